Source: an optimization exercise on an open RTL-to-GDS flow (aim: small area, a short achievable clock period and few clock cycles per item). Production flows keep margins and buffers that such runs may drop. Where RTL was checked, it was by simulation tests only, not by an equivalence proof against the original. Order is by start time. A run may have started before the one above it ended, and the first run may already hold edits. The series may have gaps, and a smaller design here may also do less where the tests do not look. The RTL of runs 1 to 8, 10, 15, 16, 18, 20 and 30 was laid out without a check of its function. Power is estimated from default activity; no workload was simulated. The clock port is modelled as an ideal driver; clocking choices that lean on that would not hold on a real chip.

## design/flow/design.v

```verilog
module output_fifo #(
  parameter DEPTH = 128,
  parameter AW    = 7
)(
  input         s_aclk,
  input         s_aresetn,
  input         s_axis_tvalid,
  output        s_axis_tready,
  input  [31:0] s_axis_tdata,
  output        m_axis_tvalid,
  input         m_axis_tready,
  output [31:0] m_axis_tdata
);
reg [31:0]  mem [0:DEPTH-1];
reg [AW-1:0] wr_ptr;
reg [AW-1:0] rd_ptr;
reg [AW:0]   count;
wire wr = s_axis_tvalid & s_axis_tready;
wire rd = m_axis_tready & m_axis_tvalid;
assign s_axis_tready = (count != DEPTH);
assign m_axis_tvalid = (count != 0);
assign m_axis_tdata  = mem[rd_ptr];
always @(posedge s_aclk)
begin
    if(!s_aresetn)
    begin
        wr_ptr <= 0;
        rd_ptr <= 0;
        count  <= 0;
    end
    else
    begin
        if(wr)
            wr_ptr <= wr_ptr + 1'b1;
        if(rd)
            rd_ptr <= rd_ptr + 1'b1;
        count <= count + wr - rd;
    end
end
always @(posedge s_aclk)
begin
    if(wr)
        mem[wr_ptr] <= s_axis_tdata;
end
endmodule
module mulitiplier(
input             i_clk,
input             i_rst_n,
input [31:0]      i_data,
input             i_data_valid,
output            o_data_ready,
output reg[31:0]  o_data,
output reg        o_data_valid,
input             i_data_ready
);
assign o_data_ready   =   ~o_data_valid | i_data_ready;
always @(posedge i_clk)
begin
    if(!i_rst_n)
        o_data_valid   <=  1'b0;
    else if(o_data_ready)
    begin
        o_data        <=    i_data[15:0]*i_data[31:0];
        o_data_valid  <=    i_data_valid;
	end  
end
endmodule
module output_ctrl #(
parameter NPOINTS = 64,
parameter CW      = 6
)(
input        i_clk,
input        i_rst_n,
input [31:0] i_data,
input        i_data_valid,
output       o_data_ready,
output [31:0]o_data,
output  reg  o_data_valid,
input        i_data_ready
);
reg [CW-1:0] sample_cnt;
reg [CW-1:0] read_cnt;
wire        valid_input_data;
wire        valid_output_data;
wire        fifo_rd_en;
wire        fifo_ready;
reg  [31:0] fifo_wr_data;
wire [31:0] fifo_rd_data;
reg         window_cnt;
reg         fifo_wr_en;
assign o_data_ready      = fifo_ready & ~(window_cnt & o_data_valid);
assign valid_input_data  = i_data_valid & o_data_ready;
assign valid_output_data = o_data_valid & i_data_ready;
assign fifo_rd_en        = valid_output_data | (window_cnt & valid_input_data);
assign o_data            = fifo_rd_data;
always @(posedge i_clk)
begin
    if(!i_rst_n)
	 begin
	     sample_cnt  <=   0;
	 end
	 else
	 begin
       if(valid_input_data)
	         sample_cnt   <=   sample_cnt + 1'b1;
	 end			
end
always @(posedge i_clk)
begin
    if(!i_rst_n)
	 begin
	     read_cnt  <=   0;
	 end
	 else
	 begin
       if(valid_output_data)
	         read_cnt   <=   read_cnt + 1'b1;
	 end			
end
always @(posedge i_clk)
begin
    if(!i_rst_n)
	     window_cnt   <=   0;
	 else
	 begin
        if((sample_cnt == NPOINTS-1) & valid_input_data)
	         window_cnt   <=   window_cnt + 1;
	 end			
end
always @(posedge i_clk)
begin
    if(!i_rst_n)
	     o_data_valid   <=   0;
	 else
	 begin
        if((read_cnt == NPOINTS-1) & valid_output_data)
	         o_data_valid    <=    1'b0;
        else if((window_cnt==1) & (sample_cnt == NPOINTS-1) & valid_input_data)
	         o_data_valid    <=    1'b1;
	 end			
end
always @(posedge i_clk)
begin
    if(valid_input_data)
	 begin
	     fifo_wr_en    <=    1'b1;
	     if(window_cnt == 0)
		      fifo_wr_data <= i_data;
		  else
            fifo_wr_data <= i_data + fifo_rd_data;		  
	 end
	 else
	     fifo_wr_en    <=    1'b0;
end
output_fifo #(
  .DEPTH(2*NPOINTS),
  .AW(CW+1)
) fifo (
  .s_aclk(i_clk),  
  .s_aresetn(i_rst_n),  
  .s_axis_tvalid(fifo_wr_en),  
  .s_axis_tready(fifo_ready),  
  .s_axis_tdata(fifo_wr_data),  
  .m_axis_tvalid(),            
  .m_axis_tready(fifo_rd_en),  
  .m_axis_tdata(fifo_rd_data)  
);
endmodule
module fft_computer(
input        i_clk,
input        i_rst_n,
input        i_data_valid,
input [31:0] i_data,
output       o_data_ready,
output       o_data_valid,
output [31:0]o_data,
input        i_data_ready
); 
wire [31:0] mult_data;
wire        mult_data_valid;
wire        mult_data_ready;
mulitiplier mult (
    .i_clk(i_clk), 
    .i_rst_n(i_rst_n), 
    .i_data(i_data), 
    .i_data_valid(i_data_valid), 
    .o_data_ready(o_data_ready), 
    .o_data(mult_data), 
    .o_data_valid(mult_data_valid), 
    .i_data_ready(mult_data_ready)
);
output_ctrl ctrl (
    .i_clk(i_clk), 
    .i_rst_n(i_rst_n), 
    .i_data(mult_data), 
    .i_data_valid(mult_data_valid), 
    .o_data_ready(mult_data_ready), 
    .o_data(o_data), 
    .o_data_valid(o_data_valid), 
    .i_data_ready(i_data_ready)
);
endmodule
```

## design/flow/constraint.sdc

```tcl
create_clock -name core_clock -period 10.0 [get_ports {i_clk}]
set_input_delay 2.0000 -clock core_clock [delete_from_list [all_inputs] [get_ports {i_clk}]]
set_output_delay 2.0000 -clock core_clock [all_outputs]
set_load 0.01 [all_outputs]
```

## design/flow/config.mk

```make
export PLATFORM = sky130hd
export DESIGN_NAME = fft_computer
export DESIGN_NICKNAME = fft_computer
export VERILOG_FILES = /design/flow/design.v
export SDC_FILE = /design/flow/constraint.sdc
export NUM_CORES = 4
export LEC_CHECK = 0
export CAP_MARGIN = 20
export CORE_MARGIN = 2
export CORE_UTILIZATION = 45
export SLEW_MARGIN = 20
export SYNTH_MEMORY_MAX_BITS = 65536
```

## design/flow/run.sh

```bash
#!/bin/bash
# synth_recipe.tcl (not shown) runs the flow's synth.tcl, then flattens the netlist and writes it again
# the make line also repeats each setting of config.mk as NAME=value (left out here)
make -C /OpenROAD-flow-scripts/flow DESIGN_CONFIG=/design/flow/config.mk WORK_HOME=/design/flow/orfs CLKGATE_MAP_FILE= SYNTH_SCRIPT=/design/flow/synth_recipe.tcl finish
```

==> results.sh, run 1 <==
export IMPL_drive_gt1_share_pct=28.44
export IMPL_whs_path_depth=2
export IMPL_io_buffers=69
export IMPL_final_min_clock_period_ns=8.240
export IMPL_skew_ns=0.07172
export IMPL_place_inst=12696
export IMPL_slew_violations=0
export IMPL_grt_ovfl_total=0
export IMPL_ir_worst_vdd_mv=0.3447
export IMPL_drtPass1Iterations=6
export IMPL_setup_tns_ns=0
export IMPL_async_flop_share_pct=0
export IMPL_required_ns=10.65
export IMPL_h_tree_depth=5
export IMPL_finalHoldViolations=0
export IMPL_core_region_area_um2=379200
export IMPL_endpoint_kind="flop"
export IMPL_worstPathArrival_ns=8.89
export IMPL_avgSynthCellArea_um2=22.31
export IMPL_syn2layout_area_growth_pct=12.99
export IMPL_p_seq_share_pct=47.5
export IMPL_relSlewSlack_pct=22.25
export IMPL_reg2regPathDepth=19
export IMPL_clkTransAtPathRegs_ns=0.06
export IMPL_worst_slew_pin_slew_ns=1.166
export IMPL_viasPerCell=6.084
export IMPL_power_density_nw_per_um2=224.0
export IMPL_drc_errors=0
export IMPL_cts_root_buf="clkbuf_16"
export IMPL_synth_enable_flop_cells=4159
export IMPL_switching_power_uw=11350
export IMPL_final_setup_viol_count=0
export IMPL_dieWidth_um=621.4
export IMPL_cts_sinks=4204
export IMPL_fin_cells=13468
export IMPL_ios=70
export IMPL_routabilityCongestion=0.8817
export IMPL_syn_area_um2=171500
export IMPL_clock_path_buffers=4
export IMPL_critical_path_class="in -> reg"
export IMPL_seq_area_frac_synth_pct=73.34
export IMPL_clkLatencyLatePin_ns=0.97
export IMPL_synth_nets=8108
export IMPL_cts_resized=0
export IMPL_ys_ff_latch=4204
export IMPL_nNetsFinal=8522
export IMPL_grt_first_pass_wirelength_um=642200
export IMPL_antenna_found_initial=55
export IMPL_cts_tree="done"
export IMPL_gr_usage_all_layers_pct=23.53
export IMPL_yosys_warnings=3
export IMPL_initial_core_util_pct=45.23
export IMPL_dr_first_iter_drc_count=10652
export IMPL_status="no timing/DRC/antenna violations"
export IMPL_drt_total_wl_um=456400
export IMPL_leakagePower_uw=0.05985
export IMPL_yosysUniqueCellTypes=63
export IMPL_rsz0062_at_grt="false"
export IMPL_maxCapViolations=0
export IMPL_placementRows=226
export IMPL_die_h_um=621.4
export IMPL_hold_path_class="reg -> reg"
export IMPL_grt_max_degree=100
export IMPL_dr_total_vias=81940
export IMPL_finalCritPeriodShare_pct=82.40
export IMPL_crit_fanout=13
export IMPL_ant_nets=0
export IMPL_wl_per_cell_um=33.89
export IMPL_synth_flop_cell="edfxtp_1"
export IMPL_dieArea_um2=386100
export IMPL_place_hpwl_um=258400
export IMPL_p_int_uw=32060
export IMPL_synth_cells=7687
export IMPL_cts_setup_buffers=0
export IMPL_switching_share_pct=26.15
export IMPL_p_comb_share_pct=17.3
export IMPL_start_kind="primary input"
export IMPL_cts_hold_fix_buffers=0
export IMPL_power_clock_fraction_pct=35.2
export IMPL_fmax_mhz=121.4
export IMPL_cts_buffers=418
export IMPL_grt_pass1_vias=84177
==> routing by layer <==
layer	track usage, %	wire, um	vias to the layer above
li1	-	-	32487
met1	33.71	183300	44980
met2	38.00	220700	3887
met3	3.940	40690	580
met4	5.811	11690	6
met5	0	42	-
==> synthesized netlist by cell type, types with 4 or more instances <==
| library cell | instances | share of area (%) |
|---|---|---|
| a21boi_0 | 8 | 0.035 |
| a21o_1 | 33 | 0.14 |
| a21oi_1 | 64 | 0.19 |
| a31oi_1 | 5 | 0.018 |
| and2_1 | 116 | 0.42 |
| and3_1 | 10 | 0.036 |
| buf_1 | 30 | 0.066 |
| buf_2 | 48 | 0.14 |
| buf_6 | 8 | 0.053 |
| clkbuf_1 | 292 | 0.64 |
| dfxtp_1 | 45 | 0.53 |
| edfxtp_1 | 4159 | 73 |
| fa_1 | 272 | 3.2 |
| ha_1 | 113 | 0.82 |
| inv_1 | 362 | 0.79 |
| mux2_2 | 59 | 0.39 |
| mux2i_1 | 23 | 0.13 |
| mux4_2 | 1324 | 17 |
| nand2_1 | 228 | 0.50 |
| nand2b_1 | 11 | 0.040 |
| nand3_1 | 22 | 0.064 |
| nand4_1 | 15 | 0.055 |
| nor2_1 | 173 | 0.38 |
| nor2b_1 | 24 | 0.088 |
| nor3_1 | 12 | 0.035 |
| o21a_1 | 8 | 0.035 |
| o21ai_0 | 27 | 0.079 |
| o21bai_1 | 11 | 0.048 |
| o22ai_1 | 10 | 0.036 |
| or2_2 | 4 | 0.015 |
| or3_1 | 11 | 0.040 |
| xnor2_1 | 74 | 0.38 |
| xor2_1 | 32 | 0.16 |
==> kinds of logic (layout without fill, tap and decap cells) <==
group	Yosys count	after routing	share of synthesized area (%)
mux	1406	1406	17.91
fa+ha+maj	385	385	3.999
compound gates	203	203	0.7725
xor+xnor	106	106	0.5413
flops	4204	4204	73.34
buf+inv	741	1493	1.694
other cells	0	13	0
simple gates	642	642	1.749
==> cell type report <==
class | count | area (um2)
inverter | 362 | 1359
clock inverter | 233 | 2181
tap | 5016 | 6276
sequential | 4204 | 125800
clock buffer | 525 | 11000
antenna | 13 | 32.53
multi-input combinational | 2742 | 43810
timing repair buffer | 373 | 3332
fill | 29391 | 185400
==> placed cells by master, fill, tap and decap left out, types with 12 or more instances in the layout <==
master / netlist / final
nor2b_1: 24 / 24
clkinv_2: 0 / 69
clkbuf_16: 0 / 423
bufinv_16: 0 / 38
nand4_1: 15 / 15
mux2_2: 59 / 59
nand2_1: 228 / 225
clkbuf_1: 292 / 99
mux4_2: 1324 / 1324
xor2_1: 32 / 32
buf_4: 1 / 274
a21o_1: 33 / 33
ha_1: 113 / 113
clkdlybuf4s50_1: 0 / 69
dfxtp_1: 45 / 38
inv_1: 362 / 362
and2_1: 116 / 116
diode_2: 0 / 13
nor2_1: 173 / 45
mux2i_1: 23 / 23
fa_1: 272 / 272
edfxtp_1: 4159 / 4159
nand3_1: 22 / 18
nor3_1: 12 / 12
a21oi_1: 64 / 64
clkinv_1: 0 / 101
buf_12: 0 / 24
o21ai_0: 27 / 27
xnor2_1: 74 / 74
nor2_4: 0 / 128
==> power groups by stage <==
stage               clock [uW]  sequential (uW)  combinational (uW)
floorplan                    0            21400                4700
global placement             0            21000                7440
detailed placement           0            21000                7560
CTS                      15500            20600                7660
global route             16100            20600                8410
finish                   15300            20600                7530
==> through the flow <==
step | instance area (um2) | worst slack (ns) | hold slack [ns] | util (%) | power (uW)
CTS | 193700 | 1.798 | 0.5181 | 51.09 | 43770
finish | 193800 | 1.760 | 0.5074 | 51.11 | 43420
floorplan | 171500 | 1.932 | 0.4599 | - | 26120
global route | 193800 | 1.463 | 0.5547 | 51.10 | 45170
global placement | 180500 | 0.8986 | 0.4735 | 47.60 | 28420
detailed placement | 180600 | 0.8617 | 0.5093 | 47.62 | 28540
==> registers in the layout, summed over array words and instances, names as in the netlist, named ones only <==
signal,cells
ctrl.fifo.wr_ptr,7
ctrl.fifo.rd_ptr,7
ctrl.window_cnt,1
ctrl.fifo.count,8
ctrl.o_data_valid,1
ctrl.sample_cnt,6
ctrl.fifo_wr_en,1
ctrl.read_cnt,6
ctrl.fifo_wr_data,32
mult.o_data_valid,1
mult.o_data,31
ctrl.fifo.mem,4096
==> worst paths after layout <==
| path | startpoint | to | slack [ns] |
|---|---|---|---|
| setup / recovery | i_data[3] | mult.o_data[31] | 1.76 |
| hold / removal | ctrl.read_cnt[5] | ctrl.read_cnt[5] | 0.51 |
| setup reg to reg | flop | ctrl.fifo_wr_data[30] | 2.21 |
| hold reg to reg | ctrl.read_cnt[5] | ctrl.read_cnt[5] | 0.51 |
==> worst max-delay path: stages <==
cell,delay (ns)
clkdlybuf4s50_1,0.83
inv_1,0.32
nor2_1,0.26
ha_1,0.30
xor2_1,0.19
fa_1,0.54
fa_1,0.52
inv_1,0.06
fa_1,0.44
fa_1,0.51
inv_1,0.05
fa_1,0.48
inv_1,0.04
ha_1,0.35
a21o_1,0.21
a21o_1,0.17
a21o_1,0.18
a21o_1,0.17
a21o_1,0.18
a32oi_1,0.23
a21oi_1,0.16
a211oi_1,0.34
o21bai_1,0.10
a21oi_1,0.19
xnor2_1,0.09
==> run 2: changes to the inputs <==
==> design/flow/design.v (replaced) <==
module output_fifo #(
  parameter NPOINTS = 64
)(
  input         i_clk,
  input         i_wr,         
  input  [31:0] i_wr_data,
  output [31:0] o_tap_pre,    
  output [31:0] o_head        
);
reg [32*NPOINTS-1:0] sr;
assign o_tap_pre = sr[32*(NPOINTS-1)-1 -: 32];
assign o_head    = sr[31:0];
always @(posedge i_clk)
    sr <= {sr[32*(NPOINTS-1)-1:0], i_wr ? i_wr_data : sr[32*NPOINTS-1 -: 32]};
endmodule
module power_tree(
  input  [31:0] x,
  input  [31:0] p0,
  output [31:0] s,
  output [31:0] c
);
  wire pp1 = (x[0] & x[1]);
  wire pp2 = (x[0] & x[2]);
  wire pp3 = (x[0] & x[3]);
  wire pp4 = (x[1] & x[2]);
  wire pp5 = (x[0] & x[4]);
  wire pp6 = (x[1] & x[3]);
  wire pp7 = (x[0] & x[5]);
  wire pp8 = (x[1] & x[4]);
  wire pp9 = (x[2] & x[3]);
  wire pp10 = (x[0] & x[6]);
  wire pp11 = (x[1] & x[5]);
  wire pp12 = (x[2] & x[4]);
  wire pp13 = (x[0] & x[7]);
  wire pp14 = (x[1] & x[6]);
  wire pp15 = (x[2] & x[5]);
  wire pp16 = (x[3] & x[4]);
  wire pp17 = (x[0] & x[8]);
  wire pp18 = (x[1] & x[7]);
  wire pp19 = (x[2] & x[6]);
  wire pp20 = (x[3] & x[5]);
  wire pp21 = (x[0] & x[9]);
  wire pp22 = (x[1] & x[8]);
  wire pp23 = (x[2] & x[7]);
  wire pp24 = (x[3] & x[6]);
  wire pp25 = (x[4] & x[5]);
  wire pp26 = (x[0] & x[10]);
  wire pp27 = (x[1] & x[9]);
  wire pp28 = (x[2] & x[8]);
  wire pp29 = (x[3] & x[7]);
  wire pp30 = (x[4] & x[6]);
  wire pp31 = (x[0] & x[11]);
  wire pp32 = (x[1] & x[10]);
  wire pp33 = (x[2] & x[9]);
  wire pp34 = (x[3] & x[8]);
  wire pp35 = (x[4] & x[7]);
  wire pp36 = (x[5] & x[6]);
  wire pp37 = (x[0] & x[12]);
  wire pp38 = (x[1] & x[11]);
  wire pp39 = (x[2] & x[10]);
  wire pp40 = (x[3] & x[9]);
  wire pp41 = (x[4] & x[8]);
  wire pp42 = (x[5] & x[7]);
  wire pp43 = (x[0] & x[13]);
  wire pp44 = (x[1] & x[12]);
  wire pp45 = (x[2] & x[11]);
  wire pp46 = (x[3] & x[10]);
  wire pp47 = (x[4] & x[9]);
  wire pp48 = (x[5] & x[8]);
  wire pp49 = (x[6] & x[7]);
  wire pp50 = (x[0] & x[14]);
  wire pp51 = (x[1] & x[13]);
  wire pp52 = (x[2] & x[12]);
  wire pp53 = (x[3] & x[11]);
  wire pp54 = (x[4] & x[10]);
  wire pp55 = (x[5] & x[9]);
  wire pp56 = (x[6] & x[8]);
  wire pp57 = (x[0] & x[15]);
  wire pp58 = (x[1] & x[14]);
  wire pp59 = (x[2] & x[13]);
  wire pp60 = (x[3] & x[12]);
  wire pp61 = (x[4] & x[11]);
  wire pp62 = (x[5] & x[10]);
  wire pp63 = (x[6] & x[9]);
  wire pp64 = (x[7] & x[8]);
  wire pp65 = (x[0] & x[16]);
  wire pp66 = (x[1] & x[15]);
  wire pp67 = (x[2] & x[14]);
  wire pp68 = (x[3] & x[13]);
  wire pp69 = (x[4] & x[12]);
  wire pp70 = (x[5] & x[11]);
  wire pp71 = (x[6] & x[10]);
  wire pp72 = (x[7] & x[9]);
  wire pp73 = (x[0] & x[17]);
  wire pp74 = (x[1] & x[16]);
  wire pp75 = (x[2] & x[15]);
  wire pp76 = (x[3] & x[14]);
  wire pp77 = (x[4] & x[13]);
  wire pp78 = (x[5] & x[12]);
  wire pp79 = (x[6] & x[11]);
  wire pp80 = (x[7] & x[10]);
  wire pp81 = (x[8] & x[9]);
  wire pp82 = (x[0] & x[18]);
  wire pp83 = (x[1] & x[17]);
  wire pp84 = (x[2] & x[16]);
  wire pp85 = (x[3] & x[15]);
  wire pp86 = (x[4] & x[14]);
  wire pp87 = (x[5] & x[13]);
  wire pp88 = (x[6] & x[12]);
  wire pp89 = (x[7] & x[11]);
  wire pp90 = (x[8] & x[10]);
  wire pp91 = (x[0] & x[19]);
  wire pp92 = (x[1] & x[18]);
  wire pp93 = (x[2] & x[17]);
  wire pp94 = (x[3] & x[16]);
  wire pp95 = (x[4] & x[15]);
  wire pp96 = (x[5] & x[14]);
  wire pp97 = (x[6] & x[13]);
  wire pp98 = (x[7] & x[12]);
  wire pp99 = (x[8] & x[11]);
  wire pp100 = (x[9] & x[10]);
  wire pp101 = (x[0] & x[20]);
  wire pp102 = (x[1] & x[19]);
  wire pp103 = (x[2] & x[18]);
  wire pp104 = (x[3] & x[17]);
  wire pp105 = (x[4] & x[16]);
  wire pp106 = (x[5] & x[15]);
  wire pp107 = (x[6] & x[14]);
  wire pp108 = (x[7] & x[13]);
  wire pp109 = (x[8] & x[12]);
  wire pp110 = (x[9] & x[11]);
  wire pp111 = (x[0] & x[21]);
  wire pp112 = (x[1] & x[20]);
  wire pp113 = (x[2] & x[19]);
  wire pp114 = (x[3] & x[18]);
  wire pp115 = (x[4] & x[17]);
  wire pp116 = (x[5] & x[16]);
  wire pp117 = (x[6] & x[15]);
  wire pp118 = (x[7] & x[14]);
  wire pp119 = (x[8] & x[13]);
  wire pp120 = (x[9] & x[12]);
  wire pp121 = (x[10] & x[11]);
  wire pp122 = (x[0] & x[22]);
  wire pp123 = (x[1] & x[21]);
  wire pp124 = (x[2] & x[20]);
  wire pp125 = (x[3] & x[19]);
  wire pp126 = (x[4] & x[18]);
  wire pp127 = (x[5] & x[17]);
  wire pp128 = (x[6] & x[16]);
  wire pp129 = (x[7] & x[15]);
  wire pp130 = (x[8] & x[14]);
  wire pp131 = (x[9] & x[13]);
  wire pp132 = (x[10] & x[12]);
  wire pp133 = (x[0] & x[23]);
  wire pp134 = (x[1] & x[22]);
  wire pp135 = (x[2] & x[21]);
  wire pp136 = (x[3] & x[20]);
  wire pp137 = (x[4] & x[19]);
  wire pp138 = (x[5] & x[18]);
  wire pp139 = (x[6] & x[17]);
  wire pp140 = (x[7] & x[16]);
  wire pp141 = (x[8] & x[15]);
  wire pp142 = (x[9] & x[14]);
  wire pp143 = (x[10] & x[13]);
  wire pp144 = (x[11] & x[12]);
  wire pp145 = (x[0] & x[24]);
  wire pp146 = (x[1] & x[23]);
  wire pp147 = (x[2] & x[22]);
  wire pp148 = (x[3] & x[21]);
  wire pp149 = (x[4] & x[20]);
  wire pp150 = (x[5] & x[19]);
  wire pp151 = (x[6] & x[18]);
  wire pp152 = (x[7] & x[17]);
  wire pp153 = (x[8] & x[16]);
  wire pp154 = (x[9] & x[15]);
  wire pp155 = (x[10] & x[14]);
  wire pp156 = (x[11] & x[13]);
  wire pp157 = (x[0] & x[25]);
  wire pp158 = (x[1] & x[24]);
  wire pp159 = (x[2] & x[23]);
  wire pp160 = (x[3] & x[22]);
  wire pp161 = (x[4] & x[21]);
  wire pp162 = (x[5] & x[20]);
  wire pp163 = (x[6] & x[19]);
  wire pp164 = (x[7] & x[18]);
  wire pp165 = (x[8] & x[17]);
  wire pp166 = (x[9] & x[16]);
  wire pp167 = (x[10] & x[15]);
  wire pp168 = (x[11] & x[14]);
  wire pp169 = (x[12] & x[13]);
  wire pp170 = (x[0] & x[26]);
  wire pp171 = (x[1] & x[25]);
  wire pp172 = (x[2] & x[24]);
  wire pp173 = (x[3] & x[23]);
  wire pp174 = (x[4] & x[22]);
  wire pp175 = (x[5] & x[21]);
  wire pp176 = (x[6] & x[20]);
  wire pp177 = (x[7] & x[19]);
  wire pp178 = (x[8] & x[18]);
  wire pp179 = (x[9] & x[17]);
  wire pp180 = (x[10] & x[16]);
  wire pp181 = (x[11] & x[15]);
  wire pp182 = (x[12] & x[14]);
  wire pp183 = (x[0] & x[27]);
  wire pp184 = (x[1] & x[26]);
  wire pp185 = (x[2] & x[25]);
  wire pp186 = (x[3] & x[24]);
  wire pp187 = (x[4] & x[23]);
  wire pp188 = (x[5] & x[22]);
  wire pp189 = (x[6] & x[21]);
  wire pp190 = (x[7] & x[20]);
  wire pp191 = (x[8] & x[19]);
  wire pp192 = (x[9] & x[18]);
  wire pp193 = (x[10] & x[17]);
  wire pp194 = (x[11] & x[16]);
  wire pp195 = (x[12] & x[15]);
  wire pp196 = (x[13] & x[14]);
  wire pp197 = (x[0] & x[28]);
  wire pp198 = (x[1] & x[27]);
  wire pp199 = (x[2] & x[26]);
  wire pp200 = (x[3] & x[25]);
  wire pp201 = (x[4] & x[24]);
  wire pp202 = (x[5] & x[23]);
  wire pp203 = (x[6] & x[22]);
  wire pp204 = (x[7] & x[21]);
  wire pp205 = (x[8] & x[20]);
  wire pp206 = (x[9] & x[19]);
  wire pp207 = (x[10] & x[18]);
  wire pp208 = (x[11] & x[17]);
  wire pp209 = (x[12] & x[16]);
  wire pp210 = (x[13] & x[15]);
  wire pp211 = (x[0] & x[29]);
  wire pp212 = (x[1] & x[28]);
  wire pp213 = (x[2] & x[27]);
  wire pp214 = (x[3] & x[26]);
  wire pp215 = (x[4] & x[25]);
  wire pp216 = (x[5] & x[24]);
  wire pp217 = (x[6] & x[23]);
  wire pp218 = (x[7] & x[22]);
  wire pp219 = (x[8] & x[21]);
  wire pp220 = (x[9] & x[20]);
  wire pp221 = (x[10] & x[19]);
  wire pp222 = (x[11] & x[18]);
  wire pp223 = (x[12] & x[17]);
  wire pp224 = (x[13] & x[16]);
  wire pp225 = (x[14] & x[15]);
  wire pp226 = (x[0] & x[30]);
  wire pp227 = (x[1] & x[29]);
  wire pp228 = (x[2] & x[28]);
  wire pp229 = (x[3] & x[27]);
  wire pp230 = (x[4] & x[26]);
  wire pp231 = (x[5] & x[25]);
  wire pp232 = (x[6] & x[24]);
  wire pp233 = (x[7] & x[23]);
  wire pp234 = (x[8] & x[22]);
  wire pp235 = (x[9] & x[21]);
  wire pp236 = (x[10] & x[20]);
  wire pp237 = (x[11] & x[19]);
  wire pp238 = (x[12] & x[18]);
  wire pp239 = (x[13] & x[17]);
  wire pp240 = (x[14] & x[16]);
  wire pp241 = (x[0] & x[31]);
  wire pp242 = (x[1] & x[30]);
  wire pp243 = (x[2] & x[29]);
  wire pp244 = (x[3] & x[28]);
  wire pp245 = (x[4] & x[27]);
  wire pp246 = (x[5] & x[26]);
  wire pp247 = (x[6] & x[25]);
  wire pp248 = (x[7] & x[24]);
  wire pp249 = (x[8] & x[23]);
  wire pp250 = (x[9] & x[22]);
  wire pp251 = (x[10] & x[21]);
  wire pp252 = (x[11] & x[20]);
  wire pp253 = (x[12] & x[19]);
  wire pp254 = (x[13] & x[18]);
  wire pp255 = (x[14] & x[17]);
  wire pp256 = (x[15] & x[16]);
  wire s257 = x[11] ^ pp117;
  wire c258 = x[11] & pp117;
  wire s259 = pp129 ^ pp130;
  wire c260 = pp129 & pp130;
  wire s261 = x[12] ^ pp141 ^ pp142;
  wire c262 = (x[12] & pp141) | (x[12] & pp142) | (pp141 & pp142);
  wire s263 = pp143 ^ pp144;
  wire c264 = pp143 & pp144;
  wire s265 = pp154 ^ pp155 ^ pp156;
  wire c266 = (pp154 & pp155) | (pp154 & pp156) | (pp155 & pp156);
  wire s267 = pp157 ^ pp158;
  wire c268 = pp157 & pp158;
  wire s269 = x[13] ^ pp167 ^ pp168;
  wire c270 = (x[13] & pp167) | (x[13] & pp168) | (pp167 & pp168);
  wire s271 = pp169 ^ pp170 ^ pp171;
  wire c272 = (pp169 & pp170) | (pp169 & pp171) | (pp170 & pp171);
  wire s273 = pp172 ^ pp173;
  wire c274 = pp172 & pp173;
  wire s275 = pp181 ^ pp182 ^ pp183;
  wire c276 = (pp181 & pp182) | (pp181 & pp183) | (pp182 & pp183);
  wire s277 = pp184 ^ pp185 ^ pp186;
  wire c278 = (pp184 & pp185) | (pp184 & pp186) | (pp185 & pp186);
  wire s279 = pp187 ^ pp188;
  wire c280 = pp187 & pp188;
  wire s281 = x[14] ^ pp195 ^ pp196;
  wire c282 = (x[14] & pp195) | (x[14] & pp196) | (pp195 & pp196);
  wire s283 = pp197 ^ pp198 ^ pp199;
  wire c284 = (pp197 & pp198) | (pp197 & pp199) | (pp198 & pp199);
  wire s285 = pp200 ^ pp201 ^ pp202;
  wire c286 = (pp200 & pp201) | (pp200 & pp202) | (pp201 & pp202);
  wire s287 = pp203 ^ pp204;
  wire c288 = pp203 & pp204;
  wire s289 = pp210 ^ pp211 ^ pp212;
  wire c290 = (pp210 & pp211) | (pp210 & pp212) | (pp211 & pp212);
  wire s291 = pp213 ^ pp214 ^ pp215;
  wire c292 = (pp213 & pp214) | (pp213 & pp215) | (pp214 & pp215);
  wire s293 = pp216 ^ pp217 ^ pp218;
  wire c294 = (pp216 & pp217) | (pp216 & pp218) | (pp217 & pp218);
  wire s295 = pp219 ^ pp220;
  wire c296 = pp219 & pp220;
  wire s297 = x[15] ^ pp225 ^ pp226;
  wire c298 = (x[15] & pp225) | (x[15] & pp226) | (pp225 & pp226);
  wire s299 = pp227 ^ pp228 ^ pp229;
  wire c300 = (pp227 & pp228) | (pp227 & pp229) | (pp228 & pp229);
  wire s301 = pp230 ^ pp231 ^ pp232;
  wire c302 = (pp230 & pp231) | (pp230 & pp232) | (pp231 & pp232);
  wire s303 = pp233 ^ pp234 ^ pp235;
  wire c304 = (pp233 & pp234) | (pp233 & pp235) | (pp234 & pp235);
  wire s305 = pp236 ^ pp237;
  wire c306 = pp236 & pp237;
  wire s307 = pp241 ^ pp242 ^ pp243;
  wire c308 = (pp241 & pp242) | (pp241 & pp243) | (pp242 & pp243);
  wire s309 = pp244 ^ pp245 ^ pp246;
  wire c310 = (pp244 & pp245) | (pp244 & pp246) | (pp245 & pp246);
  wire s311 = pp247 ^ pp248 ^ pp249;
  wire c312 = (pp247 & pp248) | (pp247 & pp249) | (pp248 & pp249);
  wire s313 = pp250 ^ pp251 ^ pp252;
  wire c314 = (pp250 & pp251) | (pp250 & pp252) | (pp251 & pp252);
  wire s315 = pp253 ^ pp254;
  wire c316 = pp253 & pp254;
  wire s317 = x[8] ^ pp57 ^ pp58;
  wire c318 = (x[8] & pp57) | (x[8] & pp58) | (pp57 & pp58);
  wire s319 = pp66 ^ pp67 ^ pp68;
  wire c320 = (pp66 & pp67) | (pp66 & pp68) | (pp67 & pp68);
  wire s321 = x[9] ^ pp75 ^ pp76;
  wire c322 = (x[9] & pp75) | (x[9] & pp76) | (pp75 & pp76);
  wire s323 = pp77 ^ pp78 ^ pp79;
  wire c324 = (pp77 & pp78) | (pp77 & pp79) | (pp78 & pp79);
  wire s325 = pp85 ^ pp86 ^ pp87;
  wire c326 = (pp85 & pp86) | (pp85 & pp87) | (pp86 & pp87);
  wire s327 = pp88 ^ pp89 ^ pp90;
  wire c328 = (pp88 & pp89) | (pp88 & pp90) | (pp89 & pp90);
  wire s329 = x[10] ^ pp95 ^ pp96;
  wire c330 = (x[10] & pp95) | (x[10] & pp96) | (pp95 & pp96);
  wire s331 = pp97 ^ pp98 ^ pp99;
  wire c332 = (pp97 & pp98) | (pp97 & pp99) | (pp98 & pp99);
  wire s333 = pp100 ^ pp101 ^ pp102;
  wire c334 = (pp100 & pp101) | (pp100 & pp102) | (pp101 & pp102);
  wire s335 = pp106 ^ pp107 ^ pp108;
  wire c336 = (pp106 & pp107) | (pp106 & pp108) | (pp107 & pp108);
  wire s337 = pp109 ^ pp110 ^ pp111;
  wire c338 = (pp109 & pp110) | (pp109 & pp111) | (pp110 & pp111);
  wire s339 = pp112 ^ pp113 ^ pp114;
  wire c340 = (pp112 & pp113) | (pp112 & pp114) | (pp113 & pp114);
  wire s341 = s257 ^ pp118 ^ pp119;
  wire c342 = (s257 & pp118) | (s257 & pp119) | (pp118 & pp119);
  wire s343 = pp120 ^ pp121 ^ pp122;
  wire c344 = (pp120 & pp121) | (pp120 & pp122) | (pp121 & pp122);
  wire s345 = pp123 ^ pp124 ^ pp125;
  wire c346 = (pp123 & pp124) | (pp123 & pp125) | (pp124 & pp125);
  wire s347 = pp126 ^ pp127;
  wire c348 = pp126 & pp127;
  wire s349 = c258 ^ s259 ^ pp131;
  wire c350 = (c258 & s259) | (c258 & pp131) | (s259 & pp131);
  wire s351 = pp132 ^ pp133 ^ pp134;
  wire c352 = (pp132 & pp133) | (pp132 & pp134) | (pp133 & pp134);
  wire s353 = pp135 ^ pp136 ^ pp137;
  wire c354 = (pp135 & pp136) | (pp135 & pp137) | (pp136 & pp137);
  wire s355 = pp138 ^ pp139 ^ pp140;
  wire c356 = (pp138 & pp139) | (pp138 & pp140) | (pp139 & pp140);
  wire s357 = c260 ^ s261 ^ s263;
  wire c358 = (c260 & s261) | (c260 & s263) | (s261 & s263);
  wire s359 = pp145 ^ pp146 ^ pp147;
  wire c360 = (pp145 & pp146) | (pp145 & pp147) | (pp146 & pp147);
  wire s361 = pp148 ^ pp149 ^ pp150;
  wire c362 = (pp148 & pp149) | (pp148 & pp150) | (pp149 & pp150);
  wire s363 = pp151 ^ pp152 ^ pp153;
  wire c364 = (pp151 & pp152) | (pp151 & pp153) | (pp152 & pp153);
  wire s365 = c262 ^ c264 ^ s265;
  wire c366 = (c262 & c264) | (c262 & s265) | (c264 & s265);
  wire s367 = s267 ^ pp159 ^ pp160;
  wire c368 = (s267 & pp159) | (s267 & pp160) | (pp159 & pp160);
  wire s369 = pp161 ^ pp162 ^ pp163;
  wire c370 = (pp161 & pp162) | (pp161 & pp163) | (pp162 & pp163);
  wire s371 = pp164 ^ pp165 ^ pp166;
  wire c372 = (pp164 & pp165) | (pp164 & pp166) | (pp165 & pp166);
  wire s373 = c266 ^ c268 ^ s269;
  wire c374 = (c266 & c268) | (c266 & s269) | (c268 & s269);
  wire s375 = s271 ^ s273 ^ pp174;
  wire c376 = (s271 & s273) | (s271 & pp174) | (s273 & pp174);
  wire s377 = pp175 ^ pp176 ^ pp177;
  wire c378 = (pp175 & pp176) | (pp175 & pp177) | (pp176 & pp177);
  wire s379 = pp178 ^ pp179 ^ pp180;
  wire c380 = (pp178 & pp179) | (pp178 & pp180) | (pp179 & pp180);
  wire s381 = c270 ^ c272 ^ c274;
  wire c382 = (c270 & c272) | (c270 & c274) | (c272 & c274);
  wire s383 = s275 ^ s277 ^ s279;
  wire c384 = (s275 & s277) | (s275 & s279) | (s277 & s279);
  wire s385 = pp189 ^ pp190 ^ pp191;
  wire c386 = (pp189 & pp190) | (pp189 & pp191) | (pp190 & pp191);
  wire s387 = pp192 ^ pp193 ^ pp194;
  wire c388 = (pp192 & pp193) | (pp192 & pp194) | (pp193 & pp194);
  wire s389 = c276 ^ c278 ^ c280;
  wire c390 = (c276 & c278) | (c276 & c280) | (c278 & c280);
  wire s391 = s281 ^ s283 ^ s285;
  wire c392 = (s281 & s283) | (s281 & s285) | (s283 & s285);
  wire s393 = s287 ^ pp205 ^ pp206;
  wire c394 = (s287 & pp205) | (s287 & pp206) | (pp205 & pp206);
  wire s395 = pp207 ^ pp208 ^ pp209;
  wire c396 = (pp207 & pp208) | (pp207 & pp209) | (pp208 & pp209);
  wire s397 = c282 ^ c284 ^ c286;
  wire c398 = (c282 & c284) | (c282 & c286) | (c284 & c286);
  wire s399 = c288 ^ s289 ^ s291;
  wire c400 = (c288 & s289) | (c288 & s291) | (s289 & s291);
  wire s401 = s293 ^ s295 ^ pp221;
  wire c402 = (s293 & s295) | (s293 & pp221) | (s295 & pp221);
  wire s403 = pp222 ^ pp223 ^ pp224;
  wire c404 = (pp222 & pp223) | (pp222 & pp224) | (pp223 & pp224);
  wire s405 = c290 ^ c292 ^ c294;
  wire c406 = (c290 & c292) | (c290 & c294) | (c292 & c294);
  wire s407 = c296 ^ s297 ^ s299;
  wire c408 = (c296 & s297) | (c296 & s299) | (s297 & s299);
  wire s409 = s301 ^ s303 ^ s305;
  wire c410 = (s301 & s303) | (s301 & s305) | (s303 & s305);
  wire s411 = pp238 ^ pp239 ^ pp240;
  wire c412 = (pp238 & pp239) | (pp238 & pp240) | (pp239 & pp240);
  wire s413 = c298 ^ c300 ^ c302;
  wire c414 = (c298 & c300) | (c298 & c302) | (c300 & c302);
  wire s415 = c304 ^ c306 ^ s307;
  wire c416 = (c304 & c306) | (c304 & s307) | (c306 & s307);
  wire s417 = s309 ^ s311 ^ s313;
  wire c418 = (s309 & s311) | (s309 & s313) | (s311 & s313);
  wire s419 = s315 ^ pp255 ^ pp256;
  wire c420 = (s315 & pp255) | (s315 & pp256) | (pp255 & pp256);
  wire s421 = x[5] ^ pp21;
  wire c422 = x[5] & pp21;
  wire s423 = pp26 ^ pp27;
  wire c424 = pp26 & pp27;
  wire s425 = x[6] ^ pp31 ^ pp32;
  wire c426 = (x[6] & pp31) | (x[6] & pp32) | (pp31 & pp32);
  wire s427 = pp33 ^ pp34;
  wire c428 = pp33 & pp34;
  wire s429 = pp37 ^ pp38 ^ pp39;
  wire c430 = (pp37 & pp38) | (pp37 & pp39) | (pp38 & pp39);
  wire s431 = pp40 ^ pp41;
  wire c432 = pp40 & pp41;
  wire s433 = x[7] ^ pp43 ^ pp44;
  wire c434 = (x[7] & pp43) | (x[7] & pp44) | (pp43 & pp44);
  wire s435 = pp45 ^ pp46 ^ pp47;
  wire c436 = (pp45 & pp46) | (pp45 & pp47) | (pp46 & pp47);
  wire s437 = pp48 ^ pp49;
  wire c438 = pp48 & pp49;
  wire s439 = pp50 ^ pp51 ^ pp52;
  wire c440 = (pp50 & pp51) | (pp50 & pp52) | (pp51 & pp52);
  wire s441 = pp53 ^ pp54 ^ pp55;
  wire c442 = (pp53 & pp54) | (pp53 & pp55) | (pp54 & pp55);
  wire s443 = pp56 ^ p0[15];
  wire c444 = pp56 & p0[15];
  wire s445 = s317 ^ pp59 ^ pp60;
  wire c446 = (s317 & pp59) | (s317 & pp60) | (pp59 & pp60);
  wire s447 = pp61 ^ pp62 ^ pp63;
  wire c448 = (pp61 & pp62) | (pp61 & pp63) | (pp62 & pp63);
  wire s449 = pp64 ^ pp65 ^ p0[16];
  wire c450 = (pp64 & pp65) | (pp64 & p0[16]) | (pp65 & p0[16]);
  wire s451 = c318 ^ s319 ^ pp69;
  wire c452 = (c318 & s319) | (c318 & pp69) | (s319 & pp69);
  wire s453 = pp70 ^ pp71 ^ pp72;
  wire c454 = (pp70 & pp71) | (pp70 & pp72) | (pp71 & pp72);
  wire s455 = pp73 ^ pp74 ^ p0[17];
  wire c456 = (pp73 & pp74) | (pp73 & p0[17]) | (pp74 & p0[17]);
  wire s457 = c320 ^ s321 ^ s323;
  wire c458 = (c320 & s321) | (c320 & s323) | (s321 & s323);
  wire s459 = pp80 ^ pp81 ^ pp82;
  wire c460 = (pp80 & pp81) | (pp80 & pp82) | (pp81 & pp82);
  wire s461 = pp83 ^ pp84 ^ p0[18];
  wire c462 = (pp83 & pp84) | (pp83 & p0[18]) | (pp84 & p0[18]);
  wire s463 = c322 ^ c324 ^ s325;
  wire c464 = (c322 & c324) | (c322 & s325) | (c324 & s325);
  wire s465 = s327 ^ pp91 ^ pp92;
  wire c466 = (s327 & pp91) | (s327 & pp92) | (pp91 & pp92);
  wire s467 = pp93 ^ pp94 ^ p0[19];
  wire c468 = (pp93 & pp94) | (pp93 & p0[19]) | (pp94 & p0[19]);
  wire s469 = c326 ^ c328 ^ s329;
  wire c470 = (c326 & c328) | (c326 & s329) | (c328 & s329);
  wire s471 = s331 ^ s333 ^ pp103;
  wire c472 = (s331 & s333) | (s331 & pp103) | (s333 & pp103);
  wire s473 = pp104 ^ pp105 ^ p0[20];
  wire c474 = (pp104 & pp105) | (pp104 & p0[20]) | (pp105 & p0[20]);
  wire s475 = c330 ^ c332 ^ c334;
  wire c476 = (c330 & c332) | (c330 & c334) | (c332 & c334);
  wire s477 = s335 ^ s337 ^ s339;
  wire c478 = (s335 & s337) | (s335 & s339) | (s337 & s339);
  wire s479 = pp115 ^ pp116 ^ p0[21];
  wire c480 = (pp115 & pp116) | (pp115 & p0[21]) | (pp116 & p0[21]);
  wire s481 = c336 ^ c338 ^ c340;
  wire c482 = (c336 & c338) | (c336 & c340) | (c338 & c340);
  wire s483 = s341 ^ s343 ^ s345;
  wire c484 = (s341 & s343) | (s341 & s345) | (s343 & s345);
  wire s485 = s347 ^ pp128 ^ p0[22];
  wire c486 = (s347 & pp128) | (s347 & p0[22]) | (pp128 & p0[22]);
  wire s487 = c342 ^ c344 ^ c346;
  wire c488 = (c342 & c344) | (c342 & c346) | (c344 & c346);
  wire s489 = c348 ^ s349 ^ s351;
  wire c490 = (c348 & s349) | (c348 & s351) | (s349 & s351);
  wire s491 = s353 ^ s355 ^ p0[23];
  wire c492 = (s353 & s355) | (s353 & p0[23]) | (s355 & p0[23]);
  wire s493 = c350 ^ c352 ^ c354;
  wire c494 = (c350 & c352) | (c350 & c354) | (c352 & c354);
  wire s495 = c356 ^ s357 ^ s359;
  wire c496 = (c356 & s357) | (c356 & s359) | (s357 & s359);
  wire s497 = s361 ^ s363 ^ p0[24];
  wire c498 = (s361 & s363) | (s361 & p0[24]) | (s363 & p0[24]);
  wire s499 = c358 ^ c360 ^ c362;
  wire c500 = (c358 & c360) | (c358 & c362) | (c360 & c362);
  wire s501 = c364 ^ s365 ^ s367;
  wire c502 = (c364 & s365) | (c364 & s367) | (s365 & s367);
  wire s503 = s369 ^ s371 ^ p0[25];
  wire c504 = (s369 & s371) | (s369 & p0[25]) | (s371 & p0[25]);
  wire s505 = c366 ^ c368 ^ c370;
  wire c506 = (c366 & c368) | (c366 & c370) | (c368 & c370);
  wire s507 = c372 ^ s373 ^ s375;
  wire c508 = (c372 & s373) | (c372 & s375) | (s373 & s375);
  wire s509 = s377 ^ s379 ^ p0[26];
  wire c510 = (s377 & s379) | (s377 & p0[26]) | (s379 & p0[26]);
  wire s511 = c374 ^ c376 ^ c378;
  wire c512 = (c374 & c376) | (c374 & c378) | (c376 & c378);
  wire s513 = c380 ^ s381 ^ s383;
  wire c514 = (c380 & s381) | (c380 & s383) | (s381 & s383);
  wire s515 = s385 ^ s387 ^ p0[27];
  wire c516 = (s385 & s387) | (s385 & p0[27]) | (s387 & p0[27]);
  wire s517 = c382 ^ c384 ^ c386;
  wire c518 = (c382 & c384) | (c382 & c386) | (c384 & c386);
  wire s519 = c388 ^ s389 ^ s391;
  wire c520 = (c388 & s389) | (c388 & s391) | (s389 & s391);
  wire s521 = s393 ^ s395 ^ p0[28];
  wire c522 = (s393 & s395) | (s393 & p0[28]) | (s395 & p0[28]);
  wire s523 = c390 ^ c392 ^ c394;
  wire c524 = (c390 & c392) | (c390 & c394) | (c392 & c394);
  wire s525 = c396 ^ s397 ^ s399;
  wire c526 = (c396 & s397) | (c396 & s399) | (s397 & s399);
  wire s527 = s401 ^ s403 ^ p0[29];
  wire c528 = (s401 & s403) | (s401 & p0[29]) | (s403 & p0[29]);
  wire s529 = c398 ^ c400 ^ c402;
  wire c530 = (c398 & c400) | (c398 & c402) | (c400 & c402);
  wire s531 = c404 ^ s405 ^ s407;
  wire c532 = (c404 & s405) | (c404 & s407) | (s405 & s407);
  wire s533 = s409 ^ s411 ^ p0[30];
  wire c534 = (s409 & s411) | (s409 & p0[30]) | (s411 & p0[30]);
  wire s535 = c406 ^ c408 ^ c410;
  wire c536 = (c406 & c408) | (c406 & c410) | (c408 & c410);
  wire s537 = c412 ^ s413 ^ s415;
  wire c538 = (c412 & s413) | (c412 & s415) | (s413 & s415);
  wire s539 = s417 ^ s419 ^ p0[31];
  wire c540 = (s417 & s419) | (s417 & p0[31]) | (s419 & p0[31]);
  wire s541 = x[3] ^ pp7;
  wire c542 = x[3] & pp7;
  wire s543 = pp10 ^ pp11;
  wire c544 = pp10 & pp11;
  wire s545 = x[4] ^ pp13 ^ pp14;
  wire c546 = (x[4] & pp13) | (x[4] & pp14) | (pp13 & pp14);
  wire s547 = pp15 ^ pp16;
  wire c548 = pp15 & pp16;
  wire s549 = pp17 ^ pp18 ^ pp19;
  wire c550 = (pp17 & pp18) | (pp17 & pp19) | (pp18 & pp19);
  wire s551 = pp20 ^ p0[9];
  wire c552 = pp20 & p0[9];
  wire s553 = s421 ^ pp22 ^ pp23;
  wire c554 = (s421 & pp22) | (s421 & pp23) | (pp22 & pp23);
  wire s555 = pp24 ^ pp25 ^ p0[10];
  wire c556 = (pp24 & pp25) | (pp24 & p0[10]) | (pp25 & p0[10]);
  wire s557 = c422 ^ s423 ^ pp28;
  wire c558 = (c422 & s423) | (c422 & pp28) | (s423 & pp28);
  wire s559 = pp29 ^ pp30 ^ p0[11];
  wire c560 = (pp29 & pp30) | (pp29 & p0[11]) | (pp30 & p0[11]);
  wire s561 = c424 ^ s425 ^ s427;
  wire c562 = (c424 & s425) | (c424 & s427) | (s425 & s427);
  wire s563 = pp35 ^ pp36 ^ p0[12];
  wire c564 = (pp35 & pp36) | (pp35 & p0[12]) | (pp36 & p0[12]);
  wire s565 = c426 ^ c428 ^ s429;
  wire c566 = (c426 & c428) | (c426 & s429) | (c428 & s429);
  wire s567 = s431 ^ pp42 ^ p0[13];
  wire c568 = (s431 & pp42) | (s431 & p0[13]) | (pp42 & p0[13]);
  wire s569 = c430 ^ c432 ^ s433;
  wire c570 = (c430 & c432) | (c430 & s433) | (c432 & s433);
  wire s571 = s435 ^ s437 ^ p0[14];
  wire c572 = (s435 & s437) | (s435 & p0[14]) | (s437 & p0[14]);
  wire s573 = c434 ^ c436 ^ c438;
  wire c574 = (c434 & c436) | (c434 & c438) | (c436 & c438);
  wire s575 = s439 ^ s441 ^ s443;
  wire c576 = (s439 & s441) | (s439 & s443) | (s441 & s443);
  wire s577 = c440 ^ c442 ^ c444;
  wire c578 = (c440 & c442) | (c440 & c444) | (c442 & c444);
  wire s579 = s445 ^ s447 ^ s449;
  wire c580 = (s445 & s447) | (s445 & s449) | (s447 & s449);
  wire s581 = c446 ^ c448 ^ c450;
  wire c582 = (c446 & c448) | (c446 & c450) | (c448 & c450);
  wire s583 = s451 ^ s453 ^ s455;
  wire c584 = (s451 & s453) | (s451 & s455) | (s453 & s455);
  wire s585 = c452 ^ c454 ^ c456;
  wire c586 = (c452 & c454) | (c452 & c456) | (c454 & c456);
  wire s587 = s457 ^ s459 ^ s461;
  wire c588 = (s457 & s459) | (s457 & s461) | (s459 & s461);
  wire s589 = c458 ^ c460 ^ c462;
  wire c590 = (c458 & c460) | (c458 & c462) | (c460 & c462);
  wire s591 = s463 ^ s465 ^ s467;
  wire c592 = (s463 & s465) | (s463 & s467) | (s465 & s467);
  wire s593 = c464 ^ c466 ^ c468;
  wire c594 = (c464 & c466) | (c464 & c468) | (c466 & c468);
  wire s595 = s469 ^ s471 ^ s473;
  wire c596 = (s469 & s471) | (s469 & s473) | (s471 & s473);
  wire s597 = c470 ^ c472 ^ c474;
  wire c598 = (c470 & c472) | (c470 & c474) | (c472 & c474);
  wire s599 = s475 ^ s477 ^ s479;
  wire c600 = (s475 & s477) | (s475 & s479) | (s477 & s479);
  wire s601 = c476 ^ c478 ^ c480;
  wire c602 = (c476 & c478) | (c476 & c480) | (c478 & c480);
  wire s603 = s481 ^ s483 ^ s485;
  wire c604 = (s481 & s483) | (s481 & s485) | (s483 & s485);
  wire s605 = c482 ^ c484 ^ c486;
  wire c606 = (c482 & c484) | (c482 & c486) | (c484 & c486);
  wire s607 = s487 ^ s489 ^ s491;
  wire c608 = (s487 & s489) | (s487 & s491) | (s489 & s491);
  wire s609 = c488 ^ c490 ^ c492;
  wire c610 = (c488 & c490) | (c488 & c492) | (c490 & c492);
  wire s611 = s493 ^ s495 ^ s497;
  wire c612 = (s493 & s495) | (s493 & s497) | (s495 & s497);
  wire s613 = c494 ^ c496 ^ c498;
  wire c614 = (c494 & c496) | (c494 & c498) | (c496 & c498);
  wire s615 = s499 ^ s501 ^ s503;
  wire c616 = (s499 & s501) | (s499 & s503) | (s501 & s503);
  wire s617 = c500 ^ c502 ^ c504;
  wire c618 = (c500 & c502) | (c500 & c504) | (c502 & c504);
  wire s619 = s505 ^ s507 ^ s509;
  wire c620 = (s505 & s507) | (s505 & s509) | (s507 & s509);
  wire s621 = c506 ^ c508 ^ c510;
  wire c622 = (c506 & c508) | (c506 & c510) | (c508 & c510);
  wire s623 = s511 ^ s513 ^ s515;
  wire c624 = (s511 & s513) | (s511 & s515) | (s513 & s515);
  wire s625 = c512 ^ c514 ^ c516;
  wire c626 = (c512 & c514) | (c512 & c516) | (c514 & c516);
  wire s627 = s517 ^ s519 ^ s521;
  wire c628 = (s517 & s519) | (s517 & s521) | (s519 & s521);
  wire s629 = c518 ^ c520 ^ c522;
  wire c630 = (c518 & c520) | (c518 & c522) | (c520 & c522);
  wire s631 = s523 ^ s525 ^ s527;
  wire c632 = (s523 & s525) | (s523 & s527) | (s525 & s527);
  wire s633 = c524 ^ c526 ^ c528;
  wire c634 = (c524 & c526) | (c524 & c528) | (c526 & c528);
  wire s635 = s529 ^ s531 ^ s533;
  wire c636 = (s529 & s531) | (s529 & s533) | (s531 & s533);
  wire s637 = c530 ^ c532 ^ c534;
  wire c638 = (c530 & c532) | (c530 & c534) | (c532 & c534);
  wire s639 = s535 ^ s537 ^ s539;
  wire c640 = (s535 & s537) | (s535 & s539) | (s537 & s539);
  wire s641 = x[2] ^ pp3;
  wire c642 = x[2] & pp3;
  wire s643 = pp5 ^ pp6;
  wire c644 = pp5 & pp6;
  wire s645 = s541 ^ pp8 ^ pp9;
  wire c646 = (s541 & pp8) | (s541 & pp9) | (pp8 & pp9);
  wire s647 = c542 ^ s543 ^ pp12;
  wire c648 = (c542 & s543) | (c542 & pp12) | (s543 & pp12);
  wire s649 = c544 ^ s545 ^ s547;
  wire c650 = (c544 & s545) | (c544 & s547) | (s545 & s547);
  wire s651 = c546 ^ c548 ^ s549;
  wire c652 = (c546 & c548) | (c546 & s549) | (c548 & s549);
  wire s653 = c550 ^ c552 ^ s553;
  wire c654 = (c550 & c552) | (c550 & s553) | (c552 & s553);
  wire s655 = c554 ^ c556 ^ s557;
  wire c656 = (c554 & c556) | (c554 & s557) | (c556 & s557);
  wire s657 = c558 ^ c560 ^ s561;
  wire c658 = (c558 & c560) | (c558 & s561) | (c560 & s561);
  wire s659 = c562 ^ c564 ^ s565;
  wire c660 = (c562 & c564) | (c562 & s565) | (c564 & s565);
  wire s661 = c566 ^ c568 ^ s569;
  wire c662 = (c566 & c568) | (c566 & s569) | (c568 & s569);
  wire s663 = c570 ^ c572 ^ s573;
  wire c664 = (c570 & c572) | (c570 & s573) | (c572 & s573);
  wire s665 = c574 ^ c576 ^ s577;
  wire c666 = (c574 & c576) | (c574 & s577) | (c576 & s577);
  wire s667 = c578 ^ c580 ^ s581;
  wire c668 = (c578 & c580) | (c578 & s581) | (c580 & s581);
  wire s669 = c582 ^ c584 ^ s585;
  wire c670 = (c582 & c584) | (c582 & s585) | (c584 & s585);
  wire s671 = c586 ^ c588 ^ s589;
  wire c672 = (c586 & c588) | (c586 & s589) | (c588 & s589);
  wire s673 = c590 ^ c592 ^ s593;
  wire c674 = (c590 & c592) | (c590 & s593) | (c592 & s593);
  wire s675 = c594 ^ c596 ^ s597;
  wire c676 = (c594 & c596) | (c594 & s597) | (c596 & s597);
  wire s677 = c598 ^ c600 ^ s601;
  wire c678 = (c598 & c600) | (c598 & s601) | (c600 & s601);
  wire s679 = c602 ^ c604 ^ s605;
  wire c680 = (c602 & c604) | (c602 & s605) | (c604 & s605);
  wire s681 = c606 ^ c608 ^ s609;
  wire c682 = (c606 & c608) | (c606 & s609) | (c608 & s609);
  wire s683 = c610 ^ c612 ^ s613;
  wire c684 = (c610 & c612) | (c610 & s613) | (c612 & s613);
  wire s685 = c614 ^ c616 ^ s617;
  wire c686 = (c614 & c616) | (c614 & s617) | (c616 & s617);
  wire s687 = c618 ^ c620 ^ s621;
  wire c688 = (c618 & c620) | (c618 & s621) | (c620 & s621);
  wire s689 = c622 ^ c624 ^ s625;
  wire c690 = (c622 & c624) | (c622 & s625) | (c624 & s625);
  wire s691 = c626 ^ c628 ^ s629;
  wire c692 = (c626 & c628) | (c626 & s629) | (c628 & s629);
  wire s693 = c630 ^ c632 ^ s633;
  wire c694 = (c630 & c632) | (c630 & s633) | (c632 & s633);
  wire s695 = c634 ^ c636 ^ s637;
  wire c696 = (c634 & c636) | (c634 & s637) | (c636 & s637);
  wire s697 = x[1] ^ pp1;
  wire c698 = x[1] & pp1;
  wire s699 = pp2 ^ p0[3];
  wire c700 = pp2 & p0[3];
  wire s701 = s641 ^ pp4 ^ p0[4];
  wire c702 = (s641 & pp4) | (s641 & p0[4]) | (pp4 & p0[4]);
  wire s703 = c642 ^ s643 ^ p0[5];
  wire c704 = (c642 & s643) | (c642 & p0[5]) | (s643 & p0[5]);
  wire s705 = c644 ^ s645 ^ p0[6];
  wire c706 = (c644 & s645) | (c644 & p0[6]) | (s645 & p0[6]);
  wire s707 = c646 ^ s647 ^ p0[7];
  wire c708 = (c646 & s647) | (c646 & p0[7]) | (s647 & p0[7]);
  wire s709 = c648 ^ s649 ^ p0[8];
  wire c710 = (c648 & s649) | (c648 & p0[8]) | (s649 & p0[8]);
  wire s711 = c650 ^ s651 ^ s551;
  wire c712 = (c650 & s651) | (c650 & s551) | (s651 & s551);
  wire s713 = c652 ^ s653 ^ s555;
  wire c714 = (c652 & s653) | (c652 & s555) | (s653 & s555);
  wire s715 = c654 ^ s655 ^ s559;
  wire c716 = (c654 & s655) | (c654 & s559) | (s655 & s559);
  wire s717 = c656 ^ s657 ^ s563;
  wire c718 = (c656 & s657) | (c656 & s563) | (s657 & s563);
  wire s719 = c658 ^ s659 ^ s567;
  wire c720 = (c658 & s659) | (c658 & s567) | (s659 & s567);
  wire s721 = c660 ^ s661 ^ s571;
  wire c722 = (c660 & s661) | (c660 & s571) | (s661 & s571);
  wire s723 = c662 ^ s663 ^ s575;
  wire c724 = (c662 & s663) | (c662 & s575) | (s663 & s575);
  wire s725 = c664 ^ s665 ^ s579;
  wire c726 = (c664 & s665) | (c664 & s579) | (s665 & s579);
  wire s727 = c666 ^ s667 ^ s583;
  wire c728 = (c666 & s667) | (c666 & s583) | (s667 & s583);
  wire s729 = c668 ^ s669 ^ s587;
  wire c730 = (c668 & s669) | (c668 & s587) | (s669 & s587);
  wire s731 = c670 ^ s671 ^ s591;
  wire c732 = (c670 & s671) | (c670 & s591) | (s671 & s591);
  wire s733 = c672 ^ s673 ^ s595;
  wire c734 = (c672 & s673) | (c672 & s595) | (s673 & s595);
  wire s735 = c674 ^ s675 ^ s599;
  wire c736 = (c674 & s675) | (c674 & s599) | (s675 & s599);
  wire s737 = c676 ^ s677 ^ s603;
  wire c738 = (c676 & s677) | (c676 & s603) | (s677 & s603);
  wire s739 = c678 ^ s679 ^ s607;
  wire c740 = (c678 & s679) | (c678 & s607) | (s679 & s607);
  wire s741 = c680 ^ s681 ^ s611;
  wire c742 = (c680 & s681) | (c680 & s611) | (s681 & s611);
  wire s743 = c682 ^ s683 ^ s615;
  wire c744 = (c682 & s683) | (c682 & s615) | (s683 & s615);
  wire s745 = c684 ^ s685 ^ s619;
  wire c746 = (c684 & s685) | (c684 & s619) | (s685 & s619);
  wire s747 = c686 ^ s687 ^ s623;
  wire c748 = (c686 & s687) | (c686 & s623) | (s687 & s623);
  wire s749 = c688 ^ s689 ^ s627;
  wire c750 = (c688 & s689) | (c688 & s627) | (s689 & s627);
  wire s751 = c690 ^ s691 ^ s631;
  wire c752 = (c690 & s691) | (c690 & s631) | (s691 & s631);
  wire s753 = c692 ^ s693 ^ s635;
  wire c754 = (c692 & s693) | (c692 & s635) | (s693 & s635);
  wire s755 = c694 ^ s695 ^ s639;
  wire c756 = (c694 & s695) | (c694 & s639) | (s695 & s639);
  assign s = {c754, c752, c750, c748, c746, c744, c742, c740, c738, c736, c734, c732, c730, c728, c726, c724, c722, c720, c718, c716, c714, c712, c710, c708, c706, c704, c702, c700, c698, s697, p0[1], x[0]};
  assign c = {s755, s753, s751, s749, s747, s745, s743, s741, s739, s737, s735, s733, s731, s729, s727, s725, s723, s721, s719, s717, s715, s713, s711, s709, s707, s705, s703, s701, s699, p0[2], 1'b0, p0[0]};
endmodule
module output_ctrl #(
  parameter LAT = 3             
)(
  input        i_clk,
  input        i_rst_n,
  input        i_data_valid,
  output       o_data_ready,
  output       o_acc,           
  output       o_win,           
  output       o_ld,            
  output       o_data_valid,
  input        i_data_ready,
  input        i_wr_sum         
);
reg [5:0] k;         
reg       win;       
reg [5:0] din;       
reg [5:0] dout;      
reg [5:0] rcnt;      
reg [6:0] avail;     
reg       pend;      
reg       rdy;
reg       can_ld;
reg       ovalid;
wire acc = i_data_valid & rdy;
wire ld  = can_ld & (~ovalid | i_data_ready);
assign o_data_ready = rdy;
assign o_acc        = acc;
assign o_win        = win;
assign o_ld         = ld;
assign o_data_valid = ovalid;
wire       last   = (k == 6'd63);
wire       rebase = acc & ~win & (k == 6'd0) & ~pend;
wire [5:0] k_n    = acc ? k + 6'd1 : k;
wire       win_n  = (acc & last) ? ~win : win;
wire [5:0] din_n  = acc ? 6'd0 : din + 6'd1;
wire [5:0] rcnt_n = ld ? rcnt + 6'd1 : rcnt;
wire [5:0] dout_n = rebase ? 6'd1 - LAT : (ld ? dout : dout + 6'd1);
wire [6:0] avail_n = avail + {6'd0, i_wr_sum} - {6'd0, ld};
wire       pend_n = (pend & ~(ld & (rcnt == 6'd63))) | (acc & win);
wire slot_free_n = win_n | ~pend_n | (k_n < rcnt_n);
wire first_n     = (k_n == 6'd0) & ~win_n;
wire rdy_n       = slot_free_n & ((din_n == 6'd0) | (first_n & ~pend_n));
wire can_ld_n    = (avail_n != 7'd0) & (dout_n == 6'd0);
always @(posedge i_clk)
begin
    if(!i_rst_n)
    begin
        k      <= 6'd0;
        win    <= 1'b0;
        din    <= 6'd0;
        dout   <= 6'd0;
        rcnt   <= 6'd0;
        avail  <= 7'd0;
        pend   <= 1'b0;
        rdy    <= 1'b1;
        can_ld <= 1'b0;
        ovalid <= 1'b0;
    end
    else
    begin
        k      <= k_n;
        win    <= win_n;
        din    <= din_n;
        dout   <= dout_n;
        rcnt   <= rcnt_n;
        avail  <= avail_n;
        pend   <= pend_n;
        rdy    <= rdy_n;
        can_ld <= can_ld_n;
        ovalid <= ld | (ovalid & ~i_data_ready);
    end
end
endmodule
module fft_computer(
input        i_clk,
input        i_rst_n,
input        i_data_valid,
input [31:0] i_data,
output       o_data_ready,
output       o_data_valid,
output [31:0]o_data,
input        i_data_ready
);
wire        acc, win, ld;
wire [31:0] tap_pre, head;
reg  [31:0] x;           
reg         v1, w1;
reg  [31:0] cs_s, cs_c;  
reg         v2, w2;
reg  [31:0] out_r;
output_ctrl ctrl (
    .i_clk(i_clk),
    .i_rst_n(i_rst_n),
    .i_data_valid(i_data_valid),
    .o_data_ready(o_data_ready),
    .o_acc(acc),
    .o_win(win),
    .o_ld(ld),
    .o_data_valid(o_data_valid),
    .i_data_ready(i_data_ready),
    .i_wr_sum(v2 & w2)
);
wire [31:0] ring_p0;
wire [31:0] p0 = w1 ? ring_p0 : 32'd0;
wire [31:0] t_s, t_c;
power_tree tree (
    .x(x),
    .p0(p0),
    .s(t_s),
    .c(t_c)
);
output_fifo store (
    .i_clk(i_clk),
    .i_wr(v2),
    .i_wr_data(cs_s + cs_c),
    .o_tap_pre(tap_pre),
    .o_head(head)
);
assign ring_p0 = tap_pre;
always @(posedge i_clk)
begin
    x    <= i_data;
    w1   <= win;
    cs_s <= t_s;
    cs_c <= t_c;
    w2   <= w1;
    if(ld)
        out_r <= head;
end
always @(posedge i_clk)
begin
    if(!i_rst_n)
    begin
        v1 <= 1'b0;
        v2 <= 1'b0;
    end
    else
    begin
        v1 <= acc;
        v2 <= v1;
    end
end
assign o_data = out_r;
endmodule
==> run 2 against run 1 <==
Net effect:
- fmax up 68%
- clock power down 52%
- first-iteration DRC count down 91%
- cell count down 59%
- critical path depth down 11
- synthesized area down 68%
- sequential cell count down 1989
- critical path type unchanged
- critical endpoint is now ctrl.can_ld
- largest cell class unchanged
- highest routed layer is now met4
==> results.sh, run 2 <==
export IMPL_status="no timing/DRC/antenna violations"
export IMPL_yosys_warnings=3
export IMPL_synth_enable_flop_cells=32
export IMPL_synth_flop_cell="dfxtp_1"
export IMPL_maxCapViolations=0
export IMPL_slew_violations=0
export IMPL_regMostFlops="store.sr"
export IMPL_dr_first_iter_drc_count=952
export IMPL_final_setup_viol_count=0
export IMPL_grt_ovfl_total=0
export IMPL_ios=70
export IMPL_required_ns=10.69
export IMPL_clkTransAtPathRegs_ns=0.06
export IMPL_worst_slew_pin_slew_ns=0.9900
export IMPL_place_area_um2=57600
export IMPL_syn2layout_area_growth_pct=16.68
export IMPL_leakagePower_uw=0.02650
export IMPL_power_density_nw_per_um2=300.1
export IMPL_routabilityCongestion=0.7865
export IMPL_drc_errors=0
export IMPL_clkLatencyLatePin_ns=0.80
export IMPL_placementRows=128
export IMPL_postLayoutCoreUtil_pct=52.78
export IMPL_hold_path_class="reg -> reg"
export IMPL_ys_ff_latch=2215
export IMPL_rsz0062_at_grt="false"
export IMPL_cts_sinks=2215
export IMPL_syn_area_um2=54980
export IMPL_async_flop_share_pct=0
export IMPL_synth_nets=3772
export IMPL_initial_core_util_pct=45.23
export IMPL_fmax_mhz=204.4
export IMPL_critical_path_class="in -> reg"
export IMPL_setup_tns_ns=0
export IMPL_relSlewSlack_pct=33.16
export IMPL_avgSynthCellArea_um2=15.91
export IMPL_gr_usage_all_layers_pct=12.95
export IMPL_dr_total_vias=22627
export IMPL_yosysTopAreaCell="dfxtp_1"
export IMPL_antenna_found_initial=1
export IMPL_cts_resized=0
export IMPL_grt_max_degree=41
export IMPL_layout_common_cells="dfxtp_1, inv_1, fa_1, clkbuf_16, and2_1"
export IMPL_ir_worst_vdd_mv=0.1791
export IMPL_viasPerCell=4.143
export IMPL_fin_cells=5461
export IMPL_dieWidth_um=353.6
export IMPL_final_min_clock_period_ns=4.891
export IMPL_wl_per_cell_um=14.27
export IMPL_drtPass1Iterations=5
export IMPL_nNetsFinal=3992
export IMPL_io_buffers=69
export IMPL_core_region_area_um2=121600
export IMPL_synthTopCellsByArea="dfxtp_1, fa_1, and2_1"
export IMPL_finish_instance_area_um2=64160
export IMPL_cts_root_buf="clkbuf_16"
export IMPL_place_hpwl_um=45910
export IMPL_synth_most_common_cell="dfxtp_1"
export IMPL_h_tree_depth=4
export IMPL_cts_hold_fix_buffers=0
export IMPL_drt_total_wl_um=77930
export IMPL_die_h_um=353.6
export IMPL_final_common_cell="dfxtp_1"
export IMPL_yosysUniqueCellTypes=60
export IMPL_skew_ns=0.04842
export IMPL_endpoint_kind="flop"
export IMPL_grt_pass1_vias=23491
export IMPL_seq_area_frac_synth_pct=81.23
export IMPL_finalHoldViolations=0
export IMPL_place_inst=5105
export IMPL_cts_buffers=193
export IMPL_clock_path_buffers=3
export IMPL_yosysTopAreaCellShare_pct=79.48
export IMPL_cts_setup_buffers=0
export IMPL_crit_fanout=40
export IMPL_ant_nets=0
export IMPL_start_kind="primary input"
export IMPL_grt_first_pass_wirelength_um=126800
export IMPL_synth_common_cells="dfxtp_1, inv_1, fa_1"
export IMPL_dieArea_um2=125000
export IMPL_cts_tree="done"
export IMPL_largest_register_ffs=2048
export IMPL_drive_gt1_share_pct=9.416
export IMPL_finalCritPeriodShare_pct=48.91
export IMPL_totalPowerFinal_uw=19260
export IMPL_synth_cells=3455
export IMPL_worstPathArrival_ns=5.58
[run 2: path summary, 6_finish.rpt]
check	start	endpoint	slack (ns)	cells after the start
setup / recovery	i_data_ready	ctrl.can_ld	5.11	14
hold / removal	store.sr[158]	store.sr[190]	0.30	0
setup reg to reg	x[11]	cs_c[31]	5.59	11
hold reg to reg	store.sr[158]	store.sr[190]	0.30	0
[run 2: critical path, stage by stage]
cell and delay [ns]:
clkdlybuf4s50_1 0.45, nand2b_1 0.12, nand2_1 0.18, inv_2 0.08, buf_4 0.60, ha_1 0.34
inv_1 0.06, ha_1 0.29, a21o_1 0.18, a21oi_1 0.23, xnor2_1 0.12, or4b_2 0.64
nor4_1 0.20, nor4_1 0.07
[run 2: cell families (layout without fill, tap and decap cells)]
| group | count (synthesis) | after routing | synth area share (%) |
|---|---|---|---|
| AOI/OAI and AO/OA | 117 | 117 | 1.516 |
| xor gates and xnor gates | 87 | 87 | 1.386 |
| adders and majority gates | 281 | 281 | 9.248 |
| buffers and inverters | 287 | 666 | 1.962 |
| DFF | 2215 | 2215 | 81.23 |
| muxes | 30 | 30 | 0.6053 |
| other | 0 | 2 | 0 |
| and+or+nand+nor | 438 | 438 | 4.055 |
[run 2: final cells by class]
class | instances | area [um2]
sequential | 2215 | 44660
multi-input combinational | 953 | 9243
antenna | 2 | 5.005
clock inverter | 79 | 1028
tap | 1625 | 2033
inverter | 229 | 859.6
clock buffer | 275 | 5529
timing repair buffer | 83 | 795.8
fill | 9866 | 57400
[run 2: metrics by stage]
step	hold slack [ns]	setup WS [ns]
6_report	0.2974	5.109
3_3_place_gp	0.3095	4.266
2_1_floorplan	0.3096	5.183
3_5_place_dp	0.3121	4.236
5_1_grt	0.3056	4.893
4_1_cts	0.2999	5.122
[run 2: layer usage]
| metal | GRT usage (%) | vias to the layer above | share of wire [%] |
|---|---|---|---|
| met5 | 0 | - | 0 |
| met4 | 5.549 | 0 | 2.7 |
| met3 | 3.381 | 157 | 4.5 |
| met2 | 19.87 | 367 | 44 |
| met1 | 17.41 | 10980 | 48 |
| li1 | - | 11123 | - |
[run 2: power breakdown]
part	switching, uW	internal [uW]
logic	966	701
clock network	3130	4230
registers	287	9940
==> run 3: changes to the inputs <==
--- a/design/flow/config.mk
+++ b/design/flow/config.mk
@@ -8,5 +8,7 @@
 export CAP_MARGIN = 20
 export CORE_MARGIN = 2
 export CORE_UTILIZATION = 45
+export CTS_BUF_LIST = sky130_fd_sc_hd__clkbuf_8
+export CTS_CLUSTER_SIZE = 30
 export SLEW_MARGIN = 20
 export SYNTH_MEMORY_MAX_BITS = 65536
==> run 3 against run 2 <==
Net effect:
- wire length grew 0.67%
- highest routed layer unchanged
- clock power is 6.5% lower
- largest power group unchanged
- total power fell by 2.5%
- still clean
- critical endpoint unchanged
==> results.sh, run 3 <==
export IMPL_clkTransAtPathRegs_ns=0.06
export IMPL_dieArea_um2=125000
export IMPL_ys_ff_latch=2215
export IMPL_power_clock_fraction_pct=36.7
export IMPL_p_int_uw=14490
export IMPL_yosysTopAreaCell="dfxtp_1"
export IMPL_status="no timing/DRC/antenna violations"
export IMPL_gr_usage_all_layers_pct=13.07
export IMPL_synth_nets=3772
export IMPL_crit_fanout=40
export IMPL_final_min_clock_period_ns=4.723
export IMPL_required_ns=10.85
export IMPL_worstPathArrival_ns=5.57
export IMPL_cts_hold_fix_buffers=0
export IMPL_dr_total_vias=23255
export IMPL_setup_tns_ns=0
export IMPL_clock_path_buffers=4
export IMPL_regMostFlops="store.sr"
export IMPL_dieWidth_um=353.6
export IMPL_h_tree_depth=5
export IMPL_largest_register_ffs=2048
export IMPL_io_buffers=69
export IMPL_synth_common_cells="dfxtp_1, inv_1, fa_1"
export IMPL_syn2layout_area_growth_pct=16.43
export IMPL_setup_ws_ns=5.277
export IMPL_p_comb_share_pct=8.8
export IMPL_place_ws_ns=4.236
export IMPL_die_h_um=353.6
export IMPL_seq_area_frac_synth_pct=81.23
export IMPL_final_common_cell="dfxtp_1"
export IMPL_synthTopCellsByArea="dfxtp_1, fa_1, and2_1"
export IMPL_syn_area_um2=54980
export IMPL_cts_setup_buffers=0
export IMPL_critical_path_class="in -> reg"
export IMPL_yosysTopAreaCellShare_pct=79.48
export IMPL_crit_chain="clkdlybuf4s50_1 > nand2b_1 > nand2_1 > inv_2 > buf_4 > ha_1 > inv_1 > ha_1 > a21o_1 > a21oi_1 > xnor2_1 > or4b_2 > nor4_1 > nor4_1"
export IMPL_yosysUniqueCellTypes=60
export IMPL_cts_resized=0
export IMPL_placementRows=128
export IMPL_finalCritPeriodShare_pct=47.23
export IMPL_place_hpwl_um=45910
export IMPL_critPathTopFamily="simple AND/OR/NAND/NOR gates"
export IMPL_layout_common_cells="dfxtp_1, clkbuf_8, inv_1, fa_1, and2_1"
export IMPL_cts_tree="done"
export IMPL_worst_slew_pin_slew_ns=0.9914
export IMPL_antenna_found_initial=2
export IMPL_relSlewSlack_pct=33.82
export IMPL_hold_slack_ns=0.2668
export IMPL_cp_slowest_cell="or4b_2"
export IMPL_clkLatencyLatePin_ns=0.97
export IMPL_initial_core_util_pct=45.23
export IMPL_grt_ovfl_total=0
export IMPL_grt_pass1_vias=24522
export IMPL_dr_first_iter_drc_count=909
export IMPL_core_region_area_um2=121600
export IMPL_viasPerCell=4.109
export IMPL_final_setup_viol_count=0
export IMPL_p_seq_share_pct=54.5
export IMPL_synth_enable_flop_cells=32
export IMPL_skew_ns=0.08728
export IMPL_maxCapViolations=0
export IMPL_postLayoutCoreUtil_pct=52.66
export IMPL_totalPowerFinal_uw=18770
export IMPL_start_kind="primary input"
export IMPL_drive_gt1_share_pct=12.32
export IMPL_grt_first_pass_wirelength_um=128600
export IMPL_worst_path_buf_inv=4
export IMPL_avgSynthCellArea_um2=15.91
export IMPL_nNetsFinal=4130
export IMPL_synth_flop_cell="dfxtp_1"
export IMPL_cts_root_buf="clkbuf_8"
export IMPL_wl_per_cell_um=13.86
export IMPL_ir_worst_vdd_mv=0.1898
export IMPL_synth_most_common_cell="dfxtp_1"
export IMPL_switching_power_uw=4279
export IMPL_cts_buffers=331
export IMPL_drc_errors=0
export IMPL_switching_share_pct=22.80
export IMPL_drtPass1Iterations=5
export IMPL_finalHoldViolations=0
export IMPL_slew_violations=0
export IMPL_yosys_warnings=3
export IMPL_grt_max_degree=41
export IMPL_ios=70
export IMPL_async_flop_share_pct=0
export IMPL_fmax_mhz=211.7
export IMPL_cp_slowest_stage_delay_ns=0.65
export IMPL_drt_total_wl_um=78450
export IMPL_cts_sinks=2215
export IMPL_ant_nets=0
export IMPL_routabilityCongestion=0.7865
export IMPL_leakagePower_uw=0.02700
export IMPL_hold_path_class="reg -> reg"
export IMPL_synth_cells=3455
export IMPL_power_density_nw_per_um2=293.1
export IMPL_rsz0062_at_grt="false"
export IMPL_endpoint_kind="flop"
==> run 3: final timing paths <==
kind,from,endpoint,slack (ns),cells after the start
setup / recovery,i_data_ready,ctrl.can_ld,5.28,14
hold / removal,store.sr[79],store.sr[111],0.27,0
setup reg to reg,x[11],cs_c[31],5.59,11
hold reg to reg,store.sr[79],store.sr[111],0.27,0
==> run 3: layout make-up <==
cell class / instances / area, um2
flip-flops and latches: 2215 / 44660
inverters: 229 / 859.6
clock buffers: 402 / 5533
repair buffers: 83 / 795.8
fillers: 9952 / 57540
well taps: 1625 / 2033
clock inverters: 152 / 885.9
multi-input cells: 953 / 9243
diodes: 1 / 2.502
==> run 3: cells by family after synthesis <==
group                      share of synthesized area [%]
buffers and inverters                              1.962
muxes                                             0.6053
and+or+nand+nor                                    4.055
adders and majority gates                          9.248
xor gates and xnor gates                           1.386
DFF                                                81.23
AOI/OAI and AO/OA                                  1.516
==> run 3: layer usage <==
metal	part of all wire [%]	GRT usage, %	up-vias
li1	-	-	11435
met3	4.7	3.711	166
met1	48	17.32	11223
met5	0	0	-
met4	3.0	6.698	0
met2	44	19.60	431
==> run 3: per-stage QoR <==
stage	std cells	area (um2)
after floorplan	3455	54980
after global placement	5105	57600
after detailed placement	5105	57600
after CTS	5659	64010
after global routing	5660	64020
final	5660	64020
==> run 3: power groups by stage <==
stage          clock [uW]  combinational (uW)  sequential [uW]
2_1_floorplan           0                1230            10300
5_1_grt              7560                1910            10300
6_report             6880                1660            10200
3_3_place_gp            0                1670            10400
4_1_cts              7160                1690            10200
3_5_place_dp            0                1680            10400
==> run 4: changes to the inputs <==
==> design/flow/design.v (replaced) <==
module output_fifo #(
  parameter NPOINTS = 64
)(
  input         i_clk,
  input         i_wr,         
  input  [31:0] i_wr_data,
  output [31:0] o_tap_pre,    
  output [31:0] o_head        
);
reg [32*NPOINTS-1:0] sr;
assign o_tap_pre = sr[32*(NPOINTS-1)-1 -: 32];
assign o_head    = sr[31:0];
always @(posedge i_clk)
    sr <= {sr[32*(NPOINTS-1)-1:0], i_wr ? i_wr_data : sr[32*NPOINTS-1 -: 32]};
endmodule
module power_tree_a(
  input  [31:0] x,
  input  [31:0] p0,
  output [91:0] m
);
  wire pp1 = x[0] & x[1];
  wire pp2 = x[0] & x[2];
  wire pp3 = x[0] & x[3];
  wire pp4 = x[0] & x[4];
  wire pp5 = x[0] & x[5];
  wire pp6 = x[0] & x[6];
  wire pp7 = x[0] & x[7];
  wire pp8 = x[0] & x[8];
  wire pp9 = x[0] & x[9];
  wire pp10 = x[0] & x[10];
  wire pp11 = x[0] & x[11];
  wire pp12 = x[0] & x[12];
  wire pp13 = x[0] & x[13];
  wire pp14 = x[0] & x[14];
  wire pp15 = x[0] & x[15];
  wire pp16 = x[1] & x[2];
  wire pp17 = x[1] & x[3];
  wire pp18 = x[1] & x[4];
  wire pp19 = x[1] & x[5];
  wire pp20 = x[1] & x[6];
  wire pp21 = x[1] & x[7];
  wire pp22 = x[1] & x[8];
  wire pp23 = x[1] & x[9];
  wire pp24 = x[1] & x[10];
  wire pp25 = x[1] & x[11];
  wire pp26 = x[1] & x[12];
  wire pp27 = x[1] & x[13];
  wire pp28 = x[1] & x[14];
  wire pp29 = x[1] & x[15];
  wire pp30 = x[2] & x[3];
  wire pp31 = x[2] & x[4];
  wire pp32 = x[2] & x[5];
  wire pp33 = x[2] & x[6];
  wire pp34 = x[2] & x[7];
  wire pp35 = x[2] & x[8];
  wire pp36 = x[2] & x[9];
  wire pp37 = x[2] & x[10];
  wire pp38 = x[2] & x[11];
  wire pp39 = x[2] & x[12];
  wire pp40 = x[2] & x[13];
  wire pp41 = x[2] & x[14];
  wire pp42 = x[2] & x[15];
  wire pp43 = x[3] & x[4];
  wire pp44 = x[3] & x[5];
  wire pp45 = x[3] & x[6];
  wire pp46 = x[3] & x[7];
  wire pp47 = x[3] & x[8];
  wire pp48 = x[3] & x[9];
  wire pp49 = x[3] & x[10];
  wire pp50 = x[3] & x[11];
  wire pp51 = x[3] & x[12];
  wire pp52 = x[3] & x[13];
  wire pp53 = x[3] & x[14];
  wire pp54 = x[3] & x[15];
  wire pp55 = x[4] & x[5];
  wire pp56 = x[4] & x[6];
  wire pp57 = x[4] & x[7];
  wire pp58 = x[4] & x[8];
  wire pp59 = x[4] & x[9];
  wire pp60 = x[4] & x[10];
  wire pp61 = x[4] & x[11];
  wire pp62 = x[4] & x[12];
  wire pp63 = x[4] & x[13];
  wire pp64 = x[4] & x[14];
  wire pp65 = x[4] & x[15];
  wire pp66 = x[5] & x[6];
  wire pp67 = x[5] & x[7];
  wire pp68 = x[5] & x[8];
  wire pp69 = x[5] & x[9];
  wire pp70 = x[5] & x[10];
  wire pp71 = x[5] & x[11];
  wire pp72 = x[5] & x[12];
  wire pp73 = x[5] & x[13];
  wire pp74 = x[5] & x[14];
  wire pp75 = x[5] & x[15];
  wire pp76 = x[6] & x[7];
  wire pp77 = x[6] & x[8];
  wire pp78 = x[6] & x[9];
  wire pp79 = x[6] & x[10];
  wire pp80 = x[6] & x[11];
  wire pp81 = x[6] & x[12];
  wire pp82 = x[6] & x[13];
  wire pp83 = x[6] & x[14];
  wire pp84 = x[6] & x[15];
  wire pp85 = x[7] & x[8];
  wire pp86 = x[7] & x[9];
  wire pp87 = x[7] & x[10];
  wire pp88 = x[7] & x[11];
  wire pp89 = x[7] & x[12];
  wire pp90 = x[7] & x[13];
  wire pp91 = x[7] & x[14];
  wire pp92 = x[7] & x[15];
  wire pp93 = x[8] & x[9];
  wire pp94 = x[8] & x[10];
  wire pp95 = x[8] & x[11];
  wire pp96 = x[8] & x[12];
  wire pp97 = x[8] & x[13];
  wire pp98 = x[8] & x[14];
  wire pp99 = x[8] & x[15];
  wire pp100 = x[9] & x[10];
  wire pp101 = x[9] & x[11];
  wire pp102 = x[9] & x[12];
  wire pp103 = x[9] & x[13];
  wire pp104 = x[9] & x[14];
  wire pp105 = x[9] & x[15];
  wire pp106 = x[10] & x[11];
  wire pp107 = x[10] & x[12];
  wire pp108 = x[10] & x[13];
  wire pp109 = x[10] & x[14];
  wire pp110 = x[10] & x[15];
  wire pp111 = x[11] & x[12];
  wire pp112 = x[11] & x[13];
  wire pp113 = x[11] & x[14];
  wire pp114 = x[11] & x[15];
  wire pp115 = x[12] & x[13];
  wire pp116 = x[12] & x[14];
  wire pp117 = x[12] & x[15];
  wire pp118 = x[13] & x[14];
  wire pp119 = x[13] & x[15];
  wire pp120 = x[14] & x[15];
  wire pp121 = x[0] & x[16];
  wire pp122 = x[0] & x[17];
  wire pp123 = x[0] & x[18];
  wire pp124 = x[0] & x[19];
  wire pp125 = x[0] & x[20];
  wire pp126 = x[0] & x[21];
  wire pp127 = x[0] & x[22];
  wire pp128 = x[0] & x[23];
  wire pp129 = x[0] & x[24];
  wire pp130 = x[0] & x[25];
  wire pp131 = x[0] & x[26];
  wire pp132 = x[0] & x[27];
  wire pp133 = x[0] & x[28];
  wire pp134 = x[0] & x[29];
  wire pp135 = x[0] & x[30];
  wire pp136 = x[0] & x[31];
  wire pp137 = x[1] & x[16];
  wire pp138 = x[1] & x[17];
  wire pp139 = x[1] & x[18];
  wire pp140 = x[1] & x[19];
  wire pp141 = x[1] & x[20];
  wire pp142 = x[1] & x[21];
  wire pp143 = x[1] & x[22];
  wire pp144 = x[1] & x[23];
  wire pp145 = x[1] & x[24];
  wire pp146 = x[1] & x[25];
  wire pp147 = x[1] & x[26];
  wire pp148 = x[1] & x[27];
  wire pp149 = x[1] & x[28];
  wire pp150 = x[1] & x[29];
  wire pp151 = x[1] & x[30];
  wire pp152 = x[2] & x[16];
  wire pp153 = x[2] & x[17];
  wire pp154 = x[2] & x[18];
  wire pp155 = x[2] & x[19];
  wire pp156 = x[2] & x[20];
  wire pp157 = x[2] & x[21];
  wire pp158 = x[2] & x[22];
  wire pp159 = x[2] & x[23];
  wire pp160 = x[2] & x[24];
  wire pp161 = x[2] & x[25];
  wire pp162 = x[2] & x[26];
  wire pp163 = x[2] & x[27];
  wire pp164 = x[2] & x[28];
  wire pp165 = x[2] & x[29];
  wire pp166 = x[3] & x[16];
  wire pp167 = x[3] & x[17];
  wire pp168 = x[3] & x[18];
  wire pp169 = x[3] & x[19];
  wire pp170 = x[3] & x[20];
  wire pp171 = x[3] & x[21];
  wire pp172 = x[3] & x[22];
  wire pp173 = x[3] & x[23];
  wire pp174 = x[3] & x[24];
  wire pp175 = x[3] & x[25];
  wire pp176 = x[3] & x[26];
  wire pp177 = x[3] & x[27];
  wire pp178 = x[3] & x[28];
  wire pp179 = x[4] & x[16];
  wire pp180 = x[4] & x[17];
  wire pp181 = x[4] & x[18];
  wire pp182 = x[4] & x[19];
  wire pp183 = x[4] & x[20];
  wire pp184 = x[4] & x[21];
  wire pp185 = x[4] & x[22];
  wire pp186 = x[4] & x[23];
  wire pp187 = x[4] & x[24];
  wire pp188 = x[4] & x[25];
  wire pp189 = x[4] & x[26];
  wire pp190 = x[4] & x[27];
  wire pp191 = x[5] & x[16];
  wire pp192 = x[5] & x[17];
  wire pp193 = x[5] & x[18];
  wire pp194 = x[5] & x[19];
  wire pp195 = x[5] & x[20];
  wire pp196 = x[5] & x[21];
  wire pp197 = x[5] & x[22];
  wire pp198 = x[5] & x[23];
  wire pp199 = x[5] & x[24];
  wire pp200 = x[5] & x[25];
  wire pp201 = x[5] & x[26];
  wire pp202 = x[6] & x[16];
  wire pp203 = x[6] & x[17];
  wire pp204 = x[6] & x[18];
  wire pp205 = x[6] & x[19];
  wire pp206 = x[6] & x[20];
  wire pp207 = x[6] & x[21];
  wire pp208 = x[6] & x[22];
  wire pp209 = x[6] & x[23];
  wire pp210 = x[6] & x[24];
  wire pp211 = x[6] & x[25];
  wire pp212 = x[7] & x[16];
  wire pp213 = x[7] & x[17];
  wire pp214 = x[7] & x[18];
  wire pp215 = x[7] & x[19];
  wire pp216 = x[7] & x[20];
  wire pp217 = x[7] & x[21];
  wire pp218 = x[7] & x[22];
  wire pp219 = x[7] & x[23];
  wire pp220 = x[7] & x[24];
  wire pp221 = x[8] & x[16];
  wire pp222 = x[8] & x[17];
  wire pp223 = x[8] & x[18];
  wire pp224 = x[8] & x[19];
  wire pp225 = x[8] & x[20];
  wire pp226 = x[8] & x[21];
  wire pp227 = x[8] & x[22];
  wire pp228 = x[8] & x[23];
  wire pp229 = x[9] & x[16];
  wire pp230 = x[9] & x[17];
  wire pp231 = x[9] & x[18];
  wire pp232 = x[9] & x[19];
  wire pp233 = x[9] & x[20];
  wire pp234 = x[9] & x[21];
  wire pp235 = x[9] & x[22];
  wire pp236 = x[10] & x[16];
  wire pp237 = x[10] & x[17];
  wire pp238 = x[10] & x[18];
  wire pp239 = x[10] & x[19];
  wire pp240 = x[10] & x[20];
  wire pp241 = x[10] & x[21];
  wire pp242 = x[11] & x[16];
  wire pp243 = x[11] & x[17];
  wire pp244 = x[11] & x[18];
  wire pp245 = x[11] & x[19];
  wire pp246 = x[11] & x[20];
  wire pp247 = x[12] & x[16];
  wire pp248 = x[12] & x[17];
  wire pp249 = x[12] & x[18];
  wire pp250 = x[12] & x[19];
  wire pp251 = x[13] & x[16];
  wire pp252 = x[13] & x[17];
  wire pp253 = x[13] & x[18];
  wire pp254 = x[14] & x[16];
  wire pp255 = x[14] & x[17];
  wire pp256 = x[15] & x[16];
  wire s257 = x[11] ^ pp84;
  wire c258 = x[11] & pp84;
  wire s259 = pp92 ^ pp98;
  wire c260 = pp92 & pp98;
  wire s261 = x[12] ^ pp99 ^ pp104;
  wire c262 = (x[12] & pp99) | (x[12] & pp104) | (pp99 & pp104);
  wire s263 = pp108 ^ pp111;
  wire c264 = pp108 & pp111;
  wire s265 = pp105 ^ pp109 ^ pp112;
  wire c266 = (pp105 & pp109) | (pp105 & pp112) | (pp109 & pp112);
  wire s267 = pp130 ^ pp145;
  wire c268 = pp130 & pp145;
  wire s269 = x[13] ^ pp110 ^ pp113;
  wire c270 = (x[13] & pp110) | (x[13] & pp113) | (pp110 & pp113);
  wire s271 = pp115 ^ pp131 ^ pp146;
  wire c272 = (pp115 & pp131) | (pp115 & pp146) | (pp131 & pp146);
  wire s273 = pp160 ^ pp173;
  wire c274 = pp160 & pp173;
  wire s275 = pp114 ^ pp116 ^ pp132;
  wire c276 = (pp114 & pp116) | (pp114 & pp132) | (pp116 & pp132);
  wire s277 = pp147 ^ pp161 ^ pp174;
  wire c278 = (pp147 & pp161) | (pp147 & pp174) | (pp161 & pp174);
  wire s279 = pp186 ^ pp197;
  wire c280 = pp186 & pp197;
  wire s281 = x[14] ^ pp117 ^ pp118;
  wire c282 = (x[14] & pp117) | (x[14] & pp118) | (pp117 & pp118);
  wire s283 = pp133 ^ pp148 ^ pp162;
  wire c284 = (pp133 & pp148) | (pp133 & pp162) | (pp148 & pp162);
  wire s285 = pp175 ^ pp187 ^ pp198;
  wire c286 = (pp175 & pp187) | (pp175 & pp198) | (pp187 & pp198);
  wire s287 = pp208 ^ pp217;
  wire c288 = pp208 & pp217;
  wire s289 = pp119 ^ pp134 ^ pp149;
  wire c290 = (pp119 & pp134) | (pp119 & pp149) | (pp134 & pp149);
  wire s291 = pp163 ^ pp176 ^ pp188;
  wire c292 = (pp163 & pp176) | (pp163 & pp188) | (pp176 & pp188);
  wire s293 = pp199 ^ pp209 ^ pp218;
  wire c294 = (pp199 & pp209) | (pp199 & pp218) | (pp209 & pp218);
  wire s295 = pp226 ^ pp233;
  wire c296 = pp226 & pp233;
  wire s297 = x[15] ^ pp120 ^ pp135;
  wire c298 = (x[15] & pp120) | (x[15] & pp135) | (pp120 & pp135);
  wire s299 = pp150 ^ pp164 ^ pp177;
  wire c300 = (pp150 & pp164) | (pp150 & pp177) | (pp164 & pp177);
  wire s301 = pp189 ^ pp200 ^ pp210;
  wire c302 = (pp189 & pp200) | (pp189 & pp210) | (pp200 & pp210);
  wire s303 = pp219 ^ pp227 ^ pp234;
  wire c304 = (pp219 & pp227) | (pp219 & pp234) | (pp227 & pp234);
  wire s305 = pp240 ^ pp245;
  wire c306 = pp240 & pp245;
  wire s307 = pp136 ^ pp151 ^ pp165;
  wire s308 = pp178 ^ pp190 ^ pp201;
  wire s309 = pp211 ^ pp220 ^ pp228;
  wire s310 = pp235 ^ pp241 ^ pp246;
  wire s311 = pp250 ^ pp253;
  wire s312 = x[8] ^ pp15 ^ pp28;
  wire c313 = (x[8] & pp15) | (x[8] & pp28) | (pp15 & pp28);
  wire s314 = pp29 ^ pp41 ^ pp52;
  wire c315 = (pp29 & pp41) | (pp29 & pp52) | (pp41 & pp52);
  wire s316 = x[9] ^ pp42 ^ pp53;
  wire c317 = (x[9] & pp42) | (x[9] & pp53) | (pp42 & pp53);
  wire s318 = pp63 ^ pp72 ^ pp80;
  wire c319 = (pp63 & pp72) | (pp63 & pp80) | (pp72 & pp80);
  wire s320 = pp54 ^ pp64 ^ pp73;
  wire c321 = (pp54 & pp64) | (pp54 & pp73) | (pp64 & pp73);
  wire s322 = pp81 ^ pp88 ^ pp94;
  wire c323 = (pp81 & pp88) | (pp81 & pp94) | (pp88 & pp94);
  wire s324 = x[10] ^ pp65 ^ pp74;
  wire c325 = (x[10] & pp65) | (x[10] & pp74) | (pp65 & pp74);
  wire s326 = pp82 ^ pp89 ^ pp95;
  wire c327 = (pp82 & pp89) | (pp82 & pp95) | (pp89 & pp95);
  wire s328 = pp100 ^ pp125 ^ pp140;
  wire c329 = (pp100 & pp125) | (pp100 & pp140) | (pp125 & pp140);
  wire s330 = pp75 ^ pp83 ^ pp90;
  wire c331 = (pp75 & pp83) | (pp75 & pp90) | (pp83 & pp90);
  wire s332 = pp96 ^ pp101 ^ pp126;
  wire c333 = (pp96 & pp101) | (pp96 & pp126) | (pp101 & pp126);
  wire s334 = pp141 ^ pp155 ^ pp168;
  wire c335 = (pp141 & pp155) | (pp141 & pp168) | (pp155 & pp168);
  wire s336 = s257 ^ pp91 ^ pp97;
  wire c337 = (s257 & pp91) | (s257 & pp97) | (pp91 & pp97);
  wire s338 = pp102 ^ pp106 ^ pp127;
  wire c339 = (pp102 & pp106) | (pp102 & pp127) | (pp106 & pp127);
  wire s340 = pp142 ^ pp156 ^ pp169;
  wire c341 = (pp142 & pp156) | (pp142 & pp169) | (pp156 & pp169);
  wire s342 = pp181 ^ pp192;
  wire c343 = pp181 & pp192;
  wire s344 = c258 ^ s259 ^ pp103;
  wire c345 = (c258 & s259) | (c258 & pp103) | (s259 & pp103);
  wire s346 = pp107 ^ pp128 ^ pp143;
  wire c347 = (pp107 & pp128) | (pp107 & pp143) | (pp128 & pp143);
  wire s348 = pp157 ^ pp170 ^ pp182;
  wire c349 = (pp157 & pp170) | (pp157 & pp182) | (pp170 & pp182);
  wire s350 = pp193 ^ pp203 ^ pp212;
  wire c351 = (pp193 & pp203) | (pp193 & pp212) | (pp203 & pp212);
  wire s352 = c260 ^ s261 ^ s263;
  wire c353 = (c260 & s261) | (c260 & s263) | (s261 & s263);
  wire s354 = pp129 ^ pp144 ^ pp158;
  wire c355 = (pp129 & pp144) | (pp129 & pp158) | (pp144 & pp158);
  wire s356 = pp171 ^ pp183 ^ pp194;
  wire c357 = (pp171 & pp183) | (pp171 & pp194) | (pp183 & pp194);
  wire s358 = pp204 ^ pp213 ^ pp221;
  wire c359 = (pp204 & pp213) | (pp204 & pp221) | (pp213 & pp221);
  wire s360 = c262 ^ c264 ^ s265;
  wire c361 = (c262 & c264) | (c262 & s265) | (c264 & s265);
  wire s362 = s267 ^ pp159 ^ pp172;
  wire c363 = (s267 & pp159) | (s267 & pp172) | (pp159 & pp172);
  wire s364 = pp184 ^ pp195 ^ pp205;
  wire c365 = (pp184 & pp195) | (pp184 & pp205) | (pp195 & pp205);
  wire s366 = pp214 ^ pp222 ^ pp229;
  wire c367 = (pp214 & pp222) | (pp214 & pp229) | (pp222 & pp229);
  wire s368 = c266 ^ c268 ^ s269;
  wire c369 = (c266 & c268) | (c266 & s269) | (c268 & s269);
  wire s370 = s271 ^ s273 ^ pp185;
  wire c371 = (s271 & s273) | (s271 & pp185) | (s273 & pp185);
  wire s372 = pp196 ^ pp206 ^ pp215;
  wire c373 = (pp196 & pp206) | (pp196 & pp215) | (pp206 & pp215);
  wire s374 = pp223 ^ pp230 ^ pp236;
  wire c375 = (pp223 & pp230) | (pp223 & pp236) | (pp230 & pp236);
  wire s376 = c270 ^ c272 ^ c274;
  wire c377 = (c270 & c272) | (c270 & c274) | (c272 & c274);
  wire s378 = s275 ^ s277 ^ s279;
  wire c379 = (s275 & s277) | (s275 & s279) | (s277 & s279);
  wire s380 = pp207 ^ pp216 ^ pp224;
  wire c381 = (pp207 & pp216) | (pp207 & pp224) | (pp216 & pp224);
  wire s382 = pp231 ^ pp237 ^ pp242;
  wire c383 = (pp231 & pp237) | (pp231 & pp242) | (pp237 & pp242);
  wire s384 = c276 ^ c278 ^ c280;
  wire c385 = (c276 & c278) | (c276 & c280) | (c278 & c280);
  wire s386 = s281 ^ s283 ^ s285;
  wire c387 = (s281 & s283) | (s281 & s285) | (s283 & s285);
  wire s388 = s287 ^ pp225 ^ pp232;
  wire c389 = (s287 & pp225) | (s287 & pp232) | (pp225 & pp232);
  wire s390 = pp238 ^ pp243 ^ pp247;
  wire c391 = (pp238 & pp243) | (pp238 & pp247) | (pp243 & pp247);
  wire s392 = c282 ^ c284 ^ c286;
  wire c393 = (c282 & c284) | (c282 & c286) | (c284 & c286);
  wire s394 = c288 ^ s289 ^ s291;
  wire c395 = (c288 & s289) | (c288 & s291) | (s289 & s291);
  wire s396 = s293 ^ s295 ^ pp239;
  wire c397 = (s293 & s295) | (s293 & pp239) | (s295 & pp239);
  wire s398 = pp244 ^ pp248 ^ pp251;
  wire c399 = (pp244 & pp248) | (pp244 & pp251) | (pp248 & pp251);
  wire s400 = c290 ^ c292 ^ c294;
  wire c401 = (c290 & c292) | (c290 & c294) | (c292 & c294);
  wire s402 = c296 ^ s297 ^ s299;
  wire c403 = (c296 & s297) | (c296 & s299) | (s297 & s299);
  wire s404 = s301 ^ s303 ^ s305;
  wire c405 = (s301 & s303) | (s301 & s305) | (s303 & s305);
  wire s406 = pp249 ^ pp252 ^ pp254;
  wire c407 = (pp249 & pp252) | (pp249 & pp254) | (pp252 & pp254);
  wire s408 = c298 ^ c300 ^ c302;
  wire s409 = c304 ^ c306 ^ s307;
  wire s410 = s308 ^ s309 ^ s310;
  wire s411 = s311 ^ pp255 ^ pp256;
  wire s412 = x[5] ^ pp9;
  wire c413 = x[5] & pp9;
  wire s414 = pp10 ^ pp23;
  wire c415 = pp10 & pp23;
  wire s416 = x[6] ^ pp11 ^ pp24;
  wire c417 = (x[6] & pp11) | (x[6] & pp24) | (pp11 & pp24);
  wire s418 = pp36 ^ pp47;
  wire c419 = pp36 & pp47;
  wire s420 = pp12 ^ pp25 ^ pp37;
  wire c421 = (pp12 & pp25) | (pp12 & pp37) | (pp25 & pp37);
  wire s422 = pp48 ^ pp58;
  wire c423 = pp48 & pp58;
  wire s424 = x[7] ^ pp13 ^ pp26;
  wire c425 = (x[7] & pp13) | (x[7] & pp26) | (pp13 & pp26);
  wire s426 = pp38 ^ pp49 ^ pp59;
  wire c427 = (pp38 & pp49) | (pp38 & pp59) | (pp49 & pp59);
  wire s428 = pp68 ^ pp76;
  wire c429 = pp68 & pp76;
  wire s430 = pp14 ^ pp27 ^ pp39;
  wire c431 = (pp14 & pp27) | (pp14 & pp39) | (pp27 & pp39);
  wire s432 = pp50 ^ pp60 ^ pp69;
  wire c433 = (pp50 & pp60) | (pp50 & pp69) | (pp60 & pp69);
  wire s434 = pp77 ^ p0[15];
  wire c435 = pp77 & p0[15];
  wire s436 = s312 ^ pp40 ^ pp51;
  wire c437 = (s312 & pp40) | (s312 & pp51) | (pp40 & pp51);
  wire s438 = pp61 ^ pp70 ^ pp78;
  wire c439 = (pp61 & pp70) | (pp61 & pp78) | (pp70 & pp78);
  wire s440 = pp85 ^ pp121 ^ p0[16];
  wire c441 = (pp85 & pp121) | (pp85 & p0[16]) | (pp121 & p0[16]);
  wire s442 = c313 ^ s314 ^ pp62;
  wire c443 = (c313 & s314) | (c313 & pp62) | (s314 & pp62);
  wire s444 = pp71 ^ pp79 ^ pp86;
  wire c445 = (pp71 & pp79) | (pp71 & pp86) | (pp79 & pp86);
  wire s446 = pp122 ^ pp137 ^ p0[17];
  wire c447 = (pp122 & pp137) | (pp122 & p0[17]) | (pp137 & p0[17]);
  wire s448 = c315 ^ s316 ^ s318;
  wire c449 = (c315 & s316) | (c315 & s318) | (s316 & s318);
  wire s450 = pp87 ^ pp93 ^ pp123;
  wire c451 = (pp87 & pp93) | (pp87 & pp123) | (pp93 & pp123);
  wire s452 = pp138 ^ pp152 ^ p0[18];
  wire c453 = (pp138 & pp152) | (pp138 & p0[18]) | (pp152 & p0[18]);
  wire s454 = c317 ^ c319 ^ s320;
  wire c455 = (c317 & c319) | (c317 & s320) | (c319 & s320);
  wire s456 = s322 ^ pp124 ^ pp139;
  wire c457 = (s322 & pp124) | (s322 & pp139) | (pp124 & pp139);
  wire s458 = pp153 ^ pp166 ^ p0[19];
  wire c459 = (pp153 & pp166) | (pp153 & p0[19]) | (pp166 & p0[19]);
  wire s460 = c321 ^ c323 ^ s324;
  wire c461 = (c321 & c323) | (c321 & s324) | (c323 & s324);
  wire s462 = s326 ^ s328 ^ pp154;
  wire c463 = (s326 & s328) | (s326 & pp154) | (s328 & pp154);
  wire s464 = pp167 ^ pp179 ^ p0[20];
  wire c465 = (pp167 & pp179) | (pp167 & p0[20]) | (pp179 & p0[20]);
  wire s466 = c325 ^ c327 ^ c329;
  wire c467 = (c325 & c327) | (c325 & c329) | (c327 & c329);
  wire s468 = s330 ^ s332 ^ s334;
  wire c469 = (s330 & s332) | (s330 & s334) | (s332 & s334);
  wire s470 = pp180 ^ pp191 ^ p0[21];
  wire c471 = (pp180 & pp191) | (pp180 & p0[21]) | (pp191 & p0[21]);
  wire s472 = c331 ^ c333 ^ c335;
  wire c473 = (c331 & c333) | (c331 & c335) | (c333 & c335);
  wire s474 = s336 ^ s338 ^ s340;
  wire c475 = (s336 & s338) | (s336 & s340) | (s338 & s340);
  wire s476 = s342 ^ pp202 ^ p0[22];
  wire c477 = (s342 & pp202) | (s342 & p0[22]) | (pp202 & p0[22]);
  wire s478 = c337 ^ c339 ^ c341;
  wire c479 = (c337 & c339) | (c337 & c341) | (c339 & c341);
  wire s480 = c343 ^ s344 ^ s346;
  wire c481 = (c343 & s344) | (c343 & s346) | (s344 & s346);
  wire s482 = s348 ^ s350 ^ p0[23];
  wire c483 = (s348 & s350) | (s348 & p0[23]) | (s350 & p0[23]);
  wire s484 = c345 ^ c347 ^ c349;
  wire c485 = (c345 & c347) | (c345 & c349) | (c347 & c349);
  wire s486 = c351 ^ s352 ^ s354;
  wire c487 = (c351 & s352) | (c351 & s354) | (s352 & s354);
  wire s488 = s356 ^ s358 ^ p0[24];
  wire c489 = (s356 & s358) | (s356 & p0[24]) | (s358 & p0[24]);
  wire s490 = c353 ^ c355 ^ c357;
  wire c491 = (c353 & c355) | (c353 & c357) | (c355 & c357);
  wire s492 = c359 ^ s360 ^ s362;
  wire c493 = (c359 & s360) | (c359 & s362) | (s360 & s362);
  wire s494 = s364 ^ s366 ^ p0[25];
  wire c495 = (s364 & s366) | (s364 & p0[25]) | (s366 & p0[25]);
  wire s496 = c361 ^ c363 ^ c365;
  wire c497 = (c361 & c363) | (c361 & c365) | (c363 & c365);
  wire s498 = c367 ^ s368 ^ s370;
  wire c499 = (c367 & s368) | (c367 & s370) | (s368 & s370);
  wire s500 = s372 ^ s374 ^ p0[26];
  wire c501 = (s372 & s374) | (s372 & p0[26]) | (s374 & p0[26]);
  wire s502 = c369 ^ c371 ^ c373;
  wire c503 = (c369 & c371) | (c369 & c373) | (c371 & c373);
  wire s504 = c375 ^ s376 ^ s378;
  wire c505 = (c375 & s376) | (c375 & s378) | (s376 & s378);
  wire s506 = s380 ^ s382 ^ p0[27];
  wire c507 = (s380 & s382) | (s380 & p0[27]) | (s382 & p0[27]);
  wire s508 = c377 ^ c379 ^ c381;
  wire c509 = (c377 & c379) | (c377 & c381) | (c379 & c381);
  wire s510 = c383 ^ s384 ^ s386;
  wire c511 = (c383 & s384) | (c383 & s386) | (s384 & s386);
  wire s512 = s388 ^ s390 ^ p0[28];
  wire c513 = (s388 & s390) | (s388 & p0[28]) | (s390 & p0[28]);
  wire s514 = c385 ^ c387 ^ c389;
  wire c515 = (c385 & c387) | (c385 & c389) | (c387 & c389);
  wire s516 = c391 ^ s392 ^ s394;
  wire c517 = (c391 & s392) | (c391 & s394) | (s392 & s394);
  wire s518 = s396 ^ s398 ^ p0[29];
  wire c519 = (s396 & s398) | (s396 & p0[29]) | (s398 & p0[29]);
  wire s520 = c393 ^ c395 ^ c397;
  wire c521 = (c393 & c395) | (c393 & c397) | (c395 & c397);
  wire s522 = c399 ^ s400 ^ s402;
  wire c523 = (c399 & s400) | (c399 & s402) | (s400 & s402);
  wire s524 = s404 ^ s406 ^ p0[30];
  wire c525 = (s404 & s406) | (s404 & p0[30]) | (s406 & p0[30]);
  wire s526 = c401 ^ c403 ^ c405;
  wire s527 = c407 ^ s408 ^ s409;
  wire s528 = s410 ^ s411 ^ p0[31];
  wire s529 = x[3] ^ pp5;
  wire c530 = x[3] & pp5;
  wire s531 = pp6 ^ pp19;
  wire c532 = pp6 & pp19;
  wire s533 = x[4] ^ pp7 ^ pp20;
  wire c534 = (x[4] & pp7) | (x[4] & pp20) | (pp7 & pp20);
  wire s535 = pp32 ^ pp43;
  wire c536 = pp32 & pp43;
  wire s537 = pp8 ^ pp21 ^ pp33;
  wire c538 = (pp8 & pp21) | (pp8 & pp33) | (pp21 & pp33);
  wire s539 = pp44 ^ p0[9];
  wire c540 = pp44 & p0[9];
  wire s541 = s412 ^ pp22 ^ pp34;
  wire c542 = (s412 & pp22) | (s412 & pp34) | (pp22 & pp34);
  wire s543 = pp45 ^ pp55 ^ p0[10];
  wire c544 = (pp45 & pp55) | (pp45 & p0[10]) | (pp55 & p0[10]);
  wire s545 = c413 ^ s414 ^ pp35;
  wire c546 = (c413 & s414) | (c413 & pp35) | (s414 & pp35);
  wire s547 = pp46 ^ pp56 ^ p0[11];
  wire c548 = (pp46 & pp56) | (pp46 & p0[11]) | (pp56 & p0[11]);
  wire s549 = c415 ^ s416 ^ s418;
  wire c550 = (c415 & s416) | (c415 & s418) | (s416 & s418);
  wire s551 = pp57 ^ pp66 ^ p0[12];
  wire c552 = (pp57 & pp66) | (pp57 & p0[12]) | (pp66 & p0[12]);
  wire s553 = c417 ^ c419 ^ s420;
  wire c554 = (c417 & c419) | (c417 & s420) | (c419 & s420);
  wire s555 = s422 ^ pp67 ^ p0[13];
  wire c556 = (s422 & pp67) | (s422 & p0[13]) | (pp67 & p0[13]);
  wire s557 = c421 ^ c423 ^ s424;
  wire c558 = (c421 & c423) | (c421 & s424) | (c423 & s424);
  wire s559 = s426 ^ s428 ^ p0[14];
  wire c560 = (s426 & s428) | (s426 & p0[14]) | (s428 & p0[14]);
  wire s561 = c425 ^ c427 ^ c429;
  wire c562 = (c425 & c427) | (c425 & c429) | (c427 & c429);
  wire s563 = s430 ^ s432 ^ s434;
  wire c564 = (s430 & s432) | (s430 & s434) | (s432 & s434);
  wire s565 = c431 ^ c433 ^ c435;
  wire c566 = (c431 & c433) | (c431 & c435) | (c433 & c435);
  wire s567 = s436 ^ s438 ^ s440;
  wire c568 = (s436 & s438) | (s436 & s440) | (s438 & s440);
  wire s569 = c437 ^ c439 ^ c441;
  wire c570 = (c437 & c439) | (c437 & c441) | (c439 & c441);
  wire s571 = s442 ^ s444 ^ s446;
  wire c572 = (s442 & s444) | (s442 & s446) | (s444 & s446);
  wire s573 = c443 ^ c445 ^ c447;
  wire c574 = (c443 & c445) | (c443 & c447) | (c445 & c447);
  wire s575 = s448 ^ s450 ^ s452;
  wire c576 = (s448 & s450) | (s448 & s452) | (s450 & s452);
  wire s577 = c449 ^ c451 ^ c453;
  wire c578 = (c449 & c451) | (c449 & c453) | (c451 & c453);
  wire s579 = s454 ^ s456 ^ s458;
  wire c580 = (s454 & s456) | (s454 & s458) | (s456 & s458);
  wire s581 = c455 ^ c457 ^ c459;
  wire c582 = (c455 & c457) | (c455 & c459) | (c457 & c459);
  wire s583 = s460 ^ s462 ^ s464;
  wire c584 = (s460 & s462) | (s460 & s464) | (s462 & s464);
  wire s585 = c461 ^ c463 ^ c465;
  wire c586 = (c461 & c463) | (c461 & c465) | (c463 & c465);
  wire s587 = s466 ^ s468 ^ s470;
  wire c588 = (s466 & s468) | (s466 & s470) | (s468 & s470);
  wire s589 = c467 ^ c469 ^ c471;
  wire c590 = (c467 & c469) | (c467 & c471) | (c469 & c471);
  wire s591 = s472 ^ s474 ^ s476;
  wire c592 = (s472 & s474) | (s472 & s476) | (s474 & s476);
  wire s593 = c473 ^ c475 ^ c477;
  wire c594 = (c473 & c475) | (c473 & c477) | (c475 & c477);
  wire s595 = s478 ^ s480 ^ s482;
  wire c596 = (s478 & s480) | (s478 & s482) | (s480 & s482);
  wire s597 = c479 ^ c481 ^ c483;
  wire c598 = (c479 & c481) | (c479 & c483) | (c481 & c483);
  wire s599 = s484 ^ s486 ^ s488;
  wire c600 = (s484 & s486) | (s484 & s488) | (s486 & s488);
  wire s601 = c485 ^ c487 ^ c489;
  wire c602 = (c485 & c487) | (c485 & c489) | (c487 & c489);
  wire s603 = s490 ^ s492 ^ s494;
  wire c604 = (s490 & s492) | (s490 & s494) | (s492 & s494);
  wire s605 = c491 ^ c493 ^ c495;
  wire c606 = (c491 & c493) | (c491 & c495) | (c493 & c495);
  wire s607 = s496 ^ s498 ^ s500;
  wire c608 = (s496 & s498) | (s496 & s500) | (s498 & s500);
  wire s609 = c497 ^ c499 ^ c501;
  wire c610 = (c497 & c499) | (c497 & c501) | (c499 & c501);
  wire s611 = s502 ^ s504 ^ s506;
  wire c612 = (s502 & s504) | (s502 & s506) | (s504 & s506);
  wire s613 = c503 ^ c505 ^ c507;
  wire c614 = (c503 & c505) | (c503 & c507) | (c505 & c507);
  wire s615 = s508 ^ s510 ^ s512;
  wire c616 = (s508 & s510) | (s508 & s512) | (s510 & s512);
  wire s617 = c509 ^ c511 ^ c513;
  wire c618 = (c509 & c511) | (c509 & c513) | (c511 & c513);
  wire s619 = s514 ^ s516 ^ s518;
  wire c620 = (s514 & s516) | (s514 & s518) | (s516 & s518);
  wire s621 = c515 ^ c517 ^ c519;
  wire c622 = (c515 & c517) | (c515 & c519) | (c517 & c519);
  wire s623 = s520 ^ s522 ^ s524;
  wire c624 = (s520 & s522) | (s520 & s524) | (s522 & s524);
  wire s625 = c521 ^ c523 ^ c525;
  wire s626 = s526 ^ s527 ^ s528;
  wire s627 = x[2] ^ pp3;
  wire c628 = x[2] & pp3;
  wire s629 = pp4 ^ pp17;
  wire c630 = pp4 & pp17;
  wire s631 = s529 ^ pp18 ^ pp30;
  wire c632 = (s529 & pp18) | (s529 & pp30) | (pp18 & pp30);
  wire s633 = c530 ^ s531 ^ pp31;
  wire c634 = (c530 & s531) | (c530 & pp31) | (s531 & pp31);
  wire s635 = c532 ^ s533 ^ s535;
  wire c636 = (c532 & s533) | (c532 & s535) | (s533 & s535);
  wire s637 = c534 ^ c536 ^ s537;
  wire c638 = (c534 & c536) | (c534 & s537) | (c536 & s537);
  wire s639 = c538 ^ c540 ^ s541;
  wire c640 = (c538 & c540) | (c538 & s541) | (c540 & s541);
  wire s641 = c542 ^ c544 ^ s545;
  wire c642 = (c542 & c544) | (c542 & s545) | (c544 & s545);
  wire s643 = c546 ^ c548 ^ s549;
  wire c644 = (c546 & c548) | (c546 & s549) | (c548 & s549);
  wire s645 = c550 ^ c552 ^ s553;
  wire c646 = (c550 & c552) | (c550 & s553) | (c552 & s553);
  wire s647 = c554 ^ c556 ^ s557;
  wire c648 = (c554 & c556) | (c554 & s557) | (c556 & s557);
  wire s649 = c558 ^ c560 ^ s561;
  wire c650 = (c558 & c560) | (c558 & s561) | (c560 & s561);
  wire s651 = c562 ^ c564 ^ s565;
  wire c652 = (c562 & c564) | (c562 & s565) | (c564 & s565);
  wire s653 = c566 ^ c568 ^ s569;
  wire c654 = (c566 & c568) | (c566 & s569) | (c568 & s569);
  wire s655 = c570 ^ c572 ^ s573;
  wire c656 = (c570 & c572) | (c570 & s573) | (c572 & s573);
  wire s657 = c574 ^ c576 ^ s577;
  wire c658 = (c574 & c576) | (c574 & s577) | (c576 & s577);
  wire s659 = c578 ^ c580 ^ s581;
  wire c660 = (c578 & c580) | (c578 & s581) | (c580 & s581);
  wire s661 = c582 ^ c584 ^ s585;
  wire c662 = (c582 & c584) | (c582 & s585) | (c584 & s585);
  wire s663 = c586 ^ c588 ^ s589;
  wire c664 = (c586 & c588) | (c586 & s589) | (c588 & s589);
  wire s665 = c590 ^ c592 ^ s593;
  wire c666 = (c590 & c592) | (c590 & s593) | (c592 & s593);
  wire s667 = c594 ^ c596 ^ s597;
  wire c668 = (c594 & c596) | (c594 & s597) | (c596 & s597);
  wire s669 = c598 ^ c600 ^ s601;
  wire c670 = (c598 & c600) | (c598 & s601) | (c600 & s601);
  wire s671 = c602 ^ c604 ^ s605;
  wire c672 = (c602 & c604) | (c602 & s605) | (c604 & s605);
  wire s673 = c606 ^ c608 ^ s609;
  wire c674 = (c606 & c608) | (c606 & s609) | (c608 & s609);
  wire s675 = c610 ^ c612 ^ s613;
  wire c676 = (c610 & c612) | (c610 & s613) | (c612 & s613);
  wire s677 = c614 ^ c616 ^ s617;
  wire c678 = (c614 & c616) | (c614 & s617) | (c616 & s617);
  wire s679 = c618 ^ c620 ^ s621;
  wire c680 = (c618 & c620) | (c618 & s621) | (c620 & s621);
  wire s681 = c622 ^ c624 ^ s625;
  assign m = {s626, s681, c680, s623, s679, c678, s619, s677, c676, s615, s675, c674, s611, s673, c672, s607, s671, c670, s603, s669, c668, s599, s667, c666, s595, s665, c664, s591, s663, c662, s587, s661, c660, s583, s659, c658, s579, s657, c656, s575, s655, c654, s571, s653, c652, s567, s651, c650, s563, s649, c648, s559, s647, c646, s555, s645, c644, s551, s643, c642, s547, s641, c640, s543, s639, c638, s539, s637, c636, p0[8], s635, c634, p0[7], s633, c632, p0[6], s631, c630, p0[5], s629, c628, p0[4], pp16, s627, p0[3], pp2, p0[2], pp1, x[1], p0[1], p0[0], x[0]};
endmodule
module power_tree_b(
  input  [91:0] m,
  output [31:0] p
);
  wire s682 = m[3] ^ m[4];
  wire c683 = m[3] & m[4];
  wire s684 = m[6] ^ m[7];
  wire c685 = m[6] & m[7];
  wire s686 = m[8] ^ m[9] ^ m[10];
  wire c687 = (m[8] & m[9]) | (m[8] & m[10]) | (m[9] & m[10]);
  wire s688 = m[11] ^ m[12] ^ m[13];
  wire c689 = (m[11] & m[12]) | (m[11] & m[13]) | (m[12] & m[13]);
  wire s690 = m[14] ^ m[15] ^ m[16];
  wire c691 = (m[14] & m[15]) | (m[14] & m[16]) | (m[15] & m[16]);
  wire s692 = m[17] ^ m[18] ^ m[19];
  wire c693 = (m[17] & m[18]) | (m[17] & m[19]) | (m[18] & m[19]);
  wire s694 = m[20] ^ m[21] ^ m[22];
  wire c695 = (m[20] & m[21]) | (m[20] & m[22]) | (m[21] & m[22]);
  wire s696 = m[23] ^ m[24] ^ m[25];
  wire c697 = (m[23] & m[24]) | (m[23] & m[25]) | (m[24] & m[25]);
  wire s698 = m[26] ^ m[27] ^ m[28];
  wire c699 = (m[26] & m[27]) | (m[26] & m[28]) | (m[27] & m[28]);
  wire s700 = m[29] ^ m[30] ^ m[31];
  wire c701 = (m[29] & m[30]) | (m[29] & m[31]) | (m[30] & m[31]);
  wire s702 = m[32] ^ m[33] ^ m[34];
  wire c703 = (m[32] & m[33]) | (m[32] & m[34]) | (m[33] & m[34]);
  wire s704 = m[35] ^ m[36] ^ m[37];
  wire c705 = (m[35] & m[36]) | (m[35] & m[37]) | (m[36] & m[37]);
  wire s706 = m[38] ^ m[39] ^ m[40];
  wire c707 = (m[38] & m[39]) | (m[38] & m[40]) | (m[39] & m[40]);
  wire s708 = m[41] ^ m[42] ^ m[43];
  wire c709 = (m[41] & m[42]) | (m[41] & m[43]) | (m[42] & m[43]);
  wire s710 = m[44] ^ m[45] ^ m[46];
  wire c711 = (m[44] & m[45]) | (m[44] & m[46]) | (m[45] & m[46]);
  wire s712 = m[47] ^ m[48] ^ m[49];
  wire c713 = (m[47] & m[48]) | (m[47] & m[49]) | (m[48] & m[49]);
  wire s714 = m[50] ^ m[51] ^ m[52];
  wire c715 = (m[50] & m[51]) | (m[50] & m[52]) | (m[51] & m[52]);
  wire s716 = m[53] ^ m[54] ^ m[55];
  wire c717 = (m[53] & m[54]) | (m[53] & m[55]) | (m[54] & m[55]);
  wire s718 = m[56] ^ m[57] ^ m[58];
  wire c719 = (m[56] & m[57]) | (m[56] & m[58]) | (m[57] & m[58]);
  wire s720 = m[59] ^ m[60] ^ m[61];
  wire c721 = (m[59] & m[60]) | (m[59] & m[61]) | (m[60] & m[61]);
  wire s722 = m[62] ^ m[63] ^ m[64];
  wire c723 = (m[62] & m[63]) | (m[62] & m[64]) | (m[63] & m[64]);
  wire s724 = m[65] ^ m[66] ^ m[67];
  wire c725 = (m[65] & m[66]) | (m[65] & m[67]) | (m[66] & m[67]);
  wire s726 = m[68] ^ m[69] ^ m[70];
  wire c727 = (m[68] & m[69]) | (m[68] & m[70]) | (m[69] & m[70]);
  wire s728 = m[71] ^ m[72] ^ m[73];
  wire c729 = (m[71] & m[72]) | (m[71] & m[73]) | (m[72] & m[73]);
  wire s730 = m[74] ^ m[75] ^ m[76];
  wire c731 = (m[74] & m[75]) | (m[74] & m[76]) | (m[75] & m[76]);
  wire s732 = m[77] ^ m[78] ^ m[79];
  wire c733 = (m[77] & m[78]) | (m[77] & m[79]) | (m[78] & m[79]);
  wire s734 = m[80] ^ m[81] ^ m[82];
  wire c735 = (m[80] & m[81]) | (m[80] & m[82]) | (m[81] & m[82]);
  wire s736 = m[83] ^ m[84] ^ m[85];
  wire c737 = (m[83] & m[84]) | (m[83] & m[85]) | (m[84] & m[85]);
  wire s738 = m[86] ^ m[87] ^ m[88];
  wire c739 = (m[86] & m[87]) | (m[86] & m[88]) | (m[87] & m[88]);
  wire s740 = m[89] ^ m[90] ^ m[91];
  wire [31:0] s = {c739, c737, c735, c733, c731, c729, c727, c725, c723, c721, c719, c717, c715, c713, c711, c709, c707, c705, c703, c701, c699, c697, c695, c693, c691, c689, c687, c685, c683, s682, m[2], m[0]};
  wire [31:0] c = {s740, s738, s736, s734, s732, s730, s728, s726, s724, s722, s720, s718, s716, s714, s712, s710, s708, s706, s704, s702, s700, s698, s696, s694, s692, s690, s688, s686, s684, m[5], 1'b0, m[1]};
  assign p = s + c;
endmodule
module output_ctrl #(
  parameter LAT = 3             
)(
  input        i_clk,
  input        i_rst_n,
  input        i_data_valid,
  output       o_data_ready,
  output       o_acc,           
  output       o_win,           
  output       o_ld,            
  output       o_data_valid,
  input        i_data_ready,
  input        i_wr_sum         
);
reg [5:0] k;         
reg       win;       
reg [5:0] din;       
reg [5:0] dout;      
reg [5:0] rcnt;      
reg [6:0] avail;     
reg       pend;      
reg       rdy;
reg       can_ld;
reg       ovalid;
wire acc = i_data_valid & rdy;
wire ld  = can_ld & (~ovalid | i_data_ready);
assign o_data_ready = rdy;
assign o_acc        = acc;
assign o_win        = win;
assign o_ld         = ld;
assign o_data_valid = ovalid;
function rdy_next;
    input       a, l;
    input [5:0] k, din, rcnt;
    input       win, pend;
    reg   [5:0] k_n, rcnt_n;
    reg         win_n, pend_n, aligned_n, free_n, first_n;
    begin
        k_n       = a ? k + 6'd1 : k;
        win_n     = (a & (k == 6'd63)) ? ~win : win;
        rcnt_n    = l ? rcnt + 6'd1 : rcnt;
        pend_n    = (pend & ~(l & (rcnt == 6'd63))) | (a & win);
        aligned_n = a | (din == 6'd63);
        first_n   = (k_n == 6'd0) & ~win_n;
        free_n    = win_n | ~pend_n | (k_n < rcnt_n);
        rdy_next  = free_n & (aligned_n | (first_n & ~pend_n));
    end
endfunction
wire r00 = rdy_next(1'b0, 1'b0, k, din, rcnt, win, pend);
wire r01 = rdy_next(1'b0, 1'b1, k, din, rcnt, win, pend);
wire r10 = rdy_next(1'b1, 1'b0, k, din, rcnt, win, pend);
wire r11 = rdy_next(1'b1, 1'b1, k, din, rcnt, win, pend);
wire [6:0] avw  = avail + {6'd0, i_wr_sum};
wire       c0   = (avw != 7'd0) & (dout == 6'd63);
wire       c1   = (avw != 7'd1) & (dout == 6'd0);
wire       rebase = acc & ~win & (k == 6'd0) & ~pend;
always @(posedge i_clk)
begin
    if(!i_rst_n)
    begin
        k      <= 6'd0;
        win    <= 1'b0;
        din    <= 6'd0;
        dout   <= 6'd0;
        rcnt   <= 6'd0;
        avail  <= 7'd0;
        pend   <= 1'b0;
        rdy    <= 1'b1;
        can_ld <= 1'b0;
        ovalid <= 1'b0;
    end
    else
    begin
        if(acc)
        begin
            k <= k + 6'd1;
            if(k == 6'd63)
                win <= ~win;
        end
        din    <= acc ? 6'd0 : din + 6'd1;
        dout   <= rebase ? 6'd1 - LAT : (ld ? dout : dout + 6'd1);
        if(ld)
            rcnt <= rcnt + 6'd1;
        avail  <= ld ? avw - 7'd1 : avw;
        pend   <= (pend & ~(ld & (rcnt == 6'd63))) | (acc & win);
        rdy    <= acc ? (ld ? r11 : r10) : (ld ? r01 : r00);
        can_ld <= ld ? c1 : c0;
        ovalid <= ld | (ovalid & ~i_data_ready);
    end
end
endmodule
module fft_computer(
input        i_clk,
input        i_rst_n,
input        i_data_valid,
input [31:0] i_data,
output       o_data_ready,
output       o_data_valid,
output [31:0]o_data,
input        i_data_ready
);
localparam MW = 92;      
wire        acc, win, ld;
wire [31:0] tap, head, sum;
wire [MW-1:0] m_d;
reg  [31:0]   x;         
reg           v1, w1;
reg  [MW-1:0] m;         
reg           v2, w2;
reg  [31:0]   out_r;
output_ctrl ctrl (
    .i_clk(i_clk),
    .i_rst_n(i_rst_n),
    .i_data_valid(i_data_valid),
    .o_data_ready(o_data_ready),
    .o_acc(acc),
    .o_win(win),
    .o_ld(ld),
    .o_data_valid(o_data_valid),
    .i_data_ready(i_data_ready),
    .i_wr_sum(v2 & w2)
);
power_tree_a tree_a (
    .x(x),
    .p0(w1 ? tap : 32'd0),
    .m(m_d)
);
power_tree_b tree_b (
    .m(m),
    .p(sum)
);
output_fifo store (
    .i_clk(i_clk),
    .i_wr(v2),
    .i_wr_data(sum),
    .o_tap_pre(tap),
    .o_head(head)
);
always @(posedge i_clk)
begin
    x  <= i_data;
    w1 <= win;
    m  <= m_d;
    w2 <= w1;
    if(ld)
        out_r <= head;
end
always @(posedge i_clk)
begin
    if(!i_rst_n)
    begin
        v1 <= 1'b0;
        v2 <= 1'b0;
    end
    else
    begin
        v1 <= acc;
        v2 <= v1;
    end
end
assign o_data = out_r;
endmodule
--- a/design/flow/config.mk
+++ b/design/flow/config.mk
@@ -8,7 +8,5 @@
 export CAP_MARGIN = 20
 export CORE_MARGIN = 2
 export CORE_UTILIZATION = 45
-export CTS_BUF_LIST = sky130_fd_sc_hd__clkbuf_8
-export CTS_CLUSTER_SIZE = 30
 export SLEW_MARGIN = 20
 export SYNTH_MEMORY_MAX_BITS = 65536
==> run 4 against run 3 <==
Net effect:
- still clean on timing, DRC and antenna
- sequential share of layout area down 0.31 points
- critical path depth is 13 lower
- synthesized area rose by 1.6%
- via count rose by 0.29%
- sequential cell count grew 29
- clock-buffer cell count fell by 125
- combinational power grew 22%
- critical endpoint is now o_data[4]
- highest routed layer unchanged
==> results.sh, run 4 <==
export IMPL_wl_per_cell_um=14.55
export IMPL_final_min_clock_period_ns=3.870
export IMPL_cts_setup_buffers=0
export IMPL_worst_path_buf_inv=1
export IMPL_dr_first_iter_drc_count=1284
export IMPL_routabilityCongestion=0.7795
export IMPL_relSlewSlack_pct=37.65
export IMPL_finalCritPeriodShare_pct=38.70
export IMPL_cts_root_buf="clkbuf_16"
export IMPL_finalHoldViolations=0
export IMPL_hp_start="store.sr[1928]"
export IMPL_yosysTopAreaCell="dfxtp_1"
export IMPL_slew_violations=0
export IMPL_regArea_um2=45250
export IMPL_yosysUniqueCellTypes=61
export IMPL_endpoint_kind="output port"
export IMPL_drtPass1Iterations=5
export IMPL_place_hpwl_um=48460
export IMPL_drc_errors=0
export IMPL_r2r_start="x[11]"
export IMPL_synth_common_cells="dfxtp_1, fa_1, inv_1"
export IMPL_critical_path_class="reg -> out"
export IMPL_crit_chain="clkdlybuf4s50_1"
export IMPL_gr_usage_all_layers_pct=13.36
export IMPL_die_h_um=356.3
export IMPL_multi_input_area_um2=9639
export IMPL_rsz0062_at_grt="false"
export IMPL_fmax_mhz=258.4
export IMPL_crit_fanout=1
export IMPL_placementRows=129
export IMPL_syn2layout_area_growth_pct=16.60
export IMPL_synth_nets=3869
export IMPL_initial_core_util_pct=45.24
export IMPL_dieArea_um2=127000
export IMPL_cts_tree="done"
export IMPL_grt_max_degree=45
export IMPL_postLayoutCoreUtil_pct=52.75
export IMPL_cp_slowest_stage_delay_ns=0.60
export IMPL_clkLatencyLatePin_ns=0.82
export IMPL_dieWidth_um=356.3
export IMPL_place_inst=5195
export IMPL_cts_resized=0
export IMPL_leakagePower_uw=0.02687
export IMPL_io_buffers=69
export IMPL_layout_common_cells="dfxtp_1, fa_1, clkbuf_16, inv_1, nand2_1"
export IMPL_ios=70
export IMPL_ys_ff_latch=2244
export IMPL_setup_tns_ns=0
export IMPL_ir_worst_vdd_mv=0.2018
export IMPL_cts_buffers=195
export IMPL_ant_nets=0
export IMPL_largest_register_ffs=2048
export IMPL_whs_path_depth=0
export IMPL_cp_slowest_cell="clkdlybuf4s50_1"
export IMPL_synthTopCellsByArea="dfxtp_1, fa_1, ha_1"
export IMPL_totalPowerFinal_uw=20320
export IMPL_grt_ovfl_total=0
export IMPL_critPathLaunch="out_r[4]"
export IMPL_grt_first_pass_wirelength_um=131500
export IMPL_cts_hold_fix_buffers=0
export IMPL_drt_total_wl_um=80730
export IMPL_drive_gt1_share_pct=9.409
export IMPL_final_common_cell="dfxtp_1"
export IMPL_synth_most_common_cell="dfxtp_1"
export IMPL_worstPathArrival_ns=1.87
export IMPL_yosys_warnings=3
export IMPL_hold_path_class="reg -> reg"
export IMPL_viasPerCell=4.203
export IMPL_cts_sinks=2244
export IMPL_seq_area_frac_synth_pct=80.99
export IMPL_clock_path_buffers=3
export IMPL_maxCapViolations=0
export IMPL_yosysTopAreaCellShare_pct=79.27
export IMPL_synth_cells=3539
export IMPL_reg2regPathDepth=8
export IMPL_worst_slew_pin_slew_ns=0.9340
export IMPL_core_region_area_um2=123500
export IMPL_h_tree_depth=4
export IMPL_synth_flop_cell="dfxtp_1"
export IMPL_start_kind="flop"
export IMPL_async_flop_share_pct=0
export IMPL_hold_slack_ns=0.2779
export IMPL_critPathTopFamily="buffers and inverters"
export IMPL_antenna_found_initial=3
export IMPL_grt_pass1_vias=24159
export IMPL_top_regs="store.sr x2048, m x92"
export IMPL_power_density_nw_per_um2=312.0
export IMPL_synth_enable_flop_cells=32
export IMPL_fill_cells=10120
export IMPL_clkTransAtPathRegs_ns=0.06
export IMPL_path_depth=1
export IMPL_required_ns=8.00
export IMPL_syn_area_um2=55860
export IMPL_dr_total_vias=23323
export IMPL_nNetsFinal=4085
export IMPL_regMostFlops="store.sr"
export IMPL_avgSynthCellArea_um2=15.79
export IMPL_status="no timing/DRC/antenna violations"
export IMPL_fin_cells=5549
export IMPL_final_setup_viol_count=0
export IMPL_skew_ns=0.05906
run 4: through the flow:
stage / cell area [um2] / worst slack [ns]
detailed placement: 58460 / 5.721
global route: 65130 / 6.053
finish: 65140 / 6.130
CTS: 65130 / 6.040
global placement: 58460 / 5.679
floorplan: 55860 / 5.976
run 4: cells by family after synthesis:
family	synth area share, %
AO/OA/AOI/OAI	1.794
XOR/XNOR	1.380
adder cells (fa/ha/maj)	9.380
buffers and inverters	1.756
flip-flops	80.99
multiplexers	0.4502
AND/OR/NAND/NOR	4.251
run 4: worst paths after layout:
check                                       to  slack (ns)
worst max-delay path                 o_data[4]        6.13
worst min-delay path            store.sr[1960]        0.28
worst max register to register           m[75]        6.27
worst min register to register  store.sr[1960]        0.28
run 4: layout make-up:
class,instances,share of cell area [%]
flip-flops and latches,2244,69.46
multi-input cells,1035,14.80
clock buffers,277,8.775
well taps,1637,3.145
clock inverters,76,1.464
repair buffers,83,1.222
inverters,196,1.129
diodes,1,0.003842
run 4: report_power, final:
part           switching [uW]  internal, uW  leakage [uW]
registers                 397         10400        0.0183
logic                    1210           824       0.00533
clock network            3170          4280       0.00327
total                    4780         15500        0.0269
run 4: metal layers:
metal	GRT usage, %	vias to the layer above	share of wire [%]
met3	3.284	153	4.9
met5	0	-	0
met4	5.300	0	2.5
met2	19.48	400	43
li1	-	11469	-
met1	19.15	11301	50
==> run 5: changes to the inputs <==
==> design/flow/design.v: back to that of run 2 <==
--- a/design/flow/config.mk
+++ b/design/flow/config.mk
@@ -8,5 +8,8 @@
 export CAP_MARGIN = 20
 export CORE_MARGIN = 2
 export CORE_UTILIZATION = 45
+export CTS_BUF_LIST = sky130_fd_sc_hd__clkbuf_16
+export CTS_CLUSTER_DIAMETER = 70
+export CTS_CLUSTER_SIZE = 32
 export SLEW_MARGIN = 20
 export SYNTH_MEMORY_MAX_BITS = 65536
==> run 5 against run 4 <==
Net effect:
- combinational power fell by 18%
- utilization is 2.7 points lower
- cell count is 5.2% lower
- hold slack better by 0.032 ns
- via count down 6.7%
- non-clock buffer count is the same
- clock-buffer cell count down 184
- clock skew fell by 0.0028 ns
- synthesized area down 1.6%
- clock power is 37% lower
- critical path depth increased by 13
- setup slack lost 1.1 ns
- critical path type is now in -> reg
- largest power group unchanged
==> results.sh, run 5 <==
export IMPL_hold_slack_ns=0.3097
export IMPL_p_int_uw=12590
export IMPL_dieArea_um2=125000
export IMPL_use_met3_pct=2.680
export IMPL_syn2layout_area_growth_pct=10.60
export IMPL_place_hpwl_um=45910
export IMPL_viasPerCell=4.140
export IMPL_cts_hold_fix_buffers=0
export IMPL_cts_tree="done"
export IMPL_drive_gt1_share_pct=5.260
export IMPL_grt_busiest_layer="met2"
export IMPL_ios=70
export IMPL_drtPass1Iterations=5
export IMPL_grt_max_degree=41
export IMPL_clock_path_buffers=3
export IMPL_antenna_found_initial=2
export IMPL_leakagePower_uw=0.02488
export IMPL_grt_use_met2_pct=18.84
export IMPL_core_region_area_um2=121600
export IMPL_final_setup_viol_count=0
export IMPL_drc_errors=0
export IMPL_yosysUniqueCellTypes=60
export IMPL_yosysTopAreaCell="dfxtp_1"
export IMPL_synth_compound_area_share_pct=1.516
export IMPL_dr_total_vias=21766
export IMPL_syn_area_um2=54980
export IMPL_finalCritPeriodShare_pct=49.63
export IMPL_grt_ovfl_total=0
export IMPL_relSlewSlack_pct=32.29
export IMPL_seq_area_frac_synth_pct=81.23
export IMPL_layout_common_cells="dfxtp_1, inv_1, fa_1, and2_1, nand2_1"
export IMPL_io_buffers=69
export IMPL_switching_share_pct=24.00
export IMPL_placementRows=128
export IMPL_clkTransAtPathRegs_ns=0.11
export IMPL_setup_tns_ns=0
export IMPL_largest_register_ffs=2048
export IMPL_cts_root_buf="clkbuf_16"
export IMPL_synth_flop_cell="dfxtp_1"
export IMPL_cts_buffers=93
export IMPL_grtUsageMet1_pct=17.20
export IMPL_h_tree_depth=3
export IMPL_avgSynthCellArea_um2=15.91
export IMPL_drt_total_wl_um=74840
export IMPL_hp_start="store.sr[446]"
export IMPL_synth_xor_xnor_area_share_pct=1.386
export IMPL_r2r_setup_slack_ns=5.56
export IMPL_async_flop_share_pct=0
export IMPL_status="no timing/DRC/antenna violations"
export IMPL_ys_ff_latch=2215
export IMPL_hold_path_class="reg -> reg"
export IMPL_maxCapViolations=0
export IMPL_ant_nets=0
export IMPL_grt_pass1_vias=21998
export IMPL_gr_usage_all_layers_pct=12.25
export IMPL_worstPathArrival_ns=5.58
export IMPL_die_h_um=353.6
export IMPL_clkLatencyLatePin_ns=0.73
export IMPL_yosys_warnings=3
export IMPL_power_density_nw_per_um2=272.5
export IMPL_fmax_mhz=201.5
export IMPL_final_min_clock_period_ns=4.963
export IMPL_initial_core_util_pct=45.23
export IMPL_synth_cells=3455
export IMPL_synth_area_mux_share_pct=0.6053
export IMPL_crit_chain="clkdlybuf4s50_1 > nand2b_1 > nand2_1 > inv_2 > buf_4 > ha_1 > inv_1 > ha_1 > a21o_1 > a21oi_1 > xnor2_1 > or4b_2 > nor4_1 > nor4_1"
export IMPL_synthTopCellsByArea="dfxtp_1, fa_1, and2_1"
export IMPL_critical_path_class="in -> reg"
export IMPL_synth_common_cells="dfxtp_1, inv_1, fa_1"
export IMPL_r2r_start="x[11]"
export IMPL_regMostFlops="store.sr"
export IMPL_power_clock_fraction_pct=28.4
export IMPL_wl_per_cell_um=14.23
export IMPL_nNetsFinal=3892
export IMPL_skew_ns=0.05625
export IMPL_dieWidth_um=353.6
export IMPL_postLayoutCoreUtil_pct=50.03
export IMPL_cp_slowest_cell="or4b_2"
export IMPL_slew_violations=0
export IMPL_crit_fanout=40
export IMPL_routabilityCongestion=0.7865
export IMPL_synth_top_family_by_area="adder cells"
export IMPL_dr_first_iter_drc_count=1119
export IMPL_grt_first_pass_wirelength_um=120800
export IMPL_worst_slew_pin_slew_ns=1.014
export IMPL_finalHoldViolations=0
export IMPL_place_area_um2=57600
export IMPL_required_ns=10.61
export IMPL_ir_worst_vdd_mv=0.1816
export IMPL_cts_sinks=2215
export IMPL_synth_nets=3772
export IMPL_yosysTopAreaCellShare_pct=79.48
export IMPL_critPathLaunch="i_data_ready"
export IMPL_rsz0062_at_grt="false"
export IMPL_finish_instance_area_um2=60810
export IMPL_cts_setup_buffers=0
export IMPL_synth_enable_flop_cells=32
export IMPL_final_common_cell="dfxtp_1"
export IMPL_switching_power_uw=3976
export IMPL_cp_slowest_stage_delay_ns=0.64
export IMPL_synthAdderAreaFrac_pct=9.248
export IMPL_synth_most_common_cell="dfxtp_1"
export IMPL_p_comb_share_pct=10.0
export IMPL_p_seq_share_pct=61.6
export IMPL_yosys_area_share_simple_pct=4.055
export IMPL_cts_resized=0
export IMPL_endpoint_kind="flop"
export IMPL_start_kind="primary input"
==> run 5: cells by family after synthesis <==
family          after synthesis
simple gates                438
xor+xnor                     87
buf+inv                     287
flops                      2215
compound gates              117
fa+ha+maj                   281
mux                          30
==> run 5: worst max-delay path: cells and delay by family <==
kind | cells | cell delay (ns)
and+or+nand+nor | 5 | 1.21
buffers and inverters | 4 | 1.19
adders and majority gates | 2 | 0.63
AOI/OAI and AO/OA | 2 | 0.41
xor gates and xnor gates | 1 | 0.12
==> run 5: final cells by class <==
| type | count | area, um2 |
|---|---|---|
| clock inverters | 58 | 884.6 |
| well taps | 1625 | 2033 |
| fillers | 10184 | 60740 |
| diodes | 2 | 5.005 |
| flip-flops and latches | 2215 | 44660 |
| multi-input cells | 953 | 9243 |
| clock buffers | 93 | 2327 |
| repair buffers | 83 | 795.8 |
| inverters | 229 | 859.6 |
==> run 5: power by group through the flow <==
| stage | sequential (uW) | clock (uW) | combinational (uW) |
|---|---|---|---|
| final | 10200 | 4700 | 1660 |
| after global routing | 10300 | 5190 | 1910 |
| after CTS | 10200 | 4880 | 1690 |
| after detailed placement | 10400 | 0 | 1680 |
| after global placement | 10400 | 0 | 1670 |
| after floorplan | 10300 | 0 | 1230 |
==> run 5: worst paths after layout <==
check / to / cells after the start
setup reg to reg: cs_c[31] / 11
setup / recovery: ctrl.can_ld / 14
hold reg to reg: store.sr[478] / 0
hold / removal: store.sr[478] / 0
==> run 5: metal layers <==
layer  share of wire (%)  vias up  wire length [um]
li1                    -    10816                 -
met1                  50    10539             37270
met2                  43      264             32400
met3                 3.9      145              2899
met4                 3.0        2              2257
met5               0.017        -                13
==> run 5: stage by stage <==
step	instances	total power (uW)	worst slack [ns]
floorplan	3455	11510	5.183
global placement	5105	12070	4.266
detailed placement	5105	12110	4.236
CTS	5256	16800	5.022
global route	5256	17430	4.818
finish	5258	16570	5.037
==> run 6: changes to the inputs <==
--- a/design/flow/config.mk
+++ b/design/flow/config.mk
@@ -8,8 +8,8 @@
 export CAP_MARGIN = 20
 export CORE_MARGIN = 2
 export CORE_UTILIZATION = 45
-export CTS_BUF_LIST = sky130_fd_sc_hd__clkbuf_16
-export CTS_CLUSTER_DIAMETER = 70
-export CTS_CLUSTER_SIZE = 32
+export CTS_BUF_LIST = sky130_fd_sc_hd__clkbuf_8
+export CTS_CLUSTER_DIAMETER = 60
+export CTS_CLUSTER_SIZE = 18
 export SLEW_MARGIN = 20
 export SYNTH_MEMORY_MAX_BITS = 65536
==> run 6 against run 5 <==
Net effect:
- synthesized cell count stayed put
- highest routed layer is now met4
- critical path depth stayed put
- largest cell class unchanged
- combinational power hardly changed
==> results.sh, run 6 <==
export IMPL_worstPathArrival_ns=5.57
export IMPL_synth_flop_cell="dfxtp_1"
export IMPL_hold_slack_ns=0.3008
export IMPL_synth_common_cells="dfxtp_1, inv_1, fa_1"
export IMPL_p_comb_share_pct=10.4
export IMPL_grt_pass1_vias=22702
export IMPL_clkLatencyLatePin_ns=0.88
export IMPL_cts_buffers=151
export IMPL_p_int_uw=12110
export IMPL_grt_first_pass_wirelength_um=122800
export IMPL_final_min_clock_period_ns=4.786
export IMPL_synthTopCellsByArea="dfxtp_1, fa_1, and2_1"
export IMPL_drc_errors=0
export IMPL_power_clock_fraction_pct=25.6
export IMPL_p_seq_share_pct=64.0
export IMPL_maxCapViolations=0
export IMPL_yosysUniqueCellTypes=60
export IMPL_initial_core_util_pct=45.23
export IMPL_ios=70
export IMPL_yosys_warnings=3
export IMPL_grt_max_degree=41
export IMPL_slew_violations=0
export IMPL_avgSynthCellArea_um2=15.91
export IMPL_finalHoldViolations=0
export IMPL_final_setup_viol_count=0
export IMPL_cts_tree="done"
export IMPL_power_density_nw_per_um2=265.1
export IMPL_async_flop_share_pct=0
export IMPL_use_met3_pct=3.180
export IMPL_start_kind="primary input"
export IMPL_critPathLaunch="i_data_ready"
export IMPL_die_h_um=353.6
export IMPL_seq_area_frac_synth_pct=81.23
export IMPL_r2r_start="x[11]"
export IMPL_critical_path_class="in -> reg"
export IMPL_switching_power_uw=3843
export IMPL_endpoint_kind="flop"
export IMPL_cts_sinks=2215
export IMPL_dr_total_vias=22095
export IMPL_cts_root_buf="clkbuf_8"
export IMPL_wl_per_cell_um=14.18
export IMPL_clock_path_buffers=3
export IMPL_yosysTopAreaCellShare_pct=79.48
export IMPL_viasPerCell=4.156
export IMPL_grt_ovfl_total=0
export IMPL_cts_resized=0
export IMPL_syn_area_um2=54980
export IMPL_routabilityCongestion=0.7865
export IMPL_io_buffers=69
export IMPL_fmax_mhz=208.9
export IMPL_syn2layout_area_growth_pct=9.480
export IMPL_yosysTopAreaCell="dfxtp_1"
export IMPL_drt_total_wl_um=75380
export IMPL_ant_nets=0
export IMPL_skew_ns=0.05405
export IMPL_fill_cells=10248
export IMPL_grtUsageMet1_pct=17.16
export IMPL_worst_slew_pin_slew_ns=0.9940
export IMPL_synth_cells=3455
export IMPL_totalPowerFinal_uw=15960
export IMPL_placementRows=128
export IMPL_antenna_found_initial=2
export IMPL_largest_register_ffs=2048
export IMPL_synth_most_common_cell="dfxtp_1"
export IMPL_switching_share_pct=24.08
export IMPL_drtPass1Iterations=5
export IMPL_layout_common_cells="dfxtp_1, inv_1, fa_1, and2_1, nand2_1"
export IMPL_cts_setup_buffers=0
export IMPL_place_hpwl_um=45910
export IMPL_dr_first_iter_drc_count=1013
export IMPL_core_region_area_um2=121600
export IMPL_synth_enable_flop_cells=32
export IMPL_status="no timing/DRC/antenna violations"
export IMPL_grt_use_met2_pct=19.11
export IMPL_required_ns=10.78
export IMPL_clkTransAtPathRegs_ns=0.10
export IMPL_dieArea_um2=125000
export IMPL_setup_tns_ns=0
export IMPL_ys_ff_latch=2215
export IMPL_h_tree_depth=4
export IMPL_synth_nets=3772
export IMPL_rsz0062_at_grt="false"
export IMPL_drive_gt1_share_pct=6.538
export IMPL_cts_hold_fix_buffers=0
export IMPL_nNetsFinal=3950
export IMPL_leakagePower_uw=0.02468
export IMPL_regMostFlops="store.sr"
export IMPL_hp_start="store.sr[769]"
export IMPL_relSlewSlack_pct=33.65
export IMPL_finalCritPeriodShare_pct=47.86
export IMPL_dieWidth_um=353.6
export IMPL_hold_path_class="reg -> reg"
export IMPL_grt_busiest_layer="met2"
export IMPL_final_common_cell="dfxtp_1"
export IMPL_ir_worst_vdd_mv=0.1658
export IMPL_multi_input_area_um2=9243
export IMPL_crit_fanout=40
export IMPL_regArea_um2=44660
export IMPL_gr_usage_all_layers_pct=12.54
==> run 6: cell counts after synthesis <==
Identical to the previous run, type by type.
==> run 6: final cells by class <==
class                           count  area share, %
Antenna cell                        6        0.02494
Inverter                          229          1.428
Multi-Input combinational cell    953          15.35
Clock inverter                     52         0.7753
Tap cell                         1625          3.378
Timing Repair Buffer               83          1.322
Clock buffer                      154          3.521
Sequential cell                  2215          74.20
==> run 6: worst paths after layout <==
| kind | end | slack (ns) | cells after the start |
|---|---|---|---|
| worst max-delay path | ctrl.can_ld | 5.21 | 14 |
| worst min-delay path | store.sr[801] | 0.30 | 0 |
| worst max register to register | cs_c[31] | 5.57 | 11 |
| worst min register to register | store.sr[801] | 0.30 | 0 |
==> run 6: layer usage <==
metal	part of all wire, %	up-vias	routed length [um]
li1	-	10929	-
met3	4.8	156	3619
met2	44	319	33030
met5	0	-	0
met1	49	10691	36710
met4	2.7	0	2017
==> run 6: power groups by stage <==
stage	combinational, uW	clock [uW]	sequential (uW)
2_1_floorplan	1230	0	10300
3_3_place_gp	1670	0	10400
3_5_place_dp	1680	0	10400
4_1_cts	1690	4310	10200
5_1_grt	1910	4650	10300
6_report	1660	4090	10200
==> run 6: kinds of logic after synthesis <==
family                     count (synthesis)  synth area share [%]
muxes                                     30                0.6053
xor gates and xnor gates                  87                 1.386
adders and majority gates                281                 9.248
and+or+nand+nor                          438                 4.055
buffers and inverters                    287                 1.962
AOI/OAI and AO/OA                        117                 1.516
DFF                                     2215                 81.23
==> run 6: worst max-delay path, cell delays in order <==
cell and delay, ns:
clkdlybuf4s50_1 0.45, nand2b_1 0.12, nand2_1 0.18, inv_2 0.08, buf_4 0.60, ha_1 0.36, inv_1 0.06, ha_1 0.16
inv_1 0.06, fa_1 0.44, xnor2_1 0.16, or4b_2 0.61, nor4_1 0.20, nor4_1 0.07
==> run 6: through the flow <==
stage               std cells  utilization, %  cell area (um2)  worst slack [ns]
floorplan                3455               -            54980             5.183
CTS                      5311           49.51            60180             5.261
global route             5316           49.52            60190             5.053
finish                   5317           49.52            60200             5.214
detailed placement       5105           47.38            57600             4.236
global placement         5105           47.38            57600             4.266
==> run 7: changes to the inputs <==
==> design/flow/design.v: back to that of run 4 <==
==> design/flow/flow/run.sh (new file) <==
#!/bin/bash
# The standard layout (standard.sh), with timing repair aimed at a
# setup slack of SETUP_SLACK_MARGIN ns instead of 0 at the same clock period.
set -euo pipefail
bash standard.sh SETUP_SLACK_MARGIN=6.5 finish > make.log 2>&1
==> design/flow/standard.sh (new file) <==
#!/bin/bash
# synth_recipe.tcl (not shown) runs the flow's synth.tcl, then flattens the netlist and writes it again
# the make line also repeats each setting of config.mk as NAME=value (left out here)
make -C /OpenROAD-flow-scripts/flow DESIGN_CONFIG=/design/flow/config.mk WORK_HOME=/design/flow/orfs CLKGATE_MAP_FILE= SYNTH_SCRIPT=/design/flow/synth_recipe.tcl "${@:-finish}"
--- a/design/flow/config.mk
+++ b/design/flow/config.mk
@@ -8,8 +8,8 @@
 export CAP_MARGIN = 20
 export CORE_MARGIN = 2
 export CORE_UTILIZATION = 45
-export CTS_BUF_LIST = sky130_fd_sc_hd__clkbuf_8
-export CTS_CLUSTER_DIAMETER = 60
-export CTS_CLUSTER_SIZE = 18
+export CTS_BUF_LIST = sky130_fd_sc_hd__clkbuf_16
+export CTS_CLUSTER_DIAMETER = 70
+export CTS_CLUSTER_SIZE = 32
 export SLEW_MARGIN = 20
 export SYNTH_MEMORY_MAX_BITS = 65536
removed: design/flow/run.sh
==> run 7 against run 6 <==
Net effect:
- still clean
- total power is 9.6% higher
- non-clock buffer count is 4 higher
- sequential cell count is 29 higher
- critical path depth is 13 lower
- wire length is 3.6% higher
- via count is 2.4% higher
- register-to-register slack better by 1.1 ns
- cell count is 0.62% higher
- hold slack worse by 0.0038 ns
- first-iteration DRC count is 26% higher
- largest cell class unchanged
- highest routed layer unchanged
==> results.sh, run 7 <==
export IMPL_status="no timing/DRC/antenna violations"
export IMPL_p_comb_share_pct=11.8
export IMPL_initial_core_util_pct=45.24
export IMPL_die_h_um=356.3
export IMPL_postLayoutCoreUtil_pct=50.01
export IMPL_nNetsFinal=3987
export IMPL_final_common_cell="dfxtp_1"
export IMPL_place_area_um2=58460
export IMPL_relSlewSlack_pct=41.15
export IMPL_skew_ns=0.05050
export IMPL_clock_path_buffers=3
export IMPL_yosys_warnings=3
export IMPL_synth_nets=3869
export IMPL_finalCritPeriodShare_pct=34.30
export IMPL_yosysTopAreaCellShare_pct=79.27
export IMPL_routabilityCongestion=0.7821
export IMPL_top_regs="store.sr x2048, m x92"
export IMPL_cts_buffers=93
export IMPL_critPathTopFamily="flip-flops"
export IMPL_ant_nets=0
export IMPL_synth_cells=3539
export IMPL_synth_flop_cell="dfxtp_1"
export IMPL_crit_fanout=1
export IMPL_wl_per_cell_um=14.59
export IMPL_regMostFlops="store.sr"
export IMPL_required_ns=8.00
export IMPL_switching_power_uw=4309
export IMPL_h_tree_depth=3
export IMPL_hold_slack_ns=0.2971
export IMPL_cp_slowest_cell="edfxtp_1"
export IMPL_io_buffers=69
export IMPL_avgSynthCellArea_um2=15.79
export IMPL_drt_total_wl_um=78080
export IMPL_rsz0062_at_grt="true"
export IMPL_yosysTopAreaCell="dfxtp_1"
export IMPL_grt_pass1_vias=22698
export IMPL_placementRows=129
export IMPL_worst_slew_pin_slew_ns=0.8817
export IMPL_seq_area_frac_synth_pct=80.99
export IMPL_clkTransAtPathRegs_ns=0.11
export IMPL_power_clock_fraction_pct=26.4
export IMPL_worst_path_buf_inv=1
export IMPL_ys_ff_latch=2244
export IMPL_cts_tree="done"
export IMPL_multi_input_area_um2=9674
export IMPL_cts_sinks=2244
export IMPL_dr_total_vias=22620
export IMPL_cp_slowest_stage_delay_ns=0.56
export IMPL_maxCapViolations=0
export IMPL_p_int_uw=13170
export IMPL_yosysUniqueCellTypes=61
export IMPL_synth_most_common_cell="dfxtp_1"
export IMPL_place_hpwl_um=48950
export IMPL_regArea_um2=45280
export IMPL_gr_usage_all_layers_pct=12.63
export IMPL_finish_instance_area_um2=61750
export IMPL_hold_path_class="reg -> reg"
export IMPL_cts_root_buf="clkbuf_16"
export IMPL_ir_worst_vdd_mv=0.1905
export IMPL_critical_path_class="reg -> out"
export IMPL_largest_register_ffs=2048
export IMPL_grt_first_pass_wirelength_um=125100
export IMPL_ios=70
export IMPL_worstPathArrival_ns=1.43
export IMPL_p_seq_share_pct=61.8
export IMPL_crit_chain="buf_6"
export IMPL_switching_share_pct=24.65
export IMPL_core_region_area_um2=123500
export IMPL_finalHoldViolations=0
export IMPL_dieArea_um2=127000
export IMPL_setup_tns_ns=0
export IMPL_power_density_nw_per_um2=283.1
export IMPL_dieWidth_um=356.3
export IMPL_drc_errors=0
export IMPL_leakagePower_uw=0.02522
export IMPL_grt_max_degree=40
export IMPL_fill_cells=10413
export IMPL_start_kind="flop"
export IMPL_final_setup_viol_count=0
export IMPL_synth_common_cells="dfxtp_1, fa_1, inv_1"
export IMPL_drive_gt1_share_pct=5.798
export IMPL_drtPass1Iterations=5
export IMPL_syn_area_um2=55860
export IMPL_synthTopCellsByArea="dfxtp_1, fa_1, ha_1"
export IMPL_clkLatencyLatePin_ns=0.70
export IMPL_antenna_found_initial=5
export IMPL_slew_violations=0
export IMPL_fmax_mhz=291.5
export IMPL_dr_first_iter_drc_count=1279
export IMPL_layout_common_cells="dfxtp_1, fa_1, inv_1, nand2_1, and2_1"
export IMPL_async_flop_share_pct=0
export IMPL_syn2layout_area_growth_pct=10.53
export IMPL_grt_ovfl_total=0
export IMPL_final_min_clock_period_ns=3.430
export IMPL_endpoint_kind="output port"
export IMPL_viasPerCell=4.228
export IMPL_synth_enable_flop_cells=32
run 7: changes by cell type after synthesis, sizes merged, moves of 14 or more:
cell | previous run | this run
inv | 229 | 195
dfxtp | 2183 | 2212
nor2 | 33 | 61
a21oi | 32 | 53
ha | 72 | 86
o21ai | 14 | 28
run 7: stage by stage:
stage | setup slack (ns) | total power (uW) | cells
4_1_cts | 6.328 | 17690 | 5341
6_report | 6.570 | 17480 | 5350
2_1_floorplan | 6.512 | 12300 | 3539
3_3_place_gp | 5.667 | 13010 | 5195
5_1_grt | 6.480 | 18410 | 5347
3_5_place_dp | 5.705 | 13040 | 5195
run 7: logic make-up after synthesis:
kind of cell,share of synthesized area [%]
flip-flops,80.99
XOR/XNOR,1.380
buffers and inverters,1.756
AO/OA/AOI/OAI,1.794
AND/OR/NAND/NOR,4.251
adder cells (fa/ha/maj),9.380
multiplexers,0.4502
run 7: timing repair:
action,4_1_cts,5_1_grt
gates cloned,0,2
gates resized for setup,62,43
buffers inserted,0,2
hold buffers,0,0
endpoints found under the setup margin,49,31
run 7: power groups by stage:
stage	logic, uW	registers, uW	clock network [uW]
final	2060	10800	4620
after floorplan	1440	10900	0
after CTS	2040	10800	4810
after global placement	2010	11000	0
after global routing	2300	11000	5150
after detailed placement	2010	11000	0
run 7: per-layer routing:
layer	share of wire [%]	vias up	GRT usage, %	wire length [um]
li1	-	11153	-	-
met1	51	11021	18.50	39940
met2	42	322	18.51	32580
met3	4.3	124	2.777	3362
met4	2.8	0	4.363	2193
met5	0	-	0	0
run 7: final timing paths:
check	startpoint	end	slack [ns]	depth (start not counted)
max	out_r[4]	o_data[4]	6.57	1
min	store.sr[868]	store.sr[900]	0.30	0
max reg2reg	m[8]	store.sr[28]	6.63	10
min reg2reg	store.sr[868]	store.sr[900]	0.30	0
run 7: final cells by class:
| cell class | instances | area share [%] |
|---|---|---|
| Antenna cell | 5 | 0.02026 |
| Clock buffer | 96 | 3.890 |
| Clock inverter | 50 | 1.151 |
| Inverter | 196 | 1.191 |
| Multi-Input combinational cell | 1035 | 15.67 |
| Sequential cell | 2244 | 73.33 |
| Tap cell | 1637 | 3.317 |
| Timing Repair Buffer | 87 | 1.433 |
==> run 8: changes to the inputs <==
==> design/flow/flow/run.sh (replaced) <==
#!/bin/bash
# The standard layout (standard.sh), with timing repair aimed at a
# setup slack of SETUP_SLACK_MARGIN ns instead of 0 at the same clock period.
set -euo pipefail
bash standard.sh SETUP_SLACK_MARGIN=6.0 finish > make.log 2>&1
--- a/design/flow/config.mk
+++ b/design/flow/config.mk
@@ -8,8 +8,8 @@
 export CAP_MARGIN = 20
 export CORE_MARGIN = 2
 export CORE_UTILIZATION = 45
-export CTS_BUF_LIST = sky130_fd_sc_hd__clkbuf_16
-export CTS_CLUSTER_DIAMETER = 70
-export CTS_CLUSTER_SIZE = 32
+export CTS_BUF_LIST = sky130_fd_sc_hd__clkbuf_8
+export CTS_CLUSTER_DIAMETER = 60
+export CTS_CLUSTER_SIZE = 18
 export SLEW_MARGIN = 20
 export SYNTH_MEMORY_MAX_BITS = 65536
==> run 8 against run 7 <==
Net effect:
- still clean on timing, DRC and antenna
- via count rose by 1.0%
- synthesized cell count did not move
- sequential share of layout area rose by 0.72 points
- clock skew fell by 0.011 ns
- utilization fell by 0.52 points
- synthesized area did not move
- clock-buffer cell count rose by 58
- total power fell by 2.5%
- clock power fell by 9.1%
- die area did not move
- setup slack got worse by 0.40 ns
- critical endpoint is now o_data[7]
- largest cell class unchanged
==> results.sh, run 8 <==
export IMPL_final_min_clock_period_ns=3.832
export IMPL_wl_met1_um=38700
export IMPL_drtPass1Iterations=5
export IMPL_crit_chain="clkdlybuf4s50_1"
export IMPL_leakagePower_uw=0.02504
export IMPL_layout_common_cells="dfxtp_1, inv_1, fa_1, nand2_1, and2_1"
export IMPL_rsz0062_at_grt="false"
export IMPL_critPathTopFamily="buffers and inverters"
export IMPL_cp_slowest_stage_delay_ns=0.55
export IMPL_largest_register_ffs=2048
export IMPL_ant_nets=0
export IMPL_nNetsFinal=4039
export IMPL_drt_total_wl_um=78430
export IMPL_fmax_mhz=261.0
export IMPL_start_kind="flop"
export IMPL_drive_gt1_share_pct=6.300
export IMPL_place_area_um2=58440
export IMPL_ys_ff_latch=2244
export IMPL_avgSynthCellArea_um2=15.79
export IMPL_dr_total_vias=22849
export IMPL_cts_tree="done"
export IMPL_power_density_nw_per_um2=278.9
export IMPL_clock_path_buffers=3
export IMPL_required_ns=8.00
export IMPL_finalCritPeriodShare_pct=38.32
export IMPL_setup_ws_ns=6.168
export IMPL_grt_max_degree=45
export IMPL_synth_flop_cell="dfxtp_1"
export IMPL_finish_instance_area_um2=61100
export IMPL_yosys_warnings=3
export IMPL_hold_path_class="reg -> reg"
export IMPL_totalPowerFinal_uw=17040
export IMPL_clkTransAtPathRegs_ns=0.11
export IMPL_grt_pass1_vias=23525
export IMPL_syn2layout_area_growth_pct=9.376
export IMPL_top_layer_used="met4"
export IMPL_grt_ovfl_total=0
export IMPL_io_buffers=69
export IMPL_regMostFlops="store.sr"
export IMPL_yosysUniqueCellTypes=61
export IMPL_wl_per_cell_um=14.50
export IMPL_cts_buffers=152
export IMPL_cts_hold_fix_buffers=0
export IMPL_yosysTopAreaCellShare_pct=79.27
export IMPL_gr_usage_all_layers_pct=13.00
export IMPL_setup_tns_ns=0
export IMPL_final_common_cell="dfxtp_1"
export IMPL_maxCapViolations=0
export IMPL_core_region_area_um2=123500
export IMPL_route_met2_wl_um=32620
export IMPL_worst_path_buf_inv=1
export IMPL_finalHoldViolations=0
export IMPL_syn_area_um2=55860
export IMPL_dieArea_um2=127000
export IMPL_final_setup_viol_count=0
export IMPL_slew_violations=0
export IMPL_cts_sinks=2244
export IMPL_relSlewSlack_pct=29.32
export IMPL_dieWidth_um=356.3
export IMPL_crit_fanout=1
export IMPL_cts_setup_buffers=0
export IMPL_synth_nets=3869
export IMPL_worstPathArrival_ns=1.83
export IMPL_fill_cells=10477
export IMPL_placementRows=129
export IMPL_antenna_found_initial=6
export IMPL_cts_resized=14
export IMPL_met3WireLength_um=4458
export IMPL_cp_slowest_cell="clkdlybuf4s50_1"
export IMPL_place_hpwl_um=48980
export IMPL_cts_root_buf="clkbuf_8"
export IMPL_drc_errors=0
export IMPL_ir_worst_vdd_mv=0.1606
export IMPL_initial_core_util_pct=45.24
export IMPL_seq_area_frac_synth_pct=80.99
export IMPL_top_regs="store.sr x2048, m x92"
export IMPL_grt_first_pass_wirelength_um=127400
export IMPL_clkLatencyLatePin_ns=0.89
export IMPL_skew_ns=0.03977
export IMPL_status="no timing/DRC/antenna violations"
export IMPL_h_tree_depth=4
export IMPL_endpoint_kind="output port"
export IMPL_async_flop_share_pct=0
export IMPL_synth_cells=3539
export IMPL_die_h_um=356.3
export IMPL_synth_common_cells="dfxtp_1, fa_1, inv_1"
export IMPL_ios=70
export IMPL_fin_cells=5407
export IMPL_synth_most_common_cell="dfxtp_1"
export IMPL_yosysTopAreaCell="dfxtp_1"
export IMPL_dr_first_iter_drc_count=1077
export IMPL_place_inst=5192
export IMPL_viasPerCell=4.226
export IMPL_place_ws_ns=5.676
export IMPL_synth_enable_flop_cells=32
export IMPL_routabilityCongestion=0.7766
export IMPL_synthTopCellsByArea="dfxtp_1, fa_1, ha_1"
export IMPL_critical_path_class="reg -> out"
export IMPL_worst_slew_pin_slew_ns=1.059
## run 8: cell counts after synthesis
No cell type changed its count.
## run 8: final timing paths
path	cells after the start	slack [ns]	start	to
worst max-delay path	1	6.17	out_r[7]	o_data[7]
worst min-delay path	0	0.31	store.sr[566]	store.sr[598]
worst max register to register	8	6.24	x[1]	m[78]
worst min register to register	0	0.31	store.sr[566]	store.sr[598]
## run 8: power breakdown
part           internal [uW]  switching, uW  total, uW
Clock                   1550           2650       4200
Sequential             10400            380      10800
Combinational            820           1220       2040
Total                  12800           4250      17000
## run 8: logic make-up after synthesis
logic type	after synthesis	share of synthesized area, %
AO/OA/AOI/OAI	152	1.794
XOR/XNOR	88	1.380
adder cells (fa/ha/maj)	294	9.380
buffers and inverters	260	1.756
flip-flops	2244	80.99
multiplexers	22	0.4502
AND/OR/NAND/NOR	479	4.251
## run 8: final cells by class
cell class	count	area [um2]	area share, %
Clock buffer	154	2120	3.469
Inverter	196	735.7	1.204
Clock inverter	53	534.3	0.8744
Antenna cell	8	20.02	0.03276
Sequential cell	2244	45250	74.05
Tap cell	1637	2048	3.352
Timing Repair Buffer	80	757.0	1.239
Multi-Input combinational cell	1035	9639	15.78
## run 8: routing by layer
metal	track usage, %	vias to the layer above
li1	-	11248
met1	18.21	11059
met2	18.57	385
met3	3.785	157
met4	6.059	0
met5	0	-
## run 8: per-stage QoR
step           utilization [%]  hold WS (ns)
2_1_floorplan                -        0.3096
3_3_place_gp             47.33        0.3096
3_5_place_dp             47.33        0.3121
4_1_cts                  49.47        0.3019
5_1_grt                  49.48        0.3049
6_report                 49.48        0.3065
==> run 9: changes to the inputs <==
--- a/design/flow/design.v
+++ b/design/flow/design.v
@@ -2,8 +2,7 @@
   parameter NPOINTS = 64
 )(
   input         i_clk,
-  input         i_wr,         
-  input  [31:0] i_wr_data,
+  input  [31:0] i_wr_data,    
   output [31:0] o_tap_pre,    
   output [31:0] o_head        
 );
@@ -11,7 +10,7 @@
 assign o_tap_pre = sr[32*(NPOINTS-1)-1 -: 32];
 assign o_head    = sr[31:0];
 always @(posedge i_clk)
-    sr <= {sr[32*(NPOINTS-1)-1:0], i_wr ? i_wr_data : sr[32*NPOINTS-1 -: 32]};
+    sr <= {sr[32*(NPOINTS-1)-1:0], i_wr_data};
 endmodule
 module power_tree_a(
   input  [31:0] x,
@@ -892,7 +891,7 @@
 );
 power_tree_a tree_a (
     .x(x),
-    .p0(w1 ? tap : 32'd0),
+    .p0((v1 & ~w1) ? 32'd0 : tap),
     .m(m_d)
 );
 power_tree_b tree_b (
@@ -901,14 +900,13 @@
 );
 output_fifo store (
     .i_clk(i_clk),
-    .i_wr(v2),
     .i_wr_data(sum),
     .o_tap_pre(tap),
     .o_head(head)
 );
 always @(posedge i_clk)
 begin
-    x  <= i_data;
+    x  <= acc ? i_data : 32'd0;
     w1 <= win;
     m  <= m_d;
     w2 <= w1;
==> design/flow/flow/run.sh (replaced) <==
#!/bin/bash
# The standard layout (standard.sh) at the same clock period, with
# timing repair aimed at a setup slack of SETUP_SLACK_MARGIN ns instead of 0
# and the port buffers started as buf_2 (repair may resize them).
set -euo pipefail
bash standard.sh SETUP_SLACK_MARGIN=7.0 "BUFFER_PORTS_ARGS=-buffer_cell sky130_fd_sc_hd__buf_2" finish > make.log 2>&1
==> run 9 against run 8 <==
Net effect:
- sequential share of layout area down 1.1 points
- critical endpoint is now o_data_ready
- wire length up 2.2%
- global-route usage is 0.30 points higher
- highest routed layer unchanged
- clock power about the same
- synthesized area shrank 1.4%
==> results.sh, run 9 <==
export IMPL_yosysTopAreaCellShare_pct=79.23
export IMPL_largest_register_ffs=2016
export IMPL_yosysTopAreaCell="dfxtp_1"
export IMPL_p_comb_share_pct=4.9
export IMPL_start_kind="flop"
export IMPL_worst_slew_pin_slew_ns=0.8666
export IMPL_endpoint_kind="output port"
export IMPL_clkTransAtPathRegs_ns=0.10
export IMPL_initial_core_util_pct=45.31
export IMPL_cts_sinks=2212
export IMPL_synth_most_common_cell="dfxtp_1"
export IMPL_synth_common_cells="dfxtp_1, fa_1, inv_1"
export IMPL_place_ws_ns=5.940
export IMPL_p_int_uw=13020
export IMPL_status="no timing/DRC/antenna violations"
export IMPL_crit_chain="buf_12 > buf_8"
export IMPL_grt_ovfl_total=0
export IMPL_required_ns=8.00
export IMPL_grt_max_degree=35
export IMPL_synth_enable_flop_cells=32
export IMPL_dr_total_vias=22850
export IMPL_antenna_found_initial=7
export IMPL_finalHoldViolations=0
export IMPL_ant_nets=0
export IMPL_power_density_nw_per_um2=271.1
export IMPL_cts_hold_fix_buffers=0
export IMPL_h_tree_depth=4
export IMPL_top_regs="store.sr x2016, m x92"
export IMPL_yosys_warnings=3
export IMPL_synth_nets=3820
export IMPL_io_buffers=69
export IMPL_final_common_cell="dfxtp_1"
export IMPL_avgSynthCellArea_um2=15.78
export IMPL_leakagePower_uw=0.02569
export IMPL_die_h_um=353.9
export IMPL_clock_path_buffers=3
export IMPL_final_min_clock_period_ns=3.489
export IMPL_drt_total_wl_um=80120
export IMPL_switching_power_uw=3601
export IMPL_synth_cells=3490
export IMPL_worst_path_buf_inv=2
export IMPL_cp_slowest_cell="dfxtp_4"
export IMPL_dieArea_um2=125200
export IMPL_relSlewSlack_pct=42.16
export IMPL_drive_gt1_share_pct=13.44
export IMPL_placementRows=128
export IMPL_seq_area_frac_synth_pct=80.97
export IMPL_clkLatencyLatePin_ns=0.88
export IMPL_power_clock_fraction_pct=25.3
export IMPL_place_hpwl_um=46230
export IMPL_dr_first_iter_drc_count=1380
export IMPL_dieWidth_um=353.9
export IMPL_gr_usage_all_layers_pct=13.30
export IMPL_p_seq_share_pct=69.8
export IMPL_yosysUniqueCellTypes=59
export IMPL_ios=70
export IMPL_skew_ns=0.04060
export IMPL_slew_violations=0
export IMPL_regMostFlops="store.sr"
export IMPL_drtPass1Iterations=5
export IMPL_ir_worst_vdd_mv=0.1628
export IMPL_layout_common_cells="dfxtp_1, inv_1, fa_1, clkbuf_8, nand2_1"
export IMPL_viasPerCell=4.223
export IMPL_wl_per_cell_um=14.81
export IMPL_setup_ws_ns=6.511
export IMPL_synthTopCellsByArea="dfxtp_1, fa_1, ha_1"
export IMPL_fmax_mhz=286.6
export IMPL_cts_buffers=151
export IMPL_cts_root_buf="clkbuf_8"
export IMPL_ys_ff_latch=2212
export IMPL_core_region_area_um2=121600
export IMPL_synth_flop_cell="dfxtp_1"
export IMPL_hold_path_class="reg -> reg"
export IMPL_syn2layout_area_growth_pct=11.26
export IMPL_cts_tree="done"
export IMPL_switching_share_pct=21.67
export IMPL_critPathTopFamily="flip-flops"
export IMPL_crit_fanout=8
export IMPL_critical_path_class="reg -> out"
export IMPL_cp_slowest_stage_delay_ns=0.36
export IMPL_maxCapViolations=0
export IMPL_nNetsFinal=4055
export IMPL_finalCritPeriodShare_pct=34.89
export IMPL_rsz0062_at_grt="true"
export IMPL_async_flop_share_pct=0
export IMPL_postLayoutCoreUtil_pct=50.42
export IMPL_setup_tns_ns=0
export IMPL_worstPathArrival_ns=1.49
export IMPL_drc_errors=0
export IMPL_grt_first_pass_wirelength_um=128900
export IMPL_routabilityCongestion=0.7905
export IMPL_grt_pass1_vias=23277
export IMPL_final_setup_viol_count=0
export IMPL_syn_area_um2=55080
[run 9: repair_timing]
item | CTS | global route
pin swaps | 27 | 40
buffers inserted | 59 | 9
setup endpoints to repair | 84 | 69
resized for setup | 101 | 80
cloned | 2 | 0
hold endpoints to repair | 0 | 0
[run 9: worst paths after layout]
kind / startpoint / end / slack [ns] / cells after the start
setup / recovery: ctrl.rdy / o_data_ready / 6.51 / 2
hold / removal: store.sr[1317] / store.sr[1349] / 0.31 / 0
setup reg to reg: x[1] / m[81] / 6.77 / 9
hold reg to reg: store.sr[1317] / store.sr[1349] / 0.31 / 0
[run 9: cell type report]
| class | count | area [um2] |
|---|---|---|
| tap | 1625 | 2033 |
| antenna | 5 | 12.51 |
| sequential | 2212 | 44690 |
| clock buffer | 155 | 2133 |
| multi-input combinational | 1016 | 9899 |
| fill | 10215 | 60270 |
| clock inverter | 54 | 561.8 |
| inverter | 199 | 747.0 |
| timing repair buffer | 145 | 1211 |
[run 9: routing by layer]
metal / global-route usage, % / vias up / wire (um)
li1: - / 11234 / -
met2: 18.79 / 390 / 33110
met1: 19.43 / 11070 / 40760
met4: 5.804 / 0 / 2441
met3: 3.155 / 156 / 3808
met5: 0 / - / 0
[run 9: kinds of logic (layout without fill, tap and decap cells)]
group                    count (synthesis)  count (layout)  share of synthesized area, %
buffers and inverters                  262             553                         1.788
adder cells (fa/ha/maj)                294             294                         9.513
AND/OR/NAND/NOR                        483             483                         4.516
AO/OA/AOI/OAI                          145             145                         1.713
multiplexers                             1               1                       0.01817
XOR/XNOR                                93              93                         1.479
flip-flops                            2212            2212                         80.97
other                                    0               5                             0
[run 9: power by group through the flow]
| stage | Clock [uW] | Sequential (uW) | Combinational, uW |
|---|---|---|---|
| 4_1_cts | 4400 | 11700 | 783 |
| 3_5_place_dp | 0 | 11800 | 691 |
| 5_1_grt | 4740 | 11800 | 889 |
| 2_1_floorplan | 0 | 11600 | 490 |
| 6_report | 4200 | 11600 | 807 |
| 3_3_place_gp | 0 | 11800 | 698 |
[run 9: worst register-to-register path, cell delays in order, from the launching register on]
cell and delay (ns):
dfxtp_4 0.36, buf_12 0.14, and2_4 0.15, fa_2 0.54, inv_2 0.04, fa_1 0.47, fa_2 0.55, inv_2 0.04
fa_2 0.36, fa_2 0.52
[run 9: stage by stage]
step / total power [uW] / std cells / cell area [um2] / hold slack (ns)
floorplan: 12050 / 3490 / 55460 / 0.3096
global placement: 12520 / 5127 / 57410 / 0.3096
detailed placement: 12530 / 5127 / 57410 / 0.3121
CTS: 16850 / 5397 / 60970 / 0.3108
global route: 17480 / 5408 / 61280 / 0.3154
finish: 16620 / 5411 / 61280 / 0.3066
Testbench counts for the RTL of run 9, summed over its fixed seeds: cycles 8,224, items 4,096.
==> run 10: changes to the inputs <==
--- a/design/flow/design.v
+++ b/design/flow/design.v
@@ -15,7 +15,7 @@
 module power_tree_a(
   input  [31:0] x,
   input  [31:0] p0,
-  output [91:0] m
+  output [62:0] m
 );
   wire pp1 = x[0] & x[1];
   wire pp2 = x[0] & x[2];
@@ -698,73 +698,73 @@
   wire s679 = c618 ^ c620 ^ s621;
   wire c680 = (c618 & c620) | (c618 & s621) | (c620 & s621);
   wire s681 = c622 ^ c624 ^ s625;
-  assign m = {s626, s681, c680, s623, s679, c678, s619, s677, c676, s615, s675, c674, s611, s673, c672, s607, s671, c670, s603, s669, c668, s599, s667, c666, s595, s665, c664, s591, s663, c662, s587, s661, c660, s583, s659, c658, s579, s657, c656, s575, s655, c654, s571, s653, c652, s567, s651, c650, s563, s649, c648, s559, s647, c646, s555, s645, c644, s551, s643, c642, s547, s641, c640, s543, s639, c638, s539, s637, c636, p0[8], s635, c634, p0[7], s633, c632, p0[6], s631, c630, p0[5], s629, c628, p0[4], pp16, s627, p0[3], pp2, p0[2], pp1, x[1], p0[1], p0[0], x[0]};
+  wire s682 = x[1] ^ pp1;
+  wire c683 = x[1] & pp1;
+  wire s684 = pp2 ^ p0[3];
+  wire c685 = pp2 & p0[3];
+  wire s686 = s627 ^ pp16 ^ p0[4];
+  wire c687 = (s627 & pp16) | (s627 & p0[4]) | (pp16 & p0[4]);
+  wire s688 = c628 ^ s629 ^ p0[5];
+  wire c689 = (c628 & s629) | (c628 & p0[5]) | (s629 & p0[5]);
+  wire s690 = c630 ^ s631 ^ p0[6];
+  wire c691 = (c630 & s631) | (c630 & p0[6]) | (s631 & p0[6]);
+  wire s692 = c632 ^ s633 ^ p0[7];
+  wire c693 = (c632 & s633) | (c632 & p0[7]) | (s633 & p0[7]);
+  wire s694 = c634 ^ s635 ^ p0[8];
+  wire c695 = (c634 & s635) | (c634 & p0[8]) | (s635 & p0[8]);
+  wire s696 = c636 ^ s637 ^ s539;
+  wire c697 = (c636 & s637) | (c636 & s539) | (s637 & s539);
+  wire s698 = c638 ^ s639 ^ s543;
+  wire c699 = (c638 & s639) | (c638 & s543) | (s639 & s543);
+  wire s700 = c640 ^ s641 ^ s547;
+  wire c701 = (c640 & s641) | (c640 & s547) | (s641 & s547);
+  wire s702 = c642 ^ s643 ^ s551;
+  wire c703 = (c642 & s643) | (c642 & s551) | (s643 & s551);
+  wire s704 = c644 ^ s645 ^ s555;
+  wire c705 = (c644 & s645) | (c644 & s555) | (s645 & s555);
+  wire s706 = c646 ^ s647 ^ s559;
+  wire c707 = (c646 & s647) | (c646 & s559) | (s647 & s559);
+  wire s708 = c648 ^ s649 ^ s563;
+  wire c709 = (c648 & s649) | (c648 & s563) | (s649 & s563);
+  wire s710 = c650 ^ s651 ^ s567;
+  wire c711 = (c650 & s651) | (c650 & s567) | (s651 & s567);
+  wire s712 = c652 ^ s653 ^ s571;
+  wire c713 = (c652 & s653) | (c652 & s571) | (s653 & s571);
+  wire s714 = c654 ^ s655 ^ s575;
+  wire c715 = (c654 & s655) | (c654 & s575) | (s655 & s575);
+  wire s716 = c656 ^ s657 ^ s579;
+  wire c717 = (c656 & s657) | (c656 & s579) | (s657 & s579);
+  wire s718 = c658 ^ s659 ^ s583;
+  wire c719 = (c658 & s659) | (c658 & s583) | (s659 & s583);
+  wire s720 = c660 ^ s661 ^ s587;
+  wire c721 = (c660 & s661) | (c660 & s587) | (s661 & s587);
+  wire s722 = c662 ^ s663 ^ s591;
+  wire c723 = (c662 & s663) | (c662 & s591) | (s663 & s591);
+  wire s724 = c664 ^ s665 ^ s595;
+  wire c725 = (c664 & s665) | (c664 & s595) | (s665 & s595);
+  wire s726 = c666 ^ s667 ^ s599;
+  wire c727 = (c666 & s667) | (c666 & s599) | (s667 & s599);
+  wire s728 = c668 ^ s669 ^ s603;
+  wire c729 = (c668 & s669) | (c668 & s603) | (s669 & s603);
+  wire s730 = c670 ^ s671 ^ s607;
+  wire c731 = (c670 & s671) | (c670 & s607) | (s671 & s607);
+  wire s732 = c672 ^ s673 ^ s611;
+  wire c733 = (c672 & s673) | (c672 & s611) | (s673 & s611);
+  wire s734 = c674 ^ s675 ^ s615;
+  wire c735 = (c674 & s675) | (c674 & s615) | (s675 & s615);
+  wire s736 = c676 ^ s677 ^ s619;
+  wire c737 = (c676 & s677) | (c676 & s619) | (s677 & s619);
+  wire s738 = c678 ^ s679 ^ s623;
+  wire c739 = (c678 & s679) | (c678 & s623) | (s679 & s623);
+  wire s740 = c680 ^ s681 ^ s626;
+  assign m = {s740, c739, s738, c737, s736, c735, s734, c733, s732, c731, s730, c729, s728, c727, s726, c725, s724, c723, s722, c721, s720, c719, s718, c717, s716, c715, s714, c713, s712, c711, s710, c709, s708, c707, s706, c705, s704, c703, s702, c701, s700, c699, s698, c697, s696, c695, s694, c693, s692, c691, s690, c689, s688, c687, s686, c685, s684, c683, p0[2], s682, p0[1], p0[0], x[0]};
 endmodule
 module power_tree_b(
-  input  [91:0] m,
+  input  [62:0] m,
   output [31:0] p
 );
-  wire s682 = m[3] ^ m[4];
-  wire c683 = m[3] & m[4];
-  wire s684 = m[6] ^ m[7];
-  wire c685 = m[6] & m[7];
-  wire s686 = m[8] ^ m[9] ^ m[10];
-  wire c687 = (m[8] & m[9]) | (m[8] & m[10]) | (m[9] & m[10]);
-  wire s688 = m[11] ^ m[12] ^ m[13];
-  wire c689 = (m[11] & m[12]) | (m[11] & m[13]) | (m[12] & m[13]);
-  wire s690 = m[14] ^ m[15] ^ m[16];
-  wire c691 = (m[14] & m[15]) | (m[14] & m[16]) | (m[15] & m[16]);
-  wire s692 = m[17] ^ m[18] ^ m[19];
-  wire c693 = (m[17] & m[18]) | (m[17] & m[19]) | (m[18] & m[19]);
-  wire s694 = m[20] ^ m[21] ^ m[22];
-  wire c695 = (m[20] & m[21]) | (m[20] & m[22]) | (m[21] & m[22]);
-  wire s696 = m[23] ^ m[24] ^ m[25];
-  wire c697 = (m[23] & m[24]) | (m[23] & m[25]) | (m[24] & m[25]);
-  wire s698 = m[26] ^ m[27] ^ m[28];
-  wire c699 = (m[26] & m[27]) | (m[26] & m[28]) | (m[27] & m[28]);
-  wire s700 = m[29] ^ m[30] ^ m[31];
-  wire c701 = (m[29] & m[30]) | (m[29] & m[31]) | (m[30] & m[31]);
-  wire s702 = m[32] ^ m[33] ^ m[34];
-  wire c703 = (m[32] & m[33]) | (m[32] & m[34]) | (m[33] & m[34]);
-  wire s704 = m[35] ^ m[36] ^ m[37];
-  wire c705 = (m[35] & m[36]) | (m[35] & m[37]) | (m[36] & m[37]);
-  wire s706 = m[38] ^ m[39] ^ m[40];
-  wire c707 = (m[38] & m[39]) | (m[38] & m[40]) | (m[39] & m[40]);
-  wire s708 = m[41] ^ m[42] ^ m[43];
-  wire c709 = (m[41] & m[42]) | (m[41] & m[43]) | (m[42] & m[43]);
-  wire s710 = m[44] ^ m[45] ^ m[46];
-  wire c711 = (m[44] & m[45]) | (m[44] & m[46]) | (m[45] & m[46]);
-  wire s712 = m[47] ^ m[48] ^ m[49];
-  wire c713 = (m[47] & m[48]) | (m[47] & m[49]) | (m[48] & m[49]);
-  wire s714 = m[50] ^ m[51] ^ m[52];
-  wire c715 = (m[50] & m[51]) | (m[50] & m[52]) | (m[51] & m[52]);
-  wire s716 = m[53] ^ m[54] ^ m[55];
-  wire c717 = (m[53] & m[54]) | (m[53] & m[55]) | (m[54] & m[55]);
-  wire s718 = m[56] ^ m[57] ^ m[58];
-  wire c719 = (m[56] & m[57]) | (m[56] & m[58]) | (m[57] & m[58]);
-  wire s720 = m[59] ^ m[60] ^ m[61];
-  wire c721 = (m[59] & m[60]) | (m[59] & m[61]) | (m[60] & m[61]);
-  wire s722 = m[62] ^ m[63] ^ m[64];
-  wire c723 = (m[62] & m[63]) | (m[62] & m[64]) | (m[63] & m[64]);
-  wire s724 = m[65] ^ m[66] ^ m[67];
-  wire c725 = (m[65] & m[66]) | (m[65] & m[67]) | (m[66] & m[67]);
-  wire s726 = m[68] ^ m[69] ^ m[70];
-  wire c727 = (m[68] & m[69]) | (m[68] & m[70]) | (m[69] & m[70]);
-  wire s728 = m[71] ^ m[72] ^ m[73];
-  wire c729 = (m[71] & m[72]) | (m[71] & m[73]) | (m[72] & m[73]);
-  wire s730 = m[74] ^ m[75] ^ m[76];
-  wire c731 = (m[74] & m[75]) | (m[74] & m[76]) | (m[75] & m[76]);
-  wire s732 = m[77] ^ m[78] ^ m[79];
-  wire c733 = (m[77] & m[78]) | (m[77] & m[79]) | (m[78] & m[79]);
-  wire s734 = m[80] ^ m[81] ^ m[82];
-  wire c735 = (m[80] & m[81]) | (m[80] & m[82]) | (m[81] & m[82]);
-  wire s736 = m[83] ^ m[84] ^ m[85];
-  wire c737 = (m[83] & m[84]) | (m[83] & m[85]) | (m[84] & m[85]);
-  wire s738 = m[86] ^ m[87] ^ m[88];
-  wire c739 = (m[86] & m[87]) | (m[86] & m[88]) | (m[87] & m[88]);
-  wire s740 = m[89] ^ m[90] ^ m[91];
-  wire [31:0] s = {c739, c737, c735, c733, c731, c729, c727, c725, c723, c721, c719, c717, c715, c713, c711, c709, c707, c705, c703, c701, c699, c697, c695, c693, c691, c689, c687, c685, c683, s682, m[2], m[0]};
-  wire [31:0] c = {s740, s738, s736, s734, s732, s730, s728, s726, s724, s722, s720, s718, s716, s714, s712, s710, s708, s706, s704, s702, s700, s698, s696, s694, s692, s690, s688, s686, s684, m[5], 1'b0, m[1]};
+  wire [31:0] s = {m[61], m[59], m[57], m[55], m[53], m[51], m[49], m[47], m[45], m[43], m[41], m[39], m[37], m[35], m[33], m[31], m[29], m[27], m[25], m[23], m[21], m[19], m[17], m[15], m[13], m[11], m[9], m[7], m[5], m[3], m[2], m[0]};
+  wire [31:0] c = {m[62], m[60], m[58], m[56], m[54], m[52], m[50], m[48], m[46], m[44], m[42], m[40], m[38], m[36], m[34], m[32], m[30], m[28], m[26], m[24], m[22], m[20], m[18], m[16], m[14], m[12], m[10], m[8], m[6], m[4], 1'b0, m[1]};
   assign p = s + c;
 endmodule
 module output_ctrl #(
@@ -868,7 +868,7 @@
 output [31:0]o_data,
 input        i_data_ready
 );
-localparam MW = 92;      
+localparam MW = 63;      
 wire        acc, win, ld;
 wire [31:0] tap, head, sum;
 wire [MW-1:0] m_d;
==> run 10 against run 9 <==
Net effect:
- critical path depth rose by 10
- clock power fell by 5.0%
- wire length fell by 3.3%
- still clean on timing, DRC and antenna
- synthesized area fell by 0.70%
- sequential cell count fell by 29
- fmax fell by 10%
- utilization fell by 0.11 points
- largest cell class unchanged
- cell count fell by 0.31%
- total power fell by 3.0%
==> results.sh, run 10 <==
export IMPL_dr_first_iter_drc_count=1117
export IMPL_drt_total_wl_um=77440
export IMPL_power_density_nw_per_um2=266.4
export IMPL_wl_per_cell_um=14.36
export IMPL_yosysTopAreaCell="dfxtp_1"
export IMPL_antenna_found_initial=2
export IMPL_crit_fanout=4
export IMPL_synth_compound_area_share_pct=1.896
export IMPL_finalCritPeriodShare_pct=38.76
export IMPL_ios=70
export IMPL_finalHoldViolations=0
export IMPL_clock_path_buffers=3
export IMPL_ir_worst_vdd_mv=0.2052
export IMPL_skew_ns=0.05662
export IMPL_routabilityCongestion=0.8270
export IMPL_worstPathArrival_ns=4.65
export IMPL_avgSynthCellArea_um2=15.60
export IMPL_hold_slack_ns=0.2955
export IMPL_ys_ff_latch=2183
export IMPL_setup_ws_ns=6.124
export IMPL_async_flop_share_pct=0
export IMPL_cts_sinks=2183
export IMPL_top_regs="store.sr x2016, m x63"
export IMPL_synth_most_common_cell="dfxtp_1"
export IMPL_dr_total_vias=22755
export IMPL_setup_tns_ns=0
export IMPL_core_region_area_um2=120300
export IMPL_synth_enable_flop_cells=32
export IMPL_fmax_mhz=258.0
export IMPL_cts_tree="done"
export IMPL_layout_common_cells="dfxtp_1, inv_1, nand2_1, clkbuf_8, fa_1"
export IMPL_yosysUniqueCellTypes=63
export IMPL_synth_nets=3835
export IMPL_drc_errors=0
export IMPL_placementRows=127
export IMPL_drive_gt1_share_pct=13.23
export IMPL_die_h_um=352.7
export IMPL_synthTopCellsByArea="dfxtp_1, fa_1, ha_1"
export IMPL_status="no timing/DRC/antenna violations"
export IMPL_syn_area_um2=54700
export IMPL_synth_xor_xnor_area_share_pct=1.361
export IMPL_viasPerCell=4.219
export IMPL_leakagePower_uw=0.02501
export IMPL_synthAdderAreaFrac_pct=9.557
export IMPL_largest_register_ffs=2016
export IMPL_dieWidth_um=352.7
export IMPL_cts_buffers=147
export IMPL_critical_path_class="reg -> reg"
export IMPL_h_tree_depth=4
export IMPL_ant_nets=0
export IMPL_grt_pass1_vias=22968
export IMPL_final_min_clock_period_ns=3.876
export IMPL_initial_core_util_pct=45.47
export IMPL_place_hpwl_um=46520
export IMPL_hold_path_class="reg -> reg"
export IMPL_grt_ovfl_total=0
export IMPL_maxCapViolations=0
export IMPL_worst_slew_pin_slew_ns=0.8661
export IMPL_seq_area_frac_synth_pct=80.48
export IMPL_regMostFlops="store.sr"
export IMPL_final_common_cell="dfxtp_1"
export IMPL_synth_top_family_by_area="adder cells"
export IMPL_synth_cells=3506
export IMPL_clkLatencyLatePin_ns=0.84
export IMPL_slew_violations=0
export IMPL_yosysTopAreaCellShare_pct=78.72
export IMPL_nNetsFinal=4053
export IMPL_dieArea_um2=124400
export IMPL_grt_first_pass_wirelength_um=125600
export IMPL_endpoint_kind="flop"
export IMPL_clkTransAtPathRegs_ns=0.11
export IMPL_start_kind="flop"
export IMPL_io_buffers=69
export IMPL_synth_area_mux_share_pct=0.03660
export IMPL_synth_flop_cell="dfxtp_1"
export IMPL_yosys_area_share_simple_pct=4.675
export IMPL_relSlewSlack_pct=42.19
export IMPL_grt_max_degree=36
export IMPL_required_ns=10.77
export IMPL_place_ws_ns=5.578
export IMPL_synth_common_cells="dfxtp_1, inv_1, fa_1"
export IMPL_rsz0062_at_grt="true"
export IMPL_cts_root_buf="clkbuf_8"
export IMPL_fill_cells=10240
export IMPL_yosys_warnings=3
export IMPL_drtPass1Iterations=5
export IMPL_totalPowerFinal_uw=16120
export IMPL_gr_usage_all_layers_pct=12.85
export IMPL_final_setup_viol_count=0
export IMPL_syn2layout_area_growth_pct=10.63
-- run 10: changes by cell type after synthesis, moves of 6 or more --
cell / previous run / this run
dfxtp_1: 2180 / 2151
o21ai_1: 0 / 6
o21ai_0: 29 / 23
a21o_1: 12 / 20
inv_1: 199 / 224
xor2_1: 32 / 24
-- run 10: critical path, cell delays in order, from the launching register on --
cell and delay (ns):
dfxtp_4 0.39, buf_12 0.14, and2_4 0.15, fa_2 0.53, inv_2 0.04, fa_2 0.55
inv_2 0.04, fa_2 0.52, inv_2 0.04, fa_2 0.33, fa_2 0.53, inv_2 0.04
fa_2 0.51
-- run 10: final timing paths --
check | from | end | slack [ns] | cells after the start
max | x[13] | m[54] | 6.12 | 12
max reg2reg | x[13] | m[54] | 6.12 | 12
min | store.sr[388] | store.sr[420] | 0.30 | 0
min reg2reg | store.sr[388] | store.sr[420] | 0.30 | 0
-- run 10: cells by family (layout without fill, tap and decap cells) --
kind of cell / count (synthesis) / after routing
AOI/OAI and AO/OA: 154 / 154
adders and majority gates: 293 / 293
xor gates and xnor gates: 85 / 85
other: 0 / 4
buffers and inverters: 290 / 562
DFF: 2183 / 2183
muxes: 2 / 2
and+or+nand+nor: 499 / 499
-- run 10: stage by stage --
step,instances,instance area [um2],util [%]
2_1_floorplan,3506,55110,-
3_3_place_gp,5124,57010,47.39
3_5_place_dp,5125,57020,47.40
4_1_cts,5384,60350,50.17
5_1_grt,5391,60510,50.30
6_report,5394,60510,50.31
-- run 10: layout make-up --
class | count | area [um2] | share of cell area [%]
Tap cell | 1612 | 2017 | 3.333
Clock buffer | 151 | 2078 | 3.434
Inverter | 224 | 859.6 | 1.420
Antenna cell | 4 | 10.01 | 0.01654
Sequential cell | 2183 | 44120 | 72.91
Multi-Input combinational cell | 1033 | 9943 | 16.43
Clock inverter | 52 | 424.2 | 0.7009
Timing Repair Buffer | 135 | 1064 | 1.757
-- run 10: timing repair --
action | in CTS | in global routing
hold endpoints to repair | 0 | 0
hold buffers | 0 | 0
setup endpoints to repair | 83 | 75
resized for setup | 123 | 51
gates cloned | 1 | 0
pin swaps | 39 | 42
buffers inserted | 55 | 6
-- run 10: report_power, final --
part,internal (uW),switching [uW],total [uW]
sequential,10800,493,11200
combinational,352,526,878
clock,1470,2530,3990
-- run 10: layer usage --
layer	track usage [%]	part of all wire, %	vias to the layer above
met5	0	0	-
met4	4.692	2.8	0
met3	3.043	4.6	157
met2	18.61	42	381
met1	18.74	51	10986
li1	-	-	11231
==> run 11: changes to the inputs <==
==> design/flow/design.v: back to that of run 9 <==
--- a/design/flow/config.mk
+++ b/design/flow/config.mk
@@ -8,8 +8,8 @@
 export CAP_MARGIN = 20
 export CORE_MARGIN = 2
 export CORE_UTILIZATION = 45
-export CTS_BUF_LIST = sky130_fd_sc_hd__clkbuf_8
-export CTS_CLUSTER_DIAMETER = 60
-export CTS_CLUSTER_SIZE = 18
+export CTS_BUF_LIST = sky130_fd_sc_hd__clkbuf_16
+export CTS_CLUSTER_DIAMETER = 70
+export CTS_CLUSTER_SIZE = 32
 export SLEW_MARGIN = 20
 export SYNTH_MEMORY_MAX_BITS = 65536
==> run 11 against run 10 <==
Net effect:
- setup slack improved by 0.56 ns
- register-to-register slack improved by 0.69 ns
- cell count is 0.61% lower
- utilization increased by 0.46 points
- total power rose by 5.1%
==> results.sh, run 11 <==
export IMPL_avgSynthCellArea_um2=15.78
export IMPL_final_setup_viol_count=0
export IMPL_synth_compound_area_share_pct=1.713
export IMPL_gr_usage_all_layers_pct=12.92
export IMPL_start_kind="flop"
export IMPL_grt_first_pass_wirelength_um=126500
export IMPL_synth_enable_flop_cells=32
export IMPL_grt_ovfl_total=0
export IMPL_synth_xor_xnor_area_share_pct=1.479
export IMPL_async_flop_share_pct=0
export IMPL_top_regs="store.sr x2016, m x92"
export IMPL_largest_register_ffs=2016
export IMPL_seq_area_frac_synth_pct=80.97
export IMPL_multi_input_area_um2=9915
export IMPL_dieArea_um2=125200
export IMPL_final_min_clock_period_ns=3.320
export IMPL_ant_nets=0
export IMPL_routabilityCongestion=0.7905
export IMPL_cp_slowest_stage_delay_ns=0.45
export IMPL_slew_violations=0
export IMPL_ios=70
export IMPL_core_region_area_um2=121600
export IMPL_critical_path_class="reg -> out"
export IMPL_h_tree_depth=3
export IMPL_synth_most_common_cell="dfxtp_1"
export IMPL_drtPass1Iterations=5
export IMPL_clock_path_buffers=3
export IMPL_synth_area_mux_share_pct=0.01817
export IMPL_synth_cells=3490
export IMPL_antenna_found_initial=4
export IMPL_required_ns=8.00
export IMPL_synth_common_cells="dfxtp_1, fa_1, inv_1"
export IMPL_crit_fanout=1
export IMPL_dr_total_vias=22610
export IMPL_skew_ns=0.02677
export IMPL_setup_tns_ns=0
export IMPL_yosysUniqueCellTypes=59
export IMPL_synthTopCellsByArea="dfxtp_1, fa_1, ha_1"
export IMPL_placementRows=128
export IMPL_drc_errors=0
export IMPL_synth_flop_cell="dfxtp_1"
export IMPL_yosysTopAreaCellShare_pct=79.23
export IMPL_worstPathArrival_ns=1.32
export IMPL_grt_pass1_vias=22509
export IMPL_cts_sinks=2212
export IMPL_critPathTopFamily="flip-flops"
export IMPL_cts_tree="done"
export IMPL_nNetsFinal=4011
export IMPL_relSlewSlack_pct=42.32
export IMPL_place_hpwl_um=46230
export IMPL_drt_total_wl_um=79410
export IMPL_rsz0062_at_grt="true"
export IMPL_clkLatencyLatePin_ns=0.70
export IMPL_leakagePower_uw=0.02585
export IMPL_worst_slew_pin_slew_ns=0.8642
export IMPL_finalHoldViolations=0
export IMPL_drive_gt1_share_pct=12.40
export IMPL_worst_path_buf_inv=1
export IMPL_regMostFlops="store.sr"
export IMPL_initial_core_util_pct=45.31
export IMPL_syn2layout_area_growth_pct=12.04
export IMPL_fill_cells=10138
export IMPL_yosys_warnings=3
export IMPL_synth_top_family_by_area="adder cells"
export IMPL_crit_chain="buf_2"
export IMPL_viasPerCell=4.217
export IMPL_fmax_mhz=301.2
export IMPL_die_h_um=353.9
export IMPL_regArea_um2=44690
export IMPL_clkTransAtPathRegs_ns=0.11
export IMPL_synth_nets=3820
export IMPL_dr_first_iter_drc_count=1432
export IMPL_maxCapViolations=0
export IMPL_io_buffers=69
export IMPL_cts_buffers=91
export IMPL_cts_hold_fix_buffers=0
export IMPL_postLayoutCoreUtil_pct=50.77
export IMPL_layout_common_cells="dfxtp_1, inv_1, fa_1, nand2_1, and2_1"
export IMPL_wl_per_cell_um=14.81
export IMPL_hold_path_class="reg -> reg"
export IMPL_grt_max_degree=35
export IMPL_yosys_area_share_simple_pct=4.516
export IMPL_yosysTopAreaCell="dfxtp_1"
export IMPL_finalCritPeriodShare_pct=33.20
export IMPL_endpoint_kind="output port"
export IMPL_ir_worst_vdd_mv=0.1927
export IMPL_ys_ff_latch=2212
export IMPL_syn_area_um2=55080
export IMPL_cts_root_buf="clkbuf_16"
export IMPL_power_density_nw_per_um2=274.5
export IMPL_final_common_cell="dfxtp_1"
export IMPL_cp_slowest_cell="edfxtp_1"
export IMPL_status="no timing/DRC/antenna violations"
export IMPL_dieWidth_um=353.9
export IMPL_synthAdderAreaFrac_pct=9.513
## run 11: changes by cell type after synthesis, moves of 4 or more
cell and change:
o2111ai_1 +4, inv_1 -25, nor2_1 -5, o21ai_1 -6, a31oi_1 -5, dfxtp_1 +29
o21ai_0 +6, a21o_1 -8, xor2_1 +8, nor2b_1 -5
## run 11: power breakdown
part	total, uW	internal, uW	switching [uW]
logic	819	337	481
clock network	4520	1860	2660
registers	11600	11100	548
total	16900	13200	3690
## run 11: layout make-up
type	count	area share, %
repair buffers	161	2.206
multi-input cells	1016	16.06
flip-flops and latches	2212	72.42
clock buffers	91	3.690
clock inverters	55	1.103
diodes	2	0.008109
well taps	1625	3.294
inverters	199	1.214
## run 11: kinds of logic after synthesis
family                     count (synthesis)
adders and majority gates                294
buffers and inverters                    262
muxes                                      1
AOI/OAI and AO/OA                        145
xor gates and xnor gates                  93
and+or+nand+nor                          483
DFF                                     2212
## run 11: worst paths after layout
kind / startpoint / to / slack, ns / depth (start not counted)
max reg2reg: x[7] / m[87] / 6.81 / 10
min: store.sr[294] / store.sr[326] / 0.31 / 0
max: out_r[30] / o_data[30] / 6.68 / 1
min reg2reg: store.sr[294] / store.sr[326] / 0.31 / 0
## run 11: through the flow
| stage | area (um2) | cells | setup WS (ns) | total power, uW | hold WS [ns] |
|---|---|---|---|---|---|
| 2_1_floorplan | 55460 | 3490 | 6.688 | 12050 | 0.3096 |
| 3_3_place_gp | 57410 | 5127 | 5.982 | 12520 | 0.3096 |
| 3_5_place_dp | 57410 | 5127 | 5.940 | 12530 | 0.3121 |
| 4_1_cts | 61240 | 5334 | 6.569 | 17130 | 0.3192 |
| 5_1_grt | 61710 | 5359 | 6.585 | 17760 | 0.3155 |
| 6_report | 61720 | 5361 | 6.680 | 16940 | 0.3052 |
## run 11: layer usage
metal  GRT usage [%]  part of all wire [%]  vias to the layer above
met1           19.35                    52                    11009
met4           4.315                   2.9                        0
met5               0                     0                        -
met3           2.485                   4.5                      136
met2           18.76                    41                      308
li1                -                     -                    11157
## run 11: repair_timing
action / CTS / global route
setup buffers: 59 / 25
hold endpoints to repair: 0 / 0
gates resized for setup: 105 / 87
cloned: 2 / 0
pin swaps: 24 / 53
setup endpoints to repair: 89 / 79
Testbench counts for the RTL of run 11, summed over its fixed seeds: cycles 8,224, items 4,096.
==> run 12: changes to the inputs <==
--- a/design/flow/config.mk
+++ b/design/flow/config.mk
@@ -9,7 +9,7 @@
 export CORE_MARGIN = 2
 export CORE_UTILIZATION = 45
 export CTS_BUF_LIST = sky130_fd_sc_hd__clkbuf_16
-export CTS_CLUSTER_DIAMETER = 70
-export CTS_CLUSTER_SIZE = 32
+export CTS_CLUSTER_DIAMETER = 80
+export CTS_CLUSTER_SIZE = 36
 export SLEW_MARGIN = 20
 export SYNTH_MEMORY_MAX_BITS = 65536
==> run 12 against run 11 <==
Net effect:
- total power fell by 1.9%
- critical path depth unchanged
- clock-buffer cell count fell by 8
- register-to-register slack got worse by 0.04 ns
- via count is 0.83% lower
- setup slack improved by 0.0031 ns
- clock skew up 0.012 ns
- hold slack improved by 0.0023 ns
- fmax barely moved
- combinational power is essentially flat
- final area is 0.87% lower
- cell count decreased by 0.82%
- largest power group unchanged
==> results.sh, run 12 <==
export IMPL_status="no timing/DRC/antenna violations"
export IMPL_avgSynthCellArea_um2=15.78
export IMPL_cts_root_buf="clkbuf_16"
export IMPL_maxCapViolations=0
export IMPL_grt_max_degree=38
export IMPL_crit_chain="buf_2"
export IMPL_cp_slowest_cell="edfxtp_1"
export IMPL_viasPerCell=4.217
export IMPL_place_area_um2=57410
export IMPL_finalCritPeriodShare_pct=33.17
export IMPL_power_clock_fraction_pct=25.2
export IMPL_drtPass1Iterations=4
export IMPL_p_comb_share_pct=4.9
export IMPL_yosysTopAreaCell="dfxtp_1"
export IMPL_ir_worst_vdd_mv=0.1959
export IMPL_top_regs="store.sr x2016, m x92"
export IMPL_drc_errors=0
export IMPL_async_flop_share_pct=0
export IMPL_worst_slew_pin_slew_ns=0.8720
export IMPL_synth_enable_flop_cells=32
export IMPL_die_h_um=353.9
export IMPL_syn2layout_area_growth_pct=11.07
export IMPL_synth_flop_cell="dfxtp_1"
export IMPL_wl_per_cell_um=14.92
export IMPL_endpoint_kind="output port"
export IMPL_cts_sinks=2212
export IMPL_switching_power_uw=3596
export IMPL_final_min_clock_period_ns=3.317
export IMPL_placementRows=128
export IMPL_dieArea_um2=125200
export IMPL_core_region_area_um2=121600
export IMPL_cts_tree="done"
export IMPL_regMostFlops="store.sr"
export IMPL_fmax_mhz=301.5
export IMPL_synth_nets=3820
export IMPL_cts_buffers=79
export IMPL_synth_common_cells="dfxtp_1, fa_1, inv_1"
export IMPL_final_setup_viol_count=0
export IMPL_dr_total_vias=22423
export IMPL_worstPathArrival_ns=1.32
export IMPL_slew_violations=0
export IMPL_synthTopCellsByArea="dfxtp_1, fa_1, ha_1"
export IMPL_final_common_cell="dfxtp_1"
export IMPL_totalPowerFinal_uw=16620
export IMPL_syn_area_um2=55080
export IMPL_worst_path_buf_inv=1
export IMPL_postLayoutCoreUtil_pct=50.33
export IMPL_setup_tns_ns=0
export IMPL_power_density_nw_per_um2=271.6
export IMPL_synth_cells=3490
export IMPL_required_ns=8.00
export IMPL_routabilityCongestion=0.7905
export IMPL_relSlewSlack_pct=41.80
export IMPL_ant_nets=0
export IMPL_yosysTopAreaCellShare_pct=79.23
export IMPL_gr_usage_all_layers_pct=12.88
export IMPL_start_kind="flop"
export IMPL_clkTransAtPathRegs_ns=0.12
export IMPL_largest_register_ffs=2016
export IMPL_drive_gt1_share_pct=11.54
export IMPL_fill_cells=10174
export IMPL_p_seq_share_pct=69.8
export IMPL_clock_path_buffers=3
export IMPL_p_int_uw=13020
export IMPL_hold_path_class="reg -> reg"
export IMPL_skew_ns=0.03920
export IMPL_finish_instance_area_um2=61180
export IMPL_layout_common_cells="dfxtp_1, inv_1, fa_1, nand2_1, and2_1"
export IMPL_initial_core_util_pct=45.31
export IMPL_cp_slowest_stage_delay_ns=0.46
export IMPL_critPathTopFamily="flip-flops"
export IMPL_synth_most_common_cell="dfxtp_1"
export IMPL_yosysUniqueCellTypes=59
export IMPL_critical_path_class="reg -> out"
export IMPL_seq_area_frac_synth_pct=80.97
export IMPL_cts_hold_fix_buffers=0
export IMPL_drt_total_wl_um=79330
export IMPL_clkLatencyLatePin_ns=0.69
export IMPL_dieWidth_um=353.9
export IMPL_grt_ovfl_total=0
export IMPL_leakagePower_uw=0.02555
export IMPL_hold_slack_ns=0.3074
export IMPL_ys_ff_latch=2212
export IMPL_nNetsFinal=3982
export IMPL_place_hpwl_um=46230
export IMPL_yosys_warnings=3
export IMPL_h_tree_depth=3
export IMPL_finalHoldViolations=0
export IMPL_grt_first_pass_wirelength_um=126400
export IMPL_ios=70
export IMPL_grt_pass1_vias=22361
export IMPL_switching_share_pct=21.64
export IMPL_crit_fanout=1
export IMPL_dr_first_iter_drc_count=1314
export IMPL_rsz0062_at_grt="true"
export IMPL_antenna_found_initial=4
export IMPL_io_buffers=69
-- run 12: cell counts after synthesis --
Identical to the previous run, type by type.
-- run 12: per-stage QoR --
stage / cells / setup WS (ns)
detailed placement: 5127 / 5.940
floorplan: 3490 / 6.688
global placement: 5127 / 5.982
finish: 5317 / 6.683
CTS: 5295 / 6.583
global route: 5315 / 6.592
-- run 12: kinds of logic after synthesis --
group | after synthesis | synth area share [%]
compound gates | 145 | 1.713
xor+xnor | 93 | 1.479
fa+ha+maj | 294 | 9.513
buf+inv | 262 | 1.788
flops | 2212 | 80.97
mux | 1 | 0.01817
simple gates | 483 | 4.516
-- run 12: layout make-up --
class	count	area [um2]	area share, %
flip-flops and latches	2212	44690	73.05
multi-input cells	1016	9958	16.28
clock buffers	83	2077	3.395
well taps	1625	2033	3.323
repair buffers	144	1197	1.957
inverters	199	749.5	1.225
clock inverters	36	470.5	0.7689
diodes	2	5.005	0.008180
-- run 12: power groups by stage --
stage          Combinational [uW]  Sequential (uW)  Clock [uW]
4_1_cts                       774            11700        4350
2_1_floorplan                 490            11600           0
6_report                      819            11600        4190
3_3_place_gp                  698            11800           0
3_5_place_dp                  691            11800           0
5_1_grt                       902            11800        4660
-- run 12: timing repair --
action,4_1_cts,5_1_grt
endpoints found under the hold margin,0,0
cloned,2,0
buffers inserted,47,20
setup endpoints to repair,88,80
gates resized for setup,103,94
pin swaps,26,46
-- run 12: final timing paths --
kind	startpoint	to	slack, ns	cells past startpoint
worst max-delay path	out_r[30]	o_data[30]	6.68	1
worst min register to register	store.sr[544]	store.sr[576]	0.31	0
worst min-delay path	store.sr[544]	store.sr[576]	0.31	0
worst max register to register	x[3]	m[81]	6.77	8
-- run 12: metal layers --
metal / share of wire, % / wire, um / global-route usage, %
met5: 0 / 0 / 0
met3: 4.2 / 3347 / 2.423
met2: 41 / 32670 / 18.69
met4: 2.6 / 2025 / 3.804
met1: 52 / 41290 / 19.53
==> run 13: changes to the inputs <==
==> design/flow/flow/run.sh (replaced) <==
#!/bin/bash
# The standard layout (standard.sh) at the same clock period, with
# timing repair aimed at a setup slack of SETUP_SLACK_MARGIN ns instead of 0
# and the port buffers started as buf_2 (repair may resize them).
set -euo pipefail
bash standard.sh SETUP_SLACK_MARGIN=7.3 "BUFFER_PORTS_ARGS=-buffer_cell sky130_fd_sc_hd__buf_2" finish > make.log 2>&1
--- a/design/flow/config.mk
+++ b/design/flow/config.mk
@@ -7,7 +7,7 @@
 export LEC_CHECK = 0
 export CAP_MARGIN = 20
 export CORE_MARGIN = 2
-export CORE_UTILIZATION = 45
+export CORE_UTILIZATION = 60
 export CTS_BUF_LIST = sky130_fd_sc_hd__clkbuf_16
 export CTS_CLUSTER_DIAMETER = 80
 export CTS_CLUSTER_SIZE = 36
==> run 13 against run 12 <==
Net effect:
- clock power is 7.2% lower
- first-iteration DRC count down 4.3%
- wire length is 2.0% higher
- setup slack gained 0.023 ns
- register-to-register slack better by 0.05 ns
- largest cell class unchanged
- via count is 1.0% higher
- sequential power hardly changed
- global-route usage up 4.7 points
- total power down 1.1%
==> results.sh, run 13 <==
export IMPL_r2r_end="m[69]"
export IMPL_synth_most_common_cell="dfxtp_1"
export IMPL_seq_area_frac_synth_pct=80.97
export IMPL_finish_instance_area_um2=61280
export IMPL_hold_end="store.sr[1939]"
export IMPL_crit_fanout=1
export IMPL_cts_hold_fix_buffers=0
export IMPL_grt_ovfl_total=0
export IMPL_cts_root_buf="clkbuf_16"
export IMPL_ir_worst_vdd_mv=0.2024
export IMPL_nNetsFinal=4017
export IMPL_start_kind="flop"
export IMPL_reg2regPathDepth=13
export IMPL_die_h_um=307.0
export IMPL_cts_tree="done"
export IMPL_clkLatencyLatePin_ns=0.69
export IMPL_r2r_setup_slack_ns=6.82
export IMPL_top_regs="store.sr x2016, m x92"
export IMPL_r2r_start="x[7]"
export IMPL_final_min_clock_period_ns=3.294
export IMPL_grt_max_degree=45
export IMPL_leakagePower_uw=0.02566
export IMPL_crit_chain="buf_2"
export IMPL_dieArea_um2=94240
export IMPL_drive_gt1_share_pct=15.15
export IMPL_critical_path_class="reg -> out"
export IMPL_place_area_um2=56980
export IMPL_syn2layout_area_growth_pct=11.25
export IMPL_status="no timing/DRC/antenna violations"
export IMPL_relSlewSlack_pct=55.05
export IMPL_io_buffers=69
export IMPL_largest_register_ffs=2016
export IMPL_grt_pass1_vias=24008
export IMPL_worst_slew_pin_slew_ns=0.6694
export IMPL_clock_path_buffers=3
export IMPL_drtPass1Iterations=5
export IMPL_skew_ns=0.03758
export IMPL_p_seq_share_pct=70.8
export IMPL_synth_cells=3490
export IMPL_syn_area_um2=55080
export IMPL_final_common_cell="dfxtp_1"
export IMPL_finalHoldViolations=0
export IMPL_synth_flop_cell="dfxtp_1"
export IMPL_cts_sinks=2212
export IMPL_ys_ff_latch=2212
export IMPL_dieWidth_um=307.0
export IMPL_dr_first_iter_drc_count=1258
export IMPL_final_setup_viol_count=0
export IMPL_grt_first_pass_wirelength_um=130100
export IMPL_clkTransAtPathRegs_ns=0.12
export IMPL_power_clock_fraction_pct=23.7
export IMPL_initial_core_util_pct=60.28
export IMPL_wl_per_cell_um=16.51
export IMPL_synth_common_cells="dfxtp_1, fa_1, inv_1"
export IMPL_switching_share_pct=21.38
export IMPL_rsz0062_at_grt="true"
export IMPL_p_int_uw=12910
export IMPL_cts_buffers=75
export IMPL_core_region_area_um2=91390
export IMPL_drc_errors=0
export IMPL_p_comb_share_pct=5.5
export IMPL_fmax_mhz=303.5
export IMPL_avgSynthCellArea_um2=15.78
export IMPL_yosys_warnings=3
export IMPL_power_density_nw_per_um2=268.1
export IMPL_slew_violations=0
export IMPL_hold_path_class="reg -> reg"
export IMPL_drt_total_wl_um=80930
export IMPL_worst_path_buf_inv=1
export IMPL_antenna_found_initial=2
export IMPL_async_flop_share_pct=0
export IMPL_finalCritPeriodShare_pct=32.94
export IMPL_setup_tns_ns=0
export IMPL_hp_start="store.sr[1907]"
export IMPL_totalPowerFinal_uw=16430
export IMPL_yosysUniqueCellTypes=59
export IMPL_regMostFlops="store.sr"
export IMPL_required_ns=8.00
export IMPL_synthTopCellsByArea="dfxtp_1, fa_1, ha_1"
export IMPL_yosysTopAreaCell="dfxtp_1"
export IMPL_routabilityCongestion=0.8069
export IMPL_whs_path_depth=0
export IMPL_synth_enable_flop_cells=32
export IMPL_yosysTopAreaCellShare_pct=79.23
export IMPL_worstPathArrival_ns=1.29
export IMPL_synth_nets=3820
export IMPL_layout_common_cells="dfxtp_1, inv_1, fa_1, nand2_1, and2_1"
export IMPL_switching_power_uw=3512
export IMPL_hold_slack_ns=0.3190
export IMPL_place_hpwl_um=47810
export IMPL_h_tree_depth=3
export IMPL_cp_slowest_stage_delay_ns=0.45
export IMPL_viasPerCell=4.620
export IMPL_endpoint_kind="output port"
export IMPL_gr_usage_all_layers_pct=17.60
export IMPL_ant_nets=0
export IMPL_ios=70
export IMPL_critPathTopFamily="flip-flops"
export IMPL_dr_total_vias=22653
export IMPL_cp_slowest_cell="edfxtp_1"
export IMPL_maxCapViolations=0
export IMPL_placementRows=111
## run 13: routing by layer
| layer | routed length, um | GRT usage (%) | share of wire [%] |
|---|---|---|---|
| met4 | 1822 | 4.515 | 2.3 |
| met1 | 39130 | 24.74 | 48 |
| met2 | 37840 | 28.79 | 47 |
| met5 | 0 | 0 | 0 |
| met3 | 2131 | 2.805 | 2.6 |
## run 13: what timing repair did
item                                    CTS  global route
setup buffers                            82            25
endpoints found under the setup margin  111           104
cloned                                    2             1
hold endpoints to repair                  0             0
resized for setup                       219            97
pin swaps                                96            77
## run 13: worst max path at each step
stage	slack, ns	cells past startpoint	to	from
global placement	6.39	8	m[75]	x[9]
global route	6.62	1	o_data[29]	out_r[29]
detailed placement	6.27	8	ctrl.avail[5]	i_data_ready
floorplan	6.68	7	ctrl.avail[5]	i_data_ready
CTS	6.61	1	o_data[29]	out_r[29]
finish	6.71	1	o_data[29]	out_r[29]
## run 13: power groups by stage
stage                     sequential, uW  clock, uW  combinational (uW)
after floorplan                    11600          0                 497
after global placement             11800          0                 685
after detailed placement           11900          0                 695
after CTS                          11700       4020                 852
after global routing               11900       4310                 992
final                              11600       3890                 909
## run 13: stage by stage
step           setup slack (ns)  util (%)  std cells
3_3_place_gp              6.392     62.35       4686
3_5_place_dp              6.266     62.35       4686
5_1_grt                   6.624     67.05       4902
2_1_floorplan             6.678         -       3490
4_1_cts                   6.611     66.43       4876
6_report                  6.706     67.06       4903
## run 13: kinds of logic after synthesis
group,share of synthesized area (%)
fa+ha+maj,9.513
buf+inv,1.788
flops,80.97
xor+xnor,1.479
simple gates,4.516
mux,0.01817
compound gates,1.713
## run 13: final cells by class
class | count | area (um2)
clock buffer | 77 | 1927
clock inverter | 29 | 310.3
timing repair buffer | 183 | 1595
multi-input combinational | 1016 | 10490
inverter | 199 | 758.2
antenna | 1 | 2.502
tap | 1186 | 1484
sequential | 2212 | 44710
fill | 6297 | 30110
==> run 14: changes to the inputs <==
==> design/flow/flow/run.sh (replaced) <==
#!/bin/bash
# The standard layout (standard.sh) at the same clock period, with
# timing repair aimed at a setup slack of SETUP_SLACK_MARGIN ns instead of 0
# and the port buffers started as buf_2 (repair may resize them).
set -euo pipefail
bash standard.sh SETUP_SLACK_MARGIN=7.0 "BUFFER_PORTS_ARGS=-buffer_cell sky130_fd_sc_hd__buf_2" finish > make.log 2>&1
--- a/design/flow/config.mk
+++ b/design/flow/config.mk
@@ -7,9 +7,9 @@
 export LEC_CHECK = 0
 export CAP_MARGIN = 20
 export CORE_MARGIN = 2
-export CORE_UTILIZATION = 60
+export CORE_UTILIZATION = 65
 export CTS_BUF_LIST = sky130_fd_sc_hd__clkbuf_16
-export CTS_CLUSTER_DIAMETER = 80
-export CTS_CLUSTER_SIZE = 36
+export CTS_CLUSTER_DIAMETER = 70
+export CTS_CLUSTER_SIZE = 32
 export SLEW_MARGIN = 20
 export SYNTH_MEMORY_MAX_BITS = 65536
==> run 14 against run 13 <==
Net effect:
- still clean on timing, DRC and antenna
- wire length increased by 8.5%
- synthesized cell count is the same
- hold slack lost 0.0073 ns
- final area fell by 1.4%
- combinational power fell by 12%
- setup slack lost 0.090 ns
- fmax shrank 2.7%
- total power rose by 1.9%
- via count increased by 0.64%
- die area fell by 7.6%
- clock skew grew 0.020 ns
- largest cell class unchanged
- highest routed layer is now met5
==> results.sh, run 14 <==
export IMPL_drt_total_wl_um=87810
export IMPL_seq_area_frac_synth_pct=80.97
export IMPL_die_h_um=295.1
export IMPL_h_tree_depth=3
export IMPL_route_met2_wl_um=43390
export IMPL_p_int_uw=13020
export IMPL_syn2layout_area_growth_pct=9.683
export IMPL_grt_first_pass_wirelength_um=140000
export IMPL_worst_slew_pin_slew_ns=0.8004
export IMPL_ys_ff_latch=2212
export IMPL_met3WireLength_um=2806
export IMPL_cts_buffers=84
export IMPL_switching_share_pct=22.23
export IMPL_ios=70
export IMPL_wl_per_cell_um=18.21
export IMPL_yosysTopAreaCellShare_pct=79.23
export IMPL_initial_core_util_pct=65.72
export IMPL_critPathTopFamily="flip-flops"
export IMPL_leakagePower_uw=0.02550
export IMPL_largest_register_ffs=2016
export IMPL_synth_compound_area_share_pct=1.713
export IMPL_synth_flop_cell="dfxtp_1"
export IMPL_regArea_um2=44700
export IMPL_ir_worst_vdd_mv=0.2167
export IMPL_grt_ovfl_total=0
export IMPL_critical_path_class="reg -> out"
export IMPL_cts_hold_fix_buffers=0
export IMPL_yosysUniqueCellTypes=59
export IMPL_clkLatencyLatePin_ns=0.69
export IMPL_yosys_warnings=3
export IMPL_grt_max_degree=35
export IMPL_synth_most_common_cell="dfxtp_1"
export IMPL_start_kind="flop"
export IMPL_r2r_end="m[75]"
export IMPL_dr_first_iter_drc_count=1025
export IMPL_clkTransAtPathRegs_ns=0.12
export IMPL_drive_gt1_share_pct=10.85
export IMPL_status="no timing/DRC/antenna violations"
export IMPL_endpoint_kind="output port"
export IMPL_r2r_start="x[9]"
export IMPL_async_flop_share_pct=0
export IMPL_crit_end="o_data[23]"
export IMPL_syn_area_um2=55080
export IMPL_clock_path_buffers=3
export IMPL_finalHoldViolations=0
export IMPL_worstPathArrival_ns=1.38
export IMPL_yosysTopAreaCell="dfxtp_1"
export IMPL_routabilityCongestion=0.8331
export IMPL_place_hpwl_um=49240
export IMPL_final_setup_viol_count=0
export IMPL_synth_cells=3490
export IMPL_dr_total_vias=22799
export IMPL_p_seq_share_pct=70.1
export IMPL_crit_fanout=1
export IMPL_wl_met1_um=39000
export IMPL_nNetsFinal=3987
export IMPL_hold_slack_ns=0.3117
export IMPL_fmax_mhz=295.4
export IMPL_top_regs="store.sr x2016, m x92"
export IMPL_fill_cells=5181
export IMPL_top_layer_used="met5"
export IMPL_r2r_setup_slack_ns=6.82
export IMPL_relSlewSlack_pct=46.64
export IMPL_switching_power_uw=3723
export IMPL_finalCritPeriodShare_pct=33.85
export IMPL_drc_errors=0
export IMPL_io_buffers=69
export IMPL_gr_usage_all_layers_pct=20.94
export IMPL_rsz0062_at_grt="true"
export IMPL_final_common_cell="dfxtp_1"
export IMPL_avgSynthCellArea_um2=15.78
export IMPL_synth_enable_flop_cells=32
export IMPL_synth_top_family_by_area="adder cells"
export IMPL_maxCapViolations=0
export IMPL_cp_slowest_cell="edfxtp_1"
export IMPL_synth_xor_xnor_area_share_pct=1.479
export IMPL_multi_input_area_um2=9799
export IMPL_hold_path_class="reg -> reg"
export IMPL_synthTopCellsByArea="dfxtp_1, fa_1, ha_1"
export IMPL_p_comb_share_pct=4.8
export IMPL_synth_common_cells="dfxtp_1, fa_1, inv_1"
export IMPL_synth_area_mux_share_pct=0.01817
export IMPL_slew_violations=0
export IMPL_drtPass1Iterations=5
export IMPL_cp_slowest_stage_delay_ns=0.50
export IMPL_critPathLaunch="out_r[23]"
export IMPL_final_min_clock_period_ns=3.385
export IMPL_synthAdderAreaFrac_pct=9.513
export IMPL_synth_nets=3820
export IMPL_regMostFlops="store.sr"
export IMPL_yosys_area_share_simple_pct=4.516
export IMPL_crit_chain="buf_2"
export IMPL_power_density_nw_per_um2=277.1
export IMPL_viasPerCell=4.729
export IMPL_grt_pass1_vias=24956
export IMPL_worst_path_buf_inv=1
export IMPL_cts_sinks=2212
export IMPL_path_depth=1
export IMPL_antenna_found_initial=7
export IMPL_setup_tns_ns=0
export IMPL_ant_nets=0
export IMPL_dieWidth_um=295.1
export IMPL_placementRows=106
export IMPL_cts_tree="done"
export IMPL_required_ns=8.00
export IMPL_cts_root_buf="clkbuf_16"
export IMPL_power_clock_fraction_pct=25.1
export IMPL_dieArea_um2=87090
export IMPL_reg2regPathDepth=9
export IMPL_core_region_area_um2=83820
export IMPL_layout_common_cells="dfxtp_1, inv_1, fa_1, nand2_1, and2_1"
export IMPL_skew_ns=0.05711
[run 14: power by group through the flow]
| stage | Clock (uW) | Combinational [uW] | Sequential (uW) |
|---|---|---|---|
| 2_1_floorplan | 0 | 490 | 11600 |
| 3_3_place_gp | 0 | 665 | 11800 |
| 3_5_place_dp | 0 | 683 | 11900 |
| 4_1_cts | 4320 | 768 | 11800 |
| 5_1_grt | 4610 | 876 | 11900 |
| 6_report | 4200 | 797 | 11700 |
[run 14: worst min-delay path by stage]
stage,from,end,slack (ns),depth (start not counted)
5_1_grt,store.sr[256],store.sr[288],0.32,0
4_1_cts,store.sr[578],store.sr[610],0.31,0
2_1_floorplan,store.sr[968],store.sr[1000],0.31,0
3_5_place_dp,store.sr[1606],store.sr[1638],0.31,0
6_report,store.sr[1251],store.sr[1283],0.31,0
3_3_place_gp,store.sr[578],store.sr[610],0.31,0
[run 14: final cells by class]
class / count / area share [%]
clock buffers: 85 / 3.521
clock inverters: 30 / 0.7145
diodes: 1 / 0.004142
multi-input cells: 1016 / 16.22
flip-flops and latches: 2212 / 73.99
inverters: 199 / 1.240
well taps: 1134 / 2.348
repair buffers: 144 / 1.959
[run 14: logic make-up after synthesis]
kind of cell / Yosys count
multiplexers: 1
adder cells (fa/ha/maj): 294
XOR/XNOR: 93
flip-flops: 2212
buffers and inverters: 262
AO/OA/AOI/OAI: 145
AND/OR/NAND/NOR: 483
[run 14: through the flow]
step	cell area [um2]	setup WS, ns	std cells	total power, uW	util [%]
after detailed placement	56790	6.165	4635	12580	67.76
after global routing	60410	6.559	4820	17430	72.08
after global placement	56790	6.147	4635	12500	67.76
after floorplan	55460	6.688	3490	12050	-
after CTS	60110	6.554	4808	16910	71.71
final	60420	6.615	4821	16740	72.08
[run 14: layer usage]
layer | track usage (%) | up-vias
met3 | 2.819 | 160
li1 | - | 11052
met2 | 35.93 | 372
met1 | 27.88 | 11213
met5 | 0 | -
met4 | 6.549 | 2
[run 14: what timing repair did]
item                                    4_1_cts  5_1_grt
gates cloned                                  2        0
resized for setup                            94       71
endpoints found under the setup margin       81       72
pin swaps                                    26       33
setup buffers                                56       12
## Run 15: large edit since run 14, in outline
design/flow/design.v: 930 -> 1099 lines; modules unchanged: 2
  power_tree_a: edited, 688 -> 732 lines, shown in part
  power_tree_b: edited, 67 -> 192 lines, not shown
  fft_computer: edited, 70 -> 70 lines
==> module power_tree_a as of run 15, first 67 of 732 lines <==
module power_tree_a(
  input  [31:0] x,
  input  [31:0] p0,
  output [69:0] m
);
  wire pp1 = x[0] & x[1];
  wire pp2 = x[0] & x[2];
  wire pp3 = x[0] & x[3];
  wire pp4 = x[0] & x[4];
  wire pp5 = x[0] & x[5];
  wire pp6 = x[0] & x[6];
  wire pp7 = x[0] & x[7];
  wire pp8 = x[0] & x[8];
  wire pp9 = x[0] & x[9];
  wire pp10 = x[0] & x[10];
  wire pp11 = x[0] & x[11];
  wire pp12 = x[0] & x[12];
  wire pp13 = x[0] & x[13];
  wire pp14 = x[0] & x[14];
  wire pp15 = x[0] & x[15];
  wire pp16 = x[1] & x[2];
  wire pp17 = x[1] & x[3];
  wire pp18 = x[1] & x[4];
  wire pp19 = x[1] & x[5];
  wire pp20 = x[1] & x[6];
  wire pp21 = x[1] & x[7];
  wire pp22 = x[1] & x[8];
  wire pp23 = x[1] & x[9];
  wire pp24 = x[1] & x[10];
  wire pp25 = x[1] & x[11];
  wire pp26 = x[1] & x[12];
  wire pp27 = x[1] & x[13];
  wire pp28 = x[1] & x[14];
  wire pp29 = x[1] & x[15];
  wire pp30 = x[2] & x[3];
  wire pp31 = x[2] & x[4];
  wire pp32 = x[2] & x[5];
  wire pp33 = x[2] & x[6];
  wire pp34 = x[2] & x[7];
  wire pp35 = x[2] & x[8];
  wire pp36 = x[2] & x[9];
  wire pp37 = x[2] & x[10];
  wire pp38 = x[2] & x[11];
  wire pp39 = x[2] & x[12];
  wire pp40 = x[2] & x[13];
  wire pp41 = x[2] & x[14];
  wire pp42 = x[2] & x[15];
  wire pp43 = x[3] & x[4];
  wire pp44 = x[3] & x[5];
  wire pp45 = x[3] & x[6];
  wire pp46 = x[3] & x[7];
  wire pp47 = x[3] & x[8];
  wire pp48 = x[3] & x[9];
  wire pp49 = x[3] & x[10];
  wire pp50 = x[3] & x[11];
  wire pp51 = x[3] & x[12];
  wire pp52 = x[3] & x[13];
  wire pp53 = x[3] & x[14];
  wire pp54 = x[3] & x[15];
  wire pp55 = x[4] & x[5];
  wire pp56 = x[4] & x[6];
  wire pp57 = x[4] & x[7];
  wire pp58 = x[4] & x[8];
  wire pp59 = x[4] & x[9];
  wire pp60 = x[4] & x[10];
  wire pp61 = x[4] & x[11];
  wire pp62 = x[4] & x[12];
==> module fft_computer, changes in run 15 <==
@@ -8,7 +8,7 @@
 output [31:0]o_data,
 input        i_data_ready
 );
-localparam MW = 92;      
+localparam MW = 70;      
 wire        acc, win, ld;
 wire [31:0] tap, head, sum;
 wire [MW-1:0] m_d;
@@ -46,7 +46,7 @@
 );
 always @(posedge i_clk)
 begin
-    x  <= acc ? i_data : 32'd0;
+    x  <= {i_data[31:16], acc ? i_data[15:0] : 16'd0};
     w1 <= win;
     m  <= m_d;
     w2 <= w1;
==> design/flow/flow/run.sh (replaced) <==
#!/bin/bash
# The standard layout (standard.sh) at the same clock period, with
# timing repair aimed at a setup slack of SETUP_SLACK_MARGIN ns instead of 0
# and the port buffers started as buf_2 (repair may resize them).
set -euo pipefail
bash standard.sh SETUP_SLACK_MARGIN=6.75 "BUFFER_PORTS_ARGS=-buffer_cell sky130_fd_sc_hd__buf_2" finish > make.log 2>&1
--- a/design/flow/config.mk
+++ b/design/flow/config.mk
@@ -7,9 +7,9 @@
 export LEC_CHECK = 0
 export CAP_MARGIN = 20
 export CORE_MARGIN = 2
-export CORE_UTILIZATION = 65
+export CORE_UTILIZATION = 60
 export CTS_BUF_LIST = sky130_fd_sc_hd__clkbuf_16
-export CTS_CLUSTER_DIAMETER = 70
-export CTS_CLUSTER_SIZE = 32
+export CTS_CLUSTER_DIAMETER = 80
+export CTS_CLUSTER_SIZE = 36
 export SLEW_MARGIN = 20
 export SYNTH_MEMORY_MAX_BITS = 65536
==> run 15 against run 14 <==
Net effect:
- utilization decreased by 5.6 points
- sequential cell count is 22 lower
- setup slack lost 0.027 ns
- cell count shrank 0.50%
- sequential share of layout area about the same
- first-iteration DRC count is 21% higher
- synthesized cell count fell by 2.4%
- sequential power about the same
- final area shrank 1.0%
- critical path depth is 12 higher
- die area grew 6.6%
==> results.sh, run 15 <==
export IMPL_status="no timing/DRC/antenna violations"
export IMPL_async_flop_share_pct=0
export IMPL_cts_hold_fix_buffers=0
export IMPL_setup_ws_ns=6.588
export IMPL_clock_path_buffers=3
export IMPL_yosysTopAreaCell="dfxtp_1"
export IMPL_synth_flop_cell="dfxtp_1"
export IMPL_worstPathArrival_ns=4.00
export IMPL_hold_path_class="reg -> reg"
export IMPL_p_comb_share_pct=6.1
export IMPL_synth_nets=3746
export IMPL_final_setup_viol_count=0
export IMPL_p_int_uw=12880
export IMPL_grt_first_pass_wirelength_um=128700
export IMPL_wl_per_cell_um=16.80
export IMPL_grt_pass1_vias=22961
export IMPL_ir_worst_vdd_mv=0.2340
export IMPL_cp_slowest_stage_delay_ns=0.55
export IMPL_slew_violations=0
export IMPL_io_buffers=69
export IMPL_crit_fanout=5
export IMPL_switching_share_pct=21.63
export IMPL_p_seq_share_pct=70.6
export IMPL_die_h_um=304.7
export IMPL_dr_first_iter_drc_count=1238
export IMPL_maxCapViolations=0
export IMPL_dieArea_um2=92870
export IMPL_final_min_clock_period_ns=3.412
export IMPL_nNetsFinal=3930
export IMPL_place_area_um2=56010
export IMPL_required_ns=10.58
export IMPL_place_hpwl_um=46550
export IMPL_relSlewSlack_pct=65.65
export IMPL_power_density_nw_per_um2=274.8
export IMPL_synth_enable_flop_cells=32
export IMPL_antenna_found_initial=2
export IMPL_largest_register_ffs=2016
export IMPL_core_region_area_um2=89870
export IMPL_cts_buffers=74
export IMPL_leakagePower_uw=0.02516
export IMPL_syn2layout_area_growth_pct=10.16
export IMPL_clkLatencyLatePin_ns=0.67
export IMPL_viasPerCell=4.544
export IMPL_cts_sinks=2190
export IMPL_synth_cells=3405
export IMPL_place_inst=4611
export IMPL_endpoint_kind="flop"
export IMPL_syn_area_um2=54270
export IMPL_regMostFlops="store.sr"
export IMPL_finalHoldViolations=0
export IMPL_synth_common_cells="dfxtp_1, inv_1, fa_1"
export IMPL_seq_area_frac_synth_pct=81.38
export IMPL_drtPass1Iterations=5
export IMPL_ios=70
export IMPL_skew_ns=0.04206
export IMPL_h_tree_depth=3
export IMPL_yosys_warnings=3
export IMPL_drc_errors=0
export IMPL_postLayoutCoreUtil_pct=66.52
export IMPL_setup_tns_ns=0
export IMPL_crit_chain="buf_12 > and2_4 > fa_1 > inv_1 > fa_1 > inv_1 > fa_1 > inv_1 > fa_2 > xnor2_2 > xnor2_1 > xnor2_1 > xnor2_1"
export IMPL_placementRows=110
export IMPL_avgSynthCellArea_um2=15.94
export IMPL_num_antenna_cells=0
export IMPL_dr_total_vias=21796
export IMPL_worst_slew_pin_slew_ns=0.5153
export IMPL_cp_slowest_cell="fa_1"
export IMPL_cts_tree="done"
export IMPL_synthTopCellsByArea="dfxtp_1, fa_1, ha_1"
export IMPL_power_clock_fraction_pct=23.3
export IMPL_initial_core_util_pct=60.38
export IMPL_final_common_cell="dfxtp_1"
export IMPL_routabilityCongestion=0.7874
export IMPL_fill_cells=6273
export IMPL_synth_most_common_cell="dfxtp_1"
export IMPL_yosysTopAreaCellShare_pct=79.61
export IMPL_place_ws_ns=5.753
export IMPL_gr_usage_all_layers_pct=17.94
export IMPL_top_regs="store.sr x2016, m x70"
export IMPL_ant_nets=0
export IMPL_rsz0062_at_grt="true"
export IMPL_drive_gt1_share_pct=10.33
export IMPL_cts_root_buf="clkbuf_16"
export IMPL_fin_cells=4797
export IMPL_drt_total_wl_um=80580
export IMPL_yosysUniqueCellTypes=48
export IMPL_grt_max_degree=46
export IMPL_switching_power_uw=3554
export IMPL_finish_instance_area_um2=59780
export IMPL_ys_ff_latch=2190
export IMPL_layout_common_cells="dfxtp_1, inv_1, fa_1, nand2_1, and2_1"
export IMPL_grt_ovfl_total=0
export IMPL_finalCritPeriodShare_pct=34.12
export IMPL_critical_path_class="reg -> reg"
export IMPL_clkTransAtPathRegs_ns=0.12
export IMPL_fmax_mhz=293.1
export IMPL_start_kind="flop"
export IMPL_dieWidth_um=304.7
==> run 15: changes by cell type after synthesis, moves of 12 or more <==
cell     change
inv_1       +58
a21oi_1     -34
dfxtp_1     -22
nor2_1      -21
and3_1      -19
nand2_1     +18
fa_1        +15
o21ai_0     -15
and2_1      -12
==> run 15: final timing paths <==
path / start / endpoint / slack (ns) / depth (start not counted)
max: x[4] / m[68] / 6.59 / 13
max reg2reg: x[4] / m[68] / 6.59 / 13
min: store.sr[1966] / store.sr[1998] / 0.32 / 0
min reg2reg: store.sr[1966] / store.sr[1998] / 0.32 / 0
==> run 15: critical path, delay by kind of cell (launching register included) <==
family / cells / cell delay, ns
fa+ha+maj: 4 / 1.90
xor+xnor: 4 / 0.60
flops: 1 / 0.38
buf+inv: 4 / 0.30
simple gates: 1 / 0.15
==> run 15: cell type report <==
type / instances / area [um2] / area share, %
flip-flops and latches: 2190 / 44240 / 74.00
multi-input cells: 904 / 9218 / 15.42
clock buffers: 75 / 1877 / 3.139
repair buffers: 162 / 1692 / 2.830
well taps: 1176 / 1471 / 2.461
inverters: 257 / 968.4 / 1.620
clock inverters: 33 / 316.6 / 0.5295
==> run 15: power groups by stage <==
| stage | clock, uW | sequential, uW | combinational [uW] |
|---|---|---|---|
| floorplan | 0 | 11500 | 537 |
| global placement | 0 | 11800 | 809 |
| detailed placement | 0 | 11800 | 814 |
| CTS | 3950 | 11700 | 950 |
| global route | 4250 | 11900 | 1110 |
| finish | 3830 | 11600 | 995 |
==> run 15: layer usage <==
metal,up-vias,global-route usage (%),wire (um)
met5,-,0,0
met4,0,5.273,2246
met3,129,3.665,3468
met2,349,27.04,34990
met1,10683,26.47,39880
li1,10635,-,-
==> run 15: metrics by stage <==
step           total power, uW  hold slack [ns]
4_1_cts                  16580           0.3244
5_1_grt                  17220           0.3285
6_report                 16430           0.3228
3_5_place_dp             12640           0.3121
3_3_place_gp             12580           0.3098
2_1_floorplan            12060           0.3096
==> run 15: logic make-up (layout without fill, tap and decap cells) <==
kind of cell | count (synthesis) | in the layout | synth area share, %
buffers and inverters | 311 | 527 | 2.151
muxes | 1 | 1 | 0.01845
xor gates and xnor gates | 85 | 85 | 1.372
adders and majority gates | 305 | 305 | 10.12
AOI/OAI and AO/OA | 79 | 79 | 0.9730
DFF | 2190 | 2190 | 81.38
and+or+nand+nor | 434 | 434 | 3.991
==> run 15: repair_timing <==
item	4_1_cts	5_1_grt
gates resized for setup	143	60
setup buffers	51	15
endpoints found under the setup margin	87	63
pin swaps	32	36
cloned	11	1
==> run 16: changes to the inputs <==
==> design/flow/flow/run.sh (replaced) <==
#!/bin/bash
# The standard layout (standard.sh) at the same clock period, with
# timing repair aimed at a setup slack of SETUP_SLACK_MARGIN ns instead of 0
# and the port buffers started as buf_2 (repair may resize them).
set -euo pipefail
bash standard.sh SETUP_SLACK_MARGIN=7.00 "BUFFER_PORTS_ARGS=-buffer_cell sky130_fd_sc_hd__buf_2" finish > make.log 2>&1
==> run 16 against run 15 <==
Net effect:
- combinational power is 9% higher
- first-iteration DRC count is 1.3% lower
- hold slack worse by 0.00086 ns
- synthesized cell count stayed put
- sequential power hardly changed
- critical path depth is 2 lower
- clock power is 2% higher
- non-clock buffer count is 24 higher
- sequential cell count stayed put
- wire length is 0.24% higher
- total power is 0.90% higher
==> results.sh, run 16 <==
export IMPL_rsz0062_at_grt="true"
export IMPL_drtPass1Iterations=5
export IMPL_cts_sinks=2190
export IMPL_required_ns=10.54
export IMPL_synth_compound_area_share_pct=0.9730
export IMPL_clkLatencyLatePin_ns=0.69
export IMPL_synth_area_mux_share_pct=0.01844
export IMPL_synthTopCellsByArea="dfxtp_1, fa_1, ha_1"
export IMPL_cp_slowest_stage_delay_ns=0.56
export IMPL_power_clock_fraction_pct=23.4
export IMPL_syn2layout_area_growth_pct=11.08
export IMPL_fmax_mhz=299.1
export IMPL_regMostFlops="store.sr"
export IMPL_finalCritPeriodShare_pct=33.44
export IMPL_power_density_nw_per_um2=275.0
export IMPL_cts_hold_fix_buffers=0
export IMPL_placementRows=110
export IMPL_worstPathArrival_ns=3.88
export IMPL_start_kind="flop"
export IMPL_final_min_clock_period_ns=3.344
export IMPL_slew_violations=0
export IMPL_yosys_area_share_simple_pct=3.991
export IMPL_cp_slowest_cell="fa_1"
export IMPL_p_seq_share_pct=70.1
export IMPL_gr_usage_all_layers_pct=17.99
export IMPL_nNetsFinal=3955
export IMPL_core_region_area_um2=89870
export IMPL_drt_total_wl_um=80770
export IMPL_layout_common_cells="dfxtp_1, inv_1, fa_1, nand2_1, and2_1"
export IMPL_synth_cells=3405
export IMPL_syn_area_um2=54270
export IMPL_synth_enable_flop_cells=32
export IMPL_synthAdderAreaFrac_pct=10.12
export IMPL_crit_fanout=6
export IMPL_synth_flop_cell="dfxtp_1"
export IMPL_switching_share_pct=22.05
export IMPL_h_tree_depth=3
export IMPL_seq_area_frac_synth_pct=81.38
export IMPL_drc_errors=0
export IMPL_hold_path_class="reg -> reg"
export IMPL_switching_power_uw=3656
export IMPL_finalHoldViolations=0
export IMPL_ant_nets=0
export IMPL_yosysTopAreaCellShare_pct=79.61
export IMPL_maxCapViolations=0
export IMPL_final_common_cell="dfxtp_1"
export IMPL_synth_most_common_cell="dfxtp_1"
export IMPL_routabilityCongestion=0.8384
export IMPL_dr_first_iter_drc_count=1222
export IMPL_status="no timing/DRC/antenna violations"
export IMPL_crit_chain="buf_12 > and2_4 > fa_1 > inv_2 > fa_1 > inv_1 > fa_1 > inv_2 > fa_2 > inv_2 > fa_2"
export IMPL_top_regs="store.sr x2016, m x70"
export IMPL_leakagePower_uw=0.02528
export IMPL_yosysUniqueCellTypes=48
export IMPL_whs_path_depth=0
export IMPL_initial_core_util_pct=60.38
export IMPL_antenna_found_initial=4
export IMPL_async_flop_share_pct=0
export IMPL_place_inst=4602
export IMPL_synth_common_cells="dfxtp_1, inv_1, fa_1"
export IMPL_cts_buffers=75
export IMPL_critical_path_class="reg -> reg"
export IMPL_grt_max_degree=38
export IMPL_relSlewSlack_pct=62.19
export IMPL_synth_xor_xnor_area_share_pct=1.372
export IMPL_reg2regPathDepth=11
export IMPL_die_h_um=304.7
export IMPL_setup_tns_ns=0
export IMPL_grt_pass1_vias=23257
export IMPL_clock_path_buffers=3
export IMPL_synth_top_family_by_area="adder cells"
export IMPL_cts_root_buf="clkbuf_16"
export IMPL_avgSynthCellArea_um2=15.94
export IMPL_final_setup_viol_count=0
export IMPL_drive_gt1_share_pct=14.11
export IMPL_viasPerCell=4.557
export IMPL_grt_first_pass_wirelength_um=129900
export IMPL_ys_ff_latch=2190
export IMPL_synth_nets=3746
export IMPL_grt_ovfl_total=0
export IMPL_clkTransAtPathRegs_ns=0.12
export IMPL_yosys_warnings=3
export IMPL_fin_cells=4823
export IMPL_worst_slew_pin_slew_ns=0.5631
export IMPL_totalPowerFinal_uw=16580
export IMPL_yosysTopAreaCell="dfxtp_1"
export IMPL_wl_per_cell_um=16.75
export IMPL_dr_total_vias=21978
export IMPL_dieArea_um2=92870
export IMPL_p_int_uw=12920
export IMPL_r2r_setup_slack_ns=6.66
export IMPL_place_hpwl_um=46520
export IMPL_p_comb_share_pct=6.5
export IMPL_io_buffers=69
export IMPL_finish_instance_area_um2=60280
export IMPL_dieWidth_um=304.7
export IMPL_place_area_um2=56080
export IMPL_endpoint_kind="flop"
export IMPL_largest_register_ffs=2016
export IMPL_cts_tree="done"
export IMPL_skew_ns=0.04103
export IMPL_ir_worst_vdd_mv=0.1932
export IMPL_ios=70
run 16: cells by family (layout without fill, tap and decap cells):
group                      after synthesis  in the layout
DFF                                   2190           2190
and+or+nand+nor                        434            434
buffers and inverters                  311            550
adders and majority gates              305            305
xor gates and xnor gates                85             85
AOI/OAI and AO/OA                       79             79
muxes                                    1              1
other                                    0              3
run 16: cell type report:
cell class	instances	area [um2]
diodes	3	7.507
clock buffers	75	1877
clock inverters	32	381.6
fillers	6263	29590
inverters	257	973.4
multi-input cells	904	9568
flip-flops and latches	2190	44260
well taps	1176	1471
repair buffers	186	1740
run 16: worst max-delay path: cells and delay by family, from the launching register on:
kind,cells,cell delay (ns)
fa+ha+maj,5,2.31
buf+inv,5,0.36
simple gates,1,0.14
flops,1,0.40
run 16: timing repair:
| action | in CTS | in global routing |
|---|---|---|
| gates resized for setup | 174 | 103 |
| pin swaps | 40 | 43 |
| setup buffers | 81 | 25 |
| cloned | 5 | 0 |
| setup endpoints to repair | 119 | 85 |
run 16: power by group through the flow:
| stage | Combinational [uW] | Sequential (uW) | Clock [uW] |
|---|---|---|---|
| after floorplan | 556 | 11500 | 0 |
| after global placement | 836 | 11800 | 0 |
| after detailed placement | 836 | 11800 | 0 |
| after CTS | 1020 | 11700 | 4010 |
| after global routing | 1180 | 11900 | 4300 |
| final | 1080 | 11600 | 3890 |
run 16: worst paths after layout:
path	startpoint	end
hold / removal	store.sr[1938]	store.sr[1970]
setup / recovery	x[13]	m[65]
hold reg to reg	store.sr[1938]	store.sr[1970]
setup reg to reg	x[13]	m[65]
run 16: routing by layer:
metal | track usage [%] | part of all wire, % | vias to the layer above
met1 | 25.92 | 49 | 10813
li1 | - | - | 10685
met5 | 0 | 0 | -
met4 | 6.067 | 3.2 | 0
met2 | 28.01 | 44 | 330
met3 | 2.969 | 3.9 | 150
run 16: through the flow:
stage                     util, %  setup WS [ns]  hold slack, ns
after global routing        67.07          6.568          0.3134
after global placement      62.39          5.930          0.3095
after CTS                   66.54          6.608          0.3194
final                       67.07          6.656          0.3220
after detailed placement    62.39          5.909          0.3121
after floorplan                 -          6.786          0.3096
==> run 17: changes to the inputs <==
==> design/flow/design.v: back to that of run 9 <==
==> design/flow/flow/run.sh (replaced) <==
#!/bin/bash
# The standard layout (standard.sh) at the same clock period, with
# timing repair aimed at a setup slack of SETUP_SLACK_MARGIN ns instead of 0
# and the port buffers started as buf_2 (repair may resize them).
set -euo pipefail
bash standard.sh SETUP_SLACK_MARGIN=7.0 "BUFFER_PORTS_ARGS=-buffer_cell sky130_fd_sc_hd__buf_2" finish > make.log 2>&1
==> run 17 against run 16 <==
Net effect:
- highest routed layer unchanged
- still clean on timing, DRC and antenna
- wire length shrank 4.1%
- hold slack better by 0.0032 ns
- sequential power is essentially flat
- largest power group unchanged
- setup slack improved by 0.055 ns
- largest cell class unchanged
- combinational power decreased by 26%
==> results.sh, run 17 <==
export IMPL_dr_total_vias=22377
export IMPL_synthTopCellsByArea="dfxtp_1, fa_1, ha_1"
export IMPL_placementRows=111
export IMPL_skew_ns=0.04070
export IMPL_drt_total_wl_um=77490
export IMPL_cp_slowest_stage_delay_ns=0.45
export IMPL_core_region_area_um2=91390
export IMPL_ios=70
export IMPL_synth_common_cells="dfxtp_1, fa_1, inv_1"
export IMPL_routabilityCongestion=0.7971
export IMPL_finalCritPeriodShare_pct=32.89
export IMPL_r2r_setup_slack_ns=6.83
export IMPL_synth_enable_flop_cells=32
export IMPL_synth_flop_cell="dfxtp_1"
export IMPL_cts_tree="done"
export IMPL_cp_slowest_cell="edfxtp_1"
export IMPL_drive_gt1_share_pct=10.57
export IMPL_whs_path_depth=0
export IMPL_r2r_start="x[0]"
export IMPL_cts_hold_fix_buffers=0
export IMPL_syn2layout_area_growth_pct=9.195
export IMPL_drtPass1Iterations=5
export IMPL_antenna_found_initial=1
export IMPL_status="no timing/DRC/antenna violations"
export IMPL_relSlewSlack_pct=46.09
export IMPL_met3WireLength_um=2441
export IMPL_route_met2_wl_um=35250
export IMPL_maxCapViolations=0
export IMPL_dr_first_iter_drc_count=1245
export IMPL_critical_path_class="reg -> out"
export IMPL_yosysUniqueCellTypes=59
export IMPL_yosysTopAreaCell="dfxtp_1"
export IMPL_async_flop_share_pct=0
export IMPL_gr_usage_all_layers_pct=16.94
export IMPL_hold_path_class="reg -> reg"
export IMPL_critPathTopFamily="flip-flops"
export IMPL_synth_cells=3490
export IMPL_syn_area_um2=55080
export IMPL_worst_slew_pin_slew_ns=0.8078
export IMPL_nNetsFinal=3972
export IMPL_wl_met1_um=37680
export IMPL_power_density_nw_per_um2=270.9
export IMPL_initial_core_util_pct=60.28
export IMPL_finalHoldViolations=0
export IMPL_reg2regPathDepth=9
export IMPL_die_h_um=307.0
export IMPL_drc_errors=0
export IMPL_ys_ff_latch=2212
export IMPL_io_buffers=69
export IMPL_largest_register_ffs=2016
export IMPL_hp_start="store.sr[291]"
export IMPL_worst_path_buf_inv=1
export IMPL_ir_worst_vdd_mv=0.1951
export IMPL_grt_first_pass_wirelength_um=125300
export IMPL_final_min_clock_period_ns=3.289
export IMPL_regMostFlops="store.sr"
export IMPL_seq_area_frac_synth_pct=80.97
export IMPL_avgSynthCellArea_um2=15.78
export IMPL_clkTransAtPathRegs_ns=0.12
export IMPL_synth_most_common_cell="dfxtp_1"
export IMPL_rsz0062_at_grt="true"
export IMPL_h_tree_depth=3
export IMPL_final_common_cell="dfxtp_1"
export IMPL_ant_nets=0
export IMPL_top_layer_used="met4"
export IMPL_dieArea_um2=94240
export IMPL_cts_sinks=2212
export IMPL_crit_fanout=1
export IMPL_r2r_end="m[78]"
export IMPL_crit_chain="buf_2"
export IMPL_dieWidth_um=307.0
export IMPL_slew_violations=0
export IMPL_hold_slack_ns=0.3252
export IMPL_top_regs="store.sr x2016, m x92"
export IMPL_grt_ovfl_total=0
export IMPL_hold_end="store.sr[323]"
export IMPL_required_ns=8.00
export IMPL_yosysTopAreaCellShare_pct=79.23
export IMPL_fmax_mhz=304.1
export IMPL_cts_root_buf="clkbuf_16"
export IMPL_cts_buffers=75
export IMPL_worstPathArrival_ns=1.29
export IMPL_endpoint_kind="output port"
export IMPL_wl_per_cell_um=15.95
export IMPL_place_hpwl_um=46800
export IMPL_fin_cells=4858
export IMPL_final_setup_viol_count=0
export IMPL_setup_tns_ns=0
export IMPL_layout_common_cells="dfxtp_1, inv_1, fa_1, nand2_1, and2_1"
export IMPL_clock_path_buffers=3
export IMPL_viasPerCell=4.606
export IMPL_grt_max_degree=38
export IMPL_synth_nets=3820
export IMPL_yosys_warnings=3
export IMPL_place_ws_ns=6.123
export IMPL_start_kind="flop"
export IMPL_leakagePower_uw=0.02533
export IMPL_setup_ws_ns=6.711
export IMPL_place_inst=4686
export IMPL_grt_pass1_vias=23276
export IMPL_clkLatencyLatePin_ns=0.67
==> run 17: cell count changes after synthesis, sizes merged, moves of 10 or more <==
cell,change
fa,-15
clkbuf,+10
and2,+11
nand2,-18
a21oi,+33
and3,+19
dfxtp,+22
nor2,+21
inv,-58
==> run 17: worst max path at each step <==
| stage | from | endpoint | cells after the start |
|---|---|---|---|
| after CTS | out_r[19] | o_data[19] | 1 |
| after global placement | i_data_ready | ctrl.avail[4] | 9 |
| after global routing | out_r[19] | o_data[19] | 1 |
| after detailed placement | i_data_ready | ctrl.avail[4] | 9 |
| after floorplan | i_data_ready | ctrl.avail[5] | 7 |
| final | out_r[26] | o_data[26] | 1 |
==> run 17: layout make-up <==
cell class | instances | area (um2)
multi-input cells | 1016 | 9886
diodes | 1 | 2.502
fillers | 6407 | 31240
clock buffers | 77 | 1927
inverters | 199 | 748.2
well taps | 1186 | 1484
flip-flops and latches | 2212 | 44700
repair buffers | 138 | 1102
clock inverters | 29 | 300.3
==> run 17: repair_timing <==
item / in CTS / in global routing
setup endpoints to repair: 88 / 71
pin swaps: 29 / 40
buffers inserted: 55 / 8
gates resized for setup: 99 / 67
cloned: 2 / 0
==> run 17: metal layers <==
layer  GRT usage (%)  vias to the layer above
met5               0                        -
met4           5.343                        0
met3           2.812                      127
met2           26.97                      319
met1           23.99                    10896
li1                -                    11035
==> run 17: cell families (layout without fill, tap and decap cells) <==
kind of cell               count (synthesis)  count (layout)  share of synthesized area [%]
muxes                                      1               1                        0.01817
AOI/OAI and AO/OA                        145             145                          1.713
adders and majority gates                294             294                          9.513
DFF                                     2212            2212                          80.97
and+or+nand+nor                          483             483                          4.516
xor gates and xnor gates                  93              93                          1.479
other                                      0               1                              0
buffers and inverters                    262             443                          1.788
==> run 17: power by group <==
| group | internal [uW] | switching, uW | leakage, uW |
|---|---|---|---|
| sequential | 11100 | 549 | 0.0184 |
| combinational | 329 | 470 | 0.00581 |
| clock | 1480 | 2400 | 0.00114 |
| total | 12900 | 3420 | 0.0253 |
==> run 17: per-stage QoR <==
step,total power [uW],utilization (%),cell area (um2)
final,16290,65.82,60150
after global routing,17040,65.82,60150
after CTS,16470,65.49,59850
after detailed placement,12540,62.21,56850
after global placement,12510,62.21,56850
after floorplan,12050,-,55460
Testbench counts for the RTL of run 17, summed over its fixed seeds: cycles 8,224, items 4,096.
==> run 18: too many edits to list; what changed since run 17 <==
design/flow/design.v: 930 -> 1104 lines; modules unchanged: 2
  power_tree_a: edited, 688 -> 688 lines, shown in part
  power_tree_b: edited, 67 -> 241 lines, not shown
  fft_computer: edited, 70 -> 70 lines
==> module power_tree_a as of run 18, first 67 of 688 lines <==
module power_tree_a(
  input  [31:0] x,
  input  [31:0] p0,
  output [91:0] m
);
  wire pp1 = x[0] & x[1];
  wire pp2 = x[0] & x[2];
  wire pp3 = x[0] & x[3];
  wire pp4 = x[0] & x[4];
  wire pp5 = x[0] & x[5];
  wire pp6 = x[0] & x[6];
  wire pp7 = x[0] & x[7];
  wire pp8 = x[0] & x[8];
  wire pp9 = x[0] & x[9];
  wire pp10 = x[0] & x[10];
  wire pp11 = x[0] & x[11];
  wire pp12 = x[0] & x[12];
  wire pp13 = x[0] & x[13];
  wire pp14 = x[0] & x[14];
  wire pp15 = x[0] & x[15];
  wire pp16 = x[1] & x[2];
  wire pp17 = x[1] & x[3];
  wire pp18 = x[1] & x[4];
  wire pp19 = x[1] & x[5];
  wire pp20 = x[1] & x[6];
  wire pp21 = x[1] & x[7];
  wire pp22 = x[1] & x[8];
  wire pp23 = x[1] & x[9];
  wire pp24 = x[1] & x[10];
  wire pp25 = x[1] & x[11];
  wire pp26 = x[1] & x[12];
  wire pp27 = x[1] & x[13];
  wire pp28 = x[1] & x[14];
  wire pp29 = x[1] & x[15];
  wire pp30 = x[2] & x[3];
  wire pp31 = x[2] & x[4];
  wire pp32 = x[2] & x[5];
  wire pp33 = x[2] & x[6];
  wire pp34 = x[2] & x[7];
  wire pp35 = x[2] & x[8];
  wire pp36 = x[2] & x[9];
  wire pp37 = x[2] & x[10];
  wire pp38 = x[2] & x[11];
  wire pp39 = x[2] & x[12];
  wire pp40 = x[2] & x[13];
  wire pp41 = x[2] & x[14];
  wire pp42 = x[2] & x[15];
  wire pp43 = x[3] & x[4];
  wire pp44 = x[3] & x[5];
  wire pp45 = x[3] & x[6];
  wire pp46 = x[3] & x[7];
  wire pp47 = x[3] & x[8];
  wire pp48 = x[3] & x[9];
  wire pp49 = x[3] & x[10];
  wire pp50 = x[3] & x[11];
  wire pp51 = x[3] & x[12];
  wire pp52 = x[3] & x[13];
  wire pp53 = x[3] & x[14];
  wire pp54 = x[3] & x[15];
  wire pp55 = x[4] & x[5];
  wire pp56 = x[4] & x[6];
  wire pp57 = x[4] & x[7];
  wire pp58 = x[4] & x[8];
  wire pp59 = x[4] & x[9];
  wire pp60 = x[4] & x[10];
  wire pp61 = x[4] & x[11];
  wire pp62 = x[4] & x[12];
==> module fft_computer, changes in run 18 <==
@@ -46,7 +46,7 @@
 );
 always @(posedge i_clk)
 begin
-    x  <= acc ? i_data : 32'd0;
+    x  <= {i_data[31:16], acc ? i_data[15:0] : 16'd0};
     w1 <= win;
     m  <= m_d;
     w2 <= w1;
==> run 18 against run 17 <==
Net effect:
- via count is 2.9% lower
- still clean
- largest cell class unchanged
- wire length about the same
- final area barely moved
- clock power is essentially flat
- first-iteration DRC count is 12% lower
==> results.sh, run 18 <==
export IMPL_worstPathArrival_ns=3.85
export IMPL_cts_sinks=2212
export IMPL_leakagePower_uw=0.02559
export IMPL_use_met3_pct=3.104
export IMPL_grt_ovfl_total=0
export IMPL_setup_ws_ns=6.714
export IMPL_clock_path_buffers=3
export IMPL_final_common_cell="dfxtp_1"
export IMPL_synthTopCellsByArea="dfxtp_1, fa_1, and2_1"
export IMPL_required_ns=10.56
export IMPL_dieArea_um2=93890
export IMPL_synth_enable_flop_cells=32
export IMPL_crit_fanout=3
export IMPL_final_min_clock_period_ns=3.286
export IMPL_place_ws_ns=6.122
export IMPL_top_regs="store.sr x2016, m x92"
export IMPL_worst_path_buf_inv=3
export IMPL_cts_root_buf="clkbuf_16"
export IMPL_syn2layout_area_growth_pct=9.702
export IMPL_core_region_area_um2=90290
export IMPL_skew_ns=0.03924
export IMPL_cts_tree="done"
export IMPL_path_depth=12
export IMPL_drtPass1Iterations=5
export IMPL_cts_hold_fix_buffers=0
export IMPL_synth_cells=3430
export IMPL_place_hpwl_um=47150
export IMPL_r2r_setup_slack_ns=6.71
export IMPL_critPathLaunch="x[6]"
export IMPL_nNetsFinal=3944
export IMPL_yosysUniqueCellTypes=49
export IMPL_crit_chain="buf_12 > and2_4 > fa_1 > inv_1 > fa_1 > inv_1 > fa_1 > fa_2 > xnor2_2 > xnor2_1 > xnor2_1 > xnor2_1"
export IMPL_fin_cells=4806
export IMPL_gr_usage_all_layers_pct=17.11
export IMPL_grt_pass1_vias=22715
export IMPL_synth_nets=3774
export IMPL_ys_ff_latch=2212
export IMPL_critPathTopFamily="adder cells"
export IMPL_placementRows=110
export IMPL_grt_first_pass_wirelength_um=125100
export IMPL_grtUsageMet1_pct=25.85
export IMPL_layout_common_cells="dfxtp_1, inv_1, and2_1, fa_1, nand2_1"
export IMPL_seq_area_frac_synth_pct=81.28
export IMPL_initial_core_util_pct=60.78
export IMPL_drc_errors=0
export IMPL_drt_total_wl_um=77510
export IMPL_viasPerCell=4.521
export IMPL_wl_per_cell_um=16.13
export IMPL_status="no timing/DRC/antenna violations"
export IMPL_finalHoldViolations=0
export IMPL_critical_path_class="reg -> reg"
export IMPL_antenna_found_initial=9
export IMPL_clkTransAtPathRegs_ns=0.11
export IMPL_ios=70
export IMPL_start_kind="flop"
export IMPL_endpoint_kind="flop"
export IMPL_drive_gt1_share_pct=11.11
export IMPL_hold_slack_ns=0.3180
export IMPL_h_tree_depth=3
export IMPL_cp_slowest_cell="fa_1"
export IMPL_synth_flop_cell="dfxtp_1"
export IMPL_cp_slowest_stage_delay_ns=0.50
export IMPL_worst_slew_pin_slew_ns=0.7782
export IMPL_ant_nets=0
export IMPL_cts_buffers=76
export IMPL_crit_end="m[90]"
export IMPL_r2r_end="m[90]"
export IMPL_reg2regPathDepth=12
export IMPL_grt_max_degree=38
export IMPL_yosysTopAreaCellShare_pct=79.53
export IMPL_power_density_nw_per_um2=276.6
export IMPL_rsz0062_at_grt="true"
export IMPL_synth_most_common_cell="dfxtp_1"
export IMPL_routabilityCongestion=0.8046
export IMPL_dr_first_iter_drc_count=1098
export IMPL_hold_path_class="reg -> reg"
export IMPL_finalCritPeriodShare_pct=32.86
export IMPL_dieWidth_um=306.4
export IMPL_dr_total_vias=21729
export IMPL_grt_busiest_layer="met1"
export IMPL_maxCapViolations=0
export IMPL_setup_tns_ns=0
export IMPL_yosys_warnings=3
export IMPL_clkLatencyLatePin_ns=0.66
export IMPL_ir_worst_vdd_mv=0.2658
export IMPL_fmax_mhz=304.3
export IMPL_final_setup_viol_count=0
export IMPL_regMostFlops="store.sr"
export IMPL_synth_common_cells="dfxtp_1, inv_1, fa_1"
export IMPL_place_inst=4628
export IMPL_r2r_start="x[6]"
export IMPL_relSlewSlack_pct=48.06
export IMPL_slew_violations=0
export IMPL_yosysTopAreaCell="dfxtp_1"
export IMPL_largest_register_ffs=2016
export IMPL_syn_area_um2=54870
export IMPL_io_buffers=69
export IMPL_async_flop_share_pct=0
export IMPL_grt_use_met2_pct=25.61
export IMPL_avgSynthCellArea_um2=16.00
export IMPL_die_h_um=306.4
==> run 18: layer usage <==
metal	share of wire [%]	wire length [um]	vias to the layer above
li1	-	-	10703
met1	50	39050	10611
met2	43	33510	311
met3	4.2	3272	104
met4	2.2	1684	0
met5	0	0	-
==> run 18: timing repair <==
action,in CTS,in global routing
pin swaps,32,26
gates cloned,1,0
endpoints found under the setup margin,87,76
buffers inserted,55,14
resized for setup,132,83
hold endpoints to repair,0,0
==> run 18: area by class of cell <==
cell class | instances | area (um2)
repair buffers | 144 | 1186
clock buffers | 77 | 1927
fillers | 6315 | 30090
diodes | 2 | 5.005
flip-flops and latches | 2212 | 44700
clock inverters | 29 | 321.6
well taps | 1176 | 1471
inverters | 259 | 987.2
multi-input cells | 907 | 9603
==> run 18: worst min path at each step <==
stage | from | to | cells after the start
final | store.sr[1942] | store.sr[1974] | 0
after global placement | store.sr[1083] | store.sr[1115] | 0
after CTS | store.sr[1942] | store.sr[1974] | 0
after global routing | store.sr[1942] | store.sr[1974] | 0
after floorplan | store.sr[968] | store.sr[1000] | 0
after detailed placement | store.sr[69] | store.sr[101] | 0
==> run 18: cell families after synthesis <==
family                     count (synthesis)  share of synthesized area [%]
xor gates and xnor gates                  80                          1.277
adders and majority gates                308                          10.07
buffers and inverters                    311                          2.132
AOI/OAI and AO/OA                         86                          1.033
and+or+nand+nor                          431                          4.161
DFF                                     2212                          81.28
muxes                                      2                        0.03876
==> run 18: metrics by stage <==
step | utilization [%] | power, uW | area [um2]
floorplan | - | 12210 | 55230
global placement | 62.76 | 12700 | 56670
detailed placement | 62.76 | 12770 | 56670
CTS | 66.21 | 16770 | 59780
global route | 66.67 | 17440 | 60190
finish | 66.67 | 16650 | 60200
==> run 18: worst register-to-register path, cell delays in order, from the launching register on <==
cell and delay [ns]:
dfxtp_4 0.37, buf_12 0.12, and2_4 0.13, fa_1 0.47, inv_1 0.05, fa_1 0.50, inv_1 0.05, fa_1 0.50
fa_2 0.38, xnor2_2 0.18, xnor2_1 0.15, xnor2_1 0.15, xnor2_1 0.14
==> run 18: power breakdown <==
part	leakage, uW	internal, uW	switching (uW)
sequential	0.0184	11100	599
combinational	0.00607	453	591
clock	0.00114	1470	2430
total	0.0256	13000	3620
==> run 19: changes to the inputs <==
==> design/flow/design.v: back to that of run 9 <==
==> design/flow/flow/run.sh (replaced) <==
#!/bin/bash
# The standard layout (standard.sh) at the same clock period, with:
# - timing repair aimed at a setup slack of SETUP_SLACK_MARGIN ns instead of 0,
# - port buffers started as buf_2 (repair may resize them),
# - clock tree synthesis without dummy load cells.
set -euo pipefail
CTS="-sink_clustering_enable -repair_clock_nets -sink_clustering_size 36 -sink_clustering_max_diameter 80 -buf_list sky130_fd_sc_hd__clkbuf_16 -dont_use_dummy_load"
bash standard.sh SETUP_SLACK_MARGIN=7.0 "BUFFER_PORTS_ARGS=-buffer_cell sky130_fd_sc_hd__buf_2" "CTS_ARGS=$CTS" finish > make.log 2>&1
==> run 19 against run 18 <==
Net effect:
- still clean on timing, DRC and antenna
- clock-buffer cell count decreased by 2
- register-to-register slack gained 0.096 ns
- non-clock buffer count is 5 lower
- clock skew increased by 0.033 ns
- critical path depth is 11 lower
- clock power is 6.4% lower
- setup slack improved by 0.0060 ns
- global-route usage decreased by 0.19 points
- hold slack worse by 0.051 ns
- synthesized area is 0.38% higher
- cell count up 0.44%
- critical path type is now reg -> out
- largest cell class unchanged
==> results.sh, run 19 <==
export IMPL_crit_chain="buf_6"
export IMPL_fmax_mhz=304.9
export IMPL_synth_most_common_cell="dfxtp_1"
export IMPL_synthTopCellsByArea="dfxtp_1, fa_1, ha_1"
export IMPL_place_ws_ns=6.123
export IMPL_h_tree_depth=3
export IMPL_endpoint_kind="output port"
export IMPL_power_clock_fraction_pct=22.8
export IMPL_synth_top_family_by_area="adder cells"
export IMPL_critPathTopFamily="flip-flops"
export IMPL_gr_usage_all_layers_pct=16.93
export IMPL_clock_path_buffers=3
export IMPL_finalCritPeriodShare_pct=32.80
export IMPL_slew_violations=0
export IMPL_grt_max_degree=37
export IMPL_leakagePower_uw=0.02513
export IMPL_syn2layout_area_growth_pct=8.609
export IMPL_crit_fanout=1
export IMPL_synth_cells=3490
export IMPL_die_h_um=307.0
export IMPL_skew_ns=0.07240
export IMPL_grt_first_pass_wirelength_um=125200
export IMPL_switching_power_uw=3307
export IMPL_p_seq_share_pct=72.3
export IMPL_synth_enable_flop_cells=32
export IMPL_synth_area_mux_share_pct=0.01817
export IMPL_final_setup_viol_count=0
export IMPL_fin_cells=4827
export IMPL_antenna_found_initial=2
export IMPL_yosysTopAreaCellShare_pct=79.23
export IMPL_synth_nets=3820
export IMPL_syn_area_um2=55080
export IMPL_use_met3_pct=2.908
export IMPL_grt_ovfl_total=0
export IMPL_power_density_nw_per_um2=268.4
export IMPL_grt_busiest_layer="met2"
export IMPL_cts_tree="done"
export IMPL_synth_compound_area_share_pct=1.713
export IMPL_yosysUniqueCellTypes=59
export IMPL_p_int_uw=12750
export IMPL_io_buffers=69
export IMPL_largest_register_ffs=2016
export IMPL_dieWidth_um=307.0
export IMPL_r2r_setup_slack_ns=6.81
export IMPL_clkLatencyLatePin_ns=0.67
export IMPL_drtPass1Iterations=5
export IMPL_required_ns=8.00
export IMPL_nNetsFinal=3973
export IMPL_drt_total_wl_um=77500
export IMPL_initial_core_util_pct=60.28
export IMPL_finalHoldViolations=0
export IMPL_top_regs="store.sr x2016, m x92"
export IMPL_yosys_area_share_simple_pct=4.516
export IMPL_ir_worst_vdd_mv=0.1951
export IMPL_cp_slowest_stage_delay_ns=0.46
export IMPL_final_min_clock_period_ns=3.280
export IMPL_dieArea_um2=94240
export IMPL_synth_flop_cell="dfxtp_1"
export IMPL_rsz0062_at_grt="true"
export IMPL_drive_gt1_share_pct=10.55
export IMPL_synth_common_cells="dfxtp_1, fa_1, inv_1"
export IMPL_worst_slew_pin_slew_ns=0.8165
export IMPL_dr_first_iter_drc_count=1283
export IMPL_final_common_cell="dfxtp_1"
export IMPL_yosysTopAreaCell="dfxtp_1"
export IMPL_drc_errors=0
export IMPL_grtUsageMet1_pct=23.81
export IMPL_p_comb_share_pct=5.0
export IMPL_place_hpwl_um=46800
export IMPL_placementRows=111
export IMPL_yosys_warnings=3
export IMPL_core_region_area_um2=91390
export IMPL_cp_slowest_cell="edfxtp_1"
export IMPL_critical_path_class="reg -> out"
export IMPL_synth_xor_xnor_area_share_pct=1.479
export IMPL_fill_cells=6430
export IMPL_relSlewSlack_pct=45.51
export IMPL_setup_tns_ns=0
export IMPL_place_inst=4686
export IMPL_ios=70
export IMPL_worst_path_buf_inv=1
export IMPL_wl_per_cell_um=16.06
export IMPL_hold_path_class="reg -> reg"
export IMPL_ant_nets=0
export IMPL_cts_buffers=75
export IMPL_grt_use_met2_pct=26.85
export IMPL_grt_pass1_vias=23268
export IMPL_postLayoutCoreUtil_pct=65.46
export IMPL_ys_ff_latch=2212
export IMPL_setup_ws_ns=6.720
export IMPL_switching_share_pct=20.59
export IMPL_synthAdderAreaFrac_pct=9.513
export IMPL_worstPathArrival_ns=1.28
export IMPL_clkTransAtPathRegs_ns=0.12
export IMPL_regMostFlops="store.sr"
export IMPL_cts_sinks=2212
export IMPL_async_flop_share_pct=0
export IMPL_viasPerCell=4.641
export IMPL_cts_root_buf="clkbuf_16"
export IMPL_dr_total_vias=22403
export IMPL_seq_area_frac_synth_pct=80.97
export IMPL_status="no timing/DRC/antenna violations"
export IMPL_routabilityCongestion=0.7971
export IMPL_totalPowerFinal_uw=16060
export IMPL_num_antenna_cells=0
export IMPL_start_kind="flop"
export IMPL_maxCapViolations=0
export IMPL_layout_common_cells="dfxtp_1, inv_1, fa_1, nand2_1, and2_1"
export IMPL_avgSynthCellArea_um2=15.78
==> run 19: cell types whose count changed after synthesis, moves of 9 or more <==
cell | before | now
and2_1 | 200 | 159
clkbuf_1 | 50 | 62
nor2_1 | 37 | 51
xor2_1 | 23 | 32
a21oi_1 | 25 | 47
inv_1 | 259 | 199
and3_1 | 21 | 41
nand2_1 | 125 | 163
o21ai_0 | 14 | 29
fa_1 | 223 | 208
==> run 19: kinds of logic (layout without fill, tap and decap cells) <==
family	after synthesis	after routing
mux	1	1
simple gates	483	483
buf+inv	262	413
flops	2212	2212
compound gates	145	145
xor+xnor	93	93
fa+ha+maj	294	294
==> run 19: cell type report <==
class / instances / area [um2] / share of cell area [%]
sequential: 2212 / 44690 / 74.70
multi-input combinational: 1016 / 9906 / 16.56
clock buffer: 75 / 1877 / 3.137
tap: 1186 / 1484 / 2.480
timing repair buffer: 139 / 1120 / 1.872
inverter: 199 / 748.2 / 1.251
==> run 19: what timing repair did <==
item	CTS	global route
setup endpoints to repair	87	74
pin swaps	27	35
buffers inserted	51	13
hold buffers	0	0
resized for setup	104	68
gates cloned	2	0
==> run 19: routing by layer <==
layer  up-vias  part of all wire, %
met4         4                  3.4
met3       150                  3.2
met5         -                0.040
met2       307                   45
li1      11013                    -
met1     10929                   48
==> run 19: final timing paths <==
path | endpoint | depth (start not counted) | startpoint
max | o_data[19] | 1 | out_r[19]
min | store.sr[1986] | 0 | store.sr[1954]
max reg2reg | m[78] | 9 | x[0]
min reg2reg | store.sr[1986] | 0 | store.sr[1954]
==> run 19: per-stage QoR <==
step,cell area [um2],hold WS [ns]
floorplan,55460,0.3096
global placement,56850,0.3105
detailed placement,56850,0.3121
CTS,59490,0.2634
global route,59820,0.2578
finish,59820,0.2672
==> run 19: power by group through the flow <==
| stage | logic (uW) | registers (uW) | clock network [uW] |
|---|---|---|---|
| 4_1_cts | 775 | 11700 | 3790 |
| 3_3_place_gp | 678 | 11800 | 0 |
| 2_1_floorplan | 490 | 11600 | 0 |
| 6_report | 799 | 11600 | 3650 |
| 3_5_place_dp | 688 | 11900 | 0 |
| 5_1_grt | 882 | 11800 | 4070 |
Testbench counts for the RTL of run 19, summed over its fixed seeds: cycles 8,224, items 4,096.
--- run 20: outline of the changes from run 19 ---
design/flow/design.v: 930 -> 1167 lines; modules unchanged: 0
  output_fifo: edited, 14 -> 15 lines
  side_fifo: new, 36 lines
  power_tree_a: edited, 688 -> 688 lines, shown in part
  power_tree_b: edited, 67 -> 241 lines, not shown
  output_ctrl: edited, 91 -> 97 lines, not shown
  fft_computer: edited, 70 -> 90 lines
==> module output_fifo as of run 20 <==
module output_fifo #(
  parameter STAGES = 63,
  parameter RW     = 30
)(
  input           i_clk,
  input  [RW-1:0] i_wr_data,    
  output [RW-1:0] o_tap_pre,    
  output [RW-1:0] o_head        
);
reg [RW*STAGES-1:0] sr;
assign o_tap_pre = sr[RW*STAGES-1 -: RW];
assign o_head    = sr[RW-1:0];
always @(posedge i_clk)
    sr <= {sr[RW*(STAGES-1)-1:0], i_wr_data};
endmodule
==> module side_fifo as of run 20 <==
module side_fifo #(
  parameter DEPTH = 4,
  parameter AW    = 2,
  parameter DW    = 2
)(
  input           i_clk,
  input           i_rst_n,
  input           i_push,
  input  [DW-1:0] i_data,
  input           i_pop,
  output [DW-1:0] o_data        
);
reg [DW-1:0] mem [0:DEPTH-1];
reg [AW-1:0] wp, rp;
assign o_data = mem[rp];
always @(posedge i_clk)
begin
    if(!i_rst_n)
    begin
        wp <= {AW{1'b0}};
        rp <= {AW{1'b0}};
    end
    else
    begin
        if(i_push)
            wp <= wp + 1'b1;
        if(i_pop)
            rp <= rp + 1'b1;
    end
end
always @(posedge i_clk)
begin
    if(i_push)
        mem[wp] <= i_data;
end
endmodule
==> module power_tree_a as of run 20, first 67 of 688 lines <==
module power_tree_a(
  input  [31:0] x,
  input  [31:0] p0,
  output [90:0] m
);
  wire pp1 = x[0] & x[1];
  wire pp2 = x[0] & x[2];
  wire pp3 = x[0] & x[3];
  wire pp4 = x[0] & x[4];
  wire pp5 = x[0] & x[5];
  wire pp6 = x[0] & x[6];
  wire pp7 = x[0] & x[7];
  wire pp8 = x[0] & x[8];
  wire pp9 = x[0] & x[9];
  wire pp10 = x[0] & x[10];
  wire pp11 = x[0] & x[11];
  wire pp12 = x[0] & x[12];
  wire pp13 = x[0] & x[13];
  wire pp14 = x[0] & x[14];
  wire pp15 = x[0] & x[15];
  wire pp16 = x[1] & x[2];
  wire pp17 = x[1] & x[3];
  wire pp18 = x[1] & x[4];
  wire pp19 = x[1] & x[5];
  wire pp20 = x[1] & x[6];
  wire pp21 = x[1] & x[7];
  wire pp22 = x[1] & x[8];
  wire pp23 = x[1] & x[9];
  wire pp24 = x[1] & x[10];
  wire pp25 = x[1] & x[11];
  wire pp26 = x[1] & x[12];
  wire pp27 = x[1] & x[13];
  wire pp28 = x[1] & x[14];
  wire pp29 = x[1] & x[15];
  wire pp30 = x[2] & x[3];
  wire pp31 = x[2] & x[4];
  wire pp32 = x[2] & x[5];
  wire pp33 = x[2] & x[6];
  wire pp34 = x[2] & x[7];
  wire pp35 = x[2] & x[8];
  wire pp36 = x[2] & x[9];
  wire pp37 = x[2] & x[10];
  wire pp38 = x[2] & x[11];
  wire pp39 = x[2] & x[12];
  wire pp40 = x[2] & x[13];
  wire pp41 = x[2] & x[14];
  wire pp42 = x[2] & x[15];
  wire pp43 = x[3] & x[4];
  wire pp44 = x[3] & x[5];
  wire pp45 = x[3] & x[6];
  wire pp46 = x[3] & x[7];
  wire pp47 = x[3] & x[8];
  wire pp48 = x[3] & x[9];
  wire pp49 = x[3] & x[10];
  wire pp50 = x[3] & x[11];
  wire pp51 = x[3] & x[12];
  wire pp52 = x[3] & x[13];
  wire pp53 = x[3] & x[14];
  wire pp54 = x[3] & x[15];
  wire pp55 = x[4] & x[5];
  wire pp56 = x[4] & x[6];
  wire pp57 = x[4] & x[7];
  wire pp58 = x[4] & x[8];
  wire pp59 = x[4] & x[9];
  wire pp60 = x[4] & x[10];
  wire pp61 = x[4] & x[11];
  wire pp62 = x[4] & x[12];
==> module fft_computer as of run 20 <==
module fft_computer(
input        i_clk,
input        i_rst_n,
input        i_data_valid,
input [31:0] i_data,
output       o_data_ready,
output       o_data_valid,
output [31:0]o_data,
input        i_data_ready
);
localparam MW = 91;      
wire        acc, win, ld;
wire [29:0] tap, head;
wire [31:0] sum, p0;
wire [1:0]  side;
wire [MW-1:0] m_d;
reg  [31:0]   x;         
reg           v1, w1;
reg  [MW-1:0] m;         
reg           v2, w2;
reg  [31:0]   out_r;
output_ctrl ctrl (
    .i_clk(i_clk),
    .i_rst_n(i_rst_n),
    .i_data_valid(i_data_valid),
    .o_data_ready(o_data_ready),
    .o_acc(acc),
    .o_win(win),
    .o_ld(ld),
    .o_data_valid(o_data_valid),
    .i_data_ready(i_data_ready),
    .i_wr_sum(v2 & w2),
    .i_fl_sum(v1 & w1)
);
wire unpack = v1 & w1;
assign p0 = (v1 & ~w1) ? 32'd0 :
            {tap[29:2],
             unpack ? (tap[1] & tap[0]) : tap[1],
             unpack & tap[1] & ~tap[0],
             1'b0,
             tap[0]};
wire pack = v2 & ~w2;
wire [29:0] wr_word = {sum[31:4], pack ? (sum[0] ? sum[3] : sum[2]) : sum[3], sum[0]};
power_tree_a tree_a (
    .x(x),
    .p0(p0),
    .m(m_d)
);
power_tree_b tree_b (
    .m(m),
    .p(sum)
);
output_fifo store (
    .i_clk(i_clk),
    .i_wr_data(wr_word),
    .o_tap_pre(tap),
    .o_head(head)
);
side_fifo side_bits (
    .i_clk(i_clk),
    .i_rst_n(i_rst_n),
    .i_push(v2 & w2),
    .i_data(sum[2:1]),
    .i_pop(ld),
    .o_data(side)
);
always @(posedge i_clk)
begin
    x  <= {i_data[31:16], acc ? i_data[15:0] : 16'd0};
    w1 <= win;
    m  <= m_d;
    w2 <= w1;
    if(ld)
        out_r <= {head[29:2], head[1], side, head[0]};
end
always @(posedge i_clk)
begin
    if(!i_rst_n)
    begin
        v1 <= 1'b0;
        v2 <= 1'b0;
    end
    else
    begin
        v1 <= acc;
        v2 <= v1;
    end
end
assign o_data = out_r;
endmodule
==> design/flow/flow/run.sh (replaced) <==
#!/bin/bash
# The standard layout (standard.sh) at the same clock period, with
# timing repair aimed at a setup slack of SETUP_SLACK_MARGIN ns instead of 0
# and the port buffers started as buf_2 (repair may resize them).
set -euo pipefail
bash standard.sh SETUP_SLACK_MARGIN=7.0 "BUFFER_PORTS_ARGS=-buffer_cell sky130_fd_sc_hd__buf_2" finish > make.log 2>&1
==> run 20 against run 19 <==
Net effect:
- still clean on timing, DRC and antenna
- clock-buffer cell count decreased by 2
- clock skew is 0.034 ns lower
- wire length shrank 0.63%
- sequential cell count shrank 119
- cell count decreased by 2.6%
- critical path type unchanged
==> results.sh, run 20 <==
export IMPL_critPathTopFamily="flip-flops"
export IMPL_wl_per_cell_um=16.39
export IMPL_routabilityCongestion=0.8224
export IMPL_synthTopCellsByArea="dfxtp_1, fa_1, and2_1"
export IMPL_leakagePower_uw=0.02473
export IMPL_cts_sinks=2093
export IMPL_worst_path_buf_inv=1
export IMPL_synth_common_cells="dfxtp_1, inv_1, fa_1"
export IMPL_drive_gt1_share_pct=12.31
export IMPL_initial_core_util_pct=60.68
export IMPL_regArea_um2=42390
export IMPL_status="no timing/DRC/antenna violations"
export IMPL_r2r_setup_slack_ns=6.69
export IMPL_skew_ns=0.03847
export IMPL_dr_total_vias=21421
export IMPL_synth_cells=3336
export IMPL_maxCapViolations=0
export IMPL_r2r_start="x[28]"
export IMPL_grt_pass1_vias=22635
export IMPL_core_region_area_um2=87020
export IMPL_syn2layout_area_growth_pct=10.53
export IMPL_cts_tree="done"
export IMPL_drc_errors=0
export IMPL_power_density_nw_per_um2=277.4
export IMPL_p_int_uw=12580
export IMPL_worstPathArrival_ns=1.36
export IMPL_drtPass1Iterations=5
export IMPL_relSlewSlack_pct=56.65
export IMPL_switching_power_uw=3608
export IMPL_yosysUniqueCellTypes=54
export IMPL_async_flop_share_pct=0
export IMPL_final_setup_viol_count=0
export IMPL_cts_root_buf="clkbuf_16"
export IMPL_grt_max_degree=38
export IMPL_clock_path_buffers=3
export IMPL_r2r_end="m[89]"
export IMPL_crit_fanout=1
export IMPL_yosysTopAreaCell="dfxtp_1"
export IMPL_critPathLaunch="out_r[18]"
export IMPL_io_buffers=69
export IMPL_yosysTopAreaCellShare_pct=77.84
export IMPL_dr_first_iter_drc_count=1036
export IMPL_dieArea_um2=90390
export IMPL_fill_cells=6002
export IMPL_synth_flop_cell="dfxtp_1"
export IMPL_die_h_um=300.7
export IMPL_rsz0062_at_grt="true"
export IMPL_seq_area_frac_synth_pct=80.11
export IMPL_cp_slowest_stage_delay_ns=0.50
export IMPL_regMostFlops="store.sr"
export IMPL_placementRows=108
export IMPL_synth_most_common_cell="dfxtp_1"
export IMPL_p_comb_share_pct=6.7
export IMPL_antenna_found_initial=2
export IMPL_grt_ovfl_total=0
export IMPL_yosys_warnings=4
export IMPL_place_hpwl_um=45400
export IMPL_multi_input_area_um2=9913
export IMPL_ant_nets=0
export IMPL_ios=70
export IMPL_h_tree_depth=3
export IMPL_fmax_mhz=297.8
export IMPL_power_clock_fraction_pct=23.5
export IMPL_top_regs="store.sr x1890, m x91"
export IMPL_clkLatencyLatePin_ns=0.68
export IMPL_path_depth=1
export IMPL_required_ns=8.00
export IMPL_cts_buffers=73
export IMPL_avgSynthCellArea_um2=15.83
export IMPL_viasPerCell=4.558
export IMPL_hold_path_class="reg -> reg"
export IMPL_p_seq_share_pct=69.8
export IMPL_gr_usage_all_layers_pct=17.44
export IMPL_cp_slowest_cell="edfxtp_1"
export IMPL_layout_common_cells="dfxtp_1, inv_1, and2_1, fa_1, nand2_1"
export IMPL_clkTransAtPathRegs_ns=0.12
export IMPL_crit_chain="buf_2"
export IMPL_worst_slew_pin_slew_ns=0.6481
export IMPL_drt_total_wl_um=77010
export IMPL_dieWidth_um=300.7
export IMPL_ir_worst_vdd_mv=0.2597
export IMPL_largest_register_ffs=1890
export IMPL_endpoint_kind="output port"
export IMPL_finalHoldViolations=0
export IMPL_setup_tns_ns=0
export IMPL_final_min_clock_period_ns=3.358
export IMPL_start_kind="flop"
export IMPL_nNetsFinal=3862
export IMPL_reg2regPathDepth=11
export IMPL_syn_area_um2=52800
export IMPL_synth_nets=3687
export IMPL_switching_share_pct=22.29
export IMPL_grt_first_pass_wirelength_um=122800
export IMPL_postLayoutCoreUtil_pct=67.06
export IMPL_slew_violations=0
export IMPL_finalCritPeriodShare_pct=33.58
export IMPL_ys_ff_latch=2093
export IMPL_critical_path_class="reg -> out"
export IMPL_final_common_cell="dfxtp_1"
export IMPL_crit_end="o_data[18]"
export IMPL_synth_enable_flop_cells=40
run 20: cell types whose count changed in the layout (fill, tap and decap cells not counted), moves of 13 or more:
| cell | change |
|---|---|
| o21ai_0 | -13 |
| nor2_1 | -27 |
| dfxtp_1 | -131 |
| and2_1 | +43 |
| a21oi_1 | -14 |
| and3_1 | -14 |
| nand2_1 | -37 |
| fa_1 | +15 |
| inv_1 | +70 |
run 20: worst min-delay path by stage:
stage                          end  cells after the start  slack, ns      startpoint
global route         store.sr[148]                      0       0.29   store.sr[118]
detailed placement  store.sr[1201]                      0       0.31  store.sr[1171]
finish               store.sr[148]                      0       0.30   store.sr[118]
CTS                  store.sr[148]                      0       0.30   store.sr[118]
global placement      store.sr[62]                      0       0.31    store.sr[32]
floorplan           store.sr[1000]                      0       0.31   store.sr[970]
run 20: cell type report:
type,instances,share of cell area (%)
diodes,3,0.01286
multi-input cells,927,16.99
clock inverters,33,0.7118
well taps,1155,2.476
flip-flops and latches,2093,72.63
clock buffers,73,3.130
repair buffers,152,2.333
inverters,264,1.717
run 20: per-layer routing:
| metal | wire [um] | global-route usage, % | vias to the layer above |
|---|---|---|---|
| li1 | - | - | 10470 |
| met4 | 1894 | 5.094 | 0 |
| met1 | 38660 | 26.32 | 10504 |
| met3 | 3068 | 2.619 | 107 |
| met2 | 33390 | 26.39 | 340 |
| met5 | 0 | 0 | - |
run 20: what timing repair did:
item,in CTS,in global routing
hold buffers,0,0
pin swaps,67,60
cloned,4,1
endpoints found under the setup margin,94,84
gates resized for setup,182,71
setup buffers,57,12
run 20: per-stage QoR:
step	total power (uW)	std cells	hold WS [ns]	worst slack [ns]	cell area, um2
2_1_floorplan	11810	3336	0.3096	6.744	53060
3_3_place_gp	12330	4517	0.3095	5.927	54530
3_5_place_dp	12380	4517	0.3121	5.902	54530
4_1_cts	16320	4684	0.3036	6.570	58000
5_1_grt	16960	4697	0.2942	6.551	58350
6_report	16190	4700	0.3040	6.642	58360
run 20: power groups by stage:
stage               Combinational, uW  Sequential (uW)  Clock (uW)
floorplan                         632            11200           0
finish                           1090            11300        3800
CTS                              1050            11400        3910
global route                     1230            11500        4190
detailed placement                868            11500           0
global placement                  862            11500           0
run 20: logic make-up after synthesis:
logic type | share of synthesized area [%]
xor+xnor | 1.339
buf+inv | 2.270
compound gates | 1.190
mux | 0.1422
flops | 80.11
fa+ha+maj | 10.63
simple gates | 4.315
==> run 21: changes to the inputs <==
--- a/design/flow/design.v
+++ b/design/flow/design.v
@@ -52,7 +52,7 @@
 module power_tree_a(
   input  [31:0] x,
   input  [31:0] p0,
-  output [90:0] m
+  output [70:0] m
 );
   wire pp1 = x[0] & x[1];
   wire pp2 = x[0] & x[2];
@@ -734,138 +734,134 @@
   wire c678 = (c614 & c616) | (c614 & s617) | (c616 & s617);
   wire s679 = c618 ^ c620 ^ s621;
   wire c680 = (c618 & c620) | (c618 & s621) | (c620 & s621);
-  wire s681 = c622 ^ c624 ^ s625;
-  assign m = {s626, s681, c680, s623, s679, c678, s619, s677, c676, s615, s675, c674, s611, s673, c672, s607, s671, c670, s603, s669, c668, s599, s667, c666, s595, s665, c664, s591, s663, c662, s587, s661, c660, s583, s659, c658, s579, s657, c656, s575, s655, c654, s571, s653, c652, s567, s651, c650, s563, s649, c648, s559, s647, c646, s555, s645, c644, s551, s643, c642, s547, s641, c640, s543, s639, c638, s539, s637, c636, s535, s635, c634, s531, s633, c632, s529, s631, c630, p0[5], s629, c628, p0[4], pp16, s627, p0[3], pp2, p0[2], pp1, x[1], p0[0], x[0]};
+  wire s681 = x[1] ^ pp1 ^ p0[2];
+  wire c682 = (x[1] & pp1) | (x[1] & p0[2]) | (pp1 & p0[2]);
+  wire s683 = pp2 ^ p0[3] ^ c682;
+  wire c684 = (pp2 & p0[3]) | (pp2 & c682) | (p0[3] & c682);
+  wire s685 = pp16 ^ p0[4] ^ s627;
+  wire c686 = (pp16 & p0[4]) | (pp16 & s627) | (p0[4] & s627);
+  wire s687 = p0[5] ^ c628 ^ s629;
+  wire c688 = (p0[5] & c628) | (p0[5] & s629) | (c628 & s629);
+  wire s689 = c630 ^ s631 ^ s529;
+  wire c690 = (c630 & s631) | (c630 & s529) | (s631 & s529);
+  wire s691 = c632 ^ s531 ^ s633;
+  wire c692 = (c632 & s531) | (c632 & s633) | (s531 & s633);
+  wire s693 = s535 ^ c634 ^ s635;
+  wire c694 = (s535 & c634) | (s535 & s635) | (c634 & s635);
+  wire s695 = s539 ^ c636 ^ s637;
+  wire c696 = (s539 & c636) | (s539 & s637) | (c636 & s637);
+  wire s697 = c638 ^ s639 ^ s543;
+  wire c698 = (c638 & s639) | (c638 & s543) | (s639 & s543);
+  wire s699 = c640 ^ s547 ^ s641;
+  wire c700 = (c640 & s547) | (c640 & s641) | (s547 & s641);
+  wire s701 = s551 ^ c642 ^ s643;
+  wire c702 = (s551 & c642) | (s551 & s643) | (c642 & s643);
+  wire s703 = s555 ^ c644 ^ s645;
+  wire c704 = (s555 & c644) | (s555 & s645) | (c644 & s645);
+  wire s705 = s559 ^ c646 ^ s647;
+  wire c706 = (s559 & c646) | (s559 & s647) | (c646 & s647);
+  wire s707 = s563 ^ c648 ^ s649;
+  wire c708 = (s563 & c648) | (s563 & s649) | (c648 & s649);
+  wire s709 = c650 ^ s651 ^ s567;
+  wire c710 = (c650 & s651) | (c650 & s567) | (s651 & s567);
+  wire s711 = c652 ^ s571 ^ s653;
+  wire c712 = (c652 & s571) | (c652 & s653) | (s571 & s653);
+  wire s713 = s575 ^ c654 ^ s655;
+  wire c714 = (s575 & c654) | (s575 & s655) | (c654 & s655);
+  wire s715 = s579 ^ c656 ^ s657;
+  wire c716 = (s579 & c656) | (s579 & s657) | (c656 & s657);
+  wire s717 = s583 ^ c658 ^ s659;
+  wire c718 = (s583 & c658) | (s583 & s659) | (c658 & s659);
+  wire s719 = s587 ^ c660 ^ s661;
+  wire c720 = (s587 & c660) | (s587 & s661) | (c660 & s661);
+  wire s721 = s591 ^ c662 ^ s663;
+  wire c722 = (s591 & c662) | (s591 & s663) | (c662 & s663);
+  wire s723 = c664 ^ s665 ^ s595;
+  wire c724 = (c664 & s665) | (c664 & s595) | (s665 & s595);
+  assign m = {s626, s625, c624, c622, c680, s623, s679, c678, s619, s677, c676, s615, s675, c674, s611, s673, c672, s607, s671, c670, s603, s669, c668, c724, s599, s667, c666, s723, c722, s721, c720, s719, c718, s717, c716, s715, c714, s713, c712, s711, c710, s709, c708, s707, c706, s705, c704, s703, c702, s701, c700, s699, c698, s697, c696, s695, c694, s693, c692, s691, c690, s689, c688, s687, c686, s685, c684, s683, s681, p0[0], x[0]};
 endmodule
 module power_tree_b(
-  input  [90:0] m,
+  input  [70:0] m,
   output [31:0] p
 );
-  wire s682 = m[2] ^ m[3];
-  wire c683 = m[2] & m[3];
-  wire s684 = m[5] ^ m[6];
-  wire c685 = m[5] & m[6];
-  wire s686 = m[7] ^ m[8] ^ m[9];
-  wire c687 = (m[7] & m[8]) | (m[7] & m[9]) | (m[8] & m[9]);
-  wire s688 = m[10] ^ m[11] ^ m[12];
-  wire c689 = (m[10] & m[11]) | (m[10] & m[12]) | (m[11] & m[12]);
-  wire s690 = m[13] ^ m[14] ^ m[15];
-  wire c691 = (m[13] & m[14]) | (m[13] & m[15]) | (m[14] & m[15]);
-  wire s692 = m[16] ^ m[17] ^ m[18];
-  wire c693 = (m[16] & m[17]) | (m[16] & m[18]) | (m[17] & m[18]);
-  wire s694 = m[19] ^ m[20] ^ m[21];
-  wire c695 = (m[19] & m[20]) | (m[19] & m[21]) | (m[20] & m[21]);
-  wire s696 = m[22] ^ m[23] ^ m[24];
-  wire c697 = (m[22] & m[23]) | (m[22] & m[24]) | (m[23] & m[24]);
-  wire s698 = m[25] ^ m[26] ^ m[27];
-  wire c699 = (m[25] & m[26]) | (m[25] & m[27]) | (m[26] & m[27]);
-  wire s700 = m[28] ^ m[29] ^ m[30];
-  wire c701 = (m[28] & m[29]) | (m[28] & m[30]) | (m[29] & m[30]);
-  wire s702 = m[31] ^ m[32] ^ m[33];
-  wire c703 = (m[31] & m[32]) | (m[31] & m[33]) | (m[32] & m[33]);
-  wire s704 = m[34] ^ m[35] ^ m[36];
-  wire c705 = (m[34] & m[35]) | (m[34] & m[36]) | (m[35] & m[36]);
-  wire s706 = m[37] ^ m[38] ^ m[39];
-  wire c707 = (m[37] & m[38]) | (m[37] & m[39]) | (m[38] & m[39]);
-  wire s708 = m[40] ^ m[41] ^ m[42];
-  wire c709 = (m[40] & m[41]) | (m[40] & m[42]) | (m[41] & m[42]);
-  wire s710 = m[43] ^ m[44] ^ m[45];
-  wire c711 = (m[43] & m[44]) | (m[43] & m[45]) | (m[44] & m[45]);
-  wire s712 = m[46] ^ m[47] ^ m[48];
-  wire c713 = (m[46] & m[47]) | (m[46] & m[48]) | (m[47] & m[48]);
-  wire s714 = m[49] ^ m[50] ^ m[51];
-  wire c715 = (m[49] & m[50]) | (m[49] & m[51]) | (m[50] & m[51]);
-  wire s716 = m[52] ^ m[53] ^ m[54];
-  wire c717 = (m[52] & m[53]) | (m[52] & m[54]) | (m[53] & m[54]);
-  wire s718 = m[55] ^ m[56] ^ m[57];
-  wire c719 = (m[55] & m[56]) | (m[55] & m[57]) | (m[56] & m[57]);
-  wire s720 = m[58] ^ m[59] ^ m[60];
-  wire c721 = (m[58] & m[59]) | (m[58] & m[60]) | (m[59] & m[60]);
-  wire s722 = m[61] ^ m[62] ^ m[63];
-  wire c723 = (m[61] & m[62]) | (m[61] & m[63]) | (m[62] & m[63]);
-  wire s724 = m[64] ^ m[65] ^ m[66];
-  wire c725 = (m[64] & m[65]) | (m[64] & m[66]) | (m[65] & m[66]);
-  wire s726 = m[67] ^ m[68] ^ m[69];
-  wire c727 = (m[67] & m[68]) | (m[67] & m[69]) | (m[68] & m[69]);
-  wire s728 = m[70] ^ m[71] ^ m[72];
-  wire c729 = (m[70] & m[71]) | (m[70] & m[72]) | (m[71] & m[72]);
-  wire s730 = m[73] ^ m[74] ^ m[75];
-  wire c731 = (m[73] & m[74]) | (m[73] & m[75]) | (m[74] & m[75]);
-  wire s732 = m[76] ^ m[77] ^ m[78];
-  wire c733 = (m[76] & m[77]) | (m[76] & m[78]) | (m[77] & m[78]);
-  wire s734 = m[79] ^ m[80] ^ m[81];
-  wire c735 = (m[79] & m[80]) | (m[79] & m[81]) | (m[80] & m[81]);
-  wire s736 = m[82] ^ m[83] ^ m[84];
-  wire c737 = (m[82] & m[83]) | (m[82] & m[84]) | (m[83] & m[84]);
-  wire s738 = m[85] ^ m[86] ^ m[87];
-  wire c739 = (m[85] & m[86]) | (m[85] & m[87]) | (m[86] & m[87]);
-  wire s740 = m[88] ^ m[89] ^ m[90];
+  wire s725 = m[44] ^ m[45] ^ m[46];
+  wire c726 = (m[44] & m[45]) | (m[44] & m[46]) | (m[45] & m[46]);
+  wire s727 = m[48] ^ m[49] ^ m[50];
+  wire c728 = (m[48] & m[49]) | (m[48] & m[50]) | (m[49] & m[50]);
+  wire s729 = m[51] ^ m[52] ^ m[53];
+  wire c730 = (m[51] & m[52]) | (m[51] & m[53]) | (m[52] & m[53]);
+  wire s731 = m[54] ^ m[55] ^ m[56];
+  wire c732 = (m[54] & m[55]) | (m[54] & m[56]) | (m[55] & m[56]);
+  wire s733 = m[57] ^ m[58] ^ m[59];
+  wire c734 = (m[57] & m[58]) | (m[57] & m[59]) | (m[58] & m[59]);
+  wire s735 = m[60] ^ m[61] ^ m[62];
+  wire c736 = (m[60] & m[61]) | (m[60] & m[62]) | (m[61] & m[62]);
+  wire s737 = m[63] ^ m[64] ^ m[65];
+  wire c738 = (m[63] & m[64]) | (m[63] & m[65]) | (m[64] & m[65]);
+  wire s739 = m[66] ^ m[67] ^ m[68];
+  wire s740 = m[69] ^ m[70];
+  wire s741 = c738 ^ s739;
   wire g0_0 = m[0] & m[1];
   wire p0_0 = m[0] ^ m[1];
-  wire g0_2 = s682 & m[4];
-  wire p0_2 = s682 ^ m[4];
-  wire g0_3 = c683 & s684;
-  wire p0_3 = c683 ^ s684;
-  wire g0_4 = c685 & s686;
-  wire p0_4 = c685 ^ s686;
-  wire g0_5 = c687 & s688;
-  wire p0_5 = c687 ^ s688;
-  wire g0_6 = c689 & s690;
-  wire p0_6 = c689 ^ s690;
-  wire g0_7 = c691 & s692;
-  wire p0_7 = c691 ^ s692;
-  wire g0_8 = c693 & s694;
-  wire p0_8 = c693 ^ s694;
-  wire g0_9 = c695 & s696;
-  wire p0_9 = c695 ^ s696;
-  wire g0_10 = c697 & s698;
-  wire p0_10 = c697 ^ s698;
-  wire g0_11 = c699 & s700;
-  wire p0_11 = c699 ^ s700;
-  wire g0_12 = c701 & s702;
-  wire p0_12 = c701 ^ s702;
-  wire g0_13 = c703 & s704;
-  wire p0_13 = c703 ^ s704;
-  wire g0_14 = c705 & s706;
-  wire p0_14 = c705 ^ s706;
-  wire g0_15 = c707 & s708;
-  wire p0_15 = c707 ^ s708;
-  wire g0_16 = c709 & s710;
-  wire p0_16 = c709 ^ s710;
-  wire g0_17 = c711 & s712;
-  wire p0_17 = c711 ^ s712;
-  wire g0_18 = c713 & s714;
-  wire p0_18 = c713 ^ s714;
-  wire g0_19 = c715 & s716;
-  wire p0_19 = c715 ^ s716;
-  wire g0_20 = c717 & s718;
-  wire p0_20 = c717 ^ s718;
-  wire g0_21 = c719 & s720;
-  wire p0_21 = c719 ^ s720;
-  wire g0_22 = c721 & s722;
-  wire p0_22 = c721 ^ s722;
-  wire g0_23 = c723 & s724;
-  wire p0_23 = c723 ^ s724;
-  wire g0_24 = c725 & s726;
-  wire p0_24 = c725 ^ s726;
-  wire g0_25 = c727 & s728;
-  wire p0_25 = c727 ^ s728;
-  wire g0_26 = c729 & s730;
-  wire p0_26 = c729 ^ s730;
-  wire g0_27 = c731 & s732;
-  wire p0_27 = c731 ^ s732;
-  wire g0_28 = c733 & s734;
-  wire p0_28 = c733 ^ s734;
-  wire g0_29 = c735 & s736;
-  wire p0_29 = c735 ^ s736;
-  wire g0_30 = c737 & s738;
-  wire p0_30 = c737 ^ s738;
-  wire g0_31 = c739 & s740;
-  wire p0_31 = c739 ^ s740;
+  wire g0_4 = m[4] & m[5];
+  wire p0_4 = m[4] ^ m[5];
+  wire g0_5 = m[6] & m[7];
+  wire p0_5 = m[6] ^ m[7];
+  wire g0_6 = m[8] & m[9];
+  wire p0_6 = m[8] ^ m[9];
+  wire g0_7 = m[10] & m[11];
+  wire p0_7 = m[10] ^ m[11];
+  wire g0_8 = m[12] & m[13];
+  wire p0_8 = m[12] ^ m[13];
+  wire g0_9 = m[14] & m[15];
+  wire p0_9 = m[14] ^ m[15];
+  wire g0_10 = m[16] & m[17];
+  wire p0_10 = m[16] ^ m[17];
+  wire g0_11 = m[18] & m[19];
+  wire p0_11 = m[18] ^ m[19];
+  wire g0_12 = m[20] & m[21];
+  wire p0_12 = m[20] ^ m[21];
+  wire g0_13 = m[22] & m[23];
+  wire p0_13 = m[22] ^ m[23];
+  wire g0_14 = m[24] & m[25];
+  wire p0_14 = m[24] ^ m[25];
+  wire g0_15 = m[26] & m[27];
+  wire p0_15 = m[26] ^ m[27];
+  wire g0_16 = m[28] & m[29];
+  wire p0_16 = m[28] ^ m[29];
+  wire g0_17 = m[30] & m[31];
+  wire p0_17 = m[30] ^ m[31];
+  wire g0_18 = m[32] & m[33];
+  wire p0_18 = m[32] ^ m[33];
+  wire g0_19 = m[34] & m[35];
+  wire p0_19 = m[34] ^ m[35];
+  wire g0_20 = m[36] & m[37];
+  wire p0_20 = m[36] ^ m[37];
+  wire g0_21 = m[38] & m[39];
+  wire p0_21 = m[38] ^ m[39];
+  wire g0_22 = m[40] & m[41];
+  wire p0_22 = m[40] ^ m[41];
+  wire g0_23 = m[42] & m[43];
+  wire p0_23 = m[42] ^ m[43];
+  wire g0_24 = m[47] & s725;
+  wire p0_24 = m[47] ^ s725;
+  wire g0_25 = c726 & s727;
+  wire p0_25 = c726 ^ s727;
+  wire g0_26 = c728 & s729;
+  wire p0_26 = c728 ^ s729;
+  wire g0_27 = c730 & s731;
+  wire p0_27 = c730 ^ s731;
+  wire g0_28 = c732 & s733;
+  wire p0_28 = c732 ^ s733;
+  wire g0_29 = c734 & s735;
+  wire p0_29 = c734 ^ s735;
+  wire g0_30 = c736 & s737;
+  wire p0_30 = c736 ^ s737;
+  wire g0_31 = s741 & s740;
+  wire p0_31 = s741 ^ s740;
   wire Gu0_1 = 1'b0 & g0_0;
   wire Pu0_1 = 1'b0 & p0_0;
-  wire Gu0_3 = g0_3 | (p0_3 & g0_2);
-  wire Pu0_3 = p0_3 & p0_2;
+  wire Pu0_3 = m[3] & m[2];
   wire Gu0_5 = g0_5 | (p0_5 & g0_4);
   wire Pu0_5 = p0_5 & p0_4;
   wire Gu0_7 = g0_7 | (p0_7 & g0_6);
@@ -894,7 +890,7 @@
   wire Pu0_29 = p0_29 & p0_28;
   wire Gu0_31 = g0_31 | (p0_31 & g0_30);
   wire Pu0_31 = p0_31 & p0_30;
-  wire Gu1_3 = Gu0_3 | (Pu0_3 & Gu0_1);
+  wire Gu1_3 = Pu0_3 & Gu0_1;
   wire Pu1_3 = Pu0_3 & Pu0_1;
   wire Gu1_7 = Gu0_7 | (Pu0_7 & Gu0_5);
   wire Pu1_7 = Pu0_7 & Pu0_5;
@@ -946,8 +942,8 @@
   wire Pd7_25 = Pu0_25 & Pd5_23;
   wire Gd7_29 = Gu0_29 | (Pu0_29 & Gd6_27);
   wire Pd7_29 = Pu0_29 & Pd6_27;
-  wire Gd8_2 = g0_2 | (p0_2 & Gu0_1);
-  wire Pd8_2 = p0_2 & Pu0_1;
+  wire Gd8_2 = m[2] & Gu0_1;
+  wire Pd8_2 = m[2] & Pu0_1;
   wire Gd8_4 = g0_4 | (p0_4 & Gu1_3);
   wire Pd8_4 = p0_4 & Pu1_3;
   wire Gd8_6 = g0_6 | (p0_6 & Gd7_5);
@@ -976,7 +972,7 @@
   wire Pd8_28 = p0_28 & Pd6_27;
   wire Gd8_30 = g0_30 | (p0_30 & Gd7_29);
   wire Pd8_30 = p0_30 & Pd7_29;
-  assign p = {(p0_31 ^ Gd8_30), (p0_30 ^ Gd7_29), (p0_29 ^ Gd8_28), (p0_28 ^ Gd6_27), (p0_27 ^ Gd8_26), (p0_26 ^ Gd7_25), (p0_25 ^ Gd8_24), (p0_24 ^ Gd5_23), (p0_23 ^ Gd8_22), (p0_22 ^ Gd7_21), (p0_21 ^ Gd8_20), (p0_20 ^ Gd6_19), (p0_19 ^ Gd8_18), (p0_18 ^ Gd7_17), (p0_17 ^ Gd8_16), (p0_16 ^ Gu3_15), (p0_15 ^ Gd8_14), (p0_14 ^ Gd7_13), (p0_13 ^ Gd8_12), (p0_12 ^ Gd6_11), (p0_11 ^ Gd8_10), (p0_10 ^ Gd7_9), (p0_9 ^ Gd8_8), (p0_8 ^ Gu2_7), (p0_7 ^ Gd8_6), (p0_6 ^ Gd7_5), (p0_5 ^ Gd8_4), (p0_4 ^ Gu1_3), (p0_3 ^ Gd8_2), (p0_2 ^ Gu0_1), (1'b0 ^ g0_0), p0_0};
+  assign p = {(p0_31 ^ Gd8_30), (p0_30 ^ Gd7_29), (p0_29 ^ Gd8_28), (p0_28 ^ Gd6_27), (p0_27 ^ Gd8_26), (p0_26 ^ Gd7_25), (p0_25 ^ Gd8_24), (p0_24 ^ Gd5_23), (p0_23 ^ Gd8_22), (p0_22 ^ Gd7_21), (p0_21 ^ Gd8_20), (p0_20 ^ Gd6_19), (p0_19 ^ Gd8_18), (p0_18 ^ Gd7_17), (p0_17 ^ Gd8_16), (p0_16 ^ Gu3_15), (p0_15 ^ Gd8_14), (p0_14 ^ Gd7_13), (p0_13 ^ Gd8_12), (p0_12 ^ Gd6_11), (p0_11 ^ Gd8_10), (p0_10 ^ Gd7_9), (p0_9 ^ Gd8_8), (p0_8 ^ Gu2_7), (p0_7 ^ Gd8_6), (p0_6 ^ Gd7_5), (p0_5 ^ Gd8_4), (p0_4 ^ Gu1_3), (m[3] ^ Gd8_2), (m[2] ^ Gu0_1), (1'b0 ^ g0_0), p0_0};
 endmodule
 module output_ctrl #(
   parameter LAT   = 3,          
@@ -1085,7 +1081,7 @@
 output [31:0]o_data,
 input        i_data_ready
 );
-localparam MW = 91;      
+localparam MW = 71;      
 wire        acc, win, ld;
 wire [29:0] tap, head;
 wire [31:0] sum, p0;
==> design/flow/flow/run.sh (replaced) <==
#!/bin/bash
# The standard layout (standard.sh) at the same clock period, with:
# - timing repair aimed at a setup slack of SETUP_SLACK_MARGIN ns instead of 0,
# - port buffers started as buf_2 (repair may resize them),
# - clock tree synthesis without dummy load cells.
set -euo pipefail
CTS="-sink_clustering_enable -repair_clock_nets -sink_clustering_size 32 -sink_clustering_max_diameter 70 -buf_list sky130_fd_sc_hd__clkbuf_16 -dont_use_dummy_load"
bash standard.sh SETUP_SLACK_MARGIN=7.0 "BUFFER_PORTS_ARGS=-buffer_cell sky130_fd_sc_hd__buf_2" "CTS_ARGS=$CTS" finish > make.log 2>&1
--- a/design/flow/config.mk
+++ b/design/flow/config.mk
@@ -9,7 +9,7 @@
 export CORE_MARGIN = 2
 export CORE_UTILIZATION = 60
 export CTS_BUF_LIST = sky130_fd_sc_hd__clkbuf_16
-export CTS_CLUSTER_DIAMETER = 80
-export CTS_CLUSTER_SIZE = 36
+export CTS_CLUSTER_DIAMETER = 70
+export CTS_CLUSTER_SIZE = 32
 export SLEW_MARGIN = 20
 export SYNTH_MEMORY_MAX_BITS = 65536
==> run 21 against run 20 <==
Net effect:
- fmax is 1.6% higher
- synthesized cell count down 0.69%
- cell count shrank 0.70%
- clock power decreased by 5%
- highest routed layer unchanged
- global-route usage increased by 0.49 points
- clock skew rose by 0.034 ns
- critical path depth unchanged
- setup slack improved by 0.052 ns
- non-clock buffer count increased by 20
- sequential share of layout area grew 0.38 points
- critical path type unchanged
- die area down 1.1%
- register-to-register slack hardly changed
==> results.sh, run 21 <==
export IMPL_antenna_found_initial=2
export IMPL_cts_root_buf="clkbuf_16"
export IMPL_ir_worst_vdd_mv=0.2143
export IMPL_grt_max_degree=38
export IMPL_power_density_nw_per_um2=275.1
export IMPL_regMostFlops="store.sr"
export IMPL_drt_total_wl_um=78120
export IMPL_layout_common_cells="dfxtp_1, inv_1, fa_1, nand2_1, and2_1"
export IMPL_synth_flop_cell="dfxtp_1"
export IMPL_slew_violations=0
export IMPL_viasPerCell=4.570
export IMPL_grt_busiest_layer="met2"
export IMPL_worst_slew_pin_slew_ns=0.8235
export IMPL_yosysTopAreaCellShare_pct=77.92
export IMPL_skew_ns=0.07206
export IMPL_cts_buffers=79
export IMPL_status="no timing/DRC/antenna violations"
export IMPL_ys_ff_latch=2073
export IMPL_crit_chain="buf_6"
export IMPL_synth_common_cells="dfxtp_1, inv_1, fa_1"
export IMPL_yosys_warnings=4
export IMPL_die_h_um=299.1
export IMPL_switching_power_uw=3383
export IMPL_syn2layout_area_growth_pct=10.10
export IMPL_final_min_clock_period_ns=3.306
export IMPL_worst_path_buf_inv=1
export IMPL_path_depth=1
export IMPL_required_ns=8.00
export IMPL_yosysUniqueCellTypes=54
export IMPL_dr_total_vias=21328
export IMPL_use_met3_pct=3.646
export IMPL_final_common_cell="dfxtp_1"
export IMPL_place_hpwl_um=45620
export IMPL_wl_per_cell_um=16.74
export IMPL_h_tree_depth=3
export IMPL_p_seq_share_pct=70.7
export IMPL_clkLatencyLatePin_ns=0.67
export IMPL_synth_cells=3313
export IMPL_critPathTopFamily="flip-flops"
export IMPL_whs_path_depth=0
export IMPL_dieArea_um2=89430
export IMPL_initial_core_util_pct=60.40
export IMPL_cts_sinks=2073
export IMPL_nNetsFinal=3859
export IMPL_drc_errors=0
export IMPL_setup_tns_ns=0
export IMPL_clock_path_buffers=3
export IMPL_fmax_mhz=302.4
export IMPL_hold_path_class="reg -> reg"
export IMPL_power_clock_fraction_pct=22.8
export IMPL_cts_tree="done"
export IMPL_r2r_setup_slack_ns=6.70
export IMPL_finish_instance_area_um2=57510
export IMPL_async_flop_share_pct=0
export IMPL_final_setup_viol_count=0
export IMPL_cp_slowest_cell="edfxtp_1"
export IMPL_start_kind="flop"
export IMPL_cts_hold_fix_buffers=0
export IMPL_grtUsageMet1_pct=26.22
export IMPL_ant_nets=0
export IMPL_crit_end="o_data[31]"
export IMPL_r2r_end="m[58]"
export IMPL_endpoint_kind="output port"
export IMPL_p_int_uw=12440
export IMPL_switching_share_pct=21.39
export IMPL_ios=70
export IMPL_critical_path_class="reg -> out"
export IMPL_yosysTopAreaCell="dfxtp_1"
export IMPL_seq_area_frac_synth_pct=80.22
export IMPL_finalHoldViolations=0
export IMPL_leakagePower_uw=0.02417
export IMPL_drive_gt1_share_pct=12.42
export IMPL_r2r_start="x[11]"
export IMPL_grt_ovfl_total=0
export IMPL_synth_most_common_cell="dfxtp_1"
export IMPL_io_buffers=69
export IMPL_relSlewSlack_pct=45.04
export IMPL_regArea_um2=41990
export IMPL_gr_usage_all_layers_pct=17.93
export IMPL_placementRows=108
export IMPL_worstPathArrival_ns=1.31
export IMPL_synth_enable_flop_cells=40
export IMPL_critPathLaunch="out_r[31]"
export IMPL_p_comb_share_pct=6.5
export IMPL_routabilityCongestion=0.8129
export IMPL_top_regs="store.sr x1890, m x71"
export IMPL_totalPowerFinal_uw=15820
export IMPL_core_region_area_um2=86480
export IMPL_grt_use_met2_pct=27.29
export IMPL_grt_pass1_vias=22776
export IMPL_avgSynthCellArea_um2=15.77
export IMPL_hp_start="store.sr[180]"
export IMPL_drtPass1Iterations=5
export IMPL_synthTopCellsByArea="dfxtp_1, fa_1, edfxtp_1"
export IMPL_clkTransAtPathRegs_ns=0.11
export IMPL_dr_first_iter_drc_count=1006
export IMPL_reg2regPathDepth=10
export IMPL_syn_area_um2=52230
export IMPL_grt_first_pass_wirelength_um=124800
export IMPL_finalCritPeriodShare_pct=33.06
export IMPL_synth_nets=3660
export IMPL_fill_cells=6050
export IMPL_rsz0062_at_grt="true"
export IMPL_multi_input_area_um2=9540
export IMPL_maxCapViolations=0
export IMPL_dieWidth_um=299.1
export IMPL_largest_register_ffs=1890
export IMPL_cp_slowest_stage_delay_ns=0.50
export IMPL_place_area_um2=53970
export IMPL_crit_fanout=1
-- run 21: how the worst min path moves through the flow --
stage	to	slack, ns
final	store.sr[210]	0.29
after global routing	store.sr[1759]	0.28
after detailed placement	store.sr[1158]	0.31
after floorplan	store.sr[1000]	0.31
after global placement	store.sr[907]	0.31
after CTS	store.sr[1759]	0.29
-- run 21: what timing repair did --
item                       CTS  global route
setup buffers               72            22
pin swaps                   31            56
gates resized for setup    127            91
cloned                       3             1
setup endpoints to repair  116            77
-- run 21: power groups by stage --
| stage | Sequential [uW] | Clock, uW | Combinational [uW] |
|---|---|---|---|
| global route | 11400 | 4010 | 1150 |
| detailed placement | 11400 | 0 | 849 |
| finish | 11200 | 3610 | 1030 |
| floorplan | 11100 | 0 | 585 |
| global placement | 11400 | 0 | 845 |
| CTS | 11200 | 3730 | 993 |
-- run 21: cell families after synthesis --
group / synth area share (%)
XOR/XNOR: 1.356
AO/OA/AOI/OAI: 1.066
AND/OR/NAND/NOR: 4.250
buffers and inverters: 2.309
flip-flops: 80.22
adder cells (fa/ha/maj): 10.65
multiplexers: 0.1461
-- run 21: per-layer routing --
layer | part of all wire, % | routed length [um]
met5 | 0 | 0
met4 | 2.8 | 2217
met3 | 5.2 | 4052
met2 | 43 | 33780
met1 | 49 | 38070
-- run 21: metrics by stage --
step | instances | utilization (%) | hold slack [ns] | setup WS, ns
2_1_floorplan | 3313 | - | 0.3096 | 6.823
3_3_place_gp | 4488 | 62.41 | 0.3096 | 5.977
3_5_place_dp | 4488 | 62.41 | 0.3121 | 5.937
4_1_cts | 4642 | 65.96 | 0.2890 | 6.645
5_1_grt | 4665 | 66.49 | 0.2799 | 6.620
6_report | 4667 | 66.49 | 0.2910 | 6.694
-- run 21: layout make-up --
| cell class | count | area share, % |
|---|---|---|
| well taps | 1155 | 2.513 |
| diodes | 2 | 0.008703 |
| clock buffers | 79 | 3.438 |
| inverters | 265 | 1.741 |
| flip-flops and latches | 2073 | 73.01 |
| multi-input cells | 921 | 16.59 |
| repair buffers | 172 | 2.696 |
Testbench counts for the RTL of run 21, summed over its fixed seeds: cycles 8,224, items 4,096.
==> run 22: changes to the inputs <==
==> design/flow/flow/run.sh (replaced) <==
#!/bin/bash
# The standard layout (standard.sh) at the same clock period, with:
# - timing repair aimed at a setup slack of SETUP_SLACK_MARGIN ns instead of 0,
# - port buffers started as buf_2 (repair may resize them),
# - clock tree synthesis without dummy load cells.
set -euo pipefail
CTS="-sink_clustering_enable -repair_clock_nets -sink_clustering_size 34 -sink_clustering_max_diameter 70 -buf_list sky130_fd_sc_hd__clkbuf_16 -dont_use_dummy_load"
bash standard.sh SETUP_SLACK_MARGIN=7.0 "BUFFER_PORTS_ARGS=-buffer_cell sky130_fd_sc_hd__buf_2" "CTS_ARGS=$CTS" finish > make.log 2>&1
--- a/design/flow/config.mk
+++ b/design/flow/config.mk
@@ -10,6 +10,6 @@
 export CORE_UTILIZATION = 60
 export CTS_BUF_LIST = sky130_fd_sc_hd__clkbuf_16
 export CTS_CLUSTER_DIAMETER = 70
-export CTS_CLUSTER_SIZE = 32
+export CTS_CLUSTER_SIZE = 34
 export SLEW_MARGIN = 20
 export SYNTH_MEMORY_MAX_BITS = 65536
==> run 22 against run 21 <==
Net effect:
- total power down 0.31%
- clock-buffer cell count decreased by 2
- combinational power barely moved
- wire length increased by 0.21%
- critical path type unchanged
- first-iteration DRC count rose by 8.6%
- global-route usage about the same
- synthesized cell count unchanged
- final area is 0.23% higher
- critical path depth is the same
- setup slack worse by 0.0050 ns
==> results.sh, run 22 <==
export IMPL_switching_power_uw=3360
export IMPL_initial_core_util_pct=60.40
export IMPL_cts_tree="done"
export IMPL_synth_flop_cell="dfxtp_1"
export IMPL_cp_slowest_cell="edfxtp_1"
export IMPL_fmax_mhz=302.0
export IMPL_grtUsageMet1_pct=25.93
export IMPL_placementRows=108
export IMPL_synth_enable_flop_cells=40
export IMPL_regMostFlops="store.sr"
export IMPL_cts_root_buf="clkbuf_16"
export IMPL_synthTopCellsByArea="dfxtp_1, fa_1, edfxtp_1"
export IMPL_clkLatencyLatePin_ns=0.67
export IMPL_maxCapViolations=0
export IMPL_cp_slowest_stage_delay_ns=0.51
export IMPL_ios=70
export IMPL_final_setup_viol_count=0
export IMPL_drt_total_wl_um=78280
export IMPL_io_buffers=69
export IMPL_crit_fanout=1
export IMPL_grt_max_degree=38
export IMPL_place_inst=4488
export IMPL_drtPass1Iterations=5
export IMPL_worst_slew_pin_slew_ns=0.8269
export IMPL_worst_path_buf_inv=1
export IMPL_yosys_warnings=4
export IMPL_status="no timing/DRC/antenna violations"
export IMPL_dieWidth_um=299.1
export IMPL_yosysUniqueCellTypes=54
export IMPL_switching_share_pct=21.31
export IMPL_antenna_found_initial=3
export IMPL_yosysTopAreaCellShare_pct=77.92
export IMPL_leakagePower_uw=0.02421
export IMPL_wl_per_cell_um=16.76
export IMPL_finalHoldViolations=0
export IMPL_grt_first_pass_wirelength_um=124400
export IMPL_layout_common_cells="dfxtp_1, inv_1, fa_1, nand2_1, and2_1"
export IMPL_nNetsFinal=3864
export IMPL_clkTransAtPathRegs_ns=0.11
export IMPL_synth_common_cells="dfxtp_1, inv_1, fa_1"
export IMPL_syn2layout_area_growth_pct=10.35
export IMPL_power_clock_fraction_pct=22.6
export IMPL_largest_register_ffs=1890
export IMPL_drc_errors=0
export IMPL_p_seq_share_pct=70.8
export IMPL_num_antenna_cells=0
export IMPL_synth_most_common_cell="dfxtp_1"
export IMPL_yosysTopAreaCell="dfxtp_1"
export IMPL_viasPerCell=4.585
export IMPL_required_ns=8.00
export IMPL_cts_sinks=2073
export IMPL_drive_gt1_share_pct=13.37
export IMPL_core_region_area_um2=86480
export IMPL_dr_total_vias=21413
export IMPL_ir_worst_vdd_mv=0.2275
export IMPL_avgSynthCellArea_um2=15.77
export IMPL_critPathTopFamily="flip-flops"
export IMPL_endpoint_kind="output port"
export IMPL_rsz0062_at_grt="true"
export IMPL_slew_violations=0
export IMPL_power_density_nw_per_um2=273.6
export IMPL_dieArea_um2=89430
export IMPL_critical_path_class="reg -> out"
export IMPL_top_regs="store.sr x1890, m x71"
export IMPL_synth_cells=3313
export IMPL_dr_first_iter_drc_count=1093
export IMPL_hold_path_class="reg -> reg"
export IMPL_cts_buffers=77
export IMPL_grt_pass1_vias=22756
export IMPL_synth_nets=3660
export IMPL_ys_ff_latch=2073
export IMPL_relSlewSlack_pct=44.81
export IMPL_grt_busiest_layer="met2"
export IMPL_grt_ovfl_total=0
export IMPL_final_min_clock_period_ns=3.311
export IMPL_start_kind="flop"
export IMPL_worstPathArrival_ns=1.31
export IMPL_p_int_uw=12410
export IMPL_setup_tns_ns=0
export IMPL_seq_area_frac_synth_pct=80.22
export IMPL_die_h_um=299.1
export IMPL_final_common_cell="dfxtp_1"
export IMPL_fin_cells=4670
export IMPL_crit_chain="buf_6"
export IMPL_async_flop_share_pct=0
export IMPL_skew_ns=0.09526
export IMPL_place_hpwl_um=45620
export IMPL_routabilityCongestion=0.8129
export IMPL_grt_use_met2_pct=27.28
export IMPL_h_tree_depth=3
export IMPL_p_comb_share_pct=6.6
export IMPL_clock_path_buffers=3
export IMPL_ant_nets=0
export IMPL_syn_area_um2=52230
export IMPL_finalCritPeriodShare_pct=33.11
export IMPL_gr_usage_all_layers_pct=17.90
export IMPL_use_met3_pct=3.921
-- run 22: cell counts after synthesis --
No cell type changed its count.
-- run 22: kinds of logic after synthesis --
family	Yosys count	synth area share [%]
DFF	2073	80.22
and+or+nand+nor	437	4.250
buffers and inverters	319	2.309
adders and majority gates	311	10.65
AOI/OAI and AO/OA	89	1.066
xor gates and xnor gates	79	1.356
muxes	5	0.1461
-- run 22: layout make-up --
cell class                 instances  area (um2)
clock buffer                      77        1927
fill                            6016       28840
inverter                         265        1001
multi-input combinational        921        9622
sequential                      2073       41990
tap                             1155        1445
timing repair buffer             179        1655
-- run 22: final timing paths --
path / startpoint / endpoint / depth (start not counted) / slack [ns]
setup / recovery: out_r[31] / o_data[31] / 1 / 6.69
hold / removal: store.sr[52] / store.sr[82] / 0 / 0.28
hold reg to reg: store.sr[52] / store.sr[82] / 0 / 0.28
setup reg to reg: x[1] / m[58] / 11 / 6.73
-- run 22: per-stage QoR --
stage	power (uW)	utilization (%)	area, um2	setup WS [ns]	hold WS, ns
floorplan	11660	-	52620	6.823	0.3096
global placement	12200	62.41	53970	5.977	0.3096
detailed placement	12240	62.41	53970	5.937	0.3121
CTS	15930	66.12	57180	6.652	0.2735
global route	16540	66.65	57640	6.626	0.2796
finish	15770	66.65	57640	6.689	0.2802
-- run 22: what timing repair did --
action,CTS,global route
hold buffers,0,0
setup endpoints to repair,115,78
cloned,3,1
gates resized for setup,164,95
pin swaps,49,59
setup buffers,78,23
endpoints found under the hold margin,0,0
-- run 22: power by group through the flow --
stage / Sequential, uW / Combinational (uW) / Clock [uW]
5_1_grt: 11400 / 1170 / 3950
3_3_place_gp: 11400 / 845 / 0
3_5_place_dp: 11400 / 849 / 0
2_1_floorplan: 11100 / 585 / 0
6_report: 11200 / 1040 / 3560
4_1_cts: 11200 / 1010 / 3680
-- run 22: per-layer routing --
| metal | part of all wire (%) | routed length (um) |
|---|---|---|
| met1 | 48 | 37510 |
| met2 | 43 | 34050 |
| met3 | 5.8 | 4513 |
| met4 | 2.8 | 2206 |
| met5 | 0 | 0 |
==> run 23: changes to the inputs <==
--- a/design/flow/config.mk
+++ b/design/flow/config.mk
@@ -7,7 +7,7 @@
 export LEC_CHECK = 0
 export CAP_MARGIN = 20
 export CORE_MARGIN = 2
-export CORE_UTILIZATION = 60
+export CORE_UTILIZATION = 65
 export CTS_BUF_LIST = sky130_fd_sc_hd__clkbuf_16
 export CTS_CLUSTER_DIAMETER = 70
 export CTS_CLUSTER_SIZE = 34
==> run 23 against run 22 <==
Net effect:
- still clean on timing, DRC and antenna
- non-clock buffer count is 21 higher
- cell count down 1.8%
- die area is 7.6% lower
- utilization increased by 6.4 points
- register-to-register slack worse by 0.05 ns
- total power grew 1.6%
- wire length is 14% higher
- highest routed layer is now met5
==> results.sh, run 23 <==
export IMPL_status="no timing/DRC/antenna violations"
export IMPL_place_ws_ns=6.023
export IMPL_seq_area_frac_synth_pct=80.22
export IMPL_routabilityCongestion=0.8173
export IMPL_ios=70
export IMPL_top_regs="store.sr x1890, m x71"
export IMPL_rsz0062_at_grt="true"
export IMPL_cts_tree="done"
export IMPL_synth_most_common_cell="dfxtp_1"
export IMPL_clock_path_buffers=3
export IMPL_start_kind="flop"
export IMPL_grt_pass1_vias=23923
export IMPL_syn_area_um2=52230
export IMPL_power_density_nw_per_um2=276.7
export IMPL_layout_common_cells="dfxtp_1, inv_1, fa_1, nand2_1, and2_1"
export IMPL_final_common_cell="dfxtp_1"
export IMPL_synth_compound_area_share_pct=1.066
export IMPL_finalCritPeriodShare_pct=33.16
export IMPL_synthAdderAreaFrac_pct=10.65
export IMPL_setup_tns_ns=0
export IMPL_grt_max_degree=35
export IMPL_ant_nets=0
export IMPL_ys_ff_latch=2073
export IMPL_die_h_um=287.5
export IMPL_final_setup_viol_count=0
export IMPL_relSlewSlack_pct=44.73
export IMPL_io_buffers=69
export IMPL_fmax_mhz=301.6
export IMPL_grt_first_pass_wirelength_um=138300
export IMPL_dieWidth_um=287.5
export IMPL_clkTransAtPathRegs_ns=0.11
export IMPL_viasPerCell=4.754
export IMPL_crit_fanout=7
export IMPL_drtPass1Iterations=4
export IMPL_setup_ws_ns=6.684
export IMPL_yosys_warnings=4
export IMPL_synth_cells=3313
export IMPL_clkLatencyLatePin_ns=0.69
export IMPL_regMostFlops="store.sr"
export IMPL_cts_sinks=2073
export IMPL_initial_core_util_pct=65.90
export IMPL_leakagePower_uw=0.02438
export IMPL_synth_top_family_by_area="adder cells"
export IMPL_cts_root_buf="clkbuf_16"
export IMPL_yosysUniqueCellTypes=54
export IMPL_drc_errors=0
export IMPL_async_flop_share_pct=0
export IMPL_final_min_clock_period_ns=3.316
export IMPL_h_tree_depth=3
export IMPL_core_region_area_um2=79260
export IMPL_dr_first_iter_drc_count=1109
export IMPL_skew_ns=0.1376
export IMPL_place_hpwl_um=48000
export IMPL_synth_flop_cell="dfxtp_1"
export IMPL_maxCapViolations=0
export IMPL_endpoint_kind="flop"
export IMPL_yosysTopAreaCellShare_pct=77.92
export IMPL_synthTopCellsByArea="dfxtp_1, fa_1, edfxtp_1"
export IMPL_yosys_area_share_simple_pct=4.250
export IMPL_drt_total_wl_um=88940
export IMPL_placementRows=103
export IMPL_synth_xor_xnor_area_share_pct=1.356
export IMPL_largest_register_ffs=1890
export IMPL_synth_common_cells="dfxtp_1, inv_1, fa_1"
export IMPL_fill_cells=4859
export IMPL_yosysTopAreaCell="dfxtp_1"
export IMPL_worst_slew_pin_slew_ns=0.8282
export IMPL_wl_per_cell_um=19.39
export IMPL_critical_path_class="reg -> reg"
export IMPL_worstPathArrival_ns=3.75
export IMPL_synth_area_mux_share_pct=0.1461
export IMPL_drive_gt1_share_pct=14.51
export IMPL_nNetsFinal=3884
export IMPL_grt_ovfl_total=0
export IMPL_hold_path_class="reg -> reg"
export IMPL_required_ns=10.44
export IMPL_dr_total_vias=21802
export IMPL_synth_nets=3660
export IMPL_synth_enable_flop_cells=40
export IMPL_syn2layout_area_growth_pct=10.87
export IMPL_antenna_found_initial=3
export IMPL_finalHoldViolations=0
export IMPL_gr_usage_all_layers_pct=22.29
export IMPL_cts_buffers=76
export IMPL_avgSynthCellArea_um2=15.77
export IMPL_dieArea_um2=82640
export IMPL_ir_worst_vdd_mv=0.2118
export IMPL_slew_violations=0
run 23: changes by cell type in the layout (fill, tap and decap cells not counted), moves of 4 or more:
| cell | before | now |
|---|---|---|
| and2_1 | 129 | 120 |
| and2_4 | 22 | 31 |
| buf_12 | 13 | 27 |
| buf_4 | 54 | 61 |
| buf_6 | 45 | 36 |
| buf_8 | 5 | 11 |
| fa_1 | 169 | 164 |
| fa_2 | 54 | 59 |
| ha_1 | 84 | 80 |
| nand2_2 | 20 | 16 |
run 23: layout make-up:
cell class | count | area, um2 | area share (%)
diodes | 1 | 2.502 | 0.004321
clock buffers | 76 | 1902 | 3.284
inverters | 265 | 1003 | 1.733
multi-input cells | 921 | 9696 | 16.74
flip-flops and latches | 2073 | 42000 | 72.52
well taps | 1050 | 1314 | 2.269
repair buffers | 200 | 1997 | 3.448
run 23: metal layers:
metal  up-vias  global-route usage (%)  routed length, um
met3       181                   4.366               4036
met1     10729                   29.41              38800
li1      10459                       -                  -
met4         2                   6.823               2738
met2       431                   37.55              43350
met5         -                       0                 13
run 23: cell families after synthesis:
logic type / after synthesis
simple gates: 437
flops: 2073
xor+xnor: 79
fa+ha+maj: 311
buf+inv: 319
compound gates: 89
mux: 5
run 23: through the flow:
stage | std cells | power (uW) | area, um2 | util (%) | hold WS, ns
6_report | 4586 | 16030 | 57910 | 73.07 | 0.2801
5_1_grt | 4585 | 16700 | 57910 | 73.07 | 0.2795
4_1_cts | 4569 | 16100 | 57400 | 72.42 | 0.2815
3_5_place_dp | 4382 | 12290 | 53830 | 67.92 | 0.3121
3_3_place_gp | 4382 | 12210 | 53830 | 67.92 | 0.3095
2_1_floorplan | 3313 | 11660 | 52620 | - | 0.3096
run 23: final timing paths:
| kind | cells past startpoint | slack, ns | start | endpoint |
|---|---|---|---|---|
| worst max register to register | 9 | 6.68 | x[3] | m[43] |
| worst min register to register | 0 | 0.28 | store.sr[903] | store.sr[933] |
| worst min-delay path | 0 | 0.28 | store.sr[903] | store.sr[933] |
| worst max-delay path | 9 | 6.68 | x[3] | m[43] |
run 23: timing repair:
| item | CTS | global route |
|---|---|---|
| buffers inserted | 107 | 16 |
| hold buffers | 0 | 0 |
| pin swaps | 55 | 74 |
| resized for setup | 173 | 133 |
| setup endpoints to repair | 106 | 82 |
| cloned | 4 | 0 |
run 23: where the power goes:
group | internal (uW) | switching [uW] | leakage [uW]
Combinational | 477 | 641 | 0.00620
Clock | 1380 | 2250 | 0.000937
Sequential | 10600 | 700 | 0.0172
run 23: critical path, stage by stage, from the launching register on:
cell	delay, ns
dfxtp_4	0.38
buf_12	0.15
and2_4	0.16
fa_1	0.49
inv_2	0.05
fa_2	0.53
inv_2	0.04
fa_2	0.35
fa_1	0.54
fa_2	0.44
==> run 24: changes to the inputs <==
--- a/design/flow/config.mk
+++ b/design/flow/config.mk
@@ -7,7 +7,7 @@
 export LEC_CHECK = 0
 export CAP_MARGIN = 20
 export CORE_MARGIN = 2
-export CORE_UTILIZATION = 65
+export CORE_UTILIZATION = 55
 export CTS_BUF_LIST = sky130_fd_sc_hd__clkbuf_16
 export CTS_CLUSTER_DIAMETER = 70
 export CTS_CLUSTER_SIZE = 34
==> run 24 against run 23 <==
Net effect:
- still clean
- clock-buffer cell count increased by 7
- largest cell class unchanged
- setup slack got worse by 0.027 ns
- first-iteration DRC count decreased by 12%
- utilization decreased by 12 points
- non-clock buffer count decreased by 5
- total power decreased by 0.29%
==> results.sh, run 24 <==
export IMPL_status="no timing/DRC/antenna violations"
export IMPL_antenna_found_initial=4
export IMPL_synth_nets=3660
export IMPL_initial_core_util_pct=55.22
export IMPL_cp_slowest_stage_delay_ns=0.49
export IMPL_drtPass1Iterations=6
export IMPL_fin_cells=4802
export IMPL_ios=70
export IMPL_finalHoldViolations=0
export IMPL_synth_cells=3313
export IMPL_final_min_clock_period_ns=3.343
export IMPL_synth_common_cells="dfxtp_1, inv_1, fa_1"
export IMPL_grt_busiest_layer="met2"
export IMPL_setup_ws_ns=6.657
export IMPL_ys_ff_latch=2073
export IMPL_dieWidth_um=312.2
export IMPL_reg2regPathDepth=11
export IMPL_die_h_um=312.2
export IMPL_grt_pass1_vias=23131
export IMPL_routabilityCongestion=0.8076
export IMPL_ant_nets=0
export IMPL_slew_violations=0
export IMPL_start_kind="flop"
export IMPL_core_region_area_um2=94590
export IMPL_clock_path_buffers=3
export IMPL_h_tree_depth=3
export IMPL_grtUsageMet1_pct=24.18
export IMPL_drive_gt1_share_pct=14.65
export IMPL_io_buffers=69
export IMPL_fmax_mhz=299.1
export IMPL_maxCapViolations=0
export IMPL_top_regs="store.sr x1890, m x71"
export IMPL_layout_common_cells="dfxtp_1, inv_1, fa_1, nand2_1, and2_1"
export IMPL_crit_chain="buf_2"
export IMPL_cts_buffers=83
export IMPL_yosysUniqueCellTypes=54
export IMPL_dr_total_vias=21709
export IMPL_skew_ns=0.1217
export IMPL_dieArea_um2=97450
export IMPL_gr_usage_all_layers_pct=17.37
export IMPL_setup_tns_ns=0
export IMPL_cts_sinks=2073
export IMPL_drt_total_wl_um=81610
export IMPL_ir_worst_vdd_mv=0.2115
export IMPL_yosysTopAreaCell="dfxtp_1"
export IMPL_yosys_warnings=4
export IMPL_worstPathArrival_ns=1.34
export IMPL_required_ns=8.00
export IMPL_avgSynthCellArea_um2=15.77
export IMPL_syn_area_um2=52230
export IMPL_grt_first_pass_wirelength_um=130900
export IMPL_critPathLaunch="out_r[28]"
export IMPL_cts_tree="done"
export IMPL_syn2layout_area_growth_pct=11.42
export IMPL_cp_slowest_cell="edfxtp_1"
export IMPL_viasPerCell=4.521
export IMPL_num_antenna_cells=0
export IMPL_async_flop_share_pct=0
export IMPL_placementRows=113
export IMPL_path_depth=1
export IMPL_power_density_nw_per_um2=274.6
export IMPL_r2r_end="m[58]"
export IMPL_critical_path_class="reg -> out"
export IMPL_endpoint_kind="output port"
export IMPL_crit_fanout=1
export IMPL_clkLatencyLatePin_ns=0.70
export IMPL_nNetsFinal=3886
export IMPL_worst_slew_pin_slew_ns=0.7512
export IMPL_synth_most_common_cell="dfxtp_1"
export IMPL_clkTransAtPathRegs_ns=0.11
export IMPL_final_setup_viol_count=0
export IMPL_final_common_cell="dfxtp_1"
export IMPL_finalCritPeriodShare_pct=33.43
export IMPL_use_met3_pct=3.179
export IMPL_synth_flop_cell="dfxtp_1"
export IMPL_relSlewSlack_pct=49.87
export IMPL_wl_per_cell_um=17.00
export IMPL_grt_use_met2_pct=27.89
export IMPL_grt_max_degree=35
export IMPL_largest_register_ffs=1890
export IMPL_dr_first_iter_drc_count=978
export IMPL_synthTopCellsByArea="dfxtp_1, fa_1, edfxtp_1"
export IMPL_synth_enable_flop_cells=40
export IMPL_totalPowerFinal_uw=15980
export IMPL_yosysTopAreaCellShare_pct=77.92
export IMPL_critPathTopFamily="flip-flops"
export IMPL_r2r_setup_slack_ns=6.71
export IMPL_rsz0062_at_grt="true"
export IMPL_grt_ovfl_total=0
export IMPL_worst_path_buf_inv=1
export IMPL_r2r_start="x[12]"
export IMPL_drc_errors=0
export IMPL_cts_root_buf="clkbuf_16"
export IMPL_leakagePower_uw=0.02437
export IMPL_place_hpwl_um=47220
export IMPL_place_inst=4598
export IMPL_seq_area_frac_synth_pct=80.22
export IMPL_regMostFlops="store.sr"
export IMPL_hold_path_class="reg -> reg"
export IMPL_crit_end="o_data[28]"
export IMPL_place_ws_ns=6.006
## run 24: cell counts after synthesis
No cell type changed its count.
## run 24: per-stage QoR
step / utilization (%) / instance area (um2) / hold slack, ns
2_1_floorplan: - / 52620 / 0.3096
3_3_place_gp: 57.20 / 54110 / 0.3103
3_5_place_dp: 57.20 / 54110 / 0.3121
4_1_cts: 61.10 / 57790 / 0.2341
5_1_grt: 61.53 / 58200 / 0.2286
6_report: 61.53 / 58200 / 0.2271
## run 24: area by class of cell
| class | count | area, um2 |
|---|---|---|
| multi-input combinational | 921 | 9667 |
| inverter | 265 | 1005 |
| clock buffer | 83 | 2077 |
| tap | 1265 | 1583 |
| timing repair buffer | 195 | 1873 |
| fill | 7008 | 36390 |
| sequential | 2073 | 41990 |
## run 24: worst min-delay path by stage
stage	slack, ns	to	startpoint	cells after the start
after floorplan	0.31	store.sr[1000]	store.sr[970]	0
after global placement	0.31	store.sr[1812]	store.sr[1782]	0
after detailed placement	0.31	store.sr[1099]	store.sr[1069]	0
after CTS	0.23	store.sr[1779]	store.sr[1749]	0
after global routing	0.23	store.sr[1779]	store.sr[1749]	0
final	0.23	store.sr[1779]	store.sr[1749]	0
## run 24: logic make-up after synthesis
group / count (synthesis) / synth area share [%]
adders and majority gates: 311 / 10.65
buffers and inverters: 319 / 2.309
xor gates and xnor gates: 79 / 1.356
and+or+nand+nor: 437 / 4.250
DFF: 2073 / 80.22
muxes: 5 / 0.1461
AOI/OAI and AO/OA: 89 / 1.066
## run 24: routing by layer
metal	part of all wire [%]	routed length, um
met1	47	38580
met4	3.1	2494
met3	3.9	3189
met2	46	37340
met5	0.015	12
## run 24: what timing repair did
action / in CTS / in global routing
cloned: 3 / 0
buffers inserted: 105 / 13
resized for setup: 216 / 101
pin swaps: 53 / 50
hold buffers: 0 / 0
endpoints found under the setup margin: 114 / 85
## run 24: report_power, final
| part | switching [uW] | internal [uW] | leakage [uW] |
|---|---|---|---|
| Sequential | 584 | 10600 | 0.0172 |
| Clock | 2220 | 1490 | 0.00102 |
| Combinational | 633 | 471 | 0.00611 |
==> run 25: changes to the inputs <==
--- a/design/flow/config.mk
+++ b/design/flow/config.mk
@@ -7,9 +7,10 @@
 export LEC_CHECK = 0
 export CAP_MARGIN = 20
 export CORE_MARGIN = 2
-export CORE_UTILIZATION = 55
+export CORE_UTILIZATION = 60
 export CTS_BUF_LIST = sky130_fd_sc_hd__clkbuf_16
 export CTS_CLUSTER_DIAMETER = 70
 export CTS_CLUSTER_SIZE = 34
+export PLACE_DENSITY = 0.72
 export SLEW_MARGIN = 20
 export SYNTH_MEMORY_MAX_BITS = 65536
==> run 25 against run 24 <==
Net effect:
- critical path depth stayed put
- cell count shrank 2.4%
- utilization increased by 5.2 points
- register-to-register slack is essentially flat
- highest routed layer is now met4
- largest power group unchanged
- clock power shrank 3%
- die area shrank 8.2%
==> results.sh, run 25 <==
export IMPL_status="no timing/DRC/antenna violations"
export IMPL_synth_top_family_by_area="adder cells"
export IMPL_ant_nets=0
export IMPL_syn2layout_area_growth_pct=10.51
export IMPL_critical_path_class="reg -> out"
export IMPL_cp_slowest_cell="edfxtp_1"
export IMPL_drt_total_wl_um=83340
export IMPL_drtPass1Iterations=5
export IMPL_regMostFlops="store.sr"
export IMPL_synth_xor_xnor_area_share_pct=1.356
export IMPL_synth_area_mux_share_pct=0.1461
export IMPL_grt_max_degree=35
export IMPL_setup_ws_ns=6.675
export IMPL_power_density_nw_per_um2=274.8
export IMPL_worst_slew_pin_slew_ns=0.8372
export IMPL_layout_common_cells="dfxtp_1, inv_1, fa_1, nand2_1, and2_1"
export IMPL_slew_violations=0
export IMPL_routabilityCongestion=0.8061
export IMPL_switching_power_uw=3444
export IMPL_maxCapViolations=0
export IMPL_ys_ff_latch=2073
export IMPL_crit_fanout=1
export IMPL_yosys_area_share_simple_pct=4.250
export IMPL_wl_per_cell_um=17.78
export IMPL_synth_compound_area_share_pct=1.066
export IMPL_drive_gt1_share_pct=13.37
export IMPL_viasPerCell=4.586
export IMPL_cts_root_buf="clkbuf_16"
export IMPL_ir_worst_vdd_mv=0.2292
export IMPL_r2r_setup_slack_ns=6.71
export IMPL_gr_usage_all_layers_pct=19.04
export IMPL_final_setup_viol_count=0
export IMPL_p_comb_share_pct=6.7
export IMPL_final_min_clock_period_ns=3.325
export IMPL_synth_nets=3660
export IMPL_grt_first_pass_wirelength_um=130800
export IMPL_yosysTopAreaCell="dfxtp_1"
export IMPL_initial_core_util_pct=60.40
export IMPL_yosysTopAreaCellShare_pct=77.92
export IMPL_synth_common_cells="dfxtp_1, inv_1, fa_1"
export IMPL_fill_cells=5891
export IMPL_core_region_area_um2=86480
export IMPL_crit_end="o_data[30]"
export IMPL_cts_buffers=77
export IMPL_syn_area_um2=52230
export IMPL_placementRows=108
export IMPL_whs_path_depth=0
export IMPL_power_clock_fraction_pct=22.6
export IMPL_crit_chain="buf_6"
export IMPL_async_flop_share_pct=0
export IMPL_start_kind="flop"
export IMPL_dr_first_iter_drc_count=1225
export IMPL_top_regs="store.sr x1890, m x71"
export IMPL_drc_errors=0
export IMPL_dr_total_vias=21496
export IMPL_switching_share_pct=21.71
export IMPL_fmax_mhz=300.8
export IMPL_synth_cells=3313
export IMPL_cts_hold_fix_buffers=0
export IMPL_dieArea_um2=89430
export IMPL_final_common_cell="dfxtp_1"
export IMPL_required_ns=8.00
export IMPL_reg2regPathDepth=8
export IMPL_p_int_uw=12420
export IMPL_critPathTopFamily="flip-flops"
export IMPL_hold_path_class="reg -> reg"
export IMPL_worst_path_buf_inv=1
export IMPL_dieWidth_um=299.1
export IMPL_clkTransAtPathRegs_ns=0.11
export IMPL_seq_area_frac_synth_pct=80.22
export IMPL_place_ws_ns=5.984
export IMPL_cts_sinks=2073
export IMPL_synth_most_common_cell="dfxtp_1"
export IMPL_r2r_end="m[41]"
export IMPL_synthTopCellsByArea="dfxtp_1, fa_1, edfxtp_1"
export IMPL_path_depth=1
export IMPL_yosys_warnings=4
export IMPL_worstPathArrival_ns=1.32
export IMPL_relSlewSlack_pct=44.13
export IMPL_h_tree_depth=3
export IMPL_setup_tns_ns=0
export IMPL_yosysUniqueCellTypes=54
export IMPL_ios=70
export IMPL_finalCritPeriodShare_pct=33.25
export IMPL_leakagePower_uw=0.02427
export IMPL_clkLatencyLatePin_ns=0.67
export IMPL_cts_tree="done"
export IMPL_r2r_start="x[13]"
export IMPL_critPathLaunch="out_r[30]"
export IMPL_p_seq_share_pct=70.7
export IMPL_finalHoldViolations=0
export IMPL_synth_enable_flop_cells=40
export IMPL_synth_flop_cell="dfxtp_1"
export IMPL_endpoint_kind="output port"
export IMPL_clock_path_buffers=3
export IMPL_synthAdderAreaFrac_pct=10.65
export IMPL_io_buffers=69
export IMPL_die_h_um=299.1
export IMPL_cp_slowest_stage_delay_ns=0.52
export IMPL_rsz0062_at_grt="true"
export IMPL_grt_pass1_vias=22947
export IMPL_place_hpwl_um=47690
export IMPL_nNetsFinal=3878
export IMPL_grt_ovfl_total=0
export IMPL_largest_register_ffs=1890
export IMPL_antenna_found_initial=6
export IMPL_skew_ns=0.1031
export IMPL_avgSynthCellArea_um2=15.77
export IMPL_hold_slack_ns=0.2579
## run 25: cell counts after synthesis
No cell type changed its count.
## run 25: how the worst min path moves through the flow
stage | startpoint | slack, ns | end
after floorplan | store.sr[970] | 0.31 | store.sr[1000]
after global placement | store.sr[190] | 0.31 | store.sr[220]
after detailed placement | store.sr[1054] | 0.31 | store.sr[1084]
after CTS | store.sr[1702] | 0.24 | store.sr[1732]
after global routing | store.sr[1702] | 0.24 | store.sr[1732]
final | store.sr[1702] | 0.26 | store.sr[1732]
## run 25: per-layer routing
layer | share of wire [%] | up-vias | routed length [um] | GRT usage (%)
met2 | 45 | 369 | 37130 | 29.70
met4 | 2.6 | 0 | 2127 | 5.488
met5 | 0 | - | 0 | 0
li1 | - | 10437 | - | -
met1 | 48 | 10581 | 40120 | 27.90
met3 | 4.8 | 109 | 3967 | 3.037
## run 25: worst reg2reg max path, stage by stage, from the launching register on
cell     delay (ns)
dfxtp_4        0.49
buf_12         0.18
nand2_4        0.05
fa_1           0.48
fa_2           0.58
inv_2          0.04
fa_2           0.33
fa_1           0.58
fa_2           0.44
## run 25: power by group through the flow
stage / Clock, uW / Sequential [uW] / Combinational (uW)
4_1_cts: 3690 / 11300 / 1020
5_1_grt: 3970 / 11400 / 1170
6_report: 3590 / 11200 / 1060
2_1_floorplan: 0 / 11100 / 585
3_5_place_dp: 0 / 11400 / 851
3_3_place_gp: 0 / 11400 / 847
## run 25: final cells by class
class | instances | area (um2) | area share, %
Sequential cell | 2073 | 42000 | 72.76
Multi-Input combinational cell | 921 | 9595 | 16.62
Clock buffer | 77 | 1927 | 3.338
Timing Repair Buffer | 192 | 1734 | 3.004
Tap cell | 1155 | 1445 | 2.504
Inverter | 265 | 1006 | 1.743
Antenna cell | 3 | 7.507 | 0.01301
Timing Repair inverter | 1 | 6.256 | 0.01084
## run 25: cell families (layout without fill, tap and decap cells)
logic type	after synthesis	after routing
multiplexers	5	5
buffers and inverters	319	535
XOR/XNOR	79	79
AO/OA/AOI/OAI	89	89
flip-flops	2073	2073
adder cells (fa/ha/maj)	311	311
AND/OR/NAND/NOR	437	437
other	0	3
## run 25: what timing repair did
| item | in CTS | in global routing |
|---|---|---|
| resized for setup | 144 | 95 |
| pin swaps | 44 | 47 |
| endpoints found under the setup margin | 108 | 80 |
| cloned | 1 | 1 |
| buffers inserted | 102 | 17 |
## run 25: stage by stage
stage | util, % | cells | power, uW | instance area (um2)
global route | 66.73 | 4684 | 16590 | 57710
detailed placement | 62.39 | 4486 | 12280 | 53960
global placement | 62.39 | 4486 | 12210 | 53960
floorplan | - | 3313 | 11660 | 52620
CTS | 66.21 | 4666 | 15990 | 57260
finish | 66.74 | 4687 | 15860 | 57720
==> run 26: changes to the inputs <==
--- a/design/flow/flow/run.sh
+++ b/design/flow/flow/run.sh
@@ -5,4 +5,4 @@
 # - clock tree synthesis without dummy load cells.
 set -euo pipefail
 CTS="-sink_clustering_enable -repair_clock_nets -sink_clustering_size 34 -sink_clustering_max_diameter 70 -buf_list sky130_fd_sc_hd__clkbuf_16 -dont_use_dummy_load"
-bash standard.sh SETUP_SLACK_MARGIN=7.0 "BUFFER_PORTS_ARGS=-buffer_cell sky130_fd_sc_hd__buf_2" "CTS_ARGS=$CTS" finish > make.log 2>&1
+bash standard.sh SETUP_SLACK_MARGIN=6.85 "BUFFER_PORTS_ARGS=-buffer_cell sky130_fd_sc_hd__buf_2" "CTS_ARGS=$CTS" finish > make.log 2>&1
--- a/design/flow/config.mk
+++ b/design/flow/config.mk
@@ -11,6 +11,5 @@
 export CTS_BUF_LIST = sky130_fd_sc_hd__clkbuf_16
 export CTS_CLUSTER_DIAMETER = 70
 export CTS_CLUSTER_SIZE = 34
-export PLACE_DENSITY = 0.72
 export SLEW_MARGIN = 20
 export SYNTH_MEMORY_MAX_BITS = 65536
==> run 26 against run 25 <==
Net effect:
- still clean
- fmax increased by 0.98%
- critical path depth up 8
- clock power about the same
- setup slack gained 0.032 ns
- die area unchanged
- first-iteration DRC count decreased by 20%
- hold slack got worse by 0.0093 ns
- global-route usage decreased by 0.88 points
- sequential cell count stayed put
- via count shrank 1.3%
- synthesized cell count unchanged
- largest power group unchanged
- highest routed layer unchanged
==> results.sh, run 26 <==
export IMPL_status="no timing/DRC/antenna violations"
export IMPL_grt_max_degree=35
export IMPL_syn_area_um2=52230
export IMPL_crit_fanout=7
export IMPL_switching_share_pct=21.45
export IMPL_grt_ovfl_total=0
export IMPL_finalCritPeriodShare_pct=32.93
export IMPL_yosysTopAreaCellShare_pct=77.92
export IMPL_yosys_warnings=4
export IMPL_synth_cells=3313
export IMPL_cp_slowest_stage_delay_ns=0.57
export IMPL_crit_chain="nand2_1 > fa_1 > inv_2 > fa_1 > inv_2 > fa_2 > fa_2 > inv_2 > fa_2"
export IMPL_yosysUniqueCellTypes=54
export IMPL_p_int_uw=12390
export IMPL_worst_slew_pin_slew_ns=0.8997
export IMPL_cts_sinks=2073
export IMPL_synth_common_cells="dfxtp_1, inv_1, fa_1"
export IMPL_finalHoldViolations=0
export IMPL_critical_path_class="reg -> reg"
export IMPL_seq_area_frac_synth_pct=80.22
export IMPL_r2r_setup_slack_ns=6.71
export IMPL_endpoint_kind="flop"
export IMPL_ys_ff_latch=2073
export IMPL_grt_first_pass_wirelength_um=126100
export IMPL_regMostFlops="store.sr"
export IMPL_clock_path_buffers=3
export IMPL_hold_path_class="reg -> reg"
export IMPL_place_hpwl_um=46670
export IMPL_placementRows=108
export IMPL_cts_buffers=77
export IMPL_p_comb_share_pct=6.4
export IMPL_cts_tree="done"
export IMPL_whs_path_depth=0
export IMPL_grt_pass1_vias=22523
export IMPL_yosysTopAreaCell="dfxtp_1"
export IMPL_switching_power_uw=3382
export IMPL_power_density_nw_per_um2=275.5
export IMPL_dieWidth_um=299.1
export IMPL_dr_total_vias=21212
export IMPL_leakagePower_uw=0.02410
export IMPL_largest_register_ffs=1890
export IMPL_nNetsFinal=3847
export IMPL_clkLatencyLatePin_ns=0.64
export IMPL_drive_gt1_share_pct=10.83
export IMPL_r2r_end="m[39]"
export IMPL_wl_per_cell_um=16.93
export IMPL_ios=70
export IMPL_rsz0062_at_grt="true"
export IMPL_maxCapViolations=0
export IMPL_initial_core_util_pct=60.40
export IMPL_dieArea_um2=89430
export IMPL_async_flop_share_pct=0
export IMPL_synth_flop_cell="dfxtp_1"
export IMPL_viasPerCell=4.558
export IMPL_ir_worst_vdd_mv=0.2236
export IMPL_cp_slowest_cell="fa_1"
export IMPL_p_seq_share_pct=70.9
export IMPL_worstPathArrival_ns=3.84
export IMPL_totalPowerFinal_uw=15770
export IMPL_ant_nets=0
export IMPL_relSlewSlack_pct=39.95
export IMPL_cts_root_buf="clkbuf_16"
export IMPL_clkTransAtPathRegs_ns=0.12
export IMPL_final_common_cell="dfxtp_1"
export IMPL_cts_hold_fix_buffers=0
export IMPL_hp_start="store.sr[1678]"
export IMPL_setup_tns_ns=0
export IMPL_final_setup_viol_count=0
export IMPL_drtPass1Iterations=6
export IMPL_skew_ns=0.09048
export IMPL_layout_common_cells="dfxtp_1, inv_1, fa_1, nand2_1, and2_1"
export IMPL_avgSynthCellArea_um2=15.77
export IMPL_top_regs="store.sr x1890, m x71"
export IMPL_drt_total_wl_um=78810
export IMPL_hold_end="store.sr[1708]"
export IMPL_synthTopCellsByArea="dfxtp_1, fa_1, edfxtp_1"
export IMPL_synth_most_common_cell="dfxtp_1"
export IMPL_core_region_area_um2=86480
export IMPL_power_clock_fraction_pct=22.7
export IMPL_dr_first_iter_drc_count=982
export IMPL_start_kind="flop"
export IMPL_fmax_mhz=303.7
export IMPL_routabilityCongestion=0.8072
export IMPL_r2r_start="x[13]"
export IMPL_reg2regPathDepth=9
export IMPL_final_min_clock_period_ns=3.293
export IMPL_slew_violations=0
export IMPL_drc_errors=0
export IMPL_synth_nets=3660
export IMPL_io_buffers=69
export IMPL_synth_enable_flop_cells=40
export IMPL_h_tree_depth=3
export IMPL_syn2layout_area_growth_pct=9.577
export IMPL_die_h_um=299.1
export IMPL_gr_usage_all_layers_pct=18.16
export IMPL_antenna_found_initial=3
export IMPL_required_ns=10.54
-- run 26: what timing repair did --
action                                 CTS  global route
buffers inserted                        64            20
endpoints found under the hold margin    0             0
resized for setup                      101            77
pin swaps                               19            43
setup endpoints to repair              102            67
gates cloned                             3             2
-- run 26: worst max path at each step --
stage,from,to,slack (ns),cells past startpoint
after global placement,i_data_ready,ctrl.rdy,5.91,8
after global routing,x[2],m[61],6.64,10
after floorplan,x[10],m[37],6.82,11
final,x[13],m[39],6.71,9
after CTS,out_r[25],o_data[25],6.65,1
after detailed placement,i_data_ready,ctrl.rdy,5.79,8
-- run 26: metrics by stage --
stage	setup WS, ns	instances	util, %	hold slack, ns	area, um2
2_1_floorplan	6.822	3313	-	0.3096	52540
3_3_place_gp	5.909	4487	62.35	0.3097	53920
3_5_place_dp	5.787	4487	62.35	0.3121	53920
4_1_cts	6.649	4631	65.68	0.2355	56800
5_1_grt	6.639	4653	66.18	0.2384	57230
6_report	6.707	4654	66.18	0.2486	57230
-- run 26: area by class of cell --
| class | count | area (um2) |
|---|---|---|
| antenna | 1 | 2.502 |
| clock buffer | 77 | 1927 |
| fill | 6085 | 29250 |
| inverter | 265 | 1002 |
| multi-input combinational | 921 | 9394 |
| sequential | 2073 | 41990 |
| tap | 1155 | 1445 |
| timing repair buffer | 162 | 1475 |
-- run 26: metal layers --
layer / global-route usage [%] / up-vias / share of wire (%)
li1: - / 10393 / -
met1: 26.58 / 10407 / 49
met2: 28.40 / 285 / 45
met3: 2.646 / 127 / 3.7
met4: 5.548 / 0 / 2.6
met5: 0 / - / 0
-- run 26: worst max-delay path: cells and delay by family, from the launching register on --
| kind | cells | cell delay, ns |
|---|---|---|
| fa+ha+maj | 5 | 2.53 |
| buf+inv | 3 | 0.14 |
| flops | 1 | 0.45 |
| simple gates | 1 | 0.11 |
-- run 26: kinds of logic after synthesis --
logic type / Yosys count / share of synthesized area [%]
buffers and inverters: 319 / 2.309
flip-flops: 2073 / 80.22
adder cells (fa/ha/maj): 311 / 10.65
AO/OA/AOI/OAI: 89 / 1.066
XOR/XNOR: 79 / 1.356
multiplexers: 5 / 0.1461
AND/OR/NAND/NOR: 437 / 4.250
-- run 26: power groups by stage --
| stage | clock [uW] | sequential, uW | combinational [uW] |
|---|---|---|---|
| 6_report | 3570 | 11200 | 1020 |
| 5_1_grt | 3960 | 11400 | 1150 |
| 4_1_cts | 3690 | 11200 | 988 |
| 3_5_place_dp | 0 | 11400 | 863 |
| 3_3_place_gp | 0 | 11400 | 857 |
| 2_1_floorplan | 0 | 11100 | 578 |
==> run 27: changes to the inputs <==
--- a/design/flow/flow/run.sh
+++ b/design/flow/flow/run.sh
@@ -5,4 +5,4 @@
 # - clock tree synthesis without dummy load cells.
 set -euo pipefail
 CTS="-sink_clustering_enable -repair_clock_nets -sink_clustering_size 34 -sink_clustering_max_diameter 70 -buf_list sky130_fd_sc_hd__clkbuf_16 -dont_use_dummy_load"
-bash standard.sh SETUP_SLACK_MARGIN=6.85 "BUFFER_PORTS_ARGS=-buffer_cell sky130_fd_sc_hd__buf_2" "CTS_ARGS=$CTS" finish > make.log 2>&1
+bash standard.sh SETUP_SLACK_MARGIN=7.15 "BUFFER_PORTS_ARGS=-buffer_cell sky130_fd_sc_hd__buf_2" "CTS_ARGS=$CTS" finish > make.log 2>&1
==> run 27 against run 26 <==
Net effect:
- largest power group unchanged
- synthesized area stayed put
- critical path depth up 2
- critical endpoint is now m[58]
- still clean
- non-clock buffer count grew 16
==> results.sh, run 27 <==
export IMPL_hold_path_class="reg -> reg"
export IMPL_critPathLaunch="x[3]"
export IMPL_worstPathArrival_ns=3.82
export IMPL_finish_instance_area_um2=57740
export IMPL_critPathTopFamily="adder cells"
export IMPL_multi_input_area_um2=9772
export IMPL_clkTransAtPathRegs_ns=0.12
export IMPL_place_ws_ns=6.166
export IMPL_core_region_area_um2=86480
export IMPL_seq_area_frac_synth_pct=80.22
export IMPL_drtPass1Iterations=5
export IMPL_drc_errors=0
export IMPL_regMostFlops="store.sr"
export IMPL_setup_tns_ns=0
export IMPL_synth_common_cells="dfxtp_1, inv_1, fa_1"
export IMPL_relSlewSlack_pct=47.60
export IMPL_top_regs="store.sr x1890, m x71"
export IMPL_antenna_found_initial=0
export IMPL_skew_ns=0.1268
export IMPL_syn2layout_area_growth_pct=10.55
export IMPL_r2r_end="m[58]"
export IMPL_drive_gt1_share_pct=14.06
export IMPL_slew_violations=0
export IMPL_leakagePower_uw=0.02413
export IMPL_gr_usage_all_layers_pct=18.55
export IMPL_grt_use_met2_pct=29.35
export IMPL_ir_worst_vdd_mv=0.2231
export IMPL_r2r_setup_slack_ns=6.66
export IMPL_yosysTopAreaCell="dfxtp_1"
export IMPL_endpoint_kind="flop"
export IMPL_synth_nets=3660
export IMPL_final_setup_viol_count=0
export IMPL_maxCapViolations=0
export IMPL_ios=70
export IMPL_whs_path_depth=0
export IMPL_yosysTopAreaCellShare_pct=77.92
export IMPL_synth_cells=3313
export IMPL_place_hpwl_um=47250
export IMPL_syn_area_um2=52230
export IMPL_reg2regPathDepth=11
export IMPL_grt_max_degree=48
export IMPL_worst_path_buf_inv=5
export IMPL_setup_ws_ns=6.662
export IMPL_clock_path_buffers=3
export IMPL_required_ns=10.49
export IMPL_io_buffers=69
export IMPL_synth_flop_cell="dfxtp_1"
export IMPL_grtUsageMet1_pct=26.59
export IMPL_start_kind="flop"
export IMPL_cts_tree="done"
export IMPL_cp_slowest_stage_delay_ns=0.49
export IMPL_hold_end="store.sr[758]"
export IMPL_grt_busiest_layer="met2"
export IMPL_dr_first_iter_drc_count=998
export IMPL_r2r_start="x[3]"
export IMPL_power_density_nw_per_um2=275.6
export IMPL_yosys_warnings=4
export IMPL_final_common_cell="dfxtp_1"
export IMPL_grt_pass1_vias=22446
export IMPL_cp_slowest_cell="fa_1"
export IMPL_dr_total_vias=21249
export IMPL_grt_ovfl_total=0
export IMPL_avgSynthCellArea_um2=15.77
export IMPL_routabilityCongestion=0.8145
export IMPL_synth_most_common_cell="dfxtp_1"
export IMPL_use_met3_pct=2.950
export IMPL_cts_sinks=2073
export IMPL_ys_ff_latch=2073
export IMPL_rsz0062_at_grt="true"
export IMPL_die_h_um=299.1
export IMPL_h_tree_depth=3
export IMPL_cts_buffers=76
export IMPL_yosysUniqueCellTypes=54
export IMPL_async_flop_share_pct=0
export IMPL_placementRows=108
export IMPL_final_min_clock_period_ns=3.338
export IMPL_clkLatencyLatePin_ns=0.68
export IMPL_cts_root_buf="clkbuf_16"
export IMPL_path_depth=11
export IMPL_synth_enable_flop_cells=40
export IMPL_hold_slack_ns=0.2560
export IMPL_viasPerCell=4.551
export IMPL_largest_register_ffs=1890
export IMPL_crit_fanout=5
export IMPL_crit_chain="buf_12 > and2_4 > fa_1 > inv_1 > fa_1 > inv_2 > fa_1 > inv_2 > fa_2 > inv_2 > fa_2"
export IMPL_grt_first_pass_wirelength_um=127200
export IMPL_hp_start="store.sr[728]"
export IMPL_worst_slew_pin_slew_ns=0.7852
export IMPL_ant_nets=0
export IMPL_critical_path_class="reg -> reg"
export IMPL_dieWidth_um=299.1
export IMPL_synthTopCellsByArea="dfxtp_1, fa_1, edfxtp_1"
export IMPL_finalCritPeriodShare_pct=33.38
export IMPL_finalHoldViolations=0
export IMPL_wl_per_cell_um=17.26
export IMPL_place_area_um2=54020
export IMPL_drt_total_wl_um=80610
export IMPL_regArea_um2=42000
export IMPL_fill_cells=5974
export IMPL_initial_core_util_pct=60.40
export IMPL_dieArea_um2=89430
export IMPL_nNetsFinal=3862
export IMPL_layout_common_cells="dfxtp_1, inv_1, fa_1, nand2_1, and2_1"
export IMPL_fmax_mhz=299.6
export IMPL_status="no timing/DRC/antenna violations"
export IMPL_totalPowerFinal_uw=15920
run 27: report_power, final:
group          internal (uW)  total, uW  switching (uW)
Clock                   1380       3570            2190
Combinational            482       1150             671
Sequential             10600      11200             618
Total                  12400      15900            3480
run 27: logic make-up after synthesis:
kind of cell / synth area share, %
flops: 80.22
simple gates: 4.250
buf+inv: 2.309
fa+ha+maj: 10.65
compound gates: 1.066
xor+xnor: 1.356
mux: 0.1461
run 27: per-layer routing:
metal  up-vias  routed length, um  share of wire [%]
met5         -                  0                  0
met4         0               2554                3.2
met3       126               2819                3.5
met2       299              36450                 45
met1     10423              38780                 48
li1      10401                  -                  -
run 27: layout make-up:
class / instances / share of cell area (%)
antenna: 1 / 0.004334
clock buffer: 76 / 3.294
inverter: 265 / 1.731
multi-input combinational: 921 / 16.92
sequential: 2073 / 72.74
tap: 1155 / 2.503
timing repair buffer: 178 / 2.804
run 27: through the flow:
step | util (%) | std cells
finish | 66.77 | 4669
global route | 66.77 | 4668
CTS | 66.33 | 4653
detailed placement | 62.46 | 4485
global placement | 62.46 | 4485
floorplan | - | 3313
run 27: how the worst max path moves through the flow:
| stage | end |
|---|---|
| 3_5_place_dp | m[52] |
| 2_1_floorplan | m[37] |
| 6_report | m[58] |
| 5_1_grt | m[58] |
| 4_1_cts | o_data[16] |
| 3_3_place_gp | m[41] |
run 27: repair_timing:
action,in CTS,in global routing
hold buffers,0,0
buffers inserted,91,15
pin swaps,60,54
gates resized for setup,174,66
gates cloned,1,0
endpoints found under the setup margin,97,95
==> run 28: changes to the inputs <==
--- a/design/flow/design.v
+++ b/design/flow/design.v
@@ -1,58 +1,22 @@
 module output_fifo #(
   parameter STAGES = 63,
-  parameter RW     = 30
+  parameter HEAD   = 60         
 )(
-  input           i_clk,
-  input  [RW-1:0] i_wr_data,    
-  output [RW-1:0] o_tap_pre,    
-  output [RW-1:0] o_head        
+  input         i_clk,
+  input  [31:0] i_wr_data,      
+  output [31:0] o_tap_pre,      
+  output [31:0] o_head          
 );
-reg [RW*STAGES-1:0] sr;
-assign o_tap_pre = sr[RW*STAGES-1 -: RW];
-assign o_head    = sr[RW-1:0];
+reg [32*STAGES-1:0] sr;
+assign o_tap_pre = sr[32*STAGES-1 -: 32];
+assign o_head    = sr[32*(HEAD+1)-1 -: 32];
 always @(posedge i_clk)
-    sr <= {sr[RW*(STAGES-1)-1:0], i_wr_data};
-endmodule
-module side_fifo #(
-  parameter DEPTH = 4,
-  parameter AW    = 2,
-  parameter DW    = 2
-)(
-  input           i_clk,
-  input           i_rst_n,
-  input           i_push,
-  input  [DW-1:0] i_data,
-  input           i_pop,
-  output [DW-1:0] o_data        
-);
-reg [DW-1:0] mem [0:DEPTH-1];
-reg [AW-1:0] wp, rp;
-assign o_data = mem[rp];
-always @(posedge i_clk)
-begin
-    if(!i_rst_n)
-    begin
-        wp <= {AW{1'b0}};
-        rp <= {AW{1'b0}};
-    end
-    else
-    begin
-        if(i_push)
-            wp <= wp + 1'b1;
-        if(i_pop)
-            rp <= rp + 1'b1;
-    end
-end
-always @(posedge i_clk)
-begin
-    if(i_push)
-        mem[wp] <= i_data;
-end
+    sr <= {sr[32*(STAGES-1)-1:0], i_wr_data};
 endmodule
 module power_tree_a(
   input  [31:0] x,
   input  [31:0] p0,
-  output [70:0] m
+  output [71:0] m
 );
   wire pp1 = x[0] & x[1];
   wire pp2 = x[0] & x[2];
@@ -778,73 +742,73 @@
   wire c722 = (s591 & c662) | (s591 & s663) | (c662 & s663);
   wire s723 = c664 ^ s665 ^ s595;
   wire c724 = (c664 & s665) | (c664 & s595) | (s665 & s595);
-  assign m = {s626, s625, c624, c622, c680, s623, s679, c678, s619, s677, c676, s615, s675, c674, s611, s673, c672, s607, s671, c670, s603, s669, c668, c724, s599, s667, c666, s723, c722, s721, c720, s719, c718, s717, c716, s715, c714, s713, c712, s711, c710, s709, c708, s707, c706, s705, c704, s703, c702, s701, c700, s699, c698, s697, c696, s695, c694, s693, c692, s691, c690, s689, c688, s687, c686, s685, c684, s683, s681, p0[0], x[0]};
+  assign m = {s626, s625, c624, c622, c680, s623, s679, c678, s619, s677, c676, s615, s675, c674, s611, s673, c672, s607, s671, c670, s603, s669, c668, c724, s599, s667, c666, s723, c722, s721, c720, s719, c718, s717, c716, s715, c714, s713, c712, s711, c710, s709, c708, s707, c706, s705, c704, s703, c702, s701, c700, s699, c698, s697, c696, s695, c694, s693, c692, s691, c690, s689, c688, s687, c686, s685, c684, s683, s681, p0[1], p0[0], x[0]};
 endmodule
 module power_tree_b(
-  input  [70:0] m,
+  input  [71:0] m,
   output [31:0] p
 );
-  wire s725 = m[44] ^ m[45] ^ m[46];
-  wire c726 = (m[44] & m[45]) | (m[44] & m[46]) | (m[45] & m[46]);
-  wire s727 = m[48] ^ m[49] ^ m[50];
-  wire c728 = (m[48] & m[49]) | (m[48] & m[50]) | (m[49] & m[50]);
-  wire s729 = m[51] ^ m[52] ^ m[53];
-  wire c730 = (m[51] & m[52]) | (m[51] & m[53]) | (m[52] & m[53]);
-  wire s731 = m[54] ^ m[55] ^ m[56];
-  wire c732 = (m[54] & m[55]) | (m[54] & m[56]) | (m[55] & m[56]);
-  wire s733 = m[57] ^ m[58] ^ m[59];
-  wire c734 = (m[57] & m[58]) | (m[57] & m[59]) | (m[58] & m[59]);
-  wire s735 = m[60] ^ m[61] ^ m[62];
-  wire c736 = (m[60] & m[61]) | (m[60] & m[62]) | (m[61] & m[62]);
-  wire s737 = m[63] ^ m[64] ^ m[65];
-  wire c738 = (m[63] & m[64]) | (m[63] & m[65]) | (m[64] & m[65]);
-  wire s739 = m[66] ^ m[67] ^ m[68];
-  wire s740 = m[69] ^ m[70];
+  wire s725 = m[45] ^ m[46] ^ m[47];
+  wire c726 = (m[45] & m[46]) | (m[45] & m[47]) | (m[46] & m[47]);
+  wire s727 = m[49] ^ m[50] ^ m[51];
+  wire c728 = (m[49] & m[50]) | (m[49] & m[51]) | (m[50] & m[51]);
+  wire s729 = m[52] ^ m[53] ^ m[54];
+  wire c730 = (m[52] & m[53]) | (m[52] & m[54]) | (m[53] & m[54]);
+  wire s731 = m[55] ^ m[56] ^ m[57];
+  wire c732 = (m[55] & m[56]) | (m[55] & m[57]) | (m[56] & m[57]);
+  wire s733 = m[58] ^ m[59] ^ m[60];
+  wire c734 = (m[58] & m[59]) | (m[58] & m[60]) | (m[59] & m[60]);
+  wire s735 = m[61] ^ m[62] ^ m[63];
+  wire c736 = (m[61] & m[62]) | (m[61] & m[63]) | (m[62] & m[63]);
+  wire s737 = m[64] ^ m[65] ^ m[66];
+  wire c738 = (m[64] & m[65]) | (m[64] & m[66]) | (m[65] & m[66]);
+  wire s739 = m[67] ^ m[68] ^ m[69];
+  wire s740 = m[70] ^ m[71];
   wire s741 = c738 ^ s739;
   wire g0_0 = m[0] & m[1];
   wire p0_0 = m[0] ^ m[1];
-  wire g0_4 = m[4] & m[5];
-  wire p0_4 = m[4] ^ m[5];
-  wire g0_5 = m[6] & m[7];
-  wire p0_5 = m[6] ^ m[7];
-  wire g0_6 = m[8] & m[9];
-  wire p0_6 = m[8] ^ m[9];
-  wire g0_7 = m[10] & m[11];
-  wire p0_7 = m[10] ^ m[11];
-  wire g0_8 = m[12] & m[13];
-  wire p0_8 = m[12] ^ m[13];
-  wire g0_9 = m[14] & m[15];
-  wire p0_9 = m[14] ^ m[15];
-  wire g0_10 = m[16] & m[17];
-  wire p0_10 = m[16] ^ m[17];
-  wire g0_11 = m[18] & m[19];
-  wire p0_11 = m[18] ^ m[19];
-  wire g0_12 = m[20] & m[21];
-  wire p0_12 = m[20] ^ m[21];
-  wire g0_13 = m[22] & m[23];
-  wire p0_13 = m[22] ^ m[23];
-  wire g0_14 = m[24] & m[25];
-  wire p0_14 = m[24] ^ m[25];
-  wire g0_15 = m[26] & m[27];
-  wire p0_15 = m[26] ^ m[27];
-  wire g0_16 = m[28] & m[29];
-  wire p0_16 = m[28] ^ m[29];
-  wire g0_17 = m[30] & m[31];
-  wire p0_17 = m[30] ^ m[31];
-  wire g0_18 = m[32] & m[33];
-  wire p0_18 = m[32] ^ m[33];
-  wire g0_19 = m[34] & m[35];
-  wire p0_19 = m[34] ^ m[35];
-  wire g0_20 = m[36] & m[37];
-  wire p0_20 = m[36] ^ m[37];
-  wire g0_21 = m[38] & m[39];
-  wire p0_21 = m[38] ^ m[39];
-  wire g0_22 = m[40] & m[41];
-  wire p0_22 = m[40] ^ m[41];
-  wire g0_23 = m[42] & m[43];
-  wire p0_23 = m[42] ^ m[43];
-  wire g0_24 = m[47] & s725;
-  wire p0_24 = m[47] ^ s725;
+  wire g0_4 = m[5] & m[6];
+  wire p0_4 = m[5] ^ m[6];
+  wire g0_5 = m[7] & m[8];
+  wire p0_5 = m[7] ^ m[8];
+  wire g0_6 = m[9] & m[10];
+  wire p0_6 = m[9] ^ m[10];
+  wire g0_7 = m[11] & m[12];
+  wire p0_7 = m[11] ^ m[12];
+  wire g0_8 = m[13] & m[14];
+  wire p0_8 = m[13] ^ m[14];
+  wire g0_9 = m[15] & m[16];
+  wire p0_9 = m[15] ^ m[16];
+  wire g0_10 = m[17] & m[18];
+  wire p0_10 = m[17] ^ m[18];
+  wire g0_11 = m[19] & m[20];
+  wire p0_11 = m[19] ^ m[20];
+  wire g0_12 = m[21] & m[22];
+  wire p0_12 = m[21] ^ m[22];
+  wire g0_13 = m[23] & m[24];
+  wire p0_13 = m[23] ^ m[24];
+  wire g0_14 = m[25] & m[26];
+  wire p0_14 = m[25] ^ m[26];
+  wire g0_15 = m[27] & m[28];
+  wire p0_15 = m[27] ^ m[28];
+  wire g0_16 = m[29] & m[30];
+  wire p0_16 = m[29] ^ m[30];
+  wire g0_17 = m[31] & m[32];
+  wire p0_17 = m[31] ^ m[32];
+  wire g0_18 = m[33] & m[34];
+  wire p0_18 = m[33] ^ m[34];
+  wire g0_19 = m[35] & m[36];
+  wire p0_19 = m[35] ^ m[36];
+  wire g0_20 = m[37] & m[38];
+  wire p0_20 = m[37] ^ m[38];
+  wire g0_21 = m[39] & m[40];
+  wire p0_21 = m[39] ^ m[40];
+  wire g0_22 = m[41] & m[42];
+  wire p0_22 = m[41] ^ m[42];
+  wire g0_23 = m[43] & m[44];
+  wire p0_23 = m[43] ^ m[44];
+  wire g0_24 = m[48] & s725;
+  wire p0_24 = m[48] ^ s725;
   wire g0_25 = c726 & s727;
   wire p0_25 = c726 ^ s727;
   wire g0_26 = c728 & s729;
@@ -859,9 +823,9 @@
   wire p0_30 = c736 ^ s737;
   wire g0_31 = s741 & s740;
   wire p0_31 = s741 ^ s740;
-  wire Gu0_1 = 1'b0 & g0_0;
-  wire Pu0_1 = 1'b0 & p0_0;
-  wire Pu0_3 = m[3] & m[2];
+  wire Gu0_1 = m[2] & g0_0;
+  wire Pu0_1 = m[2] & p0_0;
+  wire Pu0_3 = m[4] & m[3];
   wire Gu0_5 = g0_5 | (p0_5 & g0_4);
   wire Pu0_5 = p0_5 & p0_4;
   wire Gu0_7 = g0_7 | (p0_7 & g0_6);
@@ -942,8 +906,8 @@
   wire Pd7_25 = Pu0_25 & Pd5_23;
   wire Gd7_29 = Gu0_29 | (Pu0_29 & Gd6_27);
   wire Pd7_29 = Pu0_29 & Pd6_27;
-  wire Gd8_2 = m[2] & Gu0_1;
-  wire Pd8_2 = m[2] & Pu0_1;
+  wire Gd8_2 = m[3] & Gu0_1;
+  wire Pd8_2 = m[3] & Pu0_1;
   wire Gd8_4 = g0_4 | (p0_4 & Gu1_3);
   wire Pd8_4 = p0_4 & Pu1_3;
   wire Gd8_6 = g0_6 | (p0_6 & Gd7_5);
@@ -972,11 +936,10 @@
   wire Pd8_28 = p0_28 & Pd6_27;
   wire Gd8_30 = g0_30 | (p0_30 & Gd7_29);
   wire Pd8_30 = p0_30 & Pd7_29;
-  assign p = {(p0_31 ^ Gd8_30), (p0_30 ^ Gd7_29), (p0_29 ^ Gd8_28), (p0_28 ^ Gd6_27), (p0_27 ^ Gd8_26), (p0_26 ^ Gd7_25), (p0_25 ^ Gd8_24), (p0_24 ^ Gd5_23), (p0_23 ^ Gd8_22), (p0_22 ^ Gd7_21), (p0_21 ^ Gd8_20), (p0_20 ^ Gd6_19), (p0_19 ^ Gd8_18), (p0_18 ^ Gd7_17), (p0_17 ^ Gd8_16), (p0_16 ^ Gu3_15), (p0_15 ^ Gd8_14), (p0_14 ^ Gd7_13), (p0_13 ^ Gd8_12), (p0_12 ^ Gd6_11), (p0_11 ^ Gd8_10), (p0_10 ^ Gd7_9), (p0_9 ^ Gd8_8), (p0_8 ^ Gu2_7), (p0_7 ^ Gd8_6), (p0_6 ^ Gd7_5), (p0_5 ^ Gd8_4), (p0_4 ^ Gu1_3), (m[3] ^ Gd8_2), (m[2] ^ Gu0_1), (1'b0 ^ g0_0), p0_0};
+  assign p = {(p0_31 ^ Gd8_30), (p0_30 ^ Gd7_29), (p0_29 ^ Gd8_28), (p0_28 ^ Gd6_27), (p0_27 ^ Gd8_26), (p0_26 ^ Gd7_25), (p0_25 ^ Gd8_24), (p0_24 ^ Gd5_23), (p0_23 ^ Gd8_22), (p0_22 ^ Gd7_21), (p0_21 ^ Gd8_20), (p0_20 ^ Gd6_19), (p0_19 ^ Gd8_18), (p0_18 ^ Gd7_17), (p0_17 ^ Gd8_16), (p0_16 ^ Gu3_15), (p0_15 ^ Gd8_14), (p0_14 ^ Gd7_13), (p0_13 ^ Gd8_12), (p0_12 ^ Gd6_11), (p0_11 ^ Gd8_10), (p0_10 ^ Gd7_9), (p0_9 ^ Gd8_8), (p0_8 ^ Gu2_7), (p0_7 ^ Gd8_6), (p0_6 ^ Gd7_5), (p0_5 ^ Gd8_4), (p0_4 ^ Gu1_3), (m[4] ^ Gd8_2), (m[3] ^ Gu0_1), (m[2] ^ g0_0), p0_0};
 endmodule
 module output_ctrl #(
-  parameter LAT   = 3,          
-  parameter DEPTH = 4           
+  parameter LAT = 63            
 )(
   input        i_clk,
   input        i_rst_n,
@@ -986,22 +949,21 @@
   output       o_win,           
   output       o_ld,            
   output       o_data_valid,
-  input        i_data_ready,
-  input        i_wr_sum,        
-  input        i_fl_sum         
+  input        i_data_ready
 );
 reg [5:0] k;         
 reg       win;       
 reg [5:0] din;       
 reg [5:0] dout;      
 reg [5:0] rcnt;      
-reg [2:0] avail;     
 reg       pend;      
+reg       done;      
 reg       rdy;
 reg       can_ld;
 reg       ovalid;
-wire acc = i_data_valid & rdy;
-wire ld  = can_ld & (~ovalid | i_data_ready);
+wire acc  = i_data_valid & rdy;
+wire comp = acc & win & (k == 6'd63);             
+wire ld   = (can_ld | comp) & (~ovalid | i_data_ready);
 assign o_data_ready = rdy;
 assign o_acc        = acc;
 assign o_win        = win;
@@ -1011,30 +973,26 @@
     input       a, l;
     input [5:0] k, din, rcnt;
     input       win, pend;
-    input [2:0] base;            
     reg   [5:0] k_n, rcnt_n;
-    reg   [3:0] pc_n;
     reg         win_n, pend_n, aligned_n, free_n, first_n;
     begin
-        pc_n      = {1'b0, base} + {3'd0, a & win} - {3'd0, l};
         k_n       = a ? k + 6'd1 : k;
         win_n     = (a & (k == 6'd63)) ? ~win : win;
         rcnt_n    = l ? rcnt + 6'd1 : rcnt;
         pend_n    = (pend & ~(l & (rcnt == 6'd63))) | (a & win);
         aligned_n = a | (din == 6'd63);
         first_n   = (k_n == 6'd0) & ~win_n;
-        free_n    = win_n ? (pc_n < DEPTH) : (~pend_n | (k_n < rcnt_n));
+        free_n    = win_n | ~pend_n | (k_n < rcnt_n);
         rdy_next  = free_n & (aligned_n | (first_n & ~pend_n));
     end
 endfunction
-wire [2:0] base = avail + {2'd0, i_wr_sum} + {2'd0, i_fl_sum};
-wire r00 = rdy_next(1'b0, 1'b0, k, din, rcnt, win, pend, base);
-wire r01 = rdy_next(1'b0, 1'b1, k, din, rcnt, win, pend, base);
-wire r10 = rdy_next(1'b1, 1'b0, k, din, rcnt, win, pend, base);
-wire r11 = rdy_next(1'b1, 1'b1, k, din, rcnt, win, pend, base);
-wire [2:0] avw  = avail + {2'd0, i_wr_sum};
-wire       c0   = (avw != 3'd0) & (dout == 6'd63);
-wire       c1   = (avw != 3'd1) & (dout == 6'd0);
+wire r00 = rdy_next(1'b0, 1'b0, k, din, rcnt, win, pend);
+wire r01 = rdy_next(1'b0, 1'b1, k, din, rcnt, win, pend);
+wire r10 = rdy_next(1'b1, 1'b0, k, din, rcnt, win, pend);
+wire r11 = rdy_next(1'b1, 1'b1, k, din, rcnt, win, pend);
+wire       dn   = done | comp;
+wire       c0   = dn & (dout == 6'd63);
+wire       c1   = dn & (rcnt != 6'd63) & (dout == 6'd0);
 wire       rebase = acc & ~win & (k == 6'd0) & ~pend;
 always @(posedge i_clk)
 begin
@@ -1045,8 +1003,8 @@
         din    <= 6'd0;
         dout   <= 6'd0;
         rcnt   <= 6'd0;
-        avail  <= 3'd0;
         pend   <= 1'b0;
+        done   <= 1'b0;
         rdy    <= 1'b1;
         can_ld <= 1'b0;
         ovalid <= 1'b0;
@@ -1063,8 +1021,8 @@
         dout   <= rebase ? 6'd1 - LAT : (ld ? dout : dout + 6'd1);
         if(ld)
             rcnt <= rcnt + 6'd1;
-        avail  <= ld ? avw - 3'd1 : avw;
         pend   <= (pend & ~(ld & (rcnt == 6'd63))) | (acc & win);
+        done   <= dn & ~(ld & (rcnt == 6'd63));
         rdy    <= acc ? (ld ? r11 : r10) : (ld ? r01 : r00);
         can_ld <= ld ? c1 : c0;
         ovalid <= ld | (ovalid & ~i_data_ready);
@@ -1081,18 +1039,18 @@
 output [31:0]o_data,
 input        i_data_ready
 );
-localparam MW = 71;      
+localparam MW   = 72;    
+localparam HEAD = 60;    
 wire        acc, win, ld;
-wire [29:0] tap, head;
-wire [31:0] sum, p0;
-wire [1:0]  side;
+wire [31:0] tap, head, sum;
 wire [MW-1:0] m_d;
 reg  [31:0]   x;         
 reg           v1, w1;
 reg  [MW-1:0] m;         
-reg           v2, w2;
 reg  [31:0]   out_r;
-output_ctrl ctrl (
+output_ctrl #(
+    .LAT(3 + HEAD)
+) ctrl (
     .i_clk(i_clk),
     .i_rst_n(i_rst_n),
     .i_data_valid(i_data_valid),
@@ -1101,63 +1059,39 @@
     .o_win(win),
     .o_ld(ld),
     .o_data_valid(o_data_valid),
-    .i_data_ready(i_data_ready),
-    .i_wr_sum(v2 & w2),
-    .i_fl_sum(v1 & w1)
+    .i_data_ready(i_data_ready)
 );
-wire unpack = v1 & w1;
-assign p0 = (v1 & ~w1) ? 32'd0 :
-            {tap[29:2],
-             unpack ? (tap[1] & tap[0]) : tap[1],
-             unpack & tap[1] & ~tap[0],
-             1'b0,
-             tap[0]};
-wire pack = v2 & ~w2;
-wire [29:0] wr_word = {sum[31:4], pack ? (sum[0] ? sum[3] : sum[2]) : sum[3], sum[0]};
 power_tree_a tree_a (
     .x(x),
-    .p0(p0),
+    .p0((v1 & ~w1) ? 32'd0 : tap),
     .m(m_d)
 );
 power_tree_b tree_b (
     .m(m),
     .p(sum)
 );
-output_fifo store (
+output_fifo #(
+    .HEAD(HEAD)
+) store (
     .i_clk(i_clk),
-    .i_wr_data(wr_word),
+    .i_wr_data(sum),
     .o_tap_pre(tap),
     .o_head(head)
 );
-side_fifo side_bits (
-    .i_clk(i_clk),
-    .i_rst_n(i_rst_n),
-    .i_push(v2 & w2),
-    .i_data(sum[2:1]),
-    .i_pop(ld),
-    .o_data(side)
-);
 always @(posedge i_clk)
 begin
     x  <= {i_data[31:16], acc ? i_data[15:0] : 16'd0};
     w1 <= win;
     m  <= m_d;
-    w2 <= w1;
     if(ld)
-        out_r <= {head[29:2], head[1], side, head[0]};
+        out_r <= head;
 end
 always @(posedge i_clk)
 begin
     if(!i_rst_n)
-    begin
         v1 <= 1'b0;
-        v2 <= 1'b0;
-    end
     else
-    begin
         v1 <= acc;
-        v2 <= v1;
-    end
 end
 assign o_data = out_r;
 endmodule
==> design/flow/flow/run.sh (replaced) <==
#!/bin/bash
# The standard layout (standard.sh) at the same clock period, with:
# - timing repair aimed at a setup slack of SETUP_SLACK_MARGIN ns instead of 0,
# - port buffers started as buf_2 (repair may resize them),
# - clock tree synthesis without dummy load cells.
set -euo pipefail
CTS="-sink_clustering_enable -repair_clock_nets -sink_clustering_size 32 -sink_clustering_max_diameter 70 -buf_list sky130_fd_sc_hd__clkbuf_16 -dont_use_dummy_load"
bash standard.sh SETUP_SLACK_MARGIN=7.0 "BUFFER_PORTS_ARGS=-buffer_cell sky130_fd_sc_hd__buf_2" "CTS_ARGS=$CTS" finish > make.log 2>&1
--- a/design/flow/config.mk
+++ b/design/flow/config.mk
@@ -10,6 +10,6 @@
 export CORE_UTILIZATION = 60
 export CTS_BUF_LIST = sky130_fd_sc_hd__clkbuf_16
 export CTS_CLUSTER_DIAMETER = 70
-export CTS_CLUSTER_SIZE = 34
+export CTS_CLUSTER_SIZE = 32
 export SLEW_MARGIN = 20
 export SYNTH_MEMORY_MAX_BITS = 65536
==> run 28 against run 27 <==
Net effect:
- still clean
- utilization shrank 0.47 points
- largest cell class unchanged
- synthesized area grew 3.2%
- critical endpoint is now m[36]
- non-clock buffer count fell by 27
- register-to-register slack better by 0.07 ns
==> results.sh, run 28 <==
export IMPL_drtPass1Iterations=5
export IMPL_ant_nets=0
export IMPL_synthTopCellsByArea="dfxtp_1, fa_1, ha_1"
export IMPL_drive_gt1_share_pct=10.80
export IMPL_leakagePower_uw=0.02469
export IMPL_routabilityCongestion=0.8152
export IMPL_required_ns=10.45
export IMPL_place_area_um2=55730
export IMPL_synth_common_cells="dfxtp_1, inv_1, fa_1"
export IMPL_rsz0062_at_grt="true"
export IMPL_grt_max_degree=38
export IMPL_avgSynthCellArea_um2=16.03
export IMPL_syn2layout_area_growth_pct=9.171
export IMPL_critical_path_class="reg -> reg"
export IMPL_placementRows=109
export IMPL_setup_tns_ns=0
export IMPL_regMostFlops="store.sr"
export IMPL_clkLatencyLatePin_ns=0.66
export IMPL_largest_register_ffs=2016
export IMPL_slew_violations=0
export IMPL_synth_flop_cell="dfxtp_1"
export IMPL_async_flop_share_pct=0
export IMPL_power_density_nw_per_um2=275.9
export IMPL_io_buffers=69
export IMPL_worstPathArrival_ns=3.72
export IMPL_yosys_warnings=3
export IMPL_grt_first_pass_wirelength_um=125900
export IMPL_ios=70
export IMPL_cts_sinks=2184
export IMPL_final_min_clock_period_ns=3.271
export IMPL_syn_area_um2=53920
export IMPL_dieArea_um2=92280
export IMPL_worst_slew_pin_slew_ns=0.7370
export IMPL_yosysTopAreaCellShare_pct=79.90
export IMPL_ys_ff_latch=2184
export IMPL_final_common_cell="dfxtp_1"
export IMPL_hold_path_class="reg -> reg"
export IMPL_core_region_area_um2=88780
export IMPL_clkTransAtPathRegs_ns=0.11
export IMPL_synth_nets=3700
export IMPL_viasPerCell=4.548
export IMPL_ir_worst_vdd_mv=0.2060
export IMPL_h_tree_depth=3
export IMPL_grt_pass1_vias=22698
export IMPL_final_setup_viol_count=0
export IMPL_fmax_mhz=305.8
export IMPL_synth_cells=3363
export IMPL_yosysTopAreaCell="dfxtp_1"
export IMPL_status="no timing/DRC/antenna violations"
export IMPL_layout_common_cells="dfxtp_1, inv_1, fa_1, nand2_1, and2_1"
export IMPL_grt_ovfl_total=0
export IMPL_reg2regPathDepth=10
export IMPL_dr_first_iter_drc_count=1037
export IMPL_clock_path_buffers=3
export IMPL_finalHoldViolations=0
export IMPL_skew_ns=0.08895
export IMPL_fill_cells=6102
export IMPL_cts_root_buf="clkbuf_16"
export IMPL_finalCritPeriodShare_pct=32.71
export IMPL_cts_tree="done"
export IMPL_finish_instance_area_um2=58860
export IMPL_hold_slack_ns=0.2643
export IMPL_synth_enable_flop_cells=32
export IMPL_synth_most_common_cell="dfxtp_1"
export IMPL_maxCapViolations=0
export IMPL_endpoint_kind="flop"
export IMPL_drc_errors=0
export IMPL_start_kind="flop"
export IMPL_gr_usage_all_layers_pct=17.58
export IMPL_nNetsFinal=3885
export IMPL_dr_total_vias=21432
export IMPL_place_hpwl_um=47030
export IMPL_cts_buffers=83
export IMPL_relSlewSlack_pct=49.60
export IMPL_yosysUniqueCellTypes=51
export IMPL_antenna_found_initial=8
export IMPL_crit_fanout=5
export IMPL_wl_per_cell_um=16.73
export IMPL_dieWidth_um=303.8
export IMPL_cts_hold_fix_buffers=0
export IMPL_initial_core_util_pct=60.73
export IMPL_die_h_um=303.8
export IMPL_whs_path_depth=0
export IMPL_top_regs="store.sr x2016, m x72"
export IMPL_seq_area_frac_synth_pct=81.68
export IMPL_drt_total_wl_um=78830
[run 28: cell types whose count changed after synthesis, moves of 6 or more]
cell	before	now
inv_1	265	250
dfxtp_1	2033	2152
ha_1	88	78
o21ai_1	6	0
nand2_1	173	163
xnor2_1	53	47
edfxtp_1	40	32
o21ai_0	16	22
[run 28: final cells by class]
cell class	instances	area [um2]	share of cell area [%]
sequential	2184	44130	74.96
multi-input combinational	876	9049	15.37
clock buffer	83	2077	3.528
tap	1165	1458	2.476
timing repair buffer	151	1190	2.021
inverter	252	960.9	1.632
antenna	1	2.502	0.004251
[run 28: logic make-up after synthesis]
group,Yosys count,synth area share [%]
flip-flops,2184,81.68
adder cells (fa/ha/maj),301,10.09
XOR/XNOR,74,1.202
AND/OR/NAND/NOR,416,3.922
buffers and inverters,303,2.119
AO/OA/AOI/OAI,85,0.9863
[run 28: per-layer routing]
layer / track usage, % / wire length [um]
met5: 0 / 59
met4: 5.183 / 2125
met3: 3.844 / 3947
met2: 26.13 / 33020
met1: 26.09 / 39690
[run 28: path summary, 6_finish.rpt]
| kind | slack, ns | to | startpoint |
|---|---|---|---|
| setup / recovery | 6.73 | m[36] | x[15] |
| hold / removal | 0.26 | store.sr[1428] | store.sr[1396] |
| setup reg to reg | 6.73 | m[36] | x[15] |
| hold reg to reg | 0.26 | store.sr[1428] | store.sr[1396] |
[run 28: worst max-delay path, stage by stage (launching register included)]
cell     delay (ns)
dfxtp_4        0.39
buf_6          0.13
buf_4          0.13
and2_4         0.15
fa_2           0.54
fa_1           0.46
fa_2           0.36
inv_2          0.06
fa_1           0.40
inv_1          0.08
fa_2           0.42
[run 28: where the power goes]
part | internal (uW) | total [uW] | leakage (uW) | switching (uW)
clock network | 1500 | 3800 | 0.00102 | 2300
registers | 11000 | 11600 | 0.0181 | 611
logic | 386 | 864 | 0.00558 | 478
total | 12900 | 16200 | 0.0247 | 3390
[run 28: what timing repair did]
| action | in CTS | in global routing |
|---|---|---|
| gates resized for setup | 96 | 43 |
| endpoints found under the hold margin | 0 | 0 |
| buffers inserted | 72 | 5 |
| pin swaps | 35 | 21 |
| cloned | 1 | 0 |
| setup endpoints to repair | 97 | 75 |
[run 28: through the flow]
stage	util, %	total power, uW	instances	worst slack [ns]
finish	66.30	16240	4712	6.729
global route	66.30	17010	4711	6.636
CTS	66.14	16420	4706	6.708
detailed placement	62.77	12530	4550	6.198
global placement	62.77	12490	4550	6.248
floorplan	-	12010	3363	6.823
Testbench counts for the RTL of run 28, summed over its fixed seeds: cycles 8,704, items 4,096.
==> run 29: changes to the inputs <==
==> design/flow/flow/run.sh (replaced) <==
#!/bin/bash
# The standard layout (standard.sh) at the same clock period, with:
# - timing repair aimed at a setup slack of SETUP_SLACK_MARGIN ns instead of 0,
# - port buffers started as buf_2 (repair may resize them),
# - clock tree synthesis without dummy load cells.
set -euo pipefail
CTS="-sink_clustering_enable -repair_clock_nets -sink_clustering_size 34 -sink_clustering_max_diameter 70 -buf_list sky130_fd_sc_hd__clkbuf_16 -dont_use_dummy_load"
bash standard.sh SETUP_SLACK_MARGIN=7.0 "BUFFER_PORTS_ARGS=-buffer_cell sky130_fd_sc_hd__buf_2" "CTS_ARGS=$CTS" finish > make.log 2>&1
--- a/design/flow/config.mk
+++ b/design/flow/config.mk
@@ -10,6 +10,6 @@
 export CORE_UTILIZATION = 60
 export CTS_BUF_LIST = sky130_fd_sc_hd__clkbuf_16
 export CTS_CLUSTER_DIAMETER = 70
-export CTS_CLUSTER_SIZE = 32
+export CTS_CLUSTER_SIZE = 34
 export SLEW_MARGIN = 20
 export SYNTH_MEMORY_MAX_BITS = 65536
==> run 29 against run 28 <==
Net effect:
- still clean
- critical path depth is 1 higher
- utilization grew 0.17 points
- sequential power barely moved
- total power down 0.29%
- setup slack improved by 0.013 ns
- die area is the same
- critical endpoint is now m[38]
- largest power group unchanged
==> results.sh, run 29 <==
export IMPL_critical_path_class="reg -> reg"
export IMPL_place_hpwl_um=47030
export IMPL_worstPathArrival_ns=3.82
export IMPL_hold_path_class="reg -> reg"
export IMPL_grt_use_met2_pct=26.40
export IMPL_initial_core_util_pct=60.73
export IMPL_cts_sinks=2184
export IMPL_wl_per_cell_um=16.68
export IMPL_p_seq_share_pct=71.5
export IMPL_dieWidth_um=303.8
export IMPL_syn_area_um2=53920
export IMPL_ios=70
export IMPL_dr_first_iter_drc_count=1133
export IMPL_totalPowerFinal_uw=16190
export IMPL_use_met3_pct=3.649
export IMPL_yosysTopAreaCell="dfxtp_1"
export IMPL_status="no timing/DRC/antenna violations"
export IMPL_ir_worst_vdd_mv=0.2697
export IMPL_io_buffers=69
export IMPL_final_setup_viol_count=0
export IMPL_antenna_found_initial=7
export IMPL_ys_ff_latch=2184
export IMPL_rsz0062_at_grt="true"
export IMPL_grt_max_degree=38
export IMPL_dr_total_vias=21426
export IMPL_whs_path_depth=0
export IMPL_fill_cells=6089
export IMPL_cts_buffers=79
export IMPL_synth_nets=3700
export IMPL_gr_usage_all_layers_pct=17.66
export IMPL_start_kind="flop"
export IMPL_dieArea_um2=92280
export IMPL_final_common_cell="dfxtp_1"
export IMPL_power_density_nw_per_um2=274.4
export IMPL_clock_path_buffers=3
export IMPL_yosysTopAreaCellShare_pct=79.90
export IMPL_maxCapViolations=0
export IMPL_grt_ovfl_total=0
export IMPL_drt_total_wl_um=78880
export IMPL_top_regs="store.sr x2016, m x72"
export IMPL_seq_area_frac_synth_pct=81.68
export IMPL_switching_share_pct=20.97
export IMPL_grt_first_pass_wirelength_um=126800
export IMPL_cts_root_buf="clkbuf_16"
export IMPL_switching_power_uw=3395
export IMPL_p_comb_share_pct=5.5
export IMPL_drive_gt1_share_pct=11.83
export IMPL_worst_slew_pin_slew_ns=0.8267
export IMPL_ant_nets=0
export IMPL_syn2layout_area_growth_pct=9.458
export IMPL_yosys_warnings=3
export IMPL_clkLatencyLatePin_ns=0.69
export IMPL_endpoint_kind="flop"
export IMPL_fmax_mhz=307.0
export IMPL_drtPass1Iterations=5
export IMPL_power_clock_fraction_pct=23.0
export IMPL_viasPerCell=4.532
export IMPL_synth_most_common_cell="dfxtp_1"
export IMPL_slew_violations=0
export IMPL_grt_pass1_vias=22685
export IMPL_crit_fanout=6
export IMPL_cts_hold_fix_buffers=0
export IMPL_regMostFlops="store.sr"
export IMPL_final_min_clock_period_ns=3.257
export IMPL_synthTopCellsByArea="dfxtp_1, fa_1, ha_1"
export IMPL_routabilityCongestion=0.8152
export IMPL_cts_tree="done"
export IMPL_p_int_uw=12800
export IMPL_reg2regPathDepth=11
export IMPL_setup_tns_ns=0
export IMPL_layout_common_cells="dfxtp_1, inv_1, fa_1, nand2_1, and2_1"
export IMPL_synth_cells=3363
export IMPL_required_ns=10.56
export IMPL_finalCritPeriodShare_pct=32.57
export IMPL_drc_errors=0
export IMPL_nNetsFinal=3897
export IMPL_avgSynthCellArea_um2=16.03
export IMPL_leakagePower_uw=0.02473
export IMPL_grtUsageMet1_pct=26.35
export IMPL_synth_common_cells="dfxtp_1, inv_1, fa_1"
export IMPL_h_tree_depth=3
export IMPL_async_flop_share_pct=0
export IMPL_relSlewSlack_pct=43.46
export IMPL_finalHoldViolations=0
export IMPL_yosysUniqueCellTypes=51
export IMPL_grt_busiest_layer="met2"
export IMPL_clkTransAtPathRegs_ns=0.11
export IMPL_synth_enable_flop_cells=32
export IMPL_largest_register_ffs=2016
export IMPL_skew_ns=0.08357
export IMPL_die_h_um=303.8
export IMPL_placementRows=109
export IMPL_core_region_area_um2=88780
export IMPL_synth_flop_cell="dfxtp_1"
run 29: cell count changes in the layout (fill, tap and decap cells not counted), sizes merged:
cell    change
buf        +18
bufbuf      -1
clkbuf      -5
diode       +4
run 29: routing by layer:
metal	up-vias	wire length [um]	share of wire (%)
met4	4	1930	2.4
met1	10451	39680	50
li1	10535	-	-
met3	121	3742	4.7
met2	315	33500	42
met5	-	26	0.033
run 29: logic make-up (layout without fill, tap and decap cells):
kind of cell | Yosys count | after routing | share of synthesized area, %
XOR/XNOR | 74 | 74 | 1.202
AO/OA/AOI/OAI | 85 | 85 | 0.9863
flip-flops | 2184 | 2184 | 81.68
adder cells (fa/ha/maj) | 301 | 301 | 10.09
buffers and inverters | 303 | 498 | 2.119
AND/OR/NAND/NOR | 416 | 416 | 3.922
other | 0 | 5 | 0
run 29: final cells by class:
| type | count | area (um2) | share of cell area [%] |
|---|---|---|---|
| antenna | 5 | 12.51 | 0.02120 |
| clock buffer | 79 | 1977 | 3.350 |
| inverter | 252 | 958.4 | 1.624 |
| multi-input combinational | 876 | 9107 | 15.43 |
| sequential | 2184 | 44130 | 74.77 |
| tap | 1165 | 1458 | 2.470 |
| timing repair buffer | 167 | 1380 | 2.338 |
run 29: power by group through the flow:
stage | clock (uW) | combinational [uW] | sequential [uW]
after floorplan | 0 | 544 | 11500
after global placement | 0 | 751 | 11700
after detailed placement | 0 | 745 | 11800
after CTS | 3850 | 874 | 11600
after global routing | 4130 | 1010 | 11800
final | 3720 | 885 | 11600
run 29: worst paths after layout:
kind                  from       endpoint  slack (ns)
min reg2reg  store.sr[684]  store.sr[716]        0.28
max reg2reg          x[15]          m[38]        6.74
max                  x[15]          m[38]        6.74
min          store.sr[684]  store.sr[716]        0.28
run 29: per-stage QoR:
| step | std cells | hold WS (ns) | setup WS (ns) | instance area [um2] | util (%) |
|---|---|---|---|---|---|
| 6_report | 4728 | 0.2766 | 6.743 | 59020 | 66.48 |
| 5_1_grt | 4723 | 0.2837 | 6.657 | 59010 | 66.46 |
| 4_1_cts | 4716 | 0.2790 | 6.723 | 58800 | 66.23 |
| 3_5_place_dp | 4550 | 0.3121 | 6.198 | 55730 | 62.77 |
| 3_3_place_gp | 4550 | 0.3097 | 6.248 | 55730 | 62.77 |
| 2_1_floorplan | 3363 | 0.3096 | 6.823 | 54350 | - |
run 29: repair_timing:
item	4_1_cts	5_1_grt
setup buffers	87	7
pin swaps	43	38
setup endpoints to repair	97	76
endpoints found under the hold margin	0	0
gates resized for setup	133	55
run 29: critical path, cell delays in order (launching register included):
cell and delay, ns:
dfxtp_4 0.37, buf_12 0.13, buf_8 0.11, nand2_4 0.05
fa_1 0.54, inv_1 0.05, fa_1 0.49, inv_2 0.05
fa_2 0.37, fa_1 0.49, inv_1 0.05, fa_2 0.51
==> run 30: changes to the inputs <==
--- a/design/flow/design.v
+++ b/design/flow/design.v
@@ -16,7 +16,7 @@
 module power_tree_a(
   input  [31:0] x,
   input  [31:0] p0,
-  output [71:0] m
+  output [87:0] m
 );
   wire pp1 = x[0] & x[1];
   wire pp2 = x[0] & x[2];
@@ -642,301 +642,160 @@
   wire c622 = (c515 & s520) | (c515 & c517) | (s520 & c517);
   wire s623 = c519 ^ s522 ^ s524;
   wire c624 = (c519 & s522) | (c519 & s524) | (s522 & s524);
-  wire s625 = c521 ^ s526 ^ c523;
-  wire s626 = c525 ^ s527 ^ s528;
-  wire s627 = x[2] ^ pp3;
-  wire c628 = x[2] & pp3;
-  wire s629 = pp4 ^ pp17;
-  wire c630 = pp4 & pp17;
-  wire s631 = pp18 ^ pp30 ^ p0[6];
-  wire c632 = (pp18 & pp30) | (pp18 & p0[6]) | (pp30 & p0[6]);
-  wire s633 = pp31 ^ p0[7] ^ c530;
-  wire c634 = (pp31 & p0[7]) | (pp31 & c530) | (p0[7] & c530);
-  wire s635 = p0[8] ^ c532 ^ s533;
-  wire c636 = (p0[8] & c532) | (p0[8] & s533) | (c532 & s533);
-  wire s637 = c534 ^ c536 ^ s537;
-  wire c638 = (c534 & c536) | (c534 & s537) | (c536 & s537);
-  wire s639 = c538 ^ c540 ^ s541;
-  wire c640 = (c538 & c540) | (c538 & s541) | (c540 & s541);
-  wire s641 = c542 ^ s545 ^ c544;
-  wire c642 = (c542 & s545) | (c542 & c544) | (s545 & c544);
-  wire s643 = c546 ^ s549 ^ c548;
-  wire c644 = (c546 & s549) | (c546 & c548) | (s549 & c548);
-  wire s645 = c550 ^ c552 ^ s553;
-  wire c646 = (c550 & c552) | (c550 & s553) | (c552 & s553);
-  wire s647 = c554 ^ c556 ^ s557;
-  wire c648 = (c554 & c556) | (c554 & s557) | (c556 & s557);
-  wire s649 = c558 ^ c560 ^ s561;
-  wire c650 = (c558 & c560) | (c558 & s561) | (c560 & s561);
-  wire s651 = c562 ^ c564 ^ s565;
-  wire c652 = (c562 & c564) | (c562 & s565) | (c564 & s565);
-  wire s653 = c566 ^ s569 ^ c568;
-  wire c654 = (c566 & s569) | (c566 & c568) | (s569 & c568);
-  wire s655 = c570 ^ s573 ^ c572;
-  wire c656 = (c570 & s573) | (c570 & c572) | (s573 & c572);
-  wire s657 = c574 ^ s577 ^ c576;
-  wire c658 = (c574 & s577) | (c574 & c576) | (s577 & c576);
-  wire s659 = c578 ^ c580 ^ s581;
-  wire c660 = (c578 & c580) | (c578 & s581) | (c580 & s581);
-  wire s661 = c582 ^ c584 ^ s585;
-  wire c662 = (c582 & c584) | (c582 & s585) | (c584 & s585);
-  wire s663 = c586 ^ c588 ^ s589;
-  wire c664 = (c586 & c588) | (c586 & s589) | (c588 & s589);
-  wire s665 = c590 ^ c592 ^ s593;
-  wire c666 = (c590 & c592) | (c590 & s593) | (c592 & s593);
-  wire s667 = c594 ^ s597 ^ c596;
-  wire c668 = (c594 & s597) | (c594 & c596) | (s597 & c596);
-  wire s669 = c598 ^ s601 ^ c600;
-  wire c670 = (c598 & s601) | (c598 & c600) | (s601 & c600);
-  wire s671 = c602 ^ s605 ^ c604;
-  wire c672 = (c602 & s605) | (c602 & c604) | (s605 & c604);
-  wire s673 = c606 ^ s609 ^ c608;
-  wire c674 = (c606 & s609) | (c606 & c608) | (s609 & c608);
-  wire s675 = c610 ^ c612 ^ s613;
-  wire c676 = (c610 & c612) | (c610 & s613) | (c612 & s613);
-  wire s677 = c614 ^ c616 ^ s617;
-  wire c678 = (c614 & c616) | (c614 & s617) | (c616 & s617);
-  wire s679 = c618 ^ c620 ^ s621;
-  wire c680 = (c618 & c620) | (c618 & s621) | (c620 & s621);
-  wire s681 = x[1] ^ pp1 ^ p0[2];
-  wire c682 = (x[1] & pp1) | (x[1] & p0[2]) | (pp1 & p0[2]);
-  wire s683 = pp2 ^ p0[3] ^ c682;
-  wire c684 = (pp2 & p0[3]) | (pp2 & c682) | (p0[3] & c682);
-  wire s685 = pp16 ^ p0[4] ^ s627;
-  wire c686 = (pp16 & p0[4]) | (pp16 & s627) | (p0[4] & s627);
-  wire s687 = p0[5] ^ c628 ^ s629;
-  wire c688 = (p0[5] & c628) | (p0[5] & s629) | (c628 & s629);
-  wire s689 = c630 ^ s631 ^ s529;
-  wire c690 = (c630 & s631) | (c630 & s529) | (s631 & s529);
-  wire s691 = c632 ^ s531 ^ s633;
-  wire c692 = (c632 & s531) | (c632 & s633) | (s531 & s633);
-  wire s693 = s535 ^ c634 ^ s635;
-  wire c694 = (s535 & c634) | (s535 & s635) | (c634 & s635);
-  wire s695 = s539 ^ c636 ^ s637;
-  wire c696 = (s539 & c636) | (s539 & s637) | (c636 & s637);
-  wire s697 = c638 ^ s639 ^ s543;
-  wire c698 = (c638 & s639) | (c638 & s543) | (s639 & s543);
-  wire s699 = c640 ^ s547 ^ s641;
-  wire c700 = (c640 & s547) | (c640 & s641) | (s547 & s641);
-  wire s701 = s551 ^ c642 ^ s643;
-  wire c702 = (s551 & c642) | (s551 & s643) | (c642 & s643);
-  wire s703 = s555 ^ c644 ^ s645;
-  wire c704 = (s555 & c644) | (s555 & s645) | (c644 & s645);
-  wire s705 = s559 ^ c646 ^ s647;
-  wire c706 = (s559 & c646) | (s559 & s647) | (c646 & s647);
-  wire s707 = s563 ^ c648 ^ s649;
-  wire c708 = (s563 & c648) | (s563 & s649) | (c648 & s649);
-  wire s709 = c650 ^ s651 ^ s567;
-  wire c710 = (c650 & s651) | (c650 & s567) | (s651 & s567);
-  wire s711 = c652 ^ s571 ^ s653;
-  wire c712 = (c652 & s571) | (c652 & s653) | (s571 & s653);
-  wire s713 = s575 ^ c654 ^ s655;
-  wire c714 = (s575 & c654) | (s575 & s655) | (c654 & s655);
-  wire s715 = s579 ^ c656 ^ s657;
-  wire c716 = (s579 & c656) | (s579 & s657) | (c656 & s657);
-  wire s717 = s583 ^ c658 ^ s659;
-  wire c718 = (s583 & c658) | (s583 & s659) | (c658 & s659);
-  wire s719 = s587 ^ c660 ^ s661;
-  wire c720 = (s587 & c660) | (s587 & s661) | (c660 & s661);
-  wire s721 = s591 ^ c662 ^ s663;
-  wire c722 = (s591 & c662) | (s591 & s663) | (c662 & s663);
-  wire s723 = c664 ^ s665 ^ s595;
-  wire c724 = (c664 & s665) | (c664 & s595) | (s665 & s595);
-  assign m = {s626, s625, c624, c622, c680, s623, s679, c678, s619, s677, c676, s615, s675, c674, s611, s673, c672, s607, s671, c670, s603, s669, c668, c724, s599, s667, c666, s723, c722, s721, c720, s719, c718, s717, c716, s715, c714, s713, c712, s711, c710, s709, c708, s707, c706, s705, c704, s703, c702, s701, c700, s699, c698, s697, c696, s695, c694, s693, c692, s691, c690, s689, c688, s687, c686, s685, c684, s683, s681, p0[1], p0[0], x[0]};
+  wire s625 = x[1] ^ pp1 ^ p0[2];
+  wire c626 = (x[1] & pp1) | (x[1] & p0[2]) | (pp1 & p0[2]);
+  wire s627 = pp2 ^ p0[3] ^ c626;
+  wire c628 = (pp2 & p0[3]) | (pp2 & c626) | (p0[3] & c626);
+  wire s629 = x[2] ^ pp3 ^ pp16;
+  wire c630 = (x[2] & pp3) | (x[2] & pp16) | (pp3 & pp16);
+  wire s631 = p0[4] ^ s629 ^ c628;
+  wire c632 = (p0[4] & s629) | (p0[4] & c628) | (s629 & c628);
+  wire s633 = pp4 ^ pp17 ^ p0[5];
+  wire c634 = (pp4 & pp17) | (pp4 & p0[5]) | (pp17 & p0[5]);
+  wire s635 = c630 ^ s633 ^ c632;
+  wire c636 = (c630 & s633) | (c630 & c632) | (s633 & c632);
+  wire s637 = pp18 ^ pp30 ^ p0[6];
+  wire c638 = (pp18 & pp30) | (pp18 & p0[6]) | (pp30 & p0[6]);
+  wire s639 = s529 ^ c634 ^ s637;
+  wire c640 = (s529 & c634) | (s529 & s637) | (c634 & s637);
+  wire s641 = pp31 ^ p0[7] ^ c530;
+  wire c642 = (pp31 & p0[7]) | (pp31 & c530) | (p0[7] & c530);
+  wire s643 = s531 ^ c638 ^ c640;
+  wire c644 = (s531 & c638) | (s531 & c640) | (c638 & c640);
+  wire s645 = p0[8] ^ c532 ^ s533;
+  wire c646 = (p0[8] & c532) | (p0[8] & s533) | (c532 & s533);
+  wire s647 = s535 ^ c642 ^ s645;
+  wire c648 = (s535 & c642) | (s535 & s645) | (c642 & s645);
+  wire s649 = c534 ^ c536 ^ s537;
+  wire c650 = (c534 & c536) | (c534 & s537) | (c536 & s537);
+  wire s651 = s539 ^ c646 ^ s649;
+  wire c652 = (s539 & c646) | (s539 & s649) | (c646 & s649);
+  wire s653 = c538 ^ c540 ^ s541;
+  wire c654 = (c538 & c540) | (c538 & s541) | (c540 & s541);
+  wire s655 = s543 ^ c650 ^ s653;
+  wire c656 = (s543 & c650) | (s543 & s653) | (c650 & s653);
+  wire s657 = c542 ^ s545 ^ c544;
+  wire c658 = (c542 & s545) | (c542 & c544) | (s545 & c544);
+  wire s659 = s547 ^ c654 ^ c656;
+  wire c660 = (s547 & c654) | (s547 & c656) | (c654 & c656);
+  wire s661 = c546 ^ s549 ^ c548;
+  wire c662 = (c546 & s549) | (c546 & c548) | (s549 & c548);
+  wire s663 = s551 ^ c658 ^ s661;
+  wire c664 = (s551 & c658) | (s551 & s661) | (c658 & s661);
+  wire s665 = c550 ^ c552 ^ s553;
+  wire c666 = (c550 & c552) | (c550 & s553) | (c552 & s553);
+  wire s667 = s555 ^ c662 ^ s665;
+  wire c668 = (s555 & c662) | (s555 & s665) | (c662 & s665);
+  wire s669 = c554 ^ c556 ^ s557;
+  wire c670 = (c554 & c556) | (c554 & s557) | (c556 & s557);
+  wire s671 = s559 ^ c666 ^ s669;
+  wire c672 = (s559 & c666) | (s559 & s669) | (c666 & s669);
+  wire s673 = c558 ^ c560 ^ s561;
+  wire c674 = (c558 & c560) | (c558 & s561) | (c560 & s561);
+  wire s675 = s563 ^ c670 ^ s673;
+  wire c676 = (s563 & c670) | (s563 & s673) | (c670 & s673);
+  wire s677 = c562 ^ c564 ^ s565;
+  wire c678 = (c562 & c564) | (c562 & s565) | (c564 & s565);
+  wire s679 = s567 ^ c674 ^ s677;
+  wire c680 = (s567 & c674) | (s567 & s677) | (c674 & s677);
+  wire s681 = c566 ^ s569 ^ c568;
+  wire c682 = (c566 & s569) | (c566 & c568) | (s569 & c568);
+  wire s683 = c570 ^ s573 ^ c572;
+  wire c684 = (c570 & s573) | (c570 & c572) | (s573 & c572);
+  wire s685 = c574 ^ s577 ^ c576;
+  wire c686 = (c574 & s577) | (c574 & c576) | (s577 & c576);
+  wire s687 = c578 ^ c580 ^ s581;
+  wire c688 = (c578 & c580) | (c578 & s581) | (c580 & s581);
+  wire s689 = c582 ^ c584 ^ s585;
+  wire c690 = (c582 & c584) | (c582 & s585) | (c584 & s585);
+  wire s691 = c586 ^ c588 ^ s589;
+  wire c692 = (c586 & c588) | (c586 & s589) | (c588 & s589);
+  wire s693 = c590 ^ c592 ^ s593;
+  wire c694 = (c590 & c592) | (c590 & s593) | (c592 & s593);
+  assign m = {s528, s527, c525, c523, s526, c521, c624, c622, s623, s621, c620, c618, s619, s617, c616, c614, s615, s613, c612, c610, s611, s609, c608, c606, s607, s605, c604, c602, s603, s601, c600, c598, c694, s599, s597, c596, c594, s693, c692, s595, s691, c690, s591, s689, c688, s587, s687, c686, s583, s685, c684, s579, s683, c682, s575, s681, c680, c678, s571, s679, c676, s675, c672, s671, c668, s667, c664, s663, c660, s659, s657, s655, c652, s651, c648, s647, c644, s643, s641, s639, c636, s635, s631, s627, s625, p0[1], p0[0], x[0]};
 endmodule
 module power_tree_b(
-  input  [71:0] m,
+  input  [87:0] m,
   output [31:0] p
 );
-  wire s725 = m[45] ^ m[46] ^ m[47];
-  wire c726 = (m[45] & m[46]) | (m[45] & m[47]) | (m[46] & m[47]);
-  wire s727 = m[49] ^ m[50] ^ m[51];
-  wire c728 = (m[49] & m[50]) | (m[49] & m[51]) | (m[50] & m[51]);
-  wire s729 = m[52] ^ m[53] ^ m[54];
-  wire c730 = (m[52] & m[53]) | (m[52] & m[54]) | (m[53] & m[54]);
-  wire s731 = m[55] ^ m[56] ^ m[57];
-  wire c732 = (m[55] & m[56]) | (m[55] & m[57]) | (m[56] & m[57]);
-  wire s733 = m[58] ^ m[59] ^ m[60];
-  wire c734 = (m[58] & m[59]) | (m[58] & m[60]) | (m[59] & m[60]);
-  wire s735 = m[61] ^ m[62] ^ m[63];
-  wire c736 = (m[61] & m[62]) | (m[61] & m[63]) | (m[62] & m[63]);
-  wire s737 = m[64] ^ m[65] ^ m[66];
-  wire c738 = (m[64] & m[65]) | (m[64] & m[66]) | (m[65] & m[66]);
-  wire s739 = m[67] ^ m[68] ^ m[69];
-  wire s740 = m[70] ^ m[71];
-  wire s741 = c738 ^ s739;
-  wire g0_0 = m[0] & m[1];
-  wire p0_0 = m[0] ^ m[1];
-  wire g0_4 = m[5] & m[6];
-  wire p0_4 = m[5] ^ m[6];
-  wire g0_5 = m[7] & m[8];
-  wire p0_5 = m[7] ^ m[8];
-  wire g0_6 = m[9] & m[10];
-  wire p0_6 = m[9] ^ m[10];
-  wire g0_7 = m[11] & m[12];
-  wire p0_7 = m[11] ^ m[12];
-  wire g0_8 = m[13] & m[14];
-  wire p0_8 = m[13] ^ m[14];
-  wire g0_9 = m[15] & m[16];
-  wire p0_9 = m[15] ^ m[16];
-  wire g0_10 = m[17] & m[18];
-  wire p0_10 = m[17] ^ m[18];
-  wire g0_11 = m[19] & m[20];
-  wire p0_11 = m[19] ^ m[20];
-  wire g0_12 = m[21] & m[22];
-  wire p0_12 = m[21] ^ m[22];
-  wire g0_13 = m[23] & m[24];
-  wire p0_13 = m[23] ^ m[24];
-  wire g0_14 = m[25] & m[26];
-  wire p0_14 = m[25] ^ m[26];
-  wire g0_15 = m[27] & m[28];
-  wire p0_15 = m[27] ^ m[28];
-  wire g0_16 = m[29] & m[30];
-  wire p0_16 = m[29] ^ m[30];
-  wire g0_17 = m[31] & m[32];
-  wire p0_17 = m[31] ^ m[32];
-  wire g0_18 = m[33] & m[34];
-  wire p0_18 = m[33] ^ m[34];
-  wire g0_19 = m[35] & m[36];
-  wire p0_19 = m[35] ^ m[36];
-  wire g0_20 = m[37] & m[38];
-  wire p0_20 = m[37] ^ m[38];
-  wire g0_21 = m[39] & m[40];
-  wire p0_21 = m[39] ^ m[40];
-  wire g0_22 = m[41] & m[42];
-  wire p0_22 = m[41] ^ m[42];
-  wire g0_23 = m[43] & m[44];
-  wire p0_23 = m[43] ^ m[44];
-  wire g0_24 = m[48] & s725;
-  wire p0_24 = m[48] ^ s725;
-  wire g0_25 = c726 & s727;
-  wire p0_25 = c726 ^ s727;
-  wire g0_26 = c728 & s729;
-  wire p0_26 = c728 ^ s729;
-  wire g0_27 = c730 & s731;
-  wire p0_27 = c730 ^ s731;
-  wire g0_28 = c732 & s733;
-  wire p0_28 = c732 ^ s733;
-  wire g0_29 = c734 & s735;
-  wire p0_29 = c734 ^ s735;
-  wire g0_30 = c736 & s737;
-  wire p0_30 = c736 ^ s737;
-  wire g0_31 = s741 & s740;
-  wire p0_31 = s741 ^ s740;
-  wire Gu0_1 = m[2] & g0_0;
-  wire Pu0_1 = m[2] & p0_0;
-  wire Pu0_3 = m[4] & m[3];
-  wire Gu0_5 = g0_5 | (p0_5 & g0_4);
-  wire Pu0_5 = p0_5 & p0_4;
-  wire Gu0_7 = g0_7 | (p0_7 & g0_6);
-  wire Pu0_7 = p0_7 & p0_6;
-  wire Gu0_9 = g0_9 | (p0_9 & g0_8);
-  wire Pu0_9 = p0_9 & p0_8;
-  wire Gu0_11 = g0_11 | (p0_11 & g0_10);
-  wire Pu0_11 = p0_11 & p0_10;
-  wire Gu0_13 = g0_13 | (p0_13 & g0_12);
-  wire Pu0_13 = p0_13 & p0_12;
-  wire Gu0_15 = g0_15 | (p0_15 & g0_14);
-  wire Pu0_15 = p0_15 & p0_14;
-  wire Gu0_17 = g0_17 | (p0_17 & g0_16);
-  wire Pu0_17 = p0_17 & p0_16;
-  wire Gu0_19 = g0_19 | (p0_19 & g0_18);
-  wire Pu0_19 = p0_19 & p0_18;
-  wire Gu0_21 = g0_21 | (p0_21 & g0_20);
-  wire Pu0_21 = p0_21 & p0_20;
-  wire Gu0_23 = g0_23 | (p0_23 & g0_22);
-  wire Pu0_23 = p0_23 & p0_22;
-  wire Gu0_25 = g0_25 | (p0_25 & g0_24);
-  wire Pu0_25 = p0_25 & p0_24;
-  wire Gu0_27 = g0_27 | (p0_27 & g0_26);
-  wire Pu0_27 = p0_27 & p0_26;
-  wire Gu0_29 = g0_29 | (p0_29 & g0_28);
-  wire Pu0_29 = p0_29 & p0_28;
-  wire Gu0_31 = g0_31 | (p0_31 & g0_30);
-  wire Pu0_31 = p0_31 & p0_30;
-  wire Gu1_3 = Pu0_3 & Gu0_1;
-  wire Pu1_3 = Pu0_3 & Pu0_1;
-  wire Gu1_7 = Gu0_7 | (Pu0_7 & Gu0_5);
-  wire Pu1_7 = Pu0_7 & Pu0_5;
-  wire Gu1_11 = Gu0_11 | (Pu0_11 & Gu0_9);
-  wire Pu1_11 = Pu0_11 & Pu0_9;
-  wire Gu1_15 = Gu0_15 | (Pu0_15 & Gu0_13);
-  wire Pu1_15 = Pu0_15 & Pu0_13;
-  wire Gu1_19 = Gu0_19 | (Pu0_19 & Gu0_17);
-  wire Pu1_19 = Pu0_19 & Pu0_17;
-  wire Gu1_23 = Gu0_23 | (Pu0_23 & Gu0_21);
-  wire Pu1_23 = Pu0_23 & Pu0_21;
-  wire Gu1_27 = Gu0_27 | (Pu0_27 & Gu0_25);
-  wire Pu1_27 = Pu0_27 & Pu0_25;
-  wire Gu1_31 = Gu0_31 | (Pu0_31 & Gu0_29);
-  wire Pu1_31 = Pu0_31 & Pu0_29;
-  wire Gu2_7 = Gu1_7 | (Pu1_7 & Gu1_3);
-  wire Pu2_7 = Pu1_7 & Pu1_3;
-  wire Gu2_15 = Gu1_15 | (Pu1_15 & Gu1_11);
-  wire Pu2_15 = Pu1_15 & Pu1_11;
-  wire Gu2_23 = Gu1_23 | (Pu1_23 & Gu1_19);
-  wire Pu2_23 = Pu1_23 & Pu1_19;
-  wire Gu2_31 = Gu1_31 | (Pu1_31 & Gu1_27);
-  wire Pu2_31 = Pu1_31 & Pu1_27;
-  wire Gu3_15 = Gu2_15 | (Pu2_15 & Gu2_7);
-  wire Pu3_15 = Pu2_15 & Pu2_7;
-  wire Gu3_31 = Gu2_31 | (Pu2_31 & Gu2_23);
-  wire Pu3_31 = Pu2_31 & Pu2_23;
-  wire Gu4_31 = Gu3_31 | (Pu3_31 & Gu3_15);
-  wire Pu4_31 = Pu3_31 & Pu3_15;
-  wire Gd5_23 = Gu2_23 | (Pu2_23 & Gu3_15);
-  wire Pd5_23 = Pu2_23 & Pu3_15;
-  wire Gd6_11 = Gu1_11 | (Pu1_11 & Gu2_7);
-  wire Pd6_11 = Pu1_11 & Pu2_7;
-  wire Gd6_19 = Gu1_19 | (Pu1_19 & Gu3_15);
-  wire Pd6_19 = Pu1_19 & Pu3_15;
-  wire Gd6_27 = Gu1_27 | (Pu1_27 & Gd5_23);
-  wire Pd6_27 = Pu1_27 & Pd5_23;
-  wire Gd7_5 = Gu0_5 | (Pu0_5 & Gu1_3);
-  wire Pd7_5 = Pu0_5 & Pu1_3;
-  wire Gd7_9 = Gu0_9 | (Pu0_9 & Gu2_7);
-  wire Pd7_9 = Pu0_9 & Pu2_7;
-  wire Gd7_13 = Gu0_13 | (Pu0_13 & Gd6_11);
-  wire Pd7_13 = Pu0_13 & Pd6_11;
-  wire Gd7_17 = Gu0_17 | (Pu0_17 & Gu3_15);
-  wire Pd7_17 = Pu0_17 & Pu3_15;
-  wire Gd7_21 = Gu0_21 | (Pu0_21 & Gd6_19);
-  wire Pd7_21 = Pu0_21 & Pd6_19;
-  wire Gd7_25 = Gu0_25 | (Pu0_25 & Gd5_23);
-  wire Pd7_25 = Pu0_25 & Pd5_23;
-  wire Gd7_29 = Gu0_29 | (Pu0_29 & Gd6_27);
-  wire Pd7_29 = Pu0_29 & Pd6_27;
-  wire Gd8_2 = m[3] & Gu0_1;
-  wire Pd8_2 = m[3] & Pu0_1;
-  wire Gd8_4 = g0_4 | (p0_4 & Gu1_3);
-  wire Pd8_4 = p0_4 & Pu1_3;
-  wire Gd8_6 = g0_6 | (p0_6 & Gd7_5);
-  wire Pd8_6 = p0_6 & Pd7_5;
-  wire Gd8_8 = g0_8 | (p0_8 & Gu2_7);
-  wire Pd8_8 = p0_8 & Pu2_7;
-  wire Gd8_10 = g0_10 | (p0_10 & Gd7_9);
-  wire Pd8_10 = p0_10 & Pd7_9;
-  wire Gd8_12 = g0_12 | (p0_12 & Gd6_11);
-  wire Pd8_12 = p0_12 & Pd6_11;
-  wire Gd8_14 = g0_14 | (p0_14 & Gd7_13);
-  wire Pd8_14 = p0_14 & Pd7_13;
-  wire Gd8_16 = g0_16 | (p0_16 & Gu3_15);
-  wire Pd8_16 = p0_16 & Pu3_15;
-  wire Gd8_18 = g0_18 | (p0_18 & Gd7_17);
-  wire Pd8_18 = p0_18 & Pd7_17;
-  wire Gd8_20 = g0_20 | (p0_20 & Gd6_19);
-  wire Pd8_20 = p0_20 & Pd6_19;
-  wire Gd8_22 = g0_22 | (p0_22 & Gd7_21);
-  wire Pd8_22 = p0_22 & Pd7_21;
-  wire Gd8_24 = g0_24 | (p0_24 & Gd5_23);
-  wire Pd8_24 = p0_24 & Pd5_23;
-  wire Gd8_26 = g0_26 | (p0_26 & Gd7_25);
-  wire Pd8_26 = p0_26 & Pd7_25;
-  wire Gd8_28 = g0_28 | (p0_28 & Gd6_27);
-  wire Pd8_28 = p0_28 & Pd6_27;
-  wire Gd8_30 = g0_30 | (p0_30 & Gd7_29);
-  wire Pd8_30 = p0_30 & Pd7_29;
-  assign p = {(p0_31 ^ Gd8_30), (p0_30 ^ Gd7_29), (p0_29 ^ Gd8_28), (p0_28 ^ Gd6_27), (p0_27 ^ Gd8_26), (p0_26 ^ Gd7_25), (p0_25 ^ Gd8_24), (p0_24 ^ Gd5_23), (p0_23 ^ Gd8_22), (p0_22 ^ Gd7_21), (p0_21 ^ Gd8_20), (p0_20 ^ Gd6_19), (p0_19 ^ Gd8_18), (p0_18 ^ Gd7_17), (p0_17 ^ Gd8_16), (p0_16 ^ Gu3_15), (p0_15 ^ Gd8_14), (p0_14 ^ Gd7_13), (p0_13 ^ Gd8_12), (p0_12 ^ Gd6_11), (p0_11 ^ Gd8_10), (p0_10 ^ Gd7_9), (p0_9 ^ Gd8_8), (p0_8 ^ Gu2_7), (p0_7 ^ Gd8_6), (p0_6 ^ Gd7_5), (p0_5 ^ Gd8_4), (p0_4 ^ Gu1_3), (m[4] ^ Gd8_2), (m[3] ^ Gu0_1), (m[2] ^ g0_0), p0_0};
+  wire s695 = m[29] ^ m[30];
+  wire c696 = m[29] & m[30];
+  wire s697 = m[33] ^ m[34];
+  wire c698 = m[33] & m[34];
+  wire s699 = m[36] ^ m[37];
+  wire c700 = m[36] & m[37];
+  wire s701 = m[39] ^ m[40];
+  wire c702 = m[39] & m[40];
+  wire s703 = m[42] ^ m[43];
+  wire c704 = m[42] & m[43];
+  wire s705 = m[45] ^ m[46];
+  wire c706 = m[45] & m[46];
+  wire s707 = m[48] ^ m[49];
+  wire c708 = m[48] & m[49];
+  wire s709 = m[51] ^ m[52] ^ m[53];
+  wire c710 = (m[51] & m[52]) | (m[51] & m[53]) | (m[52] & m[53]);
+  wire s711 = m[54] ^ m[55];
+  wire c712 = m[54] & m[55];
+  wire s713 = m[56] ^ m[57] ^ m[58];
+  wire c714 = (m[56] & m[57]) | (m[56] & m[58]) | (m[57] & m[58]);
+  wire s715 = m[60] ^ m[61] ^ m[62];
+  wire c716 = (m[60] & m[61]) | (m[60] & m[62]) | (m[61] & m[62]);
+  wire s717 = m[64] ^ m[65] ^ m[66];
+  wire c718 = (m[64] & m[65]) | (m[64] & m[66]) | (m[65] & m[66]);
+  wire s719 = m[68] ^ m[69] ^ m[70];
+  wire c720 = (m[68] & m[69]) | (m[68] & m[70]) | (m[69] & m[70]);
+  wire s721 = m[72] ^ m[73] ^ m[74];
+  wire c722 = (m[72] & m[73]) | (m[72] & m[74]) | (m[73] & m[74]);
+  wire s723 = m[76] ^ m[77] ^ m[78];
+  wire c724 = (m[76] & m[77]) | (m[76] & m[78]) | (m[77] & m[78]);
+  wire s725 = m[80] ^ m[81] ^ m[82];
+  wire s726 = m[83] ^ m[84] ^ m[85];
+  wire s727 = m[86] ^ m[87];
+  wire s728 = m[31] ^ m[32];
+  wire c729 = m[31] & m[32];
+  wire s730 = m[35] ^ c696 ^ s697;
+  wire c731 = (m[35] & c696) | (m[35] & s697) | (c696 & s697);
+  wire s732 = m[38] ^ c698 ^ s699;
+  wire c733 = (m[38] & c698) | (m[38] & s699) | (c698 & s699);
+  wire s734 = m[41] ^ c700 ^ s701;
+  wire c735 = (m[41] & c700) | (m[41] & s701) | (c700 & s701);
+  wire s736 = m[44] ^ c702 ^ s703;
+  wire c737 = (m[44] & c702) | (m[44] & s703) | (c702 & s703);
+  wire s738 = m[47] ^ c704 ^ s705;
+  wire c739 = (m[47] & c704) | (m[47] & s705) | (c704 & s705);
+  wire s740 = m[50] ^ c706 ^ s707;
+  wire c741 = (m[50] & c706) | (m[50] & s707) | (c706 & s707);
+  wire s742 = c708 ^ s709 ^ s711;
+  wire c743 = (c708 & s709) | (c708 & s711) | (s709 & s711);
+  wire s744 = m[59] ^ c710 ^ c712;
+  wire c745 = (m[59] & c710) | (m[59] & c712) | (c710 & c712);
+  wire s746 = m[63] ^ c714 ^ s715;
+  wire c747 = (m[63] & c714) | (m[63] & s715) | (c714 & s715);
+  wire s748 = m[67] ^ c716 ^ s717;
+  wire c749 = (m[67] & c716) | (m[67] & s717) | (c716 & s717);
+  wire s750 = m[71] ^ c718 ^ s719;
+  wire c751 = (m[71] & c718) | (m[71] & s719) | (c718 & s719);
+  wire s752 = m[75] ^ c720 ^ s721;
+  wire c753 = (m[75] & c720) | (m[75] & s721) | (c720 & s721);
+  wire s754 = m[79] ^ c722 ^ s723;
+  wire c755 = (m[79] & c722) | (m[79] & s723) | (c722 & s723);
+  wire s756 = c724 ^ s725 ^ s726;
+  wire s757 = s713 ^ c743;
+  wire c758 = s713 & c743;
+  wire s759 = c745 ^ s746;
+  wire c760 = c745 & s746;
+  wire s761 = c747 ^ s748;
+  wire c762 = c747 & s748;
+  wire s763 = c749 ^ s750;
+  wire c764 = c749 & s750;
+  wire s765 = c751 ^ s752;
+  wire c766 = c751 & s752;
+  wire s767 = c753 ^ s754;
+  wire c768 = c753 & s754;
+  wire s769 = s727 ^ c755 ^ s756;
+  wire [31:0] s = {c768, c766, c764, c762, c760, c758, s757, c741, c739, c737, c735, c733, c731, c729, s728, m[27], m[25], m[23], m[21], m[19], m[17], m[15], m[13], m[11], m[9], m[7], m[6], m[5], m[4], m[3], m[2], m[0]};
+  wire [31:0] c = {s769, s767, s765, s763, s761, s759, s744, s742, s740, s738, s736, s734, s732, s730, s695, m[28], m[26], m[24], m[22], m[20], m[18], m[16], m[14], m[12], m[10], m[8], 1'b0, 1'b0, 1'b0, 1'b0, 1'b0, m[1]};
+  assign p = s + c;
 endmodule
 module output_ctrl #(
   parameter LAT = 63            
@@ -1039,7 +898,7 @@
 output [31:0]o_data,
 input        i_data_ready
 );
-localparam MW   = 72;    
+localparam MW   = 88;    
 localparam HEAD = 60;    
 wire        acc, win, ld;
 wire [31:0] tap, head, sum;
==> run 30 against run 29 <==
Net effect:
- utilization down 0.70 points
- setup slack worse by 0.071 ns
- sequential cell count up 16
- combinational power up 65%
- die area increased by 1.7%
- largest power group unchanged
- total power grew 4.2%
- non-clock buffer count is 56 lower
- clock skew is 0.0033 ns lower
- clock power up 2%
- sequential power about the same
- still clean on timing, DRC and antenna
==> results.sh, run 30 <==
export IMPL_antenna_found_initial=0
export IMPL_hold_path_class="reg -> reg"
export IMPL_dr_total_vias=22071
export IMPL_grt_ovfl_total=0
export IMPL_ir_worst_vdd_mv=0.2265
export IMPL_fin_cells=4792
export IMPL_rsz0062_at_grt="true"
export IMPL_placementRows=110
export IMPL_setup_ws_ns=6.672
export IMPL_synth_nets=3810
export IMPL_worstPathArrival_ns=1.33
export IMPL_worst_path_buf_inv=1
export IMPL_crit_fanout=1
export IMPL_hold_slack_ns=0.2671
export IMPL_cp_slowest_stage_delay_ns=0.49
export IMPL_yosysUniqueCellTypes=62
export IMPL_cts_root_buf="clkbuf_16"
export IMPL_place_ws_ns=5.784
export IMPL_synth_cells=3475
export IMPL_wl_per_cell_um=16.58
export IMPL_ys_ff_latch=2200
export IMPL_syn2layout_area_growth_pct=8.284
export IMPL_cts_buffers=82
export IMPL_layout_common_cells="dfxtp_1, inv_1, fa_1, and2_1, nand2_1"
export IMPL_cts_sinks=2200
export IMPL_async_flop_share_pct=0
export IMPL_yosys_warnings=3
export IMPL_clock_path_buffers=3
export IMPL_endpoint_kind="output port"
export IMPL_cts_hold_fix_buffers=0
export IMPL_place_inst=4670
export IMPL_routabilityCongestion=0.8416
export IMPL_maxCapViolations=0
export IMPL_power_density_nw_per_um2=284.1
export IMPL_worst_slew_pin_slew_ns=0.7910
export IMPL_gr_usage_all_layers_pct=17.00
export IMPL_ios=70
export IMPL_die_h_um=306.3
export IMPL_top_regs="store.sr x2016, m x88"
export IMPL_leakagePower_uw=0.02490
export IMPL_largest_register_ffs=2016
export IMPL_final_setup_viol_count=0
export IMPL_finalHoldViolations=0
export IMPL_syn_area_um2=54840
export IMPL_core_region_area_um2=90290
export IMPL_met3WireLength_um=3202
export IMPL_route_met2_wl_um=35210
export IMPL_ant_nets=0
export IMPL_finalCritPeriodShare_pct=33.28
export IMPL_synth_most_common_cell="dfxtp_1"
export IMPL_grt_max_degree=42
export IMPL_cts_tree="done"
export IMPL_final_common_cell="dfxtp_1"
export IMPL_synth_flop_cell="dfxtp_1"
export IMPL_drive_gt1_share_pct=7.803
export IMPL_grt_first_pass_wirelength_um=125000
export IMPL_avgSynthCellArea_um2=15.78
export IMPL_drc_errors=0
export IMPL_required_ns=8.00
export IMPL_yosysTopAreaCellShare_pct=79.14
export IMPL_critical_path_class="reg -> out"
export IMPL_yosysTopAreaCell="dfxtp_1"
export IMPL_regMostFlops="store.sr"
export IMPL_relSlewSlack_pct=47.19
export IMPL_synth_enable_flop_cells=32
export IMPL_place_hpwl_um=48150
export IMPL_skew_ns=0.08024
export IMPL_drt_total_wl_um=79470
export IMPL_status="no timing/DRC/antenna violations"
export IMPL_viasPerCell=4.606
export IMPL_critPathTopFamily="flip-flops"
export IMPL_seq_area_frac_synth_pct=80.89
export IMPL_start_kind="flop"
export IMPL_grt_pass1_vias=23130
export IMPL_slew_violations=0
export IMPL_dieWidth_um=306.3
export IMPL_h_tree_depth=3
export IMPL_synthTopCellsByArea="dfxtp_1, fa_1, ha_1"
export IMPL_initial_core_util_pct=60.74
export IMPL_r2r_setup_slack_ns=6.81
export IMPL_top_layer_used="met4"
export IMPL_dr_first_iter_drc_count=1151
export IMPL_synth_common_cells="dfxtp_1, inv_1, fa_1"
export IMPL_setup_tns_ns=0
export IMPL_clkLatencyLatePin_ns=0.68
export IMPL_drtPass1Iterations=7
export IMPL_fmax_mhz=300.4
export IMPL_postLayoutCoreUtil_pct=65.77
export IMPL_final_min_clock_period_ns=3.328
export IMPL_dieArea_um2=93840
export IMPL_crit_chain="buf_2"
export IMPL_nNetsFinal=3951
export IMPL_clkTransAtPathRegs_ns=0.11
export IMPL_io_buffers=69
export IMPL_wl_met1_um=38710
export IMPL_cp_slowest_cell="edfxtp_1"
## run 30: changes by cell type after synthesis, sizes merged, moves of 12 or more
cell	before	now
and2	152	173
dfxtp	2152	2168
fa	223	209
ha	78	90
a21oi	26	44
## run 30: path summary, 6_finish.rpt
| kind | startpoint | end | depth (start not counted) |
|---|---|---|---|
| setup / recovery | out_r[9] | o_data[9] | 1 |
| hold / removal | store.sr[1446] | store.sr[1478] | 0 |
| setup reg to reg | m[42] | store.sr[31] | 12 |
| hold reg to reg | store.sr[1446] | store.sr[1478] | 0 |
## run 30: power by group
group          leakage, uW  internal (uW)  total [uW]  switching (uW)
sequential          0.0182          11000       11600             580
combinational      0.00568            663        1460             802
clock              0.00101           1480        3800            2310
## run 30: cell type report
cell class                 count  area, um2
tap                         1176       1471
fill                        6369      30900
inverter                     250      968.4
timing repair inverter         2      17.52
sequential                  2200      44430
multi-input combinational    969       9638
antenna                        2      5.005
timing repair buffer         111      807.0
clock buffer                  82       2052
## run 30: what timing repair did
item | CTS | global route
gates resized for setup | 66 | 56
pin swaps | 9 | 29
gates cloned | 0 | 4
setup buffers | 4 | 30
endpoints found under the setup margin | 131 | 64
## run 30: metrics by stage
step / total power, uW / area [um2]
2_1_floorplan: 12320 / 54890
3_3_place_gp: 12880 / 56490
3_5_place_dp: 12930 / 56490
4_1_cts: 16920 / 58880
5_1_grt: 17680 / 59380
6_report: 16870 / 59390
## run 30: kinds of logic after synthesis
logic type      Yosys count  synth area share, %
simple gates            459                4.380
xor+xnor                 87                1.389
flops                  2200                80.89
fa+ha+maj               299                9.682
buf+inv                 306                2.183
compound gates          124                1.474
## run 30: per-layer routing
layer / up-vias / GRT usage (%)
li1: 10830 / -
met2: 330 / 26.48
met3: 139 / 3.180
met4: 0 / 5.358
met5: - / 0
met1: 10772 / 24.33
==> run 31: changes to the inputs <==
==> design/flow/design.v: back to that of run 28 <==
--- a/design/flow/flow/run.sh
+++ b/design/flow/flow/run.sh
@@ -5,4 +5,4 @@
 # - clock tree synthesis without dummy load cells.
 set -euo pipefail
 CTS="-sink_clustering_enable -repair_clock_nets -sink_clustering_size 34 -sink_clustering_max_diameter 70 -buf_list sky130_fd_sc_hd__clkbuf_16 -dont_use_dummy_load"
-bash standard.sh SETUP_SLACK_MARGIN=7.0 "BUFFER_PORTS_ARGS=-buffer_cell sky130_fd_sc_hd__buf_2" "CTS_ARGS=$CTS" finish > make.log 2>&1
+bash standard.sh SETUP_SLACK_MARGIN=7.1 "BUFFER_PORTS_ARGS=-buffer_cell sky130_fd_sc_hd__buf_2" "CTS_ARGS=$CTS" finish > make.log 2>&1
==> run 31 against run 30 <==
Net effect:
- clock power is 2% lower
- total power is 3.4% lower
- final area is 0.92% higher
- sequential cell count down 16
- via count is 2.1% lower
- clock skew is 0.0013 ns higher
- global-route usage is 1.3 points higher
- register-to-register slack got worse by 0.12 ns
- critical path type is now reg -> reg
- critical endpoint is now m[59]
- largest power group unchanged
- highest routed layer unchanged
==> results.sh, run 31 <==
export IMPL_setup_tns_ns=0
export IMPL_io_buffers=69
export IMPL_status="no timing/DRC/antenna violations"
export IMPL_yosysTopAreaCellShare_pct=79.90
export IMPL_final_min_clock_period_ns=3.311
export IMPL_cts_hold_fix_buffers=0
export IMPL_dr_first_iter_drc_count=1150
export IMPL_finalHoldViolations=0
export IMPL_place_ws_ns=6.125
export IMPL_die_h_um=303.8
export IMPL_h_tree_depth=3
export IMPL_yosysUniqueCellTypes=51
export IMPL_gr_usage_all_layers_pct=18.33
export IMPL_final_setup_viol_count=0
export IMPL_synth_cells=3363
export IMPL_yosysTopAreaCell="dfxtp_1"
export IMPL_wl_per_cell_um=17.19
export IMPL_antenna_found_initial=4
export IMPL_power_density_nw_per_um2=272.0
export IMPL_cts_root_buf="clkbuf_16"
export IMPL_dr_total_vias=21609
export IMPL_grt_pass1_vias=22820
export IMPL_setup_ws_ns=6.689
export IMPL_maxCapViolations=0
export IMPL_async_flop_share_pct=0
export IMPL_clock_path_buffers=3
export IMPL_cp_slowest_cell="fa_1"
export IMPL_regMostFlops="store.sr"
export IMPL_layout_common_cells="dfxtp_1, inv_1, fa_1, nand2_1, and2_1"
export IMPL_ir_worst_vdd_mv=0.2328
export IMPL_worstPathArrival_ns=3.83
export IMPL_finalCritPeriodShare_pct=33.11
export IMPL_synth_common_cells="dfxtp_1, inv_1, fa_1"
export IMPL_required_ns=10.52
export IMPL_hold_path_class="reg -> reg"
export IMPL_rsz0062_at_grt="true"
export IMPL_drt_total_wl_um=82000
export IMPL_core_region_area_um2=88780
export IMPL_synth_enable_flop_cells=32
export IMPL_critical_path_class="reg -> reg"
export IMPL_slew_violations=0
export IMPL_dieArea_um2=92280
export IMPL_final_common_cell="dfxtp_1"
export IMPL_initial_core_util_pct=60.73
export IMPL_ios=70
export IMPL_drc_errors=0
export IMPL_endpoint_kind="flop"
export IMPL_top_regs="store.sr x2016, m x72"
export IMPL_leakagePower_uw=0.02517
export IMPL_viasPerCell=4.531
export IMPL_syn_area_um2=53920
export IMPL_cts_buffers=80
export IMPL_fmax_mhz=302.0
export IMPL_largest_register_ffs=2016
export IMPL_synthTopCellsByArea="dfxtp_1, fa_1, ha_1"
export IMPL_syn2layout_area_growth_pct=11.15
export IMPL_dieWidth_um=303.8
export IMPL_seq_area_frac_synth_pct=81.68
export IMPL_drive_gt1_share_pct=14.57
export IMPL_ys_ff_latch=2184
export IMPL_placementRows=109
export IMPL_grt_ovfl_total=0
export IMPL_avgSynthCellArea_um2=16.03
export IMPL_synth_most_common_cell="dfxtp_1"
export IMPL_drtPass1Iterations=6
export IMPL_skew_ns=0.08153
export IMPL_cts_sinks=2184
export IMPL_grt_first_pass_wirelength_um=130000
export IMPL_crit_fanout=4
export IMPL_cp_slowest_stage_delay_ns=0.53
export IMPL_cts_tree="done"
export IMPL_postLayoutCoreUtil_pct=67.50
export IMPL_totalPowerFinal_uw=16300
export IMPL_yosys_warnings=3
export IMPL_start_kind="flop"
export IMPL_worst_slew_pin_slew_ns=0.5531
export IMPL_place_hpwl_um=46770
export IMPL_clkTransAtPathRegs_ns=0.12
export IMPL_synth_flop_cell="dfxtp_1"
export IMPL_worst_path_buf_inv=5
export IMPL_clkLatencyLatePin_ns=0.67
export IMPL_crit_chain="buf_6 > and2_4 > fa_1 > inv_1 > fa_1 > inv_2 > fa_2 > inv_2 > fa_2 > inv_2 > fa_2"
export IMPL_synth_nets=3700
export IMPL_ant_nets=0
export IMPL_relSlewSlack_pct=62.18
export IMPL_routabilityCongestion=0.8355
export IMPL_grt_max_degree=35
export IMPL_nNetsFinal=3942
export IMPL_critPathTopFamily="adder cells"
==> run 31: cell types whose count changed in the layout (fill, tap and decap cells not counted), moves of 34 or more <==
cell | before | now
fa_2 | 1 | 61
buf_6 | 7 | 41
and2_1 | 168 | 118
inv_2 | 3 | 50
inv_1 | 245 | 199
fa_1 | 208 | 162
==> run 31: cells by family (layout without fill, tap and decap cells) <==
kind of cell    after synthesis  after routing  share of synthesized area (%)
xor+xnor                     74             74                          1.202
buf+inv                     303            543                          2.119
flops                      2184           2184                          81.68
other cells                   0              1                              0
compound gates               85             85                         0.9863
fa+ha+maj                   301            301                          10.09
simple gates                416            416                          3.922
==> run 31: repair_timing <==
action                                  4_1_cts  5_1_grt
pin swaps                                    75       55
setup buffers                               120       15
resized for setup                           205       91
endpoints found under the setup margin      133       87
endpoints found under the hold margin         0        0
gates cloned                                  3        1
==> run 31: cell type report <==
class                      instances  area [um2]
antenna                            1       2.502
timing repair buffer             210        2083
tap                             1165        1458
timing repair inverter             1       8.758
fill                            6006       28850
inverter                         252       962.2
multi-input combinational        876        9281
clock buffer                      80        2002
sequential                      2184       44130
==> run 31: path summary, 6_finish.rpt <==
check	from	endpoint	slack, ns	cells past startpoint
hold reg to reg	store.sr[1278]	store.sr[1310]	0.27	0
hold / removal	store.sr[1278]	store.sr[1310]	0.27	0
setup / recovery	x[1]	m[59]	6.69	11
setup reg to reg	x[1]	m[59]	6.69	11
==> run 31: worst register-to-register path, cell delays in order, from the launching register on <==
cell and delay (ns):
dfxtp_4 0.38, buf_6 0.13, and2_4 0.14, fa_1 0.53, inv_1 0.06, fa_1 0.52, inv_2 0.04, fa_2 0.52
inv_2 0.05, fa_2 0.33, inv_2 0.06, fa_2 0.42
==> run 31: where the power goes <==
group,internal [uW],switching (uW)
Clock,1450,2280
Sequential,11000,594
Combinational,456,555
Total,12900,3430
==> run 31: metal layers <==
| metal | up-vias | share of wire (%) | GRT usage [%] |
|---|---|---|---|
| met1 | 10518 | 48 | 26.99 |
| met4 | 0 | 2.5 | 5.091 |
| met3 | 111 | 6.3 | 4.387 |
| met5 | - | 0 | 0 |
| met2 | 374 | 43 | 27.37 |
| li1 | 10606 | - | - |
==> run 31: metrics by stage <==
stage / hold WS (ns) / cells / instance area, um2
floorplan: 0.3096 / 3363 / 54400
global placement: 0.3096 / 4549 / 55750
detailed placement: 0.3121 / 4549 / 55750
CTS: 0.2709 / 4752 / 59540
global route: 0.2688 / 4768 / 59930
finish: 0.2679 / 4769 / 59930
Testbench counts for the RTL of run 31, summed over its fixed seeds: cycles 8,704, items 4,096.
==> run 32: changes to the inputs <==
--- a/design/flow/flow/run.sh
+++ b/design/flow/flow/run.sh
@@ -5,4 +5,4 @@
 # - clock tree synthesis without dummy load cells.
 set -euo pipefail
 CTS="-sink_clustering_enable -repair_clock_nets -sink_clustering_size 34 -sink_clustering_max_diameter 70 -buf_list sky130_fd_sc_hd__clkbuf_16 -dont_use_dummy_load"
-bash standard.sh SETUP_SLACK_MARGIN=7.1 "BUFFER_PORTS_ARGS=-buffer_cell sky130_fd_sc_hd__buf_2" "CTS_ARGS=$CTS" finish > make.log 2>&1
+bash standard.sh SETUP_SLACK_MARGIN=7.0 "BUFFER_PORTS_ARGS=-buffer_cell sky130_fd_sc_hd__buf_2" "CTS_ARGS=$CTS" finish > make.log 2>&1
--- a/design/flow/config.mk
+++ b/design/flow/config.mk
@@ -7,7 +7,7 @@
 export LEC_CHECK = 0
 export CAP_MARGIN = 20
 export CORE_MARGIN = 2
-export CORE_UTILIZATION = 60
+export CORE_UTILIZATION = 62
 export CTS_BUF_LIST = sky130_fd_sc_hd__clkbuf_16
 export CTS_CLUSTER_DIAMETER = 70
 export CTS_CLUSTER_SIZE = 34
==> run 32 against run 31 <==
Net effect:
- first-iteration DRC count decreased by 4.3%
- die area decreased by 3.2%
- global-route usage increased by 0.55 points
- combinational power decreased by 7%
==> results.sh, run 32 <==
export IMPL_place_hpwl_um=47590
export IMPL_placementRows=108
export IMPL_status="no timing/DRC/antenna violations"
export IMPL_clkTransAtPathRegs_ns=0.12
export IMPL_regMostFlops="store.sr"
export IMPL_cts_buffers=78
export IMPL_rsz0062_at_grt="true"
export IMPL_dr_first_iter_drc_count=1101
export IMPL_die_h_um=298.9
export IMPL_clock_path_buffers=3
export IMPL_leakagePower_uw=0.02477
export IMPL_crit_fanout=1
export IMPL_grt_pass1_vias=22887
export IMPL_relSlewSlack_pct=43.05
export IMPL_crit_chain="buf_2"
export IMPL_fmax_mhz=304.3
export IMPL_finalHoldViolations=0
export IMPL_syn2layout_area_growth_pct=9.537
export IMPL_dieWidth_um=298.9
export IMPL_worst_path_buf_inv=1
export IMPL_finalCritPeriodShare_pct=32.87
export IMPL_yosysUniqueCellTypes=51
export IMPL_cts_root_buf="clkbuf_16"
export IMPL_final_common_cell="dfxtp_1"
export IMPL_yosys_warnings=3
export IMPL_synthTopCellsByArea="dfxtp_1, fa_1, ha_1"
export IMPL_final_min_clock_period_ns=3.287
export IMPL_yosysTopAreaCellShare_pct=79.90
export IMPL_syn_area_um2=53920
export IMPL_avgSynthCellArea_um2=16.03
export IMPL_setup_tns_ns=0
export IMPL_largest_register_ffs=2016
export IMPL_synth_flop_cell="dfxtp_1"
export IMPL_async_flop_share_pct=0
export IMPL_grt_max_degree=38
export IMPL_nNetsFinal=3901
export IMPL_synth_common_cells="dfxtp_1, inv_1, fa_1"
export IMPL_core_region_area_um2=86480
export IMPL_critical_path_class="reg -> out"
export IMPL_ys_ff_latch=2184
export IMPL_synth_nets=3700
export IMPL_drive_gt1_share_pct=11.90
export IMPL_antenna_found_initial=5
export IMPL_seq_area_frac_synth_pct=81.68
export IMPL_clkLatencyLatePin_ns=0.68
export IMPL_synth_cells=3363
export IMPL_synth_most_common_cell="dfxtp_1"
export IMPL_skew_ns=0.1169
export IMPL_totalPowerFinal_uw=16260
export IMPL_ant_nets=0
export IMPL_hold_path_class="reg -> reg"
export IMPL_cp_slowest_cell="edfxtp_1"
export IMPL_grt_first_pass_wirelength_um=129600
export IMPL_start_kind="flop"
export IMPL_maxCapViolations=0
export IMPL_viasPerCell=4.530
export IMPL_endpoint_kind="output port"
export IMPL_final_setup_viol_count=0
export IMPL_cts_tree="done"
export IMPL_fill_cells=5718
export IMPL_worst_slew_pin_slew_ns=0.8327
export IMPL_routabilityCongestion=0.7994
export IMPL_dieArea_um2=89340
export IMPL_drt_total_wl_um=81760
export IMPL_cts_sinks=2184
export IMPL_wl_per_cell_um=17.32
export IMPL_worstPathArrival_ns=1.29
export IMPL_io_buffers=69
export IMPL_cts_hold_fix_buffers=0
export IMPL_slew_violations=0
export IMPL_cp_slowest_stage_delay_ns=0.44
export IMPL_hold_slack_ns=0.2740
export IMPL_power_density_nw_per_um2=275.4
export IMPL_yosysTopAreaCell="dfxtp_1"
export IMPL_required_ns=8.00
export IMPL_dr_total_vias=21380
export IMPL_initial_core_util_pct=62.35
export IMPL_drc_errors=0
export IMPL_top_regs="store.sr x2016, m x72"
export IMPL_layout_common_cells="dfxtp_1, inv_1, fa_1, nand2_1, and2_1"
export IMPL_grt_ovfl_total=0
export IMPL_h_tree_depth=3
export IMPL_gr_usage_all_layers_pct=18.89
export IMPL_drtPass1Iterations=7
export IMPL_synth_enable_flop_cells=32
export IMPL_ir_worst_vdd_mv=0.2920
export IMPL_critPathTopFamily="flip-flops"
export IMPL_ios=70
-- run 32: changes by cell type in the layout (fill, tap and decap cells not counted), sizes merged --
cell | before | now
diode | 1 | 3
inv | 249 | 250
clkinv | 3 | 2
buf | 208 | 170
clkinvlp | 1 | 0
clkbuf | 81 | 79
-- run 32: layout make-up --
| cell class | instances | area (um2) | share of cell area [%] |
|---|---|---|---|
| Antenna cell | 3 | 7.507 | 0.01271 |
| Clock buffer | 78 | 1952 | 3.305 |
| Inverter | 252 | 958.4 | 1.623 |
| Multi-Input combinational cell | 876 | 9133 | 15.46 |
| Sequential cell | 2184 | 44140 | 74.73 |
| Tap cell | 1155 | 1445 | 2.447 |
| Timing Repair Buffer | 172 | 1428 | 2.417 |
-- run 32: cell families after synthesis --
family / Yosys count / synth area share [%]
AOI/OAI and AO/OA: 85 / 0.9863
xor gates and xnor gates: 74 / 1.202
adders and majority gates: 301 / 10.09
buffers and inverters: 303 / 2.119
DFF: 2184 / 81.68
and+or+nand+nor: 416 / 3.922
-- run 32: power breakdown --
part	internal [uW]	total [uW]	switching [uW]	leakage [uW]
logic	423	935	512	0.00573
registers	11000	11600	648	0.0181
clock network	1420	3710	2300	0.000961
-- run 32: worst paths after layout --
kind,cells past startpoint,slack [ns],endpoint,start
worst max-delay path,1,6.71,o_data[15],out_r[15]
worst min-delay path,0,0.27,store.sr[1487],store.sr[1455]
worst max register to register,10,6.76,m[50],x[14]
worst min register to register,0,0.27,store.sr[1487],store.sr[1455]
-- run 32: repair_timing --
action,in CTS,in global routing
buffers inserted,85,13
cloned,1,0
resized for setup,120,64
endpoints found under the setup margin,91,75
pin swaps,41,41
-- run 32: metal layers --
layer | GRT usage [%] | routed length (um) | part of all wire [%] | vias to the layer above
li1 | - | - | - | 10528
met1 | 27.93 | 40230 | 49 | 10382
met2 | 28.91 | 35670 | 44 | 348
met3 | 3.948 | 4372 | 5.3 | 116
met4 | 4.500 | 1453 | 1.8 | 6
met5 | 0 | 36 | 0.044 | -
-- run 32: per-stage QoR --
stage | area [um2] | instances | utilization (%) | setup WS, ns
after floorplan | 54350 | 3363 | - | 6.823
after global placement | 55710 | 4540 | 64.42 | 6.211
after detailed placement | 55710 | 4540 | 64.42 | 6.172
after CTS | 58790 | 4704 | 67.98 | 6.638
after global routing | 59060 | 4719 | 68.29 | 6.634
final | 59060 | 4720 | 68.29 | 6.713
==> run 33: changes to the inputs <==
==> design/flow/flow/run.sh (replaced) <==
#!/bin/bash
# The standard layout (standard.sh) at the same clock period, with:
# - timing repair aimed at a setup slack of SETUP_SLACK_MARGIN ns instead of 0,
# - port buffers started as buf_2 (repair may resize them),
# - clock tree synthesis without dummy load cells.
set -euo pipefail
CTS="-sink_clustering_enable -repair_clock_nets -sink_clustering_size 34 -sink_clustering_max_diameter 70 -buf_list sky130_fd_sc_hd__clkbuf_16 -dont_use_dummy_load -balance_levels"
bash standard.sh SETUP_SLACK_MARGIN=7.0 "BUFFER_PORTS_ARGS=-buffer_cell sky130_fd_sc_hd__buf_2" "CTS_ARGS=$CTS" finish > make.log 2>&1
==> run 33 against run 32 <==
Net effect:
- setup slack stayed put
- global-route usage stayed put
- clock power hardly changed
- cell count unchanged
- sequential power hardly changed
- wire length unchanged
- largest power group unchanged
- non-clock buffer count is the same
- hold slack unchanged
- critical endpoint unchanged
- synthesized area is the same
==> results.sh, run 33 <==
export IMPL_grt_max_degree=38
export IMPL_postLayoutCoreUtil_pct=68.29
export IMPL_power_density_nw_per_um2=275.4
export IMPL_cts_sinks=2184
export IMPL_ant_nets=0
export IMPL_regMostFlops="store.sr"
export IMPL_dieWidth_um=298.9
export IMPL_cp_slowest_cell="edfxtp_1"
export IMPL_synth_common_cells="dfxtp_1, inv_1, fa_1"
export IMPL_fill_cells=5718
export IMPL_yosysUniqueCellTypes=51
export IMPL_place_inst=4540
export IMPL_io_buffers=69
export IMPL_cts_root_buf="clkbuf_16"
export IMPL_critPathTopFamily="flip-flops"
export IMPL_hold_path_class="reg -> reg"
export IMPL_synth_most_common_cell="dfxtp_1"
export IMPL_cts_buffers=78
export IMPL_routabilityCongestion=0.7994
export IMPL_synth_enable_flop_cells=32
export IMPL_antenna_found_initial=5
export IMPL_finalCritPeriodShare_pct=32.87
export IMPL_worst_slew_pin_slew_ns=0.8327
export IMPL_core_region_area_um2=86480
export IMPL_required_ns=8.00
export IMPL_crit_chain="buf_2"
export IMPL_status="no timing/DRC/antenna violations"
export IMPL_hold_slack_ns=0.2740
export IMPL_cp_slowest_stage_delay_ns=0.44
export IMPL_cts_tree="done"
export IMPL_maxCapViolations=0
export IMPL_critical_path_class="reg -> out"
export IMPL_fin_cells=4720
export IMPL_synth_flop_cell="dfxtp_1"
export IMPL_placementRows=108
export IMPL_dr_total_vias=21380
export IMPL_top_regs="store.sr x2016, m x72"
export IMPL_drc_errors=0
export IMPL_async_flop_share_pct=0
export IMPL_nNetsFinal=3901
export IMPL_dr_first_iter_drc_count=1101
export IMPL_die_h_um=298.9
export IMPL_h_tree_depth=3
export IMPL_initial_core_util_pct=62.35
export IMPL_seq_area_frac_synth_pct=81.68
export IMPL_grt_first_pass_wirelength_um=129600
export IMPL_clock_path_buffers=3
export IMPL_grt_ovfl_total=0
export IMPL_syn2layout_area_growth_pct=9.537
export IMPL_yosysTopAreaCellShare_pct=79.90
export IMPL_relSlewSlack_pct=43.05
export IMPL_viasPerCell=4.530
export IMPL_worst_path_buf_inv=1
export IMPL_leakagePower_uw=0.02477
export IMPL_skew_ns=0.1169
export IMPL_slew_violations=0
export IMPL_yosysTopAreaCell="dfxtp_1"
export IMPL_largest_register_ffs=2016
export IMPL_synthTopCellsByArea="dfxtp_1, fa_1, ha_1"
export IMPL_cts_hold_fix_buffers=0
export IMPL_crit_fanout=1
export IMPL_setup_tns_ns=0
export IMPL_layout_common_cells="dfxtp_1, inv_1, fa_1, nand2_1, and2_1"
export IMPL_drt_total_wl_um=81760
export IMPL_finalHoldViolations=0
export IMPL_drive_gt1_share_pct=11.90
export IMPL_drtPass1Iterations=7
export IMPL_clkLatencyLatePin_ns=0.68
export IMPL_synth_cells=3363
export IMPL_synth_nets=3700
export IMPL_syn_area_um2=53920
export IMPL_ys_ff_latch=2184
export IMPL_endpoint_kind="output port"
export IMPL_dieArea_um2=89340
export IMPL_totalPowerFinal_uw=16260
export IMPL_avgSynthCellArea_um2=16.03
export IMPL_grt_pass1_vias=22887
export IMPL_final_min_clock_period_ns=3.287
export IMPL_final_common_cell="dfxtp_1"
export IMPL_start_kind="flop"
export IMPL_gr_usage_all_layers_pct=18.89
export IMPL_final_setup_viol_count=0
export IMPL_rsz0062_at_grt="true"
export IMPL_place_hpwl_um=47590
export IMPL_wl_per_cell_um=17.32
export IMPL_yosys_warnings=3
export IMPL_clkTransAtPathRegs_ns=0.12
export IMPL_ir_worst_vdd_mv=0.2920
export IMPL_worstPathArrival_ns=1.29
export IMPL_ios=70
export IMPL_fmax_mhz=304.3
==> run 33: cell counts in the layout (fill, tap and decap cells not counted) <==
No cell type changed its count.
==> run 33: cells by family after synthesis <==
group | count (synthesis) | synth area share (%)
xor+xnor | 74 | 1.202
fa+ha+maj | 301 | 10.09
compound gates | 85 | 0.9863
simple gates | 416 | 3.922
flops | 2184 | 81.68
buf+inv | 303 | 2.119
==> run 33: path summary, 6_finish.rpt <==
| path | startpoint | cells past startpoint | to | slack (ns) |
|---|---|---|---|---|
| worst min register to register | store.sr[1455] | 0 | store.sr[1487] | 0.27 |
| worst max-delay path | out_r[15] | 1 | o_data[15] | 6.71 |
| worst max register to register | x[14] | 10 | m[50] | 6.76 |
| worst min-delay path | store.sr[1455] | 0 | store.sr[1487] | 0.27 |
==> run 33: area by class of cell <==
cell class	instances	area [um2]	area share, %
diodes	3	7.507	0.01271
clock buffers	78	1952	3.305
inverters	252	958.4	1.623
multi-input cells	876	9133	15.46
flip-flops and latches	2184	44140	74.73
well taps	1155	1445	2.447
repair buffers	172	1428	2.417
==> run 33: power breakdown <==
group          leakage [uW]  switching (uW)  internal, uW
clock network      0.000961            2300          1420
logic               0.00573             512           423
registers            0.0181             648         11000
==> run 33: timing repair <==
action / 4_1_cts / 5_1_grt
gates cloned: 1 / 0
setup endpoints to repair: 91 / 75
pin swaps: 41 / 41
buffers inserted: 85 / 13
resized for setup: 120 / 64
==> run 33: per-stage QoR <==
stage | setup WS [ns] | area, um2
after detailed placement | 6.172 | 55710
after global placement | 6.211 | 55710
after floorplan | 6.823 | 54350
after CTS | 6.638 | 58790
after global routing | 6.634 | 59060
final | 6.713 | 59060
==> run 33: per-layer routing <==
layer / global-route usage, % / share of wire (%) / wire length [um] / vias to the layer above
met5: 0 / 0.044 / 36 / -
met4: 4.500 / 1.8 / 1453 / 6
met3: 3.948 / 5.3 / 4372 / 116
met2: 28.91 / 44 / 35670 / 348
met1: 27.93 / 49 / 40230 / 10382
li1: - / - / - / 10528
==> run 34: changes to the inputs <==
==> design/flow/flow/run.sh (replaced) <==
#!/bin/bash
# The standard layout (standard.sh) at the same clock period, with:
# - timing repair aimed at a setup slack of SETUP_SLACK_MARGIN ns instead of 0,
# - port buffers started as buf_2 (repair may resize them),
# - clock tree synthesis without dummy load cells.
set -euo pipefail
CTS="-sink_clustering_enable -repair_clock_nets -sink_clustering_size 40 -sink_clustering_max_diameter 50 -buf_list sky130_fd_sc_hd__clkbuf_16 -dont_use_dummy_load"
bash standard.sh SETUP_SLACK_MARGIN=7.0 "BUFFER_PORTS_ARGS=-buffer_cell sky130_fd_sc_hd__buf_2" "CTS_ARGS=$CTS" finish > make.log 2>&1
--- a/design/flow/config.mk
+++ b/design/flow/config.mk
@@ -9,7 +9,7 @@
 export CORE_MARGIN = 2
 export CORE_UTILIZATION = 62
 export CTS_BUF_LIST = sky130_fd_sc_hd__clkbuf_16
-export CTS_CLUSTER_DIAMETER = 70
-export CTS_CLUSTER_SIZE = 34
+export CTS_CLUSTER_DIAMETER = 50
+export CTS_CLUSTER_SIZE = 40
 export SLEW_MARGIN = 20
 export SYNTH_MEMORY_MAX_BITS = 65536
==> run 34 against run 33 <==
Net effect:
- global-route usage is 0.78 points higher
- sequential power is essentially flat
- die area unchanged
- via count rose by 1.5%
- synthesized area stayed put
- clock-buffer cell count up 39
- critical path depth unchanged
==> results.sh, run 34 <==
export IMPL_crit_fanout=1
export IMPL_leakagePower_uw=0.02525
export IMPL_nNetsFinal=3943
export IMPL_dr_total_vias=21700
export IMPL_seq_area_frac_synth_pct=81.68
export IMPL_clkTransAtPathRegs_ns=0.11
export IMPL_fmax_mhz=302.7
export IMPL_core_region_area_um2=86480
export IMPL_die_h_um=298.9
export IMPL_drt_total_wl_um=84670
export IMPL_worst_path_buf_inv=1
export IMPL_yosys_warnings=3
export IMPL_slew_violations=0
export IMPL_maxCapViolations=0
export IMPL_final_setup_viol_count=0
export IMPL_relSlewSlack_pct=43.70
export IMPL_yosysTopAreaCellShare_pct=79.90
export IMPL_layout_common_cells="dfxtp_1, inv_1, fa_1, nand2_1, and2_1"
export IMPL_cts_buffers=117
export IMPL_dieWidth_um=298.9
export IMPL_synth_cells=3363
export IMPL_setup_ws_ns=6.697
export IMPL_endpoint_kind="output port"
export IMPL_start_kind="flop"
export IMPL_skew_ns=0.1314
export IMPL_gr_usage_all_layers_pct=19.66
export IMPL_yosysTopAreaCell="dfxtp_1"
export IMPL_synth_flop_cell="dfxtp_1"
export IMPL_ir_worst_vdd_mv=0.2388
export IMPL_grt_ovfl_total=0
export IMPL_drc_errors=0
export IMPL_cts_sinks=2184
export IMPL_viasPerCell=4.557
export IMPL_synth_nets=3700
export IMPL_power_density_nw_per_um2=284.9
export IMPL_grtUsageMet1_pct=28.24
export IMPL_synth_enable_flop_cells=32
export IMPL_grt_use_met2_pct=30.62
export IMPL_synth_common_cells="dfxtp_1, inv_1, fa_1"
export IMPL_p_comb_share_pct=5.5
export IMPL_p_seq_share_pct=68.1
export IMPL_wl_per_cell_um=17.78
export IMPL_grt_first_pass_wirelength_um=134500
export IMPL_fin_cells=4762
export IMPL_crit_chain="buf_2"
export IMPL_dr_first_iter_drc_count=984
export IMPL_io_buffers=69
export IMPL_h_tree_depth=3
export IMPL_critPathTopFamily="flip-flops"
export IMPL_switching_power_uw=3648
export IMPL_drtPass1Iterations=5
export IMPL_syn2layout_area_growth_pct=11.41
export IMPL_totalPowerFinal_uw=17110
export IMPL_grt_pass1_vias=23702
export IMPL_ant_nets=0
export IMPL_dieArea_um2=89340
export IMPL_power_clock_fraction_pct=26.4
export IMPL_place_hpwl_um=47590
export IMPL_final_common_cell="dfxtp_1"
export IMPL_yosysUniqueCellTypes=51
export IMPL_avgSynthCellArea_um2=16.03
export IMPL_cts_root_buf="clkbuf_16"
export IMPL_placementRows=108
export IMPL_drive_gt1_share_pct=13.24
export IMPL_worstPathArrival_ns=1.30
export IMPL_place_ws_ns=6.172
export IMPL_rsz0062_at_grt="true"
export IMPL_critical_path_class="reg -> out"
export IMPL_grt_max_degree=39
export IMPL_setup_tns_ns=0
export IMPL_largest_register_ffs=2016
export IMPL_regMostFlops="store.sr"
export IMPL_finalCritPeriodShare_pct=33.03
export IMPL_synthTopCellsByArea="dfxtp_1, fa_1, ha_1"
export IMPL_cp_slowest_stage_delay_ns=0.43
export IMPL_clkLatencyLatePin_ns=0.75
export IMPL_ys_ff_latch=2184
export IMPL_syn_area_um2=53920
export IMPL_cts_hold_fix_buffers=0
export IMPL_clock_path_buffers=3
export IMPL_required_ns=8.00
export IMPL_switching_share_pct=21.31
export IMPL_synth_most_common_cell="dfxtp_1"
export IMPL_initial_core_util_pct=62.35
export IMPL_hold_path_class="reg -> reg"
export IMPL_p_int_uw=13470
export IMPL_place_inst=4540
export IMPL_worst_slew_pin_slew_ns=0.8232
export IMPL_cts_tree="done"
export IMPL_status="no timing/DRC/antenna violations"
export IMPL_antenna_found_initial=8
export IMPL_top_regs="store.sr x2016, m x72"
export IMPL_use_met3_pct=4.442
export IMPL_final_min_clock_period_ns=3.303
export IMPL_async_flop_share_pct=0
export IMPL_finalHoldViolations=0
export IMPL_ios=70
export IMPL_hold_slack_ns=0.2865
export IMPL_grt_busiest_layer="met2"
export IMPL_routabilityCongestion=0.7994
export IMPL_cp_slowest_cell="edfxtp_1"
[run 34: cell count changes in the layout (fill, tap and decap cells not counted), moves of 4 or more]
cell       change
dfxtp_2        +5
buf_6          +8
and2_1         -4
inv_2          +4
inv_1          -4
clkbuf_16     +39
[run 34: metal layers]
layer | vias to the layer above | wire (um)
met2 | 374 | 37950
met4 | 4 | 1792
met5 | - | 18
li1 | 10613 | -
met3 | 149 | 4350
met1 | 10560 | 40550
[run 34: path summary, 6_finish.rpt]
check / slack (ns) / cells past startpoint / to / start
worst max register to register: 6.71 / 11 / m[36] / x[15]
worst min-delay path: 0.29 / 0 / store.sr[120] / store.sr[88]
worst min register to register: 0.29 / 0 / store.sr[120] / store.sr[88]
worst max-delay path: 6.70 / 1 / o_data[15] / out_r[15]
[run 34: cell type report]
| cell class | instances | area (um2) |
|---|---|---|
| antenna | 3 | 7.507 |
| clock buffer | 117 | 2928 |
| fill | 5545 | 26410 |
| inverter | 252 | 958.4 |
| multi-input combinational | 876 | 9139 |
| sequential | 2184 | 44130 |
| tap | 1155 | 1445 |
| timing repair buffer | 175 | 1463 |
[run 34: cells by family after synthesis]
group / synth area share [%]
AO/OA/AOI/OAI: 0.9863
buffers and inverters: 2.119
XOR/XNOR: 1.202
AND/OR/NAND/NOR: 3.922
adder cells (fa/ha/maj): 10.09
flip-flops: 81.68
[run 34: repair_timing]
action                                 CTS  global route
resized for setup                      135            59
pin swaps                               39            39
setup endpoints to repair               88            76
endpoints found under the hold margin    0             0
buffers inserted                        83            18
gates cloned                             1             0
[run 34: power groups by stage]
stage	logic (uW)	clock network, uW	registers, uW
global placement	758	0	11700
floorplan	544	0	11500
detailed placement	763	0	11800
CTS	896	4640	11700
finish	941	4530	11600
global route	1060	4920	11900
[run 34: through the flow]
stage,utilization (%),cell area [um2]
6_report,69.46,60070
3_5_place_dp,64.42,55710
3_3_place_gp,64.42,55710
2_1_floorplan,-,54350
4_1_cts,69.11,59770
5_1_grt,69.46,60070

==> what the ideal ports hide <==
How much do the figures lean on ideal ports? The routed layouts below were timed once more, with nothing changed but the port constraints.
Step 1 assumes that a clkbuf_16 drives the clock port and a buf_2 every other input.
Step 2, shift: input delay + t, output delay - t, t = (earliest + latest rising clock arrival at the registers) / 2. This alone moves slack from input paths to output paths.
Three values: ideal ports, drivers, drivers and shift; two values: the first two.
run	t, ns	setup WS [ns]	hold WS [ns]
run 1	1.045	1.760 / 1.820 / 0.792	0.507 / 0.507 / 0.507
run 2	0.851	5.109 / 5.156 / 4.305	0.297 / 0.297 / 0.297
run 3	0.992	5.277 / 5.320 / 4.329	0.267 / 0.267 / 0.267
run 4	0.869	6.130 / 6.057 / 5.722	0.278 / 0.278 / 0.278
run 5	0.773	5.037 / 5.086 / 4.313	0.310 / 0.310 / 0.310
run 6	0.927	5.214 / 5.259 / 4.332	0.301 / 0.301 / 0.301
run 7	0.750	6.570 / 6.500 / 6.059	0.297 / 0.297 / 0.297
run 8	0.938	6.168 / 6.102 / 5.713	0.307 / 0.307 / 0.307
run 9	0.920	6.511 / 6.448 / 6.249	0.307 / 0.307 / 0.307
run 10	0.883	6.124 / 6.124 / 6.124	0.296 / 0.296 / 0.296
run 11	0.752	6.680 / 6.614 / 6.411	0.305 / 0.305 / 0.305
run 12	0.746	6.683 / 6.612 / 6.427	0.307 / 0.307 / 0.307
run 13	0.732	6.706 / 6.640 / 6.420	0.319 / 0.319 / 0.319
run 14	0.724	6.615 / 6.550 / 6.396	0.312 / 0.312 / 0.312
run 15	0.720	6.588 / 6.588 / 6.247	0.323 / 0.323 / 0.323
run 16	0.738	6.656 / 6.630 / 6.452	0.322 / 0.322 / 0.322
run 17	0.717	6.711 / 6.647 / 6.402	0.325 / 0.325 / 0.325
run 18	0.707	6.714 / 6.669 / 6.410	0.318 / 0.318 / 0.318
run 19	0.699	6.720 / 6.656 / 6.415	0.267 / 0.267 / 0.267
run 20	0.716	6.642 / 6.577 / 6.442	0.304 / 0.304 / 0.304
run 21	0.689	6.694 / 6.631 / 6.430	0.291 / 0.291 / 0.291
run 22	0.689	6.689 / 6.627 / 6.432	0.280 / 0.280 / 0.280
run 23	0.686	6.684 / 6.634 / 6.502	0.280 / 0.280 / 0.280
run 24	0.703	6.657 / 6.591 / 6.468	0.227 / 0.227 / 0.227
run 25	0.684	6.675 / 6.612 / 6.492	0.258 / 0.258 / 0.258
run 26	0.681	6.707 / 6.679 / 6.307	0.249 / 0.249 / 0.249
run 27	0.680	6.662 / 6.658 / 6.594	0.256 / 0.256 / 0.256
run 28	0.691	6.729 / 6.708 / 6.447	0.264 / 0.264 / 0.264
run 29	0.707	6.743 / 6.716 / 6.465	0.277 / 0.277 / 0.277
run 30	0.715	6.672 / 6.601 / 6.383	0.267 / 0.267 / 0.267
run 31	0.699	6.689 / 6.646 / 6.440	0.268 / 0.268 / 0.268
run 32	0.697	6.713 / 6.646 / 6.464	0.274 / 0.274 / 0.274
run 33	0.697	6.713 / 6.646 / 6.464	0.274 / 0.274 / 0.274
run 34	0.751	6.697 / 6.629 / 6.428	0.287 / 0.287 / 0.287
After both steps setup and hold are still met in every run listed. The setup slack of run 1, which loses most, moves by +0.060 ns with the drivers and by -0.968 ns with both steps.
